This design comes from an exercise in tuning for small area, a short achievable clock period and few clock cycles on the open sky130 flow, not from production work. Where RTL was checked, it was by simulation tests only, not by an equivalence proof against the original. Runs are listed by start time; runs that overlapped did not see each other's results, and the first one shown may already differ from the original design. Not every run is shown, and edits may drop behaviour that the tests do not exercise. Only the layout flow was run in runs 5 to 9, 16, 20 to 22, 28 and 29; the RTL was not checked for function there.

==> design.v <==
module JAM (
	input				CLK,
	input				RST,
	output	reg	[2:0]	W,
	output	reg	[2:0]	J,
	input		[6:0]	Cost,
	output	reg	[3:0]	MatchCount,
	output		[9:0]	MinCost,
	output	reg			Valid
);
localparam	P_INIT	= 2'd0;
localparam	P_EVAL	= 2'd1;
localparam	P_POP	= 2'd2;
localparam	P_FIN	= 2'd3;
reg [1:0]	phase;
reg [6:0]	u [0:7];		 
reg [9:0]	base;			 
reg [9:0]	S;				 
reg [9:0]	P;				 
reg [6:0]	rstk [0:6];		 
reg [2:0]	jstk [0:6];		 
reg [7:0]	mask;			 
reg [6:0]	m;				 
reg [6:0]	gm;				 
reg [2:0]	ga;				 
assign MinCost = base;
function [3:0] next_free;
	input [7:0] b;
	input [3:0] a;
	integer k;
	begin
		next_free = 4'd8;
		for (k = 7; k >= 0; k = k - 1)
			if (!b[k] && (a == 4'd8 || k > a)) next_free = k;
	end
endfunction
wire [6:0]	m_new  = (J == 3'd0 || Cost < m) ? Cost : m;
wire		g_take = !mask[J] && Cost <= gm;
wire [6:0]	gm_new = g_take ? Cost : gm;
wire [2:0]	ga_new = g_take ? J : ga;
wire [6:0]	R      = Cost - u[W];
wire [9:0]	c      = P + R;
wire		fit    = c <= S;
wire		leaf   = W == 3'd7;
wire [7:0]	mask_d = mask | (8'd1 << J);
wire [3:0]	n_desc = next_free(mask_d, 4'd8);
wire [3:0]	n_same = next_free(mask, {1'b0, J});
wire [2:0]	jp     = jstk[W - 3'd1];
wire [7:0]	mask_p = mask & ~(8'd1 << jp);
wire [3:0]	n_up   = next_free(mask_p, {1'b0, jp});
wire [9:0]	P_up   = P - rstk[W - 3'd1];
integer i;
always @(posedge CLK) begin
	if (RST) begin
		phase		<= P_INIT;
		W			<= 3'd0;
		J			<= 3'd0;
		mask		<= 8'd0;
		base		<= 10'd0;
		S			<= 10'd0;
		P			<= 10'd0;
		MatchCount	<= 4'd0;
		Valid		<= 1'b0;
		gm			<= 7'd127;
	end else begin
		case (phase)
		P_INIT: begin
			m	<= m_new;
			J	<= J + 3'd1;
			if (J == 3'd7) begin
				u[W]	<= m_new;
				base	<= base + m_new;
				S		<= S + (gm_new - m_new);
				mask	<= mask | (8'd1 << ga_new);
				gm		<= 7'd127;
				W		<= W + 3'd1;
				if (W == 3'd7) begin
					phase	<= P_EVAL;
					mask	<= 8'd0;
				end
			end else begin
				gm	<= gm_new;
				ga	<= ga_new;
			end
		end
		P_EVAL: begin
			if (leaf) begin
				if (c < S) begin
					S			<= c;
					MatchCount	<= 4'd1;
				end else if (c == S)
					MatchCount	<= MatchCount + 4'd1;
			end
			if (!leaf && fit) begin
				jstk[W]	<= J;
				rstk[W]	<= R;
				P		<= c;
				mask	<= mask_d;
				W		<= W + 3'd1;
				J		<= n_desc[2:0];
			end else if (!n_same[3]) begin
				J		<= n_same[2:0];
			end else if (W == 3'd0) begin
				phase	<= P_FIN;
			end else begin
				P		<= P_up;
				mask	<= mask_p;
				W		<= W - 3'd1;
				if (!n_up[3])
					J	<= n_up[2:0];
				else
					phase	<= P_POP;
			end
		end
		P_POP: begin
			if (W == 3'd0) begin
				phase	<= P_FIN;
			end else begin
				P		<= P_up;
				mask	<= mask_p;
				W		<= W - 3'd1;
				if (!n_up[3]) begin
					J		<= n_up[2:0];
					phase	<= P_EVAL;
				end
			end
		end
		P_FIN: begin
			if (!Valid) base <= base + S;
			Valid	<= 1'b1;
		end
		endcase
	end
end
endmodule
==> run.sh <==
#!/bin/bash
# synth_recipe.tcl (not shown) runs the flow's synth.tcl, then flattens the netlist and writes it again
# the make line also repeats each setting of config.mk as NAME=value (left out here)
make -C /OpenROAD-flow-scripts/flow DESIGN_CONFIG=/design/flow/config.mk WORK_HOME=/design/flow/orfs CLKGATE_MAP_FILE= SYNTH_SCRIPT=/design/flow/synth_recipe.tcl finish
==> config.mk <==
export PLATFORM = sky130hd
export DESIGN_NAME = JAM
export DESIGN_NICKNAME = JAM
export VERILOG_FILES = /design/flow/design.v
export SDC_FILE = /design/flow/constraint.sdc
export NUM_CORES = 4
export LEC_CHECK = 0
export CAP_MARGIN = 20
export CORE_MARGIN = 2
export CORE_UTILIZATION = 40
export SLEW_MARGIN = 20
==> constraint.sdc <==
create_clock -name core_clock -period 10.0 [get_ports {CLK}]
set_input_delay 2.0000 -clock core_clock [delete_from_list [all_inputs] [get_ports {CLK}]]
set_output_delay 2.0000 -clock core_clock [all_outputs]
set_load 0.01 [all_outputs]
==> qor.csv, run 1 <==
stage;metric;value;unit
outcome;status;timing/DRC/antenna clean;
synthesis;Post-synth EDFFs;136;
final_layout;Final Util;45.25;%
synthesis;post-synthesis sequential area ratio;45.66;%
final_layout;FILL cells;2679;
placement;Final HPWL DP;19910;um
timing;setup ws final;1.726;ns
route;Pre-antenna DRT Iters;4;
synthesis;ys flop type;edfxtp_1;
timing;RSZ-0062 raised after global routing;no;
worst_setup_path;RR Endpoint;rstk[6][0];
grt;grt ovf;0;
route;DR vias;8154;
synthesis;Post-synth ARST share;0;%
final_layout;most frequent cells in the layout;edfxtp_1, nor2_1, ha_1;
timing;Hold Violations, Final;0;
route;initial drt markers;528;
worst_setup_path;R2R cell count;22;
final_layout;most common cell after layout, fill and taps aside;edfxtp_1;
timing;Final min period;8.274;ns
synthesis;Synth Instances;1072;
die;die area;30430;um^2
synthesis;Mean Syn Cell Area;10.84;um^2
route;DRC Markers;0;
die;Die W;174.4;um
placement;port bufs;29;
clock_tree;post-CTS sizing;0;
timing;worst-margin pin slew;1.086;ns
synthesis;Mapped Area;11620;um^2
timing;final hold slack;0.5028;ns
clock_tree;CTS sink count;197;
placement;Post-Place Setup Slack;1.245;ns
hold_path;Hold Crit Depth;2;
synthesis;library cells used by synthesis;72;
die;IO Count;30;
die;die height;174.4;um
route;WL/cell;18.67;um
worst_setup_path;crit path DAT;8.33;ns
run;number of max-cap violations;0;
worst_setup_path;CP Launch Type;input pin;
route;Routed Antenna Nets;0;
timing;count of pins over their slew limit;0;
worst_setup_path;CP Data Required Time;10.06;ns
die;# rows;62;
placement;routability cong.;0.8668;
timing;Finish-stage setup viols;0;
hold_path;Worst Hold Class;flip-flop to flip-flop;
worst_setup_path;Critical Path End Type;flip-flop;
synthesis;Synth Net Count;1171;
clock_tree;clock-pin slew on the worst setup and hold paths;0.07;ns
final_layout;layout cells sized above 1;11.46;%
grt;largest net degree at the start of global routing;63;
clock_tree;# Post-CTS Setup Buffers;0;
worst_setup_path;CP Max Fanout;13;
hold_path;Worst Hold Launch;Valid;
timing;Slew HR;27.44;%
grt;total track usage;18.63;%
grt;initial antenna violation count;0;
worst_setup_path;register-to-register setup slack;2.05;ns
clock_tree;Clock Path Buffers;2;
die;Initial Utilization;40.59;%
hold_path;Hold Crit Endpoint;Valid;
timing;total negative slack;0;ns
timing;fin crit share;82.74;%
clock_tree;H-tree depth;4;
clock_tree;Num CTS Buffers;17;
grt;first-pass GRT wire length;44330;um
route;Routed WL;27690;um
timing;Max Clock Skew;0.01513;ns
final_layout;fin nets;1185;
grt;vias in the first global route;8049;
synthesis;Yosys reg bits;197;
final_layout;diode count;0;
clock_tree;worst skew pair latency;0.44;ns
clock_tree;hold buffers post-CTS;0;
worst_setup_path;crit path launch;Cost[0];
clock_tree;root buf cell;clkbuf_16;
worst_setup_path;Setup CP Type;input pin to flip-flop;
route;Vias/cell;5.498;
synthesis;Synth Warn #;1;
clock_tree;CTS tree;done;
die;core area;28630;um^2
final_layout;Layout area overhead;11.47;%
timing;FMAX;0.1209;GHz
-- worst max path at each step --
| stage | to | slack (ns) | cells past startpoint |
|---|---|---|---|
| after CTS | rstk[4][0] | 1.68 | 21 |
| after detailed placement | jstk[4][2] | 1.25 | 21 |
| after global routing | rstk[6][0] | 1.32 | 21 |
| after floorplan | jstk[0][0] | 2.85 | 22 |
| final | rstk[6][0] | 1.73 | 22 |
| after global placement | rstk[4][5] | 1.52 | 22 |
-- routing by layer --
metal  GRT usage (%)  wire length [um]  vias up
met5               0                 0        -
met4           4.867               396        0
met3           2.865              1056       32
met2           30.84             13380      174
met1           25.55             12860     3932
li1                -                 -     4016
-- layout make-up --
| type | instances | area, um^2 | share of cell area [%] |
|---|---|---|---|
| multi-input cells | 757 | 5851 | 45.17 |
| flip-flops and latches | 197 | 5306 | 40.97 |
| well taps | 384 | 480.5 | 3.709 |
| repair buffers | 49 | 435.4 | 3.362 |
| clock buffers | 17 | 425.4 | 3.284 |
| inverters | 64 | 240.2 | 1.855 |
| clock inverters | 15 | 214.0 | 1.652 |
-- Yosys cell counts (3+ instances only) --
master | instances | share of area, %
edfxtp_1 | 136 | 35
buf_2 | 5 | 0.22
a221oi_1 | 6 | 0.45
o22ai_1 | 14 | 0.75
nand2b_1 | 20 | 1.1
dfxtp_1 | 61 | 11
mux2i_1 | 35 | 3.0
clkbuf_1 | 38 | 1.2
nor3_1 | 26 | 1.1
a31o_2 | 3 | 0.23
o21a_1 | 8 | 0.52
and3_1 | 4 | 0.22
mux2_2 | 26 | 2.5
nor2_1 | 97 | 3.1
xnor2_1 | 27 | 2.0
and2_1 | 4 | 0.22
o21ai_1 | 6 | 0.26
o21ai_0 | 40 | 1.7
o311ai_0 | 3 | 0.23
mux2_1 | 5 | 0.48
a21o_1 | 17 | 1.1
ha_1 | 84 | 9.0
nand2_1 | 47 | 1.5
a21boi_0 | 4 | 0.26
inv_1 | 62 | 2.0
buf_6 | 3 | 0.29
mux4_2 | 24 | 4.7
nand3_1 | 16 | 0.69
a211oi_1 | 26 | 1.7
mux2_4 | 5 | 0.65
o21bai_1 | 13 | 0.84
fa_1 | 6 | 1.0
nor4_1 | 8 | 0.43
a22oi_1 | 4 | 0.26
buf_1 | 8 | 0.26
o211ai_1 | 15 | 0.97
nor2b_1 | 21 | 1.1
xor2_1 | 11 | 0.83
a31oi_1 | 6 | 0.32
a21oi_1 | 83 | 3.6
o31ai_1 | 5 | 0.32
-- flip-flops by register name, indices dropped and copies added, names as in the netlist, named ones only --
name / cells
Valid: 1
gm: 7
rstk: 49
base: 10
MatchCount: 4
ga: 3
P: 10
jstk: 21
S: 10
u: 56
phase: 2
mask: 8
m: 7
J: 3
W: 3
-- worst max-delay path, cell delays in order --
cell	delay, ns
clkdlybuf4s50_1	0.46
inv_1	0.10
ha_1	0.15
inv_1	0.06
fa_1	0.39
a21o_1	0.20
a21oi_1	0.26
o21bai_1	0.10
a21oi_1	0.18
xnor2_1	0.26
ha_1	0.32
o41ai_1	0.87
nor2_1	0.15
xor2_1	0.20
ha_1	0.31
nand4_1	0.15
o21bai_1	0.14
a21oi_1	0.09
o31a_1	0.49
nor3b_1	0.42
nand2_1	0.18
nor2_1	0.85
-- through the flow --
stage,cell area [um^2],std cells
floorplan,11620,1072
global placement,12300,1450
detailed placement,12300,1450
CTS,12940,1482
global route,12950,1483
finish,12950,1483
-- cells by family (layout without fill, tap and decap cells) --
family / count (synthesis) / count (layout) / synth area share (%)
flip-flops: 197 / 197 / 45.66
XOR/XNOR: 39 / 39 / 3.004
AO/OA/AOI/OAI: 273 / 273 / 15.26
buffers and inverters: 118 / 145 / 4.059
adder cells (fa/ha/maj): 90 / 90 / 10.08
AND/OR/NAND/NOR: 260 / 260 / 10.63
multiplexers: 95 / 95 / 11.32
Testbench counts, summed over its fixed seeds: cycles 51,223.
Power of run 1 is not shown: the default activity estimate is doubtful for this run.
==> run 2, diff against run 1 <==
--- a/config.mk
+++ b/config.mk
@@ -6,6 +6,8 @@
 export NUM_CORES = 4
 export LEC_CHECK = 0
+export ABC_CLOCK_PERIOD_IN_PS = 4000
 export CAP_MARGIN = 20
 export CORE_MARGIN = 2
 export CORE_UTILIZATION = 40
+export SETUP_SLACK_MARGIN = 4
 export SLEW_MARGIN = 20
==> qor.csv, run 2 <==
stage;metric;value;unit
route;Routed Antenna Nets;0;
grt;initial antenna violation count;1;
synthesis;library cells used by synthesis;72;
synthesis;Synth top area share;35.15;%
route;Pre-antenna DRT Iters;6;
synthesis;Mapped Area;11620;um^2
placement;Inst Count DP;1440;
synthesis;largest cells by area after synthesis;edfxtp_1, dfxtp_1, ha_1, mux4_2, a21oi_1;
final_layout;most common cell after layout, fill and taps aside;edfxtp_1;
synthesis;Synth Warn #;1;
route;initial drt markers;821;
hold_path;Worst Hold Class;flip-flop to flip-flop;
timing;Slew HR;34.98;%
grt;first-pass GRT wire length;46740;um
timing;Hold Violations, Final;0;
worst_setup_path;Critical Path End Type;flip-flop;
final_layout;largest registers;u (56), rstk (49), jstk (21);
timing;count of pins over their slew limit;0;
worst_setup_path;crit path DAT;6.53;ns
grt;vias in the first global route;8305;
synthesis;Post-synth ARST share;0;%
final_layout;fin nets;1239;
clock_tree;Clock Path Buffers;2;
route;DR vias;8680;
die;Initial Utilization;40.59;%
final_layout;FILL cells;2571;
clock_tree;clock-pin slew on the worst setup and hold paths;0.08;ns
clock_tree;worst skew pair latency;0.45;ns
final_layout;Final Util;49.39;%
route;DRC Markers;0;
timing;Finish-stage setup viols;0;
worst_setup_path;Setup CP Type;input pin to flip-flop;
placement;port bufs;29;
synthesis;Synth Instances;1072;
grt;grt ovf;0;
outcome;status;timing/DRC/antenna clean;
clock_tree;CTS tree;done;
route;WL/cell;19.69;um
die;IO Count;30;
worst_setup_path;CP Launch Type;input pin;
worst_setup_path;R2R cell count;23;
worst_setup_path;RR Endpoint;rstk[0][0];
hold_path;Hold Crit Depth;2;
die;die area;30430;um^2
die;Die W;174.4;um
clock_tree;H-tree depth;4;
synthesis;count leader, synth;edfxtp_1;
synthesis;Synth Net Count;1171;
final_layout;Layout area overhead;21.66;%
final_layout;Non-Filler Instances;1537;
clock_tree;CTS sink count;197;
timing;RSZ-0062 raised after global routing;yes;
run;number of max-cap violations;0;
synthesis;Mean Syn Cell Area;10.84;um^2
hold_path;Worst Hold Launch;MatchCount[3];
placement;Post-Place Setup Slack;2.117;ns
hold_path;Hold Crit Endpoint;MatchCount[3];
timing;worst-margin pin slew;0.9754;ns
clock_tree;root buf cell;clkbuf_16;
final_layout;diode count;0;
synthesis;Post-synth EDFFs;136;
worst_setup_path;CP Max Fanout;7;
timing;fin crit share;63.68;%
timing;Final min period;6.368;ns
final_layout;most frequent cells in the layout;edfxtp_1, nor2_1, ha_1;
final_layout;max reg flops;56;
synthesis;most instantiated cells after synthesis;edfxtp_1, nor2_1, ha_1;
synthesis;post-synthesis sequential area ratio;45.66;%
grt;largest net degree at the start of global routing;62;
synthesis;Yosys reg bits;197;
route;Vias/cell;5.647;
synthesis;ys flop type;edfxtp_1;
worst_setup_path;CP Data Required Time;10.16;ns
synthesis;largest area contributor in the netlist;edfxtp_1;
die;core area;28630;um^2
clock_tree;Num CTS Buffers;17;
worst_setup_path;register-to-register setup slack;3.85;ns
placement;routability cong.;0.8444;
die;die height;174.4;um
placement;Final HPWL DP;20400;um
timing;setup ws final;3.632;ns
timing;FMAX;0.1570;GHz
final_layout;Reg with most FFs;u;
timing;total negative slack;0;ns
die;# rows;62;
grt;total track usage;19.83;%
timing;Max Clock Skew;0.01411;ns
final_layout;layout cells sized above 1;23.59;%
route;Routed WL;30260;um
==> run 2: layer usage <==
metal / track usage (%) / vias up / part of all wire [%]
li1: - / 4136 / -
met2: 32.31 / 257 / 48
met5: 0 / - / 0
met1: 27.26 / 4239 / 45
met3: 2.515 / 48 / 4.8
met4: 6.933 / 0 / 2.1
==> run 2: stage by stage <==
| step | hold slack (ns) | cell area, um^2 |
|---|---|---|
| 2_1_floorplan | 0.4705 | 11820 |
| 3_3_place_gp | 0.4827 | 12410 |
| 3_5_place_dp | 0.4892 | 12410 |
| 4_1_cts | 0.5007 | 13640 |
| 5_1_grt | 0.5373 | 14140 |
| 6_report | 0.4984 | 14140 |
==> run 2: cells by family (layout without fill, tap and decap cells) <==
group / count (synthesis) / in the layout / share of synthesized area, %
AO/OA/AOI/OAI: 273 / 273 / 15.26
multiplexers: 95 / 95 / 11.32
XOR/XNOR: 39 / 39 / 3.004
flip-flops: 197 / 197 / 45.66
AND/OR/NAND/NOR: 260 / 261 / 10.63
buffers and inverters: 118 / 198 / 4.059
adder cells (fa/ha/maj): 90 / 90 / 10.08
==> run 2: timing repair <==
action | 4_1_cts | 5_1_grt
gates cloned | 2 | 0
buffers inserted | 38 | 25
hold buffers | 0 | 0
endpoints found under the hold margin | 0 | 0
pin swaps | 42 | 46
gates resized for setup | 84 | 57
endpoints found under the setup margin | 117 | 115
==> run 2: cell type report <==
type	count	area [um^2]	area share, %
multi-input combinational	758	6541	46.27
sequential	197	5310	37.56
timing repair buffer	102	973.4	6.886
tap	384	480.5	3.399
clock buffer	18	429.2	3.036
inverter	64	255.2	1.805
clock inverter	14	147.6	1.044
==> run 2: how the worst max path moves through the flow <==
stage | to | from | depth (start not counted) | slack [ns]
floorplan | jstk[0][0] | Cost[0] | 24 | 3.66
global placement | jstk[3][0] | Cost[1] | 20 | 2.31
detailed placement | rstk[3][6] | Cost[1] | 20 | 2.12
CTS | rstk[1][4] | Cost[0] | 25 | 3.66
global route | rstk[1][1] | Cost[1] | 21 | 3.48
finish | rstk[0][0] | Cost[0] | 26 | 3.63
==> run 2: critical path: stages <==
cell      delay, ns
buf_12         0.11
inv_12         0.05
ha_4           0.12
inv_4          0.03
fa_2           0.33
a21o_1         0.20
a21oi_4        0.24
o21bai_1       0.13
a21oi_2        0.25
xnor2_4        0.13
ha_4           0.31
nor2_1         0.06
nor2_2         0.15
o41ai_4        0.12
nor2_1         0.14
xor2_1         0.21
ha_1           0.29
nand4_1        0.14
o21bai_1       0.15
a21oi_2        0.08
o31a_4         0.41
nor3b_4        0.26
buf_4          0.18
nand2_8        0.07
nor3_4         0.17
buf_6          0.16
Power of run 2 is not shown: the default activity estimate is doubtful for this run.
==> run 3, diff against run 2 <==
--- a/config.mk
+++ b/config.mk
@@ -6,5 +6,4 @@
 export NUM_CORES = 4
 export LEC_CHECK = 0
-export ABC_CLOCK_PERIOD_IN_PS = 4000
 export CAP_MARGIN = 20
 export CORE_MARGIN = 2
==> qor.csv, run 3 <==
stage;metric;value;unit
outcome;status;timing/DRC/antenna clean;
synthesis;Post-Synth XOR/XNOR Area;3.004;%
synthesis;count leader, synth;edfxtp_1;
route;Pre-antenna DRT Iters;6;
grt;largest net degree at the start of global routing;62;
synthesis;post-synthesis simple-gate area fraction;10.63;%
die;die height;174.4;um
timing;Finish-stage setup viols;0;
final_layout;largest registers;u (56), rstk (49), jstk (21);
die;core area;28630;um^2
final_layout;fin nets;1239;
clock_tree;worst skew pair latency;0.45;ns
synthesis;library cells used by synthesis;72;
synthesis;Synth Net Count;1171;
timing;FMAX;0.1570;GHz
placement;routability cong.;0.8444;
run;number of max-cap violations;0;
grt;grt ovf;0;
final_layout;diode count;0;
clock_tree;hold buffers post-CTS;0;
hold_path;Worst Hold Class;flip-flop to flip-flop;
clock_tree;Clock Path Buffers;2;
placement;port bufs;29;
timing;Final min period;6.368;ns
clock_tree;H-tree depth;4;
synthesis;Yosys reg bits;197;
grt;total track usage;19.83;%
grt;vias in the first global route;8305;
worst_setup_path;Critical Path End Type;flip-flop;
timing;fin crit share;63.68;%
worst_setup_path;crit path DAT;6.53;ns
synthesis;most instantiated cells after synthesis;edfxtp_1, nor2_1, ha_1;
synthesis;ys flop type;edfxtp_1;
timing;Hold Violations, Final;0;
timing;Max Clock Skew;0.01411;ns
synthesis;Synth Instances;1072;
synthesis;largest cells by area after synthesis;edfxtp_1, dfxtp_1, ha_1, mux4_2, a21oi_1;
timing;Slew HR;34.98;%
timing;RSZ-0062 raised after global routing;yes;
clock_tree;clock-pin slew on the worst setup and hold paths;0.08;ns
final_layout;most common cell after layout, fill and taps aside;edfxtp_1;
synthesis;Synth top area share;35.15;%
placement;dpl cell area;12410;um^2
synthesis;mux contribution to synthesized area;11.32;%
clock_tree;Num CTS Buffers;17;
final_layout;Finished Cell Area;14140;um^2
final_layout;Final Util;49.39;%
synthesis;Post-synth ARST share;0;%
synthesis;largest area contributor in the netlist;edfxtp_1;
final_layout;most frequent cells in the layout;edfxtp_1, nor2_1, ha_1;
die;IO Count;30;
die;die area;30430;um^2
clock_tree;CTS tree;done;
timing;total negative slack;0;ns
synthesis;post-synthesis sequential area ratio;45.66;%
final_layout;Layout area overhead;21.66;%
clock_tree;root buf cell;clkbuf_16;
die;# rows;62;
final_layout;max reg flops;56;
route;Vias/cell;5.647;
synthesis;Mean Syn Cell Area;10.84;um^2
placement;Final HPWL DP;20400;um
grt;initial antenna violation count;1;
route;DR vias;8680;
synthesis;largest family of logic cells by synthesized area;compound AO/OA/AOI/OAI gates;
timing;count of pins over their slew limit;0;
timing;final hold slack;0.4984;ns
die;Initial Utilization;40.59;%
worst_setup_path;CP Max Fanout;7;
timing;worst-margin pin slew;0.9754;ns
worst_setup_path;Setup CP Type;input pin to flip-flop;
synthesis;Mapped Area;11620;um^2
die;Die W;174.4;um
synthesis;Post-synth EDFFs;136;
clock_tree;CTS sink count;197;
route;WL/cell;19.69;um
synthesis;adder-cell share of the synthesized area;10.08;%
route;DRC Markers;0;
route;Routed WL;30260;um
worst_setup_path;CP Data Required Time;10.16;ns
final_layout;layout cells sized above 1;23.59;%
route;initial drt markers;821;
grt;first-pass GRT wire length;46740;um
final_layout;Reg with most FFs;u;
synthesis;Synth Warn #;1;
synthesis;Synth Area in Compound Gates;15.26;%
route;Routed Antenna Nets;0;
worst_setup_path;CP Launch Type;input pin;
==> run 3: cell counts after synthesis <==
No cell type changed its count.
==> run 3: area by class of cell <==
cell class                      instances  area (um^2)
Timing Repair Buffer                  102        973.4
Fill cell                            2571        14490
Tap cell                              384        480.5
Sequential cell                       197         5310
Clock inverter                         14        147.6
Multi-Input combinational cell        758         6541
Inverter                               64        255.2
Clock buffer                           18        429.2
==> run 3: critical path, cell delays in order <==
cell	delay [ns]
buf_12	0.11
inv_12	0.05
ha_4	0.12
inv_4	0.03
fa_2	0.33
a21o_1	0.20
a21oi_4	0.24
o21bai_1	0.13
a21oi_2	0.25
xnor2_4	0.13
ha_4	0.31
nor2_1	0.06
nor2_2	0.15
o41ai_4	0.12
nor2_1	0.14
xor2_1	0.21
ha_1	0.29
nand4_1	0.14
o21bai_1	0.15
a21oi_2	0.08
o31a_4	0.41
nor3b_4	0.26
buf_4	0.18
nand2_8	0.07
nor3_4	0.17
buf_6	0.16
==> run 3: worst paths after layout <==
path	start	depth (start not counted)	end	slack, ns
min reg2reg	MatchCount[3]	2	MatchCount[3]	0.50
min	MatchCount[3]	2	MatchCount[3]	0.50
max	Cost[0]	26	rstk[0][0]	3.63
max reg2reg	flip-flop	23	rstk[0][0]	3.85
==> run 3: cell families after synthesis <==
| group | count (synthesis) |
|---|---|
| xor gates and xnor gates | 39 |
| adders and majority gates | 90 |
| DFF | 197 |
| buffers and inverters | 118 |
| AOI/OAI and AO/OA | 273 |
| muxes | 95 |
| and+or+nand+nor | 260 |
==> run 3: timing repair <==
action / 4_1_cts / 5_1_grt
cloned: 2 / 0
endpoints found under the hold margin: 0 / 0
endpoints found under the setup margin: 117 / 115
pin swaps: 42 / 46
gates resized for setup: 84 / 57
buffers inserted: 38 / 25
==> run 3: metal layers <==
metal | track usage (%) | vias to the layer above | part of all wire, %
li1 | - | 4136 | -
met1 | 27.26 | 4239 | 45
met2 | 32.31 | 257 | 48
met3 | 2.515 | 48 | 4.8
met4 | 6.933 | 0 | 2.1
met5 | 0 | - | 0
==> run 3: stage by stage <==
step           setup WS (ns)  cells
2_1_floorplan          3.664   1072
3_3_place_gp           2.307   1440
3_5_place_dp           2.117   1440
4_1_cts                3.658   1512
5_1_grt                3.485   1537
6_report               3.632   1537
Power of run 3 is not shown: the default activity estimate is doubtful for this run.
==> run 4, diff against run 3 <==
==> design.v (replaced) <==
module JAM (
	input				CLK,
	input				RST,
	output	reg	[2:0]	W,
	output	reg	[2:0]	J,
	input		[6:0]	Cost,
	output	reg	[3:0]	MatchCount,
	output	reg	[9:0]	MinCost,
	output	reg			Valid
);
localparam	S_A		= 4'd0;		 
localparam	S_SEL	= 4'd1;		 
localparam	S_C		= 4'd2;		 
localparam	S_D		= 4'd3;		 
localparam	S_AUG	= 4'd4;		 
localparam	S_U		= 4'd5;		 
localparam	S_B1	= 4'd6;		 
localparam	S_B2	= 4'd7;		 
localparam	S_CNT	= 4'd8;		 
localparam	S_DONE	= 4'd9;
reg [3:0]	state;
reg [6:0]	nv   [0:7];		 
reg [7:0]	dst [0:7];		 
reg [3:0]	pred [0:7];		 
reg [2:0]	p    [0:7];		 
reg [7:0]	mcol;			 
reg [7:0]	sc;				 
reg [7:0]	delta;			 
reg [7:0]	ur;				 
reg [7:0]	bv;				 
reg [2:0]	bj;				 
reg [2:0]	jc;				 
reg [2:0]	I;				 
reg			first;
function [3:0] next_free;
	input [7:0] b;
	input [3:0] a;
	integer k;
	begin
		next_free = 4'd8;
		for (k = 7; k >= 0; k = k - 1)
			if (!b[k] && (a[3] || k > a)) next_free = k;
	end
endfunction
function [2:0] col_of;
	input [2:0] r;
	input [23:0] pp;
	integer k;
	begin
		col_of = 3'd0;
		for (k = 0; k < 8; k = k + 1)
			if (pp[3*k +: 3] == r) col_of = k;
	end
endfunction
wire [23:0]	p_flat = {p[7], p[6], p[5], p[4], p[3], p[2], p[1], p[0]};
wire [6:0]	nvJ   = nv[J];
wire [7:0]	dstJ = dst[J];
wire [6:0]	nv_up = sc[J] ? nvJ + delta[6:0] - dstJ[6:0] : nvJ;
wire [6:0]	nv_a  = (I == 3'd0) ? 7'd0 : nv_up;
wire [7:0]	d_a   = Cost + nv_a;
wire [8:0]	nd    = delta + Cost + nvJ - ur;
wire		upd   = nd < {1'b0, dstJ};
wire [7:0]	dn    = upd ? nd[7:0] : dstJ;
wire [7:0]	tc    = Cost + nvJ;
wire [3:0]	n_sc  = next_free(sc, {1'b0, J});
wire [3:0]	n_sc0 = next_free(sc, 4'd8);
wire [7:0]	onehotJ = 8'd1 << J;
wire [7:0]	trow  = dst[I];
wire [3:0]	n_cnt = next_free(~trow | sc, first ? 4'd8 : {1'b0, bj});
wire [2:0]	jbk   = pred[I - 3'd1][2:0];
wire [3:0]	fa    = next_free(sc, 4'd8);
wire [3:0]	fb    = next_free(sc, fa);
wire [7:0]	t6    = dst[6];
wire [7:0]	t7    = dst[7];
wire [1:0]	c6    = {1'b0, t6[fa[2:0]] & t7[fb[2:0]]} + {1'b0, t6[fb[2:0]] & t7[fa[2:0]]};
always @(posedge CLK) begin
	if (RST) begin
		state		<= S_A;
		I			<= 3'd0;
		W			<= 3'd0;
		J			<= 3'd0;
		mcol		<= 8'd0;
		sc			<= 8'd0;
		MinCost		<= 10'd0;
		MatchCount	<= 4'd0;
		Valid		<= 1'b0;
	end else begin
		case (state)
		S_A: begin
			nv[J]	<= nv_a;
			dst[J]	<= d_a;
			pred[J]	<= 4'b1000;
			sc[J]	<= 1'b0;
			if (J == 3'd0 || d_a < bv) begin
				bv	<= d_a;
				bj	<= J;
			end
			J		<= J + 3'd1;
			if (J == 3'd7) state <= S_SEL;
		end
		S_SEL: begin
			delta	<= bv;
			J		<= bj;
			if (!mcol[bj]) begin
				state	<= S_AUG;
			end else begin
				sc[bj]	<= 1'b1;
				jc		<= bj;
				W		<= p[bj];
				state	<= S_C;
			end
		end
		S_C: begin
			ur		<= Cost + nvJ;
			J		<= n_sc0[2:0];
			first	<= 1'b1;
			state	<= S_D;
		end
		S_D: begin
			if (upd) begin
				dst[J]	<= nd[7:0];
				pred[J]	<= {1'b0, jc};
			end
			if (first || dn < bv) begin
				bv	<= dn;
				bj	<= J;
			end
			first	<= 1'b0;
			if (!n_sc[3]) J <= n_sc[2:0];
			else state <= S_SEL;
		end
		S_AUG: begin
			mcol[J]	<= 1'b1;
			if (pred[J][3]) begin
				p[J]	<= I;
				J		<= 3'd0;
				if (I == 3'd7) begin
					state	<= S_U;
				end else begin
					I		<= I + 3'd1;
					W		<= I + 3'd1;
					state	<= S_A;
				end
			end else begin
				p[J]	<= p[pred[J][2:0]];
				J		<= pred[J][2:0];
			end
		end
		S_U: begin
			nv[J]	<= nv_up;
			J		<= J + 3'd1;
			if (J == 3'd7) begin
				W		<= 3'd0;
				J		<= col_of(3'd0, p_flat);
				state	<= S_B1;
			end
		end
		S_B1: begin
			ur		<= tc;
			MinCost	<= MinCost + Cost;
			sc		<= onehotJ;
			bv		<= onehotJ;
			J		<= next_free(onehotJ, 4'd8);
			state	<= S_B2;
		end
		S_B2: begin
			if (tc == ur) bv[J] <= 1'b1;
			if (!n_sc[3]) begin
				J		<= n_sc[2:0];
			end else begin
				dst[W]	<= bv | ((tc == ur) ? onehotJ : 8'd0);
				if (W == 3'd7) begin
					sc		<= 8'd0;
					I		<= 3'd0;
					first	<= 1'b1;
					state	<= S_CNT;
				end else begin
					W		<= W + 3'd1;
					J		<= col_of(W + 3'd1, p_flat);
					state	<= S_B1;
				end
			end
		end
		S_CNT: begin
			if (I == 3'd6 || n_cnt[3]) begin
				if (I == 3'd6) MatchCount <= MatchCount + {2'b00, c6};
				if (I == 3'd0) begin
					state	<= S_DONE;
				end else begin
					I		<= I - 3'd1;
					sc[jbk]	<= 1'b0;
					bj		<= jbk;
					first	<= 1'b0;
				end
			end else begin
				pred[I]	<= {1'b0, n_cnt[2:0]};
				sc[n_cnt[2:0]]	<= 1'b1;
				I		<= I + 3'd1;
				first	<= 1'b1;
			end
		end
		default: begin
			Valid	<= 1'b1;
		end
		endcase
	end
end
endmodule
==> qor.csv, run 4 <==
stage;metric;value;unit
die;core area;41850;um^2
synthesis;largest cells by area after synthesis;edfxtp_1, mux4_2, dfxtp_1, ha_1, mux2i_1;
timing;RSZ-0062 raised after global routing;yes;
route;Routed WL;53400;um
synthesis;Post-synth ARST share;0;%
final_layout;diode count;0;
worst_setup_path;CP Launch Type;input pin;
synthesis;largest area contributor in the netlist;edfxtp_1;
synthesis;Synth Net Count;1705;
hold_path;Worst Hold Launch;mcol[2];
final_layout;most frequent cells in the layout;edfxtp_1, nor2_1, a21oi_1;
route;WL/cell;24.19;um
clock_tree;hold buffers post-CTS;0;
timing;Final min period;6.764;ns
final_layout;Layout area overhead;17.74;%
worst_setup_path;CP dominant cell by count;a21o_1;
worst_setup_path;CP Max Fanout;8;
run;number of max-cap violations;0;
clock_tree;clock-pin slew on the worst setup and hold paths;0.06;ns
grt;largest net degree at the start of global routing;50;
placement;port bufs;29;
final_layout;Finished Cell Area;19900;um^2
synthesis;Yosys reg bits;260;
route;DR vias;13330;
hold_path;Hold Crit Endpoint;mcol[2];
synthesis;Mean Syn Cell Area;10.64;um^2
route;Routed Antenna Nets;0;
clock_tree;H-tree depth;1;
final_layout;FILL cells;3819;
clock_tree;worst skew pair latency;0.60;ns
synthesis;ys flop type;edfxtp_1;
worst_setup_path;crit path DAT;7.07;ns
route;DRC Markers;0;
synthesis;post-synthesis sequential area ratio;43.06;%
synthesis;largest family of logic cells by synthesized area;compound AO/OA/AOI/OAI gates;
synthesis;Synth Area in Compound Gates;14.40;%
synthesis;mux contribution to synthesized area;13.08;%
final_layout;largest registers;dst (64), nv (56), pred (32);
clock_tree;Clock Path Buffers;3;
grt;total track usage;24.15;%
die;Initial Utilization;40.38;%
hold_path;Worst Hold Class;flip-flop to flip-flop;
timing;Slew HR;25.25;%
route;Vias/cell;6.037;
synthesis;Synth Instances;1589;
route;initial drt markers;1387;
timing;total negative slack;0;ns
die;die height;209.5;um
synthesis;Post-synth EDFFs;207;
timing;Max Clock Skew;0.03020;ns
die;Die W;209.5;um
synthesis;library cells used by synthesis;82;
worst_setup_path;R2R cell count;25;
outcome;status;timing/DRC/antenna clean;
hold_path;Hold Crit Depth;2;
route;Pre-antenna DRT Iters;6;
grt;met3 global-route usage;3.831;%
die;die area;43910;um^2
timing;FMAX;0.1478;GHz
worst_setup_path;RR Endpoint;bv[1];
timing;Hold Violations, Final;0;
final_layout;fin nets;1762;
synthesis;count leader, synth;edfxtp_1;
timing;Finish-stage setup viols;0;
synthesis;adder-cell share of the synthesized area;9.092;%
clock_tree;CTS tree;done;
worst_setup_path;Slowest Stage Delay on Critical Path;0.61;ns
die;# rows;75;
grt;met1 GRT Util;31.53;%
placement;Final HPWL DP;38970;um
clock_tree;Num CTS Buffers;29;
timing;count of pins over their slew limit;0;
synthesis;most instantiated cells after synthesis;edfxtp_1, nor2_1, a21oi_1;
grt;first-pass GRT wire length;80940;um
synthesis;Mapped Area;16900;um^2
grt;GR peak layer;met2;
synthesis;Synth Warn #;1;
grt;grt ovf;0;
grt;vias in the first global route;13290;
timing;worst-margin pin slew;1.109;ns
worst_setup_path;Critical Path End Type;flip-flop;
worst_setup_path;critical path's slowest cell;fa_2;
final_layout;layout cells sized above 1;18.75;%
final_layout;most common cell after layout, fill and taps aside;edfxtp_1;
placement;routability cong.;0.9483;
synthesis;Synth top area share;36.78;%
grt;met2 Use GR;41.25;%
synthesis;post-synthesis simple-gate area fraction;12.27;%
clock_tree;root buf cell;clkbuf_16;
timing;fin crit share;67.64;%
synthesis;Post-Synth XOR/XNOR Area;3.420;%
worst_setup_path;register-to-register setup slack;3.53;ns
placement;dpl cell area;17880;um^2
grt;initial antenna violation count;0;
final_layout;Reg with most FFs;dst;
final_layout;max reg flops;64;
worst_setup_path;Setup CP Type;input pin to flip-flop;
clock_tree;CTS sink count;260;
die;IO Count;30;
worst_setup_path;CP Data Required Time;10.31;ns
[run 4: cell types whose count changed in the layout (fill, tap and decap cells not counted), sizes merged, moves of 14 or more]
cell,delta
edfxtp,+71
nor2,+60
nand2,+50
a21oi,+42
inv,+41
o21ai,+37
mux4,+34
mux2i,+28
nor3,+24
fa,+19
clkbuf,+17
mux2,-14
xor2,+14
[run 4: worst max-delay path, delay by kind of cell]
kind            cells  cell delay (ns)
buf+inv             6             0.42
compound gates     10             1.65
simple gates        4             0.70
fa+ha+maj           6             2.32
[run 4: layer usage]
metal,wire [um],vias to the layer above
met3,3403,119
met4,1906,2
met2,26060,554
met1,22020,6629
li1,-,6025
met5,14,-
[run 4: worst max path at each step]
stage / startpoint / to / slack, ns / cells past startpoint
4_1_cts: Cost[2] / bv[1] / 3.22 / 26
6_report: Cost[1] / bv[1] / 3.24 / 26
2_1_floorplan: Cost[1] / bv[0] / 2.97 / 27
3_5_place_dp: Cost[1] / bv[6] / 1.55 / 28
5_1_grt: Cost[1] / bv[6] / 3.05 / 29
3_3_place_gp: Cost[1] / bv[1] / 1.74 / 28
[run 4: cell families (layout without fill, tap and decap cells)]
group	Yosys count	in the layout
flip-flops	260	260
buffers and inverters	194	273
AND/OR/NAND/NOR	439	440
multiplexers	143	143
adder cells (fa/ha/maj)	108	108
XOR/XNOR	66	66
AO/OA/AOI/OAI	379	379
[run 4: cell type report]
cell class,instances,area [um^2],share of cell area (%)
clock buffer,36,752.0,3.779
clock inverter,18,162.7,0.8175
inverter,110,415.4,2.088
multi-input combinational,1136,9449,47.49
sequential,260,7283,36.60
tap,539,674.4,3.389
timing repair buffer,109,1161,5.835
[run 4: repair_timing]
| item | CTS | global route |
|---|---|---|
| hold endpoints to repair | 0 | 0 |
| setup endpoints to repair | 214 | 207 |
| setup buffers | 42 | 16 |
| gates cloned | 1 | 0 |
| resized for setup | 98 | 40 |
| pin swaps | 48 | 33 |
[run 4: through the flow]
step,worst slack [ns],cells,hold WS (ns),utilization [%]
3_3_place_gp,1.744,2095,0.4483,42.71
2_1_floorplan,2.968,1589,0.4315,-
5_1_grt,3.048,2208,0.5021,47.54
4_1_cts,3.224,2192,0.4776,46.84
3_5_place_dp,1.547,2095,0.4590,42.71
6_report,3.236,2208,0.4751,47.54
Testbench counts for the RTL of run 4, summed over its fixed seeds: cycles 13,815.
Power of run 4 is not shown: the default activity estimate is doubtful for this run.
==> run 5, diff against run 4 <==
--- a/design.v
+++ b/design.v
@@ -69,9 +69,18 @@
 wire [3:0]	n_cnt = next_free(~trow | sc, first ? 4'd8 : {1'b0, bj});
 wire [2:0]	jbk   = pred[I - 3'd1][2:0];
+wire [7:0]	sc_bk = sc & ~(8'd1 << jbk);
+wire [3:0]	n_par = next_free(~dst[I - 3'd1] | sc_bk, {1'b0, jbk});
 wire [3:0]	fa    = next_free(sc, 4'd8);
 wire [3:0]	fb    = next_free(sc, fa);
+wire [3:0]	fc    = next_free(sc, fb);
+wire [7:0]	t5    = dst[5];
 wire [7:0]	t6    = dst[6];
 wire [7:0]	t7    = dst[7];
-wire [1:0]	c6    = {1'b0, t6[fa[2:0]] & t7[fb[2:0]]} + {1'b0, t6[fb[2:0]] & t7[fa[2:0]]};
+wire [2:0]	ra    = {t5[fc[2:0]], t5[fb[2:0]], t5[fa[2:0]]};
+wire [2:0]	rb    = {t6[fc[2:0]], t6[fb[2:0]], t6[fa[2:0]]};
+wire [2:0]	rc    = {t7[fc[2:0]], t7[fb[2:0]], t7[fa[2:0]]};
+wire [2:0]	c5    = {2'b00, ra[0] & rb[1] & rc[2]} + {2'b00, ra[0] & rb[2] & rc[1]}
+					+ {2'b00, ra[1] & rb[0] & rc[2]} + {2'b00, ra[1] & rb[2] & rc[0]}
+					+ {2'b00, ra[2] & rb[0] & rc[1]} + {2'b00, ra[2] & rb[1] & rc[0]};
 always @(posedge CLK) begin
 	if (RST) begin
@@ -183,19 +192,21 @@
 		end
 		S_CNT: begin
-			if (I == 3'd6 || n_cnt[3]) begin
-				if (I == 3'd6) MatchCount <= MatchCount + {2'b00, c6};
-				if (I == 3'd0) begin
-					state	<= S_DONE;
-				end else begin
-					I		<= I - 3'd1;
-					sc[jbk]	<= 1'b0;
-					bj		<= jbk;
-					first	<= 1'b0;
-				end
-			end else begin
+			if (I == 3'd5) MatchCount <= MatchCount + {1'b0, c5};
+			if (I != 3'd5 && !n_cnt[3]) begin
 				pred[I]	<= {1'b0, n_cnt[2:0]};
 				sc[n_cnt[2:0]]	<= 1'b1;
 				I		<= I + 3'd1;
 				first	<= 1'b1;
+			end else if (I == 3'd0) begin
+				state	<= S_DONE;
+			end else if (!n_par[3]) begin
+				pred[I - 3'd1]	<= {1'b0, n_par[2:0]};
+				sc		<= sc_bk | (8'd1 << n_par[2:0]);
+				first	<= 1'b1;
+			end else begin
+				I		<= I - 3'd1;
+				sc		<= sc_bk;
+				bj		<= jbk;
+				first	<= 1'b0;
 			end
 		end
--- a/config.mk
+++ b/config.mk
@@ -9,4 +9,4 @@
 export CORE_MARGIN = 2
 export CORE_UTILIZATION = 40
-export SETUP_SLACK_MARGIN = 4
+export SETUP_SLACK_MARGIN = 2
 export SLEW_MARGIN = 20
==> qor.csv, run 5 <==
stage;metric;value;unit
outcome;status;timing/DRC/antenna clean;
timing;count of pins over their slew limit;0;
die;Initial Utilization;40.35;%
hold_path;Worst Hold Class;flip-flop to flip-flop;
timing;worst-margin pin slew;1.116;ns
timing;Finish-stage setup viols;0;
clock_tree;root buf cell;clkbuf_16;
grt;initial antenna violation count;0;
synthesis;Synth Instances;1690;
route;Routed WL;59450;um
synthesis;Post-synth EDFFs;207;
timing;Slew HR;25.25;%
route;Pre-antenna DRT Iters;6;
synthesis;ys flop type;edfxtp_1;
synthesis;Mapped Area;18230;um^2
placement;routability cong.;0.9475;
timing;fin crit share;77.74;%
placement;Final HPWL DP;43460;um
worst_setup_path;Slowest Stage Delay on Critical Path;0.53;ns
final_layout;layout cells sized above 1;15.31;%
final_layout;Reg with most FFs;dst;
worst_setup_path;CP Data Required Time;10.37;ns
synthesis;Post-Synth XOR/XNOR Area;3.164;%
route;WL/cell;25.50;um
route;Met1 Wirelength;25890;um
route;initial drt markers;1866;
route;routed wl met3;4327;um
final_layout;FILL cells;4209;
worst_setup_path;crit path DAT;8.14;ns
die;die height;217.5;um
synthesis;largest area contributor in the netlist;edfxtp_1;
worst_setup_path;Critical Path End Type;flip-flop;
die;core area;45190;um^2
grt;largest net degree at the start of global routing;53;
final_layout;fin nets;1824;
final_layout;Layout area overhead;11.91;%
grt;vias in the first global route;14340;
synthesis;Synth Warn #;1;
clock_tree;Num CTS Buffers;31;
worst_setup_path;critical path's slowest cell;fa_1;
clock_tree;hold buffers post-CTS;0;
grt;grt ovf;0;
clock_tree;CTS tree;done;
clock_tree;clock-pin slew on the worst setup and hold paths;0.06;ns
final_layout;most frequent cells in the layout;edfxtp_1, nor2_1, a21oi_1;
timing;FMAX;0.1286;GHz
timing;total negative slack;0;ns
synthesis;Mean Syn Cell Area;10.79;um^2
run;number of max-cap violations;0;
synthesis;count leader, synth;edfxtp_1;
synthesis;mux contribution to synthesized area;15.39;%
worst_setup_path;CP Max Fanout;10;
final_layout;most common cell after layout, fill and taps aside;edfxtp_1;
die;Die W;217.5;um
timing;RSZ-0062 raised after global routing;no;
clock_tree;CTS sink count;260;
final_layout;area of the multi-input gates;10320;um^2
synthesis;largest cells by area after synthesis;edfxtp_1, mux4_2, dfxtp_1, ha_1, a21oi_1;
final_layout;largest registers;dst (64), nv (56), pred (32);
die;IO Count;30;
synthesis;adder-cell share of the synthesized area;8.743;%
synthesis;library cells used by synthesis;97;
synthesis;post-synthesis simple-gate area fraction;12.35;%
clock_tree;worst skew pair latency;0.62;ns
route;met2 routed WL;27460;um
route;Vias/cell;6.376;
die;die area;47300;um^2
synthesis;Synth Area in Compound Gates;16.24;%
final_layout;storage element area;7283;um^2
worst_setup_path;Setup CP Type;input pin to flip-flop;
grt;total track usage;25.02;%
synthesis;largest family of logic cells by synthesized area;compound AO/OA/AOI/OAI gates;
synthesis;Synth top area share;34.10;%
route;DRC Markers;0;
worst_setup_path;CP dominant cell by count;buf_4;
synthesis;Synth Net Count;1808;
route;DR vias;14860;
final_layout;diode count;0;
synthesis;Post-synth ARST share;0;%
clock_tree;H-tree depth;1;
placement;port bufs;29;
synthesis;most instantiated cells after synthesis;edfxtp_1, nor2_1, a21oi_1;
final_layout;max reg flops;64;
route;Highest Signal Layer;met4;
clock_tree;Clock Path Buffers;3;
die;# rows;78;
timing;Final min period;7.774;ns
synthesis;Yosys reg bits;260;
timing;Hold Violations, Final;0;
synthesis;post-synthesis sequential area ratio;39.91;%
route;Routed Antenna Nets;0;
grt;first-pass GRT wire length;89870;um
worst_setup_path;CP Launch Type;input pin;
timing;Max Clock Skew;0.03188;ns
-- run 5: per-layer routing --
metal	GRT usage (%)	up-vias
met5	0	-
met4	6.895	0
met3	3.152	108
met2	40.10	717
met1	35.73	7511
li1	-	6526
-- run 5: per-stage QoR --
stage | hold slack (ns) | area (um^2) | instances | worst slack, ns | utilization [%]
floorplan | 0.4244 | 18240 | 1690 | 2.122 | -
global placement | 0.4426 | 19110 | 2262 | 0.7189 | 42.30
detailed placement | 0.4580 | 19110 | 2262 | 0.5107 | 42.30
CTS | 0.4748 | 20270 | 2324 | 2.005 | 44.86
global route | 0.5093 | 20400 | 2331 | 1.916 | 45.15
finish | 0.4701 | 20400 | 2331 | 2.226 | 45.15
-- run 5: kinds of logic (layout without fill, tap and decap cells) --
| kind of cell | count (synthesis) | after routing |
|---|---|---|
| buffers and inverters | 182 | 223 |
| adder cells (fa/ha/maj) | 111 | 111 |
| AND/OR/NAND/NOR | 466 | 466 |
| multiplexers | 164 | 164 |
| AO/OA/AOI/OAI | 442 | 442 |
| flip-flops | 260 | 260 |
| XOR/XNOR | 65 | 65 |
-- run 5: cell type report --
type                       instances  area share, %
sequential                       260          35.70
clock buffer                      34          3.955
inverter                          91          1.674
tap                              600          3.679
clock inverter                    24          1.343
timing repair buffer              74          3.072
multi-input combinational       1248          50.58
-- run 5: repair_timing --
| action | 4_1_cts | 5_1_grt |
|---|---|---|
| setup buffers | 4 | 6 |
| resized for setup | 11 | 17 |
| pin swaps | 3 | 13 |
| setup endpoints to repair | 30 | 14 |
| endpoints found under the hold margin | 0 | 0 |
-- run 5: worst max-delay path, delay by kind of cell --
kind | cells | cell delay, ns
fa+ha+maj | 6 | 2.28
compound gates | 10 | 1.95
buf+inv | 7 | 1.35
simple gates | 3 | 0.41
xor+xnor | 1 | 0.16
-- run 5: final timing paths --
kind,from,endpoint,slack [ns],depth (start not counted)
worst min register to register,MinCost[2],MinCost[2],0.47,2
worst max register to register,flip-flop,flip-flop,2.43,24
worst max-delay path,Cost[1],bv[2],2.23,27
worst min-delay path,MinCost[2],MinCost[2],0.47,2
Power of run 5 is not shown: the default activity estimate is doubtful for this run.
==> run 6, diff against run 5 <==
--- a/config.mk
+++ b/config.mk
@@ -9,4 +9,4 @@
 export CORE_MARGIN = 2
 export CORE_UTILIZATION = 40
-export SETUP_SLACK_MARGIN = 2
+export SETUP_SLACK_MARGIN = 0
 export SLEW_MARGIN = 20
==> qor.csv, run 6 <==
stage;metric;value;unit
synthesis;largest cells by area after synthesis;edfxtp_1, mux4_2, dfxtp_1, ha_1, a21oi_1;
route;WL/cell;25.36;um
die;die height;217.5;um
synthesis;Mean Syn Cell Area;10.79;um^2
worst_setup_path;CP Max Fanout;15;
timing;Finish-stage setup viols;0;
timing;fin crit share;89.92;%
placement;Final HPWL DP;43790;um
synthesis;post-synthesis sequential area ratio;39.91;%
route;DR vias;14700;
die;IO Count;30;
worst_setup_path;CP Launch Type;input pin;
synthesis;library cells used by synthesis;97;
route;Routed Antenna Nets;0;
clock_tree;worst skew pair latency;0.59;ns
grt;largest net degree at the start of global routing;53;
die;die area;47300;um^2
die;core area;45190;um^2
clock_tree;# Post-CTS Setup Buffers;0;
clock_tree;Num CTS Buffers;30;
final_layout;fin nets;1814;
synthesis;Yosys reg bits;260;
worst_setup_path;Setup CP Type;input pin to flip-flop;
worst_setup_path;crit path DAT;9.44;ns
timing;Slew HR;24.86;%
final_layout;diode count;0;
clock_tree;post-CTS sizing;0;
clock_tree;hold buffers post-CTS;0;
hold_path;Worst Hold Class;flip-flop to flip-flop;
grt;first-pass GRT wire length;90000;um
worst_setup_path;CP Data Required Time;10.45;ns
timing;FMAX;0.1112;GHz
timing;total negative slack;0;ns
die;Initial Utilization;40.35;%
placement;port bufs;29;
route;Pre-antenna DRT Iters;6;
outcome;status;timing/DRC/antenna clean;
synthesis;Synth Net Count;1808;
grt;grt ovf;0;
synthesis;largest area contributor in the netlist;edfxtp_1;
timing;count of pins over their slew limit;0;
synthesis;Post-synth EDFFs;207;
synthesis;Synth top area share;34.10;%
timing;Final min period;8.992;ns
synthesis;Mapped Area;18230;um^2
timing;Max Clock Skew;0.02609;ns
final_layout;Finished Cell Area;20120;um^2
final_layout;Layout area overhead;10.38;%
synthesis;ys flop type;edfxtp_1;
final_layout;layout cells sized above 1;13.60;%
die;Die W;217.5;um
timing;RSZ-0062 raised after global routing;no;
timing;Hold Violations, Final;0;
synthesis;count leader, synth;edfxtp_1;
route;initial drt markers;1562;
clock_tree;clock-pin slew on the worst setup and hold paths;0.07;ns
route;Vias/cell;6.335;
timing;worst-margin pin slew;1.123;ns
clock_tree;H-tree depth;1;
final_layout;max reg flops;64;
synthesis;most instantiated cells after synthesis;edfxtp_1, nor2_1, a21oi_1;
synthesis;Synth Warn #;1;
clock_tree;CTS sink count;260;
final_layout;largest registers;dst (64), nv (56), pred (32);
run;number of max-cap violations;0;
clock_tree;CTS tree;done;
synthesis;Synth Instances;1690;
placement;dpl cell area;19120;um^2
clock_tree;root buf cell;clkbuf_16;
route;Routed WL;58840;um
final_layout;Reg with most FFs;dst;
final_layout;most frequent cells in the layout;edfxtp_1, nor2_1, a21oi_1;
route;DRC Markers;0;
worst_setup_path;Critical Path End Type;flip-flop;
clock_tree;Clock Path Buffers;3;
die;# rows;78;
grt;vias in the first global route;14390;
grt;initial antenna violation count;0;
synthesis;Post-synth ARST share;0;%
grt;total track usage;24.94;%
placement;routability cong.;0.9616;
final_layout;most common cell after layout, fill and taps aside;edfxtp_1;
[run 6: final cells by class]
cell class                 count  area, um^2
fill                        4169       25060
multi-input combinational   1248       10200
sequential                   260        7281
clock buffer                  36       794.5
tap                          600       750.7
timing repair buffer          65       555.5
inverter                      91       341.6
clock inverter                20       201.4
[run 6: worst paths after layout]
path | slack, ns | end | cells past startpoint | startpoint
setup / recovery | 1.01 | flip-flop | 25 | Cost[1]
hold / removal | 0.47 | mcol[6] | 2 | mcol[6]
setup reg to reg | 1.76 | flip-flop | 23 | flip-flop
hold reg to reg | 0.47 | mcol[6] | 2 | mcol[6]
[run 6: critical path, stage by stage]
cell and delay [ns]:
clkdlybuf4s50_1 0.65, inv_1 0.17, fa_1 0.56, inv_1 0.06
fa_1 0.45, ha_1 0.30, a21oi_1 0.25, o2111ai_1 0.20
xor2_1 0.36, ha_1 0.34, a211oi_1 0.33, nor2b_1 0.18
o21ai_0 0.09, a31oi_1 0.40, nand2_1 0.42, o21a_1 0.33
ha_1 0.29, a21o_1 0.16, a21o_1 0.16, a21oi_1 0.15
o31ai_1 0.11, a2111oi_0 0.41, a211oi_1 0.22, nor2_1 0.43
mux2_2 0.40
[run 6: per-stage QoR]
stage	cells	worst slack [ns]	utilization [%]	hold WS [ns]
6_report	2320	1.008	44.54	0.4683
5_1_grt	2320	0.5182	44.54	0.5006
4_1_cts	2320	1.152	44.53	0.4717
3_5_place_dp	2264	0.5820	42.32	0.4586
3_3_place_gp	2264	0.7639	42.32	0.4480
2_1_floorplan	1690	1.864	-	0.4244
[run 6: routing by layer]
metal	track usage (%)	part of all wire, %
met1	35.10	43
met2	40.19	46
met3	3.598	7.5
met4	6.941	3.0
met5	0	0
[run 6: cell families after synthesis]
group | Yosys count | share of synthesized area, %
AND/OR/NAND/NOR | 466 | 12.35
AO/OA/AOI/OAI | 442 | 16.24
flip-flops | 260 | 39.91
buffers and inverters | 182 | 4.200
multiplexers | 164 | 15.39
adder cells (fa/ha/maj) | 111 | 8.743
XOR/XNOR | 65 | 3.164
Power of run 6 is not shown: the default activity estimate is doubtful for this run.
==> run 7, diff against run 6 <==
--- a/design.v
+++ b/design.v
@@ -10,22 +10,29 @@
 );
 localparam	S_A		= 4'd0;		 
-localparam	S_SEL	= 4'd1;		 
-localparam	S_C		= 4'd2;		 
-localparam	S_D		= 4'd3;		 
-localparam	S_AUG	= 4'd4;		 
-localparam	S_U		= 4'd5;		 
-localparam	S_B1	= 4'd6;		 
-localparam	S_B2	= 4'd7;		 
-localparam	S_CNT	= 4'd8;		 
-localparam	S_DONE	= 4'd9;
+localparam	S_WAIT	= 4'd1;		 
+localparam	S_SEL	= 4'd2;		 
+localparam	S_C		= 4'd3;		 
+localparam	S_D		= 4'd4;		 
+localparam	S_AUG	= 4'd5;		 
+localparam	S_U		= 4'd6;		 
+localparam	S_B1	= 4'd7;		 
+localparam	S_B2	= 4'd8;		 
+localparam	S_CNT	= 4'd9;		 
+localparam	S_DONE	= 4'd10;
+localparam	O_NONE	= 3'd0;
+localparam	O_A		= 3'd1;
+localparam	O_C		= 3'd2;
+localparam	O_D		= 3'd3;
+localparam	O_B1	= 3'd4;
+localparam	O_B2	= 3'd5;
+localparam	O_U		= 3'd6;
 reg [3:0]	state;
 reg [6:0]	nv   [0:7];		 
-reg [7:0]	dst [0:7];		 
+reg [7:0]	dst  [0:7];		 
 reg [3:0]	pred [0:7];		 
 reg [2:0]	p    [0:7];		 
 reg [7:0]	mcol;			 
 reg [7:0]	sc;				 
-reg [7:0]	delta;			 
-reg [7:0]	ur;				 
+reg [8:0]	delta;			 
 reg [7:0]	bv;				 
 reg [2:0]	bj;				 
@@ -33,4 +40,9 @@
 reg [2:0]	I;				 
 reg			first;
+reg [2:0]	op2;
+reg [6:0]	c2;				 
+reg [2:0]	j2;				 
+reg [2:0]	w2;				 
+reg			f2;				 
 function [3:0] next_free;
 	input [7:0] b;
@@ -54,13 +66,15 @@
 endfunction
 wire [23:0]	p_flat = {p[7], p[6], p[5], p[4], p[3], p[2], p[1], p[0]};
-wire [6:0]	nvJ   = nv[J];
-wire [7:0]	dstJ = dst[J];
-wire [6:0]	nv_up = sc[J] ? nvJ + delta[6:0] - dstJ[6:0] : nvJ;
-wire [6:0]	nv_a  = (I == 3'd0) ? 7'd0 : nv_up;
-wire [7:0]	d_a   = Cost + nv_a;
-wire [8:0]	nd    = delta + Cost + nvJ - ur;
-wire		upd   = nd < {1'b0, dstJ};
-wire [7:0]	dn    = upd ? nd[7:0] : dstJ;
-wire [7:0]	tc    = Cost + nvJ;
+wire [6:0]	nv2   = nv[j2];
+wire [7:0]	dst2  = dst[j2];
+wire [6:0]	nv_up2 = sc[j2] ? nv2 + delta[6:0] - dst2[6:0] : nv2;
+wire [6:0]	nv_a  = (I == 3'd0) ? 7'd0 : nv_up2;
+wire [7:0]	d_a   = c2 + nv_a;
+wire [8:0]	nd    = delta + c2 + nv2;
+wire		upd   = nd < {1'b0, dst2};
+wire [7:0]	dn    = upd ? nd[7:0] : dst2;
+wire [7:0]	tc    = c2 + nv2;
+wire		tight = tc == delta[7:0];
+wire [7:0]	onehot2 = 8'd1 << j2;
 wire [3:0]	n_sc  = next_free(sc, {1'b0, J});
 wire [3:0]	n_sc0 = next_free(sc, 4'd8);
@@ -86,4 +100,5 @@
 	if (RST) begin
 		state		<= S_A;
+		op2			<= O_NONE;
 		I			<= 3'd0;
 		W			<= 3'd0;
@@ -95,19 +110,58 @@
 		Valid		<= 1'b0;
 	end else begin
+		c2	<= Cost;
+		j2	<= J;
+		w2	<= W;
+		case (op2)
+		O_A: begin
+			nv[j2]	<= nv_a;
+			dst[j2]	<= d_a;
+			pred[j2]	<= 4'b1000;
+			sc[j2]	<= 1'b0;
+			if (j2 == 3'd0 || d_a < bv) begin
+				bv	<= d_a;
+				bj	<= j2;
+			end
+		end
+		O_U: begin
+			nv[j2]	<= nv_up2;
+		end
+		O_C: begin
+			delta	<= delta - {1'b0, tc};
+		end
+		O_D: begin
+			if (upd) begin
+				dst[j2]	<= nd[7:0];
+				pred[j2]	<= {1'b0, jc};
+			end
+			if (f2 || dn < bv) begin
+				bv	<= dn;
+				bj	<= j2;
+			end
+		end
+		O_B1: begin
+			delta	<= {1'b0, tc};
+			MinCost	<= MinCost + c2;
+			bv		<= onehot2;
+		end
+		O_B2: begin
+			if (tight) bv[j2] <= 1'b1;
+			if (f2) dst[w2] <= bv | (tight ? onehot2 : 8'd0);
+		end
+		default: ;
+		endcase
+		op2	<= O_NONE;
+		f2	<= 1'b0;
 		case (state)
 		S_A: begin
-			nv[J]	<= nv_a;
-			dst[J]	<= d_a;
-			pred[J]	<= 4'b1000;
-			sc[J]	<= 1'b0;
-			if (J == 3'd0 || d_a < bv) begin
-				bv	<= d_a;
-				bj	<= J;
-			end
+			op2		<= O_A;
 			J		<= J + 3'd1;
-			if (J == 3'd7) state <= S_SEL;
+			if (J == 3'd7) state <= S_WAIT;
+		end
+		S_WAIT: begin
+			state	<= S_SEL;
 		end
 		S_SEL: begin
-			delta	<= bv;
+			delta	<= {1'b0, bv};
 			J		<= bj;
 			if (!mcol[bj]) begin
@@ -121,5 +175,5 @@
 		end
 		S_C: begin
-			ur		<= Cost + nvJ;
+			op2		<= O_C;
 			J		<= n_sc0[2:0];
 			first	<= 1'b1;
@@ -127,15 +181,9 @@
 		end
 		S_D: begin
-			if (upd) begin
-				dst[J]	<= nd[7:0];
-				pred[J]	<= {1'b0, jc};
-			end
-			if (first || dn < bv) begin
-				bv	<= dn;
-				bj	<= J;
-			end
+			op2		<= O_D;
+			f2		<= first;
 			first	<= 1'b0;
 			if (!n_sc[3]) J <= n_sc[2:0];
-			else state <= S_SEL;
+			else state <= S_WAIT;
 		end
 		S_AUG: begin
@@ -157,5 +205,5 @@
 		end
 		S_U: begin
-			nv[J]	<= nv_up;
+			op2		<= O_U;
 			J		<= J + 3'd1;
 			if (J == 3'd7) begin
@@ -166,17 +214,15 @@
 		end
 		S_B1: begin
-			ur		<= tc;
-			MinCost	<= MinCost + Cost;
+			op2		<= O_B1;
 			sc		<= onehotJ;
-			bv		<= onehotJ;
 			J		<= next_free(onehotJ, 4'd8);
 			state	<= S_B2;
 		end
 		S_B2: begin
-			if (tc == ur) bv[J] <= 1'b1;
+			op2		<= O_B2;
 			if (!n_sc[3]) begin
 				J		<= n_sc[2:0];
 			end else begin
-				dst[W]	<= bv | ((tc == ur) ? onehotJ : 8'd0);
+				f2		<= 1'b1;
 				if (W == 3'd7) begin
 					sc		<= 8'd0;
--- a/config.mk
+++ b/config.mk
@@ -9,4 +9,4 @@
 export CORE_MARGIN = 2
 export CORE_UTILIZATION = 40
-export SETUP_SLACK_MARGIN = 0
+export SETUP_SLACK_MARGIN = 5
 export SLEW_MARGIN = 20
==> qor.csv, run 7 <==
stage;metric;value;unit
clock_tree;CTS sink count;273;
worst_setup_path;CP dominant cell by count;a21oi_2;
die;Initial Utilization;40.36;%
synthesis;largest area contributor in the netlist;edfxtp_1;
clock_tree;H-tree depth;1;
final_layout;Reg with most FFs;dst;
worst_setup_path;Slowest Stage Delay on Critical Path;0.59;ns
route;Vias/cell;6.303;
final_layout;fin nets;2131;
worst_setup_path;Critical Path End Type;flip-flop;
grt;initial antenna violation count;2;
synthesis;most instantiated cells after synthesis;edfxtp_1, nor2_1, nand2_1;
synthesis;Post-synth ARST share;0;%
synthesis;Mapped Area;19670;um^2
timing;Slew HR;29.39;%
synthesis;Synth Instances;1920;
timing;Finish-stage setup viols;0;
clock_tree;worst skew pair latency;0.61;ns
route;initial drt markers;1901;
grt;grt ovf;0;
final_layout;largest registers;dst (64), nv (56), pred (32);
synthesis;Yosys reg bits;273;
placement;Inst Count DP;2534;
hold_path;Worst Hold Class;flip-flop to flip-flop;
timing;Max Clock Skew;0.04661;ns
synthesis;Synth top area share;31.44;%
timing;total negative slack;0;ns
worst_setup_path;Setup CP Type;flip-flop to flip-flop;
timing;RSZ-0062 raised after global routing;yes;
synthesis;Synth Net Count;2048;
outcome;status;timing/DRC/antenna clean;
placement;routability cong.;0.9621;
worst_setup_path;CP Max Fanout;8;
die;# rows;81;
route;DR vias;16960;
synthesis;post-synthesis sequential area ratio;38.26;%
timing;count of pins over their slew limit;0;
worst_setup_path;CP bufs+invs;1;
clock_tree;Clock Path Buffers;3;
die;die height;225.8;um
worst_setup_path;critical path's slowest cell;fa_2;
synthesis;Mean Syn Cell Area;10.25;um^2
worst_setup_path;Largest delay share family, worst path;compound AO/OA/AOI/OAI gates;
worst_setup_path;CP Data Required Time;10.26;ns
final_layout;Layout area overhead;20.13;%
grt;total track usage;25.93;%
clock_tree;hold buffers post-CTS;0;
worst_setup_path;crit path DAT;6.41;ns
clock_tree;root buf cell;clkbuf_16;
final_layout;most common cell after layout, fill and taps aside;edfxtp_1;
route;Routed WL;67690;um
clock_tree;Num CTS Buffers;30;
final_layout;diode count;0;
final_layout;max reg flops;64;
synthesis;ys flop type;edfxtp_1;
die;Die W;225.8;um
clock_tree;CTS tree;done;
timing;fin crit share;61.46;%
clock_tree;clock-pin slew on the worst setup and hold paths;0.06;ns
synthesis;Post-synth EDFFs;206;
route;WL/cell;25.15;um
grt;vias in the first global route;16120;
placement;Final HPWL DP;48220;um
grt;largest net degree at the start of global routing;47;
die;die area;50970;um^2
route;Pre-antenna DRT Iters;9;
timing;FMAX;0.1627;GHz
grt;first-pass GRT wire length;99600;um
timing;Hold Violations, Final;0;
synthesis;library cells used by synthesis;90;
die;core area;48750;um^2
route;DRC Markers;0;
die;IO Count;30;
synthesis;largest cells by area after synthesis;edfxtp_1, mux4_2, dfxtp_1, ha_1, a21oi_1;
synthesis;count leader, synth;edfxtp_1;
route;Routed Antenna Nets;0;
placement;port bufs;29;
synthesis;Synth Warn #;1;
final_layout;layout cells sized above 1;23.14;%
worst_setup_path;CP Launch Type;flip-flop;
timing;worst-margin pin slew;1.030;ns
run;number of max-cap violations;0;
timing;Final min period;6.146;ns
final_layout;most frequent cells in the layout;edfxtp_1, nor2_1, nand2_1;
final_layout;Non-Filler Instances;2691;
run 7: changes by cell type after synthesis, sizes merged, moves of 8 or more:
cell	before	now
clkbuf	60	70
ha	81	97
nor2b	23	34
o21ai	78	86
a21o	15	29
mux2i	45	74
a21oi	123	152
nor2	147	194
o221ai	7	17
nand2b	11	25
inv	90	72
dfxtp	53	67
nand2	114	159
run 7: worst paths after layout:
path | start | endpoint | slack, ns | depth (start not counted)
setup reg to reg | flip-flop | bv[1] | 3.85 | 25
setup / recovery | flip-flop | bv[1] | 3.85 | 25
hold reg to reg | Valid | Valid | 0.46 | 2
hold / removal | Valid | Valid | 0.46 | 2
run 7: logic make-up after synthesis:
kind of cell               share of synthesized area [%]
AOI/OAI and AO/OA                                  17.38
xor gates and xnor gates                           2.976
adders and majority gates                          8.458
buffers and inverters                              3.619
DFF                                                38.26
muxes                                              15.33
and+or+nand+nor                                    13.98
run 7: through the flow:
stage / util [%] / instance area (um^2) / worst slack, ns / hold WS [ns]
4_1_cts: 46.86 / 22850 / 3.831 / 0.4639
3_3_place_gp: 42.51 / 20720 / 2.880 / 0.4388
2_1_floorplan: - / 19910 / 3.863 / 0.4315
6_report: 48.48 / 23640 / 3.854 / 0.4619
5_1_grt: 48.48 / 23640 / 3.642 / 0.4955
3_5_place_dp: 42.52 / 20730 / 2.804 / 0.4469
run 7: area by class of cell:
class                   instances  area [um^2]
fillers                      4441        25110
multi-input cells            1470        12400
flip-flops and latches        273         7552
repair buffers                154         1569
well taps                     664        830.8
clock buffers                  34        775.7
inverters                      74        287.8
clock inverters                22        221.5
run 7: worst reg2reg max path, delay by kind of cell, from the launching register on:
| family | cells | cell delay, ns |
|---|---|---|
| and+or+nand+nor | 5 | 0.58 |
| muxes | 3 | 1.02 |
| xor gates and xnor gates | 1 | 0.16 |
| adders and majority gates | 4 | 1.42 |
| buffers and inverters | 1 | 0.17 |
| AOI/OAI and AO/OA | 11 | 2.01 |
| DFF | 1 | 0.44 |
run 7: timing repair:
item	4_1_cts	5_1_grt
setup buffers	60	36
gates resized for setup	121	88
endpoints found under the setup margin	210	209
gates cloned	1	3
pin swaps	59	64
run 7: routing by layer:
layer	part of all wire [%]	global-route usage (%)	routed length, um
met5	0.038	0	26
met2	45	40.91	30680
met3	9.1	4.502	6139
met1	41	35.29	27800
met4	4.5	10.70	3040
Power of run 7 is not shown: the default activity estimate is doubtful for this run.
==> run 8, diff against run 7 <==
--- a/design.v
+++ b/design.v
@@ -15,9 +15,9 @@
 localparam	S_D		= 4'd4;		 
 localparam	S_AUG	= 4'd5;		 
-localparam	S_U		= 4'd6;		 
 localparam	S_B1	= 4'd7;		 
 localparam	S_B2	= 4'd8;		 
 localparam	S_CNT	= 4'd9;		 
 localparam	S_DONE	= 4'd10;
+localparam	S_UW	= 4'd6;		 
 localparam	O_NONE	= 3'd0;
 localparam	O_A		= 3'd1;
@@ -26,5 +26,4 @@
 localparam	O_B1	= 3'd4;
 localparam	O_B2	= 3'd5;
-localparam	O_U		= 3'd6;
 reg [3:0]	state;
 reg [6:0]	nv   [0:7];		 
@@ -35,4 +34,5 @@
 reg [7:0]	sc;				 
 reg [8:0]	delta;			 
+reg [7:0]	ur;				 
 reg [7:0]	bv;				 
 reg [2:0]	bj;				 
@@ -45,4 +45,6 @@
 reg [2:0]	w2;				 
 reg			f2;				 
+reg [6:0]	nvp;			 
+reg [7:0]	dstp;			 
 function [3:0] next_free;
 	input [7:0] b;
@@ -66,16 +68,18 @@
 endfunction
 wire [23:0]	p_flat = {p[7], p[6], p[5], p[4], p[3], p[2], p[1], p[0]};
-wire [6:0]	nv2   = nv[j2];
-wire [7:0]	dst2  = dst[j2];
-wire [6:0]	nv_up2 = sc[j2] ? nv2 + delta[6:0] - dst2[6:0] : nv2;
-wire [6:0]	nv_a  = (I == 3'd0) ? 7'd0 : nv_up2;
-wire [7:0]	d_a   = c2 + nv_a;
-wire [8:0]	nd    = delta + c2 + nv2;
-wire		upd   = nd < {1'b0, dst2};
-wire [7:0]	dn    = upd ? nd[7:0] : dst2;
-wire [7:0]	tc    = c2 + nv2;
-wire		tight = tc == delta[7:0];
+wire [8:0]	nd    = delta + c2 + nvp;
+wire		upd   = nd < {1'b0, dstp};
+wire		take  = f2 || (upd ? nd < {1'b0, bv} : dstp < bv);
+wire [7:0]	d_a   = c2 + nvp;
+wire [7:0]	tc    = c2 + nvp;
+wire		tight = tc == ur;
 wire [7:0]	onehot2 = 8'd1 << j2;
+wire		byp   = (op2 == O_B1 || op2 == O_B2) && j2 == J;
+wire [6:0]	nvJ   = byp ? nvp : nv[J];
+wire [7:0]	dstJ  = dst[J];
+wire [6:0]	nv_upJ = ((state == S_A || ((state == S_B1 || state == S_B2) && W == 3'd0)) && sc[J]) ? nvJ + delta[6:0] - dstJ[6:0] : nvJ;
+wire [6:0]	nv_iss = (state == S_A && I == 3'd0) ? 7'd0 : nv_upJ;
 wire [3:0]	n_sc  = next_free(sc, {1'b0, J});
+wire [3:0]	n_mc  = next_free(mcol, {1'b0, J});
 wire [3:0]	n_sc0 = next_free(sc, 4'd8);
 wire [7:0]	onehotJ = 8'd1 << J;
@@ -111,9 +115,11 @@
 	end else begin
 		c2	<= Cost;
+		nvp	<= nv_iss;
+		dstp	<= dstJ;
 		j2	<= J;
 		w2	<= W;
 		case (op2)
 		O_A: begin
-			nv[j2]	<= nv_a;
+			nv[j2]	<= nvp;
 			dst[j2]	<= d_a;
 			pred[j2]	<= 4'b1000;
@@ -124,7 +130,4 @@
 			end
 		end
-		O_U: begin
-			nv[j2]	<= nv_up2;
-		end
 		O_C: begin
 			delta	<= delta - {1'b0, tc};
@@ -135,15 +138,17 @@
 				pred[j2]	<= {1'b0, jc};
 			end
-			if (f2 || dn < bv) begin
-				bv	<= dn;
+			if (take) begin
+				bv	<= upd ? nd[7:0] : dstp;
 				bj	<= j2;
 			end
 		end
 		O_B1: begin
-			delta	<= {1'b0, tc};
+			nv[j2]	<= nvp;
+			ur		<= tc;
 			MinCost	<= MinCost + c2;
 			bv		<= onehot2;
 		end
 		O_B2: begin
+			nv[j2]	<= nvp;
 			if (tight) bv[j2] <= 1'b1;
 			if (f2) dst[w2] <= bv | (tight ? onehot2 : 8'd0);
@@ -193,5 +198,5 @@
 				J		<= 3'd0;
 				if (I == 3'd7) begin
-					state	<= S_U;
+					state	<= S_UW;
 				end else begin
 					I		<= I + 3'd1;
@@ -204,16 +209,12 @@
 			end
 		end
-		S_U: begin
-			op2		<= O_U;
-			J		<= J + 3'd1;
-			if (J == 3'd7) begin
-				W		<= 3'd0;
-				J		<= col_of(3'd0, p_flat);
-				state	<= S_B1;
-			end
+		S_UW: begin
+			W		<= 3'd0;
+			J		<= col_of(3'd0, p_flat);
+			state	<= S_B1;
 		end
 		S_B1: begin
 			op2		<= O_B1;
-			sc		<= onehotJ;
+			mcol	<= onehotJ;
 			J		<= next_free(onehotJ, 4'd8);
 			state	<= S_B2;
@@ -221,6 +222,6 @@
 		S_B2: begin
 			op2		<= O_B2;
-			if (!n_sc[3]) begin
-				J		<= n_sc[2:0];
+			if (!n_mc[3]) begin
+				J		<= n_mc[2:0];
 			end else begin
 				f2		<= 1'b1;
--- a/config.mk
+++ b/config.mk
@@ -9,4 +9,4 @@
 export CORE_MARGIN = 2
 export CORE_UTILIZATION = 40
-export SETUP_SLACK_MARGIN = 5
+export SETUP_SLACK_MARGIN = 4
 export SLEW_MARGIN = 20
==> qor.csv, run 8 <==
stage;metric;value;unit
route;initial drt markers;1606;
synthesis;Post-synth ARST share;0;%
clock_tree;worst skew pair latency;0.55;ns
placement;port bufs;29;
synthesis;Synth Instances;1911;
worst_setup_path;critical path's slowest cell;dfxtp_1;
worst_setup_path;register-to-register setup slack;4.38;ns
worst_setup_path;Setup CP Type;flip-flop to flip-flop;
die;die area;52070;um^2
die;# rows;82;
placement;Final HPWL DP;46010;um
grt;vias in the first global route;15740;
synthesis;Mean Syn Cell Area;10.52;um^2
clock_tree;CTS sink count;293;
final_layout;Reg with most FFs;dst;
worst_setup_path;CP Max Fanout;21;
final_layout;FILL cells;4753;
die;IO Count;30;
final_layout;most frequent cells in the layout;edfxtp_1, a21oi_1, nor2_1;
hold_path;Worst Hold Class;flip-flop to flip-flop;
worst_setup_path;CP dominant cell by count;fa_1;
timing;Finish-stage setup viols;0;
route;DR vias;16050;
placement;routability cong.;0.9459;
route;Vias/cell;6.167;
die;core area;49860;um^2
final_layout;most common cell after layout, fill and taps aside;edfxtp_1;
final_layout;largest registers;dst (64), nv (56), pred (32);
worst_setup_path;critical path, cell by cell;nand4_1 > nor2_1 > a21boi_1 > o22ai_1 > a21oi_1 > a21oi_2 > mux2_2 > nand2_1 > o211ai_1 > and3_1 > fa_1 > fa_1 > inv_1 > fa_1 > inv_1 > fa_1 > mux2i_1 > nor2_1;
die;Die W;228.2;um
final_layout;diode count;0;
clock_tree;CTS tree;done;
worst_setup_path;CP Launch Type;flip-flop;
synthesis;count leader, synth;edfxtp_1;
timing;RSZ-0062 raised after global routing;no;
synthesis;Mapped Area;20100;um^2
timing;fin crit share;56.17;%
timing;Max Clock Skew;0.02475;ns
route;DRC Markers;0;
worst_setup_path;CP Data Required Time;10.42;ns
synthesis;Synth top area share;34.21;%
route;Routed WL;63200;um
outcome;status;timing/DRC/antenna clean;
timing;worst-margin pin slew;1.184;ns
synthesis;library cells used by synthesis;87;
synthesis;largest area contributor in the netlist;edfxtp_1;
synthesis;largest cells by area after synthesis;edfxtp_1, mux4_2, dfxtp_1, ha_1, a21oi_1;
die;die height;228.2;um
synthesis;Synth Warn #;1;
clock_tree;Num CTS Buffers;37;
route;Routed Antenna Nets;0;
grt;first-pass GRT wire length;96990;um
timing;Slew HR;19.05;%
grt;initial antenna violation count;0;
timing;count of pins over their slew limit;0;
final_layout;max reg flops;64;
final_layout;layout cells sized above 1;13.21;%
grt;largest net degree at the start of global routing;39;
route;Pre-antenna DRT Iters;5;
grt;grt ovf;0;
worst_setup_path;crit path DAT;6.04;ns
die;Initial Utilization;40.32;%
final_layout;Layout area overhead;11.22;%
synthesis;post-synthesis sequential area ratio;40.58;%
worst_setup_path;Slowest Stage Delay on Critical Path;0.86;ns
clock_tree;# Post-CTS Setup Buffers;0;
timing;FMAX;0.1780;GHz
synthesis;most instantiated cells after synthesis;edfxtp_1, a21oi_1, nor2_1;
synthesis;Yosys reg bits;293;
grt;total track usage;24.10;%
synthesis;Synth Net Count;2041;
clock_tree;clock-pin slew on the worst setup and hold paths;0.07;ns
synthesis;ys flop type;edfxtp_1;
final_layout;fin nets;2032;
timing;total negative slack;0;ns
clock_tree;Clock Path Buffers;3;
timing;Final min period;5.617;ns
timing;Hold Violations, Final;0;
run;number of max-cap violations;0;
route;WL/cell;24.28;um
synthesis;Post-synth EDFFs;229;
clock_tree;root buf cell;clkbuf_16;
worst_setup_path;Critical Path End Type;flip-flop;
clock_tree;H-tree depth;2;
## run 8: worst paths after layout
check / startpoint / to / cells after the start
max: sc[4] / MatchCount[1] / 18
min: MinCost[5] / MinCost[5] / 2
max reg2reg: sc[4] / MatchCount[1] / 18
min reg2reg: MinCost[5] / MinCost[5] / 2
## run 8: critical path, delay by kind of cell (launching register included)
family / cells / cell delay [ns]
AOI/OAI and AO/OA: 5 / 1.22
muxes: 2 / 0.54
and+or+nand+nor: 5 / 0.85
buffers and inverters: 2 / 0.16
adders and majority gates: 4 / 1.87
DFF: 1 / 0.86
## run 8: cell families after synthesis
group	synth area share [%]
compound gates	15.48
xor+xnor	3.137
fa+ha+maj	8.465
buf+inv	3.828
flops	40.58
mux	15.65
simple gates	12.86
## run 8: timing repair
| action | CTS | global route |
|---|---|---|
| gates resized for setup | 0 | 5 |
| hold buffers | 0 | 0 |
| endpoints found under the setup margin | 0 | 11 |
## run 8: area by class of cell
class | count | area [um^2] | area share [%]
Multi-Input combinational cell | 1423 | 11260 | 50.35
Sequential cell | 293 | 8164 | 36.51
Clock buffer | 40 | 958.4 | 4.287
Tap cell | 672 | 840.8 | 3.760
Timing Repair Buffer | 58 | 503.0 | 2.250
Inverter | 89 | 334.1 | 1.494
Clock inverter | 28 | 301.5 | 1.349
## run 8: per-layer routing
metal	global-route usage [%]	routed length, um
met5	0	0
met4	7.884	2016
met3	3.400	4694
met2	38.61	29260
met1	33.72	27230
## run 8: metrics by stage
step	util (%)	instances	worst slack, ns	hold WS, ns	cell area [um^2]
detailed placement	42.26	2535	4.045	0.4711	21070
floorplan	-	1911	4.935	0.4396	20100
global route	44.84	2603	4.011	0.4895	22360
global placement	42.23	2535	4.149	0.4622	21060
finish	44.84	2603	4.383	0.4760	22360
CTS	44.78	2603	4.072	0.4820	22330
Power of run 8 is not shown: the default activity estimate is doubtful for this run.
==> run 9, diff against run 8 <==
--- a/design.v
+++ b/design.v
@@ -10,5 +10,4 @@
 );
 localparam	S_A		= 4'd0;		 
-localparam	S_WAIT	= 4'd1;		 
 localparam	S_SEL	= 4'd2;		 
 localparam	S_C		= 4'd3;		 
@@ -22,5 +21,4 @@
 localparam	O_NONE	= 3'd0;
 localparam	O_A		= 3'd1;
-localparam	O_C		= 3'd2;
 localparam	O_D		= 3'd3;
 localparam	O_B1	= 3'd4;
@@ -45,5 +43,6 @@
 reg [2:0]	w2;				 
 reg			f2;				 
-reg [6:0]	nvp;			 
+reg [8:0]	q2;				 
+wire [6:0]	nvp = q2[6:0];
 reg [7:0]	dstp;			 
 function [3:0] next_free;
@@ -68,11 +67,18 @@
 endfunction
 wire [23:0]	p_flat = {p[7], p[6], p[5], p[4], p[3], p[2], p[1], p[0]};
-wire [8:0]	nd    = delta + c2 + nvp;
+wire [8:0]	nd    = q2 + c2;
 wire		upd   = nd < {1'b0, dstp};
 wire		take  = f2 || (upd ? nd < {1'b0, bv} : dstp < bv);
 wire [7:0]	d_a   = c2 + nvp;
-wire [7:0]	tc    = c2 + nvp;
+wire [7:0]	tc    = d_a;
 wire		tight = tc == ur;
 wire [7:0]	onehot2 = 8'd1 << j2;
+wire		take_a = j2 == 3'd0 || d_a < bv;
+wire		take_f = (op2 == O_A) ? take_a : (op2 == O_D) && take;
+wire [7:0]	val_f  = (op2 == O_A) ? d_a : (upd ? nd[7:0] : dstp);
+wire [7:0]	bv_f   = take_f ? val_f : bv;
+wire [2:0]	bj_f   = take_f ? j2 : bj;
+wire		mc_f   = take_f ? mcol[j2] : mcol[bj];
+wire [2:0]	p_f    = take_f ? p[j2] : p[bj];
 wire		byp   = (op2 == O_B1 || op2 == O_B2) && j2 == J;
 wire [6:0]	nvJ   = byp ? nvp : nv[J];
@@ -89,13 +95,20 @@
 wire [7:0]	sc_bk = sc & ~(8'd1 << jbk);
 wire [3:0]	n_par = next_free(~dst[I - 3'd1] | sc_bk, {1'b0, jbk});
-wire [3:0]	fa    = next_free(sc, 4'd8);
-wire [3:0]	fb    = next_free(sc, fa);
-wire [3:0]	fc    = next_free(sc, fb);
+wire [7:0]	fr    = ~sc;
+reg  [7:0]	f_lo, f_hi;
+integer q;
+always @(*) begin
+	for (q = 0; q < 8; q = q + 1) begin
+		f_lo[q] = fr[q] && ((fr & ((8'd1 << q) - 8'd1)) == 8'd0);
+		f_hi[q] = fr[q] && ((fr & ~((8'd2 << q) - 8'd1)) == 8'd0);
+	end
+end
+wire [7:0]	f_mid = fr & ~f_lo & ~f_hi;
 wire [7:0]	t5    = dst[5];
 wire [7:0]	t6    = dst[6];
 wire [7:0]	t7    = dst[7];
-wire [2:0]	ra    = {t5[fc[2:0]], t5[fb[2:0]], t5[fa[2:0]]};
-wire [2:0]	rb    = {t6[fc[2:0]], t6[fb[2:0]], t6[fa[2:0]]};
-wire [2:0]	rc    = {t7[fc[2:0]], t7[fb[2:0]], t7[fa[2:0]]};
+wire [2:0]	ra    = {|(t5 & f_hi), |(t5 & f_mid), |(t5 & f_lo)};
+wire [2:0]	rb    = {|(t6 & f_hi), |(t6 & f_mid), |(t6 & f_lo)};
+wire [2:0]	rc    = {|(t7 & f_hi), |(t7 & f_mid), |(t7 & f_lo)};
 wire [2:0]	c5    = {2'b00, ra[0] & rb[1] & rc[2]} + {2'b00, ra[0] & rb[2] & rc[1]}
 					+ {2'b00, ra[1] & rb[0] & rc[2]} + {2'b00, ra[1] & rb[2] & rc[0]}
@@ -115,5 +128,5 @@
 	end else begin
 		c2	<= Cost;
-		nvp	<= nv_iss;
+		q2	<= (state == S_D) ? delta + {2'b00, nvJ} - {2'b00, nv[jc]} : {2'b00, nv_iss};
 		dstp	<= dstJ;
 		j2	<= J;
@@ -125,11 +138,8 @@
 			pred[j2]	<= 4'b1000;
 			sc[j2]	<= 1'b0;
-			if (j2 == 3'd0 || d_a < bv) begin
+			if (take_a) begin
 				bv	<= d_a;
 				bj	<= j2;
 			end
-		end
-		O_C: begin
-			delta	<= delta - {1'b0, tc};
 		end
 		O_D: begin
@@ -162,23 +172,20 @@
 			op2		<= O_A;
 			J		<= J + 3'd1;
-			if (J == 3'd7) state <= S_WAIT;
-		end
-		S_WAIT: begin
-			state	<= S_SEL;
+			if (J == 3'd7) state <= S_SEL;
 		end
 		S_SEL: begin
-			delta	<= {1'b0, bv};
-			J		<= bj;
-			if (!mcol[bj]) begin
+			delta	<= {1'b0, bv_f};
+			J		<= bj_f;
+			if (!mc_f) begin
 				state	<= S_AUG;
 			end else begin
-				sc[bj]	<= 1'b1;
-				jc		<= bj;
-				W		<= p[bj];
+				sc[bj_f]	<= 1'b1;
+				jc		<= bj_f;
+				W		<= p_f;
 				state	<= S_C;
 			end
 		end
 		S_C: begin
-			op2		<= O_C;
+			delta	<= delta - {2'b00, Cost};
 			J		<= n_sc0[2:0];
 			first	<= 1'b1;
@@ -190,5 +197,5 @@
 			first	<= 1'b0;
 			if (!n_sc[3]) J <= n_sc[2:0];
-			else state <= S_WAIT;
+			else state <= S_SEL;
 		end
 		S_AUG: begin
==> qor.csv, run 9 <==
stage;metric;value;unit
worst_setup_path;critical path's slowest cell;nor2_1;
timing;Max Clock Skew;0.03025;ns
timing;Slew HR;31.54;%
final_layout;Finished Cell Area;22960;um^2
worst_setup_path;Setup CP Type;flip-flop to flip-flop;
grt;total track usage;25.55;%
final_layout;most frequent cells in the layout;edfxtp_1, a21oi_1, nor2_1;
route;DR vias;16690;
hold_path;Worst Hold Class;flip-flop to flip-flop;
worst_setup_path;CP Launch Type;flip-flop;
final_layout;Reg with most FFs;dst;
placement;Final HPWL DP;50500;um
final_layout;max reg flops;64;
clock_tree;root buf cell;clkbuf_16;
synthesis;Synth Instances;1990;
final_layout;most common cell after layout, fill and taps aside;edfxtp_1;
worst_setup_path;CP Data Required Time;10.19;ns
die;IO Count;30;
worst_setup_path;Critical Path End Type;flip-flop;
clock_tree;post-CTS sizing;0;
placement;port bufs;29;
synthesis;largest cells by area after synthesis;edfxtp_1, mux4_2, dfxtp_1, ha_1, a21oi_1;
worst_setup_path;Slowest Stage Delay on Critical Path;0.67;ns
outcome;status;timing/DRC/antenna clean;
timing;Finish-stage setup viols;0;
timing;total negative slack;0;ns
die;die area;53670;um^2
final_layout;FILL cells;4821;
clock_tree;CTS tree;done;
route;Vias/cell;6.204;
grt;first-pass GRT wire length;103500;um
clock_tree;# Post-CTS Setup Buffers;0;
final_layout;largest registers;dst (64), nv (56), pred (32);
worst_setup_path;crit path DAT;5.98;ns
clock_tree;Clock Path Buffers;3;
placement;Inst Count DP;2626;
worst_setup_path;CP dominant cell by count;a21oi_1;
final_layout;Final Util;44.75;%
grt;initial antenna violation count;0;
clock_tree;clock-pin slew on the worst setup and hold paths;0.06;ns
timing;Final min period;5.783;ns
route;WL/cell;25.43;um
route;Routed WL;68420;um
final_layout;diode count;0;
timing;FMAX;0.1729;GHz
worst_setup_path;CP Max Fanout;33;
clock_tree;Num CTS Buffers;36;
placement;routability cong.;0.9541;
synthesis;Yosys reg bits;301;
synthesis;Mean Syn Cell Area;10.42;um^2
clock_tree;hold buffers post-CTS;0;
final_layout;Layout area overhead;10.72;%
synthesis;library cells used by synthesis;93;
grt;largest net degree at the start of global routing;53;
grt;grt ovf;0;
synthesis;most instantiated cells after synthesis;edfxtp_1, a21oi_1, nor2_1;
die;Initial Utilization;40.42;%
synthesis;Synth Warn #;1;
synthesis;post-synthesis sequential area ratio;40.21;%
grt;met1 GRT Util;32.84;%
final_layout;layout cells sized above 1;14.02;%
clock_tree;CTS sink count;301;
synthesis;largest area contributor in the netlist;edfxtp_1;
grt;GR peak layer;met2;
synthesis;Post-synth EDFFs;231;
timing;RSZ-0062 raised after global routing;yes;
synthesis;count leader, synth;edfxtp_1;
synthesis;Synth Net Count;2110;
synthesis;Synth top area share;33.45;%
grt;vias in the first global route;16480;
timing;worst-margin pin slew;1.025;ns
clock_tree;H-tree depth;2;
die;# rows;83;
die;die height;231.7;um
die;core area;51300;um^2
timing;count of pins over their slew limit;0;
route;initial drt markers;1486;
clock_tree;worst skew pair latency;0.59;ns
die;Die W;231.7;um
timing;Hold Violations, Final;0;
final_layout;fin nets;2104;
synthesis;ys flop type;edfxtp_1;
synthesis;Mapped Area;20730;um^2
run;number of max-cap violations;0;
final_layout;storage element area;8342;um^2
final_layout;area of the multi-input gates;11600;um^2
route;DRC Markers;0;
synthesis;Post-synth ARST share;0;%
timing;fin crit share;57.83;%
route;Routed Antenna Nets;0;
worst_setup_path;critical path, cell by cell;ha_1 > inv_1 > fa_1 > nor2b_1 > o21ai_0 > a21oi_1 > ha_1 > a211o_1 > a21oi_1 > o21ai_0 > a31o_2 > or2_2 > nor3_2 > buf_4 > or2_2 > a21oi_1 > nor2_1;
route;Pre-antenna DRT Iters;5;
placement;dpl cell area;21770;um^2
final_layout;Non-Filler Instances;2691;
grt;met2 Use GR;43.44;%
grt;met3 global-route usage;4.220;%
-- run 9: cell count changes after synthesis, moves of 10 or more --
cell | previous run | this run
mux2i_1 | 80 | 63
a21oi_1 | 165 | 179
clkbuf_1 | 72 | 82
mux4_2 | 89 | 100
xnor2_1 | 34 | 50
nor2b_1 | 26 | 42
xor2_1 | 38 | 27
o21ai_0 | 81 | 93
inv_1 | 87 | 107
-- run 9: worst paths after layout --
check | start | slack (ns) | end | cells after the start
worst max register to register | q2[0] | 4.22 | dst[0][3] | 17
worst min-delay path | MinCost[5] | 0.48 | MinCost[5] | 2
worst min register to register | MinCost[5] | 0.48 | MinCost[5] | 2
worst max-delay path | q2[0] | 4.22 | dst[0][3] | 17
-- run 9: area by class of cell --
cell class	instances	share of cell area, %
tap	680	3.706
multi-input combinational	1464	50.55
clock inverter	18	0.8011
sequential	301	36.33
inverter	111	1.815
timing repair buffer	70	2.600
clock buffer	47	4.196
-- run 9: critical path: cells and delay by family, from the launching register on --
kind                     cells  cell delay [ns]
flip-flops                   1             0.49
buffers and inverters        2             0.44
adder cells (fa/ha/maj)      3             1.02
AND/OR/NAND/NOR              5             1.71
AO/OA/AOI/OAI                7             1.70
-- run 9: layer usage --
layer,up-vias,part of all wire [%]
met3,151,6.8
li1,7528,-
met1,8285,41
met4,0,3.7
met2,730,49
met5,-,0
-- run 9: kinds of logic after synthesis --
| logic type | Yosys count | share of synthesized area [%] |
|---|---|---|
| DFF | 301 | 40.21 |
| muxes | 196 | 15.71 |
| and+or+nand+nor | 552 | 12.47 |
| xor gates and xnor gates | 77 | 3.252 |
| buffers and inverters | 225 | 4.302 |
| adders and majority gates | 111 | 7.422 |
| AOI/OAI and AO/OA | 528 | 16.63 |
-- run 9: stage by stage --
| stage | worst slack (ns) | hold slack, ns |
|---|---|---|
| floorplan | 4.793 | 0.4900 |
| global placement | 4.318 | 0.4699 |
| detailed placement | 4.241 | 0.4774 |
| CTS | 4.212 | 0.4857 |
| global route | 3.916 | 0.5075 |
| finish | 4.217 | 0.4781 |
Power of run 9 is not shown: the default activity estimate is doubtful for this run.
==> run 10, diff against run 9 <==
--- a/design.v
+++ b/design.v
@@ -27,5 +27,5 @@
 reg [6:0]	nv   [0:7];		 
 reg [7:0]	dst  [0:7];		 
-reg [3:0]	pred [0:7];		 
+reg [2:0]	pred [0:7];		 
 reg [2:0]	p    [0:7];		 
 reg [7:0]	mcol;			 
@@ -86,4 +86,5 @@
 wire [6:0]	nv_upJ = ((state == S_A || ((state == S_B1 || state == S_B2) && W == 3'd0)) && sc[J]) ? nvJ + delta[6:0] - dstJ[6:0] : nvJ;
 wire [6:0]	nv_iss = (state == S_A && I == 3'd0) ? 7'd0 : nv_upJ;
+wire [8:0]	dq    = first ? delta - {2'b00, q2[6:0]} : delta;
 wire [3:0]	n_sc  = next_free(sc, {1'b0, J});
 wire [3:0]	n_mc  = next_free(mcol, {1'b0, J});
@@ -92,5 +93,5 @@
 wire [7:0]	trow  = dst[I];
 wire [3:0]	n_cnt = next_free(~trow | sc, first ? 4'd8 : {1'b0, bj});
-wire [2:0]	jbk   = pred[I - 3'd1][2:0];
+wire [2:0]	jbk   = pred[I - 3'd1];
 wire [7:0]	sc_bk = sc & ~(8'd1 << jbk);
 wire [3:0]	n_par = next_free(~dst[I - 3'd1] | sc_bk, {1'b0, jbk});
@@ -128,5 +129,5 @@
 	end else begin
 		c2	<= Cost;
-		q2	<= (state == S_D) ? delta + {2'b00, nvJ} - {2'b00, nv[jc]} : {2'b00, nv_iss};
+		q2	<= (state == S_D) ? dq + {2'b00, nvJ} : {2'b00, nv_iss};
 		dstp	<= dstJ;
 		j2	<= J;
@@ -136,5 +137,5 @@
 			nv[j2]	<= nvp;
 			dst[j2]	<= d_a;
-			pred[j2]	<= 4'b1000;
+			pred[j2]	<= j2;
 			sc[j2]	<= 1'b0;
 			if (take_a) begin
@@ -146,5 +147,5 @@
 			if (upd) begin
 				dst[j2]	<= nd[7:0];
-				pred[j2]	<= {1'b0, jc};
+				pred[j2]	<= jc;
 			end
 			if (take) begin
@@ -196,4 +197,5 @@
 			f2		<= first;
 			first	<= 1'b0;
+			delta	<= dq;
 			if (!n_sc[3]) J <= n_sc[2:0];
 			else state <= S_SEL;
@@ -201,5 +203,5 @@
 		S_AUG: begin
 			mcol[J]	<= 1'b1;
-			if (pred[J][3]) begin
+			if (pred[J] == J) begin
 				p[J]	<= I;
 				J		<= 3'd0;
@@ -212,6 +214,6 @@
 				end
 			end else begin
-				p[J]	<= p[pred[J][2:0]];
-				J		<= pred[J][2:0];
+				p[J]	<= p[pred[J]];
+				J		<= pred[J];
 			end
 		end
@@ -248,5 +250,5 @@
 			if (I == 3'd5) MatchCount <= MatchCount + {1'b0, c5};
 			if (I != 3'd5 && !n_cnt[3]) begin
-				pred[I]	<= {1'b0, n_cnt[2:0]};
+				pred[I]	<= n_cnt[2:0];
 				sc[n_cnt[2:0]]	<= 1'b1;
 				I		<= I + 3'd1;
@@ -255,5 +257,5 @@
 				state	<= S_DONE;
 			end else if (!n_par[3]) begin
-				pred[I - 3'd1]	<= {1'b0, n_par[2:0]};
+				pred[I - 3'd1]	<= n_par[2:0];
 				sc		<= sc_bk | (8'd1 << n_par[2:0]);
 				first	<= 1'b1;
--- a/config.mk
+++ b/config.mk
@@ -9,4 +9,4 @@
 export CORE_MARGIN = 2
 export CORE_UTILIZATION = 40
-export SETUP_SLACK_MARGIN = 4
+export SETUP_SLACK_MARGIN = 5
 export SLEW_MARGIN = 20
==> qor.csv, run 10 <==
stage;metric;value;unit
outcome;status;timing/DRC/antenna clean;
timing;Slew HR;23.87;%
worst_setup_path;register-to-register setup slack;5.20;ns
grt;met2 Use GR;40.94;%
timing;count of pins over their slew limit;0;
final_layout;max reg flops;64;
clock_tree;root buf cell;clkbuf_16;
die;Initial Utilization;40.55;%
die;core area;50170;um^2
timing;FMAX;0.2084;GHz
placement;port bufs;29;
synthesis;Mapped Area;20340;um^2
clock_tree;CTS tree;done;
run;number of max-cap violations;0;
worst_setup_path;R2R cell count;13;
clock_tree;clock-pin slew on the worst setup and hold paths;0.06;ns
grt;total track usage;25.19;%
grt;initial antenna violation count;1;
worst_setup_path;RR Endpoint;pred[1][1];
synthesis;count leader, synth;edfxtp_1;
route;initial drt markers;1687;
die;die area;52680;um^2
grt;grt ovf;0;
synthesis;largest area contributor in the netlist;edfxtp_1;
worst_setup_path;Setup CP Type;flip-flop to flip-flop;
die;Die W;229.5;um
synthesis;Post-synth ARST share;0;%
worst_setup_path;critical path, cell by cell;clkbuf_8 > inv_1 > ha_2 > buf_6 > mux4_2 > mux2i_2 > o22ai_1 > a32oi_2 > nor4b_4 > nor4_2 > o31ai_2 > nor2b_4 > o21bai_1;
route;DR vias;16810;
worst_setup_path;CP Launch Type;flip-flop;
worst_setup_path;Critical Path End Type;flip-flop;
synthesis;Mean Syn Cell Area;10.09;um^2
clock_tree;CTS sink count;290;
final_layout;largest registers;dst (64), nv (56);
clock_tree;Clock Path Buffers;3;
worst_setup_path;CP bufs+invs;3;
synthesis;Synth Instances;2016;
final_layout;Layout area overhead;12.60;%
grt;met3 global-route usage;4.382;%
die;IO Count;30;
route;WL/cell;24.60;um
hold_path;Hold Crit Depth;2;
grt;first-pass GRT wire length;101800;um
route;Pre-antenna DRT Iters;5;
timing;Finish-stage setup viols;0;
worst_setup_path;Slowest Stage Delay on Critical Path;0.49;ns
route;Routed WL;67010;um
placement;routability cong.;0.9515;
synthesis;Yosys reg bits;290;
timing;Hold Violations, Final;0;
final_layout;most frequent cells in the layout;edfxtp_1, nand2_1, a21oi_1;
final_layout;FILL cells;4775;
synthesis;Synth Warn #;1;
grt;GR peak layer;met2;
placement;Final HPWL DP;49790;um
route;Routed Antenna Nets;0;
final_layout;layout cells sized above 1;13.55;%
synthesis;Post-synth EDFFs;231;
die;# rows;82;
hold_path;Hold Crit Endpoint;MinCost[6];
worst_setup_path;CP Max Fanout;30;
worst_setup_path;critical path's slowest cell;ha_2;
grt;vias in the first global route;16380;
hold_path;Worst Hold Launch;MinCost[6];
worst_setup_path;Largest delay share family, worst path;compound AO/OA/AOI/OAI gates;
clock_tree;H-tree depth;2;
synthesis;library cells used by synthesis;92;
timing;worst-margin pin slew;1.133;ns
worst_setup_path;crit path DAT;5.02;ns
timing;fin crit share;47.99;%
timing;Final min period;4.799;ns
worst_setup_path;reg-to-reg startpoint;I[0];
final_layout;fin nets;2145;
final_layout;Reg with most FFs;dst;
clock_tree;hold buffers post-CTS;0;
final_layout;most common cell after layout, fill and taps aside;edfxtp_1;
route;Vias/cell;6.169;
timing;total negative slack;0;ns
final_layout;Finished Cell Area;22910;um^2
synthesis;most instantiated cells after synthesis;edfxtp_1, nand2_1, a21oi_1;
grt;met1 GRT Util;33.14;%
worst_setup_path;CP Data Required Time;10.22;ns
synthesis;Synth top area share;34.10;%
placement;dpl cell area;21360;um^2
grt;largest net degree at the start of global routing;51;
timing;RSZ-0062 raised after global routing;no;
die;die height;229.5;um
synthesis;Synth Net Count;2135;
route;DRC Markers;0;
timing;Max Clock Skew;0.01239;ns
synthesis;post-synthesis sequential area ratio;39.90;%
clock_tree;Num CTS Buffers;36;
synthesis;largest cells by area after synthesis;edfxtp_1, mux4_2, ha_1, dfxtp_1, mux2i_1;
synthesis;ys flop type;edfxtp_1;
clock_tree;worst skew pair latency;0.56;ns
hold_path;Worst Hold Class;flip-flop to flip-flop;
==> run 10: cell types whose count changed after synthesis, moves of 11 or more <==
| cell | previous run | this run |
|---|---|---|
| nand2_1 | 156 | 167 |
| mux2i_1 | 63 | 107 |
| mux4_2 | 100 | 70 |
| a211oi_1 | 43 | 32 |
| dfxtp_1 | 70 | 59 |
| o21ai_0 | 93 | 118 |
| a21oi_1 | 179 | 163 |
==> run 10: timing repair <==
item / CTS / global route
setup buffers: 4 / 7
setup endpoints to repair: 176 / 149
resized for setup: 22 / 40
gates cloned: 0 / 1
pin swaps: 2 / 7
==> run 10: final cells by class <==
| cell class | instances | area [um^2] | share of cell area [%] |
|---|---|---|---|
| flip-flops and latches | 290 | 8122 | 35.45 |
| diodes | 1 | 2.502 | 0.01092 |
| clock inverters | 20 | 246.5 | 1.076 |
| well taps | 672 | 840.8 | 3.671 |
| multi-input cells | 1509 | 11640 | 50.81 |
| inverters | 107 | 401.6 | 1.753 |
| clock buffers | 43 | 948.4 | 4.140 |
| repair buffers | 82 | 705.7 | 3.081 |
==> run 10: cell families after synthesis <==
logic type | synth area share, %
adders and majority gates | 7.319
DFF | 39.90
buffers and inverters | 4.225
muxes | 14.30
AOI/OAI and AO/OA | 17.03
xor gates and xnor gates | 3.438
and+or+nand+nor | 13.79
==> run 10: worst max-delay path by stage <==
stage,slack (ns),end,from,cells past startpoint
after detailed placement,3.76,dst[1][4],q2[0],18
after global routing,4.95,dst[0][3],q2[1],18
after CTS,5.00,pred[0][2],I[0],13
after global placement,3.92,dst[1][4],q2[0],18
after floorplan,5.05,delta[5],q2[1],19
final,5.20,pred[1][1],I[0],13
==> run 10: per-stage QoR <==
stage	instances	setup WS [ns]	hold WS, ns	util, %
floorplan	2016	5.052	0.4895	-
global placement	2647	3.916	0.4694	42.57
detailed placement	2647	3.764	0.4618	42.57
CTS	2714	4.999	0.4845	45.18
global route	2723	4.953	0.5068	45.65
finish	2724	5.201	0.4805	45.66
==> run 10: metal layers <==
metal	vias to the layer above	wire length [um]
li1	7598	-
met4	0	2770
met5	-	0
met1	8221	27670
met2	810	31360
met3	176	5210
==> run 10: tightest hold or removal path, cell delays in order, from the launching register on <==
cell	delay, ns
dfxtp_1	0.33
nand2_1	0.06
a21oi_1	0.05
Testbench counts for the RTL of run 10, summed over its fixed seeds: cycles 11,742.
Power of run 10 is not shown: the default activity estimate is doubtful for this run.
==> run 11, diff against run 10 <==
--- a/config.mk
+++ b/config.mk
@@ -6,4 +6,5 @@
 export NUM_CORES = 4
 export LEC_CHECK = 0
+export ABC_AREA = 1
 export CAP_MARGIN = 20
 export CORE_MARGIN = 2
==> qor.csv, run 11 <==
stage;metric;value;unit
outcome;status;timing/DRC/antenna clean;
final_layout;Non-Filler Instances;3297;
synthesis;library cells used by synthesis;65;
synthesis;post-synthesis sequential area ratio;40.24;%
clock_tree;clock-pin slew on the worst setup and hold paths;0.06;ns
route;DR vias;19250;
final_layout;largest registers;dst (64), nv (56);
synthesis;most instantiated cells after synthesis;nand2_1, o21ai_0, inv_1;
timing;total negative slack;0;ns
worst_setup_path;critical path, cell by cell;inv_1 > fa_1 > nand3b_1 > nand2_2 > nand3_1 > nand3_2 > xor2_4 > ha_1 > a21oi_1 > nand2_1 > nand2_1 > nand3_4 > nor3_2 > inv_1 > o21ai_0 > inv_1 > nand2_1 > nand3_1 > inv_1;
placement;Final HPWL DP;54470;um
die;core area;49970;um^2
synthesis;largest area contributor in the netlist;edfxtp_1;
run;number of max-cap violations;0;
final_layout;diode count;0;
synthesis;largest cells by area after synthesis;edfxtp_1, o21ai_0, nand2_1, ha_1, dfxtp_1;
worst_setup_path;CP dominant cell by count;inv_1;
final_layout;most frequent cells in the layout;nand2_1, o21ai_0, inv_1;
worst_setup_path;Slowest Stage Delay on Critical Path;0.49;ns
synthesis;Synth Warn #;1;
timing;Max Clock Skew;0.03552;ns
route;Routed WL;73190;um
final_layout;Layout area overhead;12.03;%
worst_setup_path;crit path launch;c2[1];
synthesis;Synth top area share;34.39;%
route;Routed Antenna Nets;0;
die;Die W;228.6;um
timing;Slew HR;23.09;%
timing;Final min period;4.712;ns
synthesis;Post-synth EDFFs;231;
timing;Finish-stage setup viols;0;
synthesis;count leader, synth;nand2_1;
final_layout;FILL cells;4955;
route;DRC Markers;0;
synthesis;Yosys reg bits;290;
final_layout;max reg flops;64;
worst_setup_path;crit path DAT;4.93;ns
die;die area;52240;um^2
grt;largest net degree at the start of global routing;72;
timing;FMAX;0.2122;GHz
final_layout;Reg with most FFs;dst;
worst_setup_path;reg-to-reg startpoint;c2[1];
timing;count of pins over their slew limit;0;
worst_setup_path;Critical Path End Type;flip-flop;
synthesis;Mean Syn Cell Area;7.816;um^2
grt;grt ovf;0;
synthesis;Synth Net Count;2700;
timing;RSZ-0062 raised after global routing;no;
grt;initial antenna violation count;2;
worst_setup_path;Setup CP Type;flip-flop to flip-flop;
final_layout;fin nets;2718;
grt;vias in the first global route;18250;
final_layout;layout cells sized above 1;7.467;%
route;Pre-antenna DRT Iters;7;
timing;worst-margin pin slew;1.147;ns
placement;routability cong.;0.9952;
clock_tree;root buf cell;clkbuf_16;
route;initial drt markers;2055;
synthesis;ys flop type;edfxtp_1;
clock_tree;CTS sink count;290;
die;Initial Utilization;40.37;%
timing;Hold Violations, Final;0;
worst_setup_path;critical path's slowest cell;fa_1;
worst_setup_path;CP Max Fanout;14;
clock_tree;Num CTS Buffers;36;
clock_tree;CTS tree;done;
worst_setup_path;CP Launch Type;flip-flop;
clock_tree;Clock Path Buffers;3;
hold_path;Worst Hold Launch;MinCost[9];
placement;port bufs;29;
synthesis;Mapped Area;20170;um^2
worst_setup_path;CP Data Required Time;10.22;ns
placement;Inst Count DP;3217;
die;die height;228.6;um
die;# rows;82;
grt;first-pass GRT wire length;110200;um
synthesis;Synth Instances;2581;
route;Vias/cell;5.840;
final_layout;most common cell after layout, fill and taps aside;nand2_1;
hold_path;Worst Hold Class;flip-flop to flip-flop;
clock_tree;H-tree depth;2;
die;IO Count;30;
grt;total track usage;27.42;%
timing;fin crit share;47.12;%
route;WL/cell;22.20;um
synthesis;Post-synth ARST share;0;%
clock_tree;worst skew pair latency;0.57;ns
[run 11: final timing paths]
check | end | slack [ns] | cells past startpoint
setup / recovery | dst[7][1] | 5.29 | 19
hold / removal | MinCost[9] | 0.46 | 2
setup reg to reg | dst[7][1] | 5.29 | 19
hold reg to reg | MinCost[9] | 0.46 | 2
[run 11: final cells by class]
cell class	count	area [um^2]	area share, %
Multi-Input combinational cell	1850	10490	46.43
Sequential cell	290	8122	35.94
Inverter	341	1292	5.719
Clock buffer	47	1006	4.451
Tap cell	672	840.8	3.721
Timing Repair Buffer	80	676.9	2.995
Clock inverter	17	167.7	0.7419
[run 11: routing by layer]
metal	vias up	track usage [%]	wire length, um
li1	8985	-	-
met1	9220	36.15	30760
met2	879	43.67	33370
met3	167	5.115	5880
met4	2	12.60	3157
met5	-	0	13
[run 11: cell families after synthesis]
| family | share of synthesized area, % |
|---|---|
| compound gates | 21.83 |
| simple gates | 19.24 |
| xor+xnor | 2.525 |
| mux | 0.04962 |
| fa+ha+maj | 7.381 |
| flops | 40.24 |
| buf+inv | 8.733 |
[run 11: worst max-delay path: cells and delay by family (launching register included)]
| family | cells | cell delay [ns] |
|---|---|---|
| buffers and inverters | 4 | 0.82 |
| DFF | 1 | 0.45 |
| AOI/OAI and AO/OA | 2 | 0.26 |
| adders and majority gates | 2 | 0.79 |
| xor gates and xnor gates | 1 | 0.27 |
| and+or+nand+nor | 10 | 1.76 |
[run 11: repair_timing]
| action | in CTS | in global routing |
|---|---|---|
| gates resized for setup | 15 | 18 |
| hold buffers | 0 | 0 |
| pin swaps | 2 | 4 |
| endpoints found under the setup margin | 134 | 122 |
| setup buffers | 7 | 8 |
| gates cloned | 0 | 1 |
[run 11: through the flow]
| stage | setup WS, ns | area, um^2 | utilization [%] | hold slack, ns |
|---|---|---|---|---|
| global route | 4.992 | 22600 | 45.23 | 0.4932 |
| floorplan | 5.663 | 20170 | - | 0.4532 |
| CTS | 5.012 | 22460 | 44.95 | 0.4669 |
| finish | 5.288 | 22600 | 45.23 | 0.4620 |
| detailed placement | 4.200 | 21130 | 42.28 | 0.4572 |
| global placement | 4.402 | 21130 | 42.28 | 0.4487 |
Power of run 11 is not shown: the default activity estimate is doubtful for this run.
==> run 12, diff against run 11 <==
==> flow/run.sh (new file) <==
#!/bin/bash
set -euo pipefail
sed 's/SETUP_SLACK_MARGIN=[0-9.]*/SETUP_SLACK_MARGIN=6/' standard.sh > standard_margin.sh
grep -q 'SETUP_SLACK_MARGIN=6' standard_margin.sh
bash standard_margin.sh > flow_make.log 2>&1
==> standard.sh (new file) <==
#!/bin/bash
# synth_recipe.tcl (not shown) runs the flow's synth.tcl, then flattens the netlist and writes it again
# the make line also repeats each setting of config.mk as NAME=value (left out here)
make -C /OpenROAD-flow-scripts/flow DESIGN_CONFIG=/design/flow/config.mk WORK_HOME=/design/flow/orfs CLKGATE_MAP_FILE= SYNTH_SCRIPT=/design/flow/synth_recipe.tcl "${@:-finish}"
removed: run.sh
==> qor.csv, run 12 <==
stage;metric;value;unit
outcome;status;timing/DRC/antenna clean;
synthesis;Post-synth ARST share;0;%
final_layout;diode count;0;
timing;Max Clock Skew;0.03223;ns
worst_setup_path;RR Endpoint;jc[0];
route;Vias/cell;5.954;
clock_tree;hold buffers post-CTS;0;
grt;largest net degree at the start of global routing;72;
synthesis;Synth top area share;34.39;%
worst_setup_path;CP Launch Type;flip-flop;
final_layout;most common cell after layout, fill and taps aside;nand2_1;
clock_tree;CTS sink count;290;
hold_path;Worst Hold Class;flip-flop to flip-flop;
route;Routed WL;77840;um
route;DR vias;20170;
worst_setup_path;CP Data Required Time;10.28;ns
grt;met1 GRT Util;37.06;%
die;Die W;228.6;um
placement;port bufs;29;
clock_tree;Clock Path Buffers;3;
grt;vias in the first global route;18570;
synthesis;most instantiated cells after synthesis;nand2_1, o21ai_0, inv_1;
timing;fin crit share;41.93;%
clock_tree;CTS tree;done;
clock_tree;worst skew pair latency;0.58;ns
synthesis;largest area contributor in the netlist;edfxtp_1;
worst_setup_path;Critical Path End Type;flip-flop;
die;die area;52240;um^2
worst_setup_path;register-to-register setup slack;5.81;ns
timing;Final min period;4.193;ns
timing;Finish-stage setup viols;0;
synthesis;ys flop type;edfxtp_1;
timing;Slew HR;29.51;%
final_layout;Finished Cell Area;24530;um^2
final_layout;fin nets;2806;
synthesis;count leader, synth;nand2_1;
die;IO Count;30;
final_layout;layout cells sized above 1;16.46;%
route;DRC Markers;0;
final_layout;FILL cells;4808;
final_layout;max reg flops;64;
final_layout;largest registers;dst (64), nv (56);
timing;Hold Violations, Final;0;
placement;routability cong.;1.009;
die;Initial Utilization;40.37;%
route;WL/cell;22.98;um
final_layout;Layout area overhead;21.59;%
timing;worst-margin pin slew;1.046;ns
worst_setup_path;Worst Setup EP;jc[0];
grt;met3 global-route usage;4.029;%
clock_tree;clock-pin slew on the worst setup and hold paths;0.06;ns
final_layout;Reg with most FFs;dst;
run;number of max-cap violations;0;
worst_setup_path;reg-to-reg startpoint;q2[0];
synthesis;Mapped Area;20170;um^2
route;Pre-antenna DRT Iters;7;
synthesis;Post-synth EDFFs;231;
grt;initial antenna violation count;1;
grt;total track usage;27.99;%
die;core area;49970;um^2
final_layout;most frequent cells in the layout;nand2_1, o21ai_0, inv_1;
synthesis;library cells used by synthesis;65;
grt;first-pass GRT wire length;112400;um
grt;met2 Use GR;45.69;%
die;die height;228.6;um
synthesis;largest cells by area after synthesis;edfxtp_1, o21ai_0, nand2_1, ha_1, dfxtp_1;
synthesis;Synth Net Count;2700;
worst_setup_path;crit path launch;q2[0];
synthesis;Synth Instances;2581;
clock_tree;root buf cell;clkbuf_16;
die;# rows;82;
synthesis;post-synthesis sequential area ratio;40.24;%
timing;FMAX;0.2385;GHz
grt;GR peak layer;met2;
clock_tree;H-tree depth;2;
grt;grt ovf;0;
synthesis;Mean Syn Cell Area;7.816;um^2
synthesis;Yosys reg bits;290;
timing;RSZ-0062 raised after global routing;yes;
timing;total negative slack;0;ns
clock_tree;Num CTS Buffers;36;
worst_setup_path;crit path DAT;4.48;ns
worst_setup_path;Setup CP Type;flip-flop to flip-flop;
route;Routed Antenna Nets;0;
synthesis;Synth Warn #;1;
route;initial drt markers;2431;
timing;count of pins over their slew limit;0;
worst_setup_path;R2R cell count;26;
placement;Final HPWL DP;54490;um
worst_setup_path;CP Max Fanout;6;
placement;dpl cell area;21180;um^2
## run 12: cell counts after synthesis
Identical to the previous run, type by type.
## run 12: critical path, cell delays in order, from the launching register on
cell      delay (ns)
edfxtp_1        0.40
ha_2            0.22
inv_2           0.05
fa_2            0.38
nand3b_1        0.18
nand2_2         0.16
xor2_4          0.24
ha_4            0.24
and3_1          0.14
nand2_1         0.06
nand2_1         0.09
nand2_2         0.08
nand2_2         0.06
nand2_2         0.09
nand3_4         0.12
nand2_4         0.12
nand2_4         0.06
o21bai_4        0.24
buf_6           0.18
nand3_4         0.13
nand3b_1        0.14
nand2_2         0.06
nand2_2         0.08
nand3_4         0.12
nand2_2         0.12
nand2_4         0.06
nor2_4          0.12
## run 12: through the flow
step / instances / worst slack [ns] / utilization (%) / hold WS, ns
detailed placement: 3217 / 4.370 / 42.38 / 0.4473
global placement: 3217 / 4.505 / 42.38 / 0.4469
global route: 3387 / 5.618 / 49.09 / 0.4990
finish: 3387 / 5.807 / 49.09 / 0.4570
CTS: 3315 / 5.759 / 46.57 / 0.4610
floorplan: 2581 / 6.022 / - / 0.4532
## run 12: logic make-up after synthesis
logic type	count (synthesis)	share of synthesized area, %
simple gates	911	19.24
compound gates	771	21.83
buf+inv	442	8.733
flops	290	40.24
fa+ha+maj	110	7.381
xor+xnor	56	2.525
mux	1	0.04962
## run 12: how the worst min path moves through the flow
stage	from	endpoint	cells after the start
floorplan	state[3]	state[3]	2
global route	state[3]	state[3]	2
global placement	MatchCount[3]	MatchCount[3]	1
CTS	MatchCount[3]	MatchCount[3]	1
detailed placement	MatchCount[3]	MatchCount[3]	1
finish	Valid	Valid	2
## run 12: what timing repair did
action	4_1_cts	5_1_grt
pin swaps	12	50
setup buffers	31	64
setup endpoints to repair	287	227
gates cloned	1	7
gates resized for setup	126	180
## run 12: cell type report
cell class / instances / area (um^2) / share of cell area [%]
well taps: 672 / 840.8 / 3.428
repair inverters: 2 / 16.27 / 0.06632
flip-flops and latches: 290 / 8167 / 33.30
multi-input cells: 1851 / 11230 / 45.78
repair buffers: 165 / 1565 / 6.382
inverters: 341 / 1361 / 5.550
clock inverters: 26 / 390.4 / 1.592
clock buffers: 40 / 958.4 / 3.908
## run 12: routing by layer
layer / share of wire [%] / wire length [um]
met2: 46 / 35660
met3: 8.8 / 6858
met1: 41 / 31540
met5: 0 / 0
met4: 4.9 / 3776
Power of run 12 is not shown: the default activity estimate is doubtful for this run.
==> run 13, diff against run 12 <==
==> flow/run.sh (replaced) <==
#!/bin/bash
set -euo pipefail
sed 's/SETUP_SLACK_MARGIN=[0-9.]*/SETUP_SLACK_MARGIN=7/' standard.sh > standard_margin.sh
grep -q 'SETUP_SLACK_MARGIN=7' standard_margin.sh
bash standard_margin.sh > flow_make.log 2>&1
==> qor.csv, run 13 <==
stage;metric;value;unit
die;Die W;228.6;um
synthesis;library cells used by synthesis;65;
run;number of max-cap violations;0;
placement;Final HPWL DP;55830;um
route;Vias/cell;5.896;
die;# rows;82;
die;die area;52240;um^2
worst_setup_path;reg-to-reg startpoint;q2[2];
timing;FMAX;0.2368;GHz
timing;RSZ-0062 raised after global routing;yes;
timing;fin crit share;42.23;%
clock_tree;CTS tree;done;
grt;grt ovf;0;
timing;Hold Violations, Final;0;
worst_setup_path;Setup CP Type;flip-flop to flip-flop;
timing;Finish-stage setup viols;0;
synthesis;post-synthesis sequential area ratio;40.24;%
grt;first-pass GRT wire length;119200;um
grt;initial antenna violation count;1;
worst_setup_path;R2R cell count;24;
synthesis;Synth Net Count;2700;
synthesis;Synth Instances;2581;
synthesis;largest cells by area after synthesis;edfxtp_1, o21ai_0, nand2_1, ha_1, dfxtp_1;
synthesis;count leader, synth;nand2_1;
final_layout;most frequent cells in the layout;nand2_1, inv_1, o21ai_0;
die;die height;228.6;um
final_layout;fin nets;2874;
route;Routed WL;81170;um
placement;routability cong.;0.9725;
timing;worst-margin pin slew;1.009;ns
final_layout;max reg flops;64;
timing;Max Clock Skew;0.01303;ns
die;Initial Utilization;40.37;%
timing;Final min period;4.223;ns
grt;vias in the first global route;19290;
worst_setup_path;RR Endpoint;jc[1];
final_layout;largest registers;dst (64), nv (56);
grt;total track usage;29.98;%
synthesis;ys flop type;edfxtp_1;
clock_tree;Clock Path Buffers;3;
hold_path;Hold Crit Depth;2;
clock_tree;H-tree depth;2;
timing;count of pins over their slew limit;0;
synthesis;Synth top area share;34.39;%
hold_path;Hold Crit Endpoint;Valid;
timing;total negative slack;0;ns
timing;Slew HR;32.11;%
synthesis;Mean Syn Cell Area;7.816;um^2
route;DR vias;20370;
synthesis;Post-synth ARST share;0;%
hold_path;Worst Hold Class;flip-flop to flip-flop;
synthesis;Post-synth EDFFs;231;
synthesis;Synth Warn #;1;
final_layout;diode count;0;
clock_tree;worst skew pair latency;0.57;ns
synthesis;Mapped Area;20170;um^2
outcome;status;timing/DRC/antenna clean;
die;core area;49970;um^2
route;DRC Markers;0;
worst_setup_path;crit path DAT;4.50;ns
final_layout;layout cells sized above 1;24.76;%
clock_tree;root buf cell;clkbuf_16;
worst_setup_path;CP Max Fanout;7;
route;initial drt markers;2119;
synthesis;largest area contributor in the netlist;edfxtp_1;
route;WL/cell;23.49;um
hold_path;Worst Hold Launch;Valid;
final_layout;most common cell after layout, fill and taps aside;nand2_1;
grt;largest net degree at the start of global routing;74;
placement;port bufs;29;
worst_setup_path;CP Launch Type;flip-flop;
final_layout;Layout area overhead;29.59;%
clock_tree;CTS sink count;290;
route;Routed Antenna Nets;0;
die;IO Count;30;
worst_setup_path;Critical Path End Type;flip-flop;
worst_setup_path;register-to-register setup slack;5.78;ns
clock_tree;Num CTS Buffers;36;
clock_tree;clock-pin slew on the worst setup and hold paths;0.06;ns
worst_setup_path;CP Data Required Time;10.27;ns
synthesis;most instantiated cells after synthesis;nand2_1, o21ai_0, inv_1;
synthesis;Yosys reg bits;290;
route;Pre-antenna DRT Iters;6;
final_layout;Reg with most FFs;dst;
-- run 13: cell counts after synthesis --
No cell type changed its count.
-- run 13: cell type report --
type                            instances  area, um^2
Inverter                              341        1459
Timing Repair inverter                  4       40.04
Tap cell                              672       840.8
Timing Repair Buffer                  230        2205
Clock buffer                           44       962.2
Multi-Input combinational cell       1852       12210
Sequential cell                       290        8190
Clock inverter                         22       231.5
Fill cell                            4598       23820
-- run 13: how the worst max path moves through the flow --
stage | endpoint | startpoint | slack [ns] | depth (start not counted)
detailed placement | jc[1] | q2[2] | 4.66 | 26
global route | jc[2] | q2[0] | 5.67 | 27
floorplan | jc[0] | q2[0] | 6.15 | 26
CTS | jc[2] | q2[0] | 5.94 | 28
global placement | jc[1] | q2[2] | 4.92 | 26
finish | jc[1] | q2[2] | 5.78 | 24
-- run 13: cells by family (layout without fill, tap and decap cells) --
kind of cell,Yosys count,count (layout),share of synthesized area (%)
AO/OA/AOI/OAI,771,771,21.83
AND/OR/NAND/NOR,911,914,19.24
multiplexers,1,1,0.04962
buffers and inverters,442,641,8.733
flip-flops,290,290,40.24
XOR/XNOR,56,56,2.525
adder cells (fa/ha/maj),110,110,7.381
-- run 13: per-stage QoR --
step	setup slack, ns	instance area, um^2	hold slack (ns)	utilization [%]	cells
2_1_floorplan	6.153	20900	0.4532	-	2581
3_3_place_gp	4.919	21490	0.4421	43.00	3206
3_5_place_dp	4.659	21490	0.4514	43.00	3206
4_1_cts	5.943	25360	0.4546	50.75	3409
5_1_grt	5.674	26140	0.4946	52.32	3455
6_report	5.777	26140	0.4621	52.32	3455
-- run 13: worst max-delay path, stage by stage, from the launching register on --
cell and delay [ns]:
edfxtp_1 0.50, ha_4 0.30, a21oi_2 0.16, nand2_2 0.12
a21oi_2 0.17, o21bai_2 0.10, nand2_1 0.07, nand2_1 0.09
a21oi_4 0.21, buf_4 0.15, buf_6 0.11, inv_1 0.13
ha_1 0.33, a21oi_2 0.06, or2_2 0.32, nand2_4 0.13
nand2_8 0.11, buf_12 0.15, nand2_8 0.07, nand2_8 0.07
nand2_2 0.09, nand3_4 0.12, nand2_2 0.12, nand2_4 0.06
nor2_4 0.15
-- run 13: routing by layer --
metal,vias up,wire (um),track usage (%)
met5,-,0,0
met4,0,4575,14.42
met3,269,6327,5.090
met2,972,37670,49.23
met1,9793,32600,38.36
li1,9337,-,-
-- run 13: repair_timing --
action,in CTS,in global routing
buffers inserted,129,45
hold buffers,0,0
cloned,8,1
pin swaps,100,73
gates resized for setup,490,109
setup endpoints to repair,434,297
Power of run 13 is not shown: the default activity estimate is doubtful for this run.
==> run 14, diff against run 13 <==
--- a/design.v
+++ b/design.v
@@ -46,4 +46,5 @@
 wire [6:0]	nvp = q2[6:0];
 reg [7:0]	dstp;			 
+reg [2:0]	predp;			 
 function [3:0] next_free;
 	input [7:0] b;
@@ -69,4 +70,5 @@
 wire [8:0]	nd    = q2 + c2;
 wire		upd   = nd < {1'b0, dstp};
+wire [7:0]	dn    = upd ? nd[7:0] : dstp;
 wire		take  = f2 || (upd ? nd < {1'b0, bv} : dstp < bv);
 wire [7:0]	d_a   = c2 + nvp;
@@ -79,4 +81,5 @@
 wire [7:0]	bv_f   = take_f ? val_f : bv;
 wire [2:0]	bj_f   = take_f ? j2 : bj;
+wire [7:0]	onehotbj = 8'd1 << bj;
 wire		mc_f   = take_f ? mcol[j2] : mcol[bj];
 wire [2:0]	p_f    = take_f ? p[j2] : p[bj];
@@ -131,4 +134,5 @@
 		q2	<= (state == S_D) ? dq + {2'b00, nvJ} : {2'b00, nv_iss};
 		dstp	<= dstJ;
+		predp	<= pred[J];
 		j2	<= J;
 		w2	<= W;
@@ -145,10 +149,8 @@
 		end
 		O_D: begin
-			if (upd) begin
-				dst[j2]	<= nd[7:0];
-				pred[j2]	<= jc;
-			end
+			dst[j2]	<= dn;
+			pred[j2]	<= upd ? jc : predp;
 			if (take) begin
-				bv	<= upd ? nd[7:0] : dstp;
+				bv	<= dn;
 				bj	<= j2;
 			end
@@ -178,12 +180,8 @@
 			delta	<= {1'b0, bv_f};
 			J		<= bj_f;
-			if (!mc_f) begin
-				state	<= S_AUG;
-			end else begin
-				sc[bj_f]	<= 1'b1;
-				jc		<= bj_f;
-				W		<= p_f;
-				state	<= S_C;
-			end
+			jc		<= bj_f;
+			sc		<= (sc & ~((op2 == O_A) ? onehot2 : 8'd0)) | (take_f ? onehot2 : onehotbj);
+			if (mc_f) W <= p_f;
+			state	<= mc_f ? S_C : S_AUG;
 		end
 		S_C: begin
==> run.sh (new file) <==
#!/bin/bash
# synth_recipe.tcl (not shown) runs the flow's synth.tcl, then flattens the netlist and writes it again
# the make line also repeats each setting of config.mk as NAME=value (left out here)
make -C /OpenROAD-flow-scripts/flow DESIGN_CONFIG=/design/flow/config.mk WORK_HOME=/design/flow/orfs CLKGATE_MAP_FILE= SYNTH_SCRIPT=/design/flow/synth_recipe.tcl finish
removed: flow/run.sh
removed: standard.sh
==> qor.csv, run 14 <==
stage;metric;value;unit
hold_path;Hold Crit Endpoint;MatchCount[3];
worst_setup_path;Slowest Stage Delay on Critical Path;0.67;ns
final_layout;diode count;0;
synthesis;most instantiated cells after synthesis;nand2_1, inv_1, o21ai_0;
clock_tree;CTS sink count;293;
timing;count of pins over their slew limit;0;
run;number of max-cap violations;0;
timing;Hold Violations, Final;0;
placement;Inst Count DP;3257;
hold_path;Hold Crit Depth;1;
timing;Max Clock Skew;0.01796;ns
placement;routability cong.;1.037;
synthesis;largest family of logic cells by synthesized area;compound AO/OA/AOI/OAI gates;
worst_setup_path;RR Endpoint;q2[6];
route;DR vias;19660;
worst_setup_path;crit path DAT;5.07;ns
synthesis;Synth top area share;34.61;%
die;# rows;82;
final_layout;most common cell after layout, fill and taps aside;nand2_1;
die;Die W;229.3;um
final_layout;max reg flops;64;
synthesis;adder-cell share of the synthesized area;7.334;%
timing;total negative slack;0;ns
timing;Finish-stage setup viols;0;
route;initial drt markers;2444;
hold_path;Worst Hold Launch;MatchCount[3];
timing;Final min period;4.742;ns
clock_tree;Clock Path Buffers;3;
clock_tree;root buf cell;clkbuf_16;
die;die area;52570;um^2
synthesis;mux contribution to synthesized area;0;%
synthesis;Post-Synth XOR/XNOR Area;2.361;%
synthesis;Synth Area in Compound Gates;21.23;%
placement;Post-Place Setup Slack;4.808;ns
final_layout;fin nets;2751;
grt;total track usage;28.77;%
clock_tree;worst skew pair latency;0.58;ns
timing;worst-margin pin slew;1.153;ns
final_layout;Reg with most FFs;dst;
route;routed wl met3;6203;um
die;IO Count;30;
placement;Final HPWL DP;56640;um
clock_tree;CTS tree;done;
route;Highest Signal Layer;met4;
route;Vias/cell;5.900;
outcome;status;timing/DRC/antenna clean;
clock_tree;H-tree depth;2;
timing;FMAX;0.2109;GHz
final_layout;most frequent cells in the layout;nand2_1, inv_1, o21ai_0;
clock_tree;Num CTS Buffers;37;
synthesis;post-synthesis sequential area ratio;40.43;%
synthesis;largest area contributor in the netlist;edfxtp_1;
die;core area;50170;um^2
synthesis;Mean Syn Cell Area;7.710;um^2
grt;initial antenna violation count;0;
route;DRC Markers;0;
final_layout;FILL cells;4986;
route;WL/cell;23.18;um
timing;fin crit share;47.42;%
worst_setup_path;CP bufs+invs;4;
route;Routed Antenna Nets;0;
final_layout;layout cells sized above 1;6.050;%
grt;grt ovf;0;
worst_setup_path;Largest delay share family, worst path;compound AO/OA/AOI/OAI gates;
grt;largest net degree at the start of global routing;85;
synthesis;Synth Net Count;2752;
synthesis;count leader, synth;nand2_1;
worst_setup_path;CP Max Fanout;84;
die;die height;229.3;um
synthesis;Synth Warn #;1;
synthesis;Post-synth ARST share;0;%
placement;port bufs;29;
synthesis;Synth Instances;2633;
worst_setup_path;Critical Path End Type;flip-flop;
hold_path;Worst Hold Class;flip-flop to flip-flop;
final_layout;largest registers;dst (64), nv (56);
final_layout;Non-Filler Instances;3333;
worst_setup_path;critical path, cell by cell;buf_4 > inv_2 > buf_4 > o21ai_0 > a221oi_1 > a31oi_1 > fa_1 > inv_1 > ha_1 > nand2_1 > o21ai_0 > nand2_1 > nand2_1 > a21oi_1 > xor2_1 > xnor2_1 > nor2_1 > o21ai_0;
synthesis;largest cells by area after synthesis;edfxtp_1, nand2_1, o21ai_0, inv_1, ha_1;
die;Initial Utilization;40.46;%
worst_setup_path;register-to-register setup slack;5.26;ns
route;met2 routed WL;35690;um
route;Met1 Wirelength;31420;um
grt;vias in the first global route;18690;
worst_setup_path;CP Launch Type;flip-flop;
timing;Slew HR;22.80;%
grt;first-pass GRT wire length;115200;um
worst_setup_path;CP Data Required Time;10.33;ns
synthesis;ys flop type;edfxtp_1;
worst_setup_path;Setup CP Type;flip-flop to flip-flop;
clock_tree;clock-pin slew on the worst setup and hold paths;0.06;ns
worst_setup_path;R2R cell count;18;
synthesis;post-synthesis simple-gate area fraction;20.09;%
timing;RSZ-0062 raised after global routing;yes;
route;Pre-antenna DRT Iters;8;
timing;setup ws final;5.258;ns
worst_setup_path;critical path's slowest cell;buf_4;
route;Routed WL;77250;um
synthesis;Post-synth EDFFs;234;
synthesis;library cells used by synthesis;67;
final_layout;Layout area overhead;11.11;%
synthesis;Yosys reg bits;293;
synthesis;Mapped Area;20300;um^2
-- run 14: changes by cell type in the layout (fill, tap and decap cells not counted), moves of 26 or more --
| cell | before | now |
|---|---|---|
| buf_4 | 156 | 32 |
| buf_6 | 44 | 1 |
| clkdlybuf4s50_1 | 2 | 28 |
| dfxtp_1 | 25 | 51 |
| inv_1 | 273 | 330 |
| nand2_1 | 366 | 473 |
| nand2_2 | 36 | 7 |
| nand3_1 | 73 | 104 |
| nor2_1 | 247 | 290 |
| o21ai_0 | 249 | 329 |
| o21ai_1 | 83 | 4 |
| o21ai_2 | 31 | 2 |
-- run 14: how the worst max path moves through the flow --
stage	from	end	cells past startpoint
2_1_floorplan	flip-flop	q2[6]	19
3_5_place_dp	q2[0]	W[0]	28
3_3_place_gp	q2[0]	W[0]	30
5_1_grt	q2[2]	W[0]	31
6_report	flip-flop	q2[6]	18
4_1_cts	q2[0]	W[2]	28
-- run 14: repair_timing --
action                     in CTS  in global routing
gates cloned                    0                  1
hold buffers                    0                  0
setup endpoints to repair      48                120
resized for setup               3                 26
pin swaps                       0                  1
buffers inserted                0                  6
-- run 14: per-layer routing --
layer | GRT usage (%) | up-vias
met5 | 0 | -
met4 | 13.90 | 0
met3 | 4.768 | 223
met2 | 47.30 | 1054
met1 | 36.80 | 9321
li1 | - | 9066
-- run 14: layout make-up --
type / count / area (um^2) / area share [%]
clock buffers: 47 / 993.5 / 4.404
well taps: 672 / 840.8 / 3.728
repair buffers: 65 / 576.8 / 2.557
flip-flops and latches: 293 / 8218 / 36.43
multi-input cells: 1888 / 10440 / 46.26
inverters: 347 / 1314 / 5.824
clock inverters: 21 / 178.9 / 0.7932
-- run 14: logic make-up after synthesis --
logic type,after synthesis
buffers and inverters,453
AOI/OAI and AO/OA,745
adders and majority gates,110
xor gates and xnor gates,53
and+or+nand+nor,979
DFF,293
-- run 14: per-stage QoR --
step | utilization (%) | cell area [um^2] | hold slack (ns)
after global routing | 44.96 | 22560 | 0.4796
after CTS | 44.63 | 22390 | 0.4632
final | 44.96 | 22560 | 0.4628
after floorplan | - | 20300 | 0.4538
after detailed placement | 42.27 | 21210 | 0.4469
after global placement | 42.26 | 21200 | 0.4455
Testbench counts for the RTL of run 14, summed over its fixed seeds: cycles 11,742.
Power of run 14 is not shown: the default activity estimate is doubtful for this run.
==> run 15, diff against run 14 <==
--- a/config.mk
+++ b/config.mk
@@ -9,5 +9,5 @@
 export CAP_MARGIN = 20
 export CORE_MARGIN = 2
-export CORE_UTILIZATION = 40
+export CORE_UTILIZATION = 55
 export SETUP_SLACK_MARGIN = 5
 export SLEW_MARGIN = 20
==> qor.csv, run 15 <==
stage;metric;value;unit
worst_setup_path;critical path's slowest cell;nor2_1;
final_layout;FILL cells;3273;
route;WL/cell;23.79;um
synthesis;largest area contributor in the netlist;edfxtp_1;
clock_tree;hold buffers post-CTS;0;
worst_setup_path;CP Max Fanout;32;
timing;RSZ-0062 raised after global routing;no;
final_layout;largest registers;dst (64), nv (56);
route;Pre-antenna DRT Iters;7;
synthesis;Mapped Area;20300;um^2
synthesis;Synth Instances;2633;
final_layout;most common cell after layout, fill and taps aside;nand2_1;
synthesis;Post-synth EDFFs;234;
grt;first-pass GRT wire length;110900;um
die;Initial Utilization;55.58;%
placement;routability cong.;1.014;
worst_setup_path;Setup CP Type;input pin to flip-flop;
placement;Final HPWL DP;54460;um
clock_tree;root buf cell;clkbuf_16;
synthesis;Post-synth ARST share;0;%
clock_tree;worst skew pair latency;0.57;ns
grt;vias in the first global route;18930;
final_layout;max reg flops;64;
synthesis;most instantiated cells after synthesis;nand2_1, inv_1, o21ai_0;
die;die area;38460;um^2
placement;Inst Count DP;3048;
die;IO Count;30;
synthesis;Mean Syn Cell Area;7.710;um^2
worst_setup_path;CP Data Required Time;10.19;ns
timing;Final min period;4.894;ns
timing;count of pins over their slew limit;0;
route;Vias/cell;6.327;
worst_setup_path;Largest delay share family, worst path;simple AND/OR/NAND/NOR gates;
synthesis;count leader, synth;nand2_1;
synthesis;ys flop type;edfxtp_1;
clock_tree;CTS sink count;293;
synthesis;Synth Net Count;2752;
worst_setup_path;CP bufs+invs;4;
worst_setup_path;CP Launch Type;input pin;
synthesis;Synth Warn #;1;
timing;Slew HR;26.56;%
timing;final hold slack;0.4650;ns
final_layout;layout cells sized above 1;6.163;%
die;die height;196.1;um
timing;Finish-stage setup viols;0;
route;initial drt markers;2268;
outcome;status;timing/DRC/antenna clean;
timing;worst-margin pin slew;1.097;ns
timing;Hold Violations, Final;0;
run;number of max-cap violations;0;
final_layout;Non-Filler Instances;3130;
clock_tree;Num CTS Buffers;36;
die;core area;36520;um^2
worst_setup_path;Slowest Stage Delay on Critical Path;0.80;ns
clock_tree;Clock Path Buffers;3;
final_layout;fin nets;2753;
synthesis;Yosys reg bits;293;
worst_setup_path;CP dominant cell by count;buf_4;
grt;initial antenna violation count;2;
placement;port bufs;29;
worst_setup_path;crit path DAT;5.09;ns
synthesis;post-synthesis sequential area ratio;40.43;%
route;DR vias;19800;
timing;total negative slack;0;ns
final_layout;most frequent cells in the layout;nand2_1, inv_1, o21ai_0;
worst_setup_path;Critical Path End Type;flip-flop;
timing;fin crit share;48.94;%
timing;Max Clock Skew;0.01688;ns
clock_tree;clock-pin slew on the worst setup and hold paths;0.06;ns
grt;total track usage;38.30;%
die;# rows;70;
hold_path;Worst Hold Class;flip-flop to flip-flop;
grt;grt ovf;0;
clock_tree;H-tree depth;2;
synthesis;library cells used by synthesis;67;
clock_tree;CTS tree;done;
synthesis;largest cells by area after synthesis;edfxtp_1, nand2_1, o21ai_0, inv_1, ha_1;
die;Die W;196.1;um
synthesis;Synth top area share;34.61;%
route;Routed WL;74460;um
route;DRC Markers;0;
final_layout;Layout area overhead;10.21;%
route;Routed Antenna Nets;0;
worst_setup_path;critical path, cell by cell;clkdlybuf4s50_1 > buf_4 > nor3_1 > buf_4 > inv_1 > or2_2 > o21ai_0 > nand2_1 > nor2_1;
placement;dpl cell area;20920;um^2
timing;FMAX;0.2043;GHz
final_layout;Reg with most FFs;dst;
final_layout;Finished Cell Area;22370;um^2
grt;largest net degree at the start of global routing;60;
-- run 15: kinds of logic after synthesis --
family                     count (synthesis)  synth area share [%]
and+or+nand+nor                          979                 20.09
AOI/OAI and AO/OA                        745                 21.23
buffers and inverters                    453                 8.561
DFF                                      293                 40.43
adders and majority gates                110                 7.334
xor gates and xnor gates                  53                 2.361
-- run 15: worst register-to-register path: stages, from the launching register on --
cell and delay (ns):
dfxtp_1 0.33, buf_4 0.47, inv_1 0.32, buf_4 0.35, a221oi_1 0.67, a31oi_1 0.28, fa_1 0.59, fa_1 0.48
o21ai_0 0.36, nand2_1 0.09, nand2_1 0.07, a21oi_1 0.07, xor2_1 0.18, xnor2_1 0.16, nor2_1 0.08, o21ai_0 0.10
-- run 15: worst paths after layout --
check        startpoint         end  slack (ns)  cells past startpoint
max                 RST   dst[0][4]        5.11                      9
min          MinCost[9]  MinCost[9]        0.46                      2
max reg2reg   flip-flop       q2[6]        5.14                     15
min reg2reg  MinCost[9]  MinCost[9]        0.46                      2
-- run 15: metrics by stage --
stage          setup slack, ns  util (%)
6_report                 5.106     61.26
5_1_grt                  4.996     61.25
4_1_cts                  5.005     60.67
3_5_place_dp             4.047     57.29
3_3_place_gp             4.319     57.29
2_1_floorplan            5.695         -
-- run 15: area by class of cell --
type                       instances  area (um^2)  area share [%]
sequential                       293         8220           36.74
tap                              468        585.6           2.617
clock inverter                    19        229.0           1.023
inverter                         347         1325           5.922
clock buffer                      46        958.4           4.284
multi-input combinational       1889        10470           46.78
timing repair buffer              67        585.6           2.617
antenna                            1        2.502         0.01119
-- run 15: what timing repair did --
item,in CTS,in global routing
pin swaps,0,1
buffers inserted,1,13
gates cloned,0,2
gates resized for setup,11,31
endpoints found under the setup margin,71,127
-- run 15: routing by layer --
| metal | vias to the layer above | global-route usage, % | wire length (um) |
|---|---|---|---|
| met5 | - | 0 | 0 |
| met4 | 0 | 22.36 | 4400 |
| met3 | 263 | 7.186 | 7674 |
| met2 | 1211 | 62.34 | 34140 |
| met1 | 9234 | 47.85 | 28240 |
| li1 | 9095 | - | - |
Power of run 15 is not shown: the default activity estimate is doubtful for this run.
==> run 16, diff against run 15 <==
--- a/design.v
+++ b/design.v
@@ -84,6 +84,5 @@
 wire		mc_f   = take_f ? mcol[j2] : mcol[bj];
 wire [2:0]	p_f    = take_f ? p[j2] : p[bj];
-wire		byp   = (op2 == O_B1 || op2 == O_B2) && j2 == J;
-wire [6:0]	nvJ   = byp ? nvp : nv[J];
+wire [6:0]	nvJ   = nv[J];
 wire [7:0]	dstJ  = dst[J];
 wire [6:0]	nv_upJ = ((state == S_A || ((state == S_B1 || state == S_B2) && W == 3'd0)) && sc[J]) ? nvJ + delta[6:0] - dstJ[6:0] : nvJ;
@@ -205,4 +204,5 @@
 				J		<= 3'd0;
 				if (I == 3'd7) begin
+					W		<= 3'd0;
 					state	<= S_UW;
 				end else begin
@@ -217,6 +217,5 @@
 		end
 		S_UW: begin
-			W		<= 3'd0;
-			J		<= col_of(3'd0, p_flat);
+			J		<= col_of(W, p_flat);
 			state	<= S_B1;
 		end
@@ -241,5 +240,5 @@
 					W		<= W + 3'd1;
 					J		<= col_of(W + 3'd1, p_flat);
-					state	<= S_B1;
+					state	<= (W == 3'd0) ? S_UW : S_B1;
 				end
 			end
==> flow/run.sh (new file) <==
#!/bin/bash
set -euo pipefail
sed 's/SETUP_SLACK_MARGIN=[0-9.]*/SETUP_SLACK_MARGIN=6/' standard.sh > standard_margin.sh
grep -q 'SETUP_SLACK_MARGIN=6' standard_margin.sh
bash standard_margin.sh > flow_make.log 2>&1
==> standard.sh (new file) <==
#!/bin/bash
# synth_recipe.tcl (not shown) runs the flow's synth.tcl, then flattens the netlist and writes it again
# the make line also repeats each setting of config.mk as NAME=value (left out here)
make -C /OpenROAD-flow-scripts/flow DESIGN_CONFIG=/design/flow/config.mk WORK_HOME=/design/flow/orfs CLKGATE_MAP_FILE= SYNTH_SCRIPT=/design/flow/synth_recipe.tcl "${@:-finish}"
--- a/config.mk
+++ b/config.mk
@@ -9,5 +9,5 @@
 export CAP_MARGIN = 20
 export CORE_MARGIN = 2
-export CORE_UTILIZATION = 55
+export CORE_UTILIZATION = 40
 export SETUP_SLACK_MARGIN = 5
 export SLEW_MARGIN = 20
removed: run.sh
==> qor.csv, run 16 <==
stage;metric;value;unit
die;core area;50380;um^2
worst_setup_path;crit path DAT;4.61;ns
synthesis;post-synthesis sequential area ratio;40.10;%
die;die height;230.2;um
route;Vias/cell;5.918;
final_layout;fin nets;2879;
worst_setup_path;Slowest Stage Delay on Critical Path;0.50;ns
timing;total negative slack;0;ns
synthesis;Synth Net Count;2778;
die;die area;53000;um^2
clock_tree;H-tree depth;2;
timing;Finish-stage setup viols;0;
clock_tree;Num CTS Buffers;36;
worst_setup_path;CP dominant cell by count;nand2_2;
route;Routed Antenna Nets;0;
final_layout;Layout area overhead;21.18;%
synthesis;library cells used by synthesis;66;
clock_tree;CTS tree;done;
placement;port bufs;29;
synthesis;Synth Warn #;1;
final_layout;largest registers;dst (64), nv (56);
synthesis;count leader, synth;nand2_1;
final_layout;most frequent cells in the layout;nand2_1, inv_1, o21ai_0;
synthesis;Mean Syn Cell Area;7.699;um^2
synthesis;post-synthesis simple-gate area fraction;20.15;%
final_layout;layout cells sized above 1;16.28;%
synthesis;Synth top area share;34.33;%
synthesis;ys flop type;edfxtp_1;
timing;Slew HR;31.57;%
synthesis;mux contribution to synthesized area;0.09779;%
synthesis;most instantiated cells after synthesis;nand2_1, inv_1, o21ai_0;
synthesis;largest family of logic cells by synthesized area;compound AO/OA/AOI/OAI gates;
timing;Final min period;4.145;ns
grt;grt ovf;0;
grt;initial antenna violation count;1;
timing;count of pins over their slew limit;0;
clock_tree;worst skew pair latency;0.57;ns
route;Routed WL;82120;um
grt;largest net degree at the start of global routing;91;
route;WL/cell;23.73;um
worst_setup_path;critical path's slowest cell;edfxtp_1;
die;IO Count;30;
grt;vias in the first global route;18910;
synthesis;Post-synth EDFFs;234;
final_layout;max reg flops;64;
die;Initial Utilization;40.64;%
route;Pre-antenna DRT Iters;8;
timing;RSZ-0062 raised after global routing;yes;
timing;fin crit share;41.45;%
final_layout;diode count;0;
synthesis;Synth Instances;2659;
timing;worst-margin pin slew;1.017;ns
clock_tree;clock-pin slew on the worst setup and hold paths;0.06;ns
final_layout;FILL cells;4842;
die;# rows;82;
clock_tree;Clock Path Buffers;3;
timing;FMAX;0.2413;GHz
final_layout;Non-Filler Instances;3460;
timing;final hold slack;0.4505;ns
worst_setup_path;CP Launch Type;flip-flop;
synthesis;largest area contributor in the netlist;edfxtp_1;
synthesis;Synth Area in Compound Gates;20.92;%
worst_setup_path;Setup CP Type;flip-flop to flip-flop;
synthesis;Post-synth ARST share;0;%
synthesis;Post-Synth XOR/XNOR Area;2.958;%
route;initial drt markers;2252;
clock_tree;root buf cell;clkbuf_16;
placement;Final HPWL DP;57460;um
route;DRC Markers;0;
hold_path;Worst Hold Class;flip-flop to flip-flop;
grt;total track usage;29.26;%
route;DR vias;20480;
final_layout;most common cell after layout, fill and taps aside;nand2_1;
synthesis;Yosys reg bits;293;
worst_setup_path;Critical Path End Type;flip-flop;
final_layout;Reg with most FFs;dst;
worst_setup_path;register-to-register setup slack;5.86;ns
synthesis;adder-cell share of the synthesized area;7.273;%
grt;first-pass GRT wire length;117700;um
outcome;status;timing/DRC/antenna clean;
synthesis;Mapped Area;20470;um^2
worst_setup_path;CP Max Fanout;7;
synthesis;largest cells by area after synthesis;edfxtp_1, nand2_1, o21ai_0, inv_1, ha_1;
timing;Hold Violations, Final;0;
placement;Inst Count DP;3274;
timing;Max Clock Skew;0.02464;ns
placement;routability cong.;0.9805;
clock_tree;CTS sink count;293;
worst_setup_path;CP Data Required Time;10.46;ns
run;number of max-cap violations;0;
die;Die W;230.2;um
## run 16: cell types whose count changed after synthesis, moves of 5 or more
| cell | before | now |
|---|---|---|
| clkbuf_1 | 89 | 78 |
| nor2_2 | 2 | 10 |
| a32oi_1 | 1 | 6 |
| nand2_1 | 476 | 500 |
| buf_2 | 12 | 22 |
| nor4_1 | 4 | 10 |
| o22ai_1 | 33 | 44 |
| nand4_1 | 18 | 13 |
| o211ai_1 | 52 | 42 |
| o21ai_0 | 329 | 320 |
| nand3_1 | 106 | 98 |
| xor2_1 | 29 | 36 |
| o221ai_1 | 18 | 10 |
| o21ai_1 | 5 | 15 |
## run 16: metrics by stage
step	util [%]	setup slack (ns)	instance area, um^2
after floorplan	-	6.003	20500
after CTS	46.92	5.928	23640
after detailed placement	42.34	3.874	21330
after global placement	42.33	4.094	21330
after global routing	49.24	5.657	24810
final	49.24	5.855	24810
## run 16: layer usage
metal | share of wire (%) | vias to the layer above | global-route usage [%] | wire length (um)
met3 | 8.9 | 284 | 4.874 | 7286
met1 | 40 | 9792 | 37.74 | 32800
met2 | 45 | 1052 | 46.98 | 37120
met4 | 6.0 | 0 | 15.63 | 4902
li1 | - | 9349 | - | -
met5 | 0 | - | 0 | 0
## run 16: worst paths after layout
| path | from | to | cells past startpoint |
|---|---|---|---|
| max | q2[2] | W[0] | 29 |
| min | Valid | Valid | 2 |
| max reg2reg | q2[2] | W[0] | 29 |
| min reg2reg | Valid | Valid | 2 |
## run 16: worst max-delay path: cells and delay by family, from the launching register on
family,cells,cell delay [ns]
AO/OA/AOI/OAI,3,0.54
adder cells (fa/ha/maj),2,0.59
buffers and inverters,4,0.42
flip-flops,1,0.50
AND/OR/NAND/NOR,20,1.98
## run 16: layout make-up
type	instances	area, um^2	share of cell area [%]
multi-input cells	1916	11610	46.80
repair buffers	164	1578	6.360
clock inverters	20	141.4	0.5699
repair inverters	2	16.27	0.06557
inverters	347	1383	5.573
clock buffers	46	979.7	3.949
well taps	672	840.8	3.389
flip-flops and latches	293	8259	33.29
## run 16: kinds of logic (layout without fill, tap and decap cells)
group / count (synthesis) / after routing
buf+inv: 452 / 579
flops: 293 / 293
simple gates: 995 / 997
compound gates: 743 / 743
xor+xnor: 64 / 64
fa+ha+maj: 110 / 110
mux: 2 / 2
## run 16: repair_timing
action                     4_1_cts  5_1_grt
pin swaps                       36       78
cloned                           3        5
resized for setup              171      187
setup buffers                   60       52
hold buffers                     0        0
setup endpoints to repair      339      306
Power of run 16 is not shown: the default activity estimate is doubtful for this run.
==> run 17, diff against run 16 <==
--- a/design.v
+++ b/design.v
@@ -84,5 +84,6 @@
 wire		mc_f   = take_f ? mcol[j2] : mcol[bj];
 wire [2:0]	p_f    = take_f ? p[j2] : p[bj];
-wire [6:0]	nvJ   = nv[J];
+wire		byp   = (op2 == O_B1 || op2 == O_B2) && j2 == J;
+wire [6:0]	nvJ   = byp ? nvp : nv[J];
 wire [7:0]	dstJ  = dst[J];
 wire [6:0]	nv_upJ = ((state == S_A || ((state == S_B1 || state == S_B2) && W == 3'd0)) && sc[J]) ? nvJ + delta[6:0] - dstJ[6:0] : nvJ;
@@ -204,5 +205,4 @@
 				J		<= 3'd0;
 				if (I == 3'd7) begin
-					W		<= 3'd0;
 					state	<= S_UW;
 				end else begin
@@ -217,5 +217,6 @@
 		end
 		S_UW: begin
-			J		<= col_of(W, p_flat);
+			W		<= 3'd0;
+			J		<= col_of(3'd0, p_flat);
 			state	<= S_B1;
 		end
@@ -240,5 +241,5 @@
 					W		<= W + 3'd1;
 					J		<= col_of(W + 3'd1, p_flat);
-					state	<= (W == 3'd0) ? S_UW : S_B1;
+					state	<= S_B1;
 				end
 			end
==> qor.csv, run 17 <==
stage;metric;value;unit
synthesis;Synth Warn #;1;
final_layout;layout cells sized above 1;16.62;%
timing;worst-margin pin slew;1.013;ns
grt;largest net degree at the start of global routing;62;
synthesis;Synth top area share;34.61;%
timing;Final min period;3.963;ns
placement;Post-Place Setup Slack;4.012;ns
synthesis;Post-synth EDFFs;234;
timing;Max Clock Skew;0.03139;ns
route;WL/cell;24.00;um
synthesis;ys flop type;edfxtp_1;
clock_tree;root buf cell;clkbuf_16;
synthesis;Yosys reg bits;293;
placement;dpl cell area;21260;um^2
run;number of max-cap violations;0;
synthesis;library cells used by synthesis;67;
synthesis;Synth Net Count;2752;
clock_tree;Num CTS Buffers;37;
clock_tree;CTS sink count;293;
timing;total negative slack;0;ns
die;# rows;82;
clock_tree;hold buffers post-CTS;0;
die;die height;229.3;um
placement;port bufs;29;
route;Routed WL;82570;um
clock_tree;clock-pin slew on the worst setup and hold paths;0.05;ns
final_layout;area of the multi-input gates;11430;um^2
worst_setup_path;crit path DAT;4.20;ns
synthesis;Mean Syn Cell Area;7.710;um^2
worst_setup_path;CP Max Fanout;32;
final_layout;largest registers;dst (64), nv (56);
final_layout;diode count;0;
worst_setup_path;Critical Path End Type;flip-flop;
final_layout;max reg flops;64;
hold_path;Worst Hold Class;flip-flop to flip-flop;
synthesis;post-synthesis sequential area ratio;40.43;%
synthesis;largest cells by area after synthesis;edfxtp_1, nand2_1, o21ai_0, inv_1, ha_1;
synthesis;largest area contributor in the netlist;edfxtp_1;
route;Routed Antenna Nets;0;
synthesis;Mapped Area;20300;um^2
timing;Finish-stage setup viols;0;
synthesis;count leader, synth;nand2_1;
die;Initial Utilization;40.46;%
timing;fin crit share;39.63;%
timing;setup ws final;6.037;ns
worst_setup_path;CP Data Required Time;10.24;ns
synthesis;Post-synth ARST share;0;%
final_layout;FILL cells;4800;
die;core area;50170;um^2
timing;FMAX;0.2523;GHz
route;Pre-antenna DRT Iters;8;
final_layout;fin nets;2859;
clock_tree;worst skew pair latency;0.58;ns
timing;Slew HR;32.21;%
final_layout;storage element area;8248;um^2
route;DRC Markers;0;
final_layout;Layout area overhead;22.87;%
final_layout;most frequent cells in the layout;nand2_1, inv_1, o21ai_0;
synthesis;most instantiated cells after synthesis;nand2_1, inv_1, o21ai_0;
grt;first-pass GRT wire length;120000;um
final_layout;Finished Cell Area;24940;um^2
outcome;status;timing/DRC/antenna clean;
worst_setup_path;CP Launch Type;input pin;
die;die area;52570;um^2
worst_setup_path;Setup CP Type;input pin to flip-flop;
final_layout;Reg with most FFs;dst;
timing;count of pins over their slew limit;0;
grt;grt ovf;0;
grt;vias in the first global route;19220;
final_layout;most common cell after layout, fill and taps aside;nand2_1;
placement;Final HPWL DP;56920;um
grt;initial antenna violation count;1;
route;DR vias;20580;
clock_tree;Clock Path Buffers;3;
timing;Hold Violations, Final;0;
die;Die W;229.3;um
grt;total track usage;30.06;%
route;Vias/cell;5.982;
placement;routability cong.;0.9829;
clock_tree;H-tree depth;2;
route;initial drt markers;2613;
timing;RSZ-0062 raised after global routing;yes;
clock_tree;CTS tree;done;
synthesis;Synth Instances;2633;
die;IO Count;30;
run 17: changes by cell type in the layout (fill, tap and decap cells not counted), sizes merged, moves of 7 or more:
cell	previous run	this run
inv	338	331
nand2	507	481
nand3	99	107
nand4	13	21
nor2	303	296
o211ai	42	52
o221ai	10	18
o22ai	44	33
xor2	38	30
run 17: worst paths after layout:
check / start / end / slack (ns) / cells after the start
worst min register to register: MatchCount[3] / MatchCount[3] / 0.46 / 1
worst min-delay path: MatchCount[3] / MatchCount[3] / 0.46 / 1
worst max-delay path: RST / dst[6][7] / 6.04 / 8
worst max register to register: op2[2] / q2[6] / 6.05 / 18
run 17: kinds of logic after synthesis:
group	Yosys count	share of synthesized area [%]
AO/OA/AOI/OAI	745	21.23
XOR/XNOR	53	2.361
adder cells (fa/ha/maj)	110	7.334
buffers and inverters	453	8.561
flip-flops	293	40.43
AND/OR/NAND/NOR	979	20.09
run 17: repair_timing:
item,in CTS,in global routing
pin swaps,25,61
endpoints found under the setup margin,330,252
gates cloned,5,6
resized for setup,199,169
endpoints found under the hold margin,0,0
setup buffers,53,48
run 17: metrics by stage:
stage | util, % | hold slack, ns | instances
6_report | 49.72 | 0.4586 | 3440
5_1_grt | 49.72 | 0.4741 | 3440
4_1_cts | 47.41 | 0.4575 | 3386
3_5_place_dp | 42.38 | 0.4425 | 3261
3_3_place_gp | 42.38 | 0.4434 | 3261
2_1_floorplan | - | 0.4538 | 2633
run 17: per-layer routing:
layer  share of wire [%]  up-vias  track usage [%]  routed length (um)
met5                   0        -                0                   0
met4                 6.0        0            16.23                4994
met3                 9.2      283            4.793                7558
met2                  45     1171            47.99               37280
met1                  40     9829            39.12               32740
li1                    -     9294                -                   -
run 17: worst max-delay path, stage by stage:
cell	delay (ns)
clkdlybuf4s50_1	0.47
buf_6	0.34
nor3_2	0.09
buf_6	0.14
buf_4	0.21
o21ai_0	0.37
nand2_2	0.24
nor2_4	0.30
run 17: area by class of cell:
| type | count | share of cell area (%) |
|---|---|---|
| tap | 672 | 3.371 |
| clock buffer | 48 | 4.299 |
| multi-input combinational | 1891 | 45.81 |
| sequential | 293 | 33.07 |
| inverter | 347 | 5.643 |
| timing repair buffer | 170 | 6.872 |
| clock inverter | 19 | 0.9430 |
Testbench counts for the RTL of run 17, summed over its fixed seeds: cycles 11,742.
Power of run 17 is not shown: the default activity estimate is doubtful for this run.
==> run 18, diff against run 17 <==
--- a/config.mk
+++ b/config.mk
@@ -10,4 +10,6 @@
 export CORE_MARGIN = 2
 export CORE_UTILIZATION = 40
+export CTS_BUF_LIST = sky130_fd_sc_hd__clkbuf_4 sky130_fd_sc_hd__clkbuf_8
+export CTS_CLUSTER_SIZE = 30
 export SETUP_SLACK_MARGIN = 5
 export SLEW_MARGIN = 20
==> qor.csv, run 18 <==
stage;metric;value;unit
clock_tree;Num CTS Buffers;55;
worst_setup_path;CP bufs+invs;3;
synthesis;most instantiated cells after synthesis;nand2_1, inv_1, o21ai_0;
clock_tree;hold buffers post-CTS;0;
route;Pre-antenna DRT Iters;9;
grt;first-pass GRT wire length;120500;um
synthesis;post-synthesis sequential area ratio;40.43;%
die;Initial Utilization;40.46;%
placement;routability cong.;0.9829;
clock_tree;H-tree depth;2;
synthesis;Mean Syn Cell Area;7.710;um^2
route;initial drt markers;2944;
synthesis;Synth Warn #;1;
route;Routed Antenna Nets;0;
timing;count of pins over their slew limit;0;
final_layout;layout cells sized above 1;17.74;%
worst_setup_path;Slowest Stage Delay on Critical Path;0.50;ns
final_layout;Non-Filler Instances;3492;
synthesis;Yosys reg bits;293;
run;number of max-cap violations;0;
timing;worst-margin pin slew;0.9758;ns
worst_setup_path;critical path's slowest cell;o21ai_0;
final_layout;Layout area overhead;22.72;%
grt;initial antenna violation count;5;
placement;Inst Count DP;3261;
final_layout;most frequent cells in the layout;nand2_1, o21ai_0, inv_1;
synthesis;Synth Instances;2633;
worst_setup_path;CP Launch Type;flip-flop;
synthesis;Post-synth EDFFs;234;
final_layout;fin nets;2892;
hold_path;Worst Hold Class;flip-flop to flip-flop;
route;Routed WL;83480;um
timing;Max Clock Skew;0.04972;ns
grt;grt ovf;0;
route;DR vias;20910;
grt;vias in the first global route;19510;
clock_tree;Clock Path Buffers;3;
worst_setup_path;Setup CP Type;flip-flop to flip-flop;
clock_tree;CTS sink count;293;
final_layout;area of the multi-input gates;11340;um^2
timing;RSZ-0062 raised after global routing;yes;
worst_setup_path;critical path, cell by cell;ha_1 > a21oi_1 > nand2_2 > buf_4 > xor2_4 > ha_4 > and3_1 > nand2_1 > nand2_1 > nand2_1 > nand2_2 > nand2_4 > buf_4 > nand3_2 > nand2_1 > o21ai_0 > o21ai_0 > o21ai_1 > inv_2;
clock_tree;CTS tree;done;
worst_setup_path;Largest delay share family, worst path;compound AO/OA/AOI/OAI gates;
outcome;status;timing/DRC/antenna clean;
synthesis;library cells used by synthesis;67;
synthesis;ys flop type;edfxtp_1;
final_layout;FILL cells;4839;
synthesis;Synth top area share;34.61;%
timing;total negative slack;0;ns
synthesis;largest area contributor in the netlist;edfxtp_1;
timing;Finish-stage setup viols;0;
worst_setup_path;CP dominant cell by count;nand2_1;
placement;port bufs;29;
placement;Final HPWL DP;56920;um
final_layout;Reg with most FFs;dst;
die;die height;229.3;um
synthesis;Post-synth ARST share;0;%
timing;fin crit share;40.08;%
final_layout;largest registers;dst (64), nv (56);
final_layout;storage element area;8248;um^2
synthesis;largest cells by area after synthesis;edfxtp_1, nand2_1, o21ai_0, inv_1, ha_1;
synthesis;count leader, synth;nand2_1;
worst_setup_path;CP Data Required Time;10.45;ns
timing;Hold Violations, Final;0;
final_layout;most common cell after layout, fill and taps aside;nand2_1;
route;Vias/cell;5.987;
die;# rows;82;
clock_tree;root buf cell;clkbuf_8;
die;Die W;229.3;um
die;die area;52570;um^2
worst_setup_path;CP Max Fanout;8;
worst_setup_path;crit path DAT;4.46;ns
route;DRC Markers;0;
die;IO Count;30;
die;core area;50170;um^2
timing;Final min period;4.008;ns
grt;largest net degree at the start of global routing;62;
final_layout;max reg flops;64;
timing;Slew HR;34.71;%
worst_setup_path;Critical Path End Type;flip-flop;
timing;final hold slack;0.4619;ns
synthesis;Mapped Area;20300;um^2
timing;FMAX;0.2495;GHz
route;WL/cell;23.91;um
synthesis;Synth Net Count;2752;
grt;total track usage;30.21;%
clock_tree;clock-pin slew on the worst setup and hold paths;0.06;ns
clock_tree;worst skew pair latency;0.68;ns
run 18: worst reg2reg max path: cells and delay by family (launching register included):
kind | cells | cell delay [ns]
adders and majority gates | 2 | 0.66
AOI/OAI and AO/OA | 4 | 1.05
xor gates and xnor gates | 1 | 0.24
DFF | 1 | 0.47
buffers and inverters | 3 | 0.55
and+or+nand+nor | 9 | 0.83
run 18: routing by layer:
layer	part of all wire [%]	GRT usage [%]	up-vias
met5	0.014	0	-
met4	5.6	15.40	2
met3	9.4	5.129	289
met2	46	48.91	1213
met1	39	38.90	10010
li1	-	-	9399
run 18: cells by family after synthesis:
logic type / synth area share [%]
and+or+nand+nor: 20.09
DFF: 40.43
buffers and inverters: 8.561
AOI/OAI and AO/OA: 21.23
xor gates and xnor gates: 2.361
adders and majority gates: 7.334
run 18: path summary, 6_finish.rpt:
check	startpoint	endpoint	slack, ns	depth (start not counted)
min reg2reg	MatchCount[3]	MatchCount[3]	0.46	1
max	q2[3]	dst[5][5]	5.99	19
min	MatchCount[3]	MatchCount[3]	0.46	1
max reg2reg	q2[3]	dst[5][5]	5.99	19
run 18: final cells by class:
type	count	area share, %
clock buffer	71	3.546
inverter	347	5.660
tap	672	3.375
sequential	293	33.11
timing repair buffer	184	7.353
multi-input combinational	1892	45.53
clock inverter	32	1.416
antenna	1	0.01004
run 18: through the flow:
step	cell area (um^2)	worst slack (ns)	utilization, %
global placement	21260	4.190	42.38
detailed placement	21260	4.012	42.38
global route	24910	5.906	49.66
finish	24910	5.992	49.66
floorplan	20330	6.003	-
CTS	23740	5.933	47.32
run 18: what timing repair did:
action	CTS	global route
endpoints found under the setup margin	330	246
setup buffers	52	62
pin swaps	24	54
cloned	6	7
resized for setup	207	140
Power of run 18 is not shown: the default activity estimate is doubtful for this run.
==> run 19, diff against run 18 <==
==> flow/run.sh (replaced) <==
#!/bin/bash
set -euo pipefail
sed 's/SETUP_SLACK_MARGIN=[0-9.]*/SETUP_SLACK_MARGIN=7/' standard.sh > standard_margin.sh
grep -q 'SETUP_SLACK_MARGIN=7' standard_margin.sh
bash standard_margin.sh > flow_make.log 2>&1
--- a/config.mk
+++ b/config.mk
@@ -10,6 +10,4 @@
 export CORE_MARGIN = 2
 export CORE_UTILIZATION = 40
-export CTS_BUF_LIST = sky130_fd_sc_hd__clkbuf_4 sky130_fd_sc_hd__clkbuf_8
-export CTS_CLUSTER_SIZE = 30
 export SETUP_SLACK_MARGIN = 5
 export SLEW_MARGIN = 20
==> qor.csv, run 19 <==
stage;metric;value;unit
route;Routed WL;89790;um
worst_setup_path;crit path DAT;4.26;ns
worst_setup_path;Slowest Stage Delay on Critical Path;0.43;ns
timing;Final min period;3.980;ns
synthesis;Synth top area share;34.61;%
die;die area;52570;um^2
die;Die W;229.3;um
grt;total track usage;32.97;%
clock_tree;Num CTS Buffers;38;
clock_tree;CTS tree;done;
timing;Finish-stage setup viols;0;
worst_setup_path;Setup CP Type;flip-flop to flip-flop;
route;initial drt markers;2587;
synthesis;count leader, synth;nand2_1;
route;Highest Signal Layer;met4;
grt;first-pass GRT wire length;130400;um
timing;RSZ-0062 raised after global routing;yes;
synthesis;Synth Instances;2633;
final_layout;largest registers;dst (64), nv (56);
final_layout;Reg with most FFs;dst;
clock_tree;H-tree depth;2;
timing;Slew HR;23.29;%
placement;port bufs;29;
worst_setup_path;CP Data Required Time;10.28;ns
outcome;status;timing/DRC/antenna clean;
synthesis;most instantiated cells after synthesis;nand2_1, inv_1, o21ai_0;
grt;grt ovf;0;
final_layout;layout cells sized above 1;30.00;%
timing;fin crit share;39.80;%
final_layout;fin nets;3033;
route;WL/cell;24.84;um
timing;count of pins over their slew limit;0;
clock_tree;Clock Path Buffers;3;
clock_tree;worst skew pair latency;0.57;ns
worst_setup_path;critical path, cell by cell;ha_2 > fa_2 > nand3_2 > nand2_4 > a21oi_2 > inv_1 > or2_4 > nand2_4 > inv_6 > ha_4 > nand2_1 > inv_1 > nand2_1 > nand2_2 > nand2_4 > buf_4 > buf_4 > nand3_2 > o21ai_2 > or2_2 > o22ai_1 > o21ai_2 > inv_4;
synthesis;Yosys reg bits;293;
final_layout;Layout area overhead;39.19;%
synthesis;largest area contributor in the netlist;edfxtp_1;
die;IO Count;30;
grt;vias in the first global route;20920;
route;met2 routed WL;40410;um
worst_setup_path;CP Launch Type;flip-flop;
timing;Hold Violations, Final;0;
synthesis;Synth Warn #;1;
worst_setup_path;critical path's slowest cell;edfxtp_1;
grt;largest net degree at the start of global routing;54;
synthesis;Mean Syn Cell Area;7.710;um^2
die;core area;50170;um^2
clock_tree;root buf cell;clkbuf_16;
die;die height;229.3;um
timing;total negative slack;0;ns
route;Pre-antenna DRT Iters;6;
synthesis;largest cells by area after synthesis;edfxtp_1, nand2_1, o21ai_0, inv_1, ha_1;
synthesis;library cells used by synthesis;67;
final_layout;diode count;0;
route;routed wl met3;7894;um
worst_setup_path;Critical Path End Type;flip-flop;
synthesis;Mapped Area;20300;um^2
final_layout;Final Util;56.32;%
run;number of max-cap violations;0;
timing;FMAX;0.2512;GHz
hold_path;Worst Hold Class;flip-flop to flip-flop;
timing;worst-margin pin slew;1.146;ns
route;Vias/cell;6.020;
synthesis;Synth Net Count;2752;
synthesis;ys flop type;edfxtp_1;
timing;Max Clock Skew;0.02640;ns
route;Routed Antenna Nets;0;
placement;Final HPWL DP;56800;um
clock_tree;CTS sink count;293;
final_layout;most common cell after layout, fill and taps aside;nand2_1;
synthesis;Post-synth ARST share;0;%
synthesis;post-synthesis sequential area ratio;40.43;%
synthesis;Post-synth EDFFs;234;
die;# rows;82;
worst_setup_path;CP dominant cell by count;nand2_4;
route;DR vias;21760;
route;DRC Markers;0;
placement;routability cong.;0.9878;
clock_tree;clock-pin slew on the worst setup and hold paths;0.05;ns
final_layout;max reg flops;64;
grt;initial antenna violation count;1;
final_layout;most frequent cells in the layout;nand2_1, inv_1, nor2_1;
worst_setup_path;CP Max Fanout;8;
route;Met1 Wirelength;35110;um
die;Initial Utilization;40.46;%
final_layout;Non-Filler Instances;3615;
placement;Inst Count DP;3248;
run 19: cell counts after synthesis:
Identical to the previous run, type by type.
run 19: worst max-delay path: cells and delay by family (launching register included):
kind                     cells  cell delay (ns)
buffers and inverters        6             0.49
AND/OR/NAND/NOR             10             1.12
flip-flops                   1             0.43
AO/OA/AOI/OAI                4             0.79
adder cells (fa/ha/maj)      3             0.85
run 19: path summary, 6_finish.rpt:
check        slack [ns]       endpoint  cells past startpoint     startpoint
max reg2reg        6.02      dst[4][4]                     23          q2[0]
min                0.44  MatchCount[3]                      1  MatchCount[3]
max                6.02      dst[4][4]                     23          q2[0]
min reg2reg        0.44  MatchCount[3]                      1  MatchCount[3]
run 19: logic make-up (layout without fill, tap and decap cells):
family                     count (synthesis)  after routing  synth area share (%)
DFF                                      293            293                 40.43
and+or+nand+nor                          979            982                 20.09
xor gates and xnor gates                  53             53                 2.361
buffers and inverters                    453            760                 8.561
adders and majority gates                110            110                 7.334
AOI/OAI and AO/OA                        745            745                 21.23
run 19: through the flow:
step | area (um^2) | setup WS [ns] | hold WS (ns)
3_3_place_gp | 21750 | 4.615 | 0.4532
2_1_floorplan | 21170 | 6.284 | 0.4535
3_5_place_dp | 21750 | 4.388 | 0.4518
5_1_grt | 28260 | 5.836 | 0.4604
6_report | 28260 | 6.020 | 0.4444
4_1_cts | 27020 | 6.172 | 0.4448
run 19: final cells by class:
type / count / area (um^2)
repair inverters: 6 / 47.55
multi-input cells: 1890 / 12700
well taps: 672 / 840.8
clock buffers: 50 / 1091
repair buffers: 338 / 3553
clock inverters: 19 / 176.4
flip-flops and latches: 293 / 8302
fillers: 4360 / 21910
inverters: 347 / 1544
run 19: per-layer routing:
metal | track usage [%] | up-vias
li1 | - | 9679
met5 | 0 | -
met4 | 20.35 | 0
met1 | 41.68 | 10450
met3 | 5.578 | 360
met2 | 52.67 | 1276
run 19: what timing repair did:
| action | CTS | global route |
|---|---|---|
| setup buffers | 215 | 62 |
| gates resized for setup | 596 | 211 |
| pin swaps | 149 | 142 |
| hold buffers | 0 | 0 |
| cloned | 20 | 0 |
| endpoints found under the setup margin | 412 | 312 |
Power of run 19 is not shown: the default activity estimate is doubtful for this run.
==> run 20, diff against run 19 <==
--- a/design.v
+++ b/design.v
@@ -7,5 +7,5 @@
 	output	reg	[3:0]	MatchCount,
 	output	reg	[9:0]	MinCost,
-	output	reg			Valid
+	output				Valid
 );
 localparam	S_A		= 4'd0;		 
@@ -24,4 +24,7 @@
 localparam	O_B1	= 3'd4;
 localparam	O_B2	= 3'd5;
+reg			rst_q;
+reg			valid_r;
+assign Valid = valid_r & ~rst_q;
 reg [3:0]	state;
 reg [6:0]	nv   [0:7];		 
@@ -84,6 +87,5 @@
 wire		mc_f   = take_f ? mcol[j2] : mcol[bj];
 wire [2:0]	p_f    = take_f ? p[j2] : p[bj];
-wire		byp   = (op2 == O_B1 || op2 == O_B2) && j2 == J;
-wire [6:0]	nvJ   = byp ? nvp : nv[J];
+wire [6:0]	nvJ   = nv[J];
 wire [7:0]	dstJ  = dst[J];
 wire [6:0]	nv_upJ = ((state == S_A || ((state == S_B1 || state == S_B2) && W == 3'd0)) && sc[J]) ? nvJ + delta[6:0] - dstJ[6:0] : nvJ;
@@ -118,6 +120,7 @@
 					+ {2'b00, ra[1] & rb[0] & rc[2]} + {2'b00, ra[1] & rb[2] & rc[0]}
 					+ {2'b00, ra[2] & rb[0] & rc[1]} + {2'b00, ra[2] & rb[1] & rc[0]};
+always @(posedge CLK) rst_q <= RST;
 always @(posedge CLK) begin
-	if (RST) begin
+	if (rst_q) begin
 		state		<= S_A;
 		op2			<= O_NONE;
@@ -129,5 +132,5 @@
 		MinCost		<= 10'd0;
 		MatchCount	<= 4'd0;
-		Valid		<= 1'b0;
+		valid_r		<= 1'b0;
 	end else begin
 		c2	<= Cost;
@@ -205,4 +208,5 @@
 				J		<= 3'd0;
 				if (I == 3'd7) begin
+					W		<= 3'd0;
 					state	<= S_UW;
 				end else begin
@@ -217,6 +221,5 @@
 		end
 		S_UW: begin
-			W		<= 3'd0;
-			J		<= col_of(3'd0, p_flat);
+			J		<= col_of(W, p_flat);
 			state	<= S_B1;
 		end
@@ -241,5 +244,5 @@
 					W		<= W + 3'd1;
 					J		<= col_of(W + 3'd1, p_flat);
-					state	<= S_B1;
+					state	<= (W == 3'd0) ? S_UW : S_B1;
 				end
 			end
@@ -266,5 +269,5 @@
 		end
 		default: begin
-			Valid	<= 1'b1;
+			valid_r	<= 1'b1;
 		end
 		endcase
==> flow/run.sh (replaced) <==
#!/bin/bash
set -euo pipefail
sed 's/SETUP_SLACK_MARGIN=[0-9.]*/SETUP_SLACK_MARGIN=6/' standard.sh > standard_margin.sh
grep -q 'SETUP_SLACK_MARGIN=6' standard_margin.sh
bash standard_margin.sh > flow_make.log 2>&1
==> qor.csv, run 20 <==
stage;metric;value;unit
timing;worst-margin pin slew;1.110;ns
synthesis;count leader, synth;nand2_1;
worst_setup_path;register-to-register setup slack;6.06;ns
clock_tree;CTS tree;done;
final_layout;most frequent cells in the layout;nand2_1, inv_1, o21ai_0;
worst_setup_path;CP Data Required Time;8.00;ns
synthesis;ys flop type;edfxtp_1;
worst_setup_path;crit path DAT;1.97;ns
synthesis;Synth Net Count;2781;
worst_setup_path;critical path, cell by cell;clkdlybuf4s50_1;
synthesis;most instantiated cells after synthesis;nand2_1, o21ai_0, inv_1;
synthesis;Synth Area in Compound Gates;21.50;%
die;# rows;82;
grt;grt ovf;0;
hold_path;Hold Crit Endpoint;MinCost[9];
die;die area;53040;um^2
synthesis;Synth top area share;34.30;%
worst_setup_path;CP bufs+invs;1;
clock_tree;Num CTS Buffers;37;
die;Die W;230.3;um
worst_setup_path;Critical Path End Type;output pin;
run;number of max-cap violations;0;
die;die height;230.3;um
grt;largest net degree at the start of global routing;64;
worst_setup_path;R2R cell count;14;
worst_setup_path;critical path's slowest cell;dfxtp_1;
synthesis;Post-synth EDFFs;234;
timing;total negative slack;0;ns
timing;Final min period;3.965;ns
synthesis;Synth Warn #;1;
synthesis;Mapped Area;20490;um^2
final_layout;largest registers;dst (64), nv (56);
route;DR vias;20390;
route;DRC Markers;0;
synthesis;mux contribution to synthesized area;0.1466;%
hold_path;Worst Hold Launch;MinCost[9];
synthesis;post-synthesis sequential area ratio;40.16;%
worst_setup_path;Slowest Stage Delay on Critical Path;0.73;ns
timing;Finish-stage setup viols;0;
grt;first-pass GRT wire length;118000;um
synthesis;Synth Instances;2662;
timing;count of pins over their slew limit;0;
route;Routed WL;81380;um
synthesis;post-synthesis simple-gate area fraction;19.70;%
clock_tree;Clock Path Buffers;3;
timing;FMAX;0.2522;GHz
final_layout;Layout area overhead;19.73;%
die;IO Count;30;
synthesis;library cells used by synthesis;67;
final_layout;Reg with most FFs;dst;
die;core area;50380;um^2
hold_path;Hold Crit Depth;2;
worst_setup_path;CP Max Fanout;15;
route;WL/cell;23.62;um
synthesis;Yosys reg bits;294;
die;Initial Utilization;40.67;%
placement;port bufs;29;
route;Vias/cell;5.917;
final_layout;fin nets;2862;
synthesis;largest family of logic cells by synthesized area;compound AO/OA/AOI/OAI gates;
worst_setup_path;CP Launch Type;flip-flop;
route;initial drt markers;2133;
placement;Post-Place Setup Slack;4.673;ns
final_layout;most common cell after layout, fill and taps aside;nand2_1;
clock_tree;clock-pin slew on the worst setup and hold paths;0.07;ns
grt;vias in the first global route;19070;
timing;fin crit share;39.65;%
placement;Final HPWL DP;57830;um
synthesis;Post-synth ARST share;0;%
synthesis;Post-Synth XOR/XNOR Area;2.638;%
synthesis;largest cells by area after synthesis;edfxtp_1, nand2_1, o21ai_0, inv_1, dfxtp_1;
worst_setup_path;crit path launch;J[2];
clock_tree;root buf cell;clkbuf_16;
worst_setup_path;RR Endpoint;pred[4][1];
timing;Hold Violations, Final;0;
final_layout;max reg flops;64;
synthesis;adder-cell share of the synthesized area;7.268;%
clock_tree;CTS sink count;294;
timing;RSZ-0062 raised after global routing;yes;
synthesis;largest area contributor in the netlist;edfxtp_1;
timing;setup ws final;6.035;ns
clock_tree;hold buffers post-CTS;0;
final_layout;Finished Cell Area;24530;um^2
placement;dpl cell area;21390;um^2
timing;Max Clock Skew;0.03024;ns
worst_setup_path;Setup CP Type;flip-flop to output pin;
final_layout;layout cells sized above 1;13.67;%
grt;initial antenna violation count;1;
worst_setup_path;reg-to-reg startpoint;state[3];
grt;total track usage;29.31;%
clock_tree;H-tree depth;2;
route;Pre-antenna DRT Iters;7;
route;Routed Antenna Nets;0;
placement;routability cong.;0.9953;
clock_tree;worst skew pair latency;0.57;ns
worst_setup_path;Largest delay share family, worst path;flip-flops;
timing;Slew HR;25.74;%
outcome;status;timing/DRC/antenna clean;
synthesis;Mean Syn Cell Area;7.696;um^2
hold_path;Worst Hold Class;flip-flop to flip-flop;
==> run 20: metal layers <==
layer / vias up / wire (um) / track usage [%]
li1: 9355 / - / -
met1: 9648 / 33120 / 38.37
met2: 1136 / 36750 / 46.88
met3: 250 / 7126 / 4.898
met4: 2 / 4374 / 14.52
met5: - / 11 / 0
==> run 20: how the worst max path moves through the flow <==
stage,endpoint,depth (start not counted)
3_3_place_gp,W[2],26
3_5_place_dp,W[2],28
2_1_floorplan,MatchCount[2],17
4_1_cts,dst[2][0],12
5_1_grt,pred[1][0],21
6_report,J[2],1
==> run 20: cell type report <==
| class | count | area (um^2) |
|---|---|---|
| Fill cell | 4793 | 25850 |
| Multi-Input combinational cell | 1915 | 11410 |
| Sequential cell | 294 | 8273 |
| Inverter | 355 | 1403 |
| Timing Repair Buffer | 137 | 1269 |
| Clock buffer | 50 | 1039 |
| Tap cell | 672 | 840.8 |
| Clock inverter | 18 | 254.0 |
| Timing Repair inverter | 3 | 31.28 |
| Antenna cell | 2 | 5.005 |
==> run 20: logic make-up (layout without fill, tap and decap cells) <==
logic type / after synthesis / after routing
adders and majority gates: 110 / 110
buffers and inverters: 455 / 563
other: 0 / 2
xor gates and xnor gates: 60 / 60
muxes: 3 / 3
AOI/OAI and AO/OA: 768 / 768
and+or+nand+nor: 972 / 974
DFF: 294 / 294
==> run 20: per-stage QoR <==
stage | hold slack, ns | cells | utilization (%)
final | 0.4646 | 3446 | 48.69
after global routing | 0.4876 | 3444 | 48.68
after CTS | 0.4652 | 3385 | 46.30
after detailed placement | 0.4547 | 3288 | 42.47
after global placement | 0.4461 | 3288 | 42.47
after floorplan | 0.4365 | 2662 | -
==> run 20: what timing repair did <==
action	in CTS	in global routing
resized for setup	115	166
endpoints found under the setup margin	261	251
gates cloned	1	7
pin swaps	13	46
buffers inserted	28	52
Power of run 20 is not shown: the default activity estimate is doubtful for this run.
==> run 21, diff against run 20 <==
--- a/design.v
+++ b/design.v
@@ -41,4 +41,6 @@
 reg [2:0]	I;				 
 reg			first;
+reg			mp;				 
+reg			sc_old;			 
 reg [2:0]	op2;
 reg [6:0]	c2;				 
@@ -81,10 +83,5 @@
 wire		take_a = j2 == 3'd0 || d_a < bv;
 wire		take_f = (op2 == O_A) ? take_a : (op2 == O_D) && take;
-wire [7:0]	val_f  = (op2 == O_A) ? d_a : (upd ? nd[7:0] : dstp);
-wire [7:0]	bv_f   = take_f ? val_f : bv;
-wire [2:0]	bj_f   = take_f ? j2 : bj;
 wire [7:0]	onehotbj = 8'd1 << bj;
-wire		mc_f   = take_f ? mcol[j2] : mcol[bj];
-wire [2:0]	p_f    = take_f ? p[j2] : p[bj];
 wire [6:0]	nvJ   = nv[J];
 wire [7:0]	dstJ  = dst[J];
@@ -181,16 +178,23 @@
 		end
 		S_SEL: begin
-			delta	<= {1'b0, bv_f};
-			J		<= bj_f;
-			jc		<= bj_f;
-			sc		<= (sc & ~((op2 == O_A) ? onehot2 : 8'd0)) | (take_f ? onehot2 : onehotbj);
-			if (mc_f) W <= p_f;
-			state	<= mc_f ? S_C : S_AUG;
+			mp		<= take_f;
+			sc_old	<= sc[bj];
+			delta	<= {1'b0, bv};
+			J		<= bj;
+			jc		<= bj;
+			sc		<= (sc & ~((op2 == O_A) ? onehot2 : 8'd0)) | onehotbj;
+			if (mcol[bj]) W <= p[bj];
+			state	<= mcol[bj] ? S_C : S_AUG;
 		end
 		S_C: begin
-			delta	<= delta - {2'b00, Cost};
-			J		<= n_sc0[2:0];
-			first	<= 1'b1;
-			state	<= S_D;
+			if (mp) begin
+				sc[jc]	<= sc_old;
+				state	<= S_SEL;
+			end else begin
+				delta	<= delta - {2'b00, Cost};
+				J		<= n_sc0[2:0];
+				first	<= 1'b1;
+				state	<= S_D;
+			end
 		end
 		S_D: begin
@@ -203,6 +207,9 @@
 		end
 		S_AUG: begin
-			mcol[J]	<= 1'b1;
-			if (pred[J] == J) begin
+			if (mp) begin
+				sc[jc]	<= sc_old;
+				state	<= S_SEL;
+			end else if (pred[J] == J) begin
+				mcol[J]	<= 1'b1;
 				p[J]	<= I;
 				J		<= 3'd0;
@@ -216,4 +223,5 @@
 				end
 			end else begin
+				mcol[J]	<= 1'b1;
 				p[J]	<= p[pred[J]];
 				J		<= pred[J];
==> qor.csv, run 21 <==
stage;metric;value;unit
synthesis;largest cells by area after synthesis;edfxtp_1, nand2_1, o21ai_0, ha_1, inv_1;
synthesis;Post-synth ARST share;0;%
route;DRC Markers;0;
final_layout;Layout area overhead;16.54;%
final_layout;max reg flops;64;
synthesis;count leader, synth;nand2_1;
route;Routed Antenna Nets;0;
timing;Final min period;3.930;ns
worst_setup_path;Setup CP Type;flip-flop to output pin;
synthesis;most instantiated cells after synthesis;nand2_1, inv_1, o21ai_0;
grt;vias in the first global route;19070;
synthesis;largest area contributor in the netlist;edfxtp_1;
hold_path;Worst Hold Launch;valid_r;
die;Initial Utilization;40.27;%
timing;total negative slack;0;ns
route;Pre-antenna DRT Iters;6;
timing;FMAX;0.2545;GHz
final_layout;diode count;0;
final_layout;layout cells sized above 1;11.57;%
worst_setup_path;Critical Path End Type;output pin;
synthesis;Mean Syn Cell Area;7.767;um^2
worst_setup_path;RR Endpoint;pred[3][2];
route;Routed WL;80710;um
worst_setup_path;Largest delay share family, worst path;flip-flops;
worst_setup_path;crit path DAT;1.93;ns
synthesis;Synth Instances;2649;
worst_setup_path;CP Launch Type;flip-flop;
route;initial drt markers;2124;
clock_tree;Clock Path Buffers;3;
route;WL/cell;23.54;um
final_layout;largest registers;dst (64), nv (56);
hold_path;Worst Hold Class;flip-flop to flip-flop;
outcome;status;timing/DRC/antenna clean;
worst_setup_path;critical path's slowest cell;dfxtp_1;
worst_setup_path;critical path, cell by cell;clkdlybuf4s50_1;
timing;Finish-stage setup viols;0;
synthesis;Synth Net Count;2772;
timing;count of pins over their slew limit;0;
final_layout;most frequent cells in the layout;nand2_1, inv_1, o21ai_0;
worst_setup_path;reg-to-reg startpoint;bj[1];
timing;Hold Violations, Final;0;
timing;RSZ-0062 raised after global routing;yes;
final_layout;fin nets;2843;
synthesis;Post-synth EDFFs;236;
synthesis;library cells used by synthesis;66;
die;core area;51090;um^2
clock_tree;clock-pin slew on the worst setup and hold paths;0.06;ns
clock_tree;root buf cell;clkbuf_16;
final_layout;most common cell after layout, fill and taps aside;nand2_1;
grt;initial antenna violation count;0;
grt;first-pass GRT wire length;118300;um
timing;Max Clock Skew;0.03687;ns
final_layout;Reg with most FFs;dst;
worst_setup_path;CP bufs+invs;1;
hold_path;Hold Crit Depth;2;
synthesis;Mapped Area;20570;um^2
clock_tree;worst skew pair latency;0.58;ns
clock_tree;CTS sink count;293;
clock_tree;H-tree depth;2;
worst_setup_path;R2R cell count;15;
placement;port bufs;29;
grt;largest net degree at the start of global routing;59;
worst_setup_path;CP Data Required Time;8.00;ns
die;die height;230.8;um
synthesis;Synth top area share;34.45;%
placement;routability cong.;0.9705;
synthesis;Yosys reg bits;293;
worst_setup_path;CP Max Fanout;13;
route;Vias/cell;5.876;
die;die area;53260;um^2
timing;Slew HR;27.66;%
placement;Final HPWL DP;58110;um
die;# rows;83;
grt;grt ovf;0;
clock_tree;hold buffers post-CTS;0;
timing;worst-margin pin slew;1.081;ns
synthesis;Synth Warn #;1;
worst_setup_path;register-to-register setup slack;6.07;ns
run;number of max-cap violations;0;
clock_tree;CTS tree;done;
synthesis;post-synthesis sequential area ratio;39.99;%
timing;fin crit share;39.30;%
worst_setup_path;Slowest Stage Delay on Critical Path;0.70;ns
die;IO Count;30;
grt;total track usage;29.45;%
die;Die W;230.8;um
route;DR vias;20140;
synthesis;ys flop type;edfxtp_1;
clock_tree;Num CTS Buffers;37;
hold_path;Hold Crit Endpoint;valid_r;
## run 21: cell count changes after synthesis, moves of 13 or more
cell     before  now
inv_1       332  317
o21ai_0     340  269
nand2_1     459  512
nand4_1       8   22
inv_2        17    4
nor2_1      293  244
nand3_1     101  169
## run 21: metrics by stage
step	worst slack, ns	utilization, %	std cells	hold WS (ns)	instance area, um^2
after floorplan	6.095	-	2649	0.4206	20570
after global placement	5.168	42.12	3292	0.4444	21520
after detailed placement	5.093	42.12	3292	0.4506	21520
after CTS	6.012	45.34	3377	0.4599	23170
after global routing	5.884	46.92	3428	0.5038	23980
final	6.071	46.92	3428	0.4574	23980
## run 21: cell families after synthesis
group	synth area share, %
DFF	39.99
adders and majority gates	7.480
and+or+nand+nor	22.70
xor gates and xnor gates	2.889
AOI/OAI and AO/OA	18.60
buffers and inverters	8.295
muxes	0.04865
## run 21: tightest hold or removal path, cell delays in order, from the launching register on
cell	delay (ns)
dfxtp_1	0.30
inv_1	0.06
a21oi_1	0.06
## run 21: metal layers
metal | wire (um) | vias to the layer above | GRT usage [%]
met4 | 4818 | 0 | 16.96
met2 | 36600 | 1005 | 47.09
li1 | - | 9279 | -
met3 | 6503 | 249 | 4.286
met1 | 32790 | 9610 | 38.04
met5 | 0 | - | 0
## run 21: what timing repair did
item	CTS	global route
gates resized for setup	81	94
setup endpoints to repair	171	166
gates cloned	0	5
setup buffers	18	46
pin swaps	6	20
## run 21: area by class of cell
| class | instances | area [um^2] |
|---|---|---|
| Sequential cell | 293 | 8260 |
| Clock inverter | 16 | 153.9 |
| Multi-Input combinational cell | 1926 | 11110 |
| Fill cell | 5083 | 27120 |
| Tap cell | 680 | 850.8 |
| Clock buffer | 51 | 1020 |
| Inverter | 330 | 1295 |
| Timing Repair Buffer | 132 | 1281 |
## run 21: worst max path at each step
stage / start / end / slack [ns] / depth (start not counted)
3_3_place_gp: q2[0] / dst[6][4] / 5.17 / 20
2_1_floorplan: sc[0] / MatchCount[2] / 6.09 / 16
6_report: J[0] / J[0] / 6.07 / 1
4_1_cts: I[0] / pred[3][2] / 6.01 / 20
5_1_grt: I[0] / pred[3][0] / 5.88 / 20
3_5_place_dp: q2[0] / dst[4][5] / 5.09 / 20
Power of run 21 is not shown: the default activity estimate is doubtful for this run.
==> run 22, diff against run 21 <==
==> flow/run.sh (replaced) <==
#!/bin/bash
set -euo pipefail
sed 's/SETUP_SLACK_MARGIN=[0-9.]*/SETUP_SLACK_MARGIN=7/' standard.sh > standard_margin.sh
grep -q 'SETUP_SLACK_MARGIN=7' standard_margin.sh
bash standard_margin.sh > flow_make.log 2>&1
==> qor.csv, run 22 <==
stage;metric;value;unit
hold_path;Worst Hold Launch;MinCost[9];
timing;Slew HR;34.66;%
timing;Finish-stage setup viols;0;
final_layout;largest registers;dst (64), nv (56);
placement;routability cong.;1.019;
synthesis;count leader, synth;nand2_1;
clock_tree;CTS tree;done;
synthesis;Yosys reg bits;293;
final_layout;layout cells sized above 1;32.16;%
clock_tree;H-tree depth;2;
hold_path;Hold Crit Depth;2;
final_layout;Layout area overhead;41.54;%
worst_setup_path;R2R cell count;19;
synthesis;Synth Warn #;1;
final_layout;Non-Filler Instances;3672;
clock_tree;hold buffers post-CTS;0;
synthesis;largest cells by area after synthesis;edfxtp_1, nand2_1, o21ai_0, ha_1, inv_1;
synthesis;post-synthesis sequential area ratio;39.99;%
final_layout;FILL cells;4417;
grt;GR peak layer;met2;
timing;Final min period;3.796;ns
timing;FMAX;0.2635;GHz
worst_setup_path;reg-to-reg startpoint;q2[0];
placement;Final HPWL DP;57500;um
grt;vias in the first global route;20960;
timing;Hold Violations, Final;0;
route;WL/cell;24.09;um
route;Vias/cell;5.960;
die;Die W;230.8;um
final_layout;most common cell after layout, fill and taps aside;nand2_1;
die;core area;51090;um^2
synthesis;Mapped Area;20570;um^2
route;Routed Antenna Nets;0;
placement;Inst Count DP;3278;
synthesis;largest area contributor in the netlist;edfxtp_1;
grt;met3 global-route usage;6.065;%
route;DR vias;21890;
timing;RSZ-0062 raised after global routing;yes;
synthesis;Mean Syn Cell Area;7.767;um^2
worst_setup_path;crit path DAT;4.08;ns
die;IO Count;30;
timing;total negative slack;0;ns
route;DRC Markers;0;
timing;count of pins over their slew limit;0;
worst_setup_path;RR Endpoint;bv[5];
route;Routed WL;88450;um
synthesis;Synth Instances;2649;
clock_tree;CTS sink count;293;
clock_tree;Num CTS Buffers;37;
synthesis;most instantiated cells after synthesis;nand2_1, inv_1, o21ai_0;
worst_setup_path;Setup CP Type;flip-flop to flip-flop;
grt;initial antenna violation count;1;
die;# rows;83;
timing;worst-margin pin slew;0.9791;ns
worst_setup_path;Critical Path End Type;flip-flop;
final_layout;max reg flops;64;
synthesis;library cells used by synthesis;66;
run;number of max-cap violations;0;
grt;met1 GRT Util;39.12;%
route;Pre-antenna DRT Iters;6;
die;die height;230.8;um
final_layout;storage element area;8322;um^2
die;Initial Utilization;40.27;%
outcome;status;timing/DRC/antenna clean;
synthesis;Post-synth ARST share;0;%
final_layout;Reg with most FFs;dst;
worst_setup_path;CP Data Required Time;10.29;ns
synthesis;Synth Net Count;2772;
final_layout;most frequent cells in the layout;nand2_1, inv_1, edfxtp_1;
clock_tree;root buf cell;clkbuf_16;
route;initial drt markers;2406;
hold_path;Hold Crit Endpoint;MinCost[9];
timing;Max Clock Skew;0.02277;ns
final_layout;fin nets;3086;
clock_tree;Clock Path Buffers;3;
synthesis;Post-synth EDFFs;236;
worst_setup_path;register-to-register setup slack;6.20;ns
clock_tree;worst skew pair latency;0.59;ns
worst_setup_path;CP Max Fanout;8;
grt;largest net degree at the start of global routing;49;
worst_setup_path;CP Launch Type;flip-flop;
timing;fin crit share;37.96;%
grt;first-pass GRT wire length;128700;um
grt;total track usage;31.86;%
synthesis;Synth top area share;34.45;%
clock_tree;clock-pin slew on the worst setup and hold paths;0.06;ns
hold_path;Worst Hold Class;flip-flop to flip-flop;
final_layout;area of the multi-input gates;13390;um^2
grt;met2 Use GR;52.50;%
placement;port bufs;29;
final_layout;Final Util;56.99;%
synthesis;ys flop type;edfxtp_1;
timing;final hold slack;0.4746;ns
die;die area;53260;um^2
grt;grt ovf;0;
run 22: worst max path at each step:
| stage | endpoint | cells past startpoint | start |
|---|---|---|---|
| final | bv[5] | 19 | q2[0] |
| after detailed placement | dst[2][2] | 18 | q2[0] |
| after floorplan | delta[8] | 14 | Cost[0] |
| after global placement | pred[4][0] | 15 | I[0] |
| after CTS | bv[5] | 19 | q2[0] |
| after global routing | bv[7] | 19 | q2[0] |
run 22: what timing repair did:
| action | 4_1_cts | 5_1_grt |
|---|---|---|
| cloned | 18 | 5 |
| resized for setup | 554 | 296 |
| endpoints found under the setup margin | 359 | 289 |
| pin swaps | 155 | 180 |
| buffers inserted | 215 | 88 |
run 22: area by class of cell:
class | count | share of cell area, %
Multi-Input combinational cell | 1927 | 45.97
Clock inverter | 24 | 0.9367
Inverter | 330 | 4.911
Timing Repair Buffer | 367 | 13.17
Clock buffer | 43 | 3.257
Tap cell | 680 | 2.922
Timing Repair inverter | 7 | 0.2449
Sequential cell | 293 | 28.58
Antenna cell | 1 | 0.008593
run 22: cells by family after synthesis:
kind of cell,after synthesis,share of synthesized area (%)
multiplexers,1,0.04865
buffers and inverters,432,8.295
XOR/XNOR,67,2.889
AND/OR/NAND/NOR,1070,22.70
adder cells (fa/ha/maj),114,7.480
AO/OA/AOI/OAI,672,18.60
flip-flops,293,39.99
run 22: through the flow:
stage | worst slack, ns | instance area [um^2]
floorplan | 6.373 | 21290
global placement | 5.224 | 21910
detailed placement | 5.261 | 21920
CTS | 6.373 | 27040
global route | 6.094 | 29120
finish | 6.204 | 29120
run 22: critical path, cell delays in order, from the launching register on:
cell and delay (ns):
edfxtp_1 0.47, ha_2 0.25, fa_2 0.38, nand3_2 0.09
nand3_4 0.08, nand2_2 0.08, nand2_2 0.06, a21oi_4 0.17
xor2_2 0.24, inv_2 0.13, ha_4 0.24, nand2_2 0.05
o21bai_1 0.10, nand2_1 0.13, a21oi_2 0.16, nand4_1 0.24
nand3_2 0.23, o22ai_2 0.10, nor2_4 0.14, buf_12 0.14
run 22: metal layers:
layer	vias to the layer above	wire length, um
met2	1213	41630
met1	10600	33980
met5	-	0
met3	313	7386
li1	9764	-
met4	0	5453
Power of run 22 is not shown: the default activity estimate is doubtful for this run.
==> run 23, diff against run 22 <==
--- a/design.v
+++ b/design.v
@@ -88,5 +88,5 @@
 wire [6:0]	nv_upJ = ((state == S_A || ((state == S_B1 || state == S_B2) && W == 3'd0)) && sc[J]) ? nvJ + delta[6:0] - dstJ[6:0] : nvJ;
 wire [6:0]	nv_iss = (state == S_A && I == 3'd0) ? 7'd0 : nv_upJ;
-wire [8:0]	dq    = first ? delta - {2'b00, q2[6:0]} : delta;
+wire [8:0]	dq    = first ? delta - {2'b00, q2[6:0]} - {2'b00, c2} : delta;
 wire [3:0]	n_sc  = next_free(sc, {1'b0, J});
 wire [3:0]	n_mc  = next_free(mcol, {1'b0, J});
@@ -192,5 +192,4 @@
 				state	<= S_SEL;
 			end else begin
-				delta	<= delta - {2'b00, Cost};
 				J		<= n_sc0[2:0];
 				first	<= 1'b1;
==> flow/run.sh (replaced) <==
#!/bin/bash
set -euo pipefail
sed 's/SETUP_SLACK_MARGIN=[0-9.]*/SETUP_SLACK_MARGIN=6.5/' standard.sh > standard_margin.sh
grep -q 'SETUP_SLACK_MARGIN=6.5' standard_margin.sh
bash standard_margin.sh > flow_make.log 2>&1
==> qor.csv, run 23 <==
stage;metric;value;unit
worst_setup_path;Largest delay share family, worst path;adder cells;
timing;final hold slack;0.4585;ns
synthesis;count leader, synth;nand2_1;
timing;worst-margin pin slew;1.064;ns
outcome;status;timing/DRC/antenna clean;
die;die area;53320;um^2
worst_setup_path;Critical Path End Type;flip-flop;
grt;vias in the first global route;19930;
worst_setup_path;Slowest Stage Delay on Critical Path;0.56;ns
synthesis;ys flop type;edfxtp_1;
timing;setup ws final;6.254;ns
worst_setup_path;CP Launch Type;flip-flop;
route;DRC Markers;0;
synthesis;Post-synth ARST share;0;%
final_layout;most common cell after layout, fill and taps aside;nand2_1;
synthesis;Synth Net Count;2821;
timing;Final min period;3.746;ns
clock_tree;CTS tree;done;
die;IO Count;30;
final_layout;Layout area overhead;25.70;%
hold_path;Worst Hold Class;flip-flop to flip-flop;
route;initial drt markers;2411;
worst_setup_path;R2R cell count;14;
hold_path;Hold Crit Depth;1;
grt;total track usage;31.30;%
clock_tree;clock-pin slew on the worst setup and hold paths;0.06;ns
synthesis;Synth top area share;34.41;%
clock_tree;Clock Path Buffers;3;
timing;RSZ-0062 raised after global routing;yes;
clock_tree;root buf cell;clkbuf_16;
timing;Slew HR;28.32;%
final_layout;Final Util;50.67;%
worst_setup_path;CP bufs+invs;2;
die;Die W;230.9;um
synthesis;Yosys reg bits;293;
synthesis;Post-synth EDFFs;236;
grt;largest net degree at the start of global routing;68;
final_layout;largest registers;dst (64), nv (56);
worst_setup_path;RR Endpoint;MatchCount[2];
timing;FMAX;0.2669;GHz
final_layout;Reg with most FFs;dst;
placement;port bufs;29;
worst_setup_path;reg-to-reg startpoint;sc[6];
hold_path;Worst Hold Launch;MatchCount[3];
placement;Final HPWL DP;58140;um
worst_setup_path;CP Data Required Time;10.43;ns
clock_tree;worst skew pair latency;0.58;ns
clock_tree;Num CTS Buffers;36;
route;Routed WL;84990;um
grt;met2 Use GR;50.18;%
clock_tree;hold buffers post-CTS;0;
timing;fin crit share;37.46;%
worst_setup_path;register-to-register setup slack;6.25;ns
die;die height;230.9;um
route;DR vias;20820;
timing;Hold Violations, Final;0;
worst_setup_path;critical path's slowest cell;fa_1;
synthesis;Mean Syn Cell Area;7.651;um^2
timing;total negative slack;0;ns
grt;met3 global-route usage;6.151;%
die;# rows;83;
synthesis;Synth Warn #;1;
final_layout;fin nets;2977;
final_layout;FILL cells;4893;
grt;grt ovf;0;
worst_setup_path;Setup CP Type;flip-flop to flip-flop;
synthesis;library cells used by synthesis;60;
placement;routability cong.;1.021;
timing;Finish-stage setup viols;0;
die;Initial Utilization;40.31;%
synthesis;largest cells by area after synthesis;edfxtp_1, nand2_1, o21ai_0, ha_1, inv_1;
final_layout;max reg flops;64;
grt;first-pass GRT wire length;124700;um
grt;met1 GRT Util;39.71;%
clock_tree;CTS sink count;293;
worst_setup_path;critical path, cell by cell;buf_12 > clkinvlp_4 > nand2_2 > o21ai_1 > a21oi_1 > o21ai_1 > a211oi_2 > nor3_2 > fa_1 > fa_1 > fa_2 > fa_2 > xnor2_2 > a21oi_1;
hold_path;Hold Crit Endpoint;MatchCount[3];
route;Pre-antenna DRT Iters;8;
synthesis;Mapped Area;20600;um^2
synthesis;largest area contributor in the netlist;edfxtp_1;
synthesis;most instantiated cells after synthesis;nand2_1, inv_1, o21ai_0;
run;number of max-cap violations;0;
die;core area;51090;um^2
grt;GR peak layer;met2;
worst_setup_path;crit path DAT;4.17;ns
route;Routed Antenna Nets;0;
placement;Post-Place Setup Slack;4.671;ns
timing;count of pins over their slew limit;0;
timing;Max Clock Skew;0.02435;ns
clock_tree;H-tree depth;2;
synthesis;Synth Instances;2692;
worst_setup_path;CP Max Fanout;4;
grt;initial antenna violation count;1;
final_layout;most frequent cells in the layout;nand2_1, inv_1, edfxtp_1;
final_layout;layout cells sized above 1;19.68;%
route;WL/cell;23.89;um
route;Vias/cell;5.854;
synthesis;post-synthesis sequential area ratio;39.95;%
## run 23: changes by cell type in the layout (fill, tap and decap cells not counted), moves of 17 or more
| cell | before | now |
|---|---|---|
| buf_12 | 34 | 17 |
| nor2_1 | 186 | 219 |
| buf_6 | 77 | 19 |
| dfxtp_1 | 22 | 40 |
| nor2_4 | 35 | 14 |
| a21oi_2 | 45 | 12 |
| nand2_1 | 436 | 558 |
| nand3_2 | 37 | 17 |
| buf_4 | 229 | 134 |
| o21ai_0 | 203 | 223 |
| nand3_1 | 119 | 145 |
| a21oi_1 | 153 | 179 |
| nand2_4 | 44 | 6 |
## run 23: layout make-up
class	instances	area (um^2)	share of cell area (%)
timing repair inverter	1	7.507	0.02900
clock buffer	45	997.2	3.852
inverter	329	1338	5.166
tap	680	850.8	3.286
multi-input combinational	1977	12000	46.37
antenna	1	2.502	0.009666
clock inverter	21	240.2	0.9279
sequential	293	8289	32.02
timing repair buffer	210	2161	8.346
## run 23: cells by family (layout without fill, tap and decap cells)
family,Yosys count,count (layout),synth area share [%]
flops,293,293,39.95
other cells,0,1,0
xor+xnor,66,66,2.879
simple gates,1139,1142,23.00
fa+ha+maj,120,120,8.018
compound gates,649,649,17.90
buf+inv,425,606,8.261
## run 23: how the worst max path moves through the flow
stage | start | depth (start not counted) | end | slack [ns]
detailed placement | I[0] | 19 | pred[6][1] | 4.67
floorplan | flip-flop | 22 | q2[6] | 6.43
global placement | I[0] | 19 | pred[6][0] | 4.91
CTS | sc[6] | 14 | MatchCount[2] | 6.35
global route | sc[5] | 15 | MatchCount[2] | 6.14
finish | sc[6] | 14 | MatchCount[2] | 6.25
## run 23: timing repair
item	in CTS	in global routing
pin swaps	56	71
cloned	12	1
resized for setup	261	192
setup endpoints to repair	217	227
setup buffers	126	23
## run 23: routing by layer
layer  vias up  part of all wire (%)
li1       9502                     -
met1      9891                    39
met4         0                   6.3
met5         -                     0
met3       286                   9.1
met2      1144                    45
## run 23: metrics by stage
step	instances	instance area, um^2
finish	3557	25890
global route	3556	25890
CTS	3532	25000
detailed placement	3328	21510
global placement	3328	21510
floorplan	2692	20700
## run 23: worst register-to-register path: cells and delay by family, from the launching register on
family                     cells  cell delay [ns]
adders and majority gates      4             1.75
AOI/OAI and AO/OA              5             0.73
DFF                            1             0.44
buffers and inverters          2             0.30
and+or+nand+nor                2             0.24
xor gates and xnor gates       1             0.14
Testbench counts for the RTL of run 23, summed over its fixed seeds: cycles 11,912.
Power of run 23 is not shown: the default activity estimate is doubtful for this run.
==> run 24, diff against run 23 <==
==> flow/run.sh (replaced) <==
#!/bin/bash
set -euo pipefail
sed 's/SETUP_SLACK_MARGIN=[0-9.]*/SETUP_SLACK_MARGIN=6/' standard.sh > standard_margin.sh
grep -q 'SETUP_SLACK_MARGIN=6' standard_margin.sh
bash standard_margin.sh > flow_make.log 2>&1
==> qor.csv, run 24 <==
stage;metric;value;unit
worst_setup_path;CP Max Fanout;13;
placement;Final HPWL DP;58640;um
grt;total track usage;29.54;%
clock_tree;CTS sink count;293;
clock_tree;H-tree depth;2;
route;WL/cell;22.99;um
synthesis;largest cells by area after synthesis;edfxtp_1, nand2_1, o21ai_0, ha_1, inv_1;
clock_tree;Clock Path Buffers;3;
synthesis;count leader, synth;nand2_1;
worst_setup_path;critical path, cell by cell;clkdlybuf4s50_1;
run;number of max-cap violations;0;
final_layout;layout cells sized above 1;10.63;%
final_layout;largest registers;dst (64), nv (56);
route;Routed WL;79680;um
die;die height;230.9;um
placement;Post-Place Setup Slack;4.253;ns
timing;Hold Violations, Final;0;
synthesis;Mean Syn Cell Area;7.651;um^2
clock_tree;root buf cell;clkbuf_16;
worst_setup_path;crit path DAT;1.94;ns
route;DRC Markers;0;
die;Die W;230.9;um
die;# rows;83;
timing;count of pins over their slew limit;0;
timing;Finish-stage setup viols;0;
placement;Inst Count DP;3331;
die;IO Count;30;
timing;setup ws final;6.061;ns
die;die area;53320;um^2
hold_path;Worst Hold Class;flip-flop to flip-flop;
synthesis;library cells used by synthesis;60;
worst_setup_path;critical path's slowest cell;dfxtp_1;
synthesis;Synth Instances;2692;
synthesis;mux contribution to synthesized area;0;%
synthesis;largest area contributor in the netlist;edfxtp_1;
final_layout;most common cell after layout, fill and taps aside;nand2_1;
die;Initial Utilization;40.31;%
synthesis;most instantiated cells after synthesis;nand2_1, inv_1, o21ai_0;
synthesis;ys flop type;edfxtp_1;
synthesis;Post-synth EDFFs;236;
placement;port bufs;29;
route;Pre-antenna DRT Iters;8;
grt;grt ovf;0;
final_layout;Layout area overhead;15.48;%
timing;fin crit share;39.39;%
final_layout;fin nets;2886;
placement;routability cong.;0.9920;
synthesis;adder-cell share of the synthesized area;8.018;%
worst_setup_path;Largest delay share family, worst path;flip-flops;
worst_setup_path;CP bufs+invs;1;
worst_setup_path;Critical Path End Type;output pin;
timing;RSZ-0062 raised after global routing;yes;
clock_tree;clock-pin slew on the worst setup and hold paths;0.05;ns
synthesis;post-synthesis sequential area ratio;39.95;%
grt;largest net degree at the start of global routing;77;
synthesis;Post-Synth XOR/XNOR Area;2.879;%
clock_tree;hold buffers post-CTS;0;
timing;worst-margin pin slew;1.052;ns
timing;FMAX;0.2539;GHz
final_layout;Reg with most FFs;dst;
synthesis;post-synthesis simple-gate area fraction;23.00;%
timing;total negative slack;0;ns
worst_setup_path;Slowest Stage Delay on Critical Path;0.71;ns
grt;first-pass GRT wire length;118800;um
route;Routed Antenna Nets;0;
timing;Max Clock Skew;0.03105;ns
synthesis;Synth top area share;34.41;%
final_layout;max reg flops;64;
grt;initial antenna violation count;0;
synthesis;Post-synth ARST share;0;%
final_layout;Non-Filler Instances;3466;
clock_tree;Num CTS Buffers;36;
grt;vias in the first global route;19030;
synthesis;Mapped Area;20600;um^2
synthesis;Synth Net Count;2821;
synthesis;Synth Warn #;1;
worst_setup_path;CP Launch Type;flip-flop;
route;initial drt markers;2235;
die;core area;51090;um^2
route;Vias/cell;5.797;
outcome;status;timing/DRC/antenna clean;
final_layout;most frequent cells in the layout;nand2_1, inv_1, o21ai_0;
worst_setup_path;CP Data Required Time;8.00;ns
worst_setup_path;Setup CP Type;flip-flop to output pin;
synthesis;Yosys reg bits;293;
synthesis;largest family of logic cells by synthesized area;simple AND/OR/NAND/NOR gates;
clock_tree;worst skew pair latency;0.57;ns
timing;Slew HR;29.12;%
clock_tree;CTS tree;done;
timing;Final min period;3.939;ns
final_layout;FILL cells;5141;
route;DR vias;20090;
synthesis;Synth Area in Compound Gates;17.90;%
final_layout;area of the multi-input gates;11140;um^2
final_layout;storage element area;8248;um^2
==> run 24: worst paths after layout <==
check	startpoint	endpoint	slack [ns]	cells past startpoint
worst max-delay path	J[0]	J[0]	6.06	1
worst min-delay path	MatchCount[3]	MatchCount[3]	0.46	1
worst max register to register	sc[7]	MatchCount[2]	6.08	12
worst min register to register	MatchCount[3]	MatchCount[3]	0.46	1
==> run 24: worst register-to-register path: stages (launching register included) <==
cell and delay [ns]:
dfxtp_1 0.33, buf_4 0.22, inv_1 0.48, nand3_2 0.19, o221ai_2 0.24, a211oi_2 0.09, nor3_2 0.25, fa_1 0.46
fa_1 0.48, fa_2 0.42, fa_1 0.40, xnor2_1 0.14, a21oi_1 0.08
==> run 24: cell type report <==
type	instances	share of cell area, %
multi-input cells	1976	46.85
flip-flops and latches	293	34.68
inverters	329	5.408
repair buffers	120	4.640
clock buffers	49	4.208
well taps	680	3.577
clock inverters	17	0.6049
repair inverters	1	0.02104
diodes	1	0.01052
==> run 24: repair_timing <==
item                       in CTS  in global routing
resized for setup              95                 70
gates cloned                    2                  1
setup endpoints to repair     184                146
buffers inserted               25                 40
pin swaps                      10                 19
==> run 24: kinds of logic after synthesis <==
kind of cell    Yosys count
simple gates           1139
compound gates          649
buf+inv                 425
flops                   293
fa+ha+maj               120
xor+xnor                 66
==> run 24: routing by layer <==
layer	wire length (um)	up-vias	GRT usage, %
met5	0	-	0
met2	36770	971	48.07
li1	-	9317	-
met4	4300	0	15.32
met1	32880	9608	38.27
met3	5726	195	4.064
==> run 24: through the flow <==
step | hold slack (ns) | area [um^2] | utilization [%]
floorplan | 0.4206 | 20600 | -
global placement | 0.4420 | 21480 | 42.03
detailed placement | 0.4450 | 21480 | 42.03
CTS | 0.4578 | 23210 | 45.43
global route | 0.4852 | 23780 | 46.55
finish | 0.4577 | 23790 | 46.55
Power of run 24 is not shown: the default activity estimate is doubtful for this run.
==> run 25, diff against run 24 <==
==> flow/run.sh (replaced) <==
#!/bin/bash
set -euo pipefail
sed 's/SETUP_SLACK_MARGIN=[0-9.]*/SETUP_SLACK_MARGIN=5.5/' standard.sh > standard_margin.sh
grep -q 'SETUP_SLACK_MARGIN=5.5' standard_margin.sh
bash standard_margin.sh > flow_make.log 2>&1
==> qor.csv, run 25 <==
stage;metric;value;unit
timing;Max Clock Skew;0.02566;ns
timing;worst-margin pin slew;1.049;ns
grt;GR peak layer;met2;
timing;FMAX;0.2305;GHz
grt;first-pass GRT wire length;114600;um
worst_setup_path;Critical Path End Type;flip-flop;
die;Initial Utilization;40.31;%
synthesis;library cells used by synthesis;60;
synthesis;Post-Synth XOR/XNOR Area;2.879;%
timing;Slew HR;29.96;%
timing;setup ws final;5.662;ns
synthesis;post-synthesis sequential area ratio;39.95;%
placement;routability cong.;1.001;
final_layout;fin nets;2826;
clock_tree;hold buffers post-CTS;0;
synthesis;Yosys reg bits;293;
synthesis;Synth Area in Compound Gates;17.90;%
clock_tree;Num CTS Buffers;35;
worst_setup_path;critical path's slowest cell;fa_1;
final_layout;layout cells sized above 1;6.317;%
grt;total track usage;28.58;%
worst_setup_path;crit path launch;sc[5];
die;die area;53320;um^2
clock_tree;root buf cell;clkbuf_16;
timing;fin crit share;43.38;%
synthesis;largest area contributor in the netlist;edfxtp_1;
route;WL/cell;22.81;um
final_layout;Non-Filler Instances;3404;
grt;largest net degree at the start of global routing;69;
grt;grt ovf;0;
synthesis;Mean Syn Cell Area;7.651;um^2
route;Vias/cell;5.784;
die;Die W;230.9;um
worst_setup_path;CP Data Required Time;10.41;ns
clock_tree;H-tree depth;2;
route;initial drt markers;2199;
final_layout;Final Util;44.85;%
final_layout;most frequent cells in the layout;nand2_1, inv_1, o21ai_0;
route;Routed Antenna Nets;0;
final_layout;largest registers;dst (64), nv (56);
clock_tree;Clock Path Buffers;3;
timing;Hold Violations, Final;0;
worst_setup_path;crit path DAT;4.75;ns
placement;port bufs;29;
synthesis;Synth Net Count;2821;
synthesis;Synth Warn #;1;
outcome;status;timing/DRC/antenna clean;
final_layout;Reg with most FFs;dst;
grt;met2 Use GR;46.35;%
synthesis;Post-synth ARST share;0;%
worst_setup_path;Setup CP Type;flip-flop to flip-flop;
worst_setup_path;CP Launch Type;flip-flop;
worst_setup_path;Slowest Stage Delay on Critical Path;0.52;ns
clock_tree;clock-pin slew on the worst setup and hold paths;0.06;ns
synthesis;ys flop type;edfxtp_1;
worst_setup_path;critical path, cell by cell;inv_1 > nor3_1 > a221oi_1 > o21ai_0 > a21oi_1 > o21ai_0 > a211oi_1 > nor3_1 > fa_1 > fa_1 > fa_1 > fa_1 > xnor2_1 > a21oi_1;
timing;Finish-stage setup viols;0;
synthesis;largest family of logic cells by synthesized area;simple AND/OR/NAND/NOR gates;
worst_setup_path;CP dominant cell by count;fa_1;
synthesis;adder-cell share of the synthesized area;8.018;%
die;IO Count;30;
placement;Post-Place Setup Slack;4.205;ns
worst_setup_path;reg-to-reg startpoint;sc[5];
die;core area;51090;um^2
timing;Final min period;4.338;ns
grt;initial antenna violation count;0;
route;Routed WL;77640;um
clock_tree;CTS tree;done;
synthesis;Synth top area share;34.41;%
hold_path;Worst Hold Class;flip-flop to flip-flop;
synthesis;mux contribution to synthesized area;0;%
synthesis;post-synthesis simple-gate area fraction;23.00;%
final_layout;max reg flops;64;
placement;Final HPWL DP;58250;um
timing;count of pins over their slew limit;0;
final_layout;most common cell after layout, fill and taps aside;nand2_1;
run;number of max-cap violations;0;
timing;total negative slack;0;ns
final_layout;Layout area overhead;11.25;%
die;die height;230.9;um
grt;met1 GRT Util;36.87;%
synthesis;Synth Instances;2692;
die;# rows;83;
clock_tree;worst skew pair latency;0.57;ns
synthesis;count leader, synth;nand2_1;
grt;met3 global-route usage;4.113;%
synthesis;most instantiated cells after synthesis;nand2_1, inv_1, o21ai_0;
route;DRC Markers;0;
synthesis;Post-synth EDFFs;236;
worst_setup_path;CP Max Fanout;6;
grt;vias in the first global route;18570;
synthesis;largest cells by area after synthesis;edfxtp_1, nand2_1, o21ai_0, ha_1, inv_1;
timing;RSZ-0062 raised after global routing;no;
hold_path;Worst Hold Launch;valid_r;
route;Pre-antenna DRT Iters;6;
placement;Inst Count DP;3327;
clock_tree;CTS sink count;293;
synthesis;Mapped Area;20600;um^2
route;DR vias;19690;
[run 25: cell counts after synthesis]
Identical to the previous run, type by type.
[run 25: area by class of cell]
type                            instances  area (um^2)
Inverter                              329         1244
Sequential cell                       293         8248
Fill cell                            5157        28180
Multi-Input combinational cell       1974        10820
Clock buffer                           46        948.4
Antenna cell                            1        2.502
Tap cell                              680        850.8
Timing Repair Buffer                   64        595.6
Clock inverter                         17        206.4
[run 25: cell families after synthesis]
family | after synthesis
buf+inv | 425
flops | 293
simple gates | 1139
fa+ha+maj | 120
compound gates | 649
xor+xnor | 66
[run 25: per-layer routing]
layer	vias to the layer above	routed length, um
li1	9170	-
met2	921	35630
met4	0	4173
met5	-	0
met3	191	5756
met1	9406	32080
[run 25: what timing repair did]
action / 4_1_cts / 5_1_grt
setup buffers: 2 / 11
gates resized for setup: 22 / 31
pin swaps: 0 / 3
setup endpoints to repair: 145 / 147
[run 25: path summary, 6_finish.rpt]
check / cells past startpoint / end / slack, ns
worst max register to register: 14 / MatchCount[2] / 5.66
worst min register to register: 2 / valid_r / 0.46
worst max-delay path: 14 / MatchCount[2] / 5.66
worst min-delay path: 2 / valid_r / 0.46
[run 25: critical path: cells and delay by family (launching register included)]
family          cells  cell delay, ns
compound gates      6            1.04
simple gates        2            0.32
flops               1            0.38
xor+xnor            1            0.17
fa+ha+maj           4            1.91
buf+inv             1            0.37
[run 25: per-stage QoR]
step	cell area, um^2	hold slack [ns]
floorplan	20600	0.4206
global placement	21450	0.4436
detailed placement	21450	0.4513
CTS	22720	0.4593
global route	22910	0.4877
finish	22910	0.4567
Power of run 25 is not shown: the default activity estimate is doubtful for this run.
==> run 26, diff against run 25 <==
==> flow/run.sh (replaced) <==
#!/bin/bash
set -euo pipefail
sed -e 's/SETUP_SLACK_MARGIN=[0-9.]*/SETUP_SLACK_MARGIN=6/' -e 's/CLKGATE_MAP_FILE= /CLKGATE_MAP_FILE= ADDER_MAP_FILE= /' standard.sh > standard_margin.sh
grep -q 'ADDER_MAP_FILE= ' standard_margin.sh
bash standard_margin.sh > flow_make.log 2>&1
==> qor.csv, run 26 <==
stage;metric;value;unit
outcome;status;timing/DRC/antenna clean;
synthesis;ys flop type;edfxtp_1;
timing;FMAX;0.2558;GHz
die;die height;224.9;um
worst_setup_path;critical path, cell by cell;clkdlybuf4s50_1;
synthesis;Mean Syn Cell Area;7.483;um^2
clock_tree;root buf cell;clkbuf_16;
worst_setup_path;crit path launch;J[0];
clock_tree;Clock Path Buffers;3;
worst_setup_path;Setup CP Type;flip-flop to output pin;
final_layout;most frequent cells in the layout;nand2_1, nor2_1, inv_1;
worst_setup_path;crit path DAT;1.91;ns
synthesis;count leader, synth;nand2_1;
clock_tree;Num CTS Buffers;36;
timing;Slew HR;22.47;%
synthesis;Yosys reg bits;293;
grt;vias in the first global route;18140;
worst_setup_path;Slowest Stage Delay on Critical Path;0.70;ns
synthesis;Synth Net Count;2617;
grt;initial antenna violation count;2;
clock_tree;clock-pin slew on the worst setup and hold paths;0.06;ns
hold_path;Hold Crit Depth;1;
route;DRC Markers;0;
placement;dpl cell area;20320;um^2
synthesis;Post-synth ARST share;0;%
final_layout;Layout area overhead;11.55;%
worst_setup_path;Critical Path End Type;output pin;
die;Die W;224.9;um
synthesis;library cells used by synthesis;71;
route;WL/cell;22.61;um
grt;met2 Use GR;44.87;%
grt;largest net degree at the start of global routing;70;
worst_setup_path;register-to-register setup slack;6.22;ns
worst_setup_path;reg-to-reg startpoint;rst_q;
placement;routability cong.;0.9779;
worst_setup_path;CP Data Required Time;8.00;ns
timing;count of pins over their slew limit;0;
timing;total negative slack;0;ns
synthesis;largest area contributor in the netlist;edfxtp_1;
die;IO Count;30;
placement;Final HPWL DP;53990;um
grt;first-pass GRT wire length;109600;um
route;Vias/cell;5.924;
route;Routed WL;73780;um
final_layout;Reg with most FFs;dst;
clock_tree;CTS tree;done;
final_layout;layout cells sized above 1;7.364;%
timing;Finish-stage setup viols;0;
final_layout;Finished Cell Area;21770;um^2
final_layout;largest registers;dst (64), nv (56);
grt;GR peak layer;met2;
route;Routed Antenna Nets;0;
grt;grt ovf;0;
hold_path;Worst Hold Launch;rst_q;
clock_tree;CTS sink count;293;
timing;Hold Violations, Final;0;
run;number of max-cap violations;0;
route;DR vias;19330;
synthesis;Synth Warn #;1;
clock_tree;H-tree depth;2;
synthesis;Synth top area share;36.31;%
final_layout;diode count;0;
final_layout;most common cell after layout, fill and taps aside;nand2_1;
worst_setup_path;critical path's slowest cell;dfxtp_1;
die;core area;47950;um^2
synthesis;largest cells by area after synthesis;edfxtp_1, nand2_1, o21ai_0, nor2_1, inv_1;
synthesis;Mapped Area;19520;um^2
grt;met1 GRT Util;38.18;%
final_layout;fin nets;2630;
timing;fin crit share;39.09;%
route;Pre-antenna DRT Iters;12;
hold_path;Hold Crit Endpoint;valid_r;
worst_setup_path;CP bufs+invs;1;
worst_setup_path;CP Launch Type;flip-flop;
timing;RSZ-0062 raised after global routing;no;
timing;Max Clock Skew;0.03727;ns
synthesis;post-synthesis sequential area ratio;42.16;%
synthesis;Post-synth EDFFs;236;
grt;met3 global-route usage;5.931;%
worst_setup_path;RR Endpoint;dst[6][0];
worst_setup_path;Largest delay share family, worst path;flip-flops;
worst_setup_path;CP Max Fanout;11;
timing;Final min period;3.909;ns
synthesis;most instantiated cells after synthesis;nand2_1, nor2_1, inv_1;
die;die area;50570;um^2
timing;worst-margin pin slew;1.163;ns
synthesis;Synth Instances;2608;
route;initial drt markers;2179;
clock_tree;worst skew pair latency;0.57;ns
placement;port bufs;29;
final_layout;max reg flops;64;
hold_path;Worst Hold Class;flip-flop to flip-flop;
grt;total track usage;28.63;%
worst_setup_path;R2R cell count;7;
die;Initial Utilization;40.70;%
die;# rows;80;
final_layout;FILL cells;4783;
run 26: cell type report:
type / count / area, um^2 / share of cell area (%)
multi-input combinational: 1895 / 9782 / 44.93
sequential: 293 / 8238 / 37.84
inverter: 336 / 1292 / 5.937
clock buffer: 45 / 954.7 / 4.385
tap: 615 / 769.5 / 3.534
timing repair buffer: 59 / 535.5 / 2.460
clock inverter: 20 / 198.9 / 0.9138
run 26: what timing repair did:
| item | CTS | global route |
|---|---|---|
| resized for setup | 17 | 40 |
| setup endpoints to repair | 122 | 164 |
| pin swaps | 0 | 5 |
| hold buffers | 0 | 0 |
| buffers inserted | 0 | 13 |
run 26: logic make-up (layout without fill, tap and decap cells):
family,after synthesis,in the layout,share of synthesized area (%)
AOI/OAI and AO/OA,699,699,20.73
xor gates and xnor gates,73,73,3.468
adders and majority gates,1,1,0.05129
buffers and inverters,420,460,8.527
DFF,293,293,42.16
muxes,2,2,0.1026
and+or+nand+nor,1120,1120,24.96
run 26: through the flow:
step           worst slack [ns]  hold slack, ns  utilization (%)  cells
2_1_floorplan             6.784          0.4365                -   2608
3_3_place_gp              5.547          0.4256            42.36   3185
3_5_place_dp              5.588          0.4347            42.37   3185
4_1_cts                   5.995          0.4421            44.89   3250
5_1_grt                   5.981          0.4879            45.41   3263
6_report                  6.091          0.4378            45.41   3263
run 26: how the worst max path moves through the flow:
| stage | to | slack (ns) | cells past startpoint |
|---|---|---|---|
| after floorplan | bv[0] | 6.78 | 19 |
| after global placement | bv[5] | 5.55 | 19 |
| after detailed placement | pred[4][0] | 5.59 | 14 |
| after CTS | dst[4][3] | 5.99 | 17 |
| after global routing | dst[2][0] | 5.98 | 19 |
| final | J[0] | 6.09 | 1 |
run 26: routing by layer:
metal,vias up,wire [um]
met5,-,13
met4,2,3222
met3,201,6899
met2,1031,32750
met1,9122,30890
li1,8975,-
Power of run 26 is not shown: the default activity estimate is doubtful for this run.
==> run 27, diff against run 26 <==
==> flow/run.sh (replaced) <==
#!/bin/bash
set -euo pipefail
sed -e 's/SETUP_SLACK_MARGIN=[0-9.]*/SETUP_SLACK_MARGIN=6.5/' \
    -e 's/CLKGATE_MAP_FILE= /CLKGATE_MAP_FILE= ADDER_MAP_FILE= /' standard.sh > standard_margin.sh
grep -q 'SETUP_SLACK_MARGIN=6.5' standard_margin.sh
grep -q 'ADDER_MAP_FILE= ' standard_margin.sh
bash standard_margin.sh > flow_make.log 2>&1
==> qor.csv, run 27 <==
stage;metric;value;unit
final_layout;fin nets;2685;
timing;total negative slack;0;ns
worst_setup_path;register-to-register setup slack;6.53;ns
hold_path;Worst Hold Launch;rst_q;
clock_tree;CTS sink count;293;
synthesis;library cells used by synthesis;71;
final_layout;Layout area overhead;16.07;%
hold_path;Hold Crit Depth;1;
clock_tree;H-tree depth;2;
grt;grt ovf;0;
die;Die W;224.9;um
route;Vias/cell;5.908;
synthesis;largest cells by area after synthesis;edfxtp_1, nand2_1, o21ai_0, nor2_1, inv_1;
synthesis;Synth Net Count;2617;
worst_setup_path;CP dominant cell by count;nor2_1;
worst_setup_path;crit path DAT;3.71;ns
grt;met1 GRT Util;38.63;%
route;Routed Antenna Nets;0;
worst_setup_path;R2R cell count;13;
final_layout;layout cells sized above 1;11.84;%
placement;routability cong.;0.9779;
final_layout;FILL cells;4711;
timing;Max Clock Skew;0.03505;ns
worst_setup_path;CP Launch Type;flip-flop;
synthesis;Synth top area share;36.31;%
final_layout;most frequent cells in the layout;nand2_1, inv_1, nor2_1;
route;Pre-antenna DRT Iters;6;
timing;worst-margin pin slew;1.236;ns
grt;met3 global-route usage;5.683;%
route;DR vias;19610;
worst_setup_path;Slowest Stage Delay on Critical Path;0.54;ns
die;# rows;80;
route;initial drt markers;2118;
grt;met2 Use GR;44.90;%
route;Routed WL;74970;um
final_layout;max reg flops;64;
final_layout;Reg with most FFs;dst;
clock_tree;clock-pin slew on the worst setup and hold paths;0.06;ns
route;WL/cell;22.59;um
run;number of max-cap violations;0;
synthesis;Synth Instances;2608;
synthesis;post-synthesis sequential area ratio;42.16;%
synthesis;largest area contributor in the netlist;edfxtp_1;
timing;Finish-stage setup viols;0;
die;core area;47950;um^2
synthesis;Post-synth ARST share;0;%
final_layout;area of the multi-input gates;10070;um^2
final_layout;largest registers;dst (64), nv (56);
outcome;status;timing/DRC/antenna clean;
worst_setup_path;Setup CP Type;flip-flop to flip-flop;
worst_setup_path;critical path, cell by cell;inv_1 > nor2_1 > nand2_1 > nor2_1 > inv_1 > nor2_1 > nand3_1 > nor2_8 > buf_12 > a21oi_2 > inv_2 > nand2_4 > o22ai_1;
die;Initial Utilization;40.70;%
synthesis;Post-synth EDFFs;236;
die;IO Count;30;
worst_setup_path;crit path launch;state[3];
synthesis;most instantiated cells after synthesis;nand2_1, nor2_1, inv_1;
grt;largest net degree at the start of global routing;70;
worst_setup_path;reg-to-reg startpoint;state[3];
timing;count of pins over their slew limit;0;
timing;fin crit share;34.67;%
worst_setup_path;CP Max Fanout;8;
route;DRC Markers;0;
timing;Slew HR;17.57;%
final_layout;most common cell after layout, fill and taps aside;nand2_1;
synthesis;Synth Warn #;1;
clock_tree;Clock Path Buffers;3;
synthesis;ys flop type;edfxtp_1;
clock_tree;hold buffers post-CTS;0;
synthesis;count leader, synth;nand2_1;
grt;first-pass GRT wire length;110700;um
grt;total track usage;28.95;%
timing;Hold Violations, Final;0;
placement;port bufs;29;
grt;GR peak layer;met2;
final_layout;storage element area;8268;um^2
worst_setup_path;Critical Path End Type;flip-flop;
synthesis;Mapped Area;19520;um^2
clock_tree;CTS tree;done;
clock_tree;root buf cell;clkbuf_16;
grt;vias in the first global route;18380;
timing;Final min period;3.467;ns
timing;FMAX;0.2884;GHz
worst_setup_path;critical path's slowest cell;nor2_1;
placement;Final HPWL DP;53990;um
timing;RSZ-0062 raised after global routing;yes;
die;die area;50570;um^2
synthesis;Mean Syn Cell Area;7.483;um^2
clock_tree;worst skew pair latency;0.58;ns
die;die height;224.9;um
worst_setup_path;CP Data Required Time;10.24;ns
hold_path;Worst Hold Class;flip-flop to flip-flop;
synthesis;Yosys reg bits;293;
clock_tree;Num CTS Buffers;36;
grt;initial antenna violation count;5;
-- run 27: changes by cell type in the layout (fill, tap and decap cells not counted), sizes merged --
cell           previous run  this run
clkbuf                   45        46
buf                      30        84
inv                     330       327
dlygate4sd2               0        12
dlymetal6s2s              0         4
clkinv                   19        20
clkinvlp                  4         6
clkdlybuf4s50            29        13
diode                     0         1
-- run 27: cell families after synthesis --
logic type               after synthesis  share of synthesized area (%)
adder cells (fa/ha/maj)                1                        0.05129
XOR/XNOR                              73                          3.468
AO/OA/AOI/OAI                        699                          20.73
flip-flops                           293                          42.16
AND/OR/NAND/NOR                     1120                          24.96
multiplexers                           2                         0.1026
buffers and inverters                420                          8.527
-- run 27: routing by layer --
metal  up-vias  part of all wire (%)  wire, um
met1      9217                    41     30680
li1       9093                     -         -
met5         -                 0.097        73
met3       224                   9.8      7342
met2      1069                    44     33340
met4         6                   4.7      3533
-- run 27: worst paths after layout --
kind,endpoint
max,pred[7][1]
min,valid_r
max reg2reg,pred[7][1]
min reg2reg,valid_r
-- run 27: final cells by class --
| cell class | count | area share (%) |
|---|---|---|
| clock inverters | 20 | 0.8783 |
| repair buffers | 114 | 4.667 |
| well taps | 615 | 3.397 |
| multi-input cells | 1895 | 44.47 |
| diodes | 1 | 0.01105 |
| flip-flops and latches | 293 | 36.50 |
| inverters | 336 | 5.861 |
| clock buffers | 45 | 4.215 |
-- run 27: timing repair --
item,in CTS,in global routing
setup endpoints to repair,226,250
gates resized for setup,91,105
pin swaps,5,18
buffers inserted,28,40
-- run 27: stage by stage --
stage	instance area [um^2]	hold slack, ns	std cells	util, %	setup slack [ns]
6_report	22650	0.4379	3319	47.24	6.533
3_5_place_dp	20320	0.4347	3185	42.37	5.588
5_1_grt	22650	0.4879	3318	47.24	6.368
3_3_place_gp	20310	0.4256	3185	42.36	5.547
2_1_floorplan	19520	0.4365	2608	-	6.784
4_1_cts	21950	0.4421	3278	45.77	6.404
-- run 27: critical path: cells and delay by family (launching register included) --
kind | cells | cell delay, ns
flip-flops | 1 | 0.40
AO/OA/AOI/OAI | 2 | 0.32
buffers and inverters | 4 | 0.76
AND/OR/NAND/NOR | 7 | 1.65
Power of run 27 is not shown: the default activity estimate is doubtful for this run.
==> run 28, diff against run 27 <==
--- a/design.v
+++ b/design.v
@@ -14,14 +14,11 @@
 localparam	S_D		= 4'd4;		 
 localparam	S_AUG	= 4'd5;		 
-localparam	S_B1	= 4'd7;		 
-localparam	S_B2	= 4'd8;		 
+localparam	S_B		= 4'd7;		 
 localparam	S_CNT	= 4'd9;		 
 localparam	S_DONE	= 4'd10;
-localparam	S_UW	= 4'd6;		 
 localparam	O_NONE	= 3'd0;
 localparam	O_A		= 3'd1;
 localparam	O_D		= 3'd3;
-localparam	O_B1	= 3'd4;
-localparam	O_B2	= 3'd5;
+localparam	O_B		= 3'd4;
 reg			rst_q;
 reg			valid_r;
@@ -62,15 +59,4 @@
 	end
 endfunction
-function [2:0] col_of;
-	input [2:0] r;
-	input [23:0] pp;
-	integer k;
-	begin
-		col_of = 3'd0;
-		for (k = 0; k < 8; k = k + 1)
-			if (pp[3*k +: 3] == r) col_of = k;
-	end
-endfunction
-wire [23:0]	p_flat = {p[7], p[6], p[5], p[4], p[3], p[2], p[1], p[0]};
 wire [8:0]	nd    = q2 + c2;
 wire		upd   = nd < {1'b0, dstp};
@@ -78,6 +64,6 @@
 wire		take  = f2 || (upd ? nd < {1'b0, bv} : dstp < bv);
 wire [7:0]	d_a   = c2 + nvp;
-wire [7:0]	tc    = d_a;
-wire		tight = tc == ur;
+wire		b_new = j2 == 3'd0 || d_a < ur;		 
+wire [7:0]	b_row = b_new ? onehot2 : (d_a == ur) ? bv | onehot2 : bv;
 wire [7:0]	onehot2 = 8'd1 << j2;
 wire		take_a = j2 == 3'd0 || d_a < bv;
@@ -86,11 +72,9 @@
 wire [6:0]	nvJ   = nv[J];
 wire [7:0]	dstJ  = dst[J];
-wire [6:0]	nv_upJ = ((state == S_A || ((state == S_B1 || state == S_B2) && W == 3'd0)) && sc[J]) ? nvJ + delta[6:0] - dstJ[6:0] : nvJ;
+wire [6:0]	nv_upJ = ((state == S_A || (state == S_B && W == 3'd0)) && sc[J]) ? nvJ + delta[6:0] - dstJ[6:0] : nvJ;
 wire [6:0]	nv_iss = (state == S_A && I == 3'd0) ? 7'd0 : nv_upJ;
 wire [8:0]	dq    = first ? delta - {2'b00, q2[6:0]} - {2'b00, c2} : delta;
 wire [3:0]	n_sc  = next_free(sc, {1'b0, J});
-wire [3:0]	n_mc  = next_free(mcol, {1'b0, J});
 wire [3:0]	n_sc0 = next_free(sc, 4'd8);
-wire [7:0]	onehotJ = 8'd1 << J;
 wire [7:0]	trow  = dst[I];
 wire [3:0]	n_cnt = next_free(~trow | sc, first ? 4'd8 : {1'b0, bj});
@@ -156,14 +140,13 @@
 			end
 		end
-		O_B1: begin
+		O_B: begin
 			nv[j2]	<= nvp;
-			ur		<= tc;
-			MinCost	<= MinCost + c2;
-			bv		<= onehot2;
-		end
-		O_B2: begin
-			nv[j2]	<= nvp;
-			if (tight) bv[j2] <= 1'b1;
-			if (f2) dst[w2] <= bv | (tight ? onehot2 : 8'd0);
+			if (b_new) ur <= d_a;
+			bv		<= b_row;
+			if (j2 == 3'd7) dst[w2] <= b_row;
+			if (w2 == 3'd0)
+				MinCost	<= MinCost - {3'd0, nvp};
+			else if (j2 == 3'd0)
+				MinCost	<= MinCost + {2'b00, ur};
 		end
 		default: ;
@@ -215,5 +198,5 @@
 				if (I == 3'd7) begin
 					W		<= 3'd0;
-					state	<= S_UW;
+					state	<= S_B;
 				end else begin
 					I		<= I + 3'd1;
@@ -227,20 +210,9 @@
 			end
 		end
-		S_UW: begin
-			J		<= col_of(W, p_flat);
-			state	<= S_B1;
-		end
-		S_B1: begin
-			op2		<= O_B1;
-			mcol	<= onehotJ;
-			J		<= next_free(onehotJ, 4'd8);
-			state	<= S_B2;
-		end
-		S_B2: begin
-			op2		<= O_B2;
-			if (!n_mc[3]) begin
-				J		<= n_mc[2:0];
-			end else begin
-				f2		<= 1'b1;
+		S_B: begin
+			op2		<= O_B;
+			J		<= J + 3'd1;
+			if (J == 3'd7) begin
+				W		<= W + 3'd1;
 				if (W == 3'd7) begin
 					sc		<= 8'd0;
@@ -248,8 +220,4 @@
 					first	<= 1'b1;
 					state	<= S_CNT;
-				end else begin
-					W		<= W + 3'd1;
-					J		<= col_of(W + 3'd1, p_flat);
-					state	<= (W == 3'd0) ? S_UW : S_B1;
 				end
 			end
@@ -263,4 +231,5 @@
 				first	<= 1'b1;
 			end else if (I == 3'd0) begin
+				MinCost	<= MinCost + {2'b00, ur};
 				state	<= S_DONE;
 			end else if (!n_par[3]) begin
==> qor.csv, run 28 <==
stage;metric;value;unit
grt;grt ovf;0;
synthesis;most instantiated cells after synthesis;nand2_1, o21ai_0, nor2_1;
timing;RSZ-0062 raised after global routing;yes;
route;initial drt markers;2437;
synthesis;ys flop type;edfxtp_1;
worst_setup_path;crit path DAT;1.47;ns
clock_tree;CTS tree;done;
worst_setup_path;Largest delay share family, worst path;buffers and inverters;
timing;Finish-stage setup viols;0;
final_layout;max reg flops;64;
synthesis;Mapped Area;19080;um^2
worst_setup_path;CP Max Fanout;5;
grt;largest net degree at the start of global routing;64;
synthesis;Yosys reg bits;293;
die;core area;47450;um^2
timing;count of pins over their slew limit;0;
route;Vias/cell;5.972;
timing;Max Clock Skew;0.04313;ns
die;die height;222.4;um
clock_tree;worst skew pair latency;0.58;ns
final_layout;largest registers;dst (64), nv (56);
route;DRC Markers;0;
route;Routed WL;75300;um
route;Pre-antenna DRT Iters;6;
synthesis;largest area contributor in the netlist;edfxtp_1;
timing;fin crit share;34.74;%
die;Die W;222.4;um
timing;worst-margin pin slew;1.119;ns
synthesis;Post-synth EDFFs;236;
clock_tree;Num CTS Buffers;37;
clock_tree;root buf cell;clkbuf_16;
synthesis;Synth Net Count;2636;
final_layout;fin nets;2732;
final_layout;most frequent cells in the layout;nand2_1, inv_1, nor2_1;
synthesis;Mean Syn Cell Area;7.263;um^2
worst_setup_path;CP Data Required Time;8.00;ns
run;number of max-cap violations;0;
timing;Slew HR;25.41;%
final_layout;most common cell after layout, fill and taps aside;nand2_1;
final_layout;layout cells sized above 1;12.92;%
timing;total negative slack;0;ns
worst_setup_path;R2R cell count;22;
die;# rows;80;
worst_setup_path;critical path, cell by cell;clkdlybuf4s50_1;
grt;total track usage;29.49;%
clock_tree;CTS sink count;293;
hold_path;Worst Hold Class;flip-flop to flip-flop;
route;DR vias;20080;
synthesis;post-synthesis sequential area ratio;43.12;%
grt;vias in the first global route;18410;
synthesis;Synth Warn #;1;
final_layout;Reg with most FFs;dst;
placement;Final HPWL DP;53360;um
route;Routed Antenna Nets;0;
route;WL/cell;22.39;um
timing;Final min period;3.474;ns
synthesis;count leader, synth;nand2_1;
worst_setup_path;WP depth;1;
worst_setup_path;CP Launch Type;flip-flop;
worst_setup_path;CP bufs+invs;1;
worst_setup_path;Setup CP Type;flip-flop to output pin;
synthesis;Post-synth ARST share;0;%
timing;FMAX;0.2879;GHz
clock_tree;H-tree depth;2;
die;die area;49460;um^2
grt;initial antenna violation count;2;
grt;first-pass GRT wire length;111500;um
placement;port bufs;29;
worst_setup_path;Slowest Stage Delay on Critical Path;0.55;ns
synthesis;library cells used by synthesis;60;
clock_tree;clock-pin slew on the worst setup and hold paths;0.05;ns
worst_setup_path;Critical Path End Type;output pin;
die;Initial Utilization;40.21;%
timing;Hold Violations, Final;0;
die;IO Count;30;
synthesis;Synth top area share;37.14;%
hold_path;Hold Crit Depth;2;
clock_tree;Clock Path Buffers;3;
outcome;status;timing/DRC/antenna clean;
final_layout;Layout area overhead;17.95;%
placement;routability cong.;0.9683;
worst_setup_path;critical path's slowest cell;clkdlybuf4s50_1;
synthesis;Synth Instances;2627;
synthesis;largest cells by area after synthesis;edfxtp_1, nand2_1, o21ai_0, nor2_1, inv_1;
-- run 28: per-stage QoR --
stage | setup WS, ns | instances | hold WS (ns) | util [%] | instance area, um^2
final | 6.526 | 3363 | 0.4636 | 47.43 | 22500
after detailed placement | 5.419 | 3208 | 0.4576 | 42.04 | 19940
after global placement | 5.488 | 3208 | 0.4492 | 42.04 | 19940
after CTS | 6.469 | 3319 | 0.4689 | 45.78 | 21720
after global routing | 6.371 | 3362 | 0.4911 | 47.43 | 22500
after floorplan | 6.919 | 2627 | 0.4283 | - | 19080
-- run 28: per-layer routing --
layer,GRT usage (%),part of all wire [%]
met1,40.80,43
met2,46.49,44
met3,4.298,8.9
met4,11.86,4.1
met5,0,0.013
-- run 28: final timing paths --
kind | from | slack (ns) | to
max | MinCost[4] | 6.53 | MinCost[4]
min | valid_r | 0.46 | valid_r
max reg2reg | q2[1] | 6.57 | dst[4][4]
min reg2reg | valid_r | 0.46 | valid_r
-- run 28: what timing repair did --
item | 4_1_cts | 5_1_grt
endpoints found under the setup margin | 221 | 237
pin swaps | 6 | 20
gates cloned | 4 | 3
hold buffers | 0 | 0
gates resized for setup | 117 | 153
buffers inserted | 44 | 40
-- run 28: kinds of logic after synthesis --
kind of cell / after synthesis / synth area share (%)
muxes: 1 / 0.05246
buffers and inverters: 416 / 8.328
AOI/OAI and AO/OA: 730 / 21.90
adders and majority gates: 1 / 0.05246
DFF: 293 / 43.12
and+or+nand+nor: 1149 / 24.85
xor gates and xnor gates: 37 / 1.698
-- run 28: layout make-up --
class                      count  area [um^2]
clock inverter                14        113.9
inverter                     335         1305
tap                          615        769.5
fill                        4747        24940
multi-input combinational   1919         9804
antenna                        1        2.502
sequential                   293         8277
timing repair inverter         5        32.53
timing repair buffer         132         1166
clock buffer                  49         1033
-- run 28: worst register-to-register path: cells and delay by family (launching register included) --
kind	cells	cell delay [ns]
DFF	1	0.50
AOI/OAI and AO/OA	3	0.48
buffers and inverters	4	0.64
and+or+nand+nor	15	1.57
Power of run 28 is not shown: the default activity estimate is doubtful for this run.
==> run 29, diff against run 28 <==
==> flow/run.sh (replaced) <==
#!/bin/bash
set -euo pipefail
sed -e 's/SETUP_SLACK_MARGIN=[0-9.]*/SETUP_SLACK_MARGIN=7/' \
    -e 's/CLKGATE_MAP_FILE= /CLKGATE_MAP_FILE= ADDER_MAP_FILE= /' standard.sh > standard_margin.sh
grep -q 'SETUP_SLACK_MARGIN=7' standard_margin.sh
grep -q 'ADDER_MAP_FILE= ' standard_margin.sh
bash standard_margin.sh > flow_make.log 2>&1
==> qor.csv, run 29 <==
stage;metric;value;unit
outcome;status;timing/DRC/antenna clean;
grt;initial antenna violation count;1;
worst_setup_path;RR Endpoint;pred[3][1];
final_layout;layout cells sized above 1;29.66;%
timing;worst-margin pin slew;1.223;ns
final_layout;max reg flops;64;
timing;Max Clock Skew;0.02849;ns
clock_tree;CTS tree;done;
run;number of max-cap violations;0;
route;WL/cell;23.52;um
clock_tree;Num CTS Buffers;35;
worst_setup_path;Critical Path End Type;flip-flop;
final_layout;largest registers;dst (64), nv (56);
clock_tree;CTS sink count;293;
synthesis;largest area contributor in the netlist;edfxtp_1;
final_layout;fin nets;2915;
placement;Final HPWL DP;52990;um
die;die area;49460;um^2
clock_tree;clock-pin slew on the worst setup and hold paths;0.06;ns
route;Routed Antenna Nets;0;
synthesis;Post-synth ARST share;0;%
clock_tree;Clock Path Buffers;3;
timing;Hold Violations, Final;0;
route;initial drt markers;2679;
synthesis;largest cells by area after synthesis;edfxtp_1, nand2_1, o21ai_0, nor2_1, inv_1;
timing;Finish-stage setup viols;0;
worst_setup_path;reg-to-reg startpoint;I[2];
synthesis;Mapped Area;19080;um^2
clock_tree;hold buffers post-CTS;0;
synthesis;Yosys reg bits;293;
route;Pre-antenna DRT Iters;7;
worst_setup_path;R2R cell count;14;
clock_tree;H-tree depth;2;
grt;total track usage;31.55;%
die;core area;47450;um^2
clock_tree;worst skew pair latency;0.58;ns
worst_setup_path;crit path launch;I[2];
route;DRC Markers;0;
final_layout;Reg with most FFs;dst;
synthesis;Post-synth EDFFs;236;
route;Vias/cell;6.054;
die;die height;222.4;um
worst_setup_path;CP Launch Type;flip-flop;
die;Die W;222.4;um
timing;total negative slack;0;ns
synthesis;Synth Instances;2627;
synthesis;Synth Warn #;1;
timing;fin crit share;32.96;%
placement;routability cong.;0.9844;
synthesis;post-synthesis sequential area ratio;43.12;%
worst_setup_path;CP Data Required Time;10.29;ns
synthesis;count leader, synth;nand2_1;
worst_setup_path;CP Max Fanout;11;
route;DR vias;21460;
grt;grt ovf;0;
worst_setup_path;Worst Setup EP;pred[3][1];
synthesis;ys flop type;edfxtp_1;
worst_setup_path;register-to-register setup slack;6.70;ns
final_layout;most frequent cells in the layout;nand2_1, inv_1, nor2_1;
timing;RSZ-0062 raised after global routing;yes;
final_layout;most common cell after layout, fill and taps aside;nand2_1;
final_layout;Layout area overhead;38.07;%
grt;first-pass GRT wire length;118900;um
synthesis;most instantiated cells after synthesis;nand2_1, o21ai_0, nor2_1;
grt;vias in the first global route;19490;
grt;largest net degree at the start of global routing;71;
die;# rows;80;
synthesis;Synth Net Count;2636;
placement;port bufs;29;
timing;Slew HR;18.39;%
hold_path;Worst Hold Class;flip-flop to flip-flop;
die;Initial Utilization;40.21;%
route;Routed WL;83390;um
final_layout;diode count;0;
worst_setup_path;crit path DAT;3.59;ns
die;IO Count;30;
clock_tree;root buf cell;clkbuf_16;
synthesis;library cells used by synthesis;60;
timing;FMAX;0.3034;GHz
final_layout;FILL cells;4248;
worst_setup_path;Setup CP Type;flip-flop to flip-flop;
synthesis;Mean Syn Cell Area;7.263;um^2
synthesis;Synth top area share;37.14;%
timing;Final min period;3.296;ns
timing;count of pins over their slew limit;0;
[run 29: area by class of cell]
cell class              count  area [um^2]  share of cell area (%)
clock buffers              48        964.7                   3.662
clock inverters            13        157.7                  0.5985
inverters                 335         1361                   5.168
multi-input cells        1922        11620                   44.11
flip-flops and latches    293         8344                   31.68
well taps                 615        769.5                   2.921
repair buffers            314         3087                   11.72
repair inverters            5        37.54                  0.1425
[run 29: worst min-delay path by stage]
stage                     slack (ns)       to  startpoint  cells after the start
after global placement          0.45  mcol[4]     mcol[4]                      2
after detailed placement        0.45  mcol[1]     mcol[1]                      2
after CTS                       0.47  mcol[1]     mcol[1]                      2
after floorplan                 0.43  mcol[4]     mcol[4]                      2
after global routing            0.49  mcol[5]     mcol[5]                      2
final                           0.46  mcol[1]     mcol[1]                      2
[run 29: through the flow]
step	area, um^2	hold slack (ns)	setup WS (ns)	std cells	utilization [%]
after floorplan	19090	0.4283	7.019	2627	-
after global placement	19920	0.4465	5.328	3203	41.98
after detailed placement	19920	0.4504	5.249	3203	41.98
after CTS	24230	0.4657	6.731	3444	51.07
after global routing	26340	0.4927	6.609	3545	55.52
final	26340	0.4616	6.704	3545	55.52
[run 29: timing repair]
item / in CTS / in global routing
setup buffers: 165 / 99
cloned: 15 / 2
setup endpoints to repair: 319 / 351
resized for setup: 585 / 367
pin swaps: 102 / 142
[run 29: kinds of logic (layout without fill, tap and decap cells)]
group,Yosys count,after routing,share of synthesized area [%]
compound gates,730,730,21.90
xor+xnor,37,37,1.698
fa+ha+maj,1,1,0.05246
buf+inv,416,715,8.328
flops,293,293,43.12
mux,1,1,0.05246
simple gates,1149,1153,24.85
[run 29: routing by layer]
| layer | global-route usage, % | vias to the layer above | share of wire, % |
|---|---|---|---|
| met4 | 14.12 | 0 | 5.4 |
| met2 | 50.26 | 1323 | 45 |
| met1 | 41.53 | 10220 | 40 |
| li1 | - | 9584 | - |
| met5 | 0 | - | 0 |
| met3 | 6.374 | 340 | 9.9 |
[run 29: worst max-delay path: stages, from the launching register on]
cell and delay [ns]:
dfxtp_1 0.55, inv_2 0.20, nand2_8 0.13, buf_4 0.22, inv_1 0.15, nor2_1 0.48
nand3_4 0.12, o21bai_4 0.23, buf_12 0.14, o21ai_4 0.19, inv_2 0.09, nor2_4 0.23
nand2_8 0.10, nand2_1 0.11, o21ai_2 0.07
Power of run 29 is not shown: the default activity estimate is doubtful for this run.
==> run 30, diff against run 29 <==
--- a/design.v
+++ b/design.v
@@ -25,8 +25,8 @@
 assign Valid = valid_r & ~rst_q;
 reg [3:0]	state;
-reg [6:0]	nv   [0:7];		 
-reg [7:0]	dst  [0:7];		 
-reg [2:0]	pred [0:7];		 
-reg [2:0]	p    [0:7];		 
+reg [55:0]	nv;				 
+reg [63:0]	dst;			 
+reg [23:0]	pred;			 
+reg [23:0]	p;				 
 reg [7:0]	mcol;			 
 reg [7:0]	sc;				 
@@ -70,6 +70,6 @@
 wire		take_f = (op2 == O_A) ? take_a : (op2 == O_D) && take;
 wire [7:0]	onehotbj = 8'd1 << bj;
-wire [6:0]	nvJ   = nv[J];
-wire [7:0]	dstJ  = dst[J];
+wire [6:0]	nvJ   = nv[7*(J) +: 7];
+wire [7:0]	dstJ  = dst[8*(J) +: 8];
 wire [6:0]	nv_upJ = ((state == S_A || (state == S_B && W == 3'd0)) && sc[J]) ? nvJ + delta[6:0] - dstJ[6:0] : nvJ;
 wire [6:0]	nv_iss = (state == S_A && I == 3'd0) ? 7'd0 : nv_upJ;
@@ -77,9 +77,10 @@
 wire [3:0]	n_sc  = next_free(sc, {1'b0, J});
 wire [3:0]	n_sc0 = next_free(sc, 4'd8);
-wire [7:0]	trow  = dst[I];
+wire [7:0]	trow  = dst[8*(I) +: 8];
 wire [3:0]	n_cnt = next_free(~trow | sc, first ? 4'd8 : {1'b0, bj});
-wire [2:0]	jbk   = pred[I - 3'd1];
+wire [2:0]	Im1   = I - 3'd1;
+wire [2:0]	jbk   = pred[3*(Im1) +: 3];
 wire [7:0]	sc_bk = sc & ~(8'd1 << jbk);
-wire [3:0]	n_par = next_free(~dst[I - 3'd1] | sc_bk, {1'b0, jbk});
+wire [3:0]	n_par = next_free(~dst[8*(Im1) +: 8] | sc_bk, {1'b0, jbk});
 wire [7:0]	fr    = ~sc;
 reg  [7:0]	f_lo, f_hi;
@@ -92,7 +93,7 @@
 end
 wire [7:0]	f_mid = fr & ~f_lo & ~f_hi;
-wire [7:0]	t5    = dst[5];
-wire [7:0]	t6    = dst[6];
-wire [7:0]	t7    = dst[7];
+wire [7:0]	t5    = dst[8*(5) +: 8];
+wire [7:0]	t6    = dst[8*(6) +: 8];
+wire [7:0]	t7    = dst[8*(7) +: 8];
 wire [2:0]	ra    = {|(t5 & f_hi), |(t5 & f_mid), |(t5 & f_lo)};
 wire [2:0]	rb    = {|(t6 & f_hi), |(t6 & f_mid), |(t6 & f_lo)};
@@ -118,12 +119,12 @@
 		q2	<= (state == S_D) ? dq + {2'b00, nvJ} : {2'b00, nv_iss};
 		dstp	<= dstJ;
-		predp	<= pred[J];
+		predp	<= pred[3*(J) +: 3];
 		j2	<= J;
 		w2	<= W;
 		case (op2)
 		O_A: begin
-			nv[j2]	<= nvp;
-			dst[j2]	<= d_a;
-			pred[j2]	<= j2;
+			nv[7*(j2) +: 7]	<= nvp;
+			dst[8*(j2) +: 8]	<= d_a;
+			pred[3*(j2) +: 3]	<= j2;
 			sc[j2]	<= 1'b0;
 			if (take_a) begin
@@ -133,6 +134,6 @@
 		end
 		O_D: begin
-			dst[j2]	<= dn;
-			pred[j2]	<= upd ? jc : predp;
+			dst[8*(j2) +: 8]	<= dn;
+			pred[3*(j2) +: 3]	<= upd ? jc : predp;
 			if (take) begin
 				bv	<= dn;
@@ -141,8 +142,8 @@
 		end
 		O_B: begin
-			nv[j2]	<= nvp;
+			nv[7*(j2) +: 7]	<= nvp;
 			if (b_new) ur <= d_a;
 			bv		<= b_row;
-			if (j2 == 3'd7) dst[w2] <= b_row;
+			if (j2 == 3'd7) dst[8*(w2) +: 8] <= b_row;
 			if (w2 == 3'd0)
 				MinCost	<= MinCost - {3'd0, nvp};
@@ -167,5 +168,5 @@
 			jc		<= bj;
 			sc		<= (sc & ~((op2 == O_A) ? onehot2 : 8'd0)) | onehotbj;
-			if (mcol[bj]) W <= p[bj];
+			if (mcol[bj]) W <= p[3*(bj) +: 3];
 			state	<= mcol[bj] ? S_C : S_AUG;
 		end
@@ -192,7 +193,7 @@
 				sc[jc]	<= sc_old;
 				state	<= S_SEL;
-			end else if (pred[J] == J) begin
+			end else if (pred[3*(J) +: 3] == J) begin
 				mcol[J]	<= 1'b1;
-				p[J]	<= I;
+				p[3*(J) +: 3]	<= I;
 				J		<= 3'd0;
 				if (I == 3'd7) begin
@@ -206,6 +207,6 @@
 			end else begin
 				mcol[J]	<= 1'b1;
-				p[J]	<= p[pred[J]];
-				J		<= pred[J];
+				p[3*(J) +: 3]	<= p[3*(pred[3*(J) +: 3]) +: 3];
+				J		<= pred[3*(J) +: 3];
 			end
 		end
@@ -226,5 +227,5 @@
 			if (I == 3'd5) MatchCount <= MatchCount + {1'b0, c5};
 			if (I != 3'd5 && !n_cnt[3]) begin
-				pred[I]	<= n_cnt[2:0];
+				pred[3*(I) +: 3]	<= n_cnt[2:0];
 				sc[n_cnt[2:0]]	<= 1'b1;
 				I		<= I + 3'd1;
@@ -234,5 +235,5 @@
 				state	<= S_DONE;
 			end else if (!n_par[3]) begin
-				pred[I - 3'd1]	<= n_par[2:0];
+				pred[3*(Im1) +: 3]	<= n_par[2:0];
 				sc		<= sc_bk | (8'd1 << n_par[2:0]);
 				first	<= 1'b1;
==> flow/run.sh (replaced) <==
#!/bin/bash
set -euo pipefail
sed -e 's/SETUP_SLACK_MARGIN=[0-9.]*/SETUP_SLACK_MARGIN=6.5/' \
    -e 's/CLKGATE_MAP_FILE= /CLKGATE_MAP_FILE= ADDER_MAP_FILE= /' standard.sh > standard_margin.sh
grep -q 'SETUP_SLACK_MARGIN=6.5' standard_margin.sh
grep -q 'ADDER_MAP_FILE= ' standard_margin.sh
bash standard_margin.sh > flow_make.log 2>&1
==> qor.csv, run 30 <==
stage;metric;value;unit
outcome;status;timing/DRC/antenna clean;
die;die area;58320;um^2
timing;setup ws final;6.448;ns
final_layout;layout cells sized above 1;10.66;%
route;Routed WL;98870;um
route;initial drt markers;3726;
synthesis;mux contribution to synthesized area;0.04437;%
grt;initial antenna violation count;1;
final_layout;largest registers;dst (64), nv (56);
grt;vias in the first global route;22930;
synthesis;Mapped Area;22560;um^2
clock_tree;CTS tree;done;
grt;grt ovf;0;
route;DRC Markers;0;
timing;Max Clock Skew;0.02072;ns
synthesis;post-synthesis simple-gate area fraction;27.23;%
worst_setup_path;critical path's slowest cell;dfxtp_2;
worst_setup_path;CP Max Fanout;17;
route;Vias/cell;6.160;
synthesis;most instantiated cells after synthesis;nand2_1, o21ai_0, inv_1;
synthesis;Yosys reg bits;284;
clock_tree;worst skew pair latency;0.58;ns
timing;Finish-stage setup viols;0;
synthesis;Synth Instances;3316;
route;DR vias;25370;
synthesis;Synth top area share;31.41;%
final_layout;Reg with most FFs;dst;
worst_setup_path;Slowest Stage Delay on Critical Path;0.43;ns
timing;fin crit share;35.52;%
timing;Final min period;3.552;ns
final_layout;Non-Filler Instances;4118;
worst_setup_path;CP Data Required Time;8.00;ns
die;# rows;87;
final_layout;max reg flops;64;
synthesis;library cells used by synthesis;69;
timing;FMAX;0.2815;GHz
grt;total track usage;33.38;%
die;Initial Utilization;40.25;%
placement;Post-Place Setup Slack;5.311;ns
worst_setup_path;critical path, cell by cell;buf_12 > dlygate4sd2_1;
synthesis;ys flop type;edfxtp_1;
clock_tree;root buf cell;clkbuf_16;
route;Routed Antenna Nets;0;
placement;Inst Count DP;4000;
clock_tree;Num CTS Buffers;37;
synthesis;Synth Area in Compound Gates;25.96;%
final_layout;most common cell after layout, fill and taps aside;nand2_1;
worst_setup_path;crit path DAT;1.55;ns
synthesis;Mean Syn Cell Area;6.804;um^2
die;die height;241.5;um
synthesis;Post-synth ARST share;0;%
timing;count of pins over their slew limit;0;
worst_setup_path;CP bufs+invs;2;
worst_setup_path;Critical Path End Type;output pin;
clock_tree;Clock Path Buffers;3;
timing;total negative slack;0;ns
placement;port bufs;29;
route;WL/cell;24.01;um
route;Pre-antenna DRT Iters;7;
final_layout;most frequent cells in the layout;nand2_1, o21ai_0, inv_1;
clock_tree;clock-pin slew on the worst setup and hold paths;0.07;ns
synthesis;Post-Synth XOR/XNOR Area;1.398;%
die;IO Count;30;
run;number of max-cap violations;0;
synthesis;count leader, synth;nand2_1;
synthesis;largest cells by area after synthesis;edfxtp_1, nand2_1, o21ai_0, a21oi_1, inv_1;
synthesis;Synth Warn #;1;
die;Die W;241.5;um
grt;first-pass GRT wire length;146300;um
clock_tree;H-tree depth;2;
synthesis;largest area contributor in the netlist;edfxtp_1;
final_layout;fin nets;3340;
timing;worst-margin pin slew;1.170;ns
placement;Final HPWL DP;69990;um
synthesis;post-synthesis sequential area ratio;35.67;%
clock_tree;hold buffers post-CTS;0;
timing;Slew HR;22.03;%
final_layout;Layout area overhead;13.61;%
placement;routability cong.;1.084;
synthesis;Post-synth EDFFs;236;
worst_setup_path;Setup CP Type;flip-flop to output pin;
timing;Hold Violations, Final;0;
synthesis;largest family of logic cells by synthesized area;simple AND/OR/NAND/NOR gates;
hold_path;Worst Hold Class;flip-flop to flip-flop;
timing;final hold slack;0.4635;ns
worst_setup_path;Largest delay share family, worst path;buffers and inverters;
synthesis;Synth Net Count;3325;
synthesis;adder-cell share of the synthesized area;0;%
die;core area;56060;um^2
timing;RSZ-0062 raised after global routing;yes;
clock_tree;CTS sink count;284;
grt;largest net degree at the start of global routing;65;
worst_setup_path;CP Launch Type;flip-flop;
run 30: layout make-up:
cell class              count  area (um^2)
fillers                  5811        30430
multi-input cells        2488        12800
flip-flops and latches    284         8094
inverters                 410         1609
clock buffers              50         1067
repair buffers            108         1007
well taps                 756        945.9
clock inverters            16        85.08
repair inverters            2        12.51
diodes                      4        10.01
run 30: cell families after synthesis:
family / Yosys count
buffers and inverters: 547
xor gates and xnor gates: 36
DFF: 284
muxes: 1
AOI/OAI and AO/OA: 1003
and+or+nand+nor: 1445
run 30: repair_timing:
action | in CTS | in global routing
pin swaps | 7 | 13
cloned | 5 | 2
gates resized for setup | 79 | 101
buffers inserted | 17 | 24
endpoints found under the setup margin | 185 | 163
run 30: metrics by stage:
| step | utilization [%] | area (um^2) |
|---|---|---|
| floorplan | - | 22570 |
| global placement | 41.88 | 23480 |
| detailed placement | 41.88 | 23480 |
| CTS | 44.67 | 25040 |
| global route | 45.70 | 25620 |
| finish | 45.72 | 25630 |
run 30: metal layers:
layer	track usage [%]	vias up	wire (um)	share of wire, %
li1	-	11490	-	-
met1	45.69	11690	39540	40
met2	50.01	1820	41410	42
met3	7.315	366	12490	13
met4	15.81	0	5438	5.5
met5	0	-	0	0
run 30: path summary, 6_finish.rpt:
path,start,to,slack (ns),cells past startpoint
hold reg to reg,mcol[3],mcol[3],0.46,2
hold / removal,mcol[3],mcol[3],0.46,2
setup reg to reg,I[1],MinCost[6],6.50,19
setup / recovery,J[2],J[2],6.45,2
run 30: worst register-to-register path: cells and delay by family, from the launching register on:
kind / cells / cell delay (ns)
buffers and inverters: 6 / 1.10
AO/OA/AOI/OAI: 3 / 0.58
flip-flops: 1 / 0.40
AND/OR/NAND/NOR: 10 / 1.35
Testbench counts for the RTL of run 30, summed over its fixed seeds: cycles 11,840.
Power of run 30 is not shown: the default activity estimate is doubtful for this run.
==> run 31, diff against run 30 <==
--- a/config.mk
+++ b/config.mk
@@ -6,5 +6,5 @@
 export NUM_CORES = 4
 export LEC_CHECK = 0
-export ABC_AREA = 1
+export ABC_AREA = 0
 export CAP_MARGIN = 20
 export CORE_MARGIN = 2
==> qor.csv, run 31 <==
stage;metric;value;unit
synthesis;library cells used by synthesis;92;
final_layout;area of the multi-input gates;14910;um^2
worst_setup_path;CP dominant cell by count;maj3_2;
clock_tree;Num CTS Buffers;37;
timing;Final min period;4.101;ns
timing;count of pins over their slew limit;0;
worst_setup_path;CP Max Fanout;6;
clock_tree;worst skew pair latency;0.60;ns
synthesis;largest area contributor in the netlist;edfxtp_1;
worst_setup_path;CP Launch Type;flip-flop;
route;Pre-antenna DRT Iters;7;
placement;routability cong.;0.9688;
timing;Slew HR;13.22;%
route;Vias/cell;6.701;
synthesis;Mean Syn Cell Area;9.195;um^2
final_layout;FILL cells;4620;
final_layout;Reg with most FFs;dst;
die;IO Count;30;
synthesis;Mapped Area;21680;um^2
worst_setup_path;CP Data Required Time;10.41;ns
final_layout;max reg flops;64;
synthesis;Post-synth ARST share;0;%
route;Routed WL;91630;um
worst_setup_path;crit path DAT;4.51;ns
worst_setup_path;Critical Path End Type;flip-flop;
final_layout;most frequent cells in the layout;edfxtp_1, nand2_1, nor2_1;
clock_tree;CTS sink count;284;
synthesis;Synth top area share;32.69;%
grt;vias in the first global route;20540;
die;Die W;236.8;um
hold_path;Worst Hold Class;flip-flop to flip-flop;
die;core area;53710;um^2
clock_tree;clock-pin slew on the worst setup and hold paths;0.06;ns
synthesis;largest cells by area after synthesis;edfxtp_1, mux4_2, dfxtp_1, nand2_1, nor2_1;
synthesis;Synth Net Count;2367;
worst_setup_path;critical path's slowest cell;edfxtp_1;
worst_setup_path;Slowest Stage Delay on Critical Path;0.41;ns
final_layout;most common cell after layout, fill and taps aside;edfxtp_1;
die;# rows;85;
timing;worst-margin pin slew;1.300;ns
run;number of max-cap violations;0;
synthesis;Synth Instances;2358;
route;WL/cell;27.81;um
route;DRC Markers;0;
placement;dpl cell area;22900;um^2
route;Routed Antenna Nets;0;
placement;port bufs;29;
timing;Max Clock Skew;0.02696;ns
synthesis;Yosys reg bits;284;
grt;total track usage;30.83;%
die;die height;236.8;um
clock_tree;Clock Path Buffers;3;
timing;Finish-stage setup viols;0;
worst_setup_path;critical path, cell by cell;buf_12 > buf_8 > xor2_4 > nand2_2 > xnor2_4 > nor2_2 > inv_1 > maj3_2 > maj3_2 > maj3_2 > maj3_2 > maj3_2 > maj3_2 > or3_4 > a21oi_2;
timing;Hold Violations, Final;0;
synthesis;most instantiated cells after synthesis;nand2_1, nor2_1, edfxtp_1;
outcome;status;timing/DRC/antenna clean;
timing;setup ws final;5.899;ns
synthesis;ys flop type;edfxtp_1;
grt;initial antenna violation count;0;
placement;Post-Place Setup Slack;4.750;ns
clock_tree;root buf cell;clkbuf_16;
final_layout;fin nets;2579;
final_layout;storage element area;8113;um^2
timing;fin crit share;41.01;%
final_layout;Layout area overhead;33.39;%
final_layout;largest registers;dst (64), nv (56);
final_layout;layout cells sized above 1;33.55;%
timing;FMAX;0.2438;GHz
synthesis;count leader, synth;nand2_1;
grt;first-pass GRT wire length;131800;um
grt;largest net degree at the start of global routing;65;
die;die area;56080;um^2
synthesis;Synth Warn #;1;
clock_tree;hold buffers post-CTS;0;
clock_tree;CTS tree;done;
route;DR vias;22080;
final_layout;diode count;0;
final_layout;Final Util;53.85;%
route;initial drt markers;2847;
grt;grt ovf;0;
clock_tree;H-tree depth;2;
synthesis;post-synthesis sequential area ratio;37.12;%
synthesis;Post-synth EDFFs;236;
timing;RSZ-0062 raised after global routing;yes;
placement;Final HPWL DP;57110;um
final_layout;Finished Cell Area;28920;um^2
die;Initial Utilization;40.37;%
timing;total negative slack;0;ns
worst_setup_path;Setup CP Type;flip-flop to flip-flop;
## run 31: changes by cell type after synthesis, moves of 36 or more
| cell | before | now |
|---|---|---|
| nand2_1 | 764 | 250 |
| inv_1 | 360 | 63 |
| o21ai_0 | 378 | 172 |
| a21oi_1 | 290 | 143 |
| nand3_1 | 177 | 51 |
| nor2_1 | 347 | 241 |
| mux2i_1 | 1 | 77 |
| mux4_2 | 0 | 66 |
| xnor2_1 | 13 | 78 |
| o22ai_1 | 90 | 33 |
| mux2_2 | 0 | 56 |
| clkbuf_1 | 77 | 119 |
| a221oi_1 | 20 | 56 |
## run 31: cell type report
class,instances,share of cell area (%)
flip-flops and latches,284,28.05
well taps,696,3.011
clock inverters,26,1.099
multi-input cells,1844,51.54
clock buffers,42,3.301
inverters,69,0.9474
repair buffers,334,12.05
## run 31: repair_timing
item | CTS | global route
gates resized for setup | 325 | 210
cloned | 11 | 5
pin swaps | 95 | 100
setup buffers | 158 | 90
setup endpoints to repair | 210 | 161
endpoints found under the hold margin | 0 | 0
## run 31: routing by layer
| metal | global-route usage, % | part of all wire (%) | up-vias | wire length (um) |
|---|---|---|---|---|
| met5 | 0 | 0 | - | 0 |
| li1 | - | - | 9471 | - |
| met2 | 47.75 | 45 | 1493 | 41000 |
| met1 | 40.27 | 38 | 10780 | 34890 |
| met4 | 13.94 | 5.8 | 0 | 5274 |
| met3 | 8.394 | 11 | 339 | 10460 |
## run 31: stage by stage
stage	hold WS [ns]	cells
after floorplan	0.4271	2358
after global placement	0.4411	2963
after detailed placement	0.4544	2963
after CTS	0.4688	3200
after global routing	0.4831	3295
final	0.4741	3295
## run 31: logic make-up after synthesis
group | count (synthesis) | synth area share [%]
and+or+nand+nor | 794 | 17.07
muxes | 201 | 13.49
buffers and inverters | 231 | 4.288
AOI/OAI and AO/OA | 714 | 22.14
DFF | 284 | 37.12
xor gates and xnor gates | 102 | 4.397
adders and majority gates | 32 | 1.506
## run 31: path summary, 6_finish.rpt
check / start / endpoint / slack, ns / cells past startpoint
hold reg to reg: mcol[5] / mcol[5] / 0.47 / 1
setup reg to reg: c2[0] / q2[8] / 5.90 / 15
setup / recovery: c2[0] / q2[8] / 5.90 / 15
hold / removal: mcol[5] / mcol[5] / 0.47 / 1
## run 31: worst max-delay path, delay by kind of cell (launching register included)
kind / cells / cell delay (ns)
adders and majority gates: 6 / 2.03
and+or+nand+nor: 3 / 0.59
DFF: 1 / 0.41
AOI/OAI and AO/OA: 1 / 0.15
buffers and inverters: 3 / 0.36
xor gates and xnor gates: 2 / 0.36
Power of run 31 is not shown: the default activity estimate is doubtful for this run.
==> run 32, diff against run 31 <==
--- a/design.v
+++ b/design.v
@@ -103,4 +103,5 @@
 					+ {2'b00, ra[2] & rb[0] & rc[1]} + {2'b00, ra[2] & rb[1] & rc[0]};
 always @(posedge CLK) rst_q <= RST;
+integer k;
 always @(posedge CLK) begin
 	if (rst_q) begin
@@ -124,7 +125,7 @@
 		case (op2)
 		O_A: begin
-			nv[7*(j2) +: 7]	<= nvp;
-			dst[8*(j2) +: 8]	<= d_a;
-			pred[3*(j2) +: 3]	<= j2;
+			for (k = 0; k < 8; k = k + 1) if ((j2) == k) nv[7*k +: 7] <= nvp;
+			for (k = 0; k < 8; k = k + 1) if ((j2) == k) dst[8*k +: 8] <= d_a;
+			for (k = 0; k < 8; k = k + 1) if ((j2) == k) pred[3*k +: 3] <= j2;
 			sc[j2]	<= 1'b0;
 			if (take_a) begin
@@ -134,6 +135,6 @@
 		end
 		O_D: begin
-			dst[8*(j2) +: 8]	<= dn;
-			pred[3*(j2) +: 3]	<= upd ? jc : predp;
+			for (k = 0; k < 8; k = k + 1) if ((j2) == k) dst[8*k +: 8] <= dn;
+			for (k = 0; k < 8; k = k + 1) if ((j2) == k) pred[3*k +: 3] <= upd ? jc : predp;
 			if (take) begin
 				bv	<= dn;
@@ -142,8 +143,10 @@
 		end
 		O_B: begin
-			nv[7*(j2) +: 7]	<= nvp;
+			for (k = 0; k < 8; k = k + 1) if ((j2) == k) nv[7*k +: 7] <= nvp;
 			if (b_new) ur <= d_a;
 			bv		<= b_row;
-			if (j2 == 3'd7) dst[8*(w2) +: 8] <= b_row;
+			if (j2 == 3'd7) begin
+				for (k = 0; k < 8; k = k + 1) if ((w2) == k) dst[8*k +: 8] <= b_row;
+			end
 			if (w2 == 3'd0)
 				MinCost	<= MinCost - {3'd0, nvp};
@@ -195,5 +198,5 @@
 			end else if (pred[3*(J) +: 3] == J) begin
 				mcol[J]	<= 1'b1;
-				p[3*(J) +: 3]	<= I;
+				for (k = 0; k < 8; k = k + 1) if ((J) == k) p[3*k +: 3] <= I;
 				J		<= 3'd0;
 				if (I == 3'd7) begin
@@ -207,5 +210,5 @@
 			end else begin
 				mcol[J]	<= 1'b1;
-				p[3*(J) +: 3]	<= p[3*(pred[3*(J) +: 3]) +: 3];
+				for (k = 0; k < 8; k = k + 1) if ((J) == k) p[3*k +: 3] <= p[3*(pred[3*(J) +: 3]) +: 3];
 				J		<= pred[3*(J) +: 3];
 			end
@@ -227,5 +230,5 @@
 			if (I == 3'd5) MatchCount <= MatchCount + {1'b0, c5};
 			if (I != 3'd5 && !n_cnt[3]) begin
-				pred[3*(I) +: 3]	<= n_cnt[2:0];
+				for (k = 0; k < 8; k = k + 1) if ((I) == k) pred[3*k +: 3] <= n_cnt[2:0];
 				sc[n_cnt[2:0]]	<= 1'b1;
 				I		<= I + 3'd1;
@@ -235,5 +238,5 @@
 				state	<= S_DONE;
 			end else if (!n_par[3]) begin
-				pred[3*(Im1) +: 3]	<= n_par[2:0];
+				for (k = 0; k < 8; k = k + 1) if ((Im1) == k) pred[3*k +: 3] <= n_par[2:0];
 				sc		<= sc_bk | (8'd1 << n_par[2:0]);
 				first	<= 1'b1;
--- a/config.mk
+++ b/config.mk
@@ -6,5 +6,5 @@
 export NUM_CORES = 4
 export LEC_CHECK = 0
-export ABC_AREA = 0
+export ABC_AREA = 1
 export CAP_MARGIN = 20
 export CORE_MARGIN = 2
==> qor.csv, run 32 <==
stage;metric;value;unit
route;WL/cell;24.35;um
final_layout;max reg flops;64;
die;Die W;224.4;um
grt;initial antenna violation count;0;
synthesis;post-synthesis sequential area ratio;41.43;%
grt;first-pass GRT wire length;121400;um
worst_setup_path;CP Max Fanout;5;
final_layout;most frequent cells in the layout;nand2_1, inv_1, nor2_1;
worst_setup_path;register-to-register setup slack;6.57;ns
timing;Max Clock Skew;0.03818;ns
timing;Finish-stage setup viols;0;
outcome;status;timing/DRC/antenna clean;
clock_tree;H-tree depth;2;
clock_tree;CTS sink count;284;
route;Routed WL;83100;um
worst_setup_path;CP bufs+invs;1;
clock_tree;Num CTS Buffers;36;
final_layout;layout cells sized above 1;12.33;%
synthesis;ys flop type;edfxtp_1;
synthesis;Synth Warn #;1;
clock_tree;CTS tree;done;
final_layout;diode count;0;
worst_setup_path;critical path, cell by cell;clkdlybuf4s50_1;
worst_setup_path;CP Data Required Time;8.00;ns
route;Vias/cell;6.046;
route;initial drt markers;2407;
worst_setup_path;crit path DAT;1.48;ns
grt;grt ovf;0;
timing;RSZ-0062 raised after global routing;yes;
worst_setup_path;CP Launch Type;flip-flop;
die;die area;50340;um^2
die;die height;224.4;um
clock_tree;Clock Path Buffers;3;
timing;total negative slack;0;ns
worst_setup_path;WP depth;1;
worst_setup_path;Setup CP Type;flip-flop to output pin;
timing;Slew HR;21.15;%
placement;Final HPWL DP;58650;um
final_layout;FILL cells;4761;
clock_tree;worst skew pair latency;0.58;ns
placement;routability cong.;1.005;
clock_tree;root buf cell;clkbuf_16;
synthesis;Synth top area share;36.48;%
worst_setup_path;crit path launch;MinCost[5];
timing;fin crit share;34.80;%
final_layout;Reg with most FFs;dst;
synthesis;count leader, synth;nand2_1;
timing;Hold Violations, Final;0;
synthesis;largest area contributor in the netlist;edfxtp_1;
final_layout;fin nets;2779;
worst_setup_path;Critical Path End Type;output pin;
synthesis;most instantiated cells after synthesis;nand2_1, inv_1, nor2_1;
run;number of max-cap violations;0;
hold_path;Worst Hold Class;flip-flop to flip-flop;
synthesis;Synth Instances;2677;
synthesis;largest cells by area after synthesis;edfxtp_1, nand2_1, inv_1, nor2_1, o21ai_0;
synthesis;Mapped Area;19420;um^2
timing;FMAX;0.2874;GHz
synthesis;Post-synth EDFFs;236;
final_layout;largest registers;dst (64), nv (56);
route;Pre-antenna DRT Iters;7;
die;# rows;80;
placement;port bufs;29;
clock_tree;clock-pin slew on the worst setup and hold paths;0.06;ns
timing;worst-margin pin slew;1.183;ns
timing;count of pins over their slew limit;0;
worst_setup_path;critical path's slowest cell;clkdlybuf4s50_1;
die;core area;47850;um^2
final_layout;Layout area overhead;17.64;%
grt;largest net degree at the start of global routing;67;
grt;vias in the first global route;18860;
worst_setup_path;Slowest Stage Delay on Critical Path;0.55;ns
final_layout;most common cell after layout, fill and taps aside;nand2_1;
worst_setup_path;Largest delay share family, worst path;buffers and inverters;
synthesis;Yosys reg bits;284;
route;Routed Antenna Nets;0;
synthesis;Post-synth ARST share;0;%
die;IO Count;30;
worst_setup_path;R2R cell count;18;
worst_setup_path;reg-to-reg startpoint;I[1];
synthesis;library cells used by synthesis;65;
timing;Final min period;3.480;ns
synthesis;Mean Syn Cell Area;7.256;um^2
grt;total track usage;32.25;%
worst_setup_path;Worst Setup EP;MinCost[5];
route;DRC Markers;0;
synthesis;Synth Net Count;2686;
worst_setup_path;RR Endpoint;I[1];
route;DR vias;20640;
die;Initial Utilization;40.60;%
==> run 32: changes by cell type in the layout (fill, tap and decap cells not counted), moves of 54 or more <==
cell,change
buf_4,-99
buf_6,-63
inv_1,+272
mux2i_1,-61
mux4_2,-66
nand2_1,+397
nand3_1,+128
nor2_1,+67
xnor2_1,-54
==> run 32: routing by layer <==
metal | up-vias | wire (um) | GRT usage, %
met3 | 263 | 7927 | 5.539
met4 | 0 | 5191 | 17.18
li1 | 9436 | - | -
met2 | 1256 | 36440 | 49.89
met5 | - | 0 | 0
met1 | 9681 | 33540 | 43.22
==> run 32: cell type report <==
type / instances / area (um^2) / area share (%)
clock buffers: 41 / 972.2 / 4.254
clock inverters: 25 / 265.3 / 1.161
inverters: 363 / 1409 / 6.165
multi-input cells: 1947 / 10120 / 44.29
flip-flops and latches: 284 / 8087 / 35.39
well taps: 615 / 769.5 / 3.367
repair buffers: 136 / 1212 / 5.306
repair inverters: 2 / 15.01 / 0.06571
==> run 32: stage by stage <==
stage / setup WS [ns] / std cells / hold WS [ns] / util [%] / instance area, um^2
2_1_floorplan: 6.960 / 2677 / 0.4206 / - / 19420
6_report: 6.520 / 3413 / 0.4545 / 47.76 / 22850
3_3_place_gp: 5.094 / 3269 / 0.4464 / 42.57 / 20370
3_5_place_dp: 5.264 / 3269 / 0.4505 / 42.57 / 20370
4_1_cts: 6.501 / 3383 / 0.4589 / 46.45 / 22220
5_1_grt: 6.419 / 3413 / 0.5018 / 47.76 / 22850
==> run 32: how the worst min path moves through the flow <==
stage	start	end	cells past startpoint
2_1_floorplan	bj[2]	jc[2]	0
3_3_place_gp	valid_r	valid_r	2
3_5_place_dp	valid_r	valid_r	2
4_1_cts	valid_r	valid_r	2
5_1_grt	valid_r	valid_r	2
6_report	valid_r	valid_r	2
==> run 32: cells by family (layout without fill, tap and decap cells) <==
group,after synthesis,after routing,synth area share (%)
flops,284,284,41.43
simple gates,1245,1247,26.80
mux,1,1,0.05153
fa+ha+maj,1,1,0.05153
buf+inv,449,567,9.114
xor+xnor,30,30,1.353
compound gates,667,668,21.20
==> run 32: what timing repair did <==
action                                  4_1_cts  5_1_grt
hold buffers                                  0        0
hold endpoints to repair                      0        0
pin swaps                                     3       21
cloned                                        4        3
setup buffers                                44       26
resized for setup                            83      106
endpoints found under the setup margin      198      242
Testbench counts for the RTL of run 32, summed over its fixed seeds: cycles 11,840.
Power of run 32 is not shown: the default activity estimate is doubtful for this run.
==> run 33, diff against run 32 <==
==> flow/run.sh (replaced) <==
#!/bin/bash
set -euo pipefail
sed -e 's/SETUP_SLACK_MARGIN=[0-9.]*/SETUP_SLACK_MARGIN=6/' \
    -e 's/CLKGATE_MAP_FILE= /CLKGATE_MAP_FILE= ADDER_MAP_FILE= /' standard.sh > standard_margin.sh
grep -q 'SETUP_SLACK_MARGIN=6' standard_margin.sh
grep -q 'ADDER_MAP_FILE= ' standard_margin.sh
bash standard_margin.sh > flow_make.log 2>&1
==> qor.csv, run 33 <==
stage;metric;value;unit
timing;Final min period;3.905;ns
final_layout;layout cells sized above 1;8.351;%
clock_tree;CTS tree;done;
clock_tree;Clock Path Buffers;3;
placement;routability cong.;1.005;
synthesis;post-synthesis simple-gate area fraction;26.80;%
synthesis;largest area contributor in the netlist;edfxtp_1;
grt;vias in the first global route;18710;
clock_tree;CTS sink count;284;
synthesis;Mapped Area;19420;um^2
synthesis;Synth top area share;36.48;%
timing;count of pins over their slew limit;0;
timing;Slew HR;20.80;%
final_layout;largest registers;dst (64), nv (56);
synthesis;Synth Warn #;1;
clock_tree;Num CTS Buffers;36;
synthesis;adder-cell share of the synthesized area;0.05153;%
die;# rows;80;
synthesis;Post-synth EDFFs;236;
final_layout;fin nets;2735;
timing;Max Clock Skew;0.04020;ns
clock_tree;hold buffers post-CTS;0;
grt;initial antenna violation count;1;
placement;dpl cell area;20370;um^2
final_layout;most frequent cells in the layout;nand2_1, inv_1, nor2_1;
synthesis;ys flop type;edfxtp_1;
route;Highest Signal Layer;met5;
worst_setup_path;CP Max Fanout;27;
grt;grt ovf;0;
route;met2 routed WL;35340;um
synthesis;largest cells by area after synthesis;edfxtp_1, nand2_1, inv_1, nor2_1, o21ai_0;
synthesis;most instantiated cells after synthesis;nand2_1, inv_1, nor2_1;
synthesis;Synth Net Count;2686;
synthesis;mux contribution to synthesized area;0.05153;%
route;DRC Markers;0;
worst_setup_path;CP Data Required Time;8.00;ns
final_layout;Final Util;46.04;%
die;Die W;224.4;um
final_layout;max reg flops;64;
grt;total track usage;31.69;%
route;Vias/cell;6.037;
timing;fin crit share;39.05;%
final_layout;Finished Cell Area;22030;um^2
route;initial drt markers;2287;
synthesis;Post-Synth XOR/XNOR Area;1.353;%
die;Initial Utilization;40.60;%
synthesis;Yosys reg bits;284;
final_layout;most common cell after layout, fill and taps aside;nand2_1;
synthesis;Post-synth ARST share;0;%
clock_tree;worst skew pair latency;0.58;ns
route;routed wl met3;7607;um
synthesis;Synth Area in Compound Gates;21.20;%
route;DR vias;20340;
worst_setup_path;crit path DAT;1.91;ns
run;number of max-cap violations;0;
timing;worst-margin pin slew;1.188;ns
clock_tree;clock-pin slew on the worst setup and hold paths;0.06;ns
hold_path;Worst Hold Class;flip-flop to flip-flop;
route;Routed WL;80990;um
route;Met1 Wirelength;33230;um
synthesis;Mean Syn Cell Area;7.256;um^2
outcome;status;timing/DRC/antenna clean;
grt;first-pass GRT wire length;119700;um
synthesis;count leader, synth;nand2_1;
grt;largest net degree at the start of global routing;67;
timing;Finish-stage setup viols;0;
die;IO Count;30;
timing;RSZ-0062 raised after global routing;no;
route;Routed Antenna Nets;0;
clock_tree;H-tree depth;2;
die;core area;47850;um^2
route;Pre-antenna DRT Iters;6;
timing;Hold Violations, Final;0;
synthesis;post-synthesis sequential area ratio;41.43;%
synthesis;library cells used by synthesis;65;
clock_tree;root buf cell;clkbuf_16;
synthesis;largest family of logic cells by synthesized area;simple AND/OR/NAND/NOR gates;
worst_setup_path;Critical Path End Type;output pin;
timing;FMAX;0.2561;GHz
die;die height;224.4;um
final_layout;Reg with most FFs;dst;
worst_setup_path;Setup CP Type;flip-flop to output pin;
placement;port bufs;29;
timing;total negative slack;0;ns
synthesis;Synth Instances;2677;
final_layout;Layout area overhead;13.40;%
die;die area;50340;um^2
placement;Final HPWL DP;58650;um
worst_setup_path;CP Launch Type;flip-flop;
route;WL/cell;24.03;um
==> run 33: final timing paths <==
kind,startpoint,to,slack [ns],cells after the start
hold / removal,valid_r,valid_r,0.45,2
setup reg to reg,I[0],pred[4],6.18,20
hold reg to reg,valid_r,valid_r,0.45,2
setup / recovery,rst_q,Valid,6.09,3
==> run 33: critical path: stages (launching register included) <==
cell and delay, ns:
dfxtp_1 0.30, buf_4 0.42, nor2_1 0.10, clkdlybuf4s50_1 0.49
==> run 33: area by class of cell <==
type,count,area (um^2)
Fill cell,4818,25820
Clock buffer,41,972.2
Sequential cell,284,8051
Inverter,363,1390
Tap cell,615,769.5
Timing Repair Buffer,94,798.3
Antenna cell,1,2.502
Clock inverter,25,265.3
Multi-Input combinational cell,1945,9767
Timing Repair inverter,2,12.51
==> run 33: kinds of logic (layout without fill, tap and decap cells) <==
group / count (synthesis) / after routing
AO/OA/AOI/OAI: 667 / 668
AND/OR/NAND/NOR: 1245 / 1245
buffers and inverters: 449 / 525
flip-flops: 284 / 284
multiplexers: 1 / 1
other: 0 / 1
XOR/XNOR: 30 / 30
adder cells (fa/ha/maj): 1 / 1
==> run 33: repair_timing <==
item,CTS,global route
setup buffers,5,25
endpoints found under the hold margin,0,0
endpoints found under the setup margin,77,153
cloned,2,1
resized for setup,14,24
pin swaps,1,2
==> run 33: routing by layer <==
metal / track usage, % / vias to the layer above
met3: 5.539 / 241
li1: - / 9353
met2: 48.51 / 1189
met4: 16.81 / 2
met5: 0 / -
met1: 42.85 / 9559
==> run 33: per-stage QoR <==
stage	hold WS [ns]	std cells	setup slack [ns]
global placement	0.4464	3269	5.094
finish	0.4547	3370	6.095
detailed placement	0.4505	3269	5.264
global route	0.5022	3369	5.982
CTS	0.4589	3342	6.044
floorplan	0.4206	2677	6.960
Power of run 33 is not shown: the default activity estimate is doubtful for this run.
==> run 34, diff against run 33 <==
--- a/design.v
+++ b/design.v
@@ -84,22 +84,35 @@
 wire [3:0]	n_par = next_free(~dst[8*(Im1) +: 8] | sc_bk, {1'b0, jbk});
 wire [7:0]	fr    = ~sc;
-reg  [7:0]	f_lo, f_hi;
+reg  [7:0]	fm0, fm1, fm2, fm3;
 integer q;
 always @(*) begin
 	for (q = 0; q < 8; q = q + 1) begin
-		f_lo[q] = fr[q] && ((fr & ((8'd1 << q) - 8'd1)) == 8'd0);
-		f_hi[q] = fr[q] && ((fr & ~((8'd2 << q) - 8'd1)) == 8'd0);
-	end
-end
-wire [7:0]	f_mid = fr & ~f_lo & ~f_hi;
-wire [7:0]	t5    = dst[8*(5) +: 8];
-wire [7:0]	t6    = dst[8*(6) +: 8];
-wire [7:0]	t7    = dst[8*(7) +: 8];
-wire [2:0]	ra    = {|(t5 & f_hi), |(t5 & f_mid), |(t5 & f_lo)};
-wire [2:0]	rb    = {|(t6 & f_hi), |(t6 & f_mid), |(t6 & f_lo)};
-wire [2:0]	rc    = {|(t7 & f_hi), |(t7 & f_mid), |(t7 & f_lo)};
-wire [2:0]	c5    = {2'b00, ra[0] & rb[1] & rc[2]} + {2'b00, ra[0] & rb[2] & rc[1]}
-					+ {2'b00, ra[1] & rb[0] & rc[2]} + {2'b00, ra[1] & rb[2] & rc[0]}
-					+ {2'b00, ra[2] & rb[0] & rc[1]} + {2'b00, ra[2] & rb[1] & rc[0]};
+		fm0[q] = fr[q] && ((fr & ((8'd1 << q) - 8'd1)) == 8'd0);
+		fm3[q] = fr[q] && ((fr & ~((8'd2 << q) - 8'd1)) == 8'd0);
+	end
+	for (q = 0; q < 8; q = q + 1) begin
+		fm1[q] = fr[q] && !fm0[q] && ((fr & ~fm0 & ((8'd1 << q) - 8'd1)) == 8'd0);
+		fm2[q] = fr[q] && !fm3[q] && ((fr & ~fm3 & ~((8'd2 << q) - 8'd1)) == 8'd0);
+	end
+end
+reg  [3:0]	rm [0:3];
+integer rr;
+always @(*) begin
+	for (rr = 0; rr < 4; rr = rr + 1)
+		rm[rr] = {|(dst[8*(rr + 4) +: 8] & fm3), |(dst[8*(rr + 4) +: 8] & fm2),
+				  |(dst[8*(rr + 4) +: 8] & fm1), |(dst[8*(rr + 4) +: 8] & fm0)};
+end
+reg  [3:0]	c4;
+integer x0, x1, x2, x3;
+always @(*) begin
+	c4 = 4'd0;
+	for (x0 = 0; x0 < 4; x0 = x0 + 1)
+		for (x1 = 0; x1 < 4; x1 = x1 + 1)
+			for (x2 = 0; x2 < 4; x2 = x2 + 1) begin
+				x3 = 6 - x0 - x1 - x2;
+				if (x0 != x1 && x0 != x2 && x1 != x2)
+					c4 = c4 + {3'd0, rm[0][x0] & rm[1][x1] & rm[2][x2] & rm[3][x3]};
+			end
+end
 always @(posedge CLK) rst_q <= RST;
 integer k;
@@ -228,6 +241,6 @@
 		end
 		S_CNT: begin
-			if (I == 3'd5) MatchCount <= MatchCount + {1'b0, c5};
-			if (I != 3'd5 && !n_cnt[3]) begin
+			if (I == 3'd4) MatchCount <= MatchCount + c4;
+			if (I != 3'd4 && !n_cnt[3]) begin
 				for (k = 0; k < 8; k = k + 1) if ((I) == k) pred[3*k +: 3] <= n_cnt[2:0];
 				sc[n_cnt[2:0]]	<= 1'b1;
==> flow/run.sh (replaced) <==
#!/bin/bash
set -euo pipefail
sed -e 's/SETUP_SLACK_MARGIN=[0-9.]*/SETUP_SLACK_MARGIN=6.5/' \
    -e 's/CLKGATE_MAP_FILE= /CLKGATE_MAP_FILE= ADDER_MAP_FILE= /' standard.sh > standard_margin.sh
grep -q 'SETUP_SLACK_MARGIN=6.5' standard_margin.sh
grep -q 'ADDER_MAP_FILE= ' standard_margin.sh
bash standard_margin.sh > flow_make.log 2>&1
==> qor.csv, run 34 <==
stage;metric;value;unit
final_layout;largest registers;dst (64), nv (56);
worst_setup_path;CP Max Fanout;7;
placement;Final HPWL DP;63050;um
clock_tree;root buf cell;clkbuf_16;
synthesis;Synth Warn #;2;
route;Highest Signal Layer;met4;
placement;port bufs;29;
worst_setup_path;Critical Path End Type;flip-flop;
timing;worst-margin pin slew;1.141;ns
worst_setup_path;Setup CP Type;flip-flop to flip-flop;
final_layout;diode count;0;
synthesis;Synth Instances;2746;
route;Met1 Wirelength;35920;um
route;DRC Markers;0;
timing;fin crit share;40.50;%
final_layout;fin nets;3048;
clock_tree;worst skew pair latency;0.58;ns
hold_path;Worst Hold Class;flip-flop to flip-flop;
synthesis;largest area contributor in the netlist;edfxtp_1;
synthesis;largest cells by area after synthesis;edfxtp_1, nand2_1, inv_1, nor2_1, o21ai_0;
final_layout;FILL cells;4636;
timing;total negative slack;0;ns
timing;Finish-stage setup viols;0;
timing;FMAX;0.2469;GHz
clock_tree;clock-pin slew on the worst setup and hold paths;0.06;ns
grt;grt ovf;0;
worst_setup_path;crit path DAT;4.50;ns
clock_tree;CTS sink count;284;
die;Die W;227.9;um
route;Vias/cell;6.110;
route;DR vias;22830;
synthesis;Post-synth EDFFs;236;
route;Routed WL;93180;um
timing;count of pins over their slew limit;0;
clock_tree;H-tree depth;2;
worst_setup_path;Largest delay share family, worst path;simple AND/OR/NAND/NOR gates;
synthesis;most instantiated cells after synthesis;nand2_1, inv_1, nor2_1;
final_layout;max reg flops;64;
outcome;status;timing/DRC/antenna clean;
clock_tree;Num CTS Buffers;35;
timing;Final min period;4.050;ns
timing;Hold Violations, Final;0;
grt;first-pass GRT wire length;132700;um
synthesis;Synth top area share;35.34;%
die;Initial Utilization;40.22;%
worst_setup_path;CP Launch Type;flip-flop;
die;die area;51950;um^2
clock_tree;CTS tree;done;
synthesis;ys flop type;edfxtp_1;
grt;vias in the first global route;21270;
grt;initial antenna violation count;0;
run;number of max-cap violations;0;
route;Pre-antenna DRT Iters;8;
worst_setup_path;CP bufs+invs;6;
synthesis;Post-synth ARST share;0;%
synthesis;Mapped Area;20060;um^2
synthesis;Synth Net Count;2755;
worst_setup_path;critical path's slowest cell;dfxtp_4;
grt;largest net degree at the start of global routing;59;
worst_setup_path;CP Data Required Time;10.45;ns
clock_tree;Clock Path Buffers;3;
die;die height;227.9;um
timing;Slew HR;23.84;%
clock_tree;hold buffers post-CTS;0;
die;IO Count;30;
final_layout;most common cell after layout, fill and taps aside;nand2_1;
placement;routability cong.;1.022;
synthesis;Yosys reg bits;284;
synthesis;post-synthesis sequential area ratio;40.13;%
grt;total track usage;33.54;%
route;initial drt markers;2918;
route;Routed Antenna Nets;0;
die;# rows;82;
timing;Max Clock Skew;0.03675;ns
final_layout;layout cells sized above 1;29.82;%
final_layout;most frequent cells in the layout;nand2_1, inv_1, nor2_1;
route;met2 routed WL;41990;um
die;core area;49860;um^2
timing;RSZ-0062 raised after global routing;yes;
synthesis;count leader, synth;nand2_1;
route;routed wl met3;8850;um
final_layout;Reg with most FFs;dst;
synthesis;Mean Syn Cell Area;7.304;um^2
route;WL/cell;24.93;um
final_layout;Layout area overhead;37.79;%
synthesis;library cells used by synthesis;67;
worst_setup_path;Slowest Stage Delay on Critical Path;0.37;ns
## run 34: changes by cell type after synthesis, moves of 24 or more
cell,change
o21ai_0,+32
buf_2,-31
clkbuf_1,+27
nand3_1,-51
o22ai_1,+24
nor2_1,+47
inv_1,+33
nand2_1,-83
## run 34: worst register-to-register path, delay by kind of cell (launching register included)
| family | cells | cell delay [ns] |
|---|---|---|
| flops | 1 | 0.37 |
| compound gates | 2 | 0.27 |
| simple gates | 24 | 2.67 |
| buf+inv | 6 | 0.64 |
## run 34: area by class of cell
| class | count | area, um^2 | share of cell area, % |
|---|---|---|---|
| multi-input cells | 1990 | 12740 | 46.11 |
| well taps | 672 | 840.8 | 3.043 |
| repair buffers | 331 | 3178 | 11.50 |
| inverters | 397 | 1642 | 5.940 |
| flip-flops and latches | 284 | 8103 | 29.32 |
| clock buffers | 37 | 883.3 | 3.196 |
| clock inverters | 26 | 246.5 | 0.8919 |
## run 34: stage by stage
stage	hold WS, ns	area, um^2	cells	util (%)	worst slack [ns]
floorplan	0.4244	20070	2746	-	6.513
global placement	0.4414	21230	3413	42.59	4.210
detailed placement	0.4493	21240	3413	42.60	4.418
CTS	0.4624	25250	3644	50.63	6.178
global route	0.4999	27640	3737	55.42	5.722
finish	0.4595	27640	3737	55.42	5.950
## run 34: cells by family (layout without fill, tap and decap cells)
kind of cell	count (synthesis)	count (layout)	share of synthesized area (%)
compound gates	730	733	22.64
xor+xnor	37	37	1.684
fa+ha+maj	2	2	0.09982
buf+inv	479	791	9.133
flops	284	284	40.13
simple gates	1214	1218	26.31
## run 34: routing by layer
metal	global-route usage [%]	up-vias
met4	18.87	0
met3	5.800	362
li1	-	10160
met2	53.26	1397
met5	0	-
met1	43.36	10920
## run 34: final timing paths
path,from,endpoint,slack (ns),cells past startpoint
worst min-delay path,valid_r,valid_r,0.46,2
worst max-delay path,sc[1],MatchCount[3],5.95,32
worst max register to register,sc[1],MatchCount[3],5.95,32
worst min register to register,valid_r,valid_r,0.46,2
## run 34: what timing repair did
action	4_1_cts	5_1_grt
setup buffers	155	88
cloned	13	4
endpoints found under the setup margin	208	173
pin swaps	103	198
resized for setup	445	406
Testbench counts for the RTL of run 34, summed over its fixed seeds: cycles 10,945.
Power of run 34 is not shown: the default activity estimate is doubtful for this run.
==> run 35, diff against run 34 <==
--- a/design.v
+++ b/design.v
@@ -103,4 +103,6 @@
 				  |(dst[8*(rr + 4) +: 8] & fm1), |(dst[8*(rr + 4) +: 8] & fm0)};
 end
+reg  [15:0]	rm_q;
+reg			cnt_v;
 reg  [3:0]	c4;
 integer x0, x1, x2, x3;
@@ -112,5 +114,5 @@
 				x3 = 6 - x0 - x1 - x2;
 				if (x0 != x1 && x0 != x2 && x1 != x2)
-					c4 = c4 + {3'd0, rm[0][x0] & rm[1][x1] & rm[2][x2] & rm[3][x3]};
+					c4 = c4 + {3'd0, rm_q[x0] & rm_q[4 + x1] & rm_q[8 + x2] & rm_q[12 + x3]};
 			end
 end
@@ -128,6 +130,9 @@
 		MinCost		<= 10'd0;
 		MatchCount	<= 4'd0;
+		cnt_v		<= 1'b0;
 		valid_r		<= 1'b0;
 	end else begin
+		cnt_v	<= 1'b0;
+		if (cnt_v) MatchCount <= MatchCount + c4;
 		c2	<= Cost;
 		q2	<= (state == S_D) ? dq + {2'b00, nvJ} : {2'b00, nv_iss};
@@ -241,5 +246,8 @@
 		end
 		S_CNT: begin
-			if (I == 3'd4) MatchCount <= MatchCount + c4;
+			if (I == 3'd4) begin
+				rm_q	<= {rm[3], rm[2], rm[1], rm[0]};
+				cnt_v	<= 1'b1;
+			end
 			if (I != 3'd4 && !n_cnt[3]) begin
 				for (k = 0; k < 8; k = k + 1) if ((I) == k) pred[3*k +: 3] <= n_cnt[2:0];
==> qor.csv, run 35 <==
stage;metric;value;unit
outcome;status;timing/DRC/antenna clean;
clock_tree;H-tree depth;2;
worst_setup_path;CP Launch Type;flip-flop;
route;Routed Antenna Nets;0;
synthesis;post-synthesis sequential area ratio;41.52;%
die;Initial Utilization;40.30;%
synthesis;Post-synth ARST share;0;%
worst_setup_path;RR Endpoint;dst[34];
worst_setup_path;crit path DAT;3.85;ns
timing;RSZ-0062 raised after global routing;yes;
timing;total negative slack;0;ns
grt;grt ovf;0;
die;core area;51090;um^2
synthesis;Mapped Area;20590;um^2
synthesis;Mean Syn Cell Area;7.417;um^2
worst_setup_path;register-to-register setup slack;6.41;ns
final_layout;fin nets;2928;
route;Vias/cell;6.062;
worst_setup_path;reg-to-reg startpoint;q2[1];
timing;Slew HR;26.35;%
grt;largest net degree at the start of global routing;50;
route;Pre-antenna DRT Iters;6;
clock_tree;hold buffers post-CTS;0;
synthesis;largest cells by area after synthesis;edfxtp_1, nand2_1, inv_1, nor2_1, dfxtp_1;
synthesis;ys flop type;edfxtp_1;
final_layout;Finished Cell Area;24780;um^2
worst_setup_path;Critical Path End Type;flip-flop;
final_layout;most frequent cells in the layout;nand2_1, inv_1, edfxtp_1;
synthesis;Synth top area share;36.75;%
clock_tree;Clock Path Buffers;3;
synthesis;Synth Warn #;2;
final_layout;max reg flops;64;
clock_tree;CTS tree;done;
grt;vias in the first global route;20300;
clock_tree;worst skew pair latency;0.58;ns
grt;met3 global-route usage;5.731;%
placement;dpl cell area;21660;um^2
timing;Hold Violations, Final;0;
placement;routability cong.;1.064;
die;Die W;230.9;um
placement;Final HPWL DP;61840;um
run;number of max-cap violations;0;
final_layout;Layout area overhead;20.36;%
timing;Final min period;3.592;ns
worst_setup_path;R2R cell count;19;
worst_setup_path;CP Data Required Time;10.26;ns
die;# rows;83;
clock_tree;Num CTS Buffers;37;
route;DR vias;21990;
synthesis;Synth Instances;2776;
synthesis;Yosys reg bits;301;
grt;GR peak layer;met2;
synthesis;most instantiated cells after synthesis;nand2_1, inv_1, nor2_1;
timing;fin crit share;35.92;%
final_layout;layout cells sized above 1;14.93;%
hold_path;Hold Crit Depth;2;
grt;met1 GRT Util;39.41;%
final_layout;most common cell after layout, fill and taps aside;nand2_1;
final_layout;Reg with most FFs;dst;
final_layout;largest registers;dst (64), nv (56);
route;Routed WL;89490;um
clock_tree;root buf cell;clkbuf_16;
synthesis;largest area contributor in the netlist;edfxtp_1;
clock_tree;CTS sink count;301;
route;initial drt markers;2956;
die;die area;53310;um^2
hold_path;Hold Crit Endpoint;mcol[1];
timing;Finish-stage setup viols;0;
synthesis;Synth Net Count;2785;
hold_path;Worst Hold Launch;mcol[1];
placement;Post-Place Setup Slack;5.306;ns
synthesis;count leader, synth;nand2_1;
synthesis;Post-synth EDFFs;252;
route;WL/cell;24.67;um
grt;total track usage;31.74;%
die;IO Count;30;
grt;first-pass GRT wire length;127100;um
synthesis;library cells used by synthesis;75;
worst_setup_path;CP Max Fanout;10;
timing;FMAX;0.2784;GHz
timing;setup ws final;6.408;ns
timing;count of pins over their slew limit;0;
grt;initial antenna violation count;2;
placement;port bufs;29;
timing;worst-margin pin slew;1.105;ns
grt;met2 Use GR;51.54;%
clock_tree;clock-pin slew on the worst setup and hold paths;0.07;ns
route;DRC Markers;0;
timing;Max Clock Skew;0.03073;ns
worst_setup_path;Setup CP Type;flip-flop to flip-flop;
hold_path;Worst Hold Class;flip-flop to flip-flop;
die;die height;230.9;um
final_layout;Final Util;48.50;%
[run 35: changes by cell type after synthesis, sizes merged, moves of 11 or more]
cell	delta
edfxtp	+16
buf	+13
o21ai	-20
nor2	-75
nand2	+83
o22ai	+11
clkbuf	-16
nand3	+11
[run 35: worst max-delay path: stages, from the launching register on]
cell	delay [ns]
edfxtp_1	0.52
nand2_2	0.14
inv_2	0.05
nor2_4	0.10
nand2_2	0.08
nand2_2	0.10
nand2_2	0.08
nand2_2	0.08
nand2_4	0.06
buf_4	0.14
nand2_1	0.16
inv_2	0.12
o221ai_1	0.18
o211ai_1	0.11
nand2_1	0.13
nand3b_1	0.24
buf_4	0.19
nand2_8	0.09
o211ai_1	0.48
nand3_4	0.21
[run 35: worst max-delay path by stage]
stage,endpoint,start
floorplan,bv[0],q2[1]
global placement,W[0],J[0]
detailed placement,W[0],J[0]
CTS,W[0],J[0]
global route,dst[30],q2[1]
finish,dst[34],q2[1]
[run 35: through the flow]
| step | cells | hold slack (ns) |
|---|---|---|
| after floorplan | 2776 | 0.4288 |
| final | 3628 | 0.4686 |
| after global routing | 3628 | 0.5100 |
| after global placement | 3443 | 0.4467 |
| after detailed placement | 3443 | 0.4556 |
| after CTS | 3561 | 0.4720 |
[run 35: cell type report]
class / count / area [um^2]
tap: 680 / 850.8
multi-input combinational: 2001 / 11000
sequential: 301 / 8588
timing repair buffer: 172 / 1521
fill: 4990 / 26310
inverter: 404 / 1605
clock buffer: 46 / 1064
antenna: 1 / 2.502
clock inverter: 21 / 133.9
timing repair inverter: 2 / 15.01
[run 35: cell families after synthesis]
| group | after synthesis | share of synthesized area (%) |
|---|---|---|
| flops | 301 | 41.52 |
| simple gates | 1252 | 25.78 |
| fa+ha+maj | 2 | 0.09723 |
| buf+inv | 483 | 9.304 |
| compound gates | 701 | 21.58 |
| xor+xnor | 37 | 1.720 |
[run 35: layer usage]
metal  up-vias  share of wire [%]
met5         -              0.010
met4         2                7.9
met3       378                9.4
met2      1320                 45
met1     10350                 38
li1       9942                  -
[run 35: timing repair]
item,4_1_cts,5_1_grt
cloned,6,6
pin swaps,27,71
buffers inserted,45,60
resized for setup,134,149
setup endpoints to repair,201,174
Testbench counts for the RTL of run 35, summed over its fixed seeds: cycles 10,945.
Power of run 35 is not shown: the default activity estimate is doubtful for this run.
==> run 36, diff against run 35 <==
==> flow/run.sh (replaced) <==
#!/bin/bash
set -euo pipefail
sed -e 's/SETUP_SLACK_MARGIN=[0-9.]*/SETUP_SLACK_MARGIN=6/' \
    -e 's/CLKGATE_MAP_FILE= /CLKGATE_MAP_FILE= ADDER_MAP_FILE= /' standard.sh > standard_margin.sh
grep -q 'SETUP_SLACK_MARGIN=6' standard_margin.sh
grep -q 'ADDER_MAP_FILE= ' standard_margin.sh
bash standard_margin.sh > flow_make.log 2>&1
==> qor.csv, run 36 <==
stage;metric;value;unit
outcome;status;timing/DRC/antenna clean;
final_layout;area of the multi-input gates;10340;um^2
die;core area;51090;um^2
synthesis;largest cells by area after synthesis;edfxtp_1, nand2_1, inv_1, nor2_1, dfxtp_1;
clock_tree;worst skew pair latency;0.58;ns
clock_tree;CTS sink count;301;
final_layout;largest registers;dst (64), nv (56);
synthesis;largest family of logic cells by synthesized area;simple AND/OR/NAND/NOR gates;
synthesis;adder-cell share of the synthesized area;0.09723;%
synthesis;mux contribution to synthesized area;0;%
synthesis;ys flop type;edfxtp_1;
synthesis;post-synthesis sequential area ratio;41.52;%
synthesis;Post-synth ARST share;0;%
timing;Max Clock Skew;0.03156;ns
worst_setup_path;crit path DAT;1.90;ns
clock_tree;Num CTS Buffers;37;
final_layout;storage element area;8557;um^2
die;# rows;83;
timing;fin crit share;38.99;%
synthesis;Yosys reg bits;301;
synthesis;Synth top area share;36.75;%
die;IO Count;30;
synthesis;Synth Warn #;2;
grt;total track usage;30.92;%
synthesis;Synth Instances;2776;
hold_path;Worst Hold Class;flip-flop to flip-flop;
route;Pre-antenna DRT Iters;6;
clock_tree;root buf cell;clkbuf_16;
placement;Post-Place Setup Slack;5.306;ns
synthesis;count leader, synth;nand2_1;
grt;first-pass GRT wire length;124100;um
timing;RSZ-0062 raised after global routing;yes;
route;initial drt markers;2596;
timing;worst-margin pin slew;1.067;ns
final_layout;max reg flops;64;
final_layout;most common cell after layout, fill and taps aside;nand2_1;
timing;Hold Violations, Final;0;
synthesis;Synth Net Count;2785;
die;Initial Utilization;40.30;%
worst_setup_path;CP Max Fanout;31;
route;Vias/cell;6.020;
final_layout;most frequent cells in the layout;nand2_1, inv_1, nor2_1;
die;die area;53310;um^2
grt;grt ovf;0;
route;DRC Markers;0;
timing;count of pins over their slew limit;0;
timing;Slew HR;28.88;%
synthesis;Synth Area in Compound Gates;21.58;%
timing;Finish-stage setup viols;0;
route;Routed Antenna Nets;0;
final_layout;fin nets;2852;
placement;port bufs;29;
grt;initial antenna violation count;0;
clock_tree;CTS tree;done;
worst_setup_path;Setup CP Type;flip-flop to output pin;
placement;routability cong.;1.064;
synthesis;Post-Synth XOR/XNOR Area;1.720;%
timing;setup ws final;6.101;ns
run;number of max-cap violations;0;
die;die height;230.9;um
grt;vias in the first global route;19850;
worst_setup_path;CP Data Required Time;8.00;ns
placement;Final HPWL DP;61840;um
synthesis;post-synthesis simple-gate area fraction;25.78;%
clock_tree;hold buffers post-CTS;0;
final_layout;diode count;0;
final_layout;Layout area overhead;13.65;%
route;Routed WL;85120;um
clock_tree;clock-pin slew on the worst setup and hold paths;0.07;ns
final_layout;FILL cells;5116;
grt;largest net degree at the start of global routing;50;
clock_tree;Clock Path Buffers;3;
die;Die W;230.9;um
timing;Final min period;3.899;ns
timing;total negative slack;0;ns
final_layout;Reg with most FFs;dst;
worst_setup_path;CP Launch Type;flip-flop;
clock_tree;H-tree depth;2;
synthesis;Mapped Area;20590;um^2
timing;FMAX;0.2565;GHz
synthesis;library cells used by synthesis;75;
synthesis;most instantiated cells after synthesis;nand2_1, inv_1, nor2_1;
route;DR vias;21380;
final_layout;layout cells sized above 1;9.300;%
synthesis;largest area contributor in the netlist;edfxtp_1;
worst_setup_path;Critical Path End Type;output pin;
synthesis;Post-synth EDFFs;252;
synthesis;Mean Syn Cell Area;7.417;um^2
route;WL/cell;23.97;um
[run 36: layer usage]
metal,global-route usage [%],wire length [um]
met1,39.10,33180
met2,50.38,38640
met3,4.916,7684
met4,17.30,5617
met5,0,0
[run 36: logic make-up (layout without fill, tap and decap cells)]
group | Yosys count | count (layout)
xor+xnor | 37 | 37
buf+inv | 483 | 576
fa+ha+maj | 2 | 2
simple gates | 1252 | 1254
compound gates | 701 | 701
flops | 301 | 301
[run 36: final timing paths]
check | startpoint | endpoint | slack (ns) | depth (start not counted)
max | J[2] | J[2] | 6.10 | 2
min | mcol[1] | mcol[1] | 0.47 | 2
max reg2reg | q2[1] | dst[47] | 6.17 | 22
min reg2reg | mcol[1] | mcol[1] | 0.47 | 2
[run 36: worst max-delay path, cell delays in order (launching register included)]
cell	delay, ns
dfxtp_1	0.34
buf_6	0.34
clkdlybuf4s50_1	0.62
[run 36: repair_timing]
| action | in CTS | in global routing |
|---|---|---|
| cloned | 1 | 3 |
| setup endpoints to repair | 154 | 172 |
| setup buffers | 2 | 35 |
| resized for setup | 19 | 46 |
| pin swaps | 3 | 10 |
[run 36: final cells by class]
type | count | share of cell area (%)
Tap cell | 680 | 3.636
Timing Repair Buffer | 103 | 3.738
Inverter | 404 | 6.668
Clock inverter | 21 | 0.5721
Multi-Input combinational cell | 1994 | 44.21
Sequential cell | 301 | 36.57
Clock buffer | 46 | 4.545
Timing Repair inverter | 2 | 0.06416
[run 36: metrics by stage]
stage / std cells / util, % / hold WS, ns / cell area, um^2
after floorplan: 2776 / - / 0.4288 / 20590
after global placement: 3443 / 42.37 / 0.4467 / 21650
after detailed placement: 3443 / 42.39 / 0.4556 / 21660
after CTS: 3513 / 44.92 / 0.4720 / 22950
after global routing: 3551 / 45.80 / 0.5108 / 23400
final: 3551 / 45.80 / 0.4708 / 23400
Power of run 36 is not shown: the default activity estimate is doubtful for this run.
==> run 37, diff against run 36 <==
==> design.v: back to that of run 32 <==
==> flow/run.sh (replaced) <==
#!/bin/bash
set -euo pipefail
sed -e 's/SETUP_SLACK_MARGIN=[0-9.]*/SETUP_SLACK_MARGIN=6.75/' \
    -e 's/CLKGATE_MAP_FILE= /CLKGATE_MAP_FILE= ADDER_MAP_FILE= /' standard.sh > standard_margin.sh
grep -q 'SETUP_SLACK_MARGIN=6.75' standard_margin.sh
grep -q 'ADDER_MAP_FILE= ' standard_margin.sh
bash standard_margin.sh > flow_make.log 2>&1
==> qor.csv, run 37 <==
stage;metric;value;unit
route;Pre-antenna DRT Iters;7;
grt;grt ovf;0;
route;initial drt markers;2471;
clock_tree;hold buffers post-CTS;0;
timing;fin crit share;32.57;%
final_layout;layout cells sized above 1;17.64;%
clock_tree;Num CTS Buffers;36;
grt;vias in the first global route;19070;
synthesis;Post-synth EDFFs;236;
timing;Finish-stage setup viols;0;
synthesis;Synth Warn #;1;
final_layout;largest registers;dst (64), nv (56);
final_layout;Layout area overhead;24.17;%
die;die height;224.4;um
die;Initial Utilization;40.60;%
outcome;status;timing/DRC/antenna clean;
final_layout;most common cell after layout, fill and taps aside;nand2_1;
synthesis;Synth Instances;2677;
worst_setup_path;Critical Path End Type;output pin;
grt;largest net degree at the start of global routing;67;
route;Vias/cell;6.071;
worst_setup_path;crit path launch;J[0];
die;Die W;224.4;um
worst_setup_path;Slowest Stage Delay on Critical Path;0.44;ns
hold_path;Worst Hold Launch;mcol[4];
final_layout;Final Util;50.41;%
timing;count of pins over their slew limit;0;
synthesis;ys flop type;edfxtp_1;
synthesis;Synth top area share;36.48;%
synthesis;most instantiated cells after synthesis;nand2_1, inv_1, nor2_1;
grt;total track usage;32.47;%
worst_setup_path;critical path, cell by cell;clkdlybuf4s15_1;
synthesis;count leader, synth;nand2_1;
die;core area;47850;um^2
worst_setup_path;crit path DAT;1.26;ns
worst_setup_path;CP Max Fanout;7;
synthesis;library cells used by synthesis;65;
final_layout;diode count;0;
worst_setup_path;CP bufs+invs;1;
route;Routed WL;86180;um
die;# rows;80;
clock_tree;clock-pin slew on the worst setup and hold paths;0.06;ns
timing;setup ws final;6.743;ns
placement;routability cong.;1.005;
clock_tree;root buf cell;clkbuf_16;
clock_tree;CTS tree;done;
final_layout;most frequent cells in the layout;nand2_1, inv_1, nor2_1;
synthesis;Synth Net Count;2686;
clock_tree;Clock Path Buffers;3;
synthesis;Mean Syn Cell Area;7.256;um^2
route;DR vias;21150;
timing;total negative slack;0;ns
placement;Final HPWL DP;58650;um
final_layout;fin nets;2850;
worst_setup_path;Largest delay share family, worst path;flip-flops;
synthesis;Mapped Area;19420;um^2
worst_setup_path;reg-to-reg startpoint;q2[3];
timing;Slew HR;18.82;%
worst_setup_path;CP Data Required Time;8.00;ns
route;DRC Markers;0;
route;WL/cell;24.74;um
timing;worst-margin pin slew;1.218;ns
final_layout;Reg with most FFs;dst;
grt;initial antenna violation count;0;
hold_path;Worst Hold Class;flip-flop to flip-flop;
worst_setup_path;CP Launch Type;flip-flop;
die;die area;50340;um^2
placement;port bufs;29;
timing;FMAX;0.3070;GHz
die;IO Count;30;
worst_setup_path;Setup CP Type;flip-flop to output pin;
synthesis;largest area contributor in the netlist;edfxtp_1;
worst_setup_path;critical path's slowest cell;dfxtp_4;
placement;Post-Place Setup Slack;5.264;ns
synthesis;post-synthesis sequential area ratio;41.43;%
clock_tree;H-tree depth;2;
run;number of max-cap violations;0;
synthesis;Post-synth ARST share;0;%
route;Routed Antenna Nets;0;
final_layout;max reg flops;64;
timing;Final min period;3.257;ns
clock_tree;CTS sink count;284;
synthesis;Yosys reg bits;284;
timing;Max Clock Skew;0.04210;ns
synthesis;largest cells by area after synthesis;edfxtp_1, nand2_1, inv_1, nor2_1, o21ai_0;
final_layout;FILL cells;4654;
clock_tree;worst skew pair latency;0.58;ns
timing;RSZ-0062 raised after global routing;yes;
grt;first-pass GRT wire length;122300;um
timing;Hold Violations, Final;0;
==> run 37: cell types whose count changed after synthesis, sizes merged, moves of 12 or more <==
cell    delta
nand3     +17
buf       +17
nand2     -23
nor3      -16
edfxtp    -16
inv       -38
o211ai    -18
o22ai     -35
a221oi    -12
nor2      +20
==> run 37: per-stage QoR <==
step                      std cells  hold WS, ns  cell area [um^2]
after floorplan                2677       0.4206             19420
after global placement         3269       0.4464             20370
after detailed placement       3269       0.4505             20370
after CTS                      3400       0.4806             22660
after global routing           3484       0.5042             24120
final                          3484       0.4809             24120
==> run 37: metal layers <==
| layer | vias up | wire length [um] | global-route usage (%) |
|---|---|---|---|
| met2 | 1339 | 37470 | 49.99 |
| li1 | 9584 | - | - |
| met5 | - | 0 | 0 |
| met3 | 306 | 8642 | 5.578 |
| met1 | 9923 | 33850 | 43.45 |
| met4 | 0 | 6215 | 17.99 |
==> run 37: layout make-up <==
type                            instances  area (um^2)  area share, %
Multi-Input combinational cell       1957        10710          44.41
Clock inverter                         25        265.3          1.100
Timing Repair inverter                  2        15.01        0.06225
Timing Repair Buffer                  197         1813          7.517
Inverter                              363         1473          6.106
Sequential cell                       284         8100          33.58
Clock buffer                           41        972.2          4.031
Tap cell                              615        769.5          3.190
==> run 37: worst paths after layout <==
| check | end | slack (ns) | cells past startpoint |
|---|---|---|---|
| worst min register to register | mcol[4] | 0.48 | 2 |
| worst max register to register | dst[28] | 6.75 | 14 |
| worst min-delay path | mcol[4] | 0.48 | 2 |
| worst max-delay path | J[0] | 6.74 | 1 |
==> run 37: logic make-up after synthesis <==
group           after synthesis  share of synthesized area (%)
buf+inv                     449                          9.114
xor+xnor                     30                          1.353
fa+ha+maj                     1                        0.05153
simple gates               1245                          26.80
compound gates              667                          21.20
flops                       284                          41.43
mux                           1                        0.05153
==> run 37: repair_timing <==
action | in CTS | in global routing
cloned | 6 | 13
gates resized for setup | 169 | 220
endpoints found under the setup margin | 263 | 250
pin swaps | 11 | 40
setup buffers | 59 | 70
Testbench counts for the RTL of run 37, summed over its fixed seeds: cycles 11,840.
Power of run 37 is not shown: the default activity estimate is doubtful for this run.
==> run 38, diff against run 37 <==
==> flow/run.sh (replaced) <==
#!/bin/bash
set -euo pipefail
sed -e 's/SETUP_SLACK_MARGIN=[0-9.]*/SETUP_SLACK_MARGIN=6.5/' \
    -e 's/CLKGATE_MAP_FILE= /CLKGATE_MAP_FILE= ADDER_MAP_FILE= /' standard.sh > standard_margin.sh
grep -q 'SETUP_SLACK_MARGIN=6.5' standard_margin.sh
grep -q 'ADDER_MAP_FILE= ' standard_margin.sh
bash standard_margin.sh > flow_make.log 2>&1
--- a/config.mk
+++ b/config.mk
@@ -9,5 +9,5 @@
 export CAP_MARGIN = 20
 export CORE_MARGIN = 2
-export CORE_UTILIZATION = 40
+export CORE_UTILIZATION = 50
 export SETUP_SLACK_MARGIN = 5
 export SLEW_MARGIN = 20
==> qor.csv, run 38 <==
stage;metric;value;unit
synthesis;Synth Area in Compound Gates;21.20;%
die;IO Count;30;
hold_path;Worst Hold Class;flip-flop to flip-flop;
worst_setup_path;Critical Path End Type;output pin;
clock_tree;CTS tree;done;
worst_setup_path;CP Data Required Time;8.00;ns
clock_tree;root buf cell;clkbuf_16;
route;Routed Antenna Nets;0;
timing;Slew HR;24.41;%
timing;Max Clock Skew;0.02528;ns
worst_setup_path;critical path, cell by cell;buf_12 > nor2_1 > clkdlybuf4s15_1;
synthesis;Mean Syn Cell Area;7.256;um^2
clock_tree;Num CTS Buffers;35;
worst_setup_path;critical path's slowest cell;dfxtp_4;
clock_tree;Clock Path Buffers;3;
synthesis;mux contribution to synthesized area;0.05153;%
timing;Hold Violations, Final;0;
clock_tree;clock-pin slew on the worst setup and hold paths;0.06;ns
worst_setup_path;Largest delay share family, worst path;buffers and inverters;
final_layout;layout cells sized above 1;11.32;%
final_layout;Layout area overhead;15.47;%
die;# rows;72;
final_layout;Reg with most FFs;dst;
timing;Finish-stage setup viols;0;
timing;fin crit share;34.71;%
clock_tree;worst skew pair latency;0.57;ns
synthesis;Yosys reg bits;284;
grt;grt ovf;0;
run;number of max-cap violations;0;
worst_setup_path;Slowest Stage Delay on Critical Path;0.39;ns
timing;Final min period;3.471;ns
clock_tree;CTS sink count;284;
route;DR vias;21030;
synthesis;ys flop type;edfxtp_1;
timing;count of pins over their slew limit;0;
worst_setup_path;crit path DAT;1.47;ns
synthesis;most instantiated cells after synthesis;nand2_1, inv_1, nor2_1;
worst_setup_path;reg-to-reg startpoint;J[0];
synthesis;count leader, synth;nand2_1;
hold_path;Hold Crit Depth;2;
grt;largest net degree at the start of global routing;64;
final_layout;fin nets;2757;
worst_setup_path;CP bufs+invs;2;
synthesis;Synth Warn #;1;
grt;initial antenna violation count;1;
route;initial drt markers;2928;
timing;worst-margin pin slew;1.134;ns
grt;first-pass GRT wire length;119800;um
final_layout;largest registers;dst (64), nv (56);
synthesis;post-synthesis simple-gate area fraction;26.80;%
route;DRC Markers;0;
hold_path;Worst Hold Launch;mcol[4];
synthesis;Post-synth ARST share;0;%
grt;vias in the first global route;19070;
placement;Final HPWL DP;57350;um
final_layout;FILL cells;3609;
worst_setup_path;register-to-register setup slack;6.53;ns
placement;port bufs;29;
final_layout;area of the multi-input gates;10040;um^2
die;core area;38470;um^2
synthesis;Synth Net Count;2686;
synthesis;Post-Synth XOR/XNOR Area;1.353;%
synthesis;Post-synth EDFFs;236;
synthesis;Mapped Area;19420;um^2
timing;total negative slack;0;ns
synthesis;library cells used by synthesis;65;
route;Routed WL;81840;um
synthesis;adder-cell share of the synthesized area;0.05153;%
synthesis;Synth Instances;2677;
synthesis;Synth top area share;36.48;%
final_layout;max reg flops;64;
final_layout;most frequent cells in the layout;nand2_1, inv_1, nor2_1;
final_layout;most common cell after layout, fill and taps aside;nand2_1;
synthesis;largest cells by area after synthesis;edfxtp_1, nand2_1, inv_1, nor2_1, o21ai_0;
worst_setup_path;CP Max Fanout;2;
timing;FMAX;0.2881;GHz
die;Initial Utilization;50.50;%
worst_setup_path;WP depth;3;
die;die height;201.1;um
grt;total track usage;39.32;%
timing;RSZ-0062 raised after global routing;yes;
route;WL/cell;24.84;um
route;Vias/cell;6.383;
synthesis;largest area contributor in the netlist;edfxtp_1;
outcome;status;timing/DRC/antenna clean;
clock_tree;H-tree depth;2;
worst_setup_path;crit path launch;rst_q;
synthesis;post-synthesis sequential area ratio;41.43;%
worst_setup_path;R2R cell count;16;
worst_setup_path;Setup CP Type;flip-flop to output pin;
placement;routability cong.;1.007;
die;Die W;201.1;um
route;Pre-antenna DRT Iters;9;
final_layout;storage element area;8089;um^2
synthesis;largest family of logic cells by synthesized area;simple AND/OR/NAND/NOR gates;
worst_setup_path;CP Launch Type;flip-flop;
die;die area;40440;um^2
## run 38: metal layers
metal  global-route usage [%]  part of all wire [%]  up-vias  wire length, um
met2                    60.47                    43     1545            35590
met3                    7.694                    11      343             9343
met4                    24.52                   7.4        0             6026
met1                    51.17                    38     9752            30870
met5                        0                     0        -                0
li1                         -                     -     9385                -
## run 38: tightest hold or removal path, delay by kind of cell, from the launching register on
kind                   cells  cell delay (ns)
DFF                        1             0.29
buffers and inverters      1             0.06
AOI/OAI and AO/OA          1             0.06
## run 38: logic make-up (layout without fill, tap and decap cells)
group | count (synthesis) | in the layout
compound gates | 667 | 668
xor+xnor | 30 | 30
fa+ha+maj | 1 | 1
buf+inv | 449 | 543
flops | 284 | 284
mux | 1 | 1
other cells | 0 | 1
simple gates | 1245 | 1248
## run 38: worst paths after layout
path | to
worst max-delay path | Valid
worst min-delay path | mcol[4]
worst max register to register | I[2]
worst min register to register | mcol[4]
## run 38: timing repair
action | 4_1_cts | 5_1_grt
gates resized for setup | 69 | 111
hold buffers | 0 | 0
setup buffers | 32 | 21
setup endpoints to repair | 179 | 188
cloned | 5 | 4
pin swaps | 4 | 14
## run 38: cell type report
| cell class | instances | area share (%) |
|---|---|---|
| clock buffers | 47 | 4.385 |
| clock inverters | 17 | 0.7921 |
| well taps | 518 | 2.890 |
| diodes | 1 | 0.01116 |
| multi-input cells | 1948 | 44.75 |
| inverters | 363 | 6.332 |
| flip-flops and latches | 284 | 36.06 |
| repair inverters | 3 | 0.1004 |
| repair buffers | 113 | 4.675 |
## run 38: stage by stage
stage / worst slack [ns] / cells / instance area [um^2] / util [%] / hold slack, ns
6_report: 6.529 / 3294 / 22430 / 58.31 / 0.4666
5_1_grt: 6.422 / 3293 / 22430 / 58.30 / 0.4973
4_1_cts: 6.473 / 3268 / 21840 / 56.77 / 0.4686
3_5_place_dp: 5.582 / 3167 / 20190 / 52.49 / 0.4585
3_3_place_gp: 5.575 / 3167 / 20190 / 52.49 / 0.4466
2_1_floorplan: 6.960 / 2677 / 19420 / - / 0.4206
Power of run 38 is not shown: the default activity estimate is doubtful for this run.

==> static timing again, ports no longer ideal <==
The flow's constraints put no driver on any port. The routed layouts listed below were extracted and timed again, unchanged, in two steps.
Step 1 (the two cells are an assumption about what drives the block):
set clk [get_ports {CLK}]
set_driving_cell -lib_cell sky130_fd_sc_hd__clkbuf_16 $clk
set_driving_cell -lib_cell sky130_fd_sc_hd__buf_2 [delete_from_list [all_inputs] $clk]
Step 2 adds t to the input delays and takes it off the output delays; t is the mean of the earliest and latest rising clock arrival at the registers after step 1. Input paths then give back, and output paths get back, about the clock's delay inside the block.
a / b / c = ideal / step 1 / step 2; a / b = the first two.
run | t, ns | setup WS [ns] | worst setup path after step 2 | clock arrival spread, ns | pins driven straight from the clock port
run 1 | 0.487 | 1.726 / 1.756 / 1.268 | input to register | 0.015 / 0.015 | 1
run 2 | 0.493 | 3.632 / 3.637 / 3.144 | input to register | 0.014 / 0.014 | 1
run 3 | 0.493 | 3.632 / 3.637 / 3.144 | input to register | 0.014 / 0.014 | 1
run 4 | 0.635 | 3.236 / 3.222 / 2.587 | input to register | 0.030 / 0.030 | 1
run 5 | 0.655 | 2.226 / 2.257 / 1.602 | input to register | 0.033 / 0.033 | 1
run 6 | 0.629 | 1.008 / 1.042 / 0.413 | input to register | 0.026 / 0.026 | 1
run 7 | 0.649 | 3.854 / 3.854 / 3.854 | register to register | 0.047 / 0.047 | 1
run 8 | 0.591 | 4.383 / 4.383 / 4.383 | register to register | 0.024 / 0.025 | 1
run 9 | 0.625 | 4.217 / 4.217 / 4.217 | register to register | 0.031 / 0.031 | 1
run 10 | 0.606 | 5.201 / 5.201 / 4.740 | input to register | 0.013 / 0.012 | 1
run 11 | 0.607 | 5.288 / 5.288 / 4.814 | input to register | 0.036 / 0.036 | 1
run 12 | 0.621 | 5.807 / 5.807 / 5.279 | input to register | 0.033 / 0.033 | 1
run 13 | 0.619 | 5.777 / 5.777 / 5.526 | input to register | 0.013 / 0.013 | 1
run 14 | 0.637 | 5.258 / 5.258 / 4.969 | input to register | 0.018 / 0.018 | 1
run 15 | 0.621 | 5.106 / 5.137 / 4.516 | input to register | 0.018 / 0.018 | 1
run 16 | 0.614 | 5.855 / 5.855 / 5.412 | input to register | 0.026 / 0.026 | 1
run 17 | 0.621 | 6.037 / 6.055 / 5.449 | input to register | 0.032 / 0.032 | 1
run 18 | 0.715 | 5.992 / 5.992 / 5.316 | input to register | 0.050 / 0.050 | 1
run 19 | 0.621 | 6.020 / 6.020 / 5.810 | input to register | 0.026 / 0.027 | 1
run 20 | 0.615 | 6.035 / 5.977 / 5.574 | input to register | 0.031 / 0.031 | 1
run 21 | 0.615 | 6.071 / 6.015 / 5.517 | input to register | 0.037 / 0.037 | 1
run 22 | 0.635 | 6.204 / 6.204 / 6.049 | input to register | 0.023 / 0.022 | 1
run 23 | 0.626 | 6.254 / 6.254 / 6.254 | register to register | 0.024 / 0.024 | 1
run 24 | 0.613 | 6.061 / 6.006 / 6.078 | register to register | 0.032 / 0.033 | 1
run 25 | 0.613 | 5.662 / 5.662 / 5.662 | register to register | 0.026 / 0.026 | 1
run 26 | 0.617 | 6.091 / 6.030 / 6.221 | register to register | 0.038 / 0.037 | 1
run 27 | 0.623 | 6.533 / 6.491 / 6.533 | register to register | 0.035 / 0.036 | 1
run 28 | 0.616 | 6.526 / 6.467 / 6.567 | register to register | 0.046 / 0.046 | 1
run 29 | 0.628 | 6.704 / 6.704 / 6.704 | register to register | 0.028 / 0.028 | 1
run 30 | 0.635 | 6.448 / 6.384 / 6.500 | register to register | 0.022 / 0.021 | 1
run 31 | 0.639 | 5.899 / 5.899 / 5.899 | register to register | 0.027 / 0.027 | 1
run 32 | 0.620 | 6.520 / 6.461 / 6.571 | register to register | 0.038 / 0.038 | 1
run 33 | 0.617 | 6.095 / 6.036 / 6.179 | register to register | 0.040 / 0.040 | 1
run 34 | 0.619 | 5.950 / 5.950 / 5.950 | register to register | 0.037 / 0.037 | 1
run 35 | 0.631 | 6.408 / 6.352 / 6.408 | register to register | 0.031 / 0.031 | 1
run 36 | 0.631 | 6.101 / 6.036 / 6.168 | register to register | 0.032 / 0.032 | 1
run 37 | 0.619 | 6.743 / 6.683 / 6.752 | register to register | 0.042 / 0.042 | 1
run 38 | 0.615 | 6.529 / 6.470 / 6.532 | register to register | 0.026 / 0.026 | 1
After both steps setup and hold are still met in every run listed. For run 18, which loses most, drivers alone change the setup slack by 0.000 ns; drivers and shift together by -0.676 ns.
